Context: an optimization exercise on an open-source flow, tuned for small area, a short achievable clock period and few clock cycles per item. The choices shown serve that exercise and are no tape-out recipe.
At most, simulation tests tie the RTL to the original design; equivalence was not proved.
Order is by start time. A run may have started before the one above it ended, and the first run may already hold edits.
Some runs may be left out. An edit can pass the tests and still lose a function that they never use.
Only the layout flow was run in runs 7, 12, 16 to 18, 25 to 28, 30, 32, 36 to 40, 42 and 43; the RTL was not checked for function there.
No activity file was given, so power comes from the tool's default toggle rates.

===== run.sh =====
#!/bin/bash
# synth_recipe.tcl (not shown) runs the flow's synth.tcl, then flattens the netlist and writes it again
# the make line also repeats each setting of config.mk as NAME=value (left out here)
make -C /OpenROAD-flow-scripts/flow DESIGN_CONFIG=/design/flow/config.mk WORK_HOME=/design/flow/orfs CLKGATE_MAP_FILE= SYNTH_SCRIPT=/design/flow/synth_recipe.tcl finish

===== config.mk =====
export PLATFORM = sky130hd
export DESIGN_NAME = ISR
export DESIGN_NICKNAME = ISR
export VERILOG_FILES = /design/flow/design.v
export SDC_FILE = /design/flow/constraint.sdc
export NUM_CORES = 4
export LEC_CHECK = 0
export CAP_MARGIN = 20
export CORE_MARGIN = 2
export CORE_UTILIZATION = 40
export PLACE_DENSITY = 0.6
export SLEW_MARGIN = 20

===== constraint.sdc =====
create_clock -name core_clock -period 10.0 [get_ports {clock}]
set_input_delay 2.0000 -clock core_clock [delete_from_list [all_inputs] [get_ports {clock}]]
set_output_delay 2.0000 -clock core_clock [all_outputs]
set_load 0.01 [all_outputs]

===== design.v =====
module ISR(reset,
           value,
           clock,
           result,
           done
);
  input wire reset;
  input wire [63:0] value;
  input wire clock;
  output wire [31:0] result;
  output wire done;
  reg  [55:0] d;       
  reg  [31:0] r;       
  reg  [31:0] q;       
  reg  [4:0]  cnt;     
  reg         fin;
  wire [7:0] v8 = value[63:56];
  reg  [3:0] q0;
  reg  [4:0] r0;
  integer k;
  always @* begin
    q0 = 4'd0;
    for (k = 3; k >= 0; k = k - 1)
      if ({4'd0, q0 | (4'd1 << k)} * {4'd0, q0 | (4'd1 << k)} <= {1'b0, v8})
        q0 = q0 | (4'd1 << k);
    r0 = v8 - q0 * q0;
  end
  wire [33:0] rp = {r, d[55:54]};
  wire [33:0] sb = {q, 2'b01};
  wire [34:0] t  = {1'b0, rp} - {1'b0, sb};
  wire        ge = ~t[34];
  always @(posedge clock) begin
    if (reset) begin
      d   <= value[55:0];
      r   <= {27'd0, r0};
      q   <= {28'd0, q0};
      cnt <= 5'd28;
      fin <= 1'b0;
    end else begin
      d   <= {d[53:0], 2'b00};
      r   <= ge ? t[31:0] : rp[31:0];
      cnt <= cnt - 5'd1;
      if (!fin) begin
        q   <= {q[30:0], ge};
        if (cnt == 5'd1) fin <= 1'b1;
      end
    end
  end
  assign result = q;
  assign done   = fin;
endmodule

==> results of run 1 <==
## power groups by stage
| stage | sequential [mW] | combinational (mW) | clock, mW |
|---|---|---|---|
| floorplan | 0.630 | 0.980 | 0 |
| global placement | 0.643 | 1.19 | 0 |
| detailed placement | 0.643 | 1.21 | 0 |
| CTS | 0.633 | 1.22 | 0.644 |
| global route | 0.642 | 1.36 | 0.670 |
| finish | 0.632 | 1.22 | 0.627 |
## metrics by stage
| step | setup WS [ns] | power, mW | hold slack [ns] |
|---|---|---|---|
| 2_1_floorplan | 1.99 | 1.61 | 0.430 |
| 3_3_place_gp | 1.45 | 1.83 | 0.439 |
| 3_5_place_dp | 1.30 | 1.85 | 0.442 |
| 4_1_cts | 1.73 | 2.50 | 0.457 |
| 5_1_grt | 1.32 | 2.68 | 0.466 |
| 6_report | 1.73 | 2.48 | 0.452 |
## layout by cell type, fill, tap and decap left out, types with 5 or more instances in the layout
| cell | n |
|---|---|
| a31oi_1 | 6 |
| dfxtp_1 | 121 |
| inv_6 | 7 |
| nor2_1 | 72 |
| nand2b_1 | 17 |
| buf_4 | 6 |
| nand4_1 | 11 |
| clkdlybuf4s50_1 | 97 |
| nand2_1 | 28 |
| ha_1 | 60 |
| mux2_2 | 55 |
| xnor2_1 | 19 |
| mux2i_1 | 43 |
| inv_1 | 62 |
| nand3_1 | 12 |
| and2_1 | 5 |
| a21o_1 | 22 |
| and3_1 | 6 |
| a211oi_1 | 7 |
| o22ai_1 | 7 |
| nor3_1 | 10 |
| xor2_1 | 17 |
| o21ai_0 | 28 |
| clkbuf_16 | 17 |
| a21oi_1 | 45 |
## worst paths after layout
kind / to / slack, ns / cells past startpoint
setup reg to reg: q[0] / 6.27 / 11
hold / removal: d[53] / 0.45 / 1
hold reg to reg: d[53] / 0.45 / 1
setup / recovery: r[4] / 1.73 / 30
## logic make-up (layout without fill, tap and decap cells)
group,after synthesis,in the layout,synth area share (%)
buf+inv,98,197,5.77
fa+ha+maj,63,63,11.5
flops,126,126,36.3
xor+xnor,36,36,4.46
mux,98,98,14.9
compound gates,151,151,14.2
simple gates,186,186,13.0
## area by class of cell
type | count | area share (%)
Clock buffer | 18 | 4.99
Clock inverter | 14 | 1.89
Inverter | 62 | 2.65
Multi-Input combinational cell | 534 | 46.6
Sequential cell | 126 | 29.1
Tap cell | 225 | 3.20
Timing Repair Buffer | 103 | 11.5
## state kept, by name, summed over array words and instances (netlist names)
signal and flops:
d 56, r 32, fin 1, q 32, cnt 5
## critical path, delay by kind of cell
| family | cells | cell delay (ns) |
|---|---|---|
| AOI/OAI and AO/OA | 9 | 1.73 |
| and+or+nand+nor | 4 | 0.54 |
| xor gates and xnor gates | 5 | 0.70 |
| buffers and inverters | 3 | 0.72 |
| adders and majority gates | 9 | 2.82 |
## per-layer routing
metal | vias up | routed length [um] | GRT usage (%)
met4 | 0 | 249 | 6.64
met2 | 122 | 7610 | 30.4
li1 | 2849 | - | -
met3 | 18 | 894 | 6.00
met5 | - | 0 | 0
met1 | 2583 | 7030 | 20.3
==> summary.txt, run 1 <==
Status
  – Status: timing/DRC/antenna clean

Placed design
  – Placed cells: 1050
  – Placer congestion estimate: 0.855
  – Placed cell areas: 8190 um2
  – Post-DP HPWL: 11700 um
  – Input/output buffers: 98

Synthesis
  – Top post-synthesis cells by area: dfxtp_1 (35%), ha_1 (11%), mux2_2 (8.8%)
  – Mapped Cells: 758
  – Netlist cell types: 64
  – Main synth FF type: dfxtp_1
  – Synth top cells by count: dfxtp_1 (122), nor2_1 (72), inv_1 (62), ha_1 (60), mux2_2 (55)
  – Syn avg cell area: 9.32 um2
  – Synthesized net count: 887
  – Synthesized cell area: 7070 um2
  – EDFF count, synth: 4
  – Synth Register Bits: 126
  – Sequential share of the synthesized area: 36.3%
  – Post-synth top area cell: dfxtp_1
  – Proportion of netlist area held by the largest area contributor: 34.6%
  – Asr flop ratio synth: 0%
  – Ys Warns: 1
  – Count leader, synth: dfxtp_1

Critical path
  – CP required: 10.26 ns
  – WS Path Type: input port to flip-flop
  – CP endpoint kind: flip-flop
  – Arrival time worst endpoint: 8.53 ns
  – Startpoint Class: input port
  – Worst Setup SP: value[60]
  – CP max FO: 11
  – CP max stage cell: clkdlybuf4s50_1
  – Cell mode on critical path: ha_1
  – Worst r2r src: q[1]
  – Crit path largest cell delay: 0.45 ns

Global route
  – Gr ovfl total: 0
  – Largest net degree at the start of global routing: 92
  – Number of global-route vias before repair: 5715
  – Total track usage: 17.7%
  – Initial antenna violation count: 0
  – First-pass GRT wire length: 26500 um

Layout
  – Layout cells sized above 1: 12.3%
  – Number of fill cells: 1642
  – Ant diodes: 0
  – Cell area after layout: 8800 um2
  – Final Instance Count excl. Fillers: 1082
  – FF/Latch Area: 2560 um2
  – Final nets: 973
  – Area of the multi-input gates: 4100 um2
  – Utilization after layout: 50.9%
  – Area Growth Syn to Fin: 24.5%

Detailed routing
  – Final wirelength: 15800 um
  – DRC viols: 0
  – ANT nets after route: 0
  – DR vias: 5572
  – Initial drt markers: 235
  – Routed WL per cell: 14.6 um
  – Routed vias/inst: 5.15
  – Initial DRT Pass Iterations: 4

Power
  – Comb power frac: 49.1%
  – Sequential Power Share: 25.5%
  – Peak VDD IR: 0.151 mV
  – Leak Pwr: 3.66 nW
  – PD cells: 281 nW/um2
  – Int Pwr: 1.51 mW
  – Clk network pwr share: 25.3%
  – Switch Pwr: 964 uW
  – Sw Share: 38.9%

CTS
  – CTS tree: built
  – Worst-Skew Late Latency: 0.42 ns
  – Postcts setup bufs: 0
  – Clk root buf: clkbuf_16
  – Post-CTS Hold Fix Bufs: 0
  – Num Clock Sinks: 126
  – CTS-repair resized insts: 0
  – Worst-path clk slew: 0.06 ns
  – Cts bufs inserted: 17
  – Maximum clock path buffer count: 2
  – H-tree levels: 4

Die
  – CORE AREA: 17300 um2
  – Die Y: 137 um
  – Starting density of the core: 40.9%
  – Die X: 137 um
  – I/O pins: 99
  – Die ar.: 18700 um2
  – Row count: 48

Timing
  – Max frequency: 121 MHz
  – Slew at the pin with the worst max-slew slack: 0.986 ns
  – Pins over their slew limit: 0
  – Minimum clock period: 8.27 ns
  – RSZ-0062 raised after global routing: false
  – Relative slew slack: 34.3%
  – Hold Vio Cnt, Final: 0
  – Setup tns final: 0 ns
  – Period utilisation layout: 82.7%
  – Fin Clk Skew: 0.00842 ns
  – Final setup viols: 0

Flow run
  – Max cap viols: 0

Worst hold path
  – Hold path start: d[51]
  – HP Class: flip-flop to flip-flop
Testbench counts, summed over its fixed seeds: cycles 13,920, items 480.
==> inputs of run 2 (changes only) <==
==> design.v (replaced) <==
module ISR(reset,
           value,
           clock,
           result,
           done
);
  input wire reset;
  input wire [63:0] value;
  input wire clock;
  output wire [31:0] result;
  output wire done;
  reg  [55:0] d;       
  reg  [30:0] r;       
  reg  [31:0] q;       
  reg  [3:0]  cnt;     
  reg         fin;
  wire [7:0] v8 = value[63:56];
  reg  [3:0] q0;
  reg  [4:0] r0;
  integer k;
  always @* begin
    q0 = 4'd0;
    for (k = 3; k >= 0; k = k - 1)
      if ({4'd0, q0 | (4'd1 << k)} * {4'd0, q0 | (4'd1 << k)} <= {1'b0, v8})
        q0 = q0 | (4'd1 << k);
    r0 = v8 - q0 * q0;
  end
  wire [29:0] qs = q[29:0];
  wire [34:0] x  = {r, d[55:52]};             
  wire [33:0] t1 = {1'b0, x[34:2]} - {2'b00, qs, 2'b01};
  wire        ge1 = ~t1[33];
  wire [35:0] t2a = {1'b0, x} - {3'b000, qs, 3'b001};
  wire        ge2a = ~t2a[35];
  wire [35:0] m1 = {~{2'b00, qs}, 4'b1111};
  wire [35:0] m2 = {~{3'b000, qs}, 3'b000};
  wire [35:0] xe = {1'b0, x};
  wire [35:0] cs = xe ^ m1 ^ m2;
  wire [35:0] cc = (xe & m1) | (xe & m2) | (m1 & m2);
  wire [35:0] t2b = cs + {cc[34:0], 1'b0};
  wire        ge2b = ~t2b[35];
  wire        ge2 = ge1 ? ge2b : ge2a;
  wire [30:0] r1 = ge1 ? (ge2 ? t2b[30:0] : {t1[28:0], x[1:0]})
                       : (ge2 ? t2a[30:0] : x[30:0]);
  always @(posedge clock) begin
    if (reset) begin
      d   <= value[55:0];
      r   <= {26'd0, r0};
      q   <= {28'd0, q0};
      cnt <= 4'd14;
      fin <= 1'b0;
    end else begin
      d   <= {d[51:0], 4'b0000};
      r   <= r1;
      cnt <= cnt - 4'd1;
      if (!fin) begin
        q   <= {q[29:0], ge1, ge2};
        if (cnt == 4'd1) fin <= 1'b1;
      end
    end
  end
  assign result = q;
  assign done   = fin;
endmodule
==> summary.txt, run 2 <==
Status
  – Status: timing/DRC/antenna clean

Layout
  – Layout cells sized above 1: 8.92%
  – Ant diodes: 0
  – Commonest non-fill, non-tap cell in the layout: ha_1
  – Final nets: 1548
  – Final Instance Count excl. Fillers: 1675
  – Number of flip-flops in the largest register: 56
  – Cell area after layout: 12800 um2
  – Biggest register: d
  – Most frequent cells in the layout: ha_1 (127), dfxtp_1 (119), nor2_1 (99), a21oi_1 (98), clkdlybuf4s50_1 (97)
  – Area Growth Syn to Fin: 16.7%
  – Top Registers: d x56, q x32, r x31

Detailed routing
  – ANT nets after route: 0
  – DR vias: 9333
  – Initial DRT Pass Iterations: 5
  – Initial drt markers: 506
  – Routed WL per cell: 17.7 um
  – Final wirelength: 29700 um
  – DRC viols: 0
  – Routed vias/inst: 5.57

CTS
  – Worst-Skew Late Latency: 0.43 ns
  – H-tree levels: 4
  – CTS-repair resized insts: 0
  – Clk root buf: clkbuf_16
  – Postcts setup bufs: 0
  – CTS tree: built
  – Num Clock Sinks: 124
  – Worst-path clk slew: 0.06 ns
  – Maximum clock path buffer count: 2
  – Cts bufs inserted: 17
  – Post-CTS Hold Fix Bufs: 0

Synthesis
  – Ys Warns: 1
  – Synthesized cell area: 10900 um2
  – Netlist cell types: 77
  – Top post-synthesis cells by area: dfxtp_1 (22%), ha_1 (15%), fa_1 (6.2%)
  – Post-synth top area cell: dfxtp_1
  – Count leader, synth: ha_1
  – Mapped Cells: 1246
  – Synth Register Bits: 124
  – Sequential share of the synthesized area: 23.1%
  – Synthesized net count: 1473
  – Syn avg cell area: 8.77 um2
  – Main synth FF type: dfxtp_1
  – EDFF count, synth: 4
  – Synth top cells by count: ha_1 (127), dfxtp_1 (120), nor2_1 (99), a21oi_1 (98), inv_1 (76)
  – Proportion of netlist area held by the largest area contributor: 22.0%
  – Asr flop ratio synth: 0%

Timing
  – Final setup viols: 0
  – Hold Vio Cnt, Final: 0
  – Pins over their slew limit: 0
  – Worst setup margin: 1.76 ns
  – Period utilisation layout: 82.4%
  – Fin Clk Skew: 0.0115 ns
  – Setup tns final: 0 ns
  – RSZ-0062 raised after global routing: false
  – Relative slew slack: 34.0%
  – Minimum clock period: 8.24 ns
  – Max frequency: 121 MHz
  – Slew at the pin with the worst max-slew slack: 0.969 ns

Placed design
  – Placer congestion estimate: 0.927
  – Placed cell areas: 12200 um2
  – Setup WS pre-CTS: 1.27 ns
  – Input/output buffers: 98
  – Placed cells: 1643
  – Post-DP HPWL: 22800 um

Critical path
  – CP required: 10.34 ns
  – CP max FO: 11
  – Cell mode on critical path: ha_1
  – WS Path Type: input port to flip-flop
  – CP max stage cell: clkdlybuf4s50_1
  – Startpoint Class: input port
  – Arrival time worst endpoint: 8.58 ns
  – CP endpoint kind: flip-flop
  – Crit path largest cell delay: 0.48 ns

Flow run
  – Max cap viols: 0

Global route
  – Total track usage: 21.5%
  – Largest net degree at the start of global routing: 78
  – Initial antenna violation count: 0
  – Gr ovfl total: 0
  – First-pass GRT wire length: 49500 um
  – Number of global-route vias before repair: 9376

Die
  – I/O pins: 99
  – CORE AREA: 26900 um2
  – Die X: 169 um
  – Starting density of the core: 40.7%
  – Row count: 60
  – Die ar.: 28700 um2
  – Die Y: 169 um

Worst hold path
  – HP Class: flip-flop to flip-flop
[run 2: changes by cell type in the layout (fill, tap and decap cells not counted), sizes merged, moves of 27 or more]
cell and change:
xnor2 +39, nor2 +27, fa +31, ha +67, a21o +29, o21ai +39, nand2 +35, a21oi +53
[run 2: logic make-up (layout without fill, tap and decap cells)]
family / Yosys count / count (layout) / share of synthesized area (%)
muxes: 86 / 86 / 8.60
adders and majority gates: 161 / 161 / 20.8
xor gates and xnor gates: 90 / 90 / 7.21
DFF: 124 / 124 / 23.1
AOI/OAI and AO/OA: 359 / 359 / 22.3
and+or+nand+nor: 302 / 302 / 13.4
buffers and inverters: 124 / 212 / 4.64
[run 2: metrics by stage]
stage                     hold WS, ns  utilization, %
final                           0.451            47.5
after global routing            0.463            47.5
after CTS                       0.458            47.5
after detailed placement        0.443            45.2
after global placement          0.433            45.2
after floorplan                 0.414               -
[run 2: worst paths after layout]
| check | start | endpoint | slack (ns) | depth (start not counted) |
|---|---|---|---|---|
| max | value[60] | r[4] | 1.76 | 29 |
| min | cnt[0] | cnt[0] | 0.45 | 1 |
| max reg2reg | q[12] | r[4] | 5.09 | 13 |
| min reg2reg | cnt[0] | cnt[0] | 0.45 | 1 |
[run 2: per-layer routing]
metal | share of wire (%) | global-route usage, % | wire, um | up-vias
met5 | 0 | 0 | 0 | -
met2 | 47 | 36.7 | 14000 | 209
met1 | 46 | 27.5 | 13500 | 4410
met3 | 5.6 | 4.48 | 1650 | 38
met4 | 1.8 | 5.98 | 536 | 0
li1 | - | - | - | 4676
[run 2: worst max-delay path, delay by kind of cell]
family	cells	cell delay [ns]
fa+ha+maj	9	2.78
simple gates	3	0.53
xor+xnor	5	0.71
buf+inv	3	0.73
compound gates	9	1.82
[run 2: area by class of cell]
class                           count  area (um2)
Clock buffer                       17         425
Multi-Input combinational cell    998        7900
Timing Repair Buffer              104        1020
Tap cell                          341         427
Clock inverter                     15         170
Fill cell                        2651       14100
Sequential cell                   124        2520
Inverter                           76         285
Testbench counts for the RTL of run 2, summed over its fixed seeds: cycles 7,200, items 480.
Power of run 2 is not shown: the default activity estimate is doubtful for this run.
==> inputs of run 3 (changes only) <==
--- a/design.v
+++ b/design.v
@@ -18,11 +18,263 @@
   reg  [3:0] q0;
   reg  [4:0] r0;
-  integer k;
   always @* begin
-    q0 = 4'd0;
-    for (k = 3; k >= 0; k = k - 1)
-      if ({4'd0, q0 | (4'd1 << k)} * {4'd0, q0 | (4'd1 << k)} <= {1'b0, v8})
-        q0 = q0 | (4'd1 << k);
-    r0 = v8 - q0 * q0;
+    case (v8)
+      8'd0: begin q0 = 4'd0; r0 = 5'd0; end
+      8'd1: begin q0 = 4'd1; r0 = 5'd0; end
+      8'd2: begin q0 = 4'd1; r0 = 5'd1; end
+      8'd3: begin q0 = 4'd1; r0 = 5'd2; end
+      8'd4: begin q0 = 4'd2; r0 = 5'd0; end
+      8'd5: begin q0 = 4'd2; r0 = 5'd1; end
+      8'd6: begin q0 = 4'd2; r0 = 5'd2; end
+      8'd7: begin q0 = 4'd2; r0 = 5'd3; end
+      8'd8: begin q0 = 4'd2; r0 = 5'd4; end
+      8'd9: begin q0 = 4'd3; r0 = 5'd0; end
+      8'd10: begin q0 = 4'd3; r0 = 5'd1; end
+      8'd11: begin q0 = 4'd3; r0 = 5'd2; end
+      8'd12: begin q0 = 4'd3; r0 = 5'd3; end
+      8'd13: begin q0 = 4'd3; r0 = 5'd4; end
+      8'd14: begin q0 = 4'd3; r0 = 5'd5; end
+      8'd15: begin q0 = 4'd3; r0 = 5'd6; end
+      8'd16: begin q0 = 4'd4; r0 = 5'd0; end
+      8'd17: begin q0 = 4'd4; r0 = 5'd1; end
+      8'd18: begin q0 = 4'd4; r0 = 5'd2; end
+      8'd19: begin q0 = 4'd4; r0 = 5'd3; end
+      8'd20: begin q0 = 4'd4; r0 = 5'd4; end
+      8'd21: begin q0 = 4'd4; r0 = 5'd5; end
+      8'd22: begin q0 = 4'd4; r0 = 5'd6; end
+      8'd23: begin q0 = 4'd4; r0 = 5'd7; end
+      8'd24: begin q0 = 4'd4; r0 = 5'd8; end
+      8'd25: begin q0 = 4'd5; r0 = 5'd0; end
+      8'd26: begin q0 = 4'd5; r0 = 5'd1; end
+      8'd27: begin q0 = 4'd5; r0 = 5'd2; end
+      8'd28: begin q0 = 4'd5; r0 = 5'd3; end
+      8'd29: begin q0 = 4'd5; r0 = 5'd4; end
+      8'd30: begin q0 = 4'd5; r0 = 5'd5; end
+      8'd31: begin q0 = 4'd5; r0 = 5'd6; end
+      8'd32: begin q0 = 4'd5; r0 = 5'd7; end
+      8'd33: begin q0 = 4'd5; r0 = 5'd8; end
+      8'd34: begin q0 = 4'd5; r0 = 5'd9; end
+      8'd35: begin q0 = 4'd5; r0 = 5'd10; end
+      8'd36: begin q0 = 4'd6; r0 = 5'd0; end
+      8'd37: begin q0 = 4'd6; r0 = 5'd1; end
+      8'd38: begin q0 = 4'd6; r0 = 5'd2; end
+      8'd39: begin q0 = 4'd6; r0 = 5'd3; end
+      8'd40: begin q0 = 4'd6; r0 = 5'd4; end
+      8'd41: begin q0 = 4'd6; r0 = 5'd5; end
+      8'd42: begin q0 = 4'd6; r0 = 5'd6; end
+      8'd43: begin q0 = 4'd6; r0 = 5'd7; end
+      8'd44: begin q0 = 4'd6; r0 = 5'd8; end
+      8'd45: begin q0 = 4'd6; r0 = 5'd9; end
+      8'd46: begin q0 = 4'd6; r0 = 5'd10; end
+      8'd47: begin q0 = 4'd6; r0 = 5'd11; end
+      8'd48: begin q0 = 4'd6; r0 = 5'd12; end
+      8'd49: begin q0 = 4'd7; r0 = 5'd0; end
+      8'd50: begin q0 = 4'd7; r0 = 5'd1; end
+      8'd51: begin q0 = 4'd7; r0 = 5'd2; end
+      8'd52: begin q0 = 4'd7; r0 = 5'd3; end
+      8'd53: begin q0 = 4'd7; r0 = 5'd4; end
+      8'd54: begin q0 = 4'd7; r0 = 5'd5; end
+      8'd55: begin q0 = 4'd7; r0 = 5'd6; end
+      8'd56: begin q0 = 4'd7; r0 = 5'd7; end
+      8'd57: begin q0 = 4'd7; r0 = 5'd8; end
+      8'd58: begin q0 = 4'd7; r0 = 5'd9; end
+      8'd59: begin q0 = 4'd7; r0 = 5'd10; end
+      8'd60: begin q0 = 4'd7; r0 = 5'd11; end
+      8'd61: begin q0 = 4'd7; r0 = 5'd12; end
+      8'd62: begin q0 = 4'd7; r0 = 5'd13; end
+      8'd63: begin q0 = 4'd7; r0 = 5'd14; end
+      8'd64: begin q0 = 4'd8; r0 = 5'd0; end
+      8'd65: begin q0 = 4'd8; r0 = 5'd1; end
+      8'd66: begin q0 = 4'd8; r0 = 5'd2; end
+      8'd67: begin q0 = 4'd8; r0 = 5'd3; end
+      8'd68: begin q0 = 4'd8; r0 = 5'd4; end
+      8'd69: begin q0 = 4'd8; r0 = 5'd5; end
+      8'd70: begin q0 = 4'd8; r0 = 5'd6; end
+      8'd71: begin q0 = 4'd8; r0 = 5'd7; end
+      8'd72: begin q0 = 4'd8; r0 = 5'd8; end
+      8'd73: begin q0 = 4'd8; r0 = 5'd9; end
+      8'd74: begin q0 = 4'd8; r0 = 5'd10; end
+      8'd75: begin q0 = 4'd8; r0 = 5'd11; end
+      8'd76: begin q0 = 4'd8; r0 = 5'd12; end
+      8'd77: begin q0 = 4'd8; r0 = 5'd13; end
+      8'd78: begin q0 = 4'd8; r0 = 5'd14; end
+      8'd79: begin q0 = 4'd8; r0 = 5'd15; end
+      8'd80: begin q0 = 4'd8; r0 = 5'd16; end
+      8'd81: begin q0 = 4'd9; r0 = 5'd0; end
+      8'd82: begin q0 = 4'd9; r0 = 5'd1; end
+      8'd83: begin q0 = 4'd9; r0 = 5'd2; end
+      8'd84: begin q0 = 4'd9; r0 = 5'd3; end
+      8'd85: begin q0 = 4'd9; r0 = 5'd4; end
+      8'd86: begin q0 = 4'd9; r0 = 5'd5; end
+      8'd87: begin q0 = 4'd9; r0 = 5'd6; end
+      8'd88: begin q0 = 4'd9; r0 = 5'd7; end
+      8'd89: begin q0 = 4'd9; r0 = 5'd8; end
+      8'd90: begin q0 = 4'd9; r0 = 5'd9; end
+      8'd91: begin q0 = 4'd9; r0 = 5'd10; end
+      8'd92: begin q0 = 4'd9; r0 = 5'd11; end
+      8'd93: begin q0 = 4'd9; r0 = 5'd12; end
+      8'd94: begin q0 = 4'd9; r0 = 5'd13; end
+      8'd95: begin q0 = 4'd9; r0 = 5'd14; end
+      8'd96: begin q0 = 4'd9; r0 = 5'd15; end
+      8'd97: begin q0 = 4'd9; r0 = 5'd16; end
+      8'd98: begin q0 = 4'd9; r0 = 5'd17; end
+      8'd99: begin q0 = 4'd9; r0 = 5'd18; end
+      8'd100: begin q0 = 4'd10; r0 = 5'd0; end
+      8'd101: begin q0 = 4'd10; r0 = 5'd1; end
+      8'd102: begin q0 = 4'd10; r0 = 5'd2; end
+      8'd103: begin q0 = 4'd10; r0 = 5'd3; end
+      8'd104: begin q0 = 4'd10; r0 = 5'd4; end
+      8'd105: begin q0 = 4'd10; r0 = 5'd5; end
+      8'd106: begin q0 = 4'd10; r0 = 5'd6; end
+      8'd107: begin q0 = 4'd10; r0 = 5'd7; end
+      8'd108: begin q0 = 4'd10; r0 = 5'd8; end
+      8'd109: begin q0 = 4'd10; r0 = 5'd9; end
+      8'd110: begin q0 = 4'd10; r0 = 5'd10; end
+      8'd111: begin q0 = 4'd10; r0 = 5'd11; end
+      8'd112: begin q0 = 4'd10; r0 = 5'd12; end
+      8'd113: begin q0 = 4'd10; r0 = 5'd13; end
+      8'd114: begin q0 = 4'd10; r0 = 5'd14; end
+      8'd115: begin q0 = 4'd10; r0 = 5'd15; end
+      8'd116: begin q0 = 4'd10; r0 = 5'd16; end
+      8'd117: begin q0 = 4'd10; r0 = 5'd17; end
+      8'd118: begin q0 = 4'd10; r0 = 5'd18; end
+      8'd119: begin q0 = 4'd10; r0 = 5'd19; end
+      8'd120: begin q0 = 4'd10; r0 = 5'd20; end
+      8'd121: begin q0 = 4'd11; r0 = 5'd0; end
+      8'd122: begin q0 = 4'd11; r0 = 5'd1; end
+      8'd123: begin q0 = 4'd11; r0 = 5'd2; end
+      8'd124: begin q0 = 4'd11; r0 = 5'd3; end
+      8'd125: begin q0 = 4'd11; r0 = 5'd4; end
+      8'd126: begin q0 = 4'd11; r0 = 5'd5; end
+      8'd127: begin q0 = 4'd11; r0 = 5'd6; end
+      8'd128: begin q0 = 4'd11; r0 = 5'd7; end
+      8'd129: begin q0 = 4'd11; r0 = 5'd8; end
+      8'd130: begin q0 = 4'd11; r0 = 5'd9; end
+      8'd131: begin q0 = 4'd11; r0 = 5'd10; end
+      8'd132: begin q0 = 4'd11; r0 = 5'd11; end
+      8'd133: begin q0 = 4'd11; r0 = 5'd12; end
+      8'd134: begin q0 = 4'd11; r0 = 5'd13; end
+      8'd135: begin q0 = 4'd11; r0 = 5'd14; end
+      8'd136: begin q0 = 4'd11; r0 = 5'd15; end
+      8'd137: begin q0 = 4'd11; r0 = 5'd16; end
+      8'd138: begin q0 = 4'd11; r0 = 5'd17; end
+      8'd139: begin q0 = 4'd11; r0 = 5'd18; end
+      8'd140: begin q0 = 4'd11; r0 = 5'd19; end
+      8'd141: begin q0 = 4'd11; r0 = 5'd20; end
+      8'd142: begin q0 = 4'd11; r0 = 5'd21; end
+      8'd143: begin q0 = 4'd11; r0 = 5'd22; end
+      8'd144: begin q0 = 4'd12; r0 = 5'd0; end
+      8'd145: begin q0 = 4'd12; r0 = 5'd1; end
+      8'd146: begin q0 = 4'd12; r0 = 5'd2; end
+      8'd147: begin q0 = 4'd12; r0 = 5'd3; end
+      8'd148: begin q0 = 4'd12; r0 = 5'd4; end
+      8'd149: begin q0 = 4'd12; r0 = 5'd5; end
+      8'd150: begin q0 = 4'd12; r0 = 5'd6; end
+      8'd151: begin q0 = 4'd12; r0 = 5'd7; end
+      8'd152: begin q0 = 4'd12; r0 = 5'd8; end
+      8'd153: begin q0 = 4'd12; r0 = 5'd9; end
+      8'd154: begin q0 = 4'd12; r0 = 5'd10; end
+      8'd155: begin q0 = 4'd12; r0 = 5'd11; end
+      8'd156: begin q0 = 4'd12; r0 = 5'd12; end
+      8'd157: begin q0 = 4'd12; r0 = 5'd13; end
+      8'd158: begin q0 = 4'd12; r0 = 5'd14; end
+      8'd159: begin q0 = 4'd12; r0 = 5'd15; end
+      8'd160: begin q0 = 4'd12; r0 = 5'd16; end
+      8'd161: begin q0 = 4'd12; r0 = 5'd17; end
+      8'd162: begin q0 = 4'd12; r0 = 5'd18; end
+      8'd163: begin q0 = 4'd12; r0 = 5'd19; end
+      8'd164: begin q0 = 4'd12; r0 = 5'd20; end
+      8'd165: begin q0 = 4'd12; r0 = 5'd21; end
+      8'd166: begin q0 = 4'd12; r0 = 5'd22; end
+      8'd167: begin q0 = 4'd12; r0 = 5'd23; end
+      8'd168: begin q0 = 4'd12; r0 = 5'd24; end
+      8'd169: begin q0 = 4'd13; r0 = 5'd0; end
+      8'd170: begin q0 = 4'd13; r0 = 5'd1; end
+      8'd171: begin q0 = 4'd13; r0 = 5'd2; end
+      8'd172: begin q0 = 4'd13; r0 = 5'd3; end
+      8'd173: begin q0 = 4'd13; r0 = 5'd4; end
+      8'd174: begin q0 = 4'd13; r0 = 5'd5; end
+      8'd175: begin q0 = 4'd13; r0 = 5'd6; end
+      8'd176: begin q0 = 4'd13; r0 = 5'd7; end
+      8'd177: begin q0 = 4'd13; r0 = 5'd8; end
+      8'd178: begin q0 = 4'd13; r0 = 5'd9; end
+      8'd179: begin q0 = 4'd13; r0 = 5'd10; end
+      8'd180: begin q0 = 4'd13; r0 = 5'd11; end
+      8'd181: begin q0 = 4'd13; r0 = 5'd12; end
+      8'd182: begin q0 = 4'd13; r0 = 5'd13; end
+      8'd183: begin q0 = 4'd13; r0 = 5'd14; end
+      8'd184: begin q0 = 4'd13; r0 = 5'd15; end
+      8'd185: begin q0 = 4'd13; r0 = 5'd16; end
+      8'd186: begin q0 = 4'd13; r0 = 5'd17; end
+      8'd187: begin q0 = 4'd13; r0 = 5'd18; end
+      8'd188: begin q0 = 4'd13; r0 = 5'd19; end
+      8'd189: begin q0 = 4'd13; r0 = 5'd20; end
+      8'd190: begin q0 = 4'd13; r0 = 5'd21; end
+      8'd191: begin q0 = 4'd13; r0 = 5'd22; end
+      8'd192: begin q0 = 4'd13; r0 = 5'd23; end
+      8'd193: begin q0 = 4'd13; r0 = 5'd24; end
+      8'd194: begin q0 = 4'd13; r0 = 5'd25; end
+      8'd195: begin q0 = 4'd13; r0 = 5'd26; end
+      8'd196: begin q0 = 4'd14; r0 = 5'd0; end
+      8'd197: begin q0 = 4'd14; r0 = 5'd1; end
+      8'd198: begin q0 = 4'd14; r0 = 5'd2; end
+      8'd199: begin q0 = 4'd14; r0 = 5'd3; end
+      8'd200: begin q0 = 4'd14; r0 = 5'd4; end
+      8'd201: begin q0 = 4'd14; r0 = 5'd5; end
+      8'd202: begin q0 = 4'd14; r0 = 5'd6; end
+      8'd203: begin q0 = 4'd14; r0 = 5'd7; end
+      8'd204: begin q0 = 4'd14; r0 = 5'd8; end
+      8'd205: begin q0 = 4'd14; r0 = 5'd9; end
+      8'd206: begin q0 = 4'd14; r0 = 5'd10; end
+      8'd207: begin q0 = 4'd14; r0 = 5'd11; end
+      8'd208: begin q0 = 4'd14; r0 = 5'd12; end
+      8'd209: begin q0 = 4'd14; r0 = 5'd13; end
+      8'd210: begin q0 = 4'd14; r0 = 5'd14; end
+      8'd211: begin q0 = 4'd14; r0 = 5'd15; end
+      8'd212: begin q0 = 4'd14; r0 = 5'd16; end
+      8'd213: begin q0 = 4'd14; r0 = 5'd17; end
+      8'd214: begin q0 = 4'd14; r0 = 5'd18; end
+      8'd215: begin q0 = 4'd14; r0 = 5'd19; end
+      8'd216: begin q0 = 4'd14; r0 = 5'd20; end
+      8'd217: begin q0 = 4'd14; r0 = 5'd21; end
+      8'd218: begin q0 = 4'd14; r0 = 5'd22; end
+      8'd219: begin q0 = 4'd14; r0 = 5'd23; end
+      8'd220: begin q0 = 4'd14; r0 = 5'd24; end
+      8'd221: begin q0 = 4'd14; r0 = 5'd25; end
+      8'd222: begin q0 = 4'd14; r0 = 5'd26; end
+      8'd223: begin q0 = 4'd14; r0 = 5'd27; end
+      8'd224: begin q0 = 4'd14; r0 = 5'd28; end
+      8'd225: begin q0 = 4'd15; r0 = 5'd0; end
+      8'd226: begin q0 = 4'd15; r0 = 5'd1; end
+      8'd227: begin q0 = 4'd15; r0 = 5'd2; end
+      8'd228: begin q0 = 4'd15; r0 = 5'd3; end
+      8'd229: begin q0 = 4'd15; r0 = 5'd4; end
+      8'd230: begin q0 = 4'd15; r0 = 5'd5; end
+      8'd231: begin q0 = 4'd15; r0 = 5'd6; end
+      8'd232: begin q0 = 4'd15; r0 = 5'd7; end
+      8'd233: begin q0 = 4'd15; r0 = 5'd8; end
+      8'd234: begin q0 = 4'd15; r0 = 5'd9; end
+      8'd235: begin q0 = 4'd15; r0 = 5'd10; end
+      8'd236: begin q0 = 4'd15; r0 = 5'd11; end
+      8'd237: begin q0 = 4'd15; r0 = 5'd12; end
+      8'd238: begin q0 = 4'd15; r0 = 5'd13; end
+      8'd239: begin q0 = 4'd15; r0 = 5'd14; end
+      8'd240: begin q0 = 4'd15; r0 = 5'd15; end
+      8'd241: begin q0 = 4'd15; r0 = 5'd16; end
+      8'd242: begin q0 = 4'd15; r0 = 5'd17; end
+      8'd243: begin q0 = 4'd15; r0 = 5'd18; end
+      8'd244: begin q0 = 4'd15; r0 = 5'd19; end
+      8'd245: begin q0 = 4'd15; r0 = 5'd20; end
+      8'd246: begin q0 = 4'd15; r0 = 5'd21; end
+      8'd247: begin q0 = 4'd15; r0 = 5'd22; end
+      8'd248: begin q0 = 4'd15; r0 = 5'd23; end
+      8'd249: begin q0 = 4'd15; r0 = 5'd24; end
+      8'd250: begin q0 = 4'd15; r0 = 5'd25; end
+      8'd251: begin q0 = 4'd15; r0 = 5'd26; end
+      8'd252: begin q0 = 4'd15; r0 = 5'd27; end
+      8'd253: begin q0 = 4'd15; r0 = 5'd28; end
+      8'd254: begin q0 = 4'd15; r0 = 5'd29; end
+      8'd255: begin q0 = 4'd15; r0 = 5'd30; end
+    endcase
   end
   wire [29:0] qs = q[29:0];
--- a/config.mk
+++ b/config.mk
@@ -6,4 +6,5 @@
 export NUM_CORES = 4
 export LEC_CHECK = 0
+export ABC_CLOCK_PERIOD_IN_PS = 3000
 export CAP_MARGIN = 20
 export CORE_MARGIN = 2
==> summary.txt, run 3 <==
Timing
  – Slew at the pin with the worst max-slew slack: 1.05 ns
  – Relative slew slack: 30.0%
  – Pins over their slew limit: 0
  – Max frequency: 227 MHz
  – Hold Vio Cnt, Final: 0
  – Fin Clk Skew: 0.0123 ns
  – Setup tns final: 0 ns
  – Final setup viols: 0
  – Minimum clock period: 4.41 ns
  – Period utilisation layout: 44.1%
  – RSZ-0062 raised after global routing: false

Placed design
  – Placed cell areas: 12500 um2
  – Placer congestion estimate: 0.929
  – Input/output buffers: 98
  – Post-DP HPWL: 25000 um
  – Placed cells: 1796

CTS
  – H-tree levels: 4
  – Num Clock Sinks: 124
  – Worst-Skew Late Latency: 0.42 ns
  – Worst-path clk slew: 0.07 ns
  – Clk root buf: clkbuf_16
  – Maximum clock path buffer count: 2
  – Postcts setup bufs: 0
  – CTS-repair resized insts: 0
  – Post-CTS Hold Fix Bufs: 0
  – Cts bufs inserted: 17
  – CTS tree: built

Worst hold path
  – HP Class: flip-flop to flip-flop

Detailed routing
  – Initial drt markers: 628
  – DR vias: 10400
  – DRC viols: 0
  – Routed vias/inst: 5.70
  – ANT nets after route: 0
  – Initial DRT Pass Iterations: 5
  – Routed WL per cell: 18.0 um
  – Final wirelength: 32900 um

Critical path
  – Crit path largest cell delay: 0.88 ns
  – CP endpoint kind: flip-flop
  – Cell mode on critical path: o211ai_1
  – CP max stage cell: a21o_1
  – Worst path bufs/invs: 1
  – WS Path Type: flip-flop to flip-flop
  – Top delay family on crit path: compound AO/OA/AOI/OAI gates
  – CP max FO: 21
  – Arrival time worst endpoint: 4.70 ns
  – CP Cell Sequence: inv_1 -> fa_1 -> ha_1 -> a21oi_1 -> o211ai_1 -> a211o_1 -> o211ai_1 -> a21o_1 -> a211oi_1 -> a311oi_1
  – CP required: 10.29 ns
  – Startpoint Class: flip-flop

Synthesis
  – Synth Register Bits: 124
  – Count leader, synth: nor2_1
  – Synthesized cell area: 11200 um2
  – EDFF count, synth: 4
  – Post-synth top area cell: dfxtp_1
  – Top post-synthesis cells by area: dfxtp_1 (21%), ha_1 (12%), fa_1 (5.5%)
  – Syn avg cell area: 8.18 um2
  – Sequential share of the synthesized area: 22.4%
  – Main synth FF type: dfxtp_1
  – Synth top cells by count: nor2_1 (132), dfxtp_1 (120), a21oi_1 (117), nand2_1 (117), ha_1 (108)
  – Asr flop ratio synth: 0%
  – Ys Warns: 1
  – Proportion of netlist area held by the largest area contributor: 21.4%
  – Mapped Cells: 1375
  – Netlist cell types: 78
  – Synthesized net count: 1580

Layout
  – Layout cells sized above 1: 7.86%
  – Final Instance Count excl. Fillers: 1828
  – Cell area after layout: 13100 um2
  – Area Growth Syn to Fin: 16.8%
  – Commonest non-fill, non-tap cell in the layout: nor2_1
  – Biggest register: d
  – Most frequent cells in the layout: nor2_1 (131), dfxtp_1 (119), nand2_1 (117), a21oi_1 (116), ha_1 (108)
  – Ant diodes: 0
  – Top Registers: d x56, q x32, r x31
  – Final nets: 1642
  – Number of flip-flops in the largest register: 56

Die
  – Row count: 61
  – CORE AREA: 27700 um2
  – Die X: 172 um
  – I/O pins: 99
  – Starting density of the core: 40.6%
  – Die Y: 172 um
  – Die ar.: 29500 um2

Flow run
  – Max cap viols: 0

Global route
  – First-pass GRT wire length: 53400 um
  – Gr ovfl total: 0
  – Initial antenna violation count: 1
  – Number of global-route vias before repair: 9968
  – Total track usage: 22.8%
  – Largest net degree at the start of global routing: 72

Status
  – Status: timing/DRC/antenna clean
## run 3: cell count changes after synthesis, moves of 19 or more
cell,before,now
nand2_1,63,117
nor2_1,99,132
clkbuf_1,27,54
o21ai_0,64,85
xnor2_1,58,38
a21oi_1,98,117
ha_1,127,108
## run 3: worst paths after layout
path              endpoint  slack [ns]  cells after the start  start
setup / recovery     r[24]        5.59                     10  q[12]
hold reg to reg      d[27]        0.45                      1  d[23]
hold / removal       d[27]        0.45                      1  d[23]
setup reg to reg     r[24]        5.59                     10  q[12]
## run 3: layout make-up
cell class / count / area (um2)
Fill cell: 2700 / 14600
Tap cell: 378 / 473
Clock inverter: 15 / 179
Clock buffer: 17 / 425
Inverter: 72 / 270
Multi-Input combinational cell: 1115 / 8220
Sequential cell: 124 / 2520
Timing Repair Buffer: 107 / 1050
## run 3: per-stage QoR
stage | setup slack (ns) | util (%) | hold WS, ns
CTS | 5.68 | 47.4 | 0.453
global placement | 5.44 | 45.2 | 0.433
finish | 5.59 | 47.4 | 0.448
detailed placement | 5.36 | 45.2 | 0.438
global route | 5.39 | 47.4 | 0.461
floorplan | 6.08 | - | 0.414
## run 3: cell families (layout without fill, tap and decap cells)
group	count (synthesis)	count (layout)	share of synthesized area, %
AOI/OAI and AO/OA	426	426	25.3
and+or+nand+nor	392	392	16.2
muxes	89	89	8.63
xor gates and xnor gates	69	69	5.37
DFF	124	124	22.4
adders and majority gates	139	139	17.5
buffers and inverters	136	211	4.57
## run 3: metal layers
| layer | wire, um | part of all wire, % | vias to the layer above | GRT usage, % |
|---|---|---|---|---|
| met5 | 18 | 0.055 | - | 0 |
| met4 | 671 | 2.0 | 2 | 6.45 |
| met3 | 2220 | 6.7 | 45 | 4.74 |
| met2 | 15000 | 46 | 309 | 37.5 |
| met1 | 15000 | 46 | 4908 | 30.3 |
| li1 | - | - | 5149 | - |
Testbench counts for the RTL of run 3, summed over its fixed seeds: cycles 7,200, items 480.
Power of run 3 is not shown: the default activity estimate is doubtful for this run.
==> inputs of run 4 (changes only) <==
--- a/config.mk
+++ b/config.mk
@@ -6,5 +6,4 @@
 export NUM_CORES = 4
 export LEC_CHECK = 0
-export ABC_CLOCK_PERIOD_IN_PS = 3000
 export CAP_MARGIN = 20
 export CORE_MARGIN = 2
==> summary.txt, run 4 <==
Die
  – I/O pins: 99
  – Row count: 61
  – Die Y: 172 um
  – Die ar.: 29500 um2
  – Die X: 172 um
  – CORE AREA: 27700 um2
  – Starting density of the core: 40.6%

Placed design
  – Input/output buffers: 98
  – Placer congestion estimate: 0.929
  – Post-DP HPWL: 25000 um
  – Setup WS pre-CTS: 5.36 ns

Synthesis
  – Post-synth top area cell: dfxtp_1
  – Count leader, synth: nor2_1
  – Synthesized net count: 1580
  – Ys Warns: 1
  – Main synth FF type: dfxtp_1
  – Proportion of netlist area held by the largest area contributor: 21.4%
  – Synth Register Bits: 124
  – Syn avg cell area: 8.18 um2
  – Synthesized cell area: 11200 um2
  – Mapped Cells: 1375
  – Synth top cells by count: nor2_1 (132), dfxtp_1 (120), a21oi_1 (117), nand2_1 (117), ha_1 (108)
  – Sequential share of the synthesized area: 22.4%
  – Top post-synthesis cells by area: dfxtp_1 (21%), ha_1 (12%), fa_1 (5.5%)
  – Netlist cell types: 78
  – Asr flop ratio synth: 0%
  – EDFF count, synth: 4

CTS
  – Worst-path clk slew: 0.07 ns
  – Worst-Skew Late Latency: 0.42 ns
  – H-tree levels: 4
  – CTS tree: built
  – Cts bufs inserted: 17
  – Num Clock Sinks: 124
  – Post-CTS Hold Fix Bufs: 0
  – Postcts setup bufs: 0
  – Clk root buf: clkbuf_16
  – CTS-repair resized insts: 0
  – Maximum clock path buffer count: 2

Timing
  – Minimum clock period: 4.41 ns
  – Worst setup margin: 5.59 ns
  – Max frequency: 227 MHz
  – Hold Vio Cnt, Final: 0
  – RSZ-0062 raised after global routing: false
  – Period utilisation layout: 44.1%
  – Slew at the pin with the worst max-slew slack: 1.05 ns
  – Fin Clk Skew: 0.0123 ns
  – Relative slew slack: 30.0%
  – Final setup viols: 0
  – Setup tns final: 0 ns
  – Pins over their slew limit: 0

Status
  – Status: timing/DRC/antenna clean

Critical path
  – CP endpoint kind: flip-flop
  – CP Cell Sequence: inv_1 -> fa_1 -> ha_1 -> a21oi_1 -> o211ai_1 -> a211o_1 -> o211ai_1 -> a21o_1 -> a211oi_1 -> a311oi_1
  – Worst reg-to-reg setup slack: 5.59 ns
  – R2R depth: 10
  – CP max FO: 21
  – Startpoint Class: flip-flop
  – CP required: 10.29 ns
  – Crit path largest cell delay: 0.88 ns
  – WS Path Type: flip-flop to flip-flop
  – CP max stage cell: a21o_1
  – Worst r2r src: q[12]
  – Reg-to-Reg End: r[24]
  – Arrival time worst endpoint: 4.70 ns
  – Cell mode on critical path: o211ai_1

Worst hold path
  – Hold path start: d[23]
  – HP Class: flip-flop to flip-flop
  – Hold Path End: d[27]
  – Hold depth: 1

Detailed routing
  – DR vias: 10400
  – Final wirelength: 32900 um
  – ANT nets after route: 0
  – Routed WL per cell: 18.0 um
  – DRC viols: 0
  – Initial drt markers: 628
  – Routed vias/inst: 5.70
  – Initial DRT Pass Iterations: 5

Layout
  – Number of flip-flops in the largest register: 56
  – Most frequent cells in the layout: nor2_1 (131), dfxtp_1 (119), nand2_1 (117), a21oi_1 (116), ha_1 (108)
  – Final nets: 1642
  – Ant diodes: 0
  – Layout cells sized above 1: 7.86%
  – Commonest non-fill, non-tap cell in the layout: nor2_1
  – Biggest register: d
  – Top Registers: d x56, q x32, r x31
  – Area Growth Syn to Fin: 16.8%

Global route
  – Number of global-route vias before repair: 9968
  – First-pass GRT wire length: 53400 um
  – Largest net degree at the start of global routing: 72
  – Total track usage: 22.8%
  – Gr ovfl total: 0
  – Initial antenna violation count: 1

Flow run
  – Max cap viols: 0
## run 4: how the worst max path moves through the flow
stage / from / endpoint / depth (start not counted)
after detailed placement: value[56] / r[1] / 11
after global routing: q[12] / r[1] / 11
after CTS: q[12] / r[1] / 11
final: q[12] / r[24] / 10
after global placement: value[59] / r[1] / 9
after floorplan: value[56] / r[3] / 12
## run 4: cells by family (layout without fill, tap and decap cells)
family,after synthesis,count (layout),share of synthesized area [%]
simple gates,392,392,16.2
flops,124,124,22.4
fa+ha+maj,139,139,17.5
compound gates,426,426,25.3
buf+inv,136,211,4.57
mux,89,89,8.63
xor+xnor,69,69,5.37
## run 4: metal layers
| layer | GRT usage [%] | routed length (um) |
|---|---|---|
| met1 | 30.3 | 15000 |
| met4 | 6.45 | 671 |
| met5 | 0 | 18 |
| met2 | 37.5 | 15000 |
| met3 | 4.74 | 2220 |
## run 4: layout make-up
| cell class | instances | area [um2] |
|---|---|---|
| sequential | 124 | 2520 |
| multi-input combinational | 1115 | 8220 |
| fill | 2700 | 14600 |
| tap | 378 | 473 |
| clock inverter | 15 | 179 |
| timing repair buffer | 107 | 1050 |
| clock buffer | 17 | 425 |
| inverter | 72 | 270 |
## run 4: worst max-delay path, delay by kind of cell, from the launching register on
kind | cells | cell delay (ns)
buffers and inverters | 1 | 0.20
flip-flops | 1 | 0.50
adder cells (fa/ha/maj) | 2 | 0.85
AO/OA/AOI/OAI | 7 | 2.72
## run 4: per-stage QoR
step / hold slack, ns / util, % / cell area, um2 / std cells
6_report: 0.448 / 47.4 / 13100 / 1828
4_1_cts: 0.453 / 47.4 / 13100 / 1828
3_3_place_gp: 0.433 / 45.2 / 12500 / 1796
5_1_grt: 0.461 / 47.4 / 13100 / 1828
2_1_floorplan: 0.414 / - / 11200 / 1375
3_5_place_dp: 0.438 / 45.2 / 12500 / 1796
Power of run 4 is not shown: the default activity estimate is doubtful for this run.
==> inputs of run 5 (changes only) <==
==> flow/run.sh (new file) <==
#!/bin/bash
bash standard.sh BUFFER_PORTS_ARGS="-buffer_cell sky130_fd_sc_hd__buf_2" finish > standard.log 2>&1
==> standard.sh (new file) <==
#!/bin/bash
# synth_recipe.tcl (not shown) runs the flow's synth.tcl, then flattens the netlist and writes it again
# the make line also repeats each setting of config.mk as NAME=value (left out here)
make -C /OpenROAD-flow-scripts/flow DESIGN_CONFIG=/design/flow/config.mk WORK_HOME=/design/flow/orfs CLKGATE_MAP_FILE= SYNTH_SCRIPT=/design/flow/synth_recipe.tcl "${@:-finish}"
removed: run.sh
==> summary.txt, run 5 <==
Status
  – Status: timing/DRC/antenna clean

CTS
  – CTS-repair resized insts: 0
  – H-tree levels: 4
  – Post-CTS Hold Fix Bufs: 0
  – Maximum clock path buffer count: 2
  – Worst-Skew Late Latency: 0.43 ns
  – Clk root buf: clkbuf_16
  – Num Clock Sinks: 124
  – CTS tree: built
  – Postcts setup bufs: 0
  – Worst-path clk slew: 0.06 ns
  – Cts bufs inserted: 17

Layout
  – Ant diodes: 0
  – Number of fill cells: 2752
  – Area of the multi-input gates: 8220 um2
  – Number of flip-flops in the largest register: 56
  – Area Growth Syn to Fin: 12.3%
  – Most frequent cells in the layout: nor2_1 (131), dfxtp_1 (119), nand2_1 (117), a21oi_1 (116), ha_1 (108)
  – Final nets: 1639
  – Top Registers: d x56, q x32, r x31
  – Layout cells sized above 1: 14.3%
  – FF/Latch Area: 2520 um2
  – Biggest register: d
  – Commonest non-fill, non-tap cell in the layout: nor2_1

Detailed routing
  – Initial drt markers: 634
  – DRC viols: 0
  – ANT nets after route: 0
  – DR vias: 10500
  – Initial DRT Pass Iterations: 5
  – Final wirelength: 32700 um
  – Routed vias/inst: 5.77
  – Routed WL per cell: 17.9 um

Synthesis
  – Ys Warns: 1
  – Synthesized net count: 1580
  – Synth Register Bits: 124
  – Proportion of netlist area held by the largest area contributor: 21.4%
  – Netlist cell types: 78
  – Asr flop ratio synth: 0%
  – Mapped Cells: 1375
  – Count leader, synth: nor2_1
  – Post-synth top area cell: dfxtp_1
  – Main synth FF type: dfxtp_1
  – Synth top cells by count: nor2_1 (132), dfxtp_1 (120), a21oi_1 (117), nand2_1 (117), ha_1 (108)
  – Synthesized cell area: 11200 um2
  – Sequential share of the synthesized area: 22.4%
  – Top post-synthesis cells by area: dfxtp_1 (21%), ha_1 (12%), fa_1 (5.5%)
  – Syn avg cell area: 8.18 um2
  – EDFF count, synth: 4

Timing
  – Fin Clk Skew: 0.00685 ns
  – Hold Vio Cnt, Final: 0
  – Slew at the pin with the worst max-slew slack: 1.09 ns
  – Max frequency: 219 MHz
  – RSZ-0062 raised after global routing: false
  – Relative slew slack: 27.5%
  – Minimum clock period: 4.56 ns
  – Period utilisation layout: 45.6%
  – Hold slack final: 0.451 ns
  – Pins over their slew limit: 0
  – Final setup viols: 0
  – Setup tns final: 0 ns

Worst hold path
  – HP Class: flip-flop to flip-flop
  – Hold path start: d[43]

Critical path
  – CP endpoint kind: flip-flop
  – Worst Setup SP: q[0]
  – Arrival time worst endpoint: 4.88 ns
  – CP max FO: 10
  – Startpoint Class: flip-flop
  – Worst r2r src: q[0]
  – CP required: 10.32 ns
  – WS Path Type: flip-flop to flip-flop

Global route
  – Initial antenna violation count: 1
  – Largest net degree at the start of global routing: 65
  – Number of global-route vias before repair: 10000
  – Gr ovfl total: 0
  – First-pass GRT wire length: 53200 um
  – Total track usage: 22.7%

Flow run
  – Max cap viols: 0

Placed design
  – Post-DP HPWL: 24800 um
  – Input/output buffers: 98
  – Placer congestion estimate: 0.909

Die
  – Die ar.: 29500 um2
  – CORE AREA: 27700 um2
  – Starting density of the core: 40.6%
  – Die Y: 172 um
  – Die X: 172 um
  – I/O pins: 99
  – Row count: 61
run 5: changes by cell type in the layout (fill, tap and decap cells not counted), sizes merged:
cell,before,now
buf,10,104
clkbuf,17,19
clkinvlp,1,2
inv,80,78
clkinv,4,3
clkdlybuf4s50,97,0
run 5: final timing paths:
path | endpoint | slack (ns) | cells after the start
max | r[1] | 5.44 | 11
min | d[47] | 0.45 | 1
max reg2reg | r[1] | 5.44 | 11
min reg2reg | d[47] | 0.45 | 1
run 5: critical path, stage by stage (launching register included):
cell       delay [ns]
edfxtp_1         0.37
inv_1            0.13
ha_1             0.37
o21ai_0          0.15
a211oi_1         0.64
o211ai_1         0.40
a211oi_1         0.64
o2111ai_1        0.25
a21oi_1          0.76
nand2_1          0.26
and3_1           0.25
o31ai_1          0.22
run 5: metal layers:
layer / global-route usage (%) / vias to the layer above / wire (um)
li1: - / 5152 / -
met4: 8.07 / 0 / 909
met3: 4.21 / 55 / 2020
met5: 0 / - / 0
met2: 37.0 / 347 / 15000
met1: 30.0 / 4974 / 14800
run 5: kinds of logic (layout without fill, tap and decap cells):
family	Yosys count	after routing	share of synthesized area, %
compound gates	426	426	25.3
xor+xnor	69	69	5.37
fa+ha+maj	139	139	17.5
buf+inv	136	208	4.57
flops	124	124	22.4
mux	89	89	8.63
simple gates	392	392	16.2
run 5: area by class of cell:
cell class              count  area share (%)
multi-input cells        1115            65.1
clock inverters            13            1.24
clock buffers              19            3.51
well taps                 378            3.75
flip-flops and latches    124            20.0
repair buffers            104            4.26
inverters                  72            2.14
run 5: per-stage QoR:
step | worst slack (ns) | instances | cell area [um2] | utilization, %
after floorplan | 6.08 | 1375 | 11200 | -
after global placement | 5.73 | 1793 | 12000 | 43.4
after detailed placement | 5.67 | 1793 | 12000 | 43.4
after CTS | 5.64 | 1825 | 12600 | 45.6
after global routing | 5.14 | 1825 | 12600 | 45.6
final | 5.44 | 1825 | 12600 | 45.6
Power of run 5 is not shown: the default activity estimate is doubtful for this run.
==> inputs of run 6 (changes only) <==
==> flow/run.sh (replaced) <==
#!/bin/bash
bash standard.sh BUFFER_PORTS_ARGS="-buffer_cell sky130_fd_sc_hd__buf_2" SETUP_SLACK_MARGIN=6.5 finish > standard.log 2>&1
==> summary.txt, run 6 <==
CTS
  – Worst-path clk slew: 0.07 ns
  – H-tree levels: 4
  – Cts bufs inserted: 17
  – Worst-Skew Late Latency: 0.43 ns
  – CTS tree: built
  – Maximum clock path buffer count: 2
  – Clk root buf: clkbuf_16
  – Num Clock Sinks: 124

Critical path
  – CP endpoint kind: flip-flop
  – Startpoint Class: flip-flop
  – Worst r2r src: r[24]
  – Worst path bufs/invs: 4
  – CP Cell Sequence: fa_1 -> ha_1 -> a21oi_2 -> buf_4 -> nand2_1 -> a21o_1 -> a21o_1 -> a21boi_2 -> a21oi_2 -> buf_12 -> buf_12 -> buf_6 -> a21oi_4 -> a211oi_2 -> a311oi_2
  – CP max FO: 6
  – Crit path largest cell delay: 0.50 ns
  – Worst reg-to-reg setup slack: 6.49 ns
  – CP required: 10.31 ns
  – WS Path Type: flip-flop to flip-flop
  – Top delay family on crit path: compound AO/OA/AOI/OAI gates
  – Reg-to-Reg End: r[25]
  – R2R depth: 15
  – Arrival time worst endpoint: 3.82 ns
  – CP max stage cell: dfxtp_1
  – Critical path depth: 15

Synthesis
  – Top post-synthesis cells by area: dfxtp_1 (21%), ha_1 (12%), fa_1 (5.5%)
  – Sequential share of the synthesized area: 22.4%
  – Main synth FF type: dfxtp_1
  – Post-synth top area cell: dfxtp_1
  – Mapped Cells: 1375
  – Netlist cell types: 78
  – Synth top cells by count: nor2_1 (132), dfxtp_1 (120), a21oi_1 (117), nand2_1 (117), ha_1 (108)
  – Ys Warns: 1
  – Count leader, synth: nor2_1
  – Syn avg cell area: 8.18 um2
  – Synthesized cell area: 11200 um2
  – Synth Register Bits: 124
  – Proportion of netlist area held by the largest area contributor: 21.4%
  – Synthesized net count: 1580
  – EDFF count, synth: 4
  – Asr flop ratio synth: 0%

Global route
  – Largest net degree at the start of global routing: 73
  – First-pass GRT wire length: 54000 um
  – Initial antenna violation count: 3
  – Gr ovfl total: 0
  – Total track usage: 22.9%
  – Number of global-route vias before repair: 10200

Detailed routing
  – Metal3 WL: 2710 um
  – Routed vias/inst: 5.86
  – ANT nets after route: 0
  – Initial drt markers: 927
  – DRC viols: 0
  – WL met2: 16600 um
  – Initial DRT Pass Iterations: 5
  – DR vias: 11000
  – Top layer in use: met5
  – Final wirelength: 36000 um
  – Metal-1 WL: 15600 um
  – Routed WL per cell: 19.2 um

Timing
  – Fin Clk Skew: 0.0142 ns
  – Final setup viols: 0
  – RSZ-0062 raised after global routing: true
  – Relative slew slack: 57.5%
  – Period utilisation layout: 35.1%
  – Pins over their slew limit: 0
  – Max frequency: 285 MHz
  – Setup tns final: 0 ns
  – Hold Vio Cnt, Final: 0
  – Minimum clock period: 3.51 ns
  – Slew at the pin with the worst max-slew slack: 0.627 ns

Die
  – Die Y: 172 um
  – Starting density of the core: 40.6%
  – Die ar.: 29500 um2
  – Row count: 61
  – CORE AREA: 27700 um2
  – I/O pins: 99
  – Die X: 172 um

Worst hold path
  – Hold Path End: d[20]
  – Hold path start: d[16]
  – HP Class: flip-flop to flip-flop
  – Hold depth: 1

Status
  – Status: timing/DRC/antenna clean

Layout
  – Utilization after layout: 49.5%
  – Top Registers: d x56, q x32, r x31
  – Final nets: 1692
  – Final Instance Count excl. Fillers: 1879
  – Commonest non-fill, non-tap cell in the layout: nor2_1
  – Number of flip-flops in the largest register: 56
  – Most frequent cells in the layout: nor2_1 (126), nand2_1 (115), dfxtp_1 (103), a21oi_1 (101), ha_1 (95)
  – Cell area after layout: 13700 um2
  – Area Growth Syn to Fin: 22.0%
  – Layout cells sized above 1: 25.4%
  – Biggest register: d

Placed design
  – Placer congestion estimate: 0.904
  – Post-DP HPWL: 24900 um
  – Input/output buffers: 98
  – Placed cell areas: 12100 um2
  – Placed cells: 1793

Flow run
  – Max cap viols: 0
==> run 6: timing repair <==
| action | in CTS | in global routing |
|---|---|---|
| endpoints found under the setup margin | 37 | 36 |
| cloned | 1 | 7 |
| hold buffers | 0 | 0 |
| pin swaps | 11 | 38 |
| setup buffers | 13 | 32 |
| hold endpoints to repair | 0 | 0 |
| gates resized for setup | 60 | 111 |
==> run 6: cell families after synthesis <==
family	count (synthesis)	share of synthesized area, %
AO/OA/AOI/OAI	426	25.3
AND/OR/NAND/NOR	392	16.2
adder cells (fa/ha/maj)	139	17.5
buffers and inverters	136	4.57
flip-flops	124	22.4
multiplexers	89	8.63
XOR/XNOR	69	5.37
==> run 6: cell type report <==
cell class                      instances  area, um2
Tap cell                              378        473
Clock inverter                         14        134
Fill cell                            2647      14000
Antenna cell                            1       2.50
Multi-Input combinational cell       1119       8800
Sequential cell                       124       2540
Timing Repair Buffer                  153       1060
Inverter                               72        282
Clock buffer                           18        429
==> run 6: stage by stage <==
step / hold slack, ns / setup slack [ns]
4_1_cts: 0.454 / 6.46
3_5_place_dp: 0.442 / 5.76
2_1_floorplan: 0.414 / 6.39
3_3_place_gp: 0.432 / 5.78
6_report: 0.452 / 6.49
5_1_grt: 0.468 / 6.40
==> run 6: how the worst max path moves through the flow <==
stage | to | from
final | r[25] | r[24]
after global routing | r[30] | q[16]
after CTS | r[30] | q[14]
after detailed placement | q[3] | reset
after global placement | q[2] | reset
after floorplan | r[3] | value[56]
==> run 6: metal layers <==
layer | vias to the layer above | GRT usage [%]
li1 | 5267 | -
met3 | 75 | 4.90
met5 | - | 0
met1 | 5246 | 30.2
met4 | 4 | 7.63
met2 | 427 | 37.2
Power of run 6 is not shown: the default activity estimate is doubtful for this run.
==> inputs of run 7 (changes only) <==
==> design.v (replaced) <==
module ISR(reset,
           value,
           clock,
           result,
           done
);
  input wire reset;
  input wire [63:0] value;
  input wire clock;
  output wire [31:0] result;
  output wire done;
  reg  [57:0] d;       
  reg  [31:0] r;       
  reg  [31:0] q;       
  reg  [4:0]  cnt;     
  reg         fin;
  wire [5:0] vt = value[63:58];
  reg  [2:0] q0;
  reg  [3:0] r0;
  always @* begin
    case (vt)
      6'd0: begin q0 = 3'd0; r0 = 4'd0; end
      6'd1: begin q0 = 3'd1; r0 = 4'd0; end
      6'd2: begin q0 = 3'd1; r0 = 4'd1; end
      6'd3: begin q0 = 3'd1; r0 = 4'd2; end
      6'd4: begin q0 = 3'd2; r0 = 4'd0; end
      6'd5: begin q0 = 3'd2; r0 = 4'd1; end
      6'd6: begin q0 = 3'd2; r0 = 4'd2; end
      6'd7: begin q0 = 3'd2; r0 = 4'd3; end
      6'd8: begin q0 = 3'd2; r0 = 4'd4; end
      6'd9: begin q0 = 3'd3; r0 = 4'd0; end
      6'd10: begin q0 = 3'd3; r0 = 4'd1; end
      6'd11: begin q0 = 3'd3; r0 = 4'd2; end
      6'd12: begin q0 = 3'd3; r0 = 4'd3; end
      6'd13: begin q0 = 3'd3; r0 = 4'd4; end
      6'd14: begin q0 = 3'd3; r0 = 4'd5; end
      6'd15: begin q0 = 3'd3; r0 = 4'd6; end
      6'd16: begin q0 = 3'd4; r0 = 4'd0; end
      6'd17: begin q0 = 3'd4; r0 = 4'd1; end
      6'd18: begin q0 = 3'd4; r0 = 4'd2; end
      6'd19: begin q0 = 3'd4; r0 = 4'd3; end
      6'd20: begin q0 = 3'd4; r0 = 4'd4; end
      6'd21: begin q0 = 3'd4; r0 = 4'd5; end
      6'd22: begin q0 = 3'd4; r0 = 4'd6; end
      6'd23: begin q0 = 3'd4; r0 = 4'd7; end
      6'd24: begin q0 = 3'd4; r0 = 4'd8; end
      6'd25: begin q0 = 3'd5; r0 = 4'd0; end
      6'd26: begin q0 = 3'd5; r0 = 4'd1; end
      6'd27: begin q0 = 3'd5; r0 = 4'd2; end
      6'd28: begin q0 = 3'd5; r0 = 4'd3; end
      6'd29: begin q0 = 3'd5; r0 = 4'd4; end
      6'd30: begin q0 = 3'd5; r0 = 4'd5; end
      6'd31: begin q0 = 3'd5; r0 = 4'd6; end
      6'd32: begin q0 = 3'd5; r0 = 4'd7; end
      6'd33: begin q0 = 3'd5; r0 = 4'd8; end
      6'd34: begin q0 = 3'd5; r0 = 4'd9; end
      6'd35: begin q0 = 3'd5; r0 = 4'd10; end
      6'd36: begin q0 = 3'd6; r0 = 4'd0; end
      6'd37: begin q0 = 3'd6; r0 = 4'd1; end
      6'd38: begin q0 = 3'd6; r0 = 4'd2; end
      6'd39: begin q0 = 3'd6; r0 = 4'd3; end
      6'd40: begin q0 = 3'd6; r0 = 4'd4; end
      6'd41: begin q0 = 3'd6; r0 = 4'd5; end
      6'd42: begin q0 = 3'd6; r0 = 4'd6; end
      6'd43: begin q0 = 3'd6; r0 = 4'd7; end
      6'd44: begin q0 = 3'd6; r0 = 4'd8; end
      6'd45: begin q0 = 3'd6; r0 = 4'd9; end
      6'd46: begin q0 = 3'd6; r0 = 4'd10; end
      6'd47: begin q0 = 3'd6; r0 = 4'd11; end
      6'd48: begin q0 = 3'd6; r0 = 4'd12; end
      6'd49: begin q0 = 3'd7; r0 = 4'd0; end
      6'd50: begin q0 = 3'd7; r0 = 4'd1; end
      6'd51: begin q0 = 3'd7; r0 = 4'd2; end
      6'd52: begin q0 = 3'd7; r0 = 4'd3; end
      6'd53: begin q0 = 3'd7; r0 = 4'd4; end
      6'd54: begin q0 = 3'd7; r0 = 4'd5; end
      6'd55: begin q0 = 3'd7; r0 = 4'd6; end
      6'd56: begin q0 = 3'd7; r0 = 4'd7; end
      6'd57: begin q0 = 3'd7; r0 = 4'd8; end
      6'd58: begin q0 = 3'd7; r0 = 4'd9; end
      6'd59: begin q0 = 3'd7; r0 = 4'd10; end
      6'd60: begin q0 = 3'd7; r0 = 4'd11; end
      6'd61: begin q0 = 3'd7; r0 = 4'd12; end
      6'd62: begin q0 = 3'd7; r0 = 4'd13; end
      6'd63: begin q0 = 3'd7; r0 = 4'd14; end
    endcase
  end
  wire [33:0] rp = {r, d[57:56]};
  wire [33:0] sb = {q[30:0], 2'b01};
  wire [34:0] t  = {1'b0, rp} - {1'b0, sb};
  wire        ge = ~t[34];
  always @(posedge clock) begin
    if (reset) begin
      d   <= value[57:0];
      r   <= {28'd0, r0};
      q   <= {29'd0, q0};
      cnt <= 5'd29;
      fin <= 1'b0;
    end else begin
      d   <= {d[55:0], 2'b00};
      r   <= ge ? t[31:0] : rp[31:0];
      cnt <= cnt - 5'd1;
      if (!fin) begin
        q   <= {q[30:0], ge};
        if (cnt == 5'd1) fin <= 1'b1;
      end
    end
  end
  assign result = q;
  assign done   = fin;
endmodule
==> flow/run.sh (replaced) <==
#!/bin/bash
bash standard.sh BUFFER_PORTS_ARGS="-buffer_cell sky130_fd_sc_hd__buf_2" SETUP_SLACK_MARGIN=7.0 finish > standard.log 2>&1
==> summary.txt, run 7 <==
Detailed routing
  – Routed vias/inst: 5.04
  – Initial drt markers: 202
  – ANT nets after route: 0
  – Initial DRT Pass Iterations: 4
  – Final wirelength: 14100 um
  – DRC viols: 0
  – DR vias: 5055
  – Routed WL per cell: 14.0 um

Global route
  – Gr ovfl total: 0
  – First-pass GRT wire length: 23000 um
  – Total track usage: 17.1%
  – Initial antenna violation count: 0
  – Largest net degree at the start of global routing: 94
  – Number of global-route vias before repair: 5015

Critical path
  – CP required: 10.33 ns
  – Arrival time worst endpoint: 3.51 ns
  – WS Path Type: flip-flop to flip-flop
  – Crit path largest cell delay: 0.51 ns
  – CP max FO: 10
  – Worst r2r src: q[1]
  – R2R depth: 13
  – Worst Setup SP: q[1]
  – Top delay family on crit path: compound AO/OA/AOI/OAI gates
  – Startpoint Class: flip-flop
  – Reg-to-Reg End: r[26]
  – Worst reg-to-reg setup slack: 6.83 ns
  – CP endpoint kind: flip-flop
  – Worst path bufs/invs: 3
  – CP max stage cell: or4b_1
  – CP Cell Sequence: inv_1 -> ha_4 -> o21a_1 -> o31a_1 -> o311a_1 -> o21ai_2 -> a2111oi_4 -> o311a_4 -> o41ai_4 -> buf_6 -> buf_16 -> or4b_1 -> a21oi_1

Power
  – PD cells: 317 nW/um2
  – Comb power frac: 49.3%
  – Leak Pwr: 3.45 nW
  – Peak VDD IR: 0.154 mV
  – Sequential Power Share: 24.7%
  – Int Pwr: 1.67 mW
  – Clk network pwr share: 26.0%
  – Sw Share: 34.9%
  – Switch Pwr: 898 uW
  – Tot Pwr: 2.57 mW

Synthesis
  – Ys Warns: 1
  – Mapped Cells: 670
  – Synth Area in Adders: 7.41%
  – Syn avg cell area: 9.58 um2
  – Largest family of logic cells by synthesized area: multiplexers
  – Post-synth top area cell: dfxtp_1
  – Synthesized net count: 774
  – Top post-synthesis cells by area: dfxtp_1 (39%), mux2_2 (9.8%), mux2i_1 (8.3%)
  – Post-synthesis compound-gate area fraction: 12.9%
  – Main synth FF type: dfxtp_1
  – Post-synthesis simple-gate area fraction: 12.3%
  – Sequential share of the synthesized area: 40.4%
  – Synth top cells by count: dfxtp_1 (125), nor2_1 (76), mux2_2 (56), mux2i_1 (53), inv_1 (47)
  – Synthesized cell area: 6420 um2
  – Proportion of netlist area held by the largest area contributor: 39.0%
  – XOR/XNOR share of the synthesized area: 3.69%
  – Asr flop ratio synth: 0%
  – Netlist cell types: 62
  – Proportion of synthesized area in mux cells: 18.1%
  – Count leader, synth: dfxtp_1
  – Synth Register Bits: 128
  – EDFF count, synth: 3

CTS
  – CTS tree: built
  – Worst-Skew Late Latency: 0.41 ns
  – Maximum clock path buffer count: 2
  – Worst-path clk slew: 0.06 ns
  – H-tree levels: 4
  – Clk root buf: clkbuf_16
  – Num Clock Sinks: 128
  – Post-CTS Hold Fix Bufs: 0
  – Cts bufs inserted: 17

Timing
  – Slew at the pin with the worst max-slew slack: 0.770 ns
  – Relative slew slack: 48.2%
  – Minimum clock period: 3.17 ns
  – Pins over their slew limit: 0
  – RSZ-0062 raised after global routing: true
  – Hold Vio Cnt, Final: 0
  – Final setup viols: 0
  – Fin Clk Skew: 0.00886 ns
  – Max frequency: 315 MHz
  – Setup tns final: 0 ns
  – Period utilisation layout: 31.7%
  – Worst setup margin: 6.83 ns

Die
  – I/O pins: 99
  – Row count: 46
  – Die ar.: 17100 um2
  – Die Y: 131 um
  – Starting density of the core: 40.7%
  – Die X: 131 um
  – CORE AREA: 15800 um2

Layout
  – Number of flip-flops in the largest register: 58
  – Top Registers: d x58, q x32, r x32
  – Area of the multi-input gates: 3670 um2
  – Area Growth Syn to Fin: 26.3%
  – Most frequent cells in the layout: dfxtp_1 (117), buf_2 (96), nor2_1 (75), mux2_2 (56), mux2i_1 (53)
  – Final nets: 878
  – Commonest non-fill, non-tap cell in the layout: dfxtp_1
  – Ant diodes: 0
  – Biggest register: d
  – Number of fill cells: 1505
  – FF/Latch Area: 2610 um2
  – Layout cells sized above 1: 30.9%

Flow run
  – Max cap viols: 0

Placed design
  – Post-DP HPWL: 9180 um
  – Setup WS pre-CTS: 6.10 ns
  – Input/output buffers: 98
  – Placer congestion estimate: 0.858

Worst hold path
  – Hold depth: 1
  – Hold path start: cnt[0]
  – HP Class: flip-flop to flip-flop
  – Hold Path End: cnt[0]

Status
  – Status: timing/DRC/antenna clean
run 7: power by group through the flow:
stage	registers [mW]	clock network, mW	logic (mW)
3_3_place_gp	0.639	0	1.01
2_1_floorplan	0.632	0	0.890
6_report	0.634	0.669	1.27
5_1_grt	0.642	0.712	1.39
3_5_place_dp	0.640	0	1.02
4_1_cts	0.634	0.685	1.22
run 7: how the worst max path moves through the flow:
stage / endpoint / slack, ns / depth (start not counted)
after floorplan: r[1] / 6.92 / 7
after global placement: d[40] / 6.14 / 3
after detailed placement: d[35] / 6.10 / 3
after CTS: r[11] / 6.82 / 13
after global routing: r[26] / 6.68 / 13
final: r[26] / 6.83 / 13
run 7: final cells by class:
class,instances,share of cell area (%)
clock inverters,11,2.18
flip-flops and latches,128,32.1
well taps,216,3.33
inverters,47,2.22
repair buffers,115,8.99
multi-input cells,465,45.3
clock buffers,21,5.82
run 7: metrics by stage:
step	hold WS, ns	utilization [%]	std cells	cell area (um2)
after global placement	0.416	45.1	957	7110
after global routing	0.465	51.4	1003	8100
final	0.428	51.4	1003	8100
after detailed placement	0.418	45.1	957	7110
after CTS	0.431	51.0	1001	8040
after floorplan	0.400	-	670	6500
run 7: cells by family after synthesis:
group,Yosys count
compound gates,121
xor+xnor,27
fa+ha+maj,38
buf+inv,77
flops,128
mux,109
simple gates,170
run 7: metal layers:
| metal | vias up | global-route usage (%) | part of all wire (%) |
|---|---|---|---|
| li1 | 2554 | - | - |
| met1 | 2349 | 19.7 | 44 |
| met2 | 125 | 28.4 | 47 |
| met3 | 27 | 6.31 | 6.7 |
| met4 | 0 | 7.38 | 2.5 |
| met5 | - | 0 | 0 |
run 7: repair_timing:
| action | CTS | global route |
|---|---|---|
| gates cloned | 3 | 1 |
| gates resized for setup | 33 | 11 |
| pin swaps | 3 | 7 |
| buffers inserted | 9 | 1 |
| setup endpoints to repair | 108 | 84 |
==> inputs of run 8 (changes only) <==
==> design.v: back to that of run 3 <==
==> summary.txt, run 8 <==
Status
  – Status: timing/DRC/antenna clean

Synthesis
  – Synth top cells by count: nor2_1 (132), dfxtp_1 (120), a21oi_1 (117), nand2_1 (117), ha_1 (108)
  – Main synth FF type: dfxtp_1
  – Asr flop ratio synth: 0%
  – Mapped Cells: 1375
  – Post-synth top area cell: dfxtp_1
  – EDFF count, synth: 4
  – Top post-synthesis cells by area: dfxtp_1 (21%), ha_1 (12%), fa_1 (5.5%)
  – Sequential share of the synthesized area: 22.4%
  – Netlist cell types: 78
  – Count leader, synth: nor2_1
  – Synth Register Bits: 124
  – Ys Warns: 1
  – Synthesized net count: 1580
  – Syn avg cell area: 8.18 um2
  – Proportion of netlist area held by the largest area contributor: 21.4%
  – Synthesized cell area: 11200 um2

Timing
  – Final setup viols: 0
  – Hold Vio Cnt, Final: 0
  – Pins over their slew limit: 0
  – Minimum clock period: 3.51 ns
  – Fin Clk Skew: 0.00909 ns
  – Max frequency: 285 MHz
  – Setup tns final: 0 ns
  – Slew at the pin with the worst max-slew slack: 0.721 ns
  – Period utilisation layout: 35.1%
  – Relative slew slack: 51.3%
  – RSZ-0062 raised after global routing: true

Die
  – Starting density of the core: 40.6%
  – CORE AREA: 27700 um2
  – Row count: 61
  – Die X: 172 um
  – Die ar.: 29500 um2
  – Die Y: 172 um
  – I/O pins: 99

Detailed routing
  – Metal3 WL: 2710 um
  – Metal-1 WL: 16200 um
  – Routed vias/inst: 5.89
  – Routed WL per cell: 19.4 um
  – DRC viols: 0
  – DR vias: 11200
  – WL met2: 16900 um
  – Initial DRT Pass Iterations: 5
  – Top layer in use: met4
  – ANT nets after route: 0
  – Final wirelength: 36800 um
  – Initial drt markers: 672

Placed design
  – Placer congestion estimate: 0.933
  – Post-DP HPWL: 25100 um
  – Input/output buffers: 98

Critical path
  – Worst r2r src: q[8]
  – R2R depth: 14
  – Worst setup endpoint: r[5]
  – CP required: 10.30 ns
  – WS Path Type: flip-flop to flip-flop
  – Startpoint Class: flip-flop
  – CP max FO: 6
  – Arrival time worst endpoint: 3.81 ns
  – Worst Setup SP: q[8]
  – Reg-to-Reg End: r[5]
  – Worst reg-to-reg setup slack: 6.49 ns
  – CP endpoint kind: flip-flop

Layout
  – Commonest non-fill, non-tap cell in the layout: nor2_1
  – Most frequent cells in the layout: nor2_1 (119), nand2_1 (111), a21oi_1 (94), dfxtp_1 (89), buf_2 (85)
  – Number of flip-flops in the largest register: 56
  – Layout cells sized above 1: 31.0%
  – Area Growth Syn to Fin: 27.6%
  – FF/Latch Area: 2590 um2
  – Top Registers: d x56, q x32, r x31
  – Number of fill cells: 2543
  – Area of the multi-input gates: 9180 um2
  – Biggest register: d
  – Final nets: 1713

CTS
  – H-tree levels: 4
  – Post-CTS Hold Fix Bufs: 0
  – Cts bufs inserted: 17
  – Worst-Skew Late Latency: 0.43 ns
  – Maximum clock path buffer count: 2
  – Num Clock Sinks: 124
  – Clk root buf: clkbuf_16
  – CTS tree: built
  – Worst-path clk slew: 0.06 ns

Global route
  – First-pass GRT wire length: 57300 um
  – Total track usage: 24.8%
  – Largest net degree at the start of global routing: 68
  – Gr ovfl total: 0
  – Initial antenna violation count: 0
  – Number of global-route vias before repair: 10700

Worst hold path
  – HP Class: flip-flop to flip-flop

Flow run
  – Max cap viols: 0
run 8: cell count changes after synthesis, moves of 20 or more:
cell,delta
a211oi_1,+30
a21o_1,+31
a21oi_1,+78
a311oi_1,+25
clkbuf_1,+38
fa_1,+31
ha_1,+70
inv_1,+25
nand2_1,+83
nor2_1,+56
o21ai_0,+62
xnor2_1,+22
xor2_1,+20
run 8: critical path: stages, from the launching register on:
cell	delay [ns]
dfxtp_4	0.38
inv_6	0.05
fa_1	0.58
ha_4	0.23
a21oi_2	0.16
o211ai_1	0.15
a211o_1	0.35
o211ai_1	0.43
buf_6	0.23
a21oi_4	0.08
buf_12	0.15
buf_4	0.15
nor2_1	0.08
a211oi_1	0.05
a311oi_1	0.31
run 8: routing by layer:
metal,vias to the layer above,GRT usage (%)
met5,-,0
met4,0,8.03
met3,67,6.30
met2,389,39.6
met1,5417,32.5
li1,5323,-
run 8: worst min-delay path by stage:
| stage | from | endpoint | slack [ns] | cells past startpoint |
|---|---|---|---|---|
| 2_1_floorplan | cnt[0] | cnt[0] | 0.41 | 1 |
| 3_3_place_gp | cnt[0] | cnt[0] | 0.43 | 1 |
| 3_5_place_dp | cnt[0] | cnt[0] | 0.44 | 1 |
| 4_1_cts | cnt[0] | cnt[0] | 0.46 | 1 |
| 5_1_grt | d[50] | d[54] | 0.46 | 1 |
| 6_report | d[48] | d[52] | 0.45 | 1 |
run 8: what timing repair did:
| item | in CTS | in global routing |
|---|---|---|
| gates resized for setup | 126 | 89 |
| endpoints found under the setup margin | 104 | 88 |
| buffers inserted | 48 | 19 |
| gates cloned | 7 | 2 |
| pin swaps | 44 | 36 |
run 8: logic make-up after synthesis:
kind of cell / synth area share (%)
XOR/XNOR: 5.37
AO/OA/AOI/OAI: 25.3
AND/OR/NAND/NOR: 16.2
flip-flops: 22.4
adder cells (fa/ha/maj): 17.5
multiplexers: 8.63
buffers and inverters: 4.57
run 8: final cells by class:
cell class	count	share of cell area, %
diodes	1	0.0174
clock buffers	17	2.97
clock inverters	15	1.00
inverters	72	2.02
multi-input cells	1123	64.0
flip-flops and latches	124	18.0
well taps	378	3.30
repair buffers	170	8.67
run 8: metrics by stage:
stage | instance area (um2) | utilization (%) | instances | setup slack, ns | hold WS (ns)
final | 14300 | 51.8 | 1900 | 6.49 | 0.453
after global routing | 14300 | 51.8 | 1899 | 6.43 | 0.464
after CTS | 13800 | 49.8 | 1878 | 6.62 | 0.456
after detailed placement | 12300 | 44.2 | 1791 | 5.73 | 0.442
after global placement | 12300 | 44.2 | 1791 | 5.78 | 0.430
after floorplan | 11700 | - | 1375 | 6.39 | 0.414
Testbench counts for the RTL of run 8, summed over its fixed seeds: cycles 7,200, items 480.
Power of run 8 is not shown: the default activity estimate is doubtful for this run.
==> inputs of run 9 (changes only) <==
==> flow/run.sh (replaced) <==
#!/bin/bash
bash standard.sh BUFFER_PORTS_ARGS="-buffer_cell sky130_fd_sc_hd__buf_2" SETUP_SLACK_MARGIN=6.5 ABC_AREA=1 finish > standard.log 2>&1
==> summary.txt, run 9 <==
Status
  – Status: timing/DRC/antenna clean

CTS
  – Num Clock Sinks: 124
  – Maximum clock path buffer count: 2
  – Post-CTS Hold Fix Bufs: 0
  – Worst-path clk slew: 0.06 ns
  – Cts bufs inserted: 17
  – H-tree levels: 4
  – CTS tree: built
  – Clk root buf: clkbuf_16
  – Worst-Skew Late Latency: 0.42 ns

Timing
  – RSZ-0062 raised after global routing: false
  – Minimum clock period: 3.34 ns
  – Final setup viols: 0
  – Period utilisation layout: 33.4%
  – Slew at the pin with the worst max-slew slack: 0.759 ns
  – Relative slew slack: 49.0%
  – Setup tns final: 0 ns
  – Pins over their slew limit: 0
  – Fin Clk Skew: 0.0209 ns
  – Hold Vio Cnt, Final: 0
  – Max frequency: 299 MHz

Synthesis
  – Proportion of netlist area held by the largest area contributor: 19.8%
  – Post-synth top area cell: dfxtp_1
  – Ys Warns: 1
  – Top post-synthesis cells by area: dfxtp_1 (20%), nand2_1 (18%), ha_1 (11%)
  – Count leader, synth: nand2_1
  – Synth Register Bits: 124
  – Synth top cells by count: nand2_1 (567), inv_1 (194), a21oi_1 (183), nor2_1 (150), o21ai_0 (129)
  – Syn avg cell area: 6.39 um2
  – Mapped Cells: 1898
  – Asr flop ratio synth: 0%
  – EDFF count, synth: 4
  – Sequential share of the synthesized area: 20.8%
  – Main synth FF type: dfxtp_1
  – Netlist cell types: 50
  – Synthesized net count: 2103
  – Synthesized cell area: 12100 um2

Detailed routing
  – Initial drt markers: 1205
  – Routed WL per cell: 17.3 um
  – ANT nets after route: 0
  – DR vias: 13000
  – Routed vias/inst: 5.43
  – Final wirelength: 41300 um
  – DRC viols: 0
  – Initial DRT Pass Iterations: 7

Critical path
  – CP Cell Sequence: buf_2 -> clkinvlp_4 -> o211ai_1 -> o2111ai_1 -> a31oi_1 -> nand2_1 -> a22oi_1 -> nand2_1
  – CP endpoint kind: flip-flop
  – CP max stage cell: buf_2
  – CP required: 10.30 ns
  – WS Path Type: input port to flip-flop
  – Cell mode on critical path: nand2_1
  – Worst path bufs/invs: 2
  – Crit path largest cell delay: 0.36 ns
  – Startpoint Class: input port
  – Top delay family on crit path: compound AO/OA/AOI/OAI gates
  – CP max FO: 20
  – Arrival time worst endpoint: 3.64 ns

Die
  – Row count: 63
  – Die ar.: 31700 um2
  – CORE AREA: 29700 um2
  – I/O pins: 99
  – Starting density of the core: 40.8%
  – Die Y: 178 um
  – Die X: 178 um

Global route
  – First-pass GRT wire length: 64000 um
  – Gr ovfl total: 0
  – Number of global-route vias before repair: 12000
  – Initial antenna violation count: 0
  – Largest net degree at the start of global routing: 97
  – Total track usage: 25.9%

Worst hold path
  – HP Class: flip-flop to flip-flop

Placed design
  – Placer congestion estimate: 0.969
  – Input/output buffers: 98
  – Post-DP HPWL: 32700 um
  – Placed cells: 2338

Layout
  – Ant diodes: 0
  – Number of flip-flops in the largest register: 56
  – Final Instance Count excl. Fillers: 2384
  – Commonest non-fill, non-tap cell in the layout: nand2_1
  – Area Growth Syn to Fin: 13.0%
  – Biggest register: d
  – Final nets: 2186
  – Most frequent cells in the layout: nand2_1 (567), a21oi_1 (183), inv_1 (182), nor2_1 (149), o21ai_0 (127)
  – Top Registers: d x56, q x32, r x31
  – Layout cells sized above 1: 10.7%

Flow run
  – Max cap viols: 0
==> run 9: area by class of cell <==
| cell class | instances | area, um2 |
|---|---|---|
| fill | 3187 | 16000 |
| clock buffer | 19 | 443 |
| timing repair inverter | 1 | 7.51 |
| inverter | 204 | 782 |
| sequential | 124 | 2530 |
| tap | 390 | 488 |
| clock inverter | 13 | 141 |
| multi-input combinational | 1522 | 8720 |
| timing repair buffer | 111 | 596 |
==> run 9: worst reg2reg max path, cell delays in order, from the launching register on <==
cell,delay [ns]
dfxtp_1,0.33
inv_1,0.29
fa_1,0.49
ha_1,0.37
nand2_1,0.14
o21ai_1,0.21
nand2_1,0.07
nand2_1,0.09
nand2_1,0.06
nand2_1,0.16
inv_1,0.11
nand2_4,0.15
nand2_8,0.13
nand2_4,0.25
nand3_1,0.18
nand2_1,0.10
a21oi_1,0.06
==> run 9: logic make-up after synthesis <==
kind of cell / after synthesis / synth area share, %
xor gates and xnor gates: 52 / 3.76
DFF: 124 / 20.8
and+or+nand+nor: 907 / 31.5
buffers and inverters: 255 / 8.27
AOI/OAI and AO/OA: 421 / 19.4
adders and majority gates: 139 / 16.3
==> run 9: routing by layer <==
layer / GRT usage [%] / vias to the layer above / share of wire (%)
li1: - / 6439 / -
met1: 37.4 / 5938 / 47
met2: 39.6 / 512 / 42
met3: 3.58 / 67 / 7.6
met4: 8.20 / 0 / 2.7
met5: 0 / - / 0
==> run 9: worst paths after layout <==
path | from | to | slack [ns] | cells past startpoint
min | d[20] | d[24] | 0.41 | 2
max | value[60] | r[2] | 6.66 | 8
max reg2reg | q[18] | r[26] | 6.66 | 16
min reg2reg | d[20] | d[24] | 0.41 | 2
==> run 9: timing repair <==
| item | CTS | global route |
|---|---|---|
| endpoints found under the setup margin | 27 | 23 |
| pin swaps | 1 | 4 |
| cloned | 1 | 3 |
| gates resized for setup | 6 | 26 |
| setup buffers | 0 | 10 |
==> run 9: metrics by stage <==
stage	hold WS (ns)	instance area (um2)	util [%]	worst slack, ns
2_1_floorplan	0.396	12100	-	6.60
3_3_place_gp	0.400	12900	43.4	6.03
3_5_place_dp	0.403	12900	43.4	6.00
4_1_cts	0.417	13500	45.5	6.55
5_1_grt	0.431	13700	46.1	6.51
6_report	0.412	13700	46.1	6.66
Power of run 9 is not shown: the default activity estimate is doubtful for this run.
==> inputs of run 10 (changes only) <==
==> flow/run.sh (replaced) <==
#!/bin/bash
bash standard.sh BUFFER_PORTS_ARGS="-buffer_cell sky130_fd_sc_hd__buf_2" SETUP_SLACK_MARGIN=6.5 CTS_BUF_LIST="sky130_fd_sc_hd__clkbuf_4 sky130_fd_sc_hd__clkbuf_8" finish > standard.log 2>&1
==> summary.txt, run 10 <==
Layout
  – Layout cells sized above 1: 24.7%
  – Most frequent cells in the layout: nor2_1 (129), nand2_1 (114), dfxtp_1 (107), a21oi_1 (102), buf_2 (93)
  – Top Registers: d x56, q x32, r x31
  – Cell area after layout: 13500 um2
  – Area Growth Syn to Fin: 20.1%
  – Biggest register: d
  – Number of flip-flops in the largest register: 56
  – Final nets: 1687
  – Commonest non-fill, non-tap cell in the layout: nor2_1

Detailed routing
  – Routed WL per cell: 18.8 um
  – Initial DRT Pass Iterations: 5
  – ANT nets after route: 0
  – DRC viols: 0
  – Final wirelength: 35200 um
  – DR vias: 11000
  – Initial drt markers: 677
  – Routed vias/inst: 5.87

Synthesis
  – Synthesized cell area: 11200 um2
  – Ys Warns: 1
  – Main synth FF type: dfxtp_1
  – Synth Area in Adders: 17.5%
  – Synth top cells by count: nor2_1 (132), dfxtp_1 (120), a21oi_1 (117), nand2_1 (117), ha_1 (108)
  – Proportion of netlist area held by the largest area contributor: 21.4%
  – Asr flop ratio synth: 0%
  – Proportion of synthesized area in mux cells: 8.63%
  – Syn avg cell area: 8.18 um2
  – Top post-synthesis cells by area: dfxtp_1 (21%), ha_1 (12%), fa_1 (5.5%)
  – Sequential share of the synthesized area: 22.4%
  – Largest family of logic cells by synthesized area: compound AO/OA/AOI/OAI gates
  – Post-synthesis compound-gate area fraction: 25.3%
  – Synthesized net count: 1580
  – Post-synth top area cell: dfxtp_1
  – Netlist cell types: 78
  – XOR/XNOR share of the synthesized area: 5.37%
  – Mapped Cells: 1375
  – Synth Register Bits: 124
  – Count leader, synth: nor2_1
  – Post-synthesis simple-gate area fraction: 16.2%
  – EDFF count, synth: 4

CTS
  – Cts bufs inserted: 17
  – H-tree levels: 4
  – CTS tree: built
  – Worst-path clk slew: 0.09 ns
  – Maximum clock path buffer count: 2
  – Num Clock Sinks: 124
  – Clk root buf: clkbuf_8
  – Worst-Skew Late Latency: 0.46 ns

Worst hold path
  – HP Class: flip-flop to flip-flop

Die
  – Row count: 61
  – Die ar.: 29500 um2
  – Die Y: 172 um
  – Die X: 172 um
  – I/O pins: 99
  – Starting density of the core: 40.6%
  – CORE AREA: 27700 um2

Placed design
  – Placed cell areas: 12100 um2
  – Post-DP HPWL: 24900 um
  – Input/output buffers: 98
  – Placer congestion estimate: 0.904
  – Setup WS pre-CTS: 5.76 ns

Global route
  – Gr ovfl total: 0
  – Largest net degree at the start of global routing: 73
  – First-pass GRT wire length: 53600 um
  – Number of global-route vias before repair: 10200
  – Total track usage: 22.8%
  – Initial antenna violation count: 2

Timing
  – Slew at the pin with the worst max-slew slack: 0.891 ns
  – Fin Clk Skew: 0.0204 ns
  – Pins over their slew limit: 0
  – Final setup viols: 0
  – Worst setup margin: 6.48 ns
  – Hold Vio Cnt, Final: 0
  – Setup tns final: 0 ns
  – Minimum clock period: 3.52 ns
  – RSZ-0062 raised after global routing: true
  – Relative slew slack: 39.8%
  – Max frequency: 284 MHz
  – Period utilisation layout: 35.2%

Critical path
  – WS Path Type: flip-flop to flip-flop
  – Startpoint Class: flip-flop
  – CP required: 10.30 ns
  – Worst path bufs/invs: 4
  – Top delay family on crit path: compound AO/OA/AOI/OAI gates
  – CP max FO: 8
  – Arrival time worst endpoint: 3.83 ns
  – Crit path largest cell delay: 0.45 ns
  – CP endpoint kind: flip-flop
  – CP Cell Sequence: inv_2 -> buf_12 -> fa_1 -> ha_4 -> o211a_1 -> o31ai_2 -> a21o_1 -> a21oi_4 -> o211ai_1 -> buf_4 -> a21oi_4 -> buf_12 -> a21oi_2 -> a211oi_1 -> a311oi_2
  – CP max stage cell: fa_1

Status
  – Status: timing/DRC/antenna clean

Flow run
  – Max cap viols: 0
[run 10: changes by cell type in the layout (fill, tap and decap cells not counted), sizes merged, moves of 20 or more]
cell	delta
mux2i	+34
buf	+31
nand2	-471
a211oi	+30
nand3	-87
nor2	-20
a311oi	+25
a21o	+33
inv	-125
o21ai	-65
a21oi	-75
mux2	+54
[run 10: area by class of cell]
type / instances / area [um2]
Inverter: 72 / 293
Tap cell: 378 / 473
Timing Repair Buffer: 148 / 1010
Fill cell: 2673 / 14200
Sequential cell: 124 / 2540
Clock buffer: 18 / 241
Antenna cell: 1 / 2.50
Clock inverter: 14 / 134
Multi-Input combinational cell: 1119 / 8810
[run 10: cells by family after synthesis]
kind of cell / after synthesis
adders and majority gates: 139
buffers and inverters: 136
AOI/OAI and AO/OA: 426
xor gates and xnor gates: 69
muxes: 89
DFF: 124
and+or+nand+nor: 392
[run 10: timing repair]
action,CTS,global route
setup buffers,15,26
resized for setup,61,101
hold buffers,0,0
gates cloned,0,7
hold endpoints to repair,0,0
pin swaps,13,42
endpoints found under the setup margin,37,33
[run 10: worst paths after layout]
| kind | startpoint | to | depth (start not counted) | slack (ns) |
|---|---|---|---|---|
| worst max-delay path | q[0] | r[25] | 15 | 6.48 |
| worst min-delay path | d[16] | d[20] | 1 | 0.45 |
| worst max register to register | q[0] | r[25] | 15 | 6.48 |
| worst min register to register | d[16] | d[20] | 1 | 0.45 |
[run 10: through the flow]
stage	util (%)	instances	hold WS [ns]
finish	48.7	1874	0.452
global route	48.7	1874	0.469
CTS	46.2	1840	0.455
detailed placement	43.6	1793	0.442
global placement	43.5	1793	0.432
floorplan	-	1375	0.414
[run 10: metal layers]
metal,global-route usage (%),vias up,part of all wire (%)
li1,-,5260,-
met1,30.1,5262,44
met2,37.1,416,47
met3,4.46,63,7.2
met4,7.81,2,2.4
met5,0,-,0.020
Power of run 10 is not shown: the default activity estimate is doubtful for this run.
==> inputs of run 11 (changes only) <==
==> flow/run.sh (replaced) <==
#!/bin/bash
bash standard.sh BUFFER_PORTS_ARGS="-buffer_cell sky130_fd_sc_hd__buf_2" SETUP_SLACK_MARGIN=7.0 ABC_AREA=1 CTS_BUF_LIST="sky130_fd_sc_hd__clkbuf_4 sky130_fd_sc_hd__clkbuf_8" finish > standard.log 2>&1
==> summary.txt, run 11 <==
Timing
  – Hold slack final: 0.413 ns
  – Fin Clk Skew: 0.0182 ns
  – Final setup viols: 0
  – Slew at the pin with the worst max-slew slack: 0.623 ns
  – Period utilisation layout: 32.1%
  – Relative slew slack: 58.1%
  – Max frequency: 312 MHz
  – Minimum clock period: 3.21 ns
  – Hold Vio Cnt, Final: 0
  – Setup tns final: 0 ns
  – RSZ-0062 raised after global routing: true
  – Pins over their slew limit: 0

Detailed routing
  – ANT nets after route: 0
  – Routed vias/inst: 5.48
  – Final wirelength: 44800 um
  – DRC viols: 0
  – DR vias: 13400
  – Initial DRT Pass Iterations: 5
  – Initial drt markers: 1210
  – Routed WL per cell: 18.3 um

Layout
  – Area of the multi-input gates: 9620 um2
  – Biggest register: d
  – Layout cells sized above 1: 21.2%
  – Number of flip-flops in the largest register: 56
  – Final nets: 2241
  – Most frequent cells in the layout: nand2_1 (532), a21oi_1 (174), inv_1 (155), nor2_1 (135), o21ai_0 (114)
  – FF/Latch Area: 2570 um2
  – Number of fill cells: 3000
  – Area Growth Syn to Fin: 24.4%
  – Top Registers: d x56, q x32, r x31
  – Commonest non-fill, non-tap cell in the layout: nand2_1
  – Ant diodes: 0

Synthesis
  – Netlist cell types: 50
  – Synthesized cell area: 12100 um2
  – Top post-synthesis cells by area: dfxtp_1 (20%), nand2_1 (18%), ha_1 (11%)
  – Proportion of netlist area held by the largest area contributor: 19.8%
  – Main synth FF type: dfxtp_1
  – Synthesized net count: 2103
  – Syn avg cell area: 6.39 um2
  – Synth top cells by count: nand2_1 (567), inv_1 (194), a21oi_1 (183), nor2_1 (150), o21ai_0 (129)
  – Asr flop ratio synth: 0%
  – Post-synth top area cell: dfxtp_1
  – Ys Warns: 1
  – Synth Register Bits: 124
  – EDFF count, synth: 4
  – Mapped Cells: 1898
  – Count leader, synth: nand2_1
  – Sequential share of the synthesized area: 20.8%

Global route
  – First-pass GRT wire length: 67800 um
  – Number of global-route vias before repair: 12700
  – Gr ovfl total: 0
  – Largest net degree at the start of global routing: 97
  – Initial antenna violation count: 0
  – Total track usage: 27.6%

CTS
  – Cts bufs inserted: 17
  – Worst-Skew Late Latency: 0.44 ns
  – Num Clock Sinks: 124
  – CTS tree: built
  – Maximum clock path buffer count: 2
  – Clk root buf: clkbuf_8
  – H-tree levels: 4
  – Worst-path clk slew: 0.08 ns

Critical path
  – CP endpoint kind: flip-flop
  – CP required: 10.37 ns
  – CP max FO: 4
  – WS Path Type: input port to flip-flop
  – Arrival time worst endpoint: 3.57 ns
  – Startpoint Class: input port

Placed design
  – Post-DP HPWL: 32900 um
  – Input/output buffers: 98
  – Placer congestion estimate: 0.965

Die
  – Die X: 178 um
  – I/O pins: 99
  – Starting density of the core: 40.8%
  – Row count: 63
  – Die ar.: 31700 um2
  – CORE AREA: 29700 um2
  – Die Y: 178 um

Status
  – Status: timing/DRC/antenna clean

Worst hold path
  – HP Class: flip-flop to flip-flop

Flow run
  – Max cap viols: 0
## run 11: worst max-delay path: stages
cell	delay (ns)
buf_8	0.08
clkinvlp_4	0.10
buf_6	0.14
buf_6	0.11
ha_4	0.17
inv_4	0.08
nor2_4	0.05
nor2_2	0.13
inv_1	0.07
o21ai_1	0.07
a22oi_1	0.09
o311a_1	0.38
a21oi_2	0.09
## run 11: routing by layer
metal	GRT usage, %	part of all wire (%)
met5	0	0
met4	10.0	3.2
met3	3.56	8.4
met2	42.9	44
met1	39.0	44
## run 11: kinds of logic after synthesis
kind of cell             count (synthesis)  share of synthesized area [%]
adder cells (fa/ha/maj)                139                           16.3
XOR/XNOR                                52                           3.76
flip-flops                             124                           20.8
AO/OA/AOI/OAI                          421                           19.4
buffers and inverters                  255                           8.27
AND/OR/NAND/NOR                        907                           31.5
## run 11: metrics by stage
stage	cells	util [%]	setup WS [ns]	instance area [um2]
4_1_cts	2407	47.9	6.89	14200
5_1_grt	2439	50.8	6.74	15100
3_5_place_dp	2339	43.5	6.01	12900
6_report	2439	50.8	6.79	15100
2_1_floorplan	1898	-	6.73	12200
3_3_place_gp	2339	43.5	6.05	12900
## run 11: final timing paths
kind	cells after the start	slack, ns	startpoint	endpoint
max reg2reg	16	6.92	q[2]	r[28]
max	13	6.79	value[56]	r[4]
min reg2reg	2	0.41	d[22]	d[26]
min	2	0.41	d[22]	d[26]
## run 11: layout make-up
| class | instances | share of cell area (%) |
|---|---|---|
| Multi-Input combinational cell | 1529 | 63.8 |
| Sequential cell | 124 | 17.1 |
| Timing Repair Buffer | 159 | 7.87 |
| Inverter | 204 | 5.49 |
| Tap cell | 390 | 3.23 |
| Clock buffer | 19 | 1.73 |
| Clock inverter | 13 | 0.788 |
| Timing Repair inverter | 1 | 0.0498 |
## run 11: timing repair
item,4_1_cts,5_1_grt
gates cloned,9,6
endpoints found under the setup margin,130,56
hold buffers,0,0
gates resized for setup,148,150
buffers inserted,27,26
pin swaps,32,52
Power of run 11 is not shown: the default activity estimate is doubtful for this run.
==> inputs of run 12 (changes only) <==
--- a/design.v
+++ b/design.v
@@ -13,4 +13,5 @@
   reg  [30:0] r;       
   reg  [31:0] q;       
+  reg  [31:0] p;       
   reg  [3:0]  cnt;     
   reg         fin;
@@ -284,12 +285,9 @@
   wire [35:0] t2a = {1'b0, x} - {3'b000, qs, 3'b001};
   wire        ge2a = ~t2a[35];
-  wire [35:0] m1 = {~{2'b00, qs}, 4'b1111};
-  wire [35:0] m2 = {~{3'b000, qs}, 3'b000};
-  wire [35:0] xe = {1'b0, x};
-  wire [35:0] cs = xe ^ m1 ^ m2;
-  wire [35:0] cc = (xe & m1) | (xe & m2) | (m1 & m2);
-  wire [35:0] t2b = cs + {cc[34:0], 1'b0};
+  wire [35:0] t2b = {1'b0, x} - {1'b0, p, 3'b001};
   wire        ge2b = ~t2b[35];
   wire        ge2 = ge1 ? ge2b : ge2a;
+  wire [29:0] pp = p[29:0] + 30'd1;
+  wire [29:0] pm = p[29:0] - 30'd1;
   wire [30:0] r1 = ge1 ? (ge2 ? t2b[30:0] : {t1[28:0], x[1:0]})
                        : (ge2 ? t2a[30:0] : x[30:0]);
@@ -299,4 +297,5 @@
       r   <= {26'd0, r0};
       q   <= {28'd0, q0};
+      p   <= {26'd0, q0 + q0 + q0 + 6'd1};
       cnt <= 4'd14;
       fin <= 1'b0;
@@ -304,4 +303,6 @@
       d   <= {d[51:0], 4'b0000};
       r   <= r1;
+      p   <= ge1 ? (ge2 ? {pp[29:0], 2'b10} : {p[29:0], 2'b11})
+                 : (ge2 ? {p[29:0], 2'b00} : {pm[29:0], 2'b01});
       cnt <= cnt - 4'd1;
       if (!fin) begin
==> flow/run.sh (replaced) <==
#!/bin/bash
bash standard.sh BUFFER_PORTS_ARGS="-buffer_cell sky130_fd_sc_hd__buf_2" SETUP_SLACK_MARGIN=6.5 ABC_AREA=1 CTS_BUF_LIST="sky130_fd_sc_hd__clkbuf_4 sky130_fd_sc_hd__clkbuf_8" finish > standard.log 2>&1
==> summary.txt, run 12 <==
Status
  – Status: timing/DRC/antenna clean

Critical path
  – Startpoint Class: input port
  – Arrival time worst endpoint: 3.88 ns
  – WS Path Type: input port to flip-flop
  – Reg-to-Reg End: p[4]
  – CP endpoint kind: flip-flop
  – CP max FO: 5
  – CP required: 10.38 ns
  – Worst reg-to-reg setup slack: 6.66 ns
  – R2R depth: 15
  – Worst r2r src: p[6]

Timing
  – RSZ-0062 raised after global routing: true
  – Hold Vio Cnt, Final: 0
  – Relative slew slack: 42.5%
  – Period utilisation layout: 35.0%
  – Fin Clk Skew: 0.0152 ns
  – Worst setup margin: 6.50 ns
  – Minimum clock period: 3.50 ns
  – Final setup viols: 0
  – Pins over their slew limit: 0
  – Setup tns final: 0 ns
  – Slew at the pin with the worst max-slew slack: 0.862 ns
  – Hold slack final: 0.418 ns
  – Max frequency: 286 MHz

Worst hold path
  – Hold depth: 2
  – Hold path start: d[31]
  – Hold Path End: d[35]
  – HP Class: flip-flop to flip-flop

Global route
  – Gr ovfl total: 0
  – Largest net degree at the start of global routing: 78
  – Total track usage: 26.1%
  – First-pass GRT wire length: 74400 um
  – Initial antenna violation count: 1
  – Number of global-route vias before repair: 13800

Layout
  – Top Registers: d x56, p x32, q x32
  – FF/Latch Area: 3170 um2
  – Area of the multi-input gates: 9700 um2
  – Area Growth Syn to Fin: 12.1%
  – Biggest register: d
  – Number of flip-flops in the largest register: 56
  – Final Instance Count excl. Fillers: 2828
  – Commonest non-fill, non-tap cell in the layout: nand2_1
  – Most frequent cells in the layout: nand2_1 (717), nor2_1 (212), inv_1 (211), a21oi_1 (208), nand3_1 (165)
  – Number of fill cells: 3770
  – Layout cells sized above 1: 9.69%
  – Final nets: 2536
  – Ant diodes: 0

Die
  – Die X: 190 um
  – I/O pins: 99
  – Row count: 68
  – Die Y: 190 um
  – Die ar.: 36100 um2
  – Starting density of the core: 40.3%
  – CORE AREA: 34300 um2

Synthesis
  – Asr flop ratio synth: 0%
  – Top post-synthesis cells by area: dfxtp_1 (22%), nand2_1 (20%), ha_1 (9.9%)
  – Sequential share of the synthesized area: 22.9%
  – Synth top cells by count: nand2_1 (725), inv_1 (221), nor2_1 (219), a21oi_1 (214), nand3_1 (166)
  – EDFF count, synth: 4
  – Post-synth top area cell: dfxtp_1
  – Synthesized net count: 2466
  – Proportion of netlist area held by the largest area contributor: 22.0%
  – Main synth FF type: dfxtp_1
  – Netlist cell types: 52
  – Synth Register Bits: 156
  – Syn avg cell area: 6.04 um2
  – Count leader, synth: nand2_1
  – Ys Warns: 1
  – Mapped Cells: 2290
  – Synthesized cell area: 13800 um2

Detailed routing
  – Initial DRT Pass Iterations: 7
  – Routed WL per cell: 16.9 um
  – Routed vias/inst: 5.35
  – DR vias: 15100
  – DRC viols: 0
  – ANT nets after route: 0
  – Initial drt markers: 1482
  – Final wirelength: 47700 um

CTS
  – CTS tree: built
  – Maximum clock path buffer count: 2
  – Cts bufs inserted: 17
  – Clk root buf: clkbuf_8
  – Worst-path clk slew: 0.10 ns
  – Num Clock Sinks: 156
  – H-tree levels: 4
  – Worst-Skew Late Latency: 0.50 ns

Placed design
  – Input/output buffers: 98
  – Placed cells: 2779
  – Setup WS pre-CTS: 5.71 ns
  – Placer congestion estimate: 0.950
  – Post-DP HPWL: 36900 um

Flow run
  – Max cap viols: 0
==> run 12: cell count changes after synthesis, moves of 21 or more <==
cell and delta:
a21oi_1 +31, dfxtp_1 +32, fa_1 -30, inv_1 +27, nand2_1 +158, nand3_1 +58
nor2_1 +69, xor2_1 +21
==> run 12: metrics by stage <==
stage	instance area, um2	utilization, %
floorplan	14000	-
global placement	14700	42.9
detailed placement	14700	42.9
CTS	15200	44.3
global route	15500	45.2
finish	15500	45.2
==> run 12: worst max-delay path by stage <==
stage	from	end	slack, ns	cells after the start
3_3_place_gp	value[59]	p[4]	5.80	16
3_5_place_dp	reset	r[23]	5.71	6
5_1_grt	value[58]	p[4]	6.41	16
4_1_cts	value[62]	p[4]	6.49	13
6_report	value[56]	r[0]	6.50	14
2_1_floorplan	value[58]	p[4]	6.32	17
==> run 12: cell families after synthesis <==
kind of cell | Yosys count | synth area share [%]
fa+ha+maj | 110 | 10.0
simple gates | 1226 | 37.1
xor+xnor | 71 | 4.50
flops | 156 | 22.9
compound gates | 430 | 16.8
buf+inv | 297 | 8.70
==> run 12: cell type report <==
type / count / share of cell area, %
clock inverters: 14 / 1.15
flip-flops and latches: 156 / 20.4
repair buffers: 117 / 4.58
well taps: 455 / 3.67
clock buffers: 18 / 1.56
multi-input cells: 1838 / 62.6
inverters: 230 / 5.98
==> run 12: metal layers <==
metal,track usage (%),routed length [um],vias up
li1,-,-,7679
met3,3.54,2250,88
met4,9.00,1490,2
met1,34.6,22000,6898
met5,0,13,-
met2,43.5,22000,463
==> run 12: worst max-delay path, stage by stage <==
cell and delay (ns):
buf_12 0.10, clkinv_8 0.05, buf_4 0.13, ha_1 0.18
nand2_1 0.11, o21ai_0 0.15, a21boi_0 0.46, nand3_1 0.13
o211ai_1 0.11, nand2_1 0.08, o211ai_1 0.09, nand3_1 0.13
nand2_1 0.09, o21ai_0 0.07
==> run 12: timing repair <==
action	4_1_cts	5_1_grt
buffers inserted	0	16
setup endpoints to repair	44	46
hold buffers	0	0
pin swaps	0	18
gates resized for setup	16	43
gates cloned	0	1
Power of run 12 is not shown: the default activity estimate is doubtful for this run.
==> inputs of run 13 (changes only) <==
--- a/design.v
+++ b/design.v
@@ -13,5 +13,4 @@
   reg  [30:0] r;       
   reg  [31:0] q;       
-  reg  [31:0] p;       
   reg  [3:0]  cnt;     
   reg         fin;
@@ -285,9 +284,12 @@
   wire [35:0] t2a = {1'b0, x} - {3'b000, qs, 3'b001};
   wire        ge2a = ~t2a[35];
-  wire [35:0] t2b = {1'b0, x} - {1'b0, p, 3'b001};
+  wire [35:0] m1 = {~{2'b00, qs}, 4'b1111};
+  wire [35:0] m2 = {~{3'b000, qs}, 3'b000};
+  wire [35:0] xe = {1'b0, x};
+  wire [35:0] cs = xe ^ m1 ^ m2;
+  wire [35:0] cc = (xe & m1) | (xe & m2) | (m1 & m2);
+  wire [35:0] t2b = cs + {cc[34:0], 1'b0};
   wire        ge2b = ~t2b[35];
   wire        ge2 = ge1 ? ge2b : ge2a;
-  wire [29:0] pp = p[29:0] + 30'd1;
-  wire [29:0] pm = p[29:0] - 30'd1;
   wire [30:0] r1 = ge1 ? (ge2 ? t2b[30:0] : {t1[28:0], x[1:0]})
                        : (ge2 ? t2a[30:0] : x[30:0]);
@@ -297,5 +299,4 @@
       r   <= {26'd0, r0};
       q   <= {28'd0, q0};
-      p   <= {26'd0, q0 + q0 + q0 + 6'd1};
       cnt <= 4'd14;
       fin <= 1'b0;
@@ -303,6 +304,4 @@
       d   <= {d[51:0], 4'b0000};
       r   <= r1;
-      p   <= ge1 ? (ge2 ? {pp[29:0], 2'b10} : {p[29:0], 2'b11})
-                 : (ge2 ? {p[29:0], 2'b00} : {pm[29:0], 2'b01});
       cnt <= cnt - 4'd1;
       if (!fin) begin
==> summary.txt, run 13 <==
Timing
  – Period utilisation layout: 34.1%
  – Setup tns final: 0 ns
  – Max frequency: 293 MHz
  – Final setup viols: 0
  – Slew at the pin with the worst max-slew slack: 0.698 ns
  – Minimum clock period: 3.41 ns
  – RSZ-0062 raised after global routing: true
  – Fin Clk Skew: 0.0204 ns
  – Relative slew slack: 53.1%
  – Pins over their slew limit: 0
  – Hold Vio Cnt, Final: 0

Status
  – Status: timing/DRC/antenna clean

Critical path
  – Crit path largest cell delay: 0.50 ns
  – Worst reg-to-reg setup slack: 6.59 ns
  – Startpoint Class: flip-flop
  – Arrival time worst endpoint: 3.70 ns
  – WS Path Type: flip-flop to flip-flop
  – CP max FO: 11
  – CP required: 10.29 ns
  – CP endpoint kind: flip-flop
  – CP Cell Sequence: clkinvlp_4 -> fa_1 -> ha_1 -> a21oi_1 -> o21ai_1 -> a21oi_1 -> nand2_4 -> nand2_1 -> nand2_4 -> nand2_4 -> nand2_4 -> or2_2 -> nand2_1 -> a21oi_1
  – Worst r2r src: q[11]
  – R2R depth: 14
  – Top delay family on crit path: simple AND/OR/NAND/NOR gates
  – Cell mode on critical path: nand2_4
  – CP max stage cell: fa_1
  – Reg-to-Reg End: r[17]
  – Worst path bufs/invs: 1

Worst hold path
  – Hold path start: d[20]
  – Hold depth: 2
  – HP Class: flip-flop to flip-flop
  – Hold Path End: d[24]

Detailed routing
  – DRC viols: 0
  – Routed WL per cell: 17.2 um
  – Initial DRT Pass Iterations: 5
  – Routed vias/inst: 5.47
  – Final wirelength: 41100 um
  – ANT nets after route: 0
  – DR vias: 13000
  – Initial drt markers: 1235

Synthesis
  – Post-synth top area cell: dfxtp_1
  – Main synth FF type: dfxtp_1
  – Top post-synthesis cells by area: dfxtp_1 (20%), nand2_1 (18%), ha_1 (11%)
  – Synthesized cell area: 12100 um2
  – Sequential share of the synthesized area: 20.8%
  – Netlist cell types: 50
  – Synth Register Bits: 124
  – Syn avg cell area: 6.39 um2
  – EDFF count, synth: 4
  – Proportion of netlist area held by the largest area contributor: 19.8%
  – Synth top cells by count: nand2_1 (567), inv_1 (194), a21oi_1 (183), nor2_1 (150), o21ai_0 (129)
  – Asr flop ratio synth: 0%
  – Synthesized net count: 2103
  – Mapped Cells: 1898
  – Count leader, synth: nand2_1
  – Ys Warns: 1

CTS
  – Num Clock Sinks: 124
  – CTS tree: built
  – Worst-Skew Late Latency: 0.44 ns
  – Cts bufs inserted: 17
  – Clk root buf: clkbuf_8
  – Worst-path clk slew: 0.09 ns
  – H-tree levels: 4
  – Maximum clock path buffer count: 2
  – Post-CTS Hold Fix Bufs: 0

Die
  – Die Y: 178 um
  – CORE AREA: 29700 um2
  – I/O pins: 99
  – Row count: 63
  – Die ar.: 31700 um2
  – Die X: 178 um
  – Starting density of the core: 40.8%

Global route
  – Number of global-route vias before repair: 12000
  – First-pass GRT wire length: 63900 um
  – Largest net degree at the start of global routing: 97
  – Gr ovfl total: 0
  – Initial antenna violation count: 0
  – Total track usage: 25.8%

Layout
  – Final Instance Count excl. Fillers: 2382
  – Most frequent cells in the layout: nand2_1 (567), inv_1 (184), a21oi_1 (183), nor2_1 (150), o21ai_0 (127)
  – Commonest non-fill, non-tap cell in the layout: nand2_1
  – Number of flip-flops in the largest register: 56
  – Number of fill cells: 3213
  – Ant diodes: 0
  – Biggest register: d
  – Top Registers: d x56, q x32, r x31
  – Area Growth Syn to Fin: 10.9%
  – Layout cells sized above 1: 10.5%
  – Final nets: 2184

Placed design
  – Placed cells: 2338
  – Placer congestion estimate: 0.969
  – Input/output buffers: 98
  – Post-DP HPWL: 32700 um

Flow run
  – Max cap viols: 0
==> run 13: worst max path at each step <==
| stage | slack (ns) | start | cells after the start | to |
|---|---|---|---|---|
| detailed placement | 6.00 | reset | 5 | q[3] |
| finish | 6.59 | q[11] | 14 | r[17] |
| floorplan | 6.60 | value[58] | 12 | r[2] |
| global route | 6.46 | value[58] | 12 | r[1] |
| CTS | 6.51 | value[61] | 8 | q[0] |
| global placement | 6.03 | reset | 5 | q[0] |
==> run 13: kinds of logic (layout without fill, tap and decap cells) <==
kind of cell | count (synthesis) | count (layout) | synth area share, %
buffers and inverters | 255 | 347 | 8.27
flip-flops | 124 | 124 | 20.8
AND/OR/NAND/NOR | 907 | 909 | 31.5
AO/OA/AOI/OAI | 421 | 421 | 19.4
adder cells (fa/ha/maj) | 139 | 139 | 16.3
XOR/XNOR | 52 | 52 | 3.76
==> run 13: cell type report <==
class	count	area (um2)	share of cell area, %
Timing Repair inverter	1	5.00	0.0372
Multi-Input combinational cell	1521	8660	64.4
Inverter	204	781	5.81
Tap cell	390	488	3.63
Clock buffer	19	255	1.90
Sequential cell	124	2530	18.8
Timing Repair Buffer	110	588	4.37
Clock inverter	13	141	1.05
==> run 13: routing by layer <==
metal  part of all wire (%)  vias to the layer above  GRT usage, %
li1                       -                     6433             -
met1                     48                     6017          37.6
met2                     42                      520          39.7
met3                    7.0                       62          3.11
met4                    2.5                        0          7.21
met5                      0                        -             0
==> run 13: stage by stage <==
stage	instance area [um2]	utilization, %	hold slack (ns)	worst slack, ns
after floorplan	12100	-	0.396	6.60
after global placement	12900	43.4	0.400	6.03
after detailed placement	12900	43.4	0.403	6.00
after CTS	13300	44.8	0.417	6.51
after global routing	13400	45.3	0.434	6.46
final	13400	45.3	0.414	6.59
==> run 13: timing repair <==
| action | in CTS | in global routing |
|---|---|---|
| buffers inserted | 0 | 9 |
| gates resized for setup | 5 | 20 |
| gates cloned | 1 | 2 |
| endpoints found under the setup margin | 24 | 21 |
| pin swaps | 1 | 2 |
==> run 13: worst reg2reg max path, cell delays in order (launching register included) <==
cell and delay [ns]:
dfxtp_2 0.41, clkinvlp_4 0.22, fa_1 0.50, ha_1 0.36
a21oi_1 0.23, o21ai_1 0.12, a21oi_1 0.25, nand2_4 0.13
nand2_1 0.12, nand2_4 0.13, nand2_4 0.18, nand2_4 0.18
or2_2 0.31, nand2_1 0.06, a21oi_1 0.06
Testbench counts for the RTL of run 13, summed over its fixed seeds: cycles 7,200, items 480.
Power of run 13 is not shown: the default activity estimate is doubtful for this run.
==> inputs of run 14 (changes only) <==
==> flow/run.sh (replaced) <==
#!/bin/bash
bash standard.sh BUFFER_PORTS_ARGS="-buffer_cell sky130_fd_sc_hd__buf_2" SETUP_SLACK_MARGIN=6.0 ABC_AREA=1 CTS_BUF_LIST="sky130_fd_sc_hd__clkbuf_4 sky130_fd_sc_hd__clkbuf_8" finish > standard.log 2>&1
==> summary.txt, run 14 <==
Status
  – Status: timing/DRC/antenna clean

Synthesis
  – Syn avg cell area: 6.39 um2
  – Synth Area in Adders: 16.3%
  – Sequential share of the synthesized area: 20.8%
  – Ys Warns: 1
  – Netlist cell types: 50
  – Post-synth top area cell: dfxtp_1
  – Main synth FF type: dfxtp_1
  – Largest family of logic cells by synthesized area: simple AND/OR/NAND/NOR gates
  – Proportion of netlist area held by the largest area contributor: 19.8%
  – Synth top cells by count: nand2_1 (567), inv_1 (194), a21oi_1 (183), nor2_1 (150), o21ai_0 (129)
  – Asr flop ratio synth: 0%
  – Synthesized cell area: 12100 um2
  – XOR/XNOR share of the synthesized area: 3.76%
  – EDFF count, synth: 4
  – Proportion of synthesized area in mux cells: 0%
  – Synthesized net count: 2103
  – Post-synthesis compound-gate area fraction: 19.4%
  – Post-synthesis simple-gate area fraction: 31.5%
  – Top post-synthesis cells by area: dfxtp_1 (20%), nand2_1 (18%), ha_1 (11%)
  – Synth Register Bits: 124
  – Count leader, synth: nand2_1
  – Mapped Cells: 1898

Layout
  – Utilization after layout: 44.7%
  – Ant diodes: 0
  – Commonest non-fill, non-tap cell in the layout: nand2_1
  – Number of flip-flops in the largest register: 56
  – Area Growth Syn to Fin: 9.65%
  – Layout cells sized above 1: 9.14%
  – Top Registers: d x56, q x32, r x31
  – Biggest register: d
  – Most frequent cells in the layout: nand2_1 (567), inv_1 (194), a21oi_1 (183), nor2_1 (150), o21ai_0 (129)
  – Final nets: 2172
  – Number of fill cells: 3228

Die
  – Die X: 178 um
  – Die ar.: 31700 um2
  – Starting density of the core: 40.8%
  – I/O pins: 99
  – Row count: 63
  – CORE AREA: 29700 um2
  – Die Y: 178 um

Timing
  – Fin Clk Skew: 0.0253 ns
  – Max frequency: 273 MHz
  – Final setup viols: 0
  – Slew at the pin with the worst max-slew slack: 0.976 ns
  – Minimum clock period: 3.66 ns
  – RSZ-0062 raised after global routing: false
  – Setup tns final: 0 ns
  – Relative slew slack: 35.0%
  – Hold slack final: 0.414 ns
  – Hold Vio Cnt, Final: 0
  – Period utilisation layout: 36.6%
  – Pins over their slew limit: 0

Detailed routing
  – Routed WL per cell: 17.1 um
  – DRC viols: 0
  – Initial drt markers: 1093
  – Final wirelength: 40500 um
  – ANT nets after route: 0
  – Routed vias/inst: 5.43
  – Initial DRT Pass Iterations: 6
  – DR vias: 12900

Placed design
  – Placer congestion estimate: 0.969
  – Input/output buffers: 98
  – Post-DP HPWL: 32700 um

Critical path
  – Startpoint Class: flip-flop
  – CP max stage cell: dfxtp_2
  – CP max FO: 55
  – CP required: 8.00 ns
  – Worst path bufs/invs: 1
  – CP endpoint kind: output pin
  – Top delay family on crit path: flip-flops
  – CP Cell Sequence: buf_2
  – Arrival time worst endpoint: 1.66 ns
  – WS Path Type: flip-flop to output pin
  – Crit path largest cell delay: 0.95 ns

Global route
  – First-pass GRT wire length: 63700 um
  – Gr ovfl total: 0
  – Initial antenna violation count: 0
  – Number of global-route vias before repair: 12000
  – Total track usage: 25.7%
  – Largest net degree at the start of global routing: 97

CTS
  – Num Clock Sinks: 124
  – CTS tree: built
  – Postcts setup bufs: 0
  – Clk root buf: clkbuf_8
  – Worst-path clk slew: 0.09 ns
  – Cts bufs inserted: 17
  – Worst-Skew Late Latency: 0.44 ns
  – H-tree levels: 4
  – Post-CTS Hold Fix Bufs: 0
  – Maximum clock path buffer count: 2

Flow run
  – Max cap viols: 0

Worst hold path
  – HP Class: flip-flop to flip-flop
-- run 14: cell types whose count changed in the layout (fill, tap and decap cells not counted), moves of 3 or more --
cell and delta:
inv_1 +10, clkinvlp_4 -4, ha_1 +3, inv_2 -8
buf_4 -7
-- run 14: metal layers --
metal	vias up	wire, um	GRT usage, %
met5	-	0	0
met4	0	820	6.90
met3	53	2850	3.37
met2	463	17400	39.6
met1	5952	19500	37.4
li1	6405	-	-
-- run 14: cell type report --
class	count	area, um2	area share, %
inverters	204	766	5.76
clock buffers	19	255	1.92
well taps	390	488	3.67
clock inverters	13	141	1.06
multi-input cells	1519	8610	64.8
flip-flops and latches	124	2520	19.0
repair buffers	101	513	3.86
-- run 14: cell families after synthesis --
| kind of cell | Yosys count |
|---|---|
| flip-flops | 124 |
| XOR/XNOR | 52 |
| buffers and inverters | 255 |
| AND/OR/NAND/NOR | 907 |
| AO/OA/AOI/OAI | 421 |
| adder cells (fa/ha/maj) | 139 |
-- run 14: repair_timing --
item,CTS,global route
endpoints found under the hold margin,0,0
endpoints found under the setup margin,0,1
resized for setup,0,1
-- run 14: path summary, 6_finish.rpt --
check,startpoint,to,slack (ns),depth (start not counted)
setup reg to reg,q[11],r[28],6.39,14
hold / removal,d[20],d[24],0.41,2
hold reg to reg,d[20],d[24],0.41,2
setup / recovery,fin,done,6.34,1
-- run 14: through the flow --
stage          cells  worst slack, ns  area, um2
6_report        2370             6.34      13300
3_5_place_dp    2338             6.00      12900
3_3_place_gp    2338             6.03      12900
5_1_grt         2370             6.18      13300
2_1_floorplan   1898             6.60      12100
4_1_cts         2370             6.23      13300
Power of run 14 is not shown: the default activity estimate is doubtful for this run.
==> inputs of run 15 (changes only) <==
--- a/design.v
+++ b/design.v
@@ -15,9 +15,9 @@
   reg  [3:0]  cnt;     
   reg         fin;
-  wire [7:0] v8 = value[63:56];
+  wire [7:0] vt = value[63:56];
   reg  [3:0] q0;
   reg  [4:0] r0;
   always @* begin
-    case (v8)
+    case (vt)
       8'd0: begin q0 = 4'd0; r0 = 5'd0; end
       8'd1: begin q0 = 4'd1; r0 = 5'd0; end
@@ -280,7 +280,9 @@
   wire [29:0] qs = q[29:0];
   wire [34:0] x  = {r, d[55:52]};             
-  wire [33:0] t1 = {1'b0, x[34:2]} - {2'b00, qs, 2'b01};
+  wire [33:0] t1;
+  prefix_add #(.W(34), .KIND(0)) u_t1(.a({1'b0, x[34:2]}), .b(~{2'b00, qs, 2'b01}), .ci(1'b1), .y(t1));
   wire        ge1 = ~t1[33];
-  wire [35:0] t2a = {1'b0, x} - {3'b000, qs, 3'b001};
+  wire [35:0] t2a;
+  prefix_add #(.W(36), .KIND(0)) u_t2a(.a({1'b0, x}), .b(~{3'b000, qs, 3'b001}), .ci(1'b1), .y(t2a));
   wire        ge2a = ~t2a[35];
   wire [35:0] m1 = {~{2'b00, qs}, 4'b1111};
@@ -289,5 +291,6 @@
   wire [35:0] cs = xe ^ m1 ^ m2;
   wire [35:0] cc = (xe & m1) | (xe & m2) | (m1 & m2);
-  wire [35:0] t2b = cs + {cc[34:0], 1'b0};
+  wire [35:0] t2b;
+  prefix_add #(.W(36), .KIND(0)) u_t2b(.a(cs), .b({cc[34:0], 1'b0}), .ci(1'b0), .y(t2b));
   wire        ge2b = ~t2b[35];
   wire        ge2 = ge1 ? ge2b : ge2a;
@@ -314,2 +317,77 @@
   assign done   = fin;
 endmodule
+module prefix_add #(parameter W = 8, parameter KIND = 0)
+  (input wire [W-1:0] a, input wire [W-1:0] b, input wire ci,
+   output wire [W-1:0] y);
+  reg [W-1:0] g, p, pp;
+  reg [W-1:0] gn, pn;
+  reg [W:0]   c;
+  integer i, j, l, s;
+  localparam integer TOP = (W > 32) ? 32 : (W > 16) ? 16 : (W > 8) ? 8 :
+                           (W > 4) ? 4 : (W > 2) ? 2 : 1;
+  always @* begin
+    for (i = 0; i < W; i = i + 1) begin
+      g[i]  = a[i] & b[i];
+      pp[i] = a[i] ^ b[i];
+      p[i]  = pp[i];
+    end
+    g[0] = g[0] | (p[0] & ci);
+    if (KIND == 0) begin
+      for (l = 1; l < W; l = l * 2)
+        for (j = 2 * l - 1; j < W; j = j + 2 * l) begin
+          g[j] = g[j] | (p[j] & g[j - l]);
+          p[j] = p[j] & p[j - l];
+        end
+      for (l = TOP / 2; l >= 1; l = l / 2)
+        for (j = 3 * l - 1; j < W; j = j + 2 * l) begin
+          g[j] = g[j] | (p[j] & g[j - l]);
+          p[j] = p[j] & p[j - l];
+        end
+    end else if (KIND == 1) begin
+      for (l = 1; l < W; l = l * 2) begin
+        gn = g; pn = p;
+        for (j = 0; j < W; j = j + 1)
+          if ((j / l) % 2 == 1) begin
+            s = (j / l) * l - 1;
+            gn[j] = g[j] | (p[j] & g[s]);
+            pn[j] = p[j] & p[s];
+          end
+        g = gn; p = pn;
+      end
+    end else if (KIND == 2) begin
+      for (l = 1; l < W; l = l * 2) begin
+        gn = g; pn = p;
+        for (j = l; j < W; j = j + 1) begin
+          gn[j] = g[j] | (p[j] & g[j - l]);
+          pn[j] = p[j] & p[j - l];
+        end
+        g = gn; p = pn;
+      end
+    end else begin
+      for (l = 1; l < W; l = l * 2) begin
+        gn = g; pn = p;
+        for (j = 1; j < W; j = j + 2)
+          if (j - l >= 0) begin
+            if (l == 1) begin
+              gn[j] = g[j] | (p[j] & g[j - 1]);
+              pn[j] = p[j] & p[j - 1];
+            end else if (j - l >= 1) begin
+              gn[j] = g[j] | (p[j] & g[j - l]);
+              pn[j] = p[j] & p[j - l];
+            end
+          end
+        g = gn; p = pn;
+      end
+      gn = g; pn = p;
+      for (j = 2; j < W; j = j + 2) begin
+        gn[j] = g[j] | (p[j] & g[j - 1]);
+        pn[j] = p[j] & p[j - 1];
+      end
+      g = gn; p = pn;
+    end
+    c[0] = ci;
+    for (i = 0; i < W; i = i + 1)
+      c[i + 1] = g[i];
+  end
+  assign y = pp ^ c[W-1:0];
+endmodule
==> flow/run.sh (replaced) <==
#!/bin/bash
bash standard.sh BUFFER_PORTS_ARGS="-buffer_cell sky130_fd_sc_hd__buf_2" SETUP_SLACK_MARGIN=6.5 ABC_AREA=1 CTS_BUF_LIST="sky130_fd_sc_hd__clkbuf_4 sky130_fd_sc_hd__clkbuf_8" finish > standard.log 2>&1
==> summary.txt, run 15 <==
Placed design
  – Post-DP HPWL: 20300 um
  – Placer congestion estimate: 0.857
  – Input/output buffers: 98
  – Setup WS pre-CTS: 5.64 ns

Global route
  – First-pass GRT wire length: 46800 um
  – Number of global-route vias before repair: 9462
  – Largest net degree at the start of global routing: 77
  – Total track usage: 20.7%
  – Initial antenna violation count: 0
  – Gr ovfl total: 0

CTS
  – CTS tree: built
  – Num Clock Sinks: 124
  – Clk root buf: clkbuf_8
  – Worst-path clk slew: 0.09 ns
  – Cts bufs inserted: 17
  – H-tree levels: 4
  – Maximum clock path buffer count: 2
  – Worst-Skew Late Latency: 0.45 ns

Die
  – Die ar.: 27400 um2
  – I/O pins: 99
  – Starting density of the core: 40.4%
  – Die Y: 166 um
  – Row count: 59
  – Die X: 166 um
  – CORE AREA: 25800 um2

Layout
  – Biggest register: d
  – Ant diodes: 0
  – Final nets: 1726
  – Number of flip-flops in the largest register: 56
  – Top Registers: d x56, q x32, r x31
  – Layout cells sized above 1: 14.9%
  – Area Growth Syn to Fin: 12.6%
  – Commonest non-fill, non-tap cell in the layout: nand2_1
  – Most frequent cells in the layout: nand2_1 (398), inv_1 (155), dfxtp_1 (116), ha_1 (107), a21oi_1 (102)

Critical path
  – CP Cell Sequence: clkbuf_4 -> inv_2 -> ha_1 -> inv_1 -> nor2_1 -> or2_4 -> inv_2 -> o21ai_1 -> a21oi_2 -> o21ai_0 -> o211ai_1 -> nand3_1
  – CP endpoint kind: flip-flop
  – CP required: 10.32 ns
  – WS Path Type: input port to flip-flop
  – Crit path largest cell delay: 0.36 ns
  – Worst path bufs/invs: 4
  – Startpoint Class: input port
  – CP max stage cell: o211ai_1
  – Cell mode on critical path: inv_2
  – Arrival time worst endpoint: 3.68 ns
  – CP max FO: 6
  – Top delay family on crit path: compound AO/OA/AOI/OAI gates
  – Worst reg-to-reg setup slack: 6.76 ns

Detailed routing
  – DRC viols: 0
  – Routed vias/inst: 5.02
  – Routed WL per cell: 15.1 um
  – DR vias: 9195
  – Initial drt markers: 458
  – ANT nets after route: 0
  – Initial DRT Pass Iterations: 7
  – Final wirelength: 27700 um

Synthesis
  – Netlist cell types: 52
  – EDFF count, synth: 4
  – Synthesized cell area: 10400 um2
  – Ys Warns: 3
  – Mapped Cells: 1398
  – Proportion of netlist area held by the largest area contributor: 23.0%
  – Synthesized net count: 1641
  – Sequential share of the synthesized area: 24.1%
  – Top post-synthesis cells by area: dfxtp_1 (23%), nand2_1 (14%), fa_1 (13%)
  – Syn avg cell area: 7.47 um2
  – Asr flop ratio synth: 0%
  – Synth top cells by count: nand2_1 (399), inv_1 (174), dfxtp_1 (120), ha_1 (107), a21oi_1 (104)
  – Count leader, synth: nand2_1
  – Post-synth top area cell: dfxtp_1
  – Synth Register Bits: 124
  – Main synth FF type: dfxtp_1

Timing
  – Period utilisation layout: 33.6%
  – Minimum clock period: 3.36 ns
  – Pins over their slew limit: 0
  – RSZ-0062 raised after global routing: true
  – Final setup viols: 0
  – Slew at the pin with the worst max-slew slack: 0.655 ns
  – Worst setup margin: 6.64 ns
  – Max frequency: 298 MHz
  – Relative slew slack: 56.3%
  – Setup tns final: 0 ns
  – Hold Vio Cnt, Final: 0
  – Fin Clk Skew: 0.0146 ns

Status
  – Status: timing/DRC/antenna clean

Worst hold path
  – HP Class: flip-flop to flip-flop

Flow run
  – Max cap viols: 0
-- run 15: worst reg2reg max path, stage by stage (launching register included) --
cell	delay, ns
edfxtp_1	0.41
inv_2	0.11
ha_1	0.35
nand2_1	0.08
o21ai_2	0.21
nand2_1	0.10
nand2_2	0.16
nand2_1	0.09
nand2_2	0.15
nand2_1	0.13
nand3b_1	0.11
nand2_1	0.06
nand2_2	0.48
nand2_4	0.24
or2_2	0.32
o211ai_1	0.08
nand2_1	0.07
-- run 15: path summary, 6_finish.rpt --
kind           end  startpoint  cells after the start
max           r[2]   value[56]                     12
min          d[19]       d[15]                      2
max reg2reg  r[23]        q[0]                     16
min reg2reg  d[19]       d[15]                      2
-- run 15: area by class of cell --
cell class / instances / area [um2]
Tap cell: 335 / 419
Clock buffer: 17 / 234
Timing Repair Buffer: 112 / 614
Fill cell: 2634 / 14100
Timing Repair inverter: 1 / 5.00
Inverter: 180 / 699
Multi-Input combinational cell: 1047 / 7100
Sequential cell: 124 / 2530
Clock inverter: 15 / 169
-- run 15: kinds of logic (layout without fill, tap and decap cells) --
kind of cell	Yosys count	count (layout)	share of synthesized area, %
DFF	124	124	24.1
and+or+nand+nor	562	567	22.1
xor gates and xnor gates	44	44	3.69
buffers and inverters	232	325	9.02
muxes	1	1	0.0958
AOI/OAI and AO/OA	258	258	14.8
adders and majority gates	177	177	26.2
-- run 15: per-stage QoR --
step / cell area, um2 / instances / hold WS, ns / util, %
after floorplan: 10400 / 1398 / 0.396 / -
after global placement: 11100 / 1782 / 0.399 / 43.0
after detailed placement: 11100 / 1782 / 0.405 / 43.0
after CTS: 11600 / 1816 / 0.416 / 44.8
after global routing: 11800 / 1831 / 0.431 / 45.5
final: 11800 / 1831 / 0.411 / 45.5
-- run 15: metal layers --
layer  track usage [%]  wire length (um)  vias up
li1                  -                 -     4702
met1              26.2             12600     4241
met2              36.3             13300      220
met3              3.97              1340       32
met4              5.03               446        0
met5                 0                 0        -
-- run 15: what timing repair did --
| item | in CTS | in global routing |
|---|---|---|
| gates resized for setup | 10 | 37 |
| endpoints found under the setup margin | 34 | 38 |
| buffers inserted | 0 | 11 |
| hold buffers | 0 | 0 |
| pin swaps | 2 | 4 |
| cloned | 2 | 4 |
Testbench counts for the RTL of run 15, summed over its fixed seeds: cycles 7,200, items 480.
Power of run 15 is not shown: the default activity estimate is doubtful for this run.
==> inputs of run 16 (changes only) <==
--- a/design.v
+++ b/design.v
@@ -281,8 +281,8 @@
   wire [34:0] x  = {r, d[55:52]};             
   wire [33:0] t1;
-  prefix_add #(.W(34), .KIND(0)) u_t1(.a({1'b0, x[34:2]}), .b(~{2'b00, qs, 2'b01}), .ci(1'b1), .y(t1));
+  prefix_add #(.W(34), .KIND(3)) u_t1(.a({1'b0, x[34:2]}), .b(~{2'b00, qs, 2'b01}), .ci(1'b1), .y(t1));
   wire        ge1 = ~t1[33];
   wire [35:0] t2a;
-  prefix_add #(.W(36), .KIND(0)) u_t2a(.a({1'b0, x}), .b(~{3'b000, qs, 3'b001}), .ci(1'b1), .y(t2a));
+  prefix_add #(.W(36), .KIND(3)) u_t2a(.a({1'b0, x}), .b(~{3'b000, qs, 3'b001}), .ci(1'b1), .y(t2a));
   wire        ge2a = ~t2a[35];
   wire [35:0] m1 = {~{2'b00, qs}, 4'b1111};
@@ -292,5 +292,5 @@
   wire [35:0] cc = (xe & m1) | (xe & m2) | (m1 & m2);
   wire [35:0] t2b;
-  prefix_add #(.W(36), .KIND(0)) u_t2b(.a(cs), .b({cc[34:0], 1'b0}), .ci(1'b0), .y(t2b));
+  prefix_add #(.W(36), .KIND(3)) u_t2b(.a(cs), .b({cc[34:0], 1'b0}), .ci(1'b0), .y(t2b));
   wire        ge2b = ~t2b[35];
   wire        ge2 = ge1 ? ge2b : ge2a;
@@ -324,6 +324,4 @@
   reg [W:0]   c;
   integer i, j, l, s;
-  localparam integer TOP = (W > 32) ? 32 : (W > 16) ? 16 : (W > 8) ? 8 :
-                           (W > 4) ? 4 : (W > 2) ? 2 : 1;
   always @* begin
     for (i = 0; i < W; i = i + 1) begin
@@ -339,5 +337,5 @@
           p[j] = p[j] & p[j - l];
         end
-      for (l = TOP / 2; l >= 1; l = l / 2)
+      for (l = l / 2; l >= 1; l = l / 2)
         for (j = 3 * l - 1; j < W; j = j + 2 * l) begin
           g[j] = g[j] | (p[j] & g[j - l]);
==> summary.txt, run 16 <==
Layout
  – Number of flip-flops in the largest register: 56
  – Final nets: 1769
  – Cell area after layout: 12200 um2
  – Commonest non-fill, non-tap cell in the layout: nand2_1
  – Top Registers: d x56, q x32, r x31
  – Number of fill cells: 2638
  – Area Growth Syn to Fin: 17.1%
  – Utilization after layout: 47.4%
  – Ant diodes: 0
  – Most frequent cells in the layout: nand2_1 (367), inv_1 (145), a21oi_1 (135), ha_1 (101)
  – Biggest register: d
  – Layout cells sized above 1: 18.3%

Detailed routing
  – Routed WL per cell: 16.1 um
  – DRC viols: 0
  – Final wirelength: 30200 um
  – DR vias: 9732
  – ANT nets after route: 0
  – Initial DRT Pass Iterations: 5
  – Routed vias/inst: 5.19
  – Initial drt markers: 582

CTS
  – Worst-path clk slew: 0.08 ns
  – Clk root buf: clkbuf_8
  – H-tree levels: 4
  – Worst-Skew Late Latency: 0.46 ns
  – Cts bufs inserted: 17
  – CTS tree: built
  – Post-CTS Hold Fix Bufs: 0
  – Maximum clock path buffer count: 2
  – Num Clock Sinks: 124

Synthesis
  – Netlist cell types: 50
  – Main synth FF type: dfxtp_1
  – Post-synth top area cell: dfxtp_1
  – Synth top cells by count: nand2_1 (375), inv_1 (162), a21oi_1 (142), dfxtp_1 (120), ha_1 (107)
  – Synthesized cell area: 10500 um2
  – Ys Warns: 3
  – EDFF count, synth: 4
  – Count leader, synth: nand2_1
  – Synth Register Bits: 124
  – Syn avg cell area: 7.40 um2
  – Synthesized net count: 1655
  – Top post-synthesis cells by area: dfxtp_1 (23%), nand2_1 (13%), fa_1 (13%)
  – Mapped Cells: 1412
  – Proportion of netlist area held by the largest area contributor: 23.0%
  – Sequential share of the synthesized area: 24.1%
  – Asr flop ratio synth: 0%

Timing
  – Fin Clk Skew: 0.0170 ns
  – Setup tns final: 0 ns
  – Pins over their slew limit: 0
  – Period utilisation layout: 33.7%
  – Slew at the pin with the worst max-slew slack: 0.725 ns
  – Max frequency: 297 MHz
  – Final setup viols: 0
  – Minimum clock period: 3.37 ns
  – Relative slew slack: 51.7%
  – RSZ-0062 raised after global routing: true
  – Hold Vio Cnt, Final: 0

Die
  – Die Y: 166 um
  – Die ar.: 27400 um2
  – Row count: 59
  – CORE AREA: 25800 um2
  – Starting density of the core: 40.5%
  – Die X: 166 um
  – I/O pins: 99

Critical path
  – Cell mode on critical path: o21ai_0
  – Startpoint Class: input port
  – CP endpoint kind: flip-flop
  – Top delay family on crit path: compound AO/OA/AOI/OAI gates
  – CP max stage cell: inv_1
  – WS Path Type: input port to flip-flop
  – Worst path bufs/invs: 2
  – CP Cell Sequence: buf_2 -> inv_1 -> o21ai_0 -> a21boi_1 -> nor2_1 -> o21ai_0 -> o221ai_1 -> nand2_1 -> o21ai_0 -> a21oi_1 -> o21ai_1
  – Arrival time worst endpoint: 3.69 ns
  – CP max FO: 14
  – Crit path largest cell delay: 0.34 ns
  – CP required: 10.32 ns

Worst hold path
  – HP Class: flip-flop to flip-flop

Global route
  – Largest net degree at the start of global routing: 98
  – Number of global-route vias before repair: 9249
  – First-pass GRT wire length: 48300 um
  – Initial antenna violation count: 1
  – Total track usage: 21.7%
  – Gr ovfl total: 0

Flow run
  – Max cap viols: 0

Placed design
  – Placed cell areas: 11100 um2
  – Placer congestion estimate: 0.925
  – Post-DP HPWL: 21200 um
  – Input/output buffers: 98

Status
  – Status: timing/DRC/antenna clean
run 16: cell count changes after synthesis, moves of 5 or more:
cell	before	now
o21ai_1	10	21
nand3_1	63	35
inv_1	174	162
a21oi_1	104	142
nor3_1	3	9
o21ai_0	61	103
nor2_1	64	78
a21oi_2	11	4
a21boi_0	1	6
o211ai_1	17	9
xnor2_1	19	14
a31oi_1	14	8
nand2_1	399	375
run 16: stage by stage:
stage	worst slack, ns	cells	hold slack, ns
2_1_floorplan	6.61	1412	0.396
3_3_place_gp	5.95	1798	0.399
3_5_place_dp	5.94	1798	0.406
4_1_cts	6.45	1844	0.425
5_1_grt	6.46	1874	0.438
6_report	6.63	1874	0.421
run 16: per-layer routing:
layer	wire, um	up-vias	global-route usage [%]
li1	-	4845	-
met1	13900	4530	29.5
met2	13700	318	35.5
met3	2110	39	4.28
met4	526	0	5.63
met5	0	-	0
run 16: cells by family after synthesis:
| family | Yosys count | share of synthesized area (%) |
|---|---|---|
| AND/OR/NAND/NOR | 522 | 20.3 |
| AO/OA/AOI/OAI | 329 | 17.5 |
| buffers and inverters | 218 | 8.37 |
| adder cells (fa/ha/maj) | 177 | 26.2 |
| flip-flops | 124 | 24.1 |
| XOR/XNOR | 42 | 3.52 |
run 16: area by class of cell:
class,count,area (um2),share of cell area (%)
repair buffers,140,810,6.61
multi-input cells,1075,7380,60.3
clock inverters,13,154,1.26
well taps,335,419,3.42
inverters,168,646,5.27
clock buffers,19,262,2.14
flip-flops and latches,124,2570,21.0
run 16: timing repair:
action | CTS | global route
hold endpoints to repair | 0 | 0
cloned | 2 | 3
pin swaps | 7 | 20
buffers inserted | 12 | 27
setup endpoints to repair | 36 | 32
resized for setup | 44 | 67
run 16: path summary, 6_finish.rpt:
| check | startpoint | end | slack, ns | cells past startpoint |
|---|---|---|---|---|
| worst min register to register | d[2] | d[6] | 0.42 | 2 |
| worst min-delay path | d[2] | d[6] | 0.42 | 2 |
| worst max-delay path | value[58] | r[0] | 6.63 | 11 |
| worst max register to register | r[6] | r[29] | 6.65 | 18 |
run 16: worst min-delay path, stage by stage (launching register included):
cell and delay (ns):
dfxtp_1 0.31, nand2_1 0.04, nand2_1 0.04
Power of run 16 is not shown: the default activity estimate is doubtful for this run.
==> inputs of run 17 (changes only) <==
--- a/design.v
+++ b/design.v
@@ -11,5 +11,5 @@
   output wire done;
   reg  [55:0] d;       
-  reg  [30:0] r;       
+  reg  [31:0] r;       
   reg  [31:0] q;       
   reg  [3:0]  cnt;     
@@ -278,27 +278,25 @@
     endcase
   end
-  wire [29:0] qs = q[29:0];
-  wire [34:0] x  = {r, d[55:52]};             
+  wire        s  = ~r[31];
+  wire [31:0] qx = {2'b00, q[29:0]} ^ {32{s}};
+  wire [33:0] x  = {r[29:0], d[55:52]};
   wire [33:0] t1;
-  prefix_add #(.W(34), .KIND(3)) u_t1(.a({1'b0, x[34:2]}), .b(~{2'b00, qs, 2'b01}), .ci(1'b1), .y(t1));
-  wire        ge1 = ~t1[33];
-  wire [35:0] t2a;
-  prefix_add #(.W(36), .KIND(3)) u_t2a(.a({1'b0, x}), .b(~{3'b000, qs, 3'b001}), .ci(1'b1), .y(t2a));
-  wire        ge2a = ~t2a[35];
-  wire [35:0] m1 = {~{2'b00, qs}, 4'b1111};
-  wire [35:0] m2 = {~{3'b000, qs}, 3'b000};
-  wire [35:0] xe = {1'b0, x};
-  wire [35:0] cs = xe ^ m1 ^ m2;
-  wire [35:0] cc = (xe & m1) | (xe & m2) | (m1 & m2);
-  wire [35:0] t2b;
-  prefix_add #(.W(36), .KIND(3)) u_t2b(.a(cs), .b({cc[34:0], 1'b0}), .ci(1'b0), .y(t2b));
-  wire        ge2b = ~t2b[35];
-  wire        ge2 = ge1 ? ge2b : ge2a;
-  wire [30:0] r1 = ge1 ? (ge2 ? t2b[30:0] : {t1[28:0], x[1:0]})
-                       : (ge2 ? t2a[30:0] : x[30:0]);
+  prefix_add #(.W(34), .KIND(0)) u_t1(.a({r[31:0], d[55:54]}), .b({qx, 2'b11}), .ci(1'b0), .y(t1));
+  wire        b1 = ~t1[33];
+  wire [33:0] tn;
+  prefix_add #(.W(34), .KIND(0)) u_tn(.a(x), .b({qx[30:0], 3'b111}), .ci(1'b0), .y(tn));
+  wire [33:0] m1 = {qx[29:0], 4'b1111};
+  wire [33:0] m2 = {qx[30:0], 3'b000};
+  wire [33:0] cs = x ^ m1 ^ m2;
+  wire [33:0] cc = (x & m1) | (x & m2) | (m1 & m2);
+  wire [33:0] tf;
+  prefix_add #(.W(34), .KIND(0)) u_tf(.a(cs), .b({cc[32:0], 1'b0}), .ci(1'b0), .y(tf));
+  wire        far = ~(b1 ^ s);
+  wire [33:0] rn = far ? tf : tn;
+  wire        b2 = ~rn[33];
   always @(posedge clock) begin
     if (reset) begin
       d   <= value[55:0];
-      r   <= {26'd0, r0};
+      r   <= {27'd0, r0};
       q   <= {28'd0, q0};
       cnt <= 4'd14;
@@ -306,8 +304,8 @@
     end else begin
       d   <= {d[51:0], 4'b0000};
-      r   <= r1;
+      r   <= rn[31:0];
       cnt <= cnt - 4'd1;
       if (!fin) begin
-        q   <= {q[29:0], ge1, ge2};
+        q   <= {q[29:0], b1, b2};
         if (cnt == 4'd1) fin <= 1'b1;
       end
@@ -324,4 +322,6 @@
   reg [W:0]   c;
   integer i, j, l, s;
+  localparam integer TOP = (W > 32) ? 32 : (W > 16) ? 16 : (W > 8) ? 8 :
+                           (W > 4) ? 4 : (W > 2) ? 2 : 1;
   always @* begin
     for (i = 0; i < W; i = i + 1) begin
@@ -337,5 +337,5 @@
           p[j] = p[j] & p[j - l];
         end
-      for (l = l / 2; l >= 1; l = l / 2)
+      for (l = TOP / 2; l >= 1; l = l / 2)
         for (j = 3 * l - 1; j < W; j = j + 2 * l) begin
           g[j] = g[j] | (p[j] & g[j - l]);
==> summary.txt, run 17 <==
Status
  – Status: timing/DRC/antenna clean

Die
  – Row count: 56
  – Die Y: 159 um
  – Starting density of the core: 40.9%
  – I/O pins: 99
  – Die X: 159 um
  – Die ar.: 25300 um2
  – CORE AREA: 23500 um2

Layout
  – Top Registers: d x56, q x32, r x32
  – Area Growth Syn to Fin: 25.6%
  – Biggest register: d
  – Number of flip-flops in the largest register: 56
  – Layout cells sized above 1: 22.0%
  – Commonest non-fill, non-tap cell in the layout: nand2_1
  – Final nets: 1635
  – Ant diodes: 0
  – Most frequent cells in the layout: nand2_1 (345), nor2_1 (151), dfxtp_1 (120), inv_1 (99), buf_2 (98)

Detailed routing
  – ANT nets after route: 0
  – DR vias: 8682
  – Routed WL per cell: 14.5 um
  – Initial DRT Pass Iterations: 5
  – Initial drt markers: 409
  – Final wirelength: 25300 um
  – Routed vias/inst: 4.98
  – DRC viols: 0

CTS
  – Worst-Skew Late Latency: 0.46 ns
  – Maximum clock path buffer count: 2
  – H-tree levels: 4
  – Clk root buf: clkbuf_8
  – Worst-path clk slew: 0.09 ns
  – CTS tree: built
  – Num Clock Sinks: 125
  – Cts bufs inserted: 17

Synthesis
  – Netlist cell types: 48
  – Synth Register Bits: 125
  – Syn avg cell area: 7.46 um2
  – Sequential share of the synthesized area: 26.4%
  – Mapped Cells: 1290
  – Synth top cells by count: nand2_1 (361), nor2_1 (162), dfxtp_1 (121), inv_1 (115), ha_1 (103)
  – Synthesized net count: 1513
  – Main synth FF type: dfxtp_1
  – EDFF count, synth: 4
  – Asr flop ratio synth: 0%
  – Count leader, synth: nand2_1
  – Proportion of netlist area held by the largest area contributor: 25.2%
  – Top post-synthesis cells by area: dfxtp_1 (25%), nand2_1 (14%), ha_1 (13%)
  – Synthesized cell area: 9620 um2
  – Post-synth top area cell: dfxtp_1
  – Ys Warns: 2

Placed design
  – Input/output buffers: 98
  – Post-DP HPWL: 17800 um
  – Placer congestion estimate: 0.861

Global route
  – Initial antenna violation count: 1
  – First-pass GRT wire length: 40300 um
  – Total track usage: 19.3%
  – Largest net degree at the start of global routing: 85
  – Gr ovfl total: 0
  – Number of global-route vias before repair: 8328

Timing
  – Hold Vio Cnt, Final: 0
  – Period utilisation layout: 35.6%
  – Minimum clock period: 3.56 ns
  – Final setup viols: 0
  – Fin Clk Skew: 0.0166 ns
  – Max frequency: 281 MHz
  – RSZ-0062 raised after global routing: true
  – Relative slew slack: 29.2%
  – Slew at the pin with the worst max-slew slack: 1.06 ns
  – Setup tns final: 0 ns
  – Pins over their slew limit: 0

Critical path
  – CP required: 10.36 ns
  – CP max FO: 8
  – CP endpoint kind: flip-flop
  – WS Path Type: flip-flop to flip-flop
  – Arrival time worst endpoint: 3.92 ns
  – Startpoint Class: flip-flop

Flow run
  – Max cap viols: 0

Worst hold path
  – HP Class: flip-flop to flip-flop
-- run 17: worst max-delay path, cell delays in order, from the launching register on --
cell      delay (ns)
dfxtp_4         0.47
buf_12          0.13
buf_16          0.14
xor2_4          0.20
inv_4           0.07
fa_1            0.57
ha_4            0.23
a21oi_2         0.22
nand2_1         0.09
nand2_1         0.09
nand3_2         0.10
a31oi_4         0.23
o21bai_4        0.10
nand3_2         0.07
nand2_2         0.05
fa_2            0.33
xor2_1          0.16
nor2_1          0.12
nor2_1          0.07
-- run 17: kinds of logic (layout without fill, tap and decap cells) --
| family | after synthesis | in the layout | share of synthesized area, % |
|---|---|---|---|
| AOI/OAI and AO/OA | 175 | 175 | 10.9 |
| xor gates and xnor gates | 68 | 68 | 6.19 |
| buffers and inverters | 167 | 302 | 6.98 |
| DFF | 125 | 125 | 26.4 |
| adders and majority gates | 157 | 157 | 24.6 |
| and+or+nand+nor | 598 | 598 | 24.9 |
-- run 17: timing repair --
item,CTS,global route
pin swaps,19,49
hold buffers,0,0
gates resized for setup,51,102
endpoints found under the setup margin,104,38
setup buffers,25,20
cloned,2,0
-- run 17: worst paths after layout --
kind	slack [ns]	cells after the start	to	startpoint
hold / removal	0.42	2	d[53]	d[49]
setup / recovery	6.44	18	r[31]	r[31]
hold reg to reg	0.42	2	d[53]	d[49]
setup reg to reg	6.44	18	r[31]	r[31]
-- run 17: metal layers --
layer	GRT usage, %	vias to the layer above	wire length [um]	share of wire, %
li1	-	4398	-	-
met1	24.4	4015	11100	44
met2	33.3	229	12300	49
met3	4.45	38	1400	5.5
met4	5.00	2	448	1.8
met5	0	-	13	0.051
-- run 17: through the flow --
step	cell area [um2]	setup WS, ns	std cells	hold slack [ns]	utilization (%)
floorplan	9790	6.48	1290	0.396	-
global placement	10500	5.52	1665	0.401	44.4
detailed placement	10500	5.52	1665	0.404	44.4
CTS	11400	6.50	1724	0.428	48.6
global route	12100	6.24	1744	0.443	51.3
finish	12100	6.44	1744	0.424	51.3
-- run 17: area by class of cell --
type	instances	area [um2]
fillers	2316	11500
multi-input cells	998	7240
flip-flops and latches	125	2550
repair buffers	149	990
inverters	121	472
well taps	319	399
clock buffers	17	234
clock inverters	15	196
Power of run 17 is left out: the tool's default activity adds up to more than one toggle a clock period on the data nets, which glitch-free logic cannot reach.
==> inputs of run 18 (changes only) <==
==> design.v (replaced) <==
module ISR(reset,
           value,
           clock,
           result,
           done
);
  input wire reset;
  input wire [63:0] value;
  input wire clock;
  output wire [31:0] result;
  output wire done;
  reg  [59:0] d;       
  reg  [30:0] r;       
  reg  [31:0] q;       
  reg  [3:0]  cnt;     
  reg         fin;
  wire [3:0] vt = value[63:60];
  reg  [1:0] q0;
  reg  [2:0] r0;
  always @* begin
    case (vt)
      4'd0: begin q0 = 2'd0; r0 = 3'd0; end
      4'd1: begin q0 = 2'd1; r0 = 3'd0; end
      4'd2: begin q0 = 2'd1; r0 = 3'd1; end
      4'd3: begin q0 = 2'd1; r0 = 3'd2; end
      4'd4: begin q0 = 2'd2; r0 = 3'd0; end
      4'd5: begin q0 = 2'd2; r0 = 3'd1; end
      4'd6: begin q0 = 2'd2; r0 = 3'd2; end
      4'd7: begin q0 = 2'd2; r0 = 3'd3; end
      4'd8: begin q0 = 2'd2; r0 = 3'd4; end
      4'd9: begin q0 = 2'd3; r0 = 3'd0; end
      4'd10: begin q0 = 2'd3; r0 = 3'd1; end
      4'd11: begin q0 = 2'd3; r0 = 3'd2; end
      4'd12: begin q0 = 2'd3; r0 = 3'd3; end
      4'd13: begin q0 = 2'd3; r0 = 3'd4; end
      4'd14: begin q0 = 2'd3; r0 = 3'd5; end
      4'd15: begin q0 = 2'd3; r0 = 3'd6; end
    endcase
  end
  wire [29:0] qs = q[29:0];
  wire [34:0] x  = {r, d[59:56]};             
  wire [33:0] t1;
  prefix_add #(.W(34), .KIND(0)) u_t1(.a({1'b0, x[34:2]}), .b(~{2'b00, qs, 2'b01}), .ci(1'b1), .y(t1));
  wire        ge1 = ~t1[33];
  wire [35:0] t2a;
  prefix_add #(.W(36), .KIND(0)) u_t2a(.a({1'b0, x}), .b(~{3'b000, qs, 3'b001}), .ci(1'b1), .y(t2a));
  wire        ge2a = ~t2a[35];
  wire [35:0] m1 = {~{2'b00, qs}, 4'b1111};
  wire [35:0] m2 = {~{3'b000, qs}, 3'b000};
  wire [35:0] xe = {1'b0, x};
  wire [35:0] cs = xe ^ m1 ^ m2;
  wire [35:0] cc = (xe & m1) | (xe & m2) | (m1 & m2);
  wire [35:0] t2b;
  prefix_add #(.W(36), .KIND(0)) u_t2b(.a(cs), .b({cc[34:0], 1'b0}), .ci(1'b0), .y(t2b));
  wire        ge2b = ~t2b[35];
  wire        ge2 = ge1 ? ge2b : ge2a;
  wire [30:0] r1 = ge1 ? (ge2 ? t2b[30:0] : {t1[28:0], x[1:0]})
                       : (ge2 ? t2a[30:0] : x[30:0]);
  always @(posedge clock) begin
    if (reset) begin
      d   <= value[59:0];
      r   <= {28'd0, r0};
      q   <= {30'd0, q0};
      cnt <= 4'd15;
      fin <= 1'b0;
    end else begin
      d   <= {d[55:0], 4'b0000};
      r   <= r1;
      cnt <= cnt - 4'd1;
      if (!fin) begin
        q   <= {q[29:0], ge1, ge2};
        if (cnt == 4'd1) fin <= 1'b1;
      end
    end
  end
  assign result = q;
  assign done   = fin;
endmodule
module prefix_add #(parameter W = 8, parameter KIND = 0)
  (input wire [W-1:0] a, input wire [W-1:0] b, input wire ci,
   output wire [W-1:0] y);
  reg [W-1:0] g, p, pp;
  reg [W-1:0] gn, pn;
  reg [W:0]   c;
  integer i, j, l, s;
  localparam integer TOP = (W > 32) ? 32 : (W > 16) ? 16 : (W > 8) ? 8 :
                           (W > 4) ? 4 : (W > 2) ? 2 : 1;
  always @* begin
    for (i = 0; i < W; i = i + 1) begin
      g[i]  = a[i] & b[i];
      pp[i] = a[i] ^ b[i];
      p[i]  = pp[i];
    end
    g[0] = g[0] | (p[0] & ci);
    if (KIND == 0) begin
      for (l = 1; l < W; l = l * 2)
        for (j = 2 * l - 1; j < W; j = j + 2 * l) begin
          g[j] = g[j] | (p[j] & g[j - l]);
          p[j] = p[j] & p[j - l];
        end
      for (l = TOP / 2; l >= 1; l = l / 2)
        for (j = 3 * l - 1; j < W; j = j + 2 * l) begin
          g[j] = g[j] | (p[j] & g[j - l]);
          p[j] = p[j] & p[j - l];
        end
    end else if (KIND == 1) begin
      for (l = 1; l < W; l = l * 2) begin
        gn = g; pn = p;
        for (j = 0; j < W; j = j + 1)
          if ((j / l) % 2 == 1) begin
            s = (j / l) * l - 1;
            gn[j] = g[j] | (p[j] & g[s]);
            pn[j] = p[j] & p[s];
          end
        g = gn; p = pn;
      end
    end else if (KIND == 2) begin
      for (l = 1; l < W; l = l * 2) begin
        gn = g; pn = p;
        for (j = l; j < W; j = j + 1) begin
          gn[j] = g[j] | (p[j] & g[j - l]);
          pn[j] = p[j] & p[j - l];
        end
        g = gn; p = pn;
      end
    end else begin
      for (l = 1; l < W; l = l * 2) begin
        gn = g; pn = p;
        for (j = 1; j < W; j = j + 2)
          if (j - l >= 0) begin
            if (l == 1) begin
              gn[j] = g[j] | (p[j] & g[j - 1]);
              pn[j] = p[j] & p[j - 1];
            end else if (j - l >= 1) begin
              gn[j] = g[j] | (p[j] & g[j - l]);
              pn[j] = p[j] & p[j - l];
            end
          end
        g = gn; p = pn;
      end
      gn = g; pn = p;
      for (j = 2; j < W; j = j + 2) begin
        gn[j] = g[j] | (p[j] & g[j - 1]);
        pn[j] = p[j] & p[j - 1];
      end
      g = gn; p = pn;
    end
    c[0] = ci;
    for (i = 0; i < W; i = i + 1)
      c[i + 1] = g[i];
  end
  assign y = pp ^ c[W-1:0];
endmodule
==> summary.txt, run 18 <==
Status
  – Status: timing/DRC/antenna clean

Synthesis
  – Sequential share of the synthesized area: 26.3%
  – Synth Register Bits: 128
  – Count leader, synth: nand2_1
  – Mapped Cells: 1301
  – Asr flop ratio synth: 0%
  – Syn avg cell area: 7.56 um2
  – Main synth FF type: dfxtp_1
  – EDFF count, synth: 2
  – Netlist cell types: 40
  – Synthesized cell area: 9840 um2
  – Post-synth top area cell: dfxtp_1
  – Top post-synthesis cells by area: dfxtp_1 (26%), nand2_1 (16%), fa_1 (14%)
  – Proportion of netlist area held by the largest area contributor: 25.6%
  – Synth top cells by count: nand2_1 (411), inv_1 (177), dfxtp_1 (126), ha_1 (105), a21oi_1 (101)
  – Synthesized net count: 1542
  – Ys Warns: 3

CTS
  – Post-CTS Hold Fix Bufs: 0
  – CTS tree: built
  – Cts bufs inserted: 17
  – Worst-path clk slew: 0.10 ns
  – Num Clock Sinks: 128
  – Maximum clock path buffer count: 2
  – Worst-Skew Late Latency: 0.45 ns
  – H-tree levels: 4
  – Clk root buf: clkbuf_8

Timing
  – Final setup viols: 0
  – Period utilisation layout: 33.1%
  – Relative slew slack: 33.2%
  – Max frequency: 302 MHz
  – Minimum clock period: 3.31 ns
  – Setup tns final: 0 ns
  – Worst setup margin: 6.69 ns
  – Hold Vio Cnt, Final: 0
  – Slew at the pin with the worst max-slew slack: 1.00 ns
  – RSZ-0062 raised after global routing: false
  – Fin Clk Skew: 0.0164 ns
  – Pins over their slew limit: 0

Layout
  – Number of flip-flops in the largest register: 60
  – Utilization after layout: 46.6%
  – Final nets: 1637
  – Top Registers: d x60, q x32, r x31
  – Biggest register: d
  – Commonest non-fill, non-tap cell in the layout: nand2_1
  – Most frequent cells in the layout: nand2_1 (409), inv_1 (158), dfxtp_1 (110), a21oi_1 (99), ha_1 (99)
  – Layout cells sized above 1: 15.8%
  – Cell area after layout: 11300 um2
  – Ant diodes: 0
  – Area Growth Syn to Fin: 15.0%

Global route
  – Largest net degree at the start of global routing: 96
  – Total track usage: 20.2%
  – Number of global-route vias before repair: 8339
  – Initial antenna violation count: 1
  – Gr ovfl total: 0
  – First-pass GRT wire length: 41900 um

Critical path
  – CP max FO: 5
  – CP required: 10.37 ns
  – Crit path largest cell delay: 0.56 ns
  – WS Path Type: flip-flop to flip-flop
  – CP endpoint kind: flip-flop
  – Startpoint Class: flip-flop
  – CP Cell Sequence: clkinvlp_4 -> fa_1 -> ha_2 -> nand2_1 -> nand2_1 -> inv_1 -> nor2_1 -> nor2_2 -> nand2_1 -> a21oi_1 -> nand2_1 -> nand2_1 -> nand2_1 -> nand2_4 -> nand3_4 -> buf_4 -> buf_4 -> nand3_1 -> nand3_1 -> a21oi_2
  – Arrival time worst endpoint: 3.69 ns
  – Top delay family on crit path: simple AND/OR/NAND/NOR gates
  – Cell mode on critical path: nand2_1
  – Worst path bufs/invs: 4
  – CP max stage cell: fa_1

Flow run
  – Max cap viols: 0

Die
  – Row count: 57
  – Die ar.: 25900 um2
  – Die Y: 161 um
  – I/O pins: 99
  – Die X: 161 um
  – Starting density of the core: 40.6%
  – CORE AREA: 24200 um2

Detailed routing
  – Initial DRT Pass Iterations: 7
  – Final wirelength: 26100 um
  – DR vias: 8562
  – Routed WL per cell: 15.1 um
  – Initial drt markers: 435
  – ANT nets after route: 0
  – Routed vias/inst: 4.94
  – DRC viols: 0

Placed design
  – Placer congestion estimate: 0.845
  – Post-DP HPWL: 18300 um
  – Input/output buffers: 98
  – Setup WS pre-CTS: 5.97 ns
  – Placed cell areas: 10500 um2

Worst hold path
  – HP Class: flip-flop to flip-flop
run 18: changes by cell type in the layout (fill, tap and decap cells not counted), moves of 11 or more:
cell and delta:
inv_1 +59, nor2_1 -113, dfxtp_2 +11, a21oi_1 +54
fa_1 +22, nand2_1 +64, buf_4 -24
run 18: layer usage:
layer  GRT usage, %  up-vias  part of all wire (%)
li1               -     4320                     -
met1           27.0     3949                    46
met2           33.5      246                    46
met3           3.51       45                   5.9
met4           6.17        2                   1.9
met5              0        -                 0.031
run 18: metrics by stage:
step / instances / hold slack, ns
global route: 1733 / 0.421
floorplan: 1301 / 0.396
CTS: 1722 / 0.415
finish: 1733 / 0.413
global placement: 1683 / 0.400
detailed placement: 1683 / 0.403
run 18: layout make-up:
type                       count  area [um2]
sequential                   128        2620
clock inverter                15         161
multi-input combinational    957        6590
timing repair buffer         113         616
fill                        2410       12900
clock buffer                  17         234
tap                          324         405
inverter                     179         682
run 18: path summary, 6_finish.rpt:
kind / cells after the start / to / start / slack (ns)
setup / recovery: 20 / r[6] / q[25] / 6.69
hold reg to reg: 2 / d[51] / d[47] / 0.41
setup reg to reg: 20 / r[6] / q[25] / 6.69
hold / removal: 2 / d[51] / d[47] / 0.41
run 18: kinds of logic after synthesis:
logic type               share of synthesized area, %
AND/OR/NAND/NOR                                  21.8
buffers and inverters                            9.03
AO/OA/AOI/OAI                                    11.3
adder cells (fa/ha/maj)                          27.6
flip-flops                                       26.3
XOR/XNOR                                         3.92
run 18: repair_timing:
item,CTS,global route
setup buffers,4,8
pin swaps,1,7
setup endpoints to repair,32,32
resized for setup,11,58
gates cloned,3,3
run 18: tightest hold or removal path, stage by stage (launching register included):
cell and delay (ns):
dfxtp_1 0.31, nand2_1 0.04, nand2_1 0.04
Power of run 18 is not shown: the default activity estimate is doubtful for this run.
==> inputs of run 19 (changes only) <==
==> design.v: back to that of run 15 <==
==> flow/run.sh (replaced) <==
#!/bin/bash
# The standard layout (standard.sh, ORFS) with these changes:
# - port buffers are buf_2 cells instead of ORFS's automatic choice;
# - timing repair aims for 6.5 ns of setup slack at the 10 ns clock;
# - ABC maps for area (timing repair then fixes the critical paths);
# - clock tree built from clkbuf_4 and clkbuf_8 cells.
# make's output goes to standard.log; each ORFS step logs to orfs/logs/.
bash standard.sh BUFFER_PORTS_ARGS="-buffer_cell sky130_fd_sc_hd__buf_2" SETUP_SLACK_MARGIN=6.5 ABC_AREA=1 CTS_BUF_LIST="sky130_fd_sc_hd__clkbuf_4 sky130_fd_sc_hd__clkbuf_8" finish > standard.log 2>&1
==> summary.txt, run 19 <==
Status
  – Status: timing/DRC/antenna clean

Timing
  – Hold Vio Cnt, Final: 0
  – Pins over their slew limit: 0
  – Worst setup margin: 6.64 ns
  – Fin Clk Skew: 0.0146 ns
  – Max frequency: 298 MHz
  – Setup tns final: 0 ns
  – Period utilisation layout: 33.6%
  – Slew at the pin with the worst max-slew slack: 0.655 ns
  – Relative slew slack: 56.3%
  – Final setup viols: 0
  – Minimum clock period: 3.36 ns
  – RSZ-0062 raised after global routing: true

CTS
  – CTS tree: built
  – Worst-path clk slew: 0.09 ns
  – Cts bufs inserted: 17
  – Clk root buf: clkbuf_8
  – Worst-Skew Late Latency: 0.45 ns
  – Num Clock Sinks: 124
  – Maximum clock path buffer count: 2
  – H-tree levels: 4

Layout
  – Ant diodes: 0
  – Final nets: 1726
  – Area Growth Syn to Fin: 12.6%
  – Number of fill cells: 2634
  – Biggest register: d
  – Utilization after layout: 45.5%
  – Number of flip-flops in the largest register: 56
  – Layout cells sized above 1: 14.9%
  – Final Instance Count excl. Fillers: 1831
  – Commonest non-fill, non-tap cell in the layout: nand2_1
  – Most frequent cells in the layout: nand2_1 (398), inv_1 (155), dfxtp_1 (116), ha_1 (107), a21oi_1 (102)
  – Top Registers: d x56, q x32, r x31

Worst hold path
  – Hold depth: 2
  – Hold path start: d[15]
  – Hold Path End: d[19]
  – HP Class: flip-flop to flip-flop

Critical path
  – Startpoint Class: input port
  – Worst r2r src: q[0]
  – WS Path Type: input port to flip-flop
  – CP endpoint kind: flip-flop
  – CP max stage cell: o211ai_1
  – CP Cell Sequence: clkbuf_4 -> inv_2 -> ha_1 -> inv_1 -> nor2_1 -> or2_4 -> inv_2 -> o21ai_1 -> a21oi_2 -> o21ai_0 -> o211ai_1 -> nand3_1
  – Top delay family on crit path: compound AO/OA/AOI/OAI gates
  – CP required: 10.32 ns
  – Worst reg-to-reg setup slack: 6.76 ns
  – Cell mode on critical path: inv_2
  – Arrival time worst endpoint: 3.68 ns
  – Crit path largest cell delay: 0.36 ns
  – CP max FO: 6
  – R2R depth: 16
  – Reg-to-Reg End: r[23]
  – Worst path bufs/invs: 4

Synthesis
  – Proportion of synthesized area in mux cells: 0.0958%
  – Sequential share of the synthesized area: 24.1%
  – Mapped Cells: 1398
  – Synth Register Bits: 124
  – Netlist cell types: 52
  – Largest family of logic cells by synthesized area: adder cells
  – Synthesized cell area: 10400 um2
  – Count leader, synth: nand2_1
  – Synthesized net count: 1641
  – Top post-synthesis cells by area: dfxtp_1 (23%), nand2_1 (14%), fa_1 (13%)
  – Main synth FF type: dfxtp_1
  – Ys Warns: 3
  – Synth top cells by count: nand2_1 (399), inv_1 (174), dfxtp_1 (120), ha_1 (107), a21oi_1 (104)
  – Post-synth top area cell: dfxtp_1
  – Post-synthesis compound-gate area fraction: 14.8%
  – Syn avg cell area: 7.47 um2
  – Asr flop ratio synth: 0%
  – Proportion of netlist area held by the largest area contributor: 23.0%
  – Synth Area in Adders: 26.2%
  – Post-synthesis simple-gate area fraction: 22.1%
  – EDFF count, synth: 4
  – XOR/XNOR share of the synthesized area: 3.69%

Global route
  – First-pass GRT wire length: 46800 um
  – Total track usage: 20.7%
  – Gr ovfl total: 0
  – Initial antenna violation count: 0
  – Number of global-route vias before repair: 9462
  – Largest net degree at the start of global routing: 77

Placed design
  – Post-DP HPWL: 20300 um
  – Setup WS pre-CTS: 5.64 ns
  – Placer congestion estimate: 0.857
  – Input/output buffers: 98
  – Placed cells: 1782

Detailed routing
  – DR vias: 9195
  – Initial drt markers: 458
  – Final wirelength: 27700 um
  – ANT nets after route: 0
  – DRC viols: 0
  – Routed vias/inst: 5.02
  – Routed WL per cell: 15.1 um
  – Initial DRT Pass Iterations: 7

Die
  – Die X: 166 um
  – Die Y: 166 um
  – I/O pins: 99
  – Die ar.: 27400 um2
  – Starting density of the core: 40.4%
  – Row count: 59
  – CORE AREA: 25800 um2

Flow run
  – Max cap viols: 0
-- run 19: cell types whose count changed after synthesis, sizes merged, moves of 8 or more --
cell / previous run / this run
nor2: 41 / 67
o21ai: 64 / 72
buf: 13 / 21
o211ai: 4 / 21
nand3: 51 / 64
xor2: 35 / 25
xnor2: 9 / 19
a21oi: 102 / 117
nand2: 422 / 411
-- run 19: final cells by class --
| class | instances | area (um2) | share of cell area (%) |
|---|---|---|---|
| sequential | 124 | 2530 | 21.5 |
| clock buffer | 17 | 234 | 1.99 |
| multi-input combinational | 1047 | 7100 | 60.3 |
| clock inverter | 15 | 169 | 1.44 |
| inverter | 180 | 699 | 5.94 |
| timing repair buffer | 112 | 614 | 5.22 |
| timing repair inverter | 1 | 5.00 | 0.0425 |
| tap | 335 | 419 | 3.56 |
-- run 19: routing by layer --
layer / part of all wire [%] / routed length, um / track usage (%)
met2: 48 / 13300 / 36.3
met3: 4.9 / 1340 / 3.97
met5: 0 / 0 / 0
met1: 45 / 12600 / 26.2
met4: 1.6 / 446 / 5.03
-- run 19: how the worst max path moves through the flow --
stage               from  endpoint  slack (ns)  depth (start not counted)
6_report       value[56]      r[2]        6.64                         12
5_1_grt            q[11]     r[23]        6.48                         18
4_1_cts             q[2]      q[0]        6.50                         19
3_5_place_dp        q[0]      r[1]        5.64                         20
3_3_place_gp        q[0]      r[1]        5.81                         20
2_1_floorplan  value[58]      r[4]        6.56                         11
-- run 19: worst register-to-register path, stage by stage (launching register included) --
cell	delay (ns)
edfxtp_1	0.41
inv_2	0.11
ha_1	0.35
nand2_1	0.08
o21ai_2	0.21
nand2_1	0.10
nand2_2	0.16
nand2_1	0.09
nand2_2	0.15
nand2_1	0.13
nand3b_1	0.11
nand2_1	0.06
nand2_2	0.48
nand2_4	0.24
or2_2	0.32
o211ai_1	0.08
nand2_1	0.07
-- run 19: through the flow --
step | hold slack [ns] | cell area, um2
after floorplan | 0.396 | 10400
after global placement | 0.399 | 11100
after detailed placement | 0.405 | 11100
after CTS | 0.416 | 11600
after global routing | 0.431 | 11800
final | 0.411 | 11800
-- run 19: timing repair --
item / CTS / global route
resized for setup: 10 / 37
buffers inserted: 0 / 11
setup endpoints to repair: 34 / 38
cloned: 2 / 4
hold buffers: 0 / 0
pin swaps: 2 / 4
-- run 19: cells by family (layout without fill, tap and decap cells) --
| family | count (synthesis) | in the layout |
|---|---|---|
| flops | 124 | 124 |
| mux | 1 | 1 |
| simple gates | 562 | 567 |
| compound gates | 258 | 258 |
| xor+xnor | 44 | 44 |
| fa+ha+maj | 177 | 177 |
| buf+inv | 232 | 325 |
Testbench counts for the RTL of run 19, summed over its fixed seeds: cycles 7,200, items 480.
Power of run 19 is not shown: the default activity estimate is doubtful for this run.
==> inputs of run 20 (changes only) <==
==> flow/run.sh (replaced) <==
#!/bin/bash
bash standard.sh BUFFER_PORTS_ARGS="-buffer_cell sky130_fd_sc_hd__buf_2" SETUP_SLACK_MARGIN=7.0 ABC_AREA=1 CTS_BUF_LIST="sky130_fd_sc_hd__clkbuf_4 sky130_fd_sc_hd__clkbuf_8" finish > standard.log 2>&1
==> summary.txt, run 20 <==
Status
  – Status: timing/DRC/antenna clean

Die
  – CORE AREA: 25800 um2
  – Die Y: 166 um
  – Die ar.: 27400 um2
  – Starting density of the core: 40.4%
  – Row count: 59
  – I/O pins: 99
  – Die X: 166 um

Synthesis
  – Synth Register Bits: 124
  – Post-synthesis compound-gate area fraction: 14.8%
  – XOR/XNOR share of the synthesized area: 3.69%
  – Largest family of logic cells by synthesized area: adder cells
  – Ys Warns: 3
  – Synth Area in Adders: 26.2%
  – Synth top cells by count: nand2_1 (399), inv_1 (174), dfxtp_1 (120), ha_1 (107), a21oi_1 (104)
  – Post-synth top area cell: dfxtp_1
  – Post-synthesis simple-gate area fraction: 22.1%
  – Syn avg cell area: 7.47 um2
  – Sequential share of the synthesized area: 24.1%
  – Netlist cell types: 52
  – Proportion of netlist area held by the largest area contributor: 23.0%
  – EDFF count, synth: 4
  – Synthesized cell area: 10400 um2
  – Main synth FF type: dfxtp_1
  – Top post-synthesis cells by area: dfxtp_1 (23%), nand2_1 (14%), fa_1 (13%)
  – Count leader, synth: nand2_1
  – Synthesized net count: 1641
  – Proportion of synthesized area in mux cells: 0.0958%
  – Asr flop ratio synth: 0%
  – Mapped Cells: 1398

Detailed routing
  – Initial DRT Pass Iterations: 5
  – DR vias: 10200
  – Final wirelength: 33100 um
  – DRC viols: 0
  – Initial drt markers: 673
  – Routed vias/inst: 5.24
  – Routed WL per cell: 17.1 um
  – ANT nets after route: 0

CTS
  – CTS tree: built
  – Cts bufs inserted: 17
  – Num Clock Sinks: 124
  – Post-CTS Hold Fix Bufs: 0
  – Maximum clock path buffer count: 2
  – Worst-Skew Late Latency: 0.47 ns
  – Clk root buf: clkbuf_8
  – Worst-path clk slew: 0.09 ns
  – H-tree levels: 4

Placed design
  – Placer congestion estimate: 0.844
  – Post-DP HPWL: 20300 um
  – Input/output buffers: 98

Flow run
  – Max cap viols: 0

Global route
  – First-pass GRT wire length: 49600 um
  – Largest net degree at the start of global routing: 68
  – Gr ovfl total: 0
  – Initial antenna violation count: 1
  – Number of global-route vias before repair: 9682
  – Total track usage: 22.2%

Layout
  – Layout cells sized above 1: 30.1%
  – Top Registers: d x56, q x32, r x31
  – Final nets: 1835
  – Biggest register: d
  – Number of flip-flops in the largest register: 56
  – Area Growth Syn to Fin: 32.3%
  – Ant diodes: 0
  – Commonest non-fill, non-tap cell in the layout: nand2_1
  – Most frequent cells in the layout: nand2_1 (364), inv_1 (132), ha_1 (92), dfxtp_1 (92), a21oi_1 (85)

Critical path
  – Crit path largest cell delay: 0.45 ns
  – CP max FO: 7
  – CP required: 10.34 ns
  – Top delay family on crit path: simple AND/OR/NAND/NOR gates
  – CP max stage cell: fa_1
  – Worst reg-to-reg setup slack: 6.73 ns
  – Worst path bufs/invs: 5
  – CP Cell Sequence: buf_4 -> buf_6 -> inv_6 -> fa_1 -> ha_4 -> nand2_1 -> nor2_1 -> nand2_2 -> nand2_4 -> nand2_4 -> nand2_4 -> nand2_1 -> nand2_1 -> nand2_1 -> nand2_2 -> nand2_4 -> nand2_8 -> buf_12 -> nand2_8 -> clkbuf_4 -> o21ai_0 -> a21oi_1
  – CP endpoint kind: flip-flop
  – WS Path Type: flip-flop to flip-flop
  – Startpoint Class: flip-flop
  – Arrival time worst endpoint: 3.61 ns

Timing
  – Final setup viols: 0
  – Relative slew slack: 54.5%
  – Pins over their slew limit: 0
  – Max frequency: 306 MHz
  – Slew at the pin with the worst max-slew slack: 0.681 ns
  – Minimum clock period: 3.27 ns
  – Fin Clk Skew: 0.0136 ns
  – Period utilisation layout: 32.7%
  – Hold Vio Cnt, Final: 0
  – Setup tns final: 0 ns
  – RSZ-0062 raised after global routing: true

Worst hold path
  – HP Class: flip-flop to flip-flop
==> run 20: tightest hold or removal path, stage by stage, from the launching register on <==
cell and delay [ns]:
dfxtp_1 0.31, nand2_1 0.04, nand2_1 0.04
==> run 20: routing by layer <==
metal	up-vias	global-route usage, %	part of all wire [%]
met1	4791	28.8	42
met3	76	4.44	6.7
met4	2	6.92	3.2
met5	-	0	0.033
li1	4940	-	-
met2	356	37.2	48
==> run 20: worst paths after layout <==
check / startpoint / end / depth (start not counted)
setup reg to reg: q[0] / r[28] / 22
setup / recovery: q[0] / r[28] / 22
hold / removal: d[47] / d[51] / 2
hold reg to reg: d[47] / d[51] / 2
==> run 20: timing repair <==
action                     CTS  global route
setup endpoints to repair  107            50
gates cloned                 8            12
setup buffers               51            56
gates resized for setup    164           152
pin swaps                   39            67
==> run 20: kinds of logic after synthesis <==
| family | Yosys count |
|---|---|
| flip-flops | 124 |
| XOR/XNOR | 44 |
| AO/OA/AOI/OAI | 258 |
| AND/OR/NAND/NOR | 562 |
| buffers and inverters | 232 |
| adder cells (fa/ha/maj) | 177 |
| multiplexers | 1 |
==> run 20: layout make-up <==
cell class	count	area, um2
Clock buffer	17	234
Inverter	180	763
Multi-Input combinational cell	1055	7890
Sequential cell	124	2610
Clock inverter	15	171
Tap cell	335	419
Timing Repair Buffer	207	1640
Timing Repair inverter	7	85.1
Fill cell	2474	12000
==> run 20: metrics by stage <==
step / area (um2) / hold slack (ns) / setup slack [ns] / util (%) / cells
2_1_floorplan: 10500 / 0.396 / 6.74 / - / 1398
3_3_place_gp: 11200 / 0.400 / 5.79 / 43.2 / 1781
3_5_place_dp: 11200 / 0.404 / 5.64 / 43.2 / 1781
4_1_cts: 12600 / 0.420 / 6.80 / 48.6 / 1872
5_1_grt: 13800 / 0.432 / 6.66 / 53.5 / 1940
6_report: 13800 / 0.420 / 6.73 / 53.5 / 1940
Power of run 20 is not shown: the default activity estimate is doubtful for this run.
==> inputs of run 21 (changes only) <==
==> flow/run.sh (replaced) <==
#!/bin/bash
bash standard.sh BUFFER_PORTS_ARGS="-buffer_cell sky130_fd_sc_hd__buf_1" SETUP_SLACK_MARGIN=6.5 ABC_AREA=1 CTS_BUF_LIST="sky130_fd_sc_hd__clkbuf_4 sky130_fd_sc_hd__clkbuf_8" finish > standard.log 2>&1
==> summary.txt, run 21 <==
Timing
  – Relative slew slack: 24.4%
  – RSZ-0062 raised after global routing: false
  – Pins over their slew limit: 0
  – Slew at the pin with the worst max-slew slack: 1.13 ns
  – Max frequency: 295 MHz
  – Minimum clock period: 3.39 ns
  – Setup tns final: 0 ns
  – Final setup viols: 0
  – Fin Clk Skew: 0.0237 ns
  – Period utilisation layout: 33.9%
  – Hold Vio Cnt, Final: 0

Global route
  – Met3 usage: 3.75%
  – Grt met2 use: 34.8%
  – Met1 GRT Util: 26.3%
  – Largest net degree at the start of global routing: 76
  – GRT busiest layer: met2
  – Initial antenna violation count: 0
  – Number of global-route vias before repair: 9022
  – Gr ovfl total: 0
  – First-pass GRT wire length: 45400 um
  – Total track usage: 20.1%

Layout
  – Commonest non-fill, non-tap cell in the layout: nand2_1
  – Most frequent cells in the layout: nand2_1 (398), inv_1 (157), dfxtp_1 (117), ha_1 (106), a21oi_1 (104)
  – Area of the multi-input gates: 7110 um2
  – Layout cells sized above 1: 8.13%
  – Final nets: 1719
  – Ant diodes: 0
  – FF/Latch Area: 2530 um2
  – Number of flip-flops in the largest register: 56
  – Top Registers: d x56, q x32, r x31
  – Area Growth Syn to Fin: 10.9%
  – Number of fill cells: 2647
  – Biggest register: d

Synthesis
  – Mapped Cells: 1398
  – Syn avg cell area: 7.47 um2
  – Netlist cell types: 52
  – Ys Warns: 3
  – Top post-synthesis cells by area: dfxtp_1 (23%), nand2_1 (14%), fa_1 (13%)
  – Asr flop ratio synth: 0%
  – Synth top cells by count: nand2_1 (399), inv_1 (174), dfxtp_1 (120), ha_1 (107), a21oi_1 (104)
  – Count leader, synth: nand2_1
  – Sequential share of the synthesized area: 24.1%
  – Synthesized cell area: 10400 um2
  – Proportion of netlist area held by the largest area contributor: 23.0%
  – Post-synth top area cell: dfxtp_1
  – EDFF count, synth: 4
  – Main synth FF type: dfxtp_1
  – Synth Register Bits: 124
  – Synthesized net count: 1641

Critical path
  – CP max stage cell: dfxtp_4
  – WS Path Type: flip-flop to output pin
  – Startpoint Class: flip-flop
  – Arrival time worst endpoint: 1.39 ns
  – CP required: 8.00 ns
  – Worst path bufs/invs: 1
  – Top delay family on crit path: flip-flops
  – Crit path largest cell delay: 0.72 ns
  – CP endpoint kind: output pin
  – CP Cell Sequence: buf_1
  – CP max FO: 55

CTS
  – CTS tree: built
  – Post-CTS Hold Fix Bufs: 0
  – H-tree levels: 4
  – Maximum clock path buffer count: 2
  – Worst-Skew Late Latency: 0.47 ns
  – Worst-path clk slew: 0.11 ns
  – Cts bufs inserted: 17
  – Clk root buf: clkbuf_8
  – Num Clock Sinks: 124

Detailed routing
  – Routed WL per cell: 15.3 um
  – Initial DRT Pass Iterations: 6
  – Final wirelength: 27800 um
  – DR vias: 9285
  – Initial drt markers: 453
  – DRC viols: 0
  – ANT nets after route: 0
  – Routed vias/inst: 5.09

Die
  – Die Y: 166 um
  – Die ar.: 27400 um2
  – Starting density of the core: 40.4%
  – Row count: 59
  – I/O pins: 99
  – CORE AREA: 25800 um2
  – Die X: 166 um

Placed design
  – Placer congestion estimate: 0.895
  – Post-DP HPWL: 20000 um
  – Input/output buffers: 98

Flow run
  – Max cap viols: 0

Status
  – Status: timing/DRC/antenna clean

Worst hold path
  – HP Class: flip-flop to flip-flop
-- run 21: cell counts after synthesis --
Identical to the previous run, type by type.
-- run 21: tightest hold or removal path, cell delays in order, from the launching register on --
cell     delay (ns)
dfxtp_1        0.31
nand2_1        0.05
nand2_1        0.04
-- run 21: cells by family after synthesis --
kind of cell | synth area share (%)
flops | 24.1
mux | 0.0958
buf+inv | 9.02
fa+ha+maj | 26.2
compound gates | 14.8
xor+xnor | 3.69
simple gates | 22.1
-- run 21: final timing paths --
path / start / endpoint / slack, ns / depth (start not counted)
worst max-delay path: fin / done / 6.61 / 1
worst min register to register: d[5] / d[9] / 0.40 / 2
worst max register to register: q[0] / r[29] / 6.77 / 18
worst min-delay path: d[5] / d[9] / 0.40 / 2
-- run 21: area by class of cell --
type | count | area share, %
repair buffers | 105 | 3.72
well taps | 335 | 3.62
inverters | 180 | 6.01
clock buffers | 17 | 2.02
clock inverters | 15 | 1.44
multi-input cells | 1047 | 61.3
repair inverters | 1 | 0.0432
flip-flops and latches | 124 | 21.8
-- run 21: layer usage --
| metal | wire, um | part of all wire, % |
|---|---|---|
| met2 | 13200 | 48 |
| met3 | 1510 | 5.4 |
| met4 | 334 | 1.2 |
| met5 | 0 | 0 |
| met1 | 12800 | 46 |
-- run 21: per-stage QoR --
stage	cell area (um2)	hold WS (ns)	worst slack, ns	utilization (%)	instances
6_report	11600	0.401	6.61	44.9	1824
5_1_grt	11600	0.440	6.51	44.9	1824
4_1_cts	11500	0.405	6.50	44.3	1816
3_5_place_dp	11000	0.404	5.56	42.6	1782
3_3_place_gp	11000	0.400	5.67	42.6	1782
2_1_floorplan	10400	0.396	6.56	-	1398
-- run 21: repair_timing --
action,in CTS,in global routing
setup buffers,0,4
endpoints found under the setup margin,33,33
gates cloned,2,4
resized for setup,11,31
hold endpoints to repair,0,0
pin swaps,1,4
Power of run 21 is not shown: the default activity estimate is doubtful for this run.
==> inputs of run 22 (changes only) <==
==> flow/run.sh (replaced) <==
#!/bin/bash
bash standard.sh BUFFER_PORTS_ARGS="-buffer_cell sky130_fd_sc_hd__buf_2" SETUP_SLACK_MARGIN=6.5 ABC_AREA=1 CTS_BUF_LIST="sky130_fd_sc_hd__clkbuf_4 sky130_fd_sc_hd__clkbuf_8" CORE_UTILIZATION=60 PLACE_DENSITY=0.75 finish > standard.log 2>&1
==> summary.txt, run 22 <==
Synthesis
  – Synthesized cell area: 10400 um2
  – Count leader, synth: nand2_1
  – Largest family of logic cells by synthesized area: adder cells
  – Proportion of synthesized area in mux cells: 0.0958%
  – Netlist cell types: 52
  – Synthesized net count: 1641
  – Post-synthesis simple-gate area fraction: 22.1%
  – Main synth FF type: dfxtp_1
  – Synth Register Bits: 124
  – Post-synthesis compound-gate area fraction: 14.8%
  – Synth Area in Adders: 26.2%
  – Ys Warns: 3
  – Mapped Cells: 1398
  – Sequential share of the synthesized area: 24.1%
  – Post-synth top area cell: dfxtp_1
  – Synth top cells by count: nand2_1 (399), inv_1 (174), dfxtp_1 (120), ha_1 (107), a21oi_1 (104)
  – EDFF count, synth: 4
  – Proportion of netlist area held by the largest area contributor: 23.0%
  – Asr flop ratio synth: 0%
  – XOR/XNOR share of the synthesized area: 3.69%
  – Top post-synthesis cells by area: dfxtp_1 (23%), nand2_1 (14%), fa_1 (13%)
  – Syn avg cell area: 7.47 um2

Worst hold path
  – HP Class: flip-flop to flip-flop

Timing
  – Hold Vio Cnt, Final: 0
  – Pins over their slew limit: 0
  – Final setup viols: 0
  – Max frequency: 294 MHz
  – Hold slack final: 0.416 ns
  – Minimum clock period: 3.41 ns
  – Relative slew slack: 57.1%
  – Slew at the pin with the worst max-slew slack: 0.641 ns
  – Period utilisation layout: 34.1%
  – Setup tns final: 0 ns
  – Fin Clk Skew: 0.0168 ns
  – RSZ-0062 raised after global routing: true

Detailed routing
  – DR vias: 9363
  – ANT nets after route: 0
  – DRC viols: 0
  – Initial drt markers: 557
  – Routed WL per cell: 15.2 um
  – Final wirelength: 26100 um
  – Routed vias/inst: 5.45
  – Initial DRT Pass Iterations: 5

Status
  – Status: timing/DRC/antenna clean

CTS
  – Post-CTS Hold Fix Bufs: 0
  – CTS tree: built
  – Worst-path clk slew: 0.09 ns
  – Worst-Skew Late Latency: 0.47 ns
  – Cts bufs inserted: 17
  – Clk root buf: clkbuf_8
  – Num Clock Sinks: 124
  – H-tree levels: 4
  – Maximum clock path buffer count: 2

Placed design
  – Placed cells: 1671
  – Placer congestion estimate: 0.894
  – Input/output buffers: 98
  – Post-DP HPWL: 18600 um

Global route
  – Gr ovfl total: 0
  – Total track usage: 29.3%
  – Initial antenna violation count: 1
  – Number of global-route vias before repair: 9034
  – Largest net degree at the start of global routing: 69
  – First-pass GRT wire length: 43000 um

Die
  – I/O pins: 99
  – Die X: 136 um
  – Row count: 48
  – Die ar.: 18500 um2
  – Starting density of the core: 60.8%
  – Die Y: 136 um
  – CORE AREA: 17200 um2

Critical path
  – CP required: 8.00 ns
  – CP max stage cell: dfxtp_4
  – Arrival time worst endpoint: 1.41 ns
  – WS Path Type: flip-flop to output pin
  – CP Cell Sequence: buf_2
  – Crit path largest cell delay: 0.70 ns
  – Worst path bufs/invs: 1
  – Top delay family on crit path: flip-flops
  – CP endpoint kind: output pin
  – Startpoint Class: flip-flop
  – CP max FO: 55

Layout
  – Most frequent cells in the layout: nand2_1 (398), inv_1 (161), dfxtp_1 (116), ha_1 (106), a21oi_1 (102)
  – Layout cells sized above 1: 14.2%
  – Ant diodes: 0
  – Final nets: 1722
  – Top Registers: d x56, q x32, r x31
  – Final Instance Count excl. Fillers: 1717
  – Commonest non-fill, non-tap cell in the layout: nand2_1
  – Area Growth Syn to Fin: 11.0%
  – Number of flip-flops in the largest register: 56
  – Biggest register: d

Flow run
  – Max cap viols: 0
[run 22: cell types whose count changed in the layout (fill, tap and decap cells not counted), moves of 3 or more]
cell      previous run  this run
buf_1               92         0
buf_2                2        97
clkbuf_2             4         0
inv_1              157       161
inv_2               20        14
inv_6                8         5
[run 22: per-stage QoR]
step | utilization, % | worst slack [ns] | area, um2
finish | 67.5 | 6.59 | 11600
global route | 67.5 | 6.49 | 11600
CTS | 66.7 | 6.51 | 11500
detailed placement | 63.9 | 5.44 | 11000
global placement | 63.9 | 5.55 | 11000
floorplan | - | 6.56 | 10400
[run 22: logic make-up after synthesis]
kind of cell | after synthesis
DFF | 124
muxes | 1
buffers and inverters | 232
AOI/OAI and AO/OA | 258
adders and majority gates | 177
and+or+nand+nor | 562
xor gates and xnor gates | 44
[run 22: layout make-up]
class                           instances  area, um2
Fill cell                            1495       5580
Inverter                              180        701
Tap cell                              225        282
Clock buffer                           17        234
Timing Repair Buffer                  108        586
Timing Repair inverter                  1       5.00
Multi-Input combinational cell       1047       7090
Clock inverter                         15        170
Sequential cell                       124       2530
[run 22: timing repair]
| action | CTS | global route |
|---|---|---|
| pin swaps | 2 | 4 |
| cloned | 3 | 3 |
| gates resized for setup | 11 | 30 |
| setup buffers | 1 | 6 |
| endpoints found under the hold margin | 0 | 0 |
| endpoints found under the setup margin | 101 | 46 |
[run 22: routing by layer]
layer	global-route usage, %	vias to the layer above	wire length [um]
met5	0	-	13
met4	8.10	2	497
met3	6.00	51	1750
met2	50.7	308	12500
met1	37.3	4318	11300
li1	-	4684	-
[run 22: path summary, 6_finish.rpt]
check | depth (start not counted) | from | to | slack, ns
worst max-delay path | 1 | fin | done | 6.59
worst min-delay path | 2 | d[9] | d[13] | 0.42
worst max register to register | 21 | q[21] | r[4] | 6.74
worst min register to register | 2 | d[9] | d[13] | 0.42
[run 22: worst min-delay path, stage by stage (launching register included)]
cell	delay, ns
dfxtp_1	0.32
nand2_1	0.05
nand2_1	0.04
Power of run 22 is not shown: the default activity estimate is doubtful for this run.
==> inputs of run 23 (changes only) <==
==> flow/run.sh (replaced) <==
#!/bin/bash
bash standard.sh BUFFER_PORTS_ARGS="-buffer_cell sky130_fd_sc_hd__buf_1" SETUP_SLACK_MARGIN=6.5 ABC_AREA=1 CTS_BUF_LIST="sky130_fd_sc_hd__clkbuf_4 sky130_fd_sc_hd__clkbuf_8" TNS_END_PERCENT=10 finish > standard.log 2>&1
==> summary.txt, run 23 <==
Status
  – Status: timing/DRC/antenna clean

Detailed routing
  – Routed vias/inst: 5.12
  – Initial DRT Pass Iterations: 5
  – DRC viols: 0
  – Routed WL per cell: 15.3 um
  – DR vias: 9336
  – Final wirelength: 27900 um
  – Initial drt markers: 449
  – ANT nets after route: 0

Layout
  – Area Growth Syn to Fin: 10.9%
  – Final Instance Count excl. Fillers: 1824
  – Top Registers: d x56, q x32, r x31
  – Biggest register: d
  – Commonest non-fill, non-tap cell in the layout: nand2_1
  – Number of fill cells: 2648
  – Area of the multi-input gates: 7100 um2
  – Layout cells sized above 1: 7.86%
  – FF/Latch Area: 2530 um2
  – Utilization after layout: 44.8%
  – Number of flip-flops in the largest register: 56
  – Most frequent cells in the layout: nand2_1 (398), inv_1 (159), dfxtp_1 (118), ha_1 (106), a21oi_1 (104)
  – Ant diodes: 0
  – Final nets: 1719
  – Cell area after layout: 11600 um2

Critical path
  – Arrival time worst endpoint: 3.75 ns
  – Worst path bufs/invs: 4
  – CP max stage cell: or2_2
  – Cell mode on critical path: inv_1
  – CP Cell Sequence: clkbuf_2 -> inv_1 -> ha_1 -> inv_1 -> nor2_1 -> or2_2 -> inv_1 -> o21ai_0 -> a21oi_1 -> o21ai_0 -> o211ai_1 -> nand3_1
  – Crit path largest cell delay: 0.35 ns
  – CP required: 10.35 ns
  – Top delay family on crit path: compound AO/OA/AOI/OAI gates
  – Startpoint Class: input port
  – WS Path Type: input port to flip-flop
  – CP max FO: 6
  – CP endpoint kind: flip-flop

Timing
  – Fin Clk Skew: 0.0194 ns
  – Period utilisation layout: 34.0%
  – Setup tns final: 0 ns
  – Final setup viols: 0
  – Hold Vio Cnt, Final: 0
  – Minimum clock period: 3.40 ns
  – Pins over their slew limit: 0
  – Max frequency: 294 MHz
  – RSZ-0062 raised after global routing: true
  – Slew at the pin with the worst max-slew slack: 1.13 ns
  – Relative slew slack: 24.9%

CTS
  – Maximum clock path buffer count: 2
  – Num Clock Sinks: 124
  – Clk root buf: clkbuf_8
  – CTS tree: built
  – H-tree levels: 4
  – Post-CTS Hold Fix Bufs: 0
  – Worst-Skew Late Latency: 0.47 ns
  – Worst-path clk slew: 0.10 ns
  – Cts bufs inserted: 17

Placed design
  – Placer congestion estimate: 0.895
  – Input/output buffers: 98
  – Post-DP HPWL: 20000 um
  – Placed cell areas: 11000 um2
  – Placed cells: 1782

Synthesis
  – Proportion of netlist area held by the largest area contributor: 23.0%
  – Main synth FF type: dfxtp_1
  – EDFF count, synth: 4
  – Syn avg cell area: 7.47 um2
  – Synthesized cell area: 10400 um2
  – Asr flop ratio synth: 0%
  – Ys Warns: 3
  – Sequential share of the synthesized area: 24.1%
  – Netlist cell types: 52
  – Count leader, synth: nand2_1
  – Synth top cells by count: nand2_1 (399), inv_1 (174), dfxtp_1 (120), ha_1 (107), a21oi_1 (104)
  – Top post-synthesis cells by area: dfxtp_1 (23%), nand2_1 (14%), fa_1 (13%)
  – Synth Register Bits: 124
  – Post-synth top area cell: dfxtp_1
  – Mapped Cells: 1398
  – Synthesized net count: 1641

Global route
  – Total track usage: 20.1%
  – Grt met2 use: 34.8%
  – Number of global-route vias before repair: 9021
  – Largest net degree at the start of global routing: 76
  – First-pass GRT wire length: 45400 um
  – GRT busiest layer: met2
  – Gr ovfl total: 0
  – Initial antenna violation count: 0
  – Met1 GRT Util: 26.3%
  – Met3 usage: 3.75%

Die
  – I/O pins: 99
  – Die ar.: 27400 um2
  – Row count: 59
  – Starting density of the core: 40.4%
  – Die X: 166 um
  – Die Y: 166 um
  – CORE AREA: 25800 um2

Flow run
  – Max cap viols: 0

Worst hold path
  – HP Class: flip-flop to flip-flop
run 23: cell counts after synthesis:
Identical to the previous run, type by type.
run 23: stage by stage:
stage / setup WS (ns) / hold slack [ns]
global placement: 5.67 / 0.400
global route: 6.46 / 0.440
CTS: 6.49 / 0.405
floorplan: 6.56 / 0.396
finish: 6.60 / 0.407
detailed placement: 5.56 / 0.404
run 23: cells by family after synthesis:
logic type	synth area share [%]
fa+ha+maj	26.2
xor+xnor	3.69
compound gates	14.8
simple gates	22.1
buf+inv	9.02
mux	0.0958
flops	24.1
run 23: tightest hold or removal path: stages, from the launching register on:
cell	delay, ns
dfxtp_1	0.31
nand2_1	0.05
nand2_1	0.04
run 23: layout make-up:
type / instances / area share, %
repair buffers: 105 / 3.72
clock buffers: 17 / 2.02
well taps: 335 / 3.62
clock inverters: 15 / 1.44
flip-flops and latches: 124 / 21.8
inverters: 180 / 6.04
repair inverters: 1 / 0.0432
multi-input cells: 1047 / 61.3
run 23: what timing repair did:
item / CTS / global route
gates cloned: 2 / 4
endpoints found under the setup margin: 33 / 33
buffers inserted: 0 / 4
gates resized for setup: 10 / 27
pin swaps: 1 / 3
run 23: final timing paths:
path,from,to,slack [ns],cells past startpoint
max,value[56],r[2],6.60,12
max reg2reg,q[0],r[23],6.67,16
min reg2reg,d[5],d[9],0.41,2
min,d[5],d[9],0.41,2
run 23: per-layer routing:
layer	routed length, um	vias to the layer above	part of all wire [%]
met5	0	-	0
met4	326	0	1.2
li1	-	4690	-
met2	13300	277	48
met3	1420	36	5.1
met1	12900	4333	46
Power of run 23 is not shown: the default activity estimate is doubtful for this run.
==> inputs of run 24 (changes only) <==
==> flow/run.sh (replaced) <==
#!/bin/bash
bash standard.sh BUFFER_PORTS_ARGS="-buffer_cell sky130_fd_sc_hd__buf_1" SETUP_SLACK_MARGIN=6.5 ABC_AREA=0 CTS_BUF_LIST="sky130_fd_sc_hd__clkbuf_4 sky130_fd_sc_hd__clkbuf_8" finish > standard.log 2>&1
==> summary.txt, run 24 <==
Synthesis
  – Synthesized cell area: 10500 um2
  – Synth top cells by count: dfxtp_1 (120), ha_1 (107), nor2_1 (100), inv_1 (99), a21oi_1 (94)
  – Count leader, synth: dfxtp_1
  – Main synth FF type: dfxtp_1
  – Mapped Cells: 1146
  – Synth Register Bits: 124
  – Netlist cell types: 72
  – Post-synth top area cell: dfxtp_1
  – Proportion of netlist area held by the largest area contributor: 22.9%
  – Top post-synthesis cells by area: dfxtp_1 (23%), fa_1 (13%), ha_1 (13%)
  – Syn avg cell area: 9.17 um2
  – Ys Warns: 3
  – EDFF count, synth: 4
  – Sequential share of the synthesized area: 24.0%
  – Synthesized net count: 1389
  – Asr flop ratio synth: 0%

Die
  – Die X: 166 um
  – Die Y: 166 um
  – CORE AREA: 25900 um2
  – I/O pins: 99
  – Die ar.: 27600 um2
  – Starting density of the core: 40.5%
  – Row count: 59

Placed design
  – Placed cells: 1531
  – Placer congestion estimate: 0.876
  – Input/output buffers: 98
  – Setup WS pre-CTS: 5.54 ns
  – Post-DP HPWL: 20500 um
  – Placed cell areas: 11100 um2

Timing
  – Hold slack final: 0.454 ns
  – Pins over their slew limit: 0
  – Slew at the pin with the worst max-slew slack: 0.849 ns
  – Hold Vio Cnt, Final: 0
  – RSZ-0062 raised after global routing: true
  – Worst setup margin: 6.25 ns
  – Fin Clk Skew: 0.0187 ns
  – Relative slew slack: 43.4%
  – Period utilisation layout: 37.5%
  – Final setup viols: 0
  – Setup tns final: 0 ns
  – Max frequency: 267 MHz
  – Minimum clock period: 3.75 ns

Layout
  – Commonest non-fill, non-tap cell in the layout: dfxtp_1
  – Ant diodes: 0
  – Final Instance Count excl. Fillers: 1611
  – Number of flip-flops in the largest register: 56
  – Area Growth Syn to Fin: 19.5%
  – Cell area after layout: 12500 um2
  – Layout cells sized above 1: 21.4%
  – Utilization after layout: 48.4%
  – Final nets: 1506
  – Top Registers: d x56, q x32, r x31
  – Biggest register: d
  – Most frequent cells in the layout: dfxtp_1 (101), nor2_1 (99), ha_1 (93), buf_1 (93), a21oi_1 (82)

Critical path
  – CP Cell Sequence: inv_2 -> fa_1 -> ha_4 -> nand2_4 -> o311ai_4 -> o211ai_1 -> or3_4 -> and2_4 -> o21a_1 -> o21bai_1 -> a21oi_1 -> fa_2 -> mux2_4 -> o22ai_1
  – CP required: 10.38 ns
  – WS Path Type: flip-flop to flip-flop
  – CP endpoint kind: flip-flop
  – CP max FO: 4
  – Startpoint Class: flip-flop
  – Arrival time worst endpoint: 4.13 ns
  – Crit path largest cell delay: 0.47 ns
  – CP max stage cell: fa_1

CTS
  – H-tree levels: 4
  – Clk root buf: clkbuf_8
  – Post-CTS Hold Fix Bufs: 0
  – Maximum clock path buffer count: 2
  – Cts bufs inserted: 17
  – Worst-Skew Late Latency: 0.46 ns
  – CTS tree: built
  – Worst-path clk slew: 0.08 ns
  – Num Clock Sinks: 124

Detailed routing
  – Routed vias/inst: 5.47
  – DRC viols: 0
  – ANT nets after route: 0
  – Final wirelength: 28400 um
  – DR vias: 8811
  – Routed WL per cell: 17.6 um
  – Initial drt markers: 629
  – Initial DRT Pass Iterations: 5

Status
  – Status: timing/DRC/antenna clean

Power
  – PD cells: 353 nW/um2
  – Peak VDD IR: 0.170 mV
  – Sw Share: 45.9%
  – Int Pwr: 2.40 mW
  – Leak Pwr: 5.05 nW
  – Comb power frac: 74.0%
  – Switch Pwr: 2.03 mW
  – Sequential Power Share: 15.8%
  – Tot Pwr: 4.43 mW
  – Clk network pwr share: 10.2%

Global route
  – First-pass GRT wire length: 45900 um
  – Number of global-route vias before repair: 8727
  – Initial antenna violation count: 0
  – Total track usage: 20.5%
  – Gr ovfl total: 0
  – Largest net degree at the start of global routing: 73

Worst hold path
  – HP Class: flip-flop to flip-flop

Flow run
  – Max cap viols: 0
[run 24: cell types whose count changed in the layout (fill, tap and decap cells not counted), moves of 17 or more]
cell | before | now
dfxtp_1 | 118 | 101
a21oi_1 | 104 | 82
buf_4 | 6 | 42
mux2_2 | 0 | 52
nand3_1 | 63 | 14
o22ai_1 | 4 | 26
nor2_1 | 62 | 99
mux2i_1 | 1 | 45
nand2_1 | 398 | 42
o21ai_0 | 61 | 41
inv_1 | 159 | 80
[run 24: power groups by stage]
stage,Combinational (mW),Sequential (mW),Clock (mW)
2_1_floorplan,2.09,0.672,0
3_3_place_gp,2.58,0.712,0
3_5_place_dp,2.61,0.712,0
4_1_cts,2.91,0.698,0.464
5_1_grt,3.62,0.709,0.482
6_report,3.28,0.700,0.451
[run 24: logic make-up after synthesis]
family / after synthesis / synth area share, %
AND/OR/NAND/NOR: 239 / 10.6
multiplexers: 113 / 11.7
flip-flops: 124 / 24.0
AO/OA/AOI/OAI: 284 / 17.3
buffers and inverters: 158 / 6.04
XOR/XNOR: 49 / 4.09
adder cells (fa/ha/maj): 179 / 26.3
[run 24: final timing paths]
| path | from | to | slack [ns] | cells after the start |
|---|---|---|---|---|
| setup / recovery | q[1] | r[26] | 6.25 | 14 |
| setup reg to reg | q[1] | r[26] | 6.25 | 14 |
| hold reg to reg | cnt[0] | cnt[0] | 0.45 | 1 |
| hold / removal | cnt[0] | cnt[0] | 0.45 | 1 |
[run 24: metal layers]
layer | wire length [um] | up-vias | GRT usage, %
met4 | 255 | 0 | 4.42
li1 | - | 4295 | -
met3 | 1690 | 24 | 4.69
met5 | 0 | - | 0
met2 | 13300 | 220 | 33.4
met1 | 13200 | 4272 | 27.9
[run 24: worst max-delay path, delay by kind of cell (launching register included)]
| kind | cells | cell delay, ns |
|---|---|---|
| compound gates | 6 | 1.02 |
| flops | 1 | 0.41 |
| simple gates | 3 | 0.65 |
| buf+inv | 1 | 0.13 |
| fa+ha+maj | 3 | 1.22 |
| mux | 1 | 0.26 |
[run 24: repair_timing]
item,in CTS,in global routing
resized for setup,60,104
buffers inserted,24,23
gates cloned,1,0
setup endpoints to repair,33,33
endpoints found under the hold margin,0,0
pin swaps,17,36
[run 24: cell type report]
type	count	area, um2
inverter	102	413
sequential	124	2570
fill	2489	13400
clock buffer	19	255
tap	335	419
clock inverter	13	128
multi-input combinational	865	7880
timing repair buffer	153	880
==> inputs of run 25 (changes only) <==
==> design.v (replaced) <==
module ISR(reset,
           value,
           clock,
           result,
           done
);
  input wire reset;
  input wire [63:0] value;
  input wire clock;
  output wire [31:0] result;
  output wire done;
  reg  [55:0] d;       
  reg  [30:0] r;       
  reg  [31:0] q;       
  reg  [3:0]  cnt;     
  reg         fin;
  wire [7:0] vt = value[63:56];
  reg  [3:0] q0;
  reg  [4:0] r0;
  wire [16:0] ge;
  assign ge[0] = 1'b1;
  assign ge[16] = 1'b0;
  assign ge[1] = vt >= 8'd1;
  assign ge[2] = vt >= 8'd4;
  assign ge[3] = vt >= 8'd9;
  assign ge[4] = vt >= 8'd16;
  assign ge[5] = vt >= 8'd25;
  assign ge[6] = vt >= 8'd36;
  assign ge[7] = vt >= 8'd49;
  assign ge[8] = vt >= 8'd64;
  assign ge[9] = vt >= 8'd81;
  assign ge[10] = vt >= 8'd100;
  assign ge[11] = vt >= 8'd121;
  assign ge[12] = vt >= 8'd144;
  assign ge[13] = vt >= 8'd169;
  assign ge[14] = vt >= 8'd196;
  assign ge[15] = vt >= 8'd225;
  integer kk;
  always @* begin
    q0 = 4'd0;
    r0 = 5'd0;
    for (kk = 1; kk < 16; kk = kk + 1)
      if (ge[kk]) q0 = kk;
    for (kk = 0; kk < 16; kk = kk + 1)
      if (ge[kk] & ~ge[kk + 1]) r0 = r0 | (vt[4:0] - kk * kk);
  end
  wire [29:0] qs = q[29:0];
  wire [34:0] x  = {r, d[55:52]};             
  wire [33:0] t1;
  prefix_add #(.W(34), .KIND(0)) u_t1(.a({1'b0, x[34:2]}), .b(~{2'b00, qs, 2'b01}), .ci(1'b1), .y(t1));
  wire        ge1 = ~t1[33];
  wire [35:0] t2a;
  prefix_add #(.W(36), .KIND(0)) u_t2a(.a({1'b0, x}), .b(~{3'b000, qs, 3'b001}), .ci(1'b1), .y(t2a));
  wire        ge2a = ~t2a[35];
  wire [35:0] m1 = {~{2'b00, qs}, 4'b1111};
  wire [35:0] m2 = {~{3'b000, qs}, 3'b000};
  wire [35:0] xe = {1'b0, x};
  wire [35:0] cs = xe ^ m1 ^ m2;
  wire [35:0] cc = (xe & m1) | (xe & m2) | (m1 & m2);
  wire [35:0] t2b;
  prefix_add #(.W(36), .KIND(0)) u_t2b(.a(cs), .b({cc[34:0], 1'b0}), .ci(1'b0), .y(t2b));
  wire        ge2b = ~t2b[35];
  wire        ge2 = ge1 ? ge2b : ge2a;
  wire [30:0] r1 = ge1 ? (ge2 ? t2b[30:0] : {t1[28:0], x[1:0]})
                       : (ge2 ? t2a[30:0] : x[30:0]);
  always @(posedge clock) begin
    if (reset) begin
      d   <= value[55:0];
      r   <= {26'd0, r0};
      q   <= {28'd0, q0};
      cnt <= 4'd14;
      fin <= 1'b0;
    end else begin
      d   <= {d[51:0], 4'b0000};
      r   <= r1;
      cnt <= cnt - 4'd1;
      if (!fin) begin
        q   <= {q[29:0], ge1, ge2};
        if (cnt == 4'd1) fin <= 1'b1;
      end
    end
  end
  assign result = q;
  assign done   = fin;
endmodule
module prefix_add #(parameter W = 8, parameter KIND = 0)
  (input wire [W-1:0] a, input wire [W-1:0] b, input wire ci,
   output wire [W-1:0] y);
  reg [W-1:0] g, p, pp;
  reg [W-1:0] gn, pn;
  reg [W:0]   c;
  integer i, j, l, s;
  localparam integer TOP = (W > 32) ? 32 : (W > 16) ? 16 : (W > 8) ? 8 :
                           (W > 4) ? 4 : (W > 2) ? 2 : 1;
  always @* begin
    for (i = 0; i < W; i = i + 1) begin
      g[i]  = a[i] & b[i];
      pp[i] = a[i] ^ b[i];
      p[i]  = pp[i];
    end
    g[0] = g[0] | (p[0] & ci);
    if (KIND == 0) begin
      for (l = 1; l < W; l = l * 2)
        for (j = 2 * l - 1; j < W; j = j + 2 * l) begin
          g[j] = g[j] | (p[j] & g[j - l]);
          p[j] = p[j] & p[j - l];
        end
      for (l = TOP / 2; l >= 1; l = l / 2)
        for (j = 3 * l - 1; j < W; j = j + 2 * l) begin
          g[j] = g[j] | (p[j] & g[j - l]);
          p[j] = p[j] & p[j - l];
        end
    end else if (KIND == 1) begin
      for (l = 1; l < W; l = l * 2) begin
        gn = g; pn = p;
        for (j = 0; j < W; j = j + 1)
          if ((j / l) % 2 == 1) begin
            s = (j / l) * l - 1;
            gn[j] = g[j] | (p[j] & g[s]);
            pn[j] = p[j] & p[s];
          end
        g = gn; p = pn;
      end
    end else if (KIND == 2) begin
      for (l = 1; l < W; l = l * 2) begin
        gn = g; pn = p;
        for (j = l; j < W; j = j + 1) begin
          gn[j] = g[j] | (p[j] & g[j - l]);
          pn[j] = p[j] & p[j - l];
        end
        g = gn; p = pn;
      end
    end else begin
      for (l = 1; l < W; l = l * 2) begin
        gn = g; pn = p;
        for (j = 1; j < W; j = j + 2)
          if (j - l >= 0) begin
            if (l == 1) begin
              gn[j] = g[j] | (p[j] & g[j - 1]);
              pn[j] = p[j] & p[j - 1];
            end else if (j - l >= 1) begin
              gn[j] = g[j] | (p[j] & g[j - l]);
              pn[j] = p[j] & p[j - l];
            end
          end
        g = gn; p = pn;
      end
      gn = g; pn = p;
      for (j = 2; j < W; j = j + 2) begin
        gn[j] = g[j] | (p[j] & g[j - 1]);
        pn[j] = p[j] & p[j - 1];
      end
      g = gn; p = pn;
    end
    c[0] = ci;
    for (i = 0; i < W; i = i + 1)
      c[i + 1] = g[i];
  end
  assign y = pp ^ c[W-1:0];
endmodule
==> flow/run.sh (replaced) <==
#!/bin/bash
bash standard.sh BUFFER_PORTS_ARGS="-buffer_cell sky130_fd_sc_hd__buf_1" SETUP_SLACK_MARGIN=6.0 ABC_AREA=1 CTS_BUF_LIST="sky130_fd_sc_hd__clkbuf_4 sky130_fd_sc_hd__clkbuf_8" finish > standard.log 2>&1
==> summary.txt, run 25 <==
Die
  – Die ar.: 26600 um2
  – Row count: 58
  – Die X: 163 um
  – Starting density of the core: 40.5%
  – Die Y: 163 um
  – CORE AREA: 25000 um2
  – I/O pins: 99

Layout
  – FF/Latch Area: 2520 um2
  – Biggest register: d
  – Layout cells sized above 1: 5.47%
  – Final nets: 1677
  – Number of fill cells: 2532
  – Number of flip-flops in the largest register: 56
  – Commonest non-fill, non-tap cell in the layout: nand2_1
  – Ant diodes: 0
  – Area of the multi-input gates: 6800 um2
  – Top Registers: d x56, q x32, r x31
  – Area Growth Syn to Fin: 10.4%
  – Most frequent cells in the layout: nand2_1 (414), inv_1 (169), dfxtp_1 (119), ha_1 (109), buf_1 (97)

Synthesis
  – Sequential share of the synthesized area: 24.9%
  – Mapped Cells: 1350
  – Count leader, synth: nand2_1
  – Synthesized net count: 1595
  – Proportion of netlist area held by the largest area contributor: 23.7%
  – Main synth FF type: dfxtp_1
  – Netlist cell types: 41
  – Syn avg cell area: 7.50 um2
  – Top post-synthesis cells by area: dfxtp_1 (24%), nand2_1 (15%), fa_1 (14%)
  – Post-synth top area cell: dfxtp_1
  – Synthesized cell area: 10100 um2
  – Asr flop ratio synth: 0%
  – EDFF count, synth: 4
  – Synth top cells by count: nand2_1 (414), inv_1 (169), dfxtp_1 (120), ha_1 (109), a21oi_1 (95)
  – Synth Register Bits: 124
  – Ys Warns: 3

Placed design
  – Placer congestion estimate: 0.890
  – Post-DP HPWL: 19400 um
  – Input/output buffers: 98

Global route
  – First-pass GRT wire length: 43200 um
  – Initial antenna violation count: 0
  – Total track usage: 20.3%
  – Largest net degree at the start of global routing: 92
  – Gr ovfl total: 0
  – Number of global-route vias before repair: 8704

Critical path
  – CP max stage cell: a21oi_2
  – Arrival time worst endpoint: 4.00 ns
  – Worst reg-to-reg setup slack: 6.32 ns
  – R2R depth: 18
  – Worst Setup SP: q[2]
  – CP endpoint kind: flip-flop
  – CP max FO: 12
  – CP required: 10.32 ns
  – Worst r2r src: q[2]
  – Cell mode on critical path: nand2_1
  – Reg-to-Reg End: r[9]
  – Startpoint Class: flip-flop
  – Crit path largest cell delay: 0.52 ns
  – WS Path Type: flip-flop to flip-flop
  – CP Cell Sequence: inv_1 -> fa_1 -> ha_1 -> nand2_1 -> nor2_1 -> nand2_1 -> nand2_2 -> nand2_1 -> nand2_2 -> nand2_1 -> nand2_1 -> nand2_1 -> nand2_1 -> nand2_2 -> a21oi_2 -> nand2_1 -> nand3_1 -> a21oi_1
  – Worst setup endpoint: r[9]

Detailed routing
  – DR vias: 8707
  – Final wirelength: 26200 um
  – Routed vias/inst: 4.91
  – Routed WL per cell: 14.7 um
  – Initial drt markers: 489
  – ANT nets after route: 0
  – DRC viols: 0
  – Initial DRT Pass Iterations: 5

CTS
  – Num Clock Sinks: 124
  – H-tree levels: 4
  – Clk root buf: clkbuf_8
  – Post-CTS Hold Fix Bufs: 0
  – Worst-Skew Late Latency: 0.47 ns
  – Maximum clock path buffer count: 2
  – Cts bufs inserted: 17
  – Worst-path clk slew: 0.09 ns
  – CTS tree: built

Worst hold path
  – HP Class: flip-flop to flip-flop

Timing
  – Max frequency: 272 MHz
  – Setup tns final: 0 ns
  – Slew at the pin with the worst max-slew slack: 0.936 ns
  – Pins over their slew limit: 0
  – RSZ-0062 raised after global routing: false
  – Relative slew slack: 37.6%
  – Fin Clk Skew: 0.0200 ns
  – Hold Vio Cnt, Final: 0
  – Final setup viols: 0
  – Minimum clock period: 3.68 ns
  – Period utilisation layout: 36.8%

Flow run
  – Max cap viols: 0

Status
  – Status: timing/DRC/antenna clean
run 25: how the worst min path moves through the flow:
stage                     startpoint  cells past startpoint  slack [ns]     to
after floorplan                 d[6]                      2        0.40  d[10]
after global placement         d[47]                      2        0.40  d[51]
after detailed placement       d[20]                      2        0.41  d[24]
after CTS                      d[16]                      2        0.42  d[20]
after global routing           d[16]                      2        0.44  d[20]
final                          d[42]                      2        0.42  d[46]
run 25: area by class of cell:
cell class	instances	share of cell area (%)
Inverter	173	5.83
Tap cell	330	3.69
Clock buffer	17	2.09
Multi-Input combinational cell	1012	60.8
Sequential cell	124	22.6
Clock inverter	15	1.30
Timing Repair Buffer	104	3.73
run 25: timing repair:
item | 4_1_cts | 5_1_grt
cloned | 1 | 3
pin swaps | 1 | 3
endpoints found under the hold margin | 0 | 0
resized for setup | 3 | 1
buffers inserted | 0 | 2
setup endpoints to repair | 31 | 32
run 25: kinds of logic after synthesis:
kind of cell / synth area share, %
AOI/OAI and AO/OA: 13.3
xor gates and xnor gates: 3.80
adders and majority gates: 27.3
buffers and inverters: 8.59
DFF: 24.9
and+or+nand+nor: 22.1
run 25: per-layer routing:
metal	routed length, um	GRT usage (%)	share of wire, %
met2	12400	34.6	47
met5	0	0	0
met4	250	4.30	0.96
met3	1340	4.37	5.1
met1	12200	26.3	47
run 25: stage by stage:
stage | hold WS (ns) | util (%) | cells | setup slack (ns) | instance area, um2
3_5_place_dp | 0.405 | 42.8 | 1737 | 5.28 | 10700
5_1_grt | 0.436 | 44.7 | 1775 | 6.02 | 11200
2_1_floorplan | 0.396 | - | 1350 | 6.45 | 10100
6_report | 0.419 | 44.7 | 1775 | 6.32 | 11200
4_1_cts | 0.424 | 44.5 | 1770 | 6.01 | 11100
3_3_place_gp | 0.400 | 42.8 | 1737 | 5.35 | 10700
run 25: worst max-delay path, delay by kind of cell, from the launching register on:
family	cells	cell delay [ns]
compound gates	2	0.60
flops	1	0.49
buf+inv	1	0.23
fa+ha+maj	2	0.83
simple gates	13	1.38
Power of run 25 is not shown: the default activity estimate is doubtful for this run.
==> inputs of run 26 (changes only) <==
==> flow/run.sh (replaced) <==
#!/bin/bash
bash standard.sh BUFFER_PORTS_ARGS="-buffer_cell sky130_fd_sc_hd__buf_1" SETUP_SLACK_MARGIN=6.5 ABC_AREA=1 CTS_BUF_LIST="sky130_fd_sc_hd__clkbuf_4 sky130_fd_sc_hd__clkbuf_8" finish > standard.log 2>&1
==> summary.txt, run 26 <==
Synthesis
  – Top post-synthesis cells by area: dfxtp_1 (24%), nand2_1 (15%), fa_1 (14%)
  – EDFF count, synth: 4
  – Sequential share of the synthesized area: 24.9%
  – Synthesized net count: 1595
  – Synth Register Bits: 124
  – Count leader, synth: nand2_1
  – Ys Warns: 3
  – Asr flop ratio synth: 0%
  – Post-synth top area cell: dfxtp_1
  – Synthesized cell area: 10100 um2
  – Synth top cells by count: nand2_1 (414), inv_1 (169), dfxtp_1 (120), ha_1 (109), a21oi_1 (95)
  – Proportion of netlist area held by the largest area contributor: 23.7%
  – Netlist cell types: 41
  – Syn avg cell area: 7.50 um2
  – Main synth FF type: dfxtp_1
  – Mapped Cells: 1350

Placed design
  – Placed cells: 1737
  – Placed cell areas: 10700 um2
  – Input/output buffers: 98
  – Post-DP HPWL: 19000 um
  – Placer congestion estimate: 0.850

Global route
  – GRT busiest layer: met2
  – Initial antenna violation count: 1
  – First-pass GRT wire length: 43200 um
  – Total track usage: 20.4%
  – Grt met2 use: 34.0%
  – Met1 GRT Util: 26.8%
  – Largest net degree at the start of global routing: 92
  – Number of global-route vias before repair: 8516
  – Gr ovfl total: 0
  – Met3 usage: 4.93%

Worst hold path
  – HP Class: flip-flop to flip-flop

Critical path
  – CP required: 10.34 ns
  – Arrival time worst endpoint: 3.69 ns
  – CP endpoint kind: flip-flop
  – Startpoint Class: input port
  – CP Cell Sequence: clkbuf_2 -> inv_2 -> ha_1 -> inv_1 -> nand2_2 -> nand3_1 -> inv_2 -> nand2_1 -> nand3_1 -> inv_1 -> a21oi_2 -> nor2_1 -> a211oi_2 -> o2111ai_2 -> nand2_1 -> nand2_1
  – WS Path Type: input port to flip-flop
  – CP max stage cell: a211oi_2
  – Cell mode on critical path: nand2_1
  – Crit path largest cell delay: 0.23 ns
  – CP max FO: 4

Layout
  – Commonest non-fill, non-tap cell in the layout: nand2_1
  – Ant diodes: 0
  – Area Growth Syn to Fin: 13.7%
  – Final nets: 1688
  – Number of fill cells: 2585
  – Final Instance Count excl. Fillers: 1786
  – Layout cells sized above 1: 11.0%
  – Top Registers: d x56, q x32, r x31
  – Most frequent cells in the layout: nand2_1 (406), inv_1 (147), dfxtp_1 (106), ha_1 (102), buf_1 (93)
  – Biggest register: d
  – Utilization after layout: 46.0%
  – Cell area after layout: 11500 um2
  – Number of flip-flops in the largest register: 56

Timing
  – Minimum clock period: 3.35 ns
  – Slew at the pin with the worst max-slew slack: 0.943 ns
  – Setup tns final: 0 ns
  – RSZ-0062 raised after global routing: true
  – Relative slew slack: 37.1%
  – Max frequency: 299 MHz
  – Final setup viols: 0
  – Pins over their slew limit: 0
  – Period utilisation layout: 33.5%
  – Hold Vio Cnt, Final: 0
  – Fin Clk Skew: 0.0127 ns

Die
  – Starting density of the core: 40.5%
  – Die ar.: 26600 um2
  – Row count: 58
  – CORE AREA: 25000 um2
  – Die X: 163 um
  – I/O pins: 99
  – Die Y: 163 um

CTS
  – Cts bufs inserted: 17
  – H-tree levels: 4
  – CTS tree: built
  – Worst-Skew Late Latency: 0.45 ns
  – Maximum clock path buffer count: 2
  – Post-CTS Hold Fix Bufs: 0
  – Clk root buf: clkbuf_8
  – Num Clock Sinks: 124
  – Worst-path clk slew: 0.08 ns

Detailed routing
  – ANT nets after route: 0
  – Initial DRT Pass Iterations: 4
  – DRC viols: 0
  – DR vias: 8805
  – Routed WL per cell: 14.8 um
  – Final wirelength: 26400 um
  – Initial drt markers: 489
  – Routed vias/inst: 4.93

Status
  – Status: timing/DRC/antenna clean

Flow run
  – Max cap viols: 0
## run 26: cell families (layout without fill, tap and decap cells)
| logic type | Yosys count | in the layout | synth area share (%) |
|---|---|---|---|
| AND/OR/NAND/NOR | 554 | 559 | 22.1 |
| AO/OA/AOI/OAI | 231 | 232 | 13.3 |
| buffers and inverters | 218 | 318 | 8.59 |
| adder cells (fa/ha/maj) | 179 | 179 | 27.3 |
| flip-flops | 124 | 124 | 24.9 |
| XOR/XNOR | 44 | 44 | 3.80 |
## run 26: layout make-up
cell class | instances | area (um2) | area share (%)
sequential | 124 | 2540 | 22.1
inverter | 173 | 658 | 5.71
timing repair buffer | 113 | 508 | 4.41
clock inverter | 12 | 114 | 0.989
multi-input combinational | 1014 | 7010 | 60.9
clock buffer | 20 | 269 | 2.34
tap | 330 | 413 | 3.59
## run 26: per-layer routing
metal,vias to the layer above,wire length (um)
met2,186,12300
met4,2,276
met5,-,13
li1,4532,-
met1,4061,12300
met3,24,1550
## run 26: worst paths after layout
check / startpoint / slack [ns] / cells after the start / to
setup / recovery: value[56] / 6.65 / 16 / r[4]
hold / removal: d[21] / 0.42 / 2 / d[25]
setup reg to reg: q[24] / 6.72 / 16 / r[23]
hold reg to reg: d[21] / 0.42 / 2 / d[25]
## run 26: what timing repair did
item	CTS	global route
pin swaps	3	11
setup buffers	5	6
gates resized for setup	22	73
cloned	4	2
endpoints found under the setup margin	32	33
## run 26: metrics by stage
step | hold slack (ns) | setup slack, ns
after floorplan | 0.396 | 6.53
after global placement | 0.399 | 5.28
after detailed placement | 0.403 | 5.20
after CTS | 0.424 | 6.49
after global routing | 0.440 | 6.49
final | 0.419 | 6.65
## run 26: critical path, delay by kind of cell
| family | cells | cell delay [ns] |
|---|---|---|
| and+or+nand+nor | 7 | 0.56 |
| AOI/OAI and AO/OA | 3 | 0.56 |
| buffers and inverters | 5 | 0.41 |
| adders and majority gates | 1 | 0.16 |
Power of run 26 is not shown: the default activity estimate is doubtful for this run.
==> inputs of run 27 (changes only) <==
==> flow/run.sh (replaced) <==
#!/bin/bash
bash standard.sh BUFFER_PORTS_ARGS="-buffer_cell sky130_fd_sc_hd__buf_1" SETUP_SLACK_MARGIN=6.5 ABC_AREA=1 CTS_BUF_LIST="sky130_fd_sc_hd__clkbuf_4 sky130_fd_sc_hd__clkbuf_8" CTS_CLUSTER_SIZE=30 CTS_CLUSTER_DIAMETER=100 finish > standard.log 2>&1
==> summary.txt, run 27 <==
Status
  – Status: timing/DRC/antenna clean

Timing
  – Hold Vio Cnt, Final: 0
  – Pins over their slew limit: 0
  – Setup tns final: 0 ns
  – Period utilisation layout: 33.5%
  – Fin Clk Skew: 0.0127 ns
  – Relative slew slack: 37.1%
  – RSZ-0062 raised after global routing: true
  – Max frequency: 299 MHz
  – Slew at the pin with the worst max-slew slack: 0.943 ns
  – Minimum clock period: 3.35 ns
  – Final setup viols: 0

Synthesis
  – Mapped Cells: 1350
  – EDFF count, synth: 4
  – Ys Warns: 3
  – Sequential share of the synthesized area: 24.9%
  – Synthesized cell area: 10100 um2
  – Count leader, synth: nand2_1
  – Netlist cell types: 41
  – Main synth FF type: dfxtp_1
  – Syn avg cell area: 7.50 um2
  – Synth top cells by count: nand2_1 (414), inv_1 (169), dfxtp_1 (120), ha_1 (109), a21oi_1 (95)
  – Synth Register Bits: 124
  – Top post-synthesis cells by area: dfxtp_1 (24%), nand2_1 (15%), fa_1 (14%)
  – Post-synth top area cell: dfxtp_1
  – Proportion of netlist area held by the largest area contributor: 23.7%
  – Synthesized net count: 1595
  – Asr flop ratio synth: 0%

Detailed routing
  – DRC viols: 0
  – Routed WL per cell: 14.8 um
  – Initial DRT Pass Iterations: 4
  – DR vias: 8805
  – Final wirelength: 26400 um
  – ANT nets after route: 0
  – Routed vias/inst: 4.93
  – Initial drt markers: 489

Die
  – I/O pins: 99
  – Die Y: 163 um
  – Starting density of the core: 40.5%
  – Die ar.: 26600 um2
  – Die X: 163 um
  – CORE AREA: 25000 um2
  – Row count: 58

Layout
  – Utilization after layout: 46.0%
  – Cell area after layout: 11500 um2
  – Top Registers: d x56, q x32, r x31
  – Number of flip-flops in the largest register: 56
  – Layout cells sized above 1: 11.0%
  – Area Growth Syn to Fin: 13.7%
  – Biggest register: d
  – Number of fill cells: 2585
  – Commonest non-fill, non-tap cell in the layout: nand2_1
  – Most frequent cells in the layout: nand2_1 (406), inv_1 (147), dfxtp_1 (106), ha_1 (102), buf_1 (93)
  – Final nets: 1688
  – Ant diodes: 0

Global route
  – Total track usage: 20.4%
  – Initial antenna violation count: 1
  – Number of global-route vias before repair: 8516
  – Largest net degree at the start of global routing: 92
  – Gr ovfl total: 0
  – First-pass GRT wire length: 43200 um

Flow run
  – Max cap viols: 0

CTS
  – Cts bufs inserted: 17
  – Maximum clock path buffer count: 2
  – CTS tree: built
  – Worst-path clk slew: 0.08 ns
  – Worst-Skew Late Latency: 0.45 ns
  – Clk root buf: clkbuf_8
  – H-tree levels: 4
  – Num Clock Sinks: 124

Critical path
  – CP required: 10.34 ns
  – CP endpoint kind: flip-flop
  – CP max FO: 4
  – Arrival time worst endpoint: 3.69 ns
  – Worst path bufs/invs: 5
  – CP max stage cell: a211oi_2
  – Cell mode on critical path: nand2_1
  – WS Path Type: input port to flip-flop
  – CP Cell Sequence: clkbuf_2 -> inv_2 -> ha_1 -> inv_1 -> nand2_2 -> nand3_1 -> inv_2 -> nand2_1 -> nand3_1 -> inv_1 -> a21oi_2 -> nor2_1 -> a211oi_2 -> o2111ai_2 -> nand2_1 -> nand2_1
  – Top delay family on crit path: simple AND/OR/NAND/NOR gates
  – Crit path largest cell delay: 0.23 ns
  – Startpoint Class: input port

Placed design
  – Placer congestion estimate: 0.850
  – Post-DP HPWL: 19000 um
  – Placed cell areas: 10700 um2
  – Input/output buffers: 98

Worst hold path
  – HP Class: flip-flop to flip-flop
[run 27: repair_timing]
| item | 4_1_cts | 5_1_grt |
|---|---|---|
| setup endpoints to repair | 32 | 33 |
| buffers inserted | 5 | 6 |
| hold buffers | 0 | 0 |
| pin swaps | 3 | 11 |
| gates cloned | 4 | 2 |
| resized for setup | 22 | 73 |
| endpoints found under the hold margin | 0 | 0 |
[run 27: final cells by class]
class	count	area (um2)	share of cell area (%)
Tap cell	330	413	3.59
Sequential cell	124	2540	22.1
Clock inverter	12	114	0.989
Timing Repair Buffer	113	508	4.41
Clock buffer	20	269	2.34
Inverter	173	658	5.71
Multi-Input combinational cell	1014	7010	60.9
[run 27: final timing paths]
kind / from / end / slack, ns / cells past startpoint
worst max-delay path: value[56] / r[4] / 6.65 / 16
worst min register to register: d[21] / d[25] / 0.42 / 2
worst min-delay path: d[21] / d[25] / 0.42 / 2
worst max register to register: q[24] / r[23] / 6.72 / 16
[run 27: per-layer routing]
metal  wire, um  global-route usage [%]
met1      12300                    26.8
met2      12300                    34.0
met3       1550                    4.93
met4        276                    4.63
met5         13                       0
[run 27: tightest hold or removal path: stages, from the launching register on]
cell and delay, ns:
dfxtp_1 0.31, nand2_1 0.04, nand2_1 0.04
[run 27: cell families (layout without fill, tap and decap cells)]
logic type,Yosys count,in the layout,share of synthesized area (%)
flip-flops,124,124,24.9
buffers and inverters,218,318,8.59
XOR/XNOR,44,44,3.80
adder cells (fa/ha/maj),179,179,27.3
AO/OA/AOI/OAI,231,232,13.3
AND/OR/NAND/NOR,554,559,22.1
[run 27: stage by stage]
stage	cells	hold slack, ns	setup slack (ns)
floorplan	1350	0.396	6.53
global placement	1737	0.399	5.28
detailed placement	1737	0.403	5.20
CTS	1778	0.424	6.49
global route	1786	0.440	6.49
finish	1786	0.419	6.65
Power of run 27 is not shown: the default activity estimate is doubtful for this run.
==> inputs of run 28 (changes only) <==
==> flow/run.sh (replaced) <==
#!/bin/bash
bash standard.sh BUFFER_PORTS_ARGS="-buffer_cell sky130_fd_sc_hd__buf_1" SETUP_SLACK_MARGIN=6.8 ABC_AREA=1 CTS_BUF_LIST="sky130_fd_sc_hd__clkbuf_4 sky130_fd_sc_hd__clkbuf_8" finish > standard.log 2>&1
==> summary.txt, run 28 <==
Synthesis
  – Top post-synthesis cells by area: dfxtp_1 (24%), nand2_1 (15%), fa_1 (14%)
  – Ys Warns: 3
  – Synth Register Bits: 124
  – Mapped Cells: 1350
  – Synthesized net count: 1595
  – Main synth FF type: dfxtp_1
  – Synthesized cell area: 10100 um2
  – Asr flop ratio synth: 0%
  – Synth top cells by count: nand2_1 (414), inv_1 (169), dfxtp_1 (120), ha_1 (109), a21oi_1 (95)
  – Count leader, synth: nand2_1
  – Post-synth top area cell: dfxtp_1
  – EDFF count, synth: 4
  – Netlist cell types: 41
  – Sequential share of the synthesized area: 24.9%
  – Syn avg cell area: 7.50 um2
  – Proportion of netlist area held by the largest area contributor: 23.7%

CTS
  – H-tree levels: 4
  – Clk root buf: clkbuf_8
  – Maximum clock path buffer count: 2
  – CTS tree: built
  – Post-CTS Hold Fix Bufs: 0
  – Worst-path clk slew: 0.08 ns
  – Cts bufs inserted: 17
  – Num Clock Sinks: 124
  – Worst-Skew Late Latency: 0.47 ns

Critical path
  – CP Cell Sequence: buf_6 -> inv_4 -> ha_1 -> nand2_1 -> nand2_2 -> o21ai_2 -> inv_1 -> o21ai_4 -> nor2_4 -> buf_4 -> o2111ai_2 -> nand2_1 -> nand3_1
  – Top delay family on crit path: compound AO/OA/AOI/OAI gates
  – CP endpoint kind: flip-flop
  – CP required: 10.40 ns
  – Worst path bufs/invs: 4
  – WS Path Type: input port to flip-flop
  – Startpoint Class: input port
  – Crit path largest cell delay: 0.20 ns
  – CP max stage cell: o21ai_2
  – Cell mode on critical path: nand2_1
  – Arrival time worst endpoint: 3.66 ns
  – CP max FO: 4

Die
  – Die Y: 163 um
  – CORE AREA: 25000 um2
  – Die X: 163 um
  – I/O pins: 99
  – Row count: 58
  – Die ar.: 26600 um2
  – Starting density of the core: 40.5%

Detailed routing
  – DR vias: 9173
  – Initial drt markers: 564
  – ANT nets after route: 0
  – Final wirelength: 28500 um
  – Routed WL per cell: 15.5 um
  – DRC viols: 0
  – Initial DRT Pass Iterations: 7
  – Routed vias/inst: 4.99

Global route
  – Number of global-route vias before repair: 8651
  – Largest net degree at the start of global routing: 92
  – Gr ovfl total: 0
  – Total track usage: 20.8%
  – First-pass GRT wire length: 44100 um
  – Initial antenna violation count: 0

Placed design
  – Input/output buffers: 98
  – Post-DP HPWL: 19200 um
  – Placer congestion estimate: 0.873

Timing
  – Max frequency: 307 MHz
  – Period utilisation layout: 32.6%
  – Hold slack final: 0.421 ns
  – Final setup viols: 0
  – Relative slew slack: 44.9%
  – RSZ-0062 raised after global routing: true
  – Setup tns final: 0 ns
  – Pins over their slew limit: 0
  – Slew at the pin with the worst max-slew slack: 0.826 ns
  – Fin Clk Skew: 0.0177 ns
  – Hold Vio Cnt, Final: 0
  – Minimum clock period: 3.26 ns

Worst hold path
  – HP Class: flip-flop to flip-flop

Layout
  – Commonest non-fill, non-tap cell in the layout: nand2_1
  – Final nets: 1739
  – Number of fill cells: 2424
  – Biggest register: d
  – Layout cells sized above 1: 21.5%
  – Number of flip-flops in the largest register: 56
  – Ant diodes: 0
  – Top Registers: d x56, q x32, r x31
  – Area Growth Syn to Fin: 25.4%
  – Most frequent cells in the layout: nand2_1 (384), inv_1 (131), dfxtp_1 (97), ha_1 (92), buf_1 (85)

Status
  – Status: timing/DRC/antenna clean

Flow run
  – Max cap viols: 0
==> run 28: cell counts after synthesis <==
No cell type changed its count.
==> run 28: tightest hold or removal path, stage by stage (launching register included) <==
cell     delay, ns
dfxtp_1       0.31
nand2_1       0.05
nand2_1       0.05
==> run 28: final timing paths <==
check	start	to	slack, ns	depth (start not counted)
max reg2reg	q[24]	r[25]	6.78	17
min	d[43]	d[47]	0.42	2
min reg2reg	d[43]	d[47]	0.42	2
max	value[59]	r[3]	6.74	13
==> run 28: layer usage <==
metal	vias up	wire length (um)	GRT usage (%)
met5	-	0	0
met4	0	360	4.99
met3	32	1580	4.52
met2	231	13800	35.2
met1	4269	12700	27.2
li1	4641	-	-
==> run 28: per-stage QoR <==
| stage | util (%) | setup WS, ns | std cells | instance area [um2] |
|---|---|---|---|---|
| after global routing | 50.7 | 6.63 | 1837 | 12700 |
| final | 50.7 | 6.74 | 1837 | 12700 |
| after detailed placement | 43.0 | 5.22 | 1737 | 10800 |
| after global placement | 43.0 | 5.35 | 1737 | 10800 |
| after floorplan | - | 6.58 | 1350 | 10200 |
| after CTS | 46.1 | 6.76 | 1787 | 11500 |
==> run 28: logic make-up (layout without fill, tap and decap cells) <==
kind of cell,after synthesis,after routing,share of synthesized area [%]
AOI/OAI and AO/OA,231,231,13.3
adders and majority gates,179,179,27.3
buffers and inverters,218,369,8.59
and+or+nand+nor,554,560,22.1
xor gates and xnor gates,44,44,3.80
DFF,124,124,24.9
==> run 28: final cells by class <==
cell class / instances / area, um2 / area share (%)
repair buffers: 164 / 1130 / 8.89
inverters: 173 / 701 / 5.52
clock inverters: 13 / 110 / 0.867
well taps: 330 / 413 / 3.25
flip-flops and latches: 124 / 2580 / 20.3
multi-input cells: 1014 / 7520 / 59.2
clock buffers: 19 / 255 / 2.01
==> run 28: what timing repair did <==
item,CTS,global route
pin swaps,20,54
gates resized for setup,93,176
endpoints found under the setup margin,37,37
gates cloned,4,7
buffers inserted,14,43
Power of run 28 is not shown: the default activity estimate is doubtful for this run.
==> inputs of run 29 (changes only) <==
--- a/design.v
+++ b/design.v
@@ -15,4 +15,5 @@
   reg  [3:0]  cnt;     
   reg         fin;
+  reg         lead;    
   wire [7:0] vt = value[63:56];
   reg  [3:0] q0;
@@ -64,4 +65,5 @@
   wire [30:0] r1 = ge1 ? (ge2 ? t2b[30:0] : {t1[28:0], x[1:0]})
                        : (ge2 ? t2a[30:0] : x[30:0]);
+  wire        skip = lead && (d[55:40] == 16'd0) && (cnt > 4'd4);
   always @(posedge clock) begin
     if (reset) begin
@@ -71,8 +73,10 @@
       cnt <= 4'd14;
       fin <= 1'b0;
+      lead <= (vt == 8'd0);
     end else begin
-      d   <= {d[51:0], 4'b0000};
+      d   <= skip ? {d[39:0], 16'd0} : {d[51:0], 4'b0000};
+      lead <= lead && (d[55:52] == 4'd0);
       r   <= r1;
-      cnt <= cnt - 4'd1;
+      cnt <= cnt - (skip ? 4'd4 : 4'd1);
       if (!fin) begin
         q   <= {q[29:0], ge1, ge2};
==> flow/run.sh (replaced) <==
#!/bin/bash
bash standard.sh BUFFER_PORTS_ARGS="-buffer_cell sky130_fd_sc_hd__buf_1" SETUP_SLACK_MARGIN=6.5 ABC_AREA=1 CTS_BUF_LIST="sky130_fd_sc_hd__clkbuf_4 sky130_fd_sc_hd__clkbuf_8" finish > standard.log 2>&1
==> summary.txt, run 29 <==
Synthesis
  – Mapped Cells: 1386
  – Count leader, synth: nand2_1
  – Ys Warns: 3
  – Top post-synthesis cells by area: dfxtp_1 (23%), fa_1 (13%), ha_1 (13%)
  – Post-synth top area cell: dfxtp_1
  – Proportion of netlist area held by the largest area contributor: 23.2%
  – Syn avg cell area: 7.53 um2
  – Synth Register Bits: 125
  – Netlist cell types: 43
  – Synthesized cell area: 10400 um2
  – Asr flop ratio synth: 0%
  – Sequential share of the synthesized area: 24.4%
  – Synthesized net count: 1634
  – Synth top cells by count: nand2_1 (326), a21oi_1 (158), inv_1 (155), dfxtp_1 (121), ha_1 (112)
  – EDFF count, synth: 4
  – Main synth FF type: dfxtp_1

Critical path
  – CP max FO: 4
  – CP endpoint kind: flip-flop
  – CP required: 10.34 ns
  – Reg-to-Reg End: r[23]
  – Arrival time worst endpoint: 3.73 ns
  – Cell mode on critical path: nand2_1
  – Worst r2r src: q[2]
  – R2R depth: 17
  – CP Cell Sequence: buf_2 -> inv_4 -> ha_4 -> inv_2 -> a21oi_4 -> nand2_4 -> a31oi_4 -> nor2_1 -> nor2_2 -> nand3_2 -> nor3_4 -> buf_4 -> o22ai_1 -> nand2_1 -> nand2_1
  – Startpoint Class: input port
  – Worst reg-to-reg setup slack: 6.68 ns
  – CP max stage cell: nor3_4
  – WS Path Type: input port to flip-flop
  – Crit path largest cell delay: 0.23 ns

CTS
  – Clk root buf: clkbuf_8
  – Maximum clock path buffer count: 2
  – Cts bufs inserted: 17
  – CTS tree: built
  – H-tree levels: 4
  – Worst-Skew Late Latency: 0.46 ns
  – Post-CTS Hold Fix Bufs: 0
  – Worst-path clk slew: 0.11 ns
  – Num Clock Sinks: 125

Layout
  – Area Growth Syn to Fin: 14.2%
  – Biggest register: d
  – Utilization after layout: 46.1%
  – Layout cells sized above 1: 10.8%
  – Cell area after layout: 11900 um2
  – Number of flip-flops in the largest register: 56
  – Ant diodes: 0
  – Final nets: 1723
  – Commonest non-fill, non-tap cell in the layout: nand2_1
  – Top Registers: d x56, q x32, r x31
  – Most frequent cells in the layout: nand2_1 (319), a21oi_1 (153), inv_1 (132), ha_1 (109), dfxtp_1 (107)

Detailed routing
  – Final wirelength: 28900 um
  – Routed vias/inst: 5.11
  – Routed WL per cell: 15.8 um
  – DR vias: 9318
  – ANT nets after route: 0
  – Initial DRT Pass Iterations: 5
  – DRC viols: 0
  – Initial drt markers: 478

Power
  – Leak Pwr: 5.39 nW
  – PD cells: 334 nW/um2
  – Int Pwr: 1.88 mW
  – Clk network pwr share: 11.7%
  – Comb power frac: 70.4%
  – Switch Pwr: 2.10 mW
  – Peak VDD IR: 0.305 mV
  – Tot Pwr: 3.98 mW
  – Sw Share: 52.8%
  – Sequential Power Share: 17.9%

Die
  – Row count: 59
  – Die Y: 166 um
  – CORE AREA: 25800 um2
  – I/O pins: 99
  – Die ar.: 27400 um2
  – Starting density of the core: 40.4%
  – Die X: 166 um

Flow run
  – Max cap viols: 0

Timing
  – Setup tns final: 0 ns
  – RSZ-0062 raised after global routing: true
  – Max frequency: 294 MHz
  – Minimum clock period: 3.40 ns
  – Worst setup margin: 6.60 ns
  – Pins over their slew limit: 0
  – Relative slew slack: 31.7%
  – Hold Vio Cnt, Final: 0
  – Period utilisation layout: 34.0%
  – Fin Clk Skew: 0.0152 ns
  – Final setup viols: 0
  – Slew at the pin with the worst max-slew slack: 1.02 ns

Worst hold path
  – Hold Path End: d[24]
  – Hold path start: d[20]
  – HP Class: flip-flop to flip-flop
  – Hold depth: 2

Global route
  – First-pass GRT wire length: 45500 um
  – Total track usage: 21.0%
  – Gr ovfl total: 0
  – Initial antenna violation count: 0
  – Largest net degree at the start of global routing: 90
  – Number of global-route vias before repair: 8968

Status
  – Status: timing/DRC/antenna clean

Placed design
  – Placer congestion estimate: 0.881
  – Placed cell areas: 11100 um2
  – Post-DP HPWL: 20500 um
  – Input/output buffers: 98
  – Setup WS pre-CTS: 5.52 ns
run 29: worst max-delay path, delay by kind of cell:
family | cells | cell delay (ns)
AO/OA/AOI/OAI | 3 | 0.36
adder cells (fa/ha/maj) | 1 | 0.13
buffers and inverters | 4 | 0.43
AND/OR/NAND/NOR | 7 | 0.79
run 29: area by class of cell:
class                      instances  area (um2)
clock buffer                      17         234
clock inverter                    15         178
fill                            2624       13900
inverter                         166         659
multi-input combinational       1048        7320
sequential                       125        2560
tap                              335         419
timing repair buffer             117         546
run 29: worst max-delay path by stage:
stage          startpoint   end  slack [ns]  cells after the start
2_1_floorplan   value[57]  q[0]        6.41                     13
3_3_place_gp         q[0]  r[3]        5.66                     16
3_5_place_dp         q[3]  r[2]        5.52                     16
4_1_cts         value[58]  r[0]        6.50                     14
5_1_grt             q[11]  r[3]        6.50                     18
6_report        value[59]  r[1]        6.60                     15
run 29: logic make-up after synthesis:
group / Yosys count / synth area share [%]
AND/OR/NAND/NOR: 483 / 18.9
AO/OA/AOI/OAI: 335 / 17.9
buffers and inverters: 217 / 8.22
adder cells (fa/ha/maj): 182 / 26.9
flip-flops: 125 / 24.4
XOR/XNOR: 44 / 3.69
run 29: power groups by stage:
| stage | Clock [mW] | Combinational [mW] | Sequential, mW |
|---|---|---|---|
| global route | 0.493 | 3.17 | 0.721 |
| CTS | 0.477 | 2.72 | 0.708 |
| floorplan | 0 | 2.03 | 0.684 |
| finish | 0.467 | 2.80 | 0.711 |
| global placement | 0 | 2.55 | 0.725 |
| detailed placement | 0 | 2.57 | 0.725 |
run 29: routing by layer:
layer  wire, um  GRT usage, %  share of wire (%)  vias up
met4        352          4.78                1.2        0
met3       1150          2.97                4.0       23
li1           -             -                  -     4767
met1      13700          28.2                 47     4327
met5          0             0                  0        -
met2      13700          35.9                 47      201
run 29: per-stage QoR:
| step | std cells | hold slack [ns] |
|---|---|---|
| 2_1_floorplan | 1386 | 0.444 |
| 3_3_place_gp | 1774 | 0.453 |
| 3_5_place_dp | 1774 | 0.457 |
| 4_1_cts | 1816 | 0.470 |
| 5_1_grt | 1823 | 0.489 |
| 6_report | 1823 | 0.468 |
run 29: what timing repair did:
item,CTS,global route
resized for setup,20,62
setup buffers,7,6
cloned,3,1
setup endpoints to repair,34,33
pin swaps,8,13
Testbench counts for the RTL of run 29, summed over its fixed seeds: cycles 6,012, items 480.
==> inputs of run 30 (changes only) <==
--- a/design.v
+++ b/design.v
@@ -65,5 +65,5 @@
   wire [30:0] r1 = ge1 ? (ge2 ? t2b[30:0] : {t1[28:0], x[1:0]})
                        : (ge2 ? t2a[30:0] : x[30:0]);
-  wire        skip = lead && (d[55:40] == 16'd0) && (cnt > 4'd4);
+  wire        skip = lead && (d[55:36] == 20'd0) && (cnt > 4'd5);
   always @(posedge clock) begin
     if (reset) begin
@@ -75,8 +75,8 @@
       lead <= (vt == 8'd0);
     end else begin
-      d   <= skip ? {d[39:0], 16'd0} : {d[51:0], 4'b0000};
+      d   <= skip ? {d[35:0], 20'd0} : {d[51:0], 4'b0000};
       lead <= lead && (d[55:52] == 4'd0);
       r   <= r1;
-      cnt <= cnt - (skip ? 4'd4 : 4'd1);
+      cnt <= cnt - (skip ? 4'd5 : 4'd1);
       if (!fin) begin
         q   <= {q[29:0], ge1, ge2};
==> summary.txt, run 30 <==
Detailed routing
  – DRC viols: 0
  – Final wirelength: 29200 um
  – ANT nets after route: 0
  – Routed WL per cell: 15.3 um
  – Initial DRT Pass Iterations: 4
  – Initial drt markers: 572
  – DR vias: 9670
  – Routed vias/inst: 5.08

CTS
  – Maximum clock path buffer count: 2
  – CTS tree: built
  – Clk root buf: clkbuf_8
  – Worst-path clk slew: 0.10 ns
  – Post-CTS Hold Fix Bufs: 0
  – Cts bufs inserted: 17
  – H-tree levels: 4
  – Worst-Skew Late Latency: 0.47 ns
  – Num Clock Sinks: 125

Die
  – Row count: 60
  – Die X: 168 um
  – Starting density of the core: 40.5%
  – Die Y: 168 um
  – I/O pins: 99
  – Die ar.: 28400 um2
  – CORE AREA: 26700 um2

Synthesis
  – EDFF count, synth: 4
  – Top post-synthesis cells by area: dfxtp_1 (22%), fa_1 (13%), ha_1 (13%)
  – Ys Warns: 3
  – Post-synth top area cell: dfxtp_1
  – Netlist cell types: 47
  – Sequential share of the synthesized area: 23.5%
  – Syn avg cell area: 7.43 um2
  – Proportion of netlist area held by the largest area contributor: 22.4%
  – Synth Register Bits: 125
  – Main synth FF type: dfxtp_1
  – Synthesized cell area: 10800 um2
  – Count leader, synth: nand2_1
  – Mapped Cells: 1455
  – Synth top cells by count: nand2_1 (344), inv_1 (221), dfxtp_1 (121), ha_1 (112), a21oi_1 (106)
  – Asr flop ratio synth: 0%
  – Synthesized net count: 1703

Critical path
  – Startpoint Class: input port
  – CP required: 10.34 ns
  – WS Path Type: input port to flip-flop
  – Arrival time worst endpoint: 3.75 ns
  – CP endpoint kind: flip-flop
  – CP max FO: 6

Timing
  – Pins over their slew limit: 0
  – Relative slew slack: 52.9%
  – Fin Clk Skew: 0.0205 ns
  – Period utilisation layout: 34.1%
  – Hold Vio Cnt, Final: 0
  – Final setup viols: 0
  – Slew at the pin with the worst max-slew slack: 0.706 ns
  – Setup tns final: 0 ns
  – RSZ-0062 raised after global routing: true
  – Max frequency: 293 MHz
  – Minimum clock period: 3.41 ns

Layout
  – Area of the multi-input gates: 7320 um2
  – Biggest register: d
  – FF/Latch Area: 2550 um2
  – Ant diodes: 0
  – Number of flip-flops in the largest register: 56
  – Final nets: 1798
  – Layout cells sized above 1: 9.53%
  – Number of fill cells: 2717
  – Commonest non-fill, non-tap cell in the layout: nand2_1
  – Most frequent cells in the layout: nand2_1 (342), inv_1 (204), dfxtp_1 (113), ha_1 (109), a21oi_1 (102)
  – Top Registers: d x56, q x32, r x31
  – Area Growth Syn to Fin: 12.2%

Global route
  – Initial antenna violation count: 0
  – Total track usage: 20.5%
  – First-pass GRT wire length: 46800 um
  – Gr ovfl total: 0
  – Number of global-route vias before repair: 9394
  – Largest net degree at the start of global routing: 72

Placed design
  – Post-DP HPWL: 20400 um
  – Input/output buffers: 98
  – Placer congestion estimate: 0.860

Worst hold path
  – HP Class: flip-flop to flip-flop

Flow run
  – Max cap viols: 0

Status
  – Status: timing/DRC/antenna clean
run 30: cell count changes in the layout (fill, tap and decap cells not counted), moves of 13 or more:
| cell | before | now |
|---|---|---|
| a21oi_1 | 153 | 102 |
| inv_1 | 132 | 204 |
| nand2_1 | 319 | 342 |
| nand3_1 | 55 | 85 |
| nor2_1 | 69 | 54 |
| o21a_1 | 16 | 1 |
| o21ai_0 | 76 | 95 |
| o21ai_1 | 22 | 5 |
| o22a_1 | 0 | 14 |
| o31ai_1 | 4 | 17 |
| xnor2_1 | 28 | 15 |
| xor2_1 | 15 | 30 |
run 30: cell type report:
cell class	instances	share of cell area (%)
Clock buffer	17	1.93
Clock inverter	15	1.41
Inverter	230	7.17
Multi-Input combinational cell	1054	60.4
Sequential cell	125	21.0
Tap cell	341	3.52
Timing Repair Buffer	122	4.57
run 30: kinds of logic (layout without fill, tap and decap cells):
group / count (synthesis) / count (layout) / share of synthesized area, %
AND/OR/NAND/NOR: 541 / 546 / 21.7
buffers and inverters: 282 / 384 / 10.4
AO/OA/AOI/OAI: 280 / 281 / 14.8
adder cells (fa/ha/maj): 182 / 182 / 25.9
flip-flops: 125 / 125 / 23.5
XOR/XNOR: 45 / 45 / 3.65
run 30: path summary, 6_finish.rpt:
kind             start    end  slack (ns)  cells after the start
max          value[59]   r[1]        6.59                     14
max reg2reg      q[15]  r[27]        6.69                     17
min reg2reg       d[6]  d[10]        0.46                      2
min               d[6]  d[10]        0.46                      2
run 30: metal layers:
metal | track usage (%) | up-vias | part of all wire [%]
met4 | 4.76 | 0 | 1.5
met3 | 3.06 | 32 | 4.2
met2 | 36.0 | 196 | 48
li1 | - | 4920 | -
met5 | 0 | - | 0
met1 | 26.7 | 4522 | 46
run 30: worst max-delay path, cell delays in order:
cell	delay [ns]
clkbuf_2	0.13
inv_1	0.11
ha_2	0.25
nand2_1	0.10
a21oi_1	0.26
nand2_1	0.09
nand3_1	0.08
nand3_1	0.13
a21oi_2	0.17
inv_1	0.07
o21ai_0	0.15
o21ai_0	0.10
nand2_1	0.06
o21ai_1	0.06
run 30: per-stage QoR:
step	utilization [%]	worst slack, ns	hold slack (ns)	instance area (um2)	instances
2_1_floorplan	-	6.50	0.430	10800	1455
3_3_place_gp	42.7	5.97	0.443	11400	1847
3_5_place_dp	42.7	5.92	0.453	11400	1847
4_1_cts	44.4	6.50	0.459	11900	1882
5_1_grt	45.4	6.41	0.484	12100	1904
6_report	45.4	6.59	0.458	12100	1904
run 30: repair_timing:
action                                  CTS  global route
buffers inserted                          1            18
gates resized for setup                   9            39
endpoints found under the setup margin   32            32
pin swaps                                 3             9
cloned                                    2             4
Power of run 30 is not shown: the default activity estimate is doubtful for this run.
==> inputs of run 31 (changes only) <==
--- a/design.v
+++ b/design.v
@@ -65,5 +65,5 @@
   wire [30:0] r1 = ge1 ? (ge2 ? t2b[30:0] : {t1[28:0], x[1:0]})
                        : (ge2 ? t2a[30:0] : x[30:0]);
-  wire        skip = lead && (d[55:36] == 20'd0) && (cnt > 4'd5);
+  wire        skip = lead && (d[55:40] == 16'd0) && (cnt > 4'd4);
   always @(posedge clock) begin
     if (reset) begin
@@ -75,8 +75,8 @@
       lead <= (vt == 8'd0);
     end else begin
-      d   <= skip ? {d[35:0], 20'd0} : {d[51:0], 4'b0000};
+      d   <= skip ? {d[39:0], 16'd0} : {d[51:0], 4'b0000};
       lead <= lead && (d[55:52] == 4'd0);
       r   <= r1;
-      cnt <= cnt - (skip ? 4'd5 : 4'd1);
+      cnt <= cnt - (skip ? 4'd4 : 4'd1);
       if (!fin) begin
         q   <= {q[29:0], ge1, ge2};
==> flow/run.sh (replaced) <==
#!/bin/bash
# The standard layout (standard.sh, ORFS) with these changes:
# - port buffers are buf_1 cells instead of ORFS's automatic choice;
# - timing repair aims for 6.5 ns of setup slack at the 10 ns clock;
# - ABC maps for area (timing repair then fixes the critical paths);
# - clock tree built from clkbuf_4 and clkbuf_8 cells.
# make's output goes to standard.log; each ORFS step logs to orfs/logs/.
bash standard.sh BUFFER_PORTS_ARGS="-buffer_cell sky130_fd_sc_hd__buf_1" SETUP_SLACK_MARGIN=6.5 ABC_AREA=1 CTS_BUF_LIST="sky130_fd_sc_hd__clkbuf_4 sky130_fd_sc_hd__clkbuf_8" finish > standard.log 2>&1
==> summary.txt, run 31 <==
Detailed routing
  – Final wirelength: 28900 um
  – ANT nets after route: 0
  – WL met2: 13700 um
  – Initial DRT Pass Iterations: 5
  – Metal-1 WL: 13700 um
  – Initial drt markers: 478
  – Metal3 WL: 1150 um
  – Top layer in use: met4
  – DRC viols: 0
  – DR vias: 9318
  – Routed WL per cell: 15.8 um
  – Routed vias/inst: 5.11

Global route
  – Gr ovfl total: 0
  – Number of global-route vias before repair: 8968
  – Largest net degree at the start of global routing: 90
  – Initial antenna violation count: 0
  – First-pass GRT wire length: 45500 um
  – Total track usage: 21.0%

Timing
  – Relative slew slack: 31.7%
  – Fin Clk Skew: 0.0152 ns
  – Max frequency: 294 MHz
  – Worst setup margin: 6.60 ns
  – Pins over their slew limit: 0
  – Slew at the pin with the worst max-slew slack: 1.02 ns
  – Final setup viols: 0
  – Period utilisation layout: 34.0%
  – RSZ-0062 raised after global routing: true
  – Minimum clock period: 3.40 ns
  – Hold Vio Cnt, Final: 0
  – Setup tns final: 0 ns

Synthesis
  – Asr flop ratio synth: 0%
  – Synth top cells by count: nand2_1 (326), a21oi_1 (158), inv_1 (155), dfxtp_1 (121), ha_1 (112)
  – Mapped Cells: 1386
  – Count leader, synth: nand2_1
  – Synthesized net count: 1634
  – Main synth FF type: dfxtp_1
  – Synthesized cell area: 10400 um2
  – Post-synth top area cell: dfxtp_1
  – Ys Warns: 3
  – EDFF count, synth: 4
  – Proportion of netlist area held by the largest area contributor: 23.2%
  – Syn avg cell area: 7.53 um2
  – Netlist cell types: 43
  – Top post-synthesis cells by area: dfxtp_1 (23%), fa_1 (13%), ha_1 (13%)
  – Synth Register Bits: 125
  – Sequential share of the synthesized area: 24.4%

Layout
  – Layout cells sized above 1: 10.8%
  – Area Growth Syn to Fin: 14.2%
  – Cell area after layout: 11900 um2
  – Number of flip-flops in the largest register: 56
  – Top Registers: d x56, q x32, r x31
  – Biggest register: d
  – Commonest non-fill, non-tap cell in the layout: nand2_1
  – Final nets: 1723
  – Ant diodes: 0
  – Number of fill cells: 2624
  – Area of the multi-input gates: 7320 um2
  – Most frequent cells in the layout: nand2_1 (319), a21oi_1 (153), inv_1 (132), ha_1 (109), dfxtp_1 (107)
  – FF/Latch Area: 2560 um2

Die
  – Die Y: 166 um
  – I/O pins: 99
  – Die ar.: 27400 um2
  – Starting density of the core: 40.4%
  – Row count: 59
  – Die X: 166 um
  – CORE AREA: 25800 um2

Critical path
  – Cell mode on critical path: nand2_1
  – WS Path Type: input port to flip-flop
  – Arrival time worst endpoint: 3.73 ns
  – CP required: 10.34 ns
  – Worst reg-to-reg setup slack: 6.68 ns
  – CP endpoint kind: flip-flop
  – R2R depth: 17
  – CP max stage cell: nor3_4
  – Crit path largest cell delay: 0.23 ns
  – CP max FO: 4
  – Worst r2r src: q[2]
  – Reg-to-Reg End: r[23]
  – CP Cell Sequence: buf_2 -> inv_4 -> ha_4 -> inv_2 -> a21oi_4 -> nand2_4 -> a31oi_4 -> nor2_1 -> nor2_2 -> nand3_2 -> nor3_4 -> buf_4 -> o22ai_1 -> nand2_1 -> nand2_1
  – Startpoint Class: input port

CTS
  – Worst-Skew Late Latency: 0.46 ns
  – Cts bufs inserted: 17
  – Maximum clock path buffer count: 2
  – H-tree levels: 4
  – Clk root buf: clkbuf_8
  – Post-CTS Hold Fix Bufs: 0
  – Worst-path clk slew: 0.11 ns
  – Num Clock Sinks: 125
  – CTS tree: built

Placed design
  – Placer congestion estimate: 0.881
  – Placed cell areas: 11100 um2
  – Input/output buffers: 98
  – Setup WS pre-CTS: 5.52 ns
  – Post-DP HPWL: 20500 um

Worst hold path
  – Hold depth: 2
  – Hold path start: d[20]
  – HP Class: flip-flop to flip-flop
  – Hold Path End: d[24]

Power
  – Leak Pwr: 5.39 nW
  – Tot Pwr: 3.98 mW
  – Peak VDD IR: 0.305 mV
  – PD cells: 334 nW/um2

Flow run
  – Max cap viols: 0

Status
  – Status: timing/DRC/antenna clean
## run 31: changes by cell type after synthesis, moves of 13 or more
cell,change
xnor2_1,+14
inv_1,-66
o31ai_1,-13
nand2_1,-18
o21ai_0,-19
o21a_1,+15
o21ai_1,+17
nor2_1,+15
a21oi_1,+52
nand3_1,-31
xor2_1,-15
o22a_1,-14
## run 31: cell type report
| type | instances | area share, % |
|---|---|---|
| inverters | 166 | 5.53 |
| flip-flops and latches | 125 | 21.5 |
| well taps | 335 | 3.52 |
| multi-input cells | 1048 | 61.4 |
| clock buffers | 17 | 1.96 |
| clock inverters | 15 | 1.49 |
| repair buffers | 117 | 4.58 |
## run 31: power by group
part / leakage, nW / internal, mW / switching (mW)
registers: 1.05 / 0.597 / 0.114
logic: 4.13 / 1.09 / 1.71
clock network: 0.203 / 0.191 / 0.276
## run 31: worst max path at each step
stage / end / startpoint / slack, ns
after global placement: r[3] / q[0] / 5.66
after CTS: r[0] / value[58] / 6.50
final: r[1] / value[59] / 6.60
after floorplan: q[0] / value[57] / 6.41
after detailed placement: r[2] / q[3] / 5.52
after global routing: r[3] / q[11] / 6.50
## run 31: repair_timing
action                     CTS  global route
buffers inserted             7             6
resized for setup           20            62
cloned                       3             1
pin swaps                    8            13
setup endpoints to repair   34            33
## run 31: metrics by stage
stage / util (%) / hold slack [ns] / cells
3_3_place_gp: 43.1 / 0.453 / 1774
6_report: 46.1 / 0.468 / 1823
5_1_grt: 46.1 / 0.489 / 1823
3_5_place_dp: 43.1 / 0.457 / 1774
2_1_floorplan: - / 0.444 / 1386
4_1_cts: 45.2 / 0.470 / 1816
## run 31: critical path: cells and delay by family
family / cells / cell delay, ns
and+or+nand+nor: 7 / 0.79
buffers and inverters: 4 / 0.43
AOI/OAI and AO/OA: 3 / 0.36
adders and majority gates: 1 / 0.13
## run 31: metal layers
metal | GRT usage [%] | vias to the layer above
li1 | - | 4767
met1 | 28.2 | 4327
met2 | 35.9 | 201
met3 | 2.97 | 23
met4 | 4.78 | 0
met5 | 0 | -
## run 31: logic make-up after synthesis
group / Yosys count / synth area share (%)
AND/OR/NAND/NOR: 483 / 18.9
AO/OA/AOI/OAI: 335 / 17.9
adder cells (fa/ha/maj): 182 / 26.9
XOR/XNOR: 44 / 3.69
flip-flops: 125 / 24.4
buffers and inverters: 217 / 8.22
Testbench counts for the RTL of run 31, summed over its fixed seeds: cycles 6,012, items 480.
==> inputs of run 32 (changes only) <==
--- a/design.v
+++ b/design.v
@@ -10,5 +10,5 @@
   output wire [31:0] result;
   output wire done;
-  reg  [55:0] d;       
+  reg  [59:0] d;       
   reg  [30:0] r;       
   reg  [31:0] q;       
@@ -16,36 +16,24 @@
   reg         fin;
   reg         lead;    
-  wire [7:0] vt = value[63:56];
-  reg  [3:0] q0;
-  reg  [4:0] r0;
-  wire [16:0] ge;
+  wire [3:0] vt = value[63:60];
+  reg  [1:0] q0;
+  reg  [2:0] r0;
+  wire [4:0] ge;
   assign ge[0] = 1'b1;
-  assign ge[16] = 1'b0;
-  assign ge[1] = vt >= 8'd1;
-  assign ge[2] = vt >= 8'd4;
-  assign ge[3] = vt >= 8'd9;
-  assign ge[4] = vt >= 8'd16;
-  assign ge[5] = vt >= 8'd25;
-  assign ge[6] = vt >= 8'd36;
-  assign ge[7] = vt >= 8'd49;
-  assign ge[8] = vt >= 8'd64;
-  assign ge[9] = vt >= 8'd81;
-  assign ge[10] = vt >= 8'd100;
-  assign ge[11] = vt >= 8'd121;
-  assign ge[12] = vt >= 8'd144;
-  assign ge[13] = vt >= 8'd169;
-  assign ge[14] = vt >= 8'd196;
-  assign ge[15] = vt >= 8'd225;
+  assign ge[4] = 1'b0;
+  assign ge[1] = vt >= 4'd1;
+  assign ge[2] = vt >= 4'd4;
+  assign ge[3] = vt >= 4'd9;
   integer kk;
   always @* begin
-    q0 = 4'd0;
-    r0 = 5'd0;
-    for (kk = 1; kk < 16; kk = kk + 1)
+    q0 = 2'd0;
+    r0 = 3'd0;
+    for (kk = 1; kk < 4; kk = kk + 1)
       if (ge[kk]) q0 = kk;
-    for (kk = 0; kk < 16; kk = kk + 1)
-      if (ge[kk] & ~ge[kk + 1]) r0 = r0 | (vt[4:0] - kk * kk);
+    for (kk = 0; kk < 4; kk = kk + 1)
+      if (ge[kk] & ~ge[kk + 1]) r0 = r0 | (vt[2:0] - kk * kk);
   end
   wire [29:0] qs = q[29:0];
-  wire [34:0] x  = {r, d[55:52]};             
+  wire [34:0] x  = {r, d[59:56]};             
   wire [33:0] t1;
   prefix_add #(.W(34), .KIND(0)) u_t1(.a({1'b0, x[34:2]}), .b(~{2'b00, qs, 2'b01}), .ci(1'b1), .y(t1));
@@ -65,16 +53,16 @@
   wire [30:0] r1 = ge1 ? (ge2 ? t2b[30:0] : {t1[28:0], x[1:0]})
                        : (ge2 ? t2a[30:0] : x[30:0]);
-  wire        skip = lead && (d[55:40] == 16'd0) && (cnt > 4'd4);
+  wire        skip = lead && (d[59:44] == 16'd0) && (cnt > 4'd4);
   always @(posedge clock) begin
     if (reset) begin
-      d   <= value[55:0];
-      r   <= {26'd0, r0};
-      q   <= {28'd0, q0};
-      cnt <= 4'd14;
+      d   <= value[59:0];
+      r   <= {28'd0, r0};
+      q   <= {30'd0, q0};
+      cnt <= 4'd15;
       fin <= 1'b0;
-      lead <= (vt == 8'd0);
+      lead <= (vt == 4'd0);
     end else begin
-      d   <= skip ? {d[39:0], 16'd0} : {d[51:0], 4'b0000};
-      lead <= lead && (d[55:52] == 4'd0);
+      d   <= skip ? {d[43:0], 16'd0} : {d[55:0], 4'b0000};
+      lead <= lead && (d[59:56] == 4'd0);
       r   <= r1;
       cnt <= cnt - (skip ? 4'd4 : 4'd1);
==> flow/run.sh (replaced) <==
#!/bin/bash
bash standard.sh BUFFER_PORTS_ARGS="-buffer_cell sky130_fd_sc_hd__buf_1" SETUP_SLACK_MARGIN=6.5 ABC_AREA=1 CTS_BUF_LIST="sky130_fd_sc_hd__clkbuf_4 sky130_fd_sc_hd__clkbuf_8" finish > standard.log 2>&1
==> summary.txt, run 32 <==
CTS
  – Clk root buf: clkbuf_8
  – H-tree levels: 4
  – Cts bufs inserted: 17
  – CTS tree: built
  – Worst-path clk slew: 0.10 ns
  – Worst-Skew Late Latency: 0.47 ns
  – Post-CTS Hold Fix Bufs: 0
  – Maximum clock path buffer count: 2
  – Num Clock Sinks: 129

Synthesis
  – Top post-synthesis cells by area: dfxtp_1 (25%), fa_1 (14%), ha_1 (13%)
  – Post-synth top area cell: dfxtp_1
  – Proportion of netlist area held by the largest area contributor: 24.9%
  – Syn avg cell area: 7.56 um2
  – Sequential share of the synthesized area: 25.5%
  – Post-synthesis simple-gate area fraction: 21.5%
  – Ys Warns: 3
  – Synthesized cell area: 10200 um2
  – Synth Area in Adders: 26.7%
  – XOR/XNOR share of the synthesized area: 3.60%
  – Synthesized net count: 1595
  – Main synth FF type: dfxtp_1
  – Largest family of logic cells by synthesized area: adder cells
  – Synth Register Bits: 129
  – Mapped Cells: 1353
  – Count leader, synth: nand2_1
  – Proportion of synthesized area in mux cells: 0%
  – Netlist cell types: 39
  – EDFF count, synth: 2
  – Post-synthesis compound-gate area fraction: 13.9%
  – Asr flop ratio synth: 0%
  – Synth top cells by count: nand2_1 (290), inv_1 (168), a21oi_1 (163), dfxtp_1 (127), nand3_1 (113)

Timing
  – Max frequency: 297 MHz
  – Relative slew slack: 55.4%
  – Setup tns final: 0 ns
  – Final setup viols: 0
  – Pins over their slew limit: 0
  – Minimum clock period: 3.37 ns
  – Fin Clk Skew: 0.0232 ns
  – RSZ-0062 raised after global routing: false
  – Slew at the pin with the worst max-slew slack: 0.669 ns
  – Worst setup margin: 6.63 ns
  – Hold Vio Cnt, Final: 0
  – Period utilisation layout: 33.7%

Global route
  – Gr ovfl total: 0
  – Total track usage: 21.4%
  – Largest net degree at the start of global routing: 74
  – Initial antenna violation count: 0
  – First-pass GRT wire length: 45200 um
  – Number of global-route vias before repair: 8898

Critical path
  – CP max FO: 59
  – Startpoint Class: flip-flop
  – CP endpoint kind: output pin
  – Arrival time worst endpoint: 1.37 ns
  – WS Path Type: flip-flop to output pin
  – CP required: 8.00 ns

Die
  – Die ar.: 26900 um2
  – Row count: 58
  – Starting density of the core: 40.7%
  – Die Y: 164 um
  – CORE AREA: 25100 um2
  – I/O pins: 99
  – Die X: 164 um

Layout
  – Area Growth Syn to Fin: 11.7%
  – Number of flip-flops in the largest register: 60
  – Commonest non-fill, non-tap cell in the layout: nand2_1
  – Biggest register: d
  – Most frequent cells in the layout: nand2_1 (288), a21oi_1 (161), inv_1 (154), dfxtp_1 (115), nand3_1 (113)
  – Ant diodes: 0
  – Final nets: 1677
  – Top Registers: d x60, q x32, r x31
  – Layout cells sized above 1: 7.60%
  – Number of fill cells: 2641

Placed design
  – Setup WS pre-CTS: 5.49 ns
  – Post-DP HPWL: 20000 um
  – Input/output buffers: 98
  – Placer congestion estimate: 0.843

Worst hold path
  – HP Class: flip-flop to flip-flop

Detailed routing
  – Routed vias/inst: 5.12
  – Routed WL per cell: 15.9 um
  – Final wirelength: 28200 um
  – Initial drt markers: 574
  – Initial DRT Pass Iterations: 5
  – ANT nets after route: 0
  – DRC viols: 0
  – DR vias: 9095

Flow run
  – Max cap viols: 0

Status
  – Status: timing/DRC/antenna clean
-- run 32: path summary, 6_finish.rpt --
check             start    end  slack (ns)  cells after the start
setup / recovery    fin   done        6.63                      2
hold / removal     d[7]  d[11]        0.46                      2
hold reg to reg    d[7]  d[11]        0.46                      2
setup reg to reg  q[16]  r[18]        6.68                     17
-- run 32: final cells by class --
cell class	instances	area (um2)	area share (%)
multi-input cells	1004	6870	60.1
flip-flops and latches	129	2620	22.9
inverters	176	673	5.89
repair buffers	107	454	3.98
well taps	330	413	3.62
clock buffers	17	234	2.05
clock inverters	15	158	1.38
-- run 32: per-stage QoR --
stage | instances | instance area [um2] | hold WS, ns | util, %
after CTS | 1770 | 11300 | 0.459 | 44.9
after detailed placement | 1735 | 10800 | 0.455 | 43.1
final | 1778 | 11400 | 0.464 | 45.5
after global routing | 1778 | 11400 | 0.483 | 45.5
after floorplan | 1353 | 10200 | 0.444 | -
after global placement | 1735 | 10800 | 0.451 | 43.1
-- run 32: per-layer routing --
metal,vias up,GRT usage (%),routed length [um]
met4,0,5.54,438
li1,4567,-,-
met5,-,0,0
met1,4237,28.2,12800
met3,28,4.14,1790
met2,263,35.9,13300
-- run 32: cell families after synthesis --
family                     Yosys count
and+or+nand+nor                    516
AOI/OAI and AO/OA                  262
adders and majority gates          176
xor gates and xnor gates            42
DFF                                129
buffers and inverters              228
-- run 32: repair_timing --
action	in CTS	in global routing
gates resized for setup	11	36
setup endpoints to repair	86	76
setup buffers	0	3
gates cloned	3	5
pin swaps	2	2
-- run 32: worst max-delay path: stages (launching register included) --
cell,delay (ns)
dfxtp_2,0.33
buf_6,0.36
buf_1,0.20
Power of run 32 is not shown: the default activity estimate is doubtful for this run.
==> inputs of run 33 (changes only) <==
==> design.v: back to that of run 29 <==
==> flow/run.sh (replaced) <==
#!/bin/bash
bash standard.sh BUFFER_PORTS_ARGS="-buffer_cell sky130_fd_sc_hd__buf_1" SETUP_SLACK_MARGIN=6.5 ABC_AREA=1 CTS_ARGS='-sink_clustering_enable -repair_clock_nets -dont_use_dummy_load -sink_clustering_size 30 -sink_clustering_max_diameter 150 -buf_list sky130_fd_sc_hd__clkbuf_8' finish > standard.log 2>&1
==> summary.txt, run 33 <==
Timing
  – Setup tns final: 0 ns
  – Hold Vio Cnt, Final: 0
  – Slew at the pin with the worst max-slew slack: 1.02 ns
  – Minimum clock period: 3.48 ns
  – Worst setup margin: 6.52 ns
  – Period utilisation layout: 34.8%
  – Pins over their slew limit: 0
  – Final setup viols: 0
  – RSZ-0062 raised after global routing: true
  – Relative slew slack: 31.6%
  – Hold slack final: 0.447 ns
  – Fin Clk Skew: 0.0357 ns
  – Max frequency: 287 MHz

Die
  – Starting density of the core: 40.4%
  – I/O pins: 99
  – Die Y: 166 um
  – CORE AREA: 25800 um2
  – Die ar.: 27400 um2
  – Die X: 166 um
  – Row count: 59

Detailed routing
  – DRC viols: 0
  – DR vias: 9358
  – Routed vias/inst: 5.15
  – Initial DRT Pass Iterations: 5
  – ANT nets after route: 0
  – Routed WL per cell: 16.0 um
  – Final wirelength: 29100 um
  – Initial drt markers: 518

Layout
  – Most frequent cells in the layout: nand2_1 (320), a21oi_1 (153), inv_1 (124), dfxtp_1 (110), ha_1 (109)
  – Layout cells sized above 1: 10.9%
  – Biggest register: d
  – Final Instance Count excl. Fillers: 1817
  – Utilization after layout: 45.8%
  – Ant diodes: 0
  – Commonest non-fill, non-tap cell in the layout: nand2_1
  – Final nets: 1732
  – Number of fill cells: 2633
  – Area Growth Syn to Fin: 13.5%
  – Number of flip-flops in the largest register: 56
  – Cell area after layout: 11800 um2
  – Top Registers: d x56, q x32, r x31

Global route
  – Total track usage: 21.0%
  – Met3 usage: 3.47%
  – GRT busiest layer: met2
  – Grt met2 use: 35.7%
  – Largest net degree at the start of global routing: 90
  – Gr ovfl total: 0
  – First-pass GRT wire length: 45400 um
  – Number of global-route vias before repair: 8924
  – Initial antenna violation count: 0
  – Met1 GRT Util: 28.1%

Synthesis
  – Main synth FF type: dfxtp_1
  – Netlist cell types: 43
  – Syn avg cell area: 7.53 um2
  – Synthesized net count: 1634
  – Top post-synthesis cells by area: dfxtp_1 (23%), fa_1 (13%), ha_1 (13%)
  – Count leader, synth: nand2_1
  – Synth Register Bits: 125
  – Synth top cells by count: nand2_1 (326), a21oi_1 (158), inv_1 (155), dfxtp_1 (121), ha_1 (112)
  – Sequential share of the synthesized area: 24.4%
  – Synthesized cell area: 10400 um2
  – Post-synth top area cell: dfxtp_1
  – Mapped Cells: 1386
  – Ys Warns: 3
  – Proportion of netlist area held by the largest area contributor: 23.2%
  – Asr flop ratio synth: 0%
  – EDFF count, synth: 4

CTS
  – Worst-Skew Late Latency: 0.46 ns
  – H-tree levels: 4
  – Post-CTS Hold Fix Bufs: 0
  – Num Clock Sinks: 125
  – Maximum clock path buffer count: 2
  – Clk root buf: clkbuf_8
  – Cts bufs inserted: 17
  – Worst-path clk slew: 0.11 ns
  – CTS tree: built

Placed design
  – Placed cells: 1774
  – Placed cell areas: 11100 um2
  – Post-DP HPWL: 20500 um
  – Placer congestion estimate: 0.881
  – Setup WS pre-CTS: 5.52 ns
  – Input/output buffers: 98

Power
  – Peak VDD IR: 0.253 mV
  – Tot Pwr: 3.87 mW
  – Leak Pwr: 5.37 nW
  – PD cells: 326 nW/um2

Flow run
  – Max cap viols: 0

Critical path
  – Crit path largest cell delay: 0.23 ns
  – WS Path Type: input port to flip-flop
  – Worst path bufs/invs: 4
  – Top delay family on crit path: simple AND/OR/NAND/NOR gates
  – Worst setup endpoint: r[1]
  – Worst Setup SP: value[59]
  – Worst reg-to-reg setup slack: 6.66 ns
  – Reg-to-Reg End: r[23]
  – CP Cell Sequence: buf_12 -> inv_8 -> ha_4 -> clkinvlp_4 -> a21oi_4 -> nand2_4 -> a31oi_4 -> nor2_2 -> nor2_2 -> nand3_2 -> nor3_4 -> buf_4 -> o22ai_2 -> nand2_1 -> nand2_1
  – R2R depth: 16
  – Arrival time worst endpoint: 3.78 ns
  – CP max stage cell: nor3_4
  – CP endpoint kind: flip-flop
  – Startpoint Class: input port
  – Critical path depth: 15
  – CP max FO: 4
  – CP required: 10.30 ns
  – Worst r2r src: q[9]

Status
  – Status: timing/DRC/antenna clean

Worst hold path
  – HP Class: flip-flop to flip-flop
run 33: cell count changes after synthesis, moves of 20 or more:
cell	delta
xor2_1	-20
nand2_1	+36
o21ai_1	+21
nand3_1	-57
o21ai_0	+25
xnor2_1	+22
run 33: area by class of cell:
cell class	count	area, um2	area share [%]
Multi-Input combinational cell	1049	7330	61.9
Sequential cell	125	2560	21.6
Inverter	166	668	5.64
Timing Repair Buffer	125	633	5.35
Tap cell	335	419	3.54
Clock buffer	17	234	1.98
run 33: metal layers:
metal	vias up	part of all wire, %
met3	23	3.5
met5	-	0
met1	4381	47
met2	185	48
met4	0	1.2
li1	4769	-
run 33: repair_timing:
item	in CTS	in global routing
gates cloned	3	2
setup endpoints to repair	34	33
setup buffers	8	13
pin swaps	10	19
resized for setup	24	74
run 33: how the worst min path moves through the flow:
stage	from	to	slack (ns)	cells past startpoint
3_3_place_gp	d[17]	d[21]	0.45	2
6_report	d[25]	d[29]	0.45	2
5_1_grt	d[20]	d[24]	0.47	2
2_1_floorplan	d[12]	d[16]	0.44	2
3_5_place_dp	d[11]	d[15]	0.46	2
4_1_cts	d[25]	d[29]	0.45	2
run 33: kinds of logic (layout without fill, tap and decap cells):
group | after synthesis | count (layout) | share of synthesized area (%)
DFF | 125 | 125 | 24.4
AOI/OAI and AO/OA | 335 | 336 | 17.9
buffers and inverters | 217 | 308 | 8.22
adders and majority gates | 182 | 182 | 26.9
and+or+nand+nor | 483 | 487 | 18.9
xor gates and xnor gates | 44 | 44 | 3.69
run 33: power by group:
group          internal, mW  switching, mW
clock network         0.150          0.189
registers             0.598          0.114
logic                  1.09           1.73
total                  1.84           2.03
run 33: worst reg2reg max path: stages, from the launching register on:
cell,delay [ns]
dfxtp_2,0.38
inv_2,0.10
fa_1,0.50
ha_1,0.36
a21o_1,0.19
nand2_1,0.06
nand2_1,0.07
nor2_1,0.20
nand2_4,0.13
nand2_1,0.09
nand3_1,0.11
a31o_2,0.24
fa_1,0.40
xnor2_2,0.19
nand2_1,0.07
nand3_1,0.07
a21oi_1,0.08
Testbench counts for the RTL of run 33, summed over its fixed seeds: cycles 6,012, items 480.
==> inputs of run 34 (changes only) <==
==> run.sh (new file) <==
#!/bin/bash
# synth_recipe.tcl (not shown) runs the flow's synth.tcl, then flattens the netlist and writes it again
# the make line also repeats each setting of config.mk as NAME=value (left out here)
make -C /OpenROAD-flow-scripts/flow DESIGN_CONFIG=/design/flow/config.mk WORK_HOME=/design/flow/orfs CLKGATE_MAP_FILE= SYNTH_SCRIPT=/design/flow/synth_recipe.tcl finish
--- a/config.mk
+++ b/config.mk
@@ -6,7 +6,10 @@
 export NUM_CORES = 4
 export LEC_CHECK = 0
+export ABC_AREA = 1
 export CAP_MARGIN = 20
 export CORE_MARGIN = 2
 export CORE_UTILIZATION = 40
+export CTS_BUF_LIST = sky130_fd_sc_hd__clkbuf_4 sky130_fd_sc_hd__clkbuf_8
 export PLACE_DENSITY = 0.6
+export SETUP_SLACK_MARGIN = 5
 export SLEW_MARGIN = 20
removed: flow/run.sh
removed: standard.sh
==> summary.txt, run 34 <==
Status
  – Status: timing/DRC/antenna clean

Detailed routing
  – Routed WL per cell: 15.5 um
  – WL met2: 13400 um
  – ANT nets after route: 0
  – Initial drt markers: 508
  – Final wirelength: 27900 um
  – Top layer in use: met4
  – DRC viols: 0
  – Initial DRT Pass Iterations: 5
  – Routed vias/inst: 5.13
  – DR vias: 9275
  – Metal3 WL: 1020 um
  – Metal-1 WL: 13100 um

Layout
  – Final Instance Count excl. Fillers: 1807
  – Biggest register: d
  – Most frequent cells in the layout: nand2_1 (326), a21oi_1 (158), inv_1 (155), dfxtp_1 (120), ha_1 (112)
  – Commonest non-fill, non-tap cell in the layout: nand2_1
  – Top Registers: d x56, q x32, r x31
  – Area of the multi-input gates: 7060 um2
  – Number of fill cells: 2691
  – Final nets: 1707
  – Layout cells sized above 1: 5.23%
  – Ant diodes: 0
  – Utilization after layout: 46.8%
  – Number of flip-flops in the largest register: 56
  – FF/Latch Area: 2540 um2
  – Area Growth Syn to Fin: 15.9%

CTS
  – H-tree levels: 4
  – Num Clock Sinks: 125
  – Maximum clock path buffer count: 2
  – CTS tree: built
  – Clk root buf: clkbuf_8
  – CTS-repair resized insts: 0
  – Post-CTS Hold Fix Bufs: 0
  – Postcts setup bufs: 0
  – Worst-path clk slew: 0.10 ns
  – Worst-Skew Late Latency: 0.47 ns
  – Cts bufs inserted: 17

Critical path
  – R2R depth: 19
  – Arrival time worst endpoint: 4.68 ns
  – WS Path Type: flip-flop to flip-flop
  – Cell mode on critical path: nand2_1
  – Startpoint Class: flip-flop
  – CP max stage cell: buf_4
  – Crit path largest cell delay: 0.49 ns
  – CP endpoint kind: flip-flop
  – CP Cell Sequence: inv_1 -> ha_1 -> nand2_1 -> nand2_1 -> a21oi_1 -> nand2_1 -> nand2_1 -> nand2_2 -> nand2_4 -> nand3_4 -> inv_4 -> nand3_2 -> nand2_2 -> buf_4 -> nand2_1 -> nand3_1 -> nand2_1 -> nand2_1 -> nand2_1
  – Reg-to-Reg End: r[4]
  – CP required: 10.35 ns
  – Worst r2r src: q[3]
  – Worst reg-to-reg setup slack: 5.66 ns
  – CP max FO: 45

Synthesis
  – Ys Warns: 3
  – Synth top cells by count: nand2_1 (326), a21oi_1 (158), inv_1 (155), dfxtp_1 (121), ha_1 (112)
  – Mapped Cells: 1386
  – Synthesized net count: 1634
  – Post-synth top area cell: dfxtp_1
  – Count leader, synth: nand2_1
  – Top post-synthesis cells by area: dfxtp_1 (23%), fa_1 (13%), ha_1 (13%)
  – Proportion of netlist area held by the largest area contributor: 23.2%
  – Main synth FF type: dfxtp_1
  – Synth Register Bits: 125
  – Asr flop ratio synth: 0%
  – Sequential share of the synthesized area: 24.4%
  – Synthesized cell area: 10400 um2
  – Syn avg cell area: 7.53 um2
  – EDFF count, synth: 4
  – Netlist cell types: 43

Timing
  – RSZ-0062 raised after global routing: false
  – Final setup viols: 0
  – Relative slew slack: 29.1%
  – Fin Clk Skew: 0.0195 ns
  – Worst setup margin: 5.66 ns
  – Slew at the pin with the worst max-slew slack: 1.06 ns
  – Setup tns final: 0 ns
  – Period utilisation layout: 43.4%
  – Hold Vio Cnt, Final: 0
  – Pins over their slew limit: 0
  – Max frequency: 231 MHz
  – Minimum clock period: 4.34 ns

Power
  – Switch Pwr: 1.96 mW
  – Sequential Power Share: 18.7%
  – Peak VDD IR: 0.153 mV
  – Clk network pwr share: 12.7%
  – Int Pwr: 1.86 mW
  – Sw Share: 51.3%
  – Leak Pwr: 5.51 nW
  – Comb power frac: 68.5%
  – PD cells: 316 nW/um2

Worst hold path
  – Hold path start: d[27]
  – Hold Path End: d[31]
  – Hold depth: 2
  – HP Class: flip-flop to flip-flop

Global route
  – Number of global-route vias before repair: 9182
  – Total track usage: 21.2%
  – First-pass GRT wire length: 45900 um
  – Gr ovfl total: 0
  – Initial antenna violation count: 0
  – Largest net degree at the start of global routing: 108

Die
  – Die ar.: 27400 um2
  – Row count: 59
  – I/O pins: 99
  – Die Y: 166 um
  – Starting density of the core: 40.4%
  – CORE AREA: 25800 um2
  – Die X: 166 um

Flow run
  – Max cap viols: 0

Placed design
  – Placed cells: 1775
  – Setup WS pre-CTS: 5.31 ns
  – Placer congestion estimate: 0.887
  – Post-DP HPWL: 21000 um
  – Input/output buffers: 98
==> run 34: cell counts after synthesis <==
Identical to the previous run, type by type.
==> run 34: metal layers <==
metal  global-route usage, %  up-vias
li1                        -     4706
met2                    36.1      207
met1                    28.2     4328
met5                       0        -
met3                    3.02       34
met4                    5.64        0
==> run 34: critical path, delay by kind of cell (launching register included) <==
kind	cells	cell delay, ns
adder cells (fa/ha/maj)	1	0.31
flip-flops	1	0.47
buffers and inverters	3	1.02
AO/OA/AOI/OAI	1	0.14
AND/OR/NAND/NOR	14	2.25
==> run 34: logic make-up (layout without fill, tap and decap cells) <==
kind of cell | Yosys count | after routing | share of synthesized area (%)
compound gates | 335 | 335 | 17.9
buf+inv | 217 | 303 | 8.22
xor+xnor | 44 | 44 | 3.69
fa+ha+maj | 182 | 182 | 26.9
flops | 125 | 125 | 24.4
simple gates | 483 | 483 | 18.9
==> run 34: layout make-up <==
cell class	instances	share of cell area (%)
tap	335	3.47
timing repair buffer	105	8.52
multi-input combinational	1044	58.3
clock inverter	15	1.54
sequential	125	21.0
clock buffer	17	1.93
inverter	166	5.17
==> run 34: stage by stage <==
stage | total power [mW] | cell area [um2] | hold slack, ns
floorplan | 2.71 | 10400 | 0.444
global placement | 3.32 | 11700 | 0.455
detailed placement | 3.34 | 11700 | 0.454
CTS | 3.84 | 12100 | 0.460
global route | 4.26 | 12100 | 0.481
finish | 3.82 | 12100 | 0.464
==> run 34: worst max path at each step <==
stage | startpoint | end | slack [ns] | cells past startpoint
CTS | q[1] | r[4] | 5.67 | 19
detailed placement | value[58] | q[0] | 5.31 | 13
global placement | value[58] | q[0] | 5.40 | 13
finish | q[3] | r[4] | 5.66 | 19
global route | q[1] | r[4] | 5.30 | 19
floorplan | value[57] | q[0] | 6.27 | 12
==> run 34: power by group through the flow <==
stage	clock network (mW)	registers [mW]	logic [mW]
floorplan	0	0.684	2.03
global placement	0	0.730	2.59
detailed placement	0	0.727	2.61
CTS	0.495	0.717	2.63
global route	0.517	0.729	3.02
finish	0.488	0.717	2.62
==> inputs of run 35 (changes only) <==
==> flow/run.sh (new file) <==
#!/bin/bash
bash standard.sh BUFFER_PORTS_ARGS="-buffer_cell sky130_fd_sc_hd__buf_1" SETUP_SLACK_MARGIN=6.3 ABC_AREA=1 CTS_BUF_LIST="sky130_fd_sc_hd__clkbuf_4 sky130_fd_sc_hd__clkbuf_8" finish > standard.log 2>&1
==> standard.sh (new file) <==
#!/bin/bash
# synth_recipe.tcl (not shown) runs the flow's synth.tcl, then flattens the netlist and writes it again
# the make line also repeats each setting of config.mk as NAME=value (left out here)
make -C /OpenROAD-flow-scripts/flow DESIGN_CONFIG=/design/flow/config.mk WORK_HOME=/design/flow/orfs CLKGATE_MAP_FILE= SYNTH_SCRIPT=/design/flow/synth_recipe.tcl "${@:-finish}"
==> config.mk (replaced) <==
export PLATFORM = sky130hd
export DESIGN_NAME = ISR
export DESIGN_NICKNAME = ISR
export VERILOG_FILES = /design/flow/design.v
export SDC_FILE = /design/flow/constraint.sdc
export NUM_CORES = 4
export LEC_CHECK = 0
export CAP_MARGIN = 20
export CORE_MARGIN = 2
export CORE_UTILIZATION = 40
export PLACE_DENSITY = 0.6
export SLEW_MARGIN = 20
removed: run.sh
==> summary.txt, run 35 <==
Power
  – Leak Pwr: 5.33 nW
  – Switch Pwr: 2.07 mW
  – Peak VDD IR: 0.165 mV
  – Comb power frac: 69.7%
  – Clk network pwr share: 12.3%
  – Sw Share: 52.2%
  – Int Pwr: 1.90 mW
  – PD cells: 339 nW/um2
  – Sequential Power Share: 18.1%

Critical path
  – Crit path largest cell delay: 0.21 ns
  – CP required: 10.18 ns
  – CP endpoint kind: flip-flop
  – CP max FO: 4
  – Arrival time worst endpoint: 3.76 ns
  – CP Cell Sequence: buf_1 -> inv_2 -> ha_2 -> inv_1 -> a21oi_2 -> nand2_2 -> a31oi_2 -> nor2_1 -> nor2_2 -> nand3_2 -> nor3_4 -> inv_1 -> nand2_1 -> o21ai_0
  – Cell mode on critical path: inv_1
  – Startpoint Class: input port
  – WS Path Type: input port to flip-flop
  – CP max stage cell: a21oi_2

CTS
  – Cts bufs inserted: 17
  – Worst-path clk slew: 0.11 ns
  – Maximum clock path buffer count: 2
  – Post-CTS Hold Fix Bufs: 0
  – Num Clock Sinks: 125
  – H-tree levels: 4
  – CTS tree: built
  – Clk root buf: clkbuf_8
  – Worst-Skew Late Latency: 0.46 ns

Worst hold path
  – HP Class: flip-flop to flip-flop

Status
  – Status: timing/DRC/antenna clean

Die
  – Starting density of the core: 40.4%
  – Row count: 59
  – I/O pins: 99
  – Die Y: 166 um
  – CORE AREA: 25800 um2
  – Die ar.: 27400 um2
  – Die X: 166 um

Placed design
  – Input/output buffers: 98
  – Setup WS pre-CTS: 5.60 ns
  – Post-DP HPWL: 20700 um
  – Placer congestion estimate: 0.883
  – Placed cells: 1774

Timing
  – Relative slew slack: 30.8%
  – Hold Vio Cnt, Final: 0
  – Period utilisation layout: 35.9%
  – RSZ-0062 raised after global routing: true
  – Pins over their slew limit: 0
  – Final setup viols: 0
  – Fin Clk Skew: 0.0202 ns
  – Minimum clock period: 3.59 ns
  – Setup tns final: 0 ns
  – Max frequency: 279 MHz
  – Worst setup margin: 6.41 ns
  – Slew at the pin with the worst max-slew slack: 1.03 ns

Synthesis
  – Synthesized cell area: 10400 um2
  – Main synth FF type: dfxtp_1
  – Synth Register Bits: 125
  – Netlist cell types: 43
  – Sequential share of the synthesized area: 24.4%
  – Syn avg cell area: 7.53 um2
  – Proportion of netlist area held by the largest area contributor: 23.2%
  – Top post-synthesis cells by area: dfxtp_1 (23%), fa_1 (13%), ha_1 (13%)
  – Asr flop ratio synth: 0%
  – Ys Warns: 3
  – Synth top cells by count: nand2_1 (326), a21oi_1 (158), inv_1 (155), dfxtp_1 (121), ha_1 (112)
  – Mapped Cells: 1386
  – Synthesized net count: 1634
  – Count leader, synth: nand2_1
  – Post-synth top area cell: dfxtp_1
  – EDFF count, synth: 4

Detailed routing
  – Initial drt markers: 509
  – Final wirelength: 28400 um
  – Initial DRT Pass Iterations: 4
  – Routed vias/inst: 5.13
  – Routed WL per cell: 15.6 um
  – DRC viols: 0
  – ANT nets after route: 0
  – DR vias: 9335

Layout
  – Top Registers: d x56, q x32, r x31
  – Number of flip-flops in the largest register: 56
  – Biggest register: d
  – Number of fill cells: 2613
  – Ant diodes: 0
  – Most frequent cells in the layout: nand2_1 (323), a21oi_1 (155), inv_1 (145), dfxtp_1 (117), ha_1 (111)
  – Area of the multi-input gates: 7190 um2
  – Final nets: 1718
  – Commonest non-fill, non-tap cell in the layout: nand2_1
  – Layout cells sized above 1: 7.62%
  – Final Instance Count excl. Fillers: 1818
  – Area Growth Syn to Fin: 12.1%
  – FF/Latch Area: 2550 um2

Global route
  – Initial antenna violation count: 0
  – Largest net degree at the start of global routing: 83
  – Total track usage: 21.3%
  – First-pass GRT wire length: 45900 um
  – Gr ovfl total: 0
  – Number of global-route vias before repair: 9074

Flow run
  – Max cap viols: 0
run 35: per-stage QoR:
step | hold WS [ns] | cell area (um2) | utilization, % | total power, mW
2_1_floorplan | 0.444 | 10400 | - | 2.72
3_3_place_gp | 0.455 | 11100 | 42.8 | 3.27
6_report | 0.467 | 11700 | 45.3 | 3.97
3_5_place_dp | 0.459 | 11100 | 42.8 | 3.29
4_1_cts | 0.465 | 11600 | 44.8 | 3.90
5_1_grt | 0.494 | 11700 | 45.3 | 4.40
run 35: power by group through the flow:
stage          combinational (mW)  sequential [mW]  clock, mW
6_report                     2.76            0.716      0.487
5_1_grt                      3.15            0.728      0.518
4_1_cts                      2.69            0.715      0.498
3_5_place_dp                 2.56            0.727          0
3_3_place_gp                 2.54            0.726          0
2_1_floorplan                2.03            0.684          0
run 35: layer usage:
metal / vias up / wire length (um) / track usage [%]
met1: 4337 / 13400 / 28.7
li1: 4751 / - / -
met2: 216 / 13300 / 35.4
met5: - / 0 / 0
met4: 0 / 457 / 5.76
met3: 31 / 1230 / 3.30
run 35: critical path, delay by kind of cell:
kind            cells  cell delay [ns]
compound gates      3             0.50
fa+ha+maj           1             0.18
buf+inv             4             0.38
simple gates        6             0.70
run 35: path summary, 6_finish.rpt:
kind	from	end	slack, ns	depth (start not counted)
max	value[56]	q[0]	6.41	14
min reg2reg	d[24]	d[28]	0.47	2
min	d[24]	d[28]	0.47	2
max reg2reg	q[0]	r[3]	6.56	18
run 35: cell type report:
cell class,instances,area share (%)
multi-input combinational,1048,61.4
sequential,125,21.8
inverter,166,5.35
timing repair buffer,112,4.23
tap,335,3.58
clock buffer,17,2.00
clock inverter,15,1.62
run 35: kinds of logic (layout without fill, tap and decap cells):
group / count (synthesis) / in the layout / share of synthesized area [%]
and+or+nand+nor: 483 / 486 / 18.9
AOI/OAI and AO/OA: 335 / 336 / 17.9
buffers and inverters: 217 / 310 / 8.22
xor gates and xnor gates: 44 / 44 / 3.69
DFF: 125 / 125 / 24.4
adders and majority gates: 182 / 182 / 26.9
run 35: what timing repair did:
item	4_1_cts	5_1_grt
buffers inserted	1	7
pin swaps	2	6
gates cloned	3	1
resized for setup	7	26
endpoints found under the setup margin	32	32
==> inputs of run 36 (changes only) <==
--- a/design.v
+++ b/design.v
@@ -10,42 +10,31 @@
   output wire [31:0] result;
   output wire done;
-  reg  [55:0] d;       
+  reg  [59:0] d;       
   reg  [30:0] r;       
   reg  [31:0] q;       
   reg  [3:0]  cnt;     
   reg         fin;
+  reg         run;     
   reg         lead;    
-  wire [7:0] vt = value[63:56];
-  reg  [3:0] q0;
-  reg  [4:0] r0;
-  wire [16:0] ge;
+  wire [3:0] vt = value[63:60];
+  reg  [1:0] q0;
+  reg  [2:0] r0;
+  wire [4:0] ge;
   assign ge[0] = 1'b1;
-  assign ge[16] = 1'b0;
-  assign ge[1] = vt >= 8'd1;
-  assign ge[2] = vt >= 8'd4;
-  assign ge[3] = vt >= 8'd9;
-  assign ge[4] = vt >= 8'd16;
-  assign ge[5] = vt >= 8'd25;
-  assign ge[6] = vt >= 8'd36;
-  assign ge[7] = vt >= 8'd49;
-  assign ge[8] = vt >= 8'd64;
-  assign ge[9] = vt >= 8'd81;
-  assign ge[10] = vt >= 8'd100;
-  assign ge[11] = vt >= 8'd121;
-  assign ge[12] = vt >= 8'd144;
-  assign ge[13] = vt >= 8'd169;
-  assign ge[14] = vt >= 8'd196;
-  assign ge[15] = vt >= 8'd225;
+  assign ge[4] = 1'b0;
+  assign ge[1] = vt >= 4'd1;
+  assign ge[2] = vt >= 4'd4;
+  assign ge[3] = vt >= 4'd9;
   integer kk;
   always @* begin
-    q0 = 4'd0;
-    r0 = 5'd0;
-    for (kk = 1; kk < 16; kk = kk + 1)
+    q0 = 2'd0;
+    r0 = 3'd0;
+    for (kk = 1; kk < 4; kk = kk + 1)
       if (ge[kk]) q0 = kk;
-    for (kk = 0; kk < 16; kk = kk + 1)
-      if (ge[kk] & ~ge[kk + 1]) r0 = r0 | (vt[4:0] - kk * kk);
+    for (kk = 0; kk < 4; kk = kk + 1)
+      if (ge[kk] & ~ge[kk + 1]) r0 = r0 | (vt[2:0] - kk * kk);
   end
   wire [29:0] qs = q[29:0];
-  wire [34:0] x  = {r, d[55:52]};             
+  wire [34:0] x  = {r, d[59:56]};             
   wire [33:0] t1;
   prefix_add #(.W(34), .KIND(0)) u_t1(.a({1'b0, x[34:2]}), .b(~{2'b00, qs, 2'b01}), .ci(1'b1), .y(t1));
@@ -65,21 +54,25 @@
   wire [30:0] r1 = ge1 ? (ge2 ? t2b[30:0] : {t1[28:0], x[1:0]})
                        : (ge2 ? t2a[30:0] : x[30:0]);
-  wire        skip = lead && (d[55:40] == 16'd0) && (cnt > 4'd4);
+  wire        skip = lead && (d[59:44] == 16'd0) && (cnt > 4'd4);
   always @(posedge clock) begin
     if (reset) begin
-      d   <= value[55:0];
-      r   <= {26'd0, r0};
-      q   <= {28'd0, q0};
-      cnt <= 4'd14;
+      d   <= value[59:0];
+      r   <= {28'd0, r0};
+      q   <= {30'd0, q0};
+      cnt <= 4'd15;
       fin <= 1'b0;
-      lead <= (vt == 8'd0);
+      run <= 1'b1;
+      lead <= (vt == 4'd0);
     end else begin
-      d   <= skip ? {d[39:0], 16'd0} : {d[51:0], 4'b0000};
-      lead <= lead && (d[55:52] == 4'd0);
+      d   <= skip ? {d[43:0], 16'd0} : {d[55:0], 4'b0000};
+      lead <= lead && (d[59:56] == 4'd0);
       r   <= r1;
       cnt <= cnt - (skip ? 4'd4 : 4'd1);
-      if (!fin) begin
+      if (run) begin
         q   <= {q[29:0], ge1, ge2};
-        if (cnt == 4'd1) fin <= 1'b1;
+        if (cnt == 4'd1) begin
+          fin <= 1'b1;
+          run <= 1'b0;
+        end
       end
     end
==> flow/run.sh (replaced) <==
#!/bin/bash
bash standard.sh BUFFER_PORTS_ARGS="-buffer_cell sky130_fd_sc_hd__buf_1" SETUP_SLACK_MARGIN=6.5 ABC_AREA=1 CTS_BUF_LIST="sky130_fd_sc_hd__clkbuf_4 sky130_fd_sc_hd__clkbuf_8" finish > standard.log 2>&1
==> summary.txt, run 36 <==
Status
  – Status: timing/DRC/antenna clean

CTS
  – Clk root buf: clkbuf_8
  – Post-CTS Hold Fix Bufs: 0
  – Worst-Skew Late Latency: 0.48 ns
  – CTS tree: built
  – Num Clock Sinks: 130
  – Cts bufs inserted: 17
  – Worst-path clk slew: 0.11 ns
  – H-tree levels: 4
  – Maximum clock path buffer count: 2

Detailed routing
  – Final wirelength: 28100 um
  – DRC viols: 0
  – Initial drt markers: 583
  – Routed WL per cell: 15.8 um
  – ANT nets after route: 0
  – Initial DRT Pass Iterations: 7
  – Routed vias/inst: 5.08
  – DR vias: 9054

Synthesis
  – Netlist cell types: 37
  – EDFF count, synth: 2
  – Synthesized net count: 1607
  – Asr flop ratio synth: 0%
  – Post-synth top area cell: dfxtp_1
  – Sequential share of the synthesized area: 25.3%
  – Ys Warns: 3
  – Main synth FF type: dfxtp_1
  – Synth top cells by count: nand2_1 (290), inv_1 (175), a21oi_1 (155), dfxtp_1 (128), ha_1 (106)
  – Synthesized cell area: 10300 um2
  – Mapped Cells: 1365
  – Syn avg cell area: 7.58 um2
  – Synth Register Bits: 130
  – Proportion of netlist area held by the largest area contributor: 24.8%
  – Count leader, synth: nand2_1
  – Top post-synthesis cells by area: dfxtp_1 (25%), fa_1 (14%), ha_1 (13%)

Critical path
  – Worst reg-to-reg setup slack: 6.68 ns
  – Worst r2r src: q[0]
  – Worst path bufs/invs: 1
  – R2R depth: 17
  – WS Path Type: flip-flop to flip-flop
  – Reg-to-Reg End: r[27]
  – CP required: 10.35 ns
  – CP max FO: 5
  – Startpoint Class: flip-flop
  – CP Cell Sequence: inv_2 -> fa_1 -> ha_1 -> nand2_1 -> nor2_1 -> nand3_1 -> nand2_1 -> nand2_1 -> nand2_4 -> nand2_1 -> nand2_2 -> a31oi_1 -> fa_1 -> xor2_2 -> nand3_1 -> nand3_1 -> a21oi_1
  – CP max stage cell: edfxtp_1
  – Top delay family on crit path: adder cells
  – Crit path largest cell delay: 0.47 ns
  – CP endpoint kind: flip-flop
  – Cell mode on critical path: nand2_1
  – Arrival time worst endpoint: 3.67 ns

Layout
  – Final nets: 1683
  – Ant diodes: 0
  – Area of the multi-input gates: 6910 um2
  – Number of flip-flops in the largest register: 60
  – Utilization after layout: 45.6%
  – Top Registers: d x60, q x32, r x31
  – Number of fill cells: 2634
  – FF/Latch Area: 2640 um2
  – Area Growth Syn to Fin: 11.3%
  – Most frequent cells in the layout: nand2_1 (288), inv_1 (161), a21oi_1 (153), dfxtp_1 (115), ha_1 (106)
  – Biggest register: d
  – Layout cells sized above 1: 9.22%
  – Commonest non-fill, non-tap cell in the layout: nand2_1

Timing
  – Max frequency: 301 MHz
  – Period utilisation layout: 33.2%
  – RSZ-0062 raised after global routing: true
  – Hold Vio Cnt, Final: 0
  – Relative slew slack: 44.0%
  – Fin Clk Skew: 0.0242 ns
  – Minimum clock period: 3.32 ns
  – Final setup viols: 0
  – Setup tns final: 0 ns
  – Hold slack final: 0.462 ns
  – Pins over their slew limit: 0
  – Slew at the pin with the worst max-slew slack: 0.840 ns

Die
  – I/O pins: 99
  – Starting density of the core: 41.0%
  – Die X: 165 um
  – Die ar.: 27200 um2
  – CORE AREA: 25300 um2
  – Die Y: 165 um
  – Row count: 58

Global route
  – Largest net degree at the start of global routing: 83
  – First-pass GRT wire length: 44700 um
  – Gr ovfl total: 0
  – Total track usage: 21.1%
  – Number of global-route vias before repair: 8850
  – Initial antenna violation count: 0

Worst hold path
  – HP Class: flip-flop to flip-flop
  – Hold Path End: d[10]
  – Hold depth: 2
  – Hold path start: d[6]

Placed design
  – Placer congestion estimate: 0.860
  – Input/output buffers: 98
  – Post-DP HPWL: 20600 um

Flow run
  – Max cap viols: 0
run 36: cell count changes after synthesis, sizes merged, moves of 8 or more:
cell,change
inv,+18
nand2,-21
nand3,+54
nor2,+10
o211ai,-8
o21a,-16
o21ai,-42
xnor2,-22
xor2,+20
run 36: cell families after synthesis:
logic type                 after synthesis  synth area share, %
AOI/OAI and AO/OA                      260                 13.8
xor gates and xnor gates                42                 3.55
adders and majority gates              176                 26.4
buffers and inverters                  236                 9.04
DFF                                    130                 25.3
and+or+nand+nor                        521                 21.9
run 36: worst reg2reg max path, delay by kind of cell (launching register included):
| kind | cells | cell delay (ns) |
|---|---|---|
| flip-flops | 1 | 0.47 |
| XOR/XNOR | 1 | 0.24 |
| AO/OA/AOI/OAI | 2 | 0.19 |
| buffers and inverters | 1 | 0.17 |
| AND/OR/NAND/NOR | 10 | 0.95 |
| adder cells (fa/ha/maj) | 3 | 1.19 |
run 36: repair_timing:
item	4_1_cts	5_1_grt
pin swaps	1	2
buffers inserted	0	5
cloned	1	2
resized for setup	7	37
setup endpoints to repair	32	32
run 36: layout make-up:
type / count / area share, %
Inverter: 182 / 6.02
Sequential cell: 130 / 22.9
Clock buffer: 17 / 2.03
Clock inverter: 15 / 1.35
Timing Repair Buffer: 108 / 4.10
Tap cell: 330 / 3.59
Multi-Input combinational cell: 1002 / 60.0
run 36: stage by stage:
step           worst slack [ns]  instances  cell area [um2]
5_1_grt                    6.46       1784            11500
6_report                   6.68       1784            11500
4_1_cts                    6.49       1777            11400
2_1_floorplan              6.82       1365            10300
3_3_place_gp               5.96       1744            10900
3_5_place_dp               5.85       1744            10900
run 36: worst max-delay path by stage:
| stage | startpoint | endpoint | slack, ns | cells after the start |
|---|---|---|---|---|
| floorplan | reset | r[23] | 6.82 | 4 |
| global placement | q[0] | r[30] | 5.96 | 20 |
| detailed placement | q[0] | r[28] | 5.85 | 20 |
| CTS | q[22] | r[4] | 6.49 | 19 |
| global route | q[9] | r[27] | 6.46 | 17 |
| finish | q[0] | r[27] | 6.68 | 17 |
run 36: metal layers:
metal / share of wire [%] / routed length, um / GRT usage (%) / up-vias
met5: 0 / 0 / 0 / -
met4: 2.2 / 616 / 6.52 / 0
met3: 3.7 / 1050 / 3.94 / 44
met2: 46 / 13000 / 34.1 / 181
met1: 48 / 13500 / 28.7 / 4255
li1: - / - / - / 4574
Power of run 36 is not shown: the default activity estimate is doubtful for this run.
==> inputs of run 37 (changes only) <==
--- a/design.v
+++ b/design.v
@@ -10,5 +10,5 @@
   output wire [31:0] result;
   output wire done;
-  reg  [59:0] d;       
+  reg  [55:0] d;       
   reg  [30:0] r;       
   reg  [31:0] q;       
@@ -17,24 +17,36 @@
   reg         run;     
   reg         lead;    
-  wire [3:0] vt = value[63:60];
-  reg  [1:0] q0;
-  reg  [2:0] r0;
-  wire [4:0] ge;
+  wire [7:0] vt = value[63:56];
+  reg  [3:0] q0;
+  reg  [4:0] r0;
+  wire [16:0] ge;
   assign ge[0] = 1'b1;
-  assign ge[4] = 1'b0;
-  assign ge[1] = vt >= 4'd1;
-  assign ge[2] = vt >= 4'd4;
-  assign ge[3] = vt >= 4'd9;
+  assign ge[16] = 1'b0;
+  assign ge[1] = vt >= 8'd1;
+  assign ge[2] = vt >= 8'd4;
+  assign ge[3] = vt >= 8'd9;
+  assign ge[4] = vt >= 8'd16;
+  assign ge[5] = vt >= 8'd25;
+  assign ge[6] = vt >= 8'd36;
+  assign ge[7] = vt >= 8'd49;
+  assign ge[8] = vt >= 8'd64;
+  assign ge[9] = vt >= 8'd81;
+  assign ge[10] = vt >= 8'd100;
+  assign ge[11] = vt >= 8'd121;
+  assign ge[12] = vt >= 8'd144;
+  assign ge[13] = vt >= 8'd169;
+  assign ge[14] = vt >= 8'd196;
+  assign ge[15] = vt >= 8'd225;
   integer kk;
   always @* begin
-    q0 = 2'd0;
-    r0 = 3'd0;
-    for (kk = 1; kk < 4; kk = kk + 1)
+    q0 = 4'd0;
+    r0 = 5'd0;
+    for (kk = 1; kk < 16; kk = kk + 1)
       if (ge[kk]) q0 = kk;
-    for (kk = 0; kk < 4; kk = kk + 1)
-      if (ge[kk] & ~ge[kk + 1]) r0 = r0 | (vt[2:0] - kk * kk);
+    for (kk = 0; kk < 16; kk = kk + 1)
+      if (ge[kk] & ~ge[kk + 1]) r0 = r0 | (vt[4:0] - kk * kk);
   end
   wire [29:0] qs = q[29:0];
-  wire [34:0] x  = {r, d[59:56]};             
+  wire [34:0] x  = {r, d[55:52]};             
   wire [33:0] t1;
   prefix_add #(.W(34), .KIND(0)) u_t1(.a({1'b0, x[34:2]}), .b(~{2'b00, qs, 2'b01}), .ci(1'b1), .y(t1));
@@ -54,17 +66,17 @@
   wire [30:0] r1 = ge1 ? (ge2 ? t2b[30:0] : {t1[28:0], x[1:0]})
                        : (ge2 ? t2a[30:0] : x[30:0]);
-  wire        skip = lead && (d[59:44] == 16'd0) && (cnt > 4'd4);
+  wire        skip = lead && (d[55:40] == 16'd0) && (cnt > 4'd4);
   always @(posedge clock) begin
     if (reset) begin
-      d   <= value[59:0];
-      r   <= {28'd0, r0};
-      q   <= {30'd0, q0};
-      cnt <= 4'd15;
+      d   <= value[55:0];
+      r   <= {26'd0, r0};
+      q   <= {28'd0, q0};
+      cnt <= 4'd14;
       fin <= 1'b0;
       run <= 1'b1;
-      lead <= (vt == 4'd0);
+      lead <= (vt == 8'd0);
     end else begin
-      d   <= skip ? {d[43:0], 16'd0} : {d[55:0], 4'b0000};
-      lead <= lead && (d[59:56] == 4'd0);
+      d   <= skip ? {d[39:0], 16'd0} : {d[51:0], 4'b0000};
+      lead <= lead && (d[55:52] == 4'd0);
       r   <= r1;
       cnt <= cnt - (skip ? 4'd4 : 4'd1);
==> summary.txt, run 37 <==
Status
  – Status: timing/DRC/antenna clean

Timing
  – Slew at the pin with the worst max-slew slack: 1.01 ns
  – Setup tns final: 0 ns
  – Max frequency: 288 MHz
  – Period utilisation layout: 34.7%
  – Pins over their slew limit: 0
  – Fin Clk Skew: 0.0202 ns
  – Relative slew slack: 32.6%
  – Minimum clock period: 3.47 ns
  – Hold Vio Cnt, Final: 0
  – RSZ-0062 raised after global routing: true
  – Final setup viols: 0

Detailed routing
  – Routed WL per cell: 15.5 um
  – Initial DRT Pass Iterations: 5
  – DR vias: 9564
  – ANT nets after route: 0
  – Initial drt markers: 543
  – DRC viols: 0
  – Routed vias/inst: 5.16
  – Final wirelength: 28800 um

Global route
  – Total track usage: 20.7%
  – Largest net degree at the start of global routing: 63
  – Number of global-route vias before repair: 9308
  – Initial antenna violation count: 0
  – First-pass GRT wire length: 47200 um
  – Gr ovfl total: 0

Critical path
  – CP required: 10.19 ns
  – CP max stage cell: o211ai_1
  – CP Cell Sequence: buf_4 -> inv_4 -> ha_4 -> inv_4 -> a21oi_4 -> nand2_2 -> o211ai_1 -> o21ai_1 -> inv_1 -> nand4_1 -> buf_4 -> nand2_1 -> o21ai_0
  – Worst reg-to-reg setup slack: 6.68 ns
  – Worst r2r src: q[3]
  – WS Path Type: input port to flip-flop
  – Startpoint Class: input port
  – Arrival time worst endpoint: 3.66 ns
  – Reg-to-Reg End: r[27]
  – R2R depth: 17
  – CP endpoint kind: flip-flop
  – Crit path largest cell delay: 0.30 ns
  – CP max FO: 4

Placed design
  – Placed cells: 1791
  – Post-DP HPWL: 20500 um
  – Input/output buffers: 98
  – Placer congestion estimate: 0.857

CTS
  – Clk root buf: clkbuf_8
  – Num Clock Sinks: 126
  – CTS tree: built
  – Post-CTS Hold Fix Bufs: 0
  – Worst-Skew Late Latency: 0.47 ns
  – Cts bufs inserted: 17
  – H-tree levels: 4
  – Worst-path clk slew: 0.11 ns
  – Maximum clock path buffer count: 2

Layout
  – Number of flip-flops in the largest register: 56
  – Final nets: 1754
  – Area Growth Syn to Fin: 14.5%
  – Most frequent cells in the layout: nand2_1 (302), a21oi_1 (170), inv_1 (153), dfxtp_1 (111), ha_1 (107)
  – Top Registers: d x56, q x32, r x31
  – Commonest non-fill, non-tap cell in the layout: nand2_1
  – Biggest register: d
  – Ant diodes: 0
  – Final Instance Count excl. Fillers: 1854
  – Layout cells sized above 1: 11.6%

Die
  – Die Y: 167 um
  – Die ar.: 27800 um2
  – Starting density of the core: 40.7%
  – Die X: 167 um
  – CORE AREA: 26000 um2
  – Row count: 59
  – I/O pins: 99

Flow run
  – Max cap viols: 0

Synthesis
  – Asr flop ratio synth: 0%
  – Post-synth top area cell: dfxtp_1
  – Synth top cells by count: nand2_1 (310), a21oi_1 (174), inv_1 (174), dfxtp_1 (122), ha_1 (112)
  – Ys Warns: 3
  – Mapped Cells: 1405
  – Synthesized cell area: 10600 um2
  – EDFF count, synth: 4
  – Sequential share of the synthesized area: 24.2%
  – Count leader, synth: nand2_1
  – Proportion of netlist area held by the largest area contributor: 23.1%
  – Synthesized net count: 1653
  – Synth Register Bits: 126
  – Main synth FF type: dfxtp_1
  – Top post-synthesis cells by area: dfxtp_1 (23%), fa_1 (13%), ha_1 (13%)
  – Syn avg cell area: 7.53 um2
  – Netlist cell types: 47

Worst hold path
  – Hold Path End: d[4]
  – Hold depth: 2
  – Hold path start: d[0]
  – HP Class: flip-flop to flip-flop
[run 37: layout make-up]
type / instances / area, um2
fillers: 2604 / 13900
multi-input cells: 1052 / 7340
flip-flops and latches: 126 / 2580
inverters: 180 / 707
repair buffers: 129 / 661
well taps: 335 / 419
clock buffers: 17 / 234
clock inverters: 15 / 166
[run 37: cell families (layout without fill, tap and decap cells)]
kind of cell	Yosys count	after routing	synth area share, %
and+or+nand+nor	505	509	20.0
buffers and inverters	231	341	8.99
AOI/OAI and AO/OA	317	317	16.7
DFF	126	126	24.2
adders and majority gates	182	182	26.5
xor gates and xnor gates	44	44	3.64
[run 37: how the worst max path moves through the flow]
stage	start	end	slack, ns
floorplan	value[58]	r[1]	6.49
global placement	reset	r[2]	5.70
detailed placement	reset	r[2]	5.65
CTS	reset	q[1]	6.50
global route	value[59]	r[3]	6.40
finish	value[56]	q[0]	6.53
[run 37: worst max-delay path, delay by kind of cell]
kind                     cells  cell delay (ns)
AO/OA/AOI/OAI                4             0.68
AND/OR/NAND/NOR              3             0.33
adder cells (fa/ha/maj)      1             0.14
buffers and inverters        5             0.52
[run 37: through the flow]
| step | hold WS (ns) | instance area (um2) | util, % | setup slack (ns) |
|---|---|---|---|---|
| global placement | 0.442 | 11200 | 43.0 | 5.70 |
| detailed placement | 0.450 | 11200 | 43.0 | 5.65 |
| floorplan | 0.429 | 10600 | - | 6.49 |
| finish | 0.460 | 12100 | 46.6 | 6.53 |
| global route | 0.486 | 12100 | 46.6 | 6.40 |
| CTS | 0.462 | 11700 | 45.1 | 6.50 |
[run 37: repair_timing]
action / in CTS / in global routing
gates cloned: 3 / 1
setup buffers: 4 / 23
endpoints found under the hold margin: 0 / 0
setup endpoints to repair: 39 / 33
resized for setup: 23 / 72
pin swaps: 6 / 17
[run 37: routing by layer]
layer	routed length (um)	up-vias	track usage [%]
met5	0	-	0
met4	503	0	5.66
met3	1430	39	3.14
met2	13500	264	33.9
met1	13300	4442	28.5
li1	-	4819	-
Power of run 37 is not shown: the default activity estimate is doubtful for this run.
==> inputs of run 38 (changes only) <==
--- a/design.v
+++ b/design.v
@@ -15,5 +15,4 @@
   reg  [3:0]  cnt;     
   reg         fin;
-  reg         run;     
   reg         lead;    
   wire [7:0] vt = value[63:56];
@@ -67,4 +66,5 @@
                        : (ge2 ? t2a[30:0] : x[30:0]);
   wire        skip = lead && (d[55:40] == 16'd0) && (cnt > 4'd4);
+  wire        skip2 = !skip && lead && (d[55:48] == 8'd0) && (cnt > 4'd2);
   always @(posedge clock) begin
     if (reset) begin
@@ -74,17 +74,13 @@
       cnt <= 4'd14;
       fin <= 1'b0;
-      run <= 1'b1;
       lead <= (vt == 8'd0);
     end else begin
-      d   <= skip ? {d[39:0], 16'd0} : {d[51:0], 4'b0000};
+      d   <= skip ? {d[39:0], 16'd0} : skip2 ? {d[47:0], 8'd0} : {d[51:0], 4'b0000};
       lead <= lead && (d[55:52] == 4'd0);
       r   <= r1;
-      cnt <= cnt - (skip ? 4'd4 : 4'd1);
-      if (run) begin
+      cnt <= cnt - (skip ? 4'd4 : skip2 ? 4'd2 : 4'd1);
+      if (!fin) begin
         q   <= {q[29:0], ge1, ge2};
-        if (cnt == 4'd1) begin
-          fin <= 1'b1;
-          run <= 1'b0;
-        end
+        if (cnt == 4'd1) fin <= 1'b1;
       end
     end
==> summary.txt, run 38 <==
Synthesis
  – Mapped Cells: 1532
  – Synth Register Bits: 125
  – Proportion of netlist area held by the largest area contributor: 21.9%
  – Post-synth top area cell: dfxtp_1
  – Synth top cells by count: nand2_1 (373), inv_1 (220), a21oi_1 (131), dfxtp_1 (121), ha_1 (112)
  – Top post-synthesis cells by area: dfxtp_1 (22%), fa_1 (13%), ha_1 (13%)
  – Asr flop ratio synth: 0%
  – Synthesized cell area: 11000 um2
  – Synthesized net count: 1781
  – Sequential share of the synthesized area: 23.0%
  – Syn avg cell area: 7.21 um2
  – EDFF count, synth: 4
  – Netlist cell types: 49
  – Ys Warns: 3
  – Main synth FF type: dfxtp_1
  – Count leader, synth: nand2_1

Critical path
  – WS Path Type: input port to flip-flop
  – Top delay family on crit path: simple AND/OR/NAND/NOR gates
  – CP required: 10.20 ns
  – Arrival time worst endpoint: 3.62 ns
  – Startpoint Class: input port
  – Worst path bufs/invs: 5
  – CP Cell Sequence: buf_2 -> inv_12 -> ha_1 -> nand2_1 -> inv_1 -> nor2_2 -> inv_1 -> o21ai_2 -> nor3_1 -> nor2_1 -> nand3_1 -> nor2_2 -> inv_1 -> nand2_1 -> o21ai_1
  – Crit path largest cell delay: 0.19 ns
  – CP endpoint kind: flip-flop
  – CP max stage cell: ha_1
  – CP max FO: 5
  – Cell mode on critical path: inv_1

Die
  – Die ar.: 28900 um2
  – I/O pins: 99
  – Die Y: 170 um
  – CORE AREA: 27000 um2
  – Die X: 170 um
  – Row count: 60
  – Starting density of the core: 40.8%

Detailed routing
  – Initial DRT Pass Iterations: 5
  – ANT nets after route: 0
  – Initial drt markers: 605
  – Final wirelength: 31300 um
  – Routed WL per cell: 15.8 um
  – Routed vias/inst: 5.14
  – DR vias: 10200
  – DRC viols: 0

CTS
  – Maximum clock path buffer count: 2
  – Worst-Skew Late Latency: 0.47 ns
  – CTS tree: built
  – H-tree levels: 4
  – Worst-path clk slew: 0.09 ns
  – Num Clock Sinks: 125
  – Clk root buf: clkbuf_8
  – Cts bufs inserted: 17

Timing
  – Final setup viols: 0
  – Minimum clock period: 3.42 ns
  – RSZ-0062 raised after global routing: true
  – Hold Vio Cnt, Final: 0
  – Slew at the pin with the worst max-slew slack: 0.637 ns
  – Period utilisation layout: 34.2%
  – Pins over their slew limit: 0
  – Relative slew slack: 57.3%
  – Fin Clk Skew: 0.0177 ns
  – Max frequency: 292 MHz
  – Setup tns final: 0 ns

Placed design
  – Placer congestion estimate: 0.883
  – Post-DP HPWL: 22300 um
  – Input/output buffers: 98

Global route
  – Gr ovfl total: 0
  – Number of global-route vias before repair: 9992
  – Total track usage: 22.0%
  – First-pass GRT wire length: 50700 um
  – Initial antenna violation count: 1
  – Largest net degree at the start of global routing: 102

Layout
  – Final nets: 1880
  – Area Growth Syn to Fin: 14.6%
  – Number of flip-flops in the largest register: 56
  – Ant diodes: 0
  – Commonest non-fill, non-tap cell in the layout: nand2_1
  – Most frequent cells in the layout: nand2_1 (369), inv_1 (197), a21oi_1 (126), ha_1 (106), dfxtp_1 (106)
  – Biggest register: d
  – Top Registers: d x56, q x32, r x31
  – Number of fill cells: 2775
  – Layout cells sized above 1: 10.7%

Worst hold path
  – HP Class: flip-flop to flip-flop

Status
  – Status: timing/DRC/antenna clean

Flow run
  – Max cap viols: 0
==> run 38: cell types whose count changed after synthesis, sizes merged, moves of 11 or more <==
cell / before / now
nand2: 321 / 383
inv: 179 / 228
a21oi: 178 / 134
nand3: 73 / 96
o21ai: 75 / 97
o21a: 16 / 1
xnor2: 28 / 15
xor2: 16 / 28
o22ai: 2 / 13
==> run 38: worst paths after layout <==
| kind | from | slack [ns] | to | cells after the start |
|---|---|---|---|---|
| worst min-delay path | d[36] | 0.48 | d[40] | 2 |
| worst max-delay path | value[57] | 6.58 | q[0] | 15 |
| worst min register to register | d[36] | 0.48 | d[40] | 2 |
| worst max register to register | q[2] | 6.65 | r[14] | 16 |
==> run 38: logic make-up after synthesis <==
family / count (synthesis) / share of synthesized area, %
simple gates: 592 / 22.3
compound gates: 303 / 15.5
buf+inv: 286 / 10.2
fa+ha+maj: 183 / 25.6
flops: 125 / 23.0
xor+xnor: 43 / 3.41
==> run 38: worst min-delay path, delay by kind of cell, from the launching register on <==
kind	cells	cell delay, ns
compound gates	1	0.06
flops	1	0.32
simple gates	1	0.06
==> run 38: what timing repair did <==
item,4_1_cts,5_1_grt
cloned,3,0
gates resized for setup,23,76
hold buffers,0,0
pin swaps,4,10
endpoints found under the setup margin,108,54
setup buffers,10,21
==> run 38: metal layers <==
metal	up-vias	GRT usage [%]	wire length, um	share of wire (%)
met1	4740	28.5	14200	45
li1	5181	-	-	-
met2	239	37.7	15000	48
met5	-	0	13	0.042
met4	2	5.91	609	1.9
met3	39	3.91	1500	4.8
==> run 38: layout make-up <==
type                       instances  area, um2  area share, %
clock buffer                      17        234           1.85
clock inverter                    15        168           1.32
inverter                         230        916           7.24
multi-input combinational       1124       7650           60.4
sequential                       125       2580           20.4
tap                              341        427           3.37
timing repair buffer             133        687           5.43
==> run 38: stage by stage <==
step / cells / worst slack, ns / hold slack, ns / instance area, um2 / util [%]
CTS: 1964 / 6.50 / 0.479 / 12300 / 45.4
floorplan: 1532 / 6.50 / 0.439 / 11100 / -
detailed placement: 1919 / 5.69 / 0.462 / 11700 / 43.2
global placement: 1919 / 5.73 / 0.453 / 11700 / 43.2
finish: 1985 / 6.58 / 0.476 / 12700 / 46.8
global route: 1985 / 6.43 / 0.487 / 12700 / 46.8
Power of run 38 is not shown: the default activity estimate is doubtful for this run.
==> inputs of run 39 (changes only) <==
--- a/design.v
+++ b/design.v
@@ -10,5 +10,5 @@
   output wire [31:0] result;
   output wire done;
-  reg  [55:0] d;       
+  reg  [59:0] d;       
   reg  [30:0] r;       
   reg  [31:0] q;       
@@ -16,36 +16,24 @@
   reg         fin;
   reg         lead;    
-  wire [7:0] vt = value[63:56];
-  reg  [3:0] q0;
-  reg  [4:0] r0;
-  wire [16:0] ge;
+  wire [3:0] vt = value[63:60];
+  reg  [1:0] q0;
+  reg  [2:0] r0;
+  wire [4:0] ge;
   assign ge[0] = 1'b1;
-  assign ge[16] = 1'b0;
-  assign ge[1] = vt >= 8'd1;
-  assign ge[2] = vt >= 8'd4;
-  assign ge[3] = vt >= 8'd9;
-  assign ge[4] = vt >= 8'd16;
-  assign ge[5] = vt >= 8'd25;
-  assign ge[6] = vt >= 8'd36;
-  assign ge[7] = vt >= 8'd49;
-  assign ge[8] = vt >= 8'd64;
-  assign ge[9] = vt >= 8'd81;
-  assign ge[10] = vt >= 8'd100;
-  assign ge[11] = vt >= 8'd121;
-  assign ge[12] = vt >= 8'd144;
-  assign ge[13] = vt >= 8'd169;
-  assign ge[14] = vt >= 8'd196;
-  assign ge[15] = vt >= 8'd225;
+  assign ge[4] = 1'b0;
+  assign ge[1] = vt >= 4'd1;
+  assign ge[2] = vt >= 4'd4;
+  assign ge[3] = vt >= 4'd9;
   integer kk;
   always @* begin
-    q0 = 4'd0;
-    r0 = 5'd0;
-    for (kk = 1; kk < 16; kk = kk + 1)
+    q0 = 2'd0;
+    r0 = 3'd0;
+    for (kk = 1; kk < 4; kk = kk + 1)
       if (ge[kk]) q0 = kk;
-    for (kk = 0; kk < 16; kk = kk + 1)
-      if (ge[kk] & ~ge[kk + 1]) r0 = r0 | (vt[4:0] - kk * kk);
+    for (kk = 0; kk < 4; kk = kk + 1)
+      if (ge[kk] & ~ge[kk + 1]) r0 = r0 | (vt[2:0] - kk * kk);
   end
   wire [29:0] qs = q[29:0];
-  wire [34:0] x  = {r, d[55:52]};             
+  wire [34:0] x  = {r, d[59:56]};             
   wire [33:0] t1;
   prefix_add #(.W(34), .KIND(0)) u_t1(.a({1'b0, x[34:2]}), .b(~{2'b00, qs, 2'b01}), .ci(1'b1), .y(t1));
@@ -65,17 +53,17 @@
   wire [30:0] r1 = ge1 ? (ge2 ? t2b[30:0] : {t1[28:0], x[1:0]})
                        : (ge2 ? t2a[30:0] : x[30:0]);
-  wire        skip = lead && (d[55:40] == 16'd0) && (cnt > 4'd4);
-  wire        skip2 = !skip && lead && (d[55:48] == 8'd0) && (cnt > 4'd2);
+  wire        skip = lead && (d[59:44] == 16'd0) && (cnt > 4'd4);
+  wire        skip2 = !skip && lead && (d[59:52] == 8'd0) && (cnt > 4'd2);
   always @(posedge clock) begin
     if (reset) begin
-      d   <= value[55:0];
-      r   <= {26'd0, r0};
-      q   <= {28'd0, q0};
-      cnt <= 4'd14;
+      d   <= value[59:0];
+      r   <= {28'd0, r0};
+      q   <= {30'd0, q0};
+      cnt <= 4'd15;
       fin <= 1'b0;
-      lead <= (vt == 8'd0);
+      lead <= (vt == 4'd0);
     end else begin
-      d   <= skip ? {d[39:0], 16'd0} : skip2 ? {d[47:0], 8'd0} : {d[51:0], 4'b0000};
-      lead <= lead && (d[55:52] == 4'd0);
+      d   <= skip ? {d[43:0], 16'd0} : skip2 ? {d[51:0], 8'd0} : {d[55:0], 4'b0000};
+      lead <= lead && (d[59:56] == 4'd0);
       r   <= r1;
       cnt <= cnt - (skip ? 4'd4 : skip2 ? 4'd2 : 4'd1);
==> summary.txt, run 39 <==
Timing
  – Max frequency: 299 MHz
  – Hold slack final: 0.470 ns
  – Relative slew slack: 31.1%
  – Final setup viols: 0
  – Slew at the pin with the worst max-slew slack: 1.03 ns
  – Minimum clock period: 3.34 ns
  – Period utilisation layout: 33.4%
  – Hold Vio Cnt, Final: 0
  – Pins over their slew limit: 0
  – Setup tns final: 0 ns
  – Fin Clk Skew: 0.0167 ns
  – RSZ-0062 raised after global routing: false

Layout
  – Layout cells sized above 1: 8.13%
  – Number of flip-flops in the largest register: 60
  – Top Registers: d x60, q x32, r x31
  – Final nets: 1768
  – Ant diodes: 0
  – Most frequent cells in the layout: nand2_1 (282), inv_1 (219), a21oi_1 (136), dfxtp_1 (119), ha_1 (106)
  – Commonest non-fill, non-tap cell in the layout: nand2_1
  – Number of fill cells: 2737
  – Area Growth Syn to Fin: 11.3%
  – Biggest register: d

Synthesis
  – Syn avg cell area: 7.48 um2
  – Synth top cells by count: nand2_1 (283), inv_1 (231), a21oi_1 (140), dfxtp_1 (127), ha_1 (107)
  – Synthesized net count: 1691
  – Synth Register Bits: 129
  – Main synth FF type: dfxtp_1
  – Count leader, synth: nand2_1
  – Top post-synthesis cells by area: dfxtp_1 (23%), fa_1 (13%), ha_1 (12%)
  – Asr flop ratio synth: 0%
  – EDFF count, synth: 2
  – Netlist cell types: 51
  – Post-synth top area cell: dfxtp_1
  – Synthesized cell area: 10800 um2
  – Mapped Cells: 1447
  – Proportion of netlist area held by the largest area contributor: 23.5%
  – Ys Warns: 3
  – Sequential share of the synthesized area: 24.0%

Die
  – Starting density of the core: 40.4%
  – Die Y: 169 um
  – Die ar.: 28400 um2
  – CORE AREA: 26800 um2
  – Row count: 60
  – I/O pins: 99
  – Die X: 169 um

Placed design
  – Input/output buffers: 98
  – Placer congestion estimate: 0.875
  – Post-DP HPWL: 20800 um

CTS
  – Post-CTS Hold Fix Bufs: 0
  – H-tree levels: 4
  – Clk root buf: clkbuf_8
  – CTS tree: built
  – Maximum clock path buffer count: 2
  – Num Clock Sinks: 129
  – Worst-path clk slew: 0.09 ns
  – Worst-Skew Late Latency: 0.48 ns
  – Cts bufs inserted: 17

Global route
  – Largest net degree at the start of global routing: 117
  – Number of global-route vias before repair: 9480
  – First-pass GRT wire length: 48400 um
  – Total track usage: 21.2%
  – Initial antenna violation count: 0
  – Gr ovfl total: 0

Detailed routing
  – Top layer in use: met4
  – DRC viols: 0
  – Routed WL per cell: 15.6 um
  – Metal-1 WL: 13300 um
  – Initial drt markers: 555
  – ANT nets after route: 0
  – DR vias: 9629
  – Final wirelength: 29400 um
  – Initial DRT Pass Iterations: 5
  – Routed vias/inst: 5.13
  – WL met2: 14000 um
  – Metal3 WL: 1550 um

Critical path
  – WS Path Type: flip-flop to flip-flop
  – CP max FO: 5
  – Worst r2r src: q[3]
  – Arrival time worst endpoint: 3.74 ns
  – CP required: 10.39 ns
  – Worst Setup SP: q[3]
  – R2R depth: 18
  – CP endpoint kind: flip-flop
  – Startpoint Class: flip-flop
  – Worst reg-to-reg setup slack: 6.66 ns

Status
  – Status: timing/DRC/antenna clean

Flow run
  – Max cap viols: 0

Worst hold path
  – HP Class: flip-flop to flip-flop
  – Hold path start: d[1]
  – Hold depth: 2
-- run 39: changes by cell type after synthesis, moves of 6 or more --
cell	delta
o22ai_1	-13
nand2_2	+17
nand3_1	-12
a21oi_1	+9
nand4_1	+27
a221oi_1	-7
o221ai_1	+6
nand2_1	-90
dfxtp_1	+6
nor2_1	-47
o21ai_1	+25
inv_1	+11
a41oi_1	-7
-- run 39: cell type report --
| type | instances | area (um2) | share of cell area (%) |
|---|---|---|---|
| multi-input combinational | 1025 | 7180 | 59.6 |
| sequential | 129 | 2620 | 21.7 |
| inverter | 236 | 898 | 7.46 |
| timing repair buffer | 115 | 515 | 4.28 |
| tap | 341 | 427 | 3.54 |
| clock buffer | 17 | 234 | 1.94 |
| clock inverter | 15 | 184 | 1.53 |
-- run 39: path summary, 6_finish.rpt --
kind / endpoint
hold / removal: d[5]
setup / recovery: r[29]
setup reg to reg: r[29]
hold reg to reg: d[5]
-- run 39: timing repair --
item,in CTS,in global routing
resized for setup,15,28
endpoints found under the setup margin,55,43
buffers inserted,2,8
endpoints found under the hold margin,0,0
pin swaps,1,3
cloned,2,2
-- run 39: worst max-delay path, cell delays in order (launching register included) --
cell and delay [ns]:
dfxtp_2 0.39, inv_2 0.09, fa_1 0.52, ha_1 0.36
nand2_1 0.10, inv_1 0.04, a21oi_1 0.16, nand2_2 0.11
nand2_1 0.10, nand2_2 0.12, nand2_1 0.10, nand2_2 0.09
nand2_1 0.08, nand2_1 0.08, fa_1 0.39, xnor2_1 0.15
nand2_1 0.07, nand3_1 0.09, a21oi_2 0.22
-- run 39: cell families (layout without fill, tap and decap cells) --
| group | count (synthesis) | in the layout | share of synthesized area [%] |
|---|---|---|---|
| and+or+nand+nor | 488 | 490 | 20.2 |
| DFF | 129 | 129 | 24.0 |
| buffers and inverters | 297 | 383 | 11.0 |
| xor gates and xnor gates | 43 | 43 | 3.48 |
| adders and majority gates | 178 | 178 | 25.5 |
| AOI/OAI and AO/OA | 312 | 314 | 15.8 |
-- run 39: routing by layer --
layer,GRT usage [%],vias up
met4,5.58,0
met3,3.27,30
met2,35.8,240
met1,28.3,4484
met5,0,-
li1,-,4875
-- run 39: through the flow --
stage | std cells | worst slack [ns] | util (%) | area, um2
after floorplan | 1447 | 6.81 | - | 10800
after global placement | 1832 | 5.74 | 42.5 | 11400
after detailed placement | 1832 | 5.72 | 42.5 | 11400
after CTS | 1868 | 6.50 | 44.2 | 11900
after global routing | 1878 | 6.50 | 45.0 | 12000
final | 1878 | 6.66 | 45.0 | 12000
Power of run 39 is not shown: the default activity estimate is doubtful for this run.
==> inputs of run 40 (changes only) <==
--- a/design.v
+++ b/design.v
@@ -15,4 +15,5 @@
   reg  [3:0]  cnt;     
   reg         fin;
+  reg         run;     
   reg         lead;    
   wire [3:0] vt = value[63:60];
@@ -54,5 +55,4 @@
                        : (ge2 ? t2a[30:0] : x[30:0]);
   wire        skip = lead && (d[59:44] == 16'd0) && (cnt > 4'd4);
-  wire        skip2 = !skip && lead && (d[59:52] == 8'd0) && (cnt > 4'd2);
   always @(posedge clock) begin
     if (reset) begin
@@ -62,13 +62,17 @@
       cnt <= 4'd15;
       fin <= 1'b0;
+      run <= 1'b1;
       lead <= (vt == 4'd0);
     end else begin
-      d   <= skip ? {d[43:0], 16'd0} : skip2 ? {d[51:0], 8'd0} : {d[55:0], 4'b0000};
+      d   <= skip ? {d[43:0], 16'd0} : {d[55:0], 4'b0000};
       lead <= lead && (d[59:56] == 4'd0);
       r   <= r1;
-      cnt <= cnt - (skip ? 4'd4 : skip2 ? 4'd2 : 4'd1);
-      if (!fin) begin
+      cnt <= cnt - (skip ? 4'd4 : 4'd1);
+      if (run) begin
         q   <= {q[29:0], ge1, ge2};
-        if (cnt == 4'd1) fin <= 1'b1;
+        if (cnt == 4'd1) begin
+          fin <= 1'b1;
+          run <= 1'b0;
+        end
       end
     end
--- a/config.mk
+++ b/config.mk
@@ -6,7 +6,7 @@
 export NUM_CORES = 4
 export LEC_CHECK = 0
-export CAP_MARGIN = 20
+export CAP_MARGIN = 0
 export CORE_MARGIN = 2
 export CORE_UTILIZATION = 40
 export PLACE_DENSITY = 0.6
-export SLEW_MARGIN = 20
+export SLEW_MARGIN = 0
==> summary.txt, run 40 <==
Status
  – Status: timing/DRC/antenna clean

Worst hold path
  – Hold depth: 2
  – HP Class: flip-flop to flip-flop

Critical path
  – R2R depth: 17
  – CP Cell Sequence: clkbuf_4 -> inv_2 -> buf_4 -> nand2_1
  – CP max FO: 56
  – Startpoint Class: input port
  – CP max stage cell: buf_4
  – Crit path largest cell delay: 0.58 ns
  – CP endpoint kind: flip-flop
  – Critical path depth: 4
  – WS Path Type: input port to flip-flop
  – Worst path bufs/invs: 3
  – CP required: 10.20 ns
  – Top delay family on crit path: buffers and inverters
  – Arrival time worst endpoint: 3.52 ns

Timing
  – Period utilisation layout: 33.2%
  – Slew at the pin with the worst max-slew slack: 1.08 ns
  – Pins over their slew limit: 0
  – Setup tns final: 0 ns
  – Minimum clock period: 3.32 ns
  – Max frequency: 301 MHz
  – Final setup viols: 0
  – Relative slew slack: 28.2%
  – Fin Clk Skew: 0.0250 ns
  – RSZ-0062 raised after global routing: true
  – Hold Vio Cnt, Final: 0

Global route
  – Gr ovfl total: 0
  – First-pass GRT wire length: 44700 um
  – Initial antenna violation count: 0
  – Largest net degree at the start of global routing: 83
  – Number of global-route vias before repair: 8850
  – Total track usage: 21.1%

Die
  – Starting density of the core: 41.0%
  – Row count: 58
  – CORE AREA: 25300 um2
  – Die ar.: 27200 um2
  – Die X: 165 um
  – Die Y: 165 um
  – I/O pins: 99

Detailed routing
  – Final wirelength: 28100 um
  – DRC viols: 0
  – Routed WL per cell: 15.8 um
  – Initial DRT Pass Iterations: 7
  – DR vias: 9055
  – Initial drt markers: 583
  – ANT nets after route: 0
  – Routed vias/inst: 5.08

Synthesis
  – Synthesized cell area: 10300 um2
  – Synth top cells by count: nand2_1 (290), inv_1 (175), a21oi_1 (155), dfxtp_1 (128), ha_1 (106)
  – Count leader, synth: nand2_1
  – Mapped Cells: 1365
  – EDFF count, synth: 2
  – Ys Warns: 3
  – Main synth FF type: dfxtp_1
  – Sequential share of the synthesized area: 25.3%
  – Asr flop ratio synth: 0%
  – Post-synth top area cell: dfxtp_1
  – Synthesized net count: 1607
  – Syn avg cell area: 7.58 um2
  – Top post-synthesis cells by area: dfxtp_1 (25%), fa_1 (14%), ha_1 (13%)
  – Synth Register Bits: 130
  – Netlist cell types: 37
  – Proportion of netlist area held by the largest area contributor: 24.8%

Layout
  – Area Growth Syn to Fin: 11.3%
  – Number of flip-flops in the largest register: 60
  – Top Registers: d x60, q x32, r x31
  – Area of the multi-input gates: 6910 um2
  – Layout cells sized above 1: 9.22%
  – Commonest non-fill, non-tap cell in the layout: nand2_1
  – Biggest register: d
  – Most frequent cells in the layout: nand2_1 (288), inv_1 (161), a21oi_1 (153), dfxtp_1 (115), ha_1 (106)
  – FF/Latch Area: 2640 um2
  – Number of fill cells: 2635
  – Final nets: 1683
  – Ant diodes: 0

CTS
  – Cts bufs inserted: 17
  – Post-CTS Hold Fix Bufs: 0
  – Worst-Skew Late Latency: 0.48 ns
  – Maximum clock path buffer count: 2
  – H-tree levels: 4
  – Clk root buf: clkbuf_8
  – Worst-path clk slew: 0.11 ns
  – CTS tree: built
  – Num Clock Sinks: 130

Placed design
  – Placer congestion estimate: 0.860
  – Input/output buffers: 98
  – Post-DP HPWL: 20600 um

Flow run
  – Max cap viols: 0
run 40: changes by cell type after synthesis, moves of 7 or more:
| cell | before | now |
|---|---|---|
| nand2_2 | 24 | 15 |
| nand4_1 | 35 | 4 |
| o21ai_0 | 97 | 40 |
| nand3_2 | 1 | 10 |
| o221ai_1 | 7 | 0 |
| nand3_1 | 83 | 102 |
| a21oi_1 | 140 | 155 |
| nor2_1 | 42 | 81 |
| a21oi_2 | 2 | 12 |
| nand2_1 | 283 | 290 |
| o21ai_1 | 25 | 16 |
| inv_1 | 231 | 175 |
run 40: per-stage QoR:
stage / cells / instance area (um2) / util (%) / setup WS [ns] / hold slack [ns]
CTS: 1777 / 11400 / 45.0 / 6.49 / 0.464
detailed placement: 1744 / 10900 / 43.3 / 5.85 / 0.455
floorplan: 1365 / 10300 / - / 6.82 / 0.444
global placement: 1744 / 10900 / 43.3 / 5.96 / 0.450
global route: 1784 / 11500 / 45.6 / 6.46 / 0.477
finish: 1784 / 11500 / 45.6 / 6.68 / 0.462
run 40: area by class of cell:
class / count / share of cell area, %
multi-input cells: 1002 / 60.0
flip-flops and latches: 130 / 22.9
inverters: 182 / 6.02
repair buffers: 108 / 4.10
well taps: 330 / 3.59
clock buffers: 17 / 2.03
clock inverters: 15 / 1.35
run 40: worst paths after layout:
kind / startpoint / end / slack [ns]
worst max-delay path: reset / q[1] / 6.68
worst min-delay path: d[6] / d[10] / 0.46
worst max register to register: q[0] / r[27] / 6.68
worst min register to register: d[6] / d[10] / 0.46
run 40: cells by family after synthesis:
kind of cell    count (synthesis)  synth area share (%)
compound gates                260                  13.8
xor+xnor                       42                  3.55
fa+ha+maj                     176                  26.4
simple gates                  521                  21.9
buf+inv                       236                  9.04
flops                         130                  25.3
run 40: timing repair:
item | 4_1_cts | 5_1_grt
setup endpoints to repair | 32 | 32
pin swaps | 1 | 2
gates resized for setup | 7 | 37
gates cloned | 1 | 2
buffers inserted | 0 | 5
run 40: layer usage:
metal / global-route usage (%) / vias up / wire length (um)
li1: - / 4573 / -
met5: 0 / - / 0
met2: 34.1 / 180 / 13000
met3: 3.94 / 44 / 1040
met1: 28.7 / 4258 / 13400
met4: 6.52 / 0 / 616
run 40: worst register-to-register path: cells and delay by family (launching register included):
family | cells | cell delay [ns]
compound gates | 2 | 0.19
xor+xnor | 1 | 0.24
fa+ha+maj | 3 | 1.27
buf+inv | 1 | 0.12
flops | 1 | 0.44
simple gates | 10 | 0.95
Power of run 40 is not shown: the default activity estimate is doubtful for this run.
==> inputs of run 41 (changes only) <==
==> design.v: back to that of run 29 <==
==> summary.txt, run 41 <==
Timing
  – Pins over their slew limit: 0
  – Period utilisation layout: 34.0%
  – RSZ-0062 raised after global routing: true
  – Setup tns final: 0 ns
  – Max frequency: 294 MHz
  – Final setup viols: 0
  – Hold slack final: 0.468 ns
  – Fin Clk Skew: 0.0152 ns
  – Slew at the pin with the worst max-slew slack: 1.02 ns
  – Relative slew slack: 31.7%
  – Minimum clock period: 3.40 ns
  – Hold Vio Cnt, Final: 0
  – Worst setup margin: 6.60 ns

Die
  – Die X: 166 um
  – CORE AREA: 25800 um2
  – Row count: 59
  – Die Y: 166 um
  – I/O pins: 99
  – Starting density of the core: 40.4%
  – Die ar.: 27400 um2

Placed design
  – Placed cells: 1774
  – Setup WS pre-CTS: 5.52 ns
  – Post-DP HPWL: 20500 um
  – Placed cell areas: 11100 um2
  – Input/output buffers: 98
  – Placer congestion estimate: 0.881

CTS
  – Clk root buf: clkbuf_8
  – Worst-path clk slew: 0.11 ns
  – Num Clock Sinks: 125
  – Worst-Skew Late Latency: 0.46 ns
  – Cts bufs inserted: 17
  – CTS tree: built
  – H-tree levels: 4
  – Maximum clock path buffer count: 2

Flow run
  – Max cap viols: 0

Synthesis
  – Post-synth top area cell: dfxtp_1
  – Count leader, synth: nand2_1
  – Sequential share of the synthesized area: 24.4%
  – Synth Register Bits: 125
  – Proportion of netlist area held by the largest area contributor: 23.2%
  – EDFF count, synth: 4
  – Ys Warns: 3
  – Syn avg cell area: 7.53 um2
  – Netlist cell types: 43
  – Top post-synthesis cells by area: dfxtp_1 (23%), fa_1 (13%), ha_1 (13%)
  – Synthesized net count: 1634
  – Asr flop ratio synth: 0%
  – Mapped Cells: 1386
  – Main synth FF type: dfxtp_1
  – Synth top cells by count: nand2_1 (326), a21oi_1 (158), inv_1 (155), dfxtp_1 (121), ha_1 (112)
  – Synthesized cell area: 10400 um2

Power
  – Tot Pwr: 3.98 mW
  – Leak Pwr: 5.39 nW
  – PD cells: 334 nW/um2
  – Peak VDD IR: 0.305 mV

Detailed routing
  – Initial drt markers: 478
  – Final wirelength: 28900 um
  – Initial DRT Pass Iterations: 5
  – ANT nets after route: 0
  – Routed WL per cell: 15.8 um
  – Routed vias/inst: 5.11
  – DRC viols: 0
  – DR vias: 9318

Layout
  – Final nets: 1723
  – Layout cells sized above 1: 10.8%
  – Number of fill cells: 2624
  – Biggest register: d
  – Number of flip-flops in the largest register: 56
  – Area Growth Syn to Fin: 14.2%
  – Most frequent cells in the layout: nand2_1 (319), a21oi_1 (153), inv_1 (132), ha_1 (109), dfxtp_1 (107)
  – Final Instance Count excl. Fillers: 1823
  – Utilization after layout: 46.1%
  – Commonest non-fill, non-tap cell in the layout: nand2_1
  – Top Registers: d x56, q x32, r x31
  – Ant diodes: 0
  – Cell area after layout: 11900 um2

Critical path
  – Arrival time worst endpoint: 3.73 ns
  – Startpoint Class: input port
  – Reg-to-Reg End: r[23]
  – CP max FO: 4
  – R2R depth: 17
  – Worst Setup SP: value[59]
  – Worst reg-to-reg setup slack: 6.68 ns
  – WS Path Type: input port to flip-flop
  – CP endpoint kind: flip-flop
  – CP required: 10.34 ns
  – Worst r2r src: q[2]

Global route
  – Largest net degree at the start of global routing: 90
  – Gr ovfl total: 0
  – Initial antenna violation count: 0
  – First-pass GRT wire length: 45500 um
  – Number of global-route vias before repair: 8968
  – Total track usage: 21.0%

Worst hold path
  – Hold depth: 2
  – Hold path start: d[20]
  – Hold Path End: d[24]
  – HP Class: flip-flop to flip-flop

Status
  – Status: timing/DRC/antenna clean
## run 41: layer usage
metal,track usage [%],routed length (um)
met1,28.2,13700
met2,35.9,13700
met3,2.97,1150
met4,4.78,352
met5,0,0
## run 41: timing repair
item / in CTS / in global routing
hold buffers: 0 / 0
gates cloned: 3 / 1
endpoints found under the setup margin: 34 / 33
setup buffers: 7 / 6
resized for setup: 20 / 62
pin swaps: 8 / 13
## run 41: layout make-up
cell class / instances / area, um2 / area share, %
Clock buffer: 17 / 234 / 1.96
Tap cell: 335 / 419 / 3.52
Clock inverter: 15 / 178 / 1.49
Timing Repair Buffer: 117 / 546 / 4.58
Sequential cell: 125 / 2560 / 21.5
Multi-Input combinational cell: 1048 / 7320 / 61.4
Inverter: 166 / 659 / 5.53
## run 41: how the worst max path moves through the flow
stage	end	slack (ns)
final	r[1]	6.60
after global routing	r[3]	6.50
after CTS	r[0]	6.50
after detailed placement	r[2]	5.52
after global placement	r[3]	5.66
after floorplan	q[0]	6.41
## run 41: logic make-up after synthesis
family	synth area share [%]
flops	24.4
fa+ha+maj	26.9
buf+inv	8.22
simple gates	18.9
xor+xnor	3.69
compound gates	17.9
## run 41: critical path, cell delays in order
cell and delay (ns):
buf_2 0.14, inv_4 0.09, ha_4 0.13, inv_2 0.06, a21oi_4 0.15, nand2_4 0.09
a31oi_4 0.15, nor2_1 0.07, nor2_2 0.14, nand3_2 0.12, nor3_4 0.23, buf_4 0.14
o22ai_1 0.06, nand2_1 0.07, nand2_1 0.07
## run 41: report_power, final
part	leakage (nW)	total, mW	internal, mW	switching (mW)
logic	4.13	2.80	1.09	1.71
clock network	0.203	0.467	0.191	0.276
registers	1.05	0.711	0.597	0.114
Testbench counts for the RTL of run 41, summed over its fixed seeds: cycles 6,012, items 480.
==> inputs of run 42 (changes only) <==
--- a/design.v
+++ b/design.v
@@ -10,5 +10,5 @@
   output wire [31:0] result;
   output wire done;
-  reg  [55:0] d;       
+  reg  [59:0] d;       
   reg  [30:0] r;       
   reg  [31:0] q;       
@@ -16,41 +16,29 @@
   reg         fin;
   reg         lead;    
-  wire [7:0] vt = value[63:56];
-  reg  [3:0] q0;
-  reg  [4:0] r0;
-  wire [16:0] ge;
+  wire [3:0] vt = value[63:60];
+  reg  [1:0] q0;
+  reg  [2:0] r0;
+  wire [4:0] ge;
   assign ge[0] = 1'b1;
-  assign ge[16] = 1'b0;
-  assign ge[1] = vt >= 8'd1;
-  assign ge[2] = vt >= 8'd4;
-  assign ge[3] = vt >= 8'd9;
-  assign ge[4] = vt >= 8'd16;
-  assign ge[5] = vt >= 8'd25;
-  assign ge[6] = vt >= 8'd36;
-  assign ge[7] = vt >= 8'd49;
-  assign ge[8] = vt >= 8'd64;
-  assign ge[9] = vt >= 8'd81;
-  assign ge[10] = vt >= 8'd100;
-  assign ge[11] = vt >= 8'd121;
-  assign ge[12] = vt >= 8'd144;
-  assign ge[13] = vt >= 8'd169;
-  assign ge[14] = vt >= 8'd196;
-  assign ge[15] = vt >= 8'd225;
+  assign ge[4] = 1'b0;
+  assign ge[1] = vt >= 4'd1;
+  assign ge[2] = vt >= 4'd4;
+  assign ge[3] = vt >= 4'd9;
   integer kk;
   always @* begin
-    q0 = 4'd0;
-    r0 = 5'd0;
-    for (kk = 1; kk < 16; kk = kk + 1)
+    q0 = 2'd0;
+    r0 = 3'd0;
+    for (kk = 1; kk < 4; kk = kk + 1)
       if (ge[kk]) q0 = kk;
-    for (kk = 0; kk < 16; kk = kk + 1)
-      if (ge[kk] & ~ge[kk + 1]) r0 = r0 | (vt[4:0] - kk * kk);
+    for (kk = 0; kk < 4; kk = kk + 1)
+      if (ge[kk] & ~ge[kk + 1]) r0 = r0 | (vt[2:0] - kk * kk);
   end
   wire [29:0] qs = q[29:0];
-  wire [34:0] x  = {r, d[55:52]};             
+  wire [34:0] x  = {r, d[59:56]};             
   wire [33:0] t1;
-  prefix_add #(.W(34), .KIND(0)) u_t1(.a({1'b0, x[34:2]}), .b(~{2'b00, qs, 2'b01}), .ci(1'b1), .y(t1));
+  prefix_add #(.W(34), .KIND(1)) u_t1(.a({1'b0, x[34:2]}), .b(~{2'b00, qs, 2'b01}), .ci(1'b1), .y(t1));
   wire        ge1 = ~t1[33];
   wire [35:0] t2a;
-  prefix_add #(.W(36), .KIND(0)) u_t2a(.a({1'b0, x}), .b(~{3'b000, qs, 3'b001}), .ci(1'b1), .y(t2a));
+  prefix_add #(.W(36), .KIND(1)) u_t2a(.a({1'b0, x}), .b(~{3'b000, qs, 3'b001}), .ci(1'b1), .y(t2a));
   wire        ge2a = ~t2a[35];
   wire [35:0] m1 = {~{2'b00, qs}, 4'b1111};
@@ -60,21 +48,21 @@
   wire [35:0] cc = (xe & m1) | (xe & m2) | (m1 & m2);
   wire [35:0] t2b;
-  prefix_add #(.W(36), .KIND(0)) u_t2b(.a(cs), .b({cc[34:0], 1'b0}), .ci(1'b0), .y(t2b));
+  prefix_add #(.W(36), .KIND(1)) u_t2b(.a(cs), .b({cc[34:0], 1'b0}), .ci(1'b0), .y(t2b));
   wire        ge2b = ~t2b[35];
   wire        ge2 = ge1 ? ge2b : ge2a;
   wire [30:0] r1 = ge1 ? (ge2 ? t2b[30:0] : {t1[28:0], x[1:0]})
                        : (ge2 ? t2a[30:0] : x[30:0]);
-  wire        skip = lead && (d[55:40] == 16'd0) && (cnt > 4'd4);
+  wire        skip = lead && (d[59:44] == 16'd0) && (cnt > 4'd4);
   always @(posedge clock) begin
     if (reset) begin
-      d   <= value[55:0];
-      r   <= {26'd0, r0};
-      q   <= {28'd0, q0};
-      cnt <= 4'd14;
+      d   <= value[59:0];
+      r   <= {28'd0, r0};
+      q   <= {30'd0, q0};
+      cnt <= 4'd15;
       fin <= 1'b0;
-      lead <= (vt == 8'd0);
+      lead <= (vt == 4'd0);
     end else begin
-      d   <= skip ? {d[39:0], 16'd0} : {d[51:0], 4'b0000};
-      lead <= lead && (d[55:52] == 4'd0);
+      d   <= skip ? {d[43:0], 16'd0} : {d[55:0], 4'b0000};
+      lead <= lead && (d[59:56] == 4'd0);
       r   <= r1;
       cnt <= cnt - (skip ? 4'd4 : 4'd1);
--- a/config.mk
+++ b/config.mk
@@ -6,7 +6,7 @@
 export NUM_CORES = 4
 export LEC_CHECK = 0
-export CAP_MARGIN = 0
+export CAP_MARGIN = 20
 export CORE_MARGIN = 2
 export CORE_UTILIZATION = 40
 export PLACE_DENSITY = 0.6
-export SLEW_MARGIN = 0
+export SLEW_MARGIN = 20
==> summary.txt, run 42 <==
Timing
  – Setup tns final: 0 ns
  – Slew at the pin with the worst max-slew slack: 0.801 ns
  – Max frequency: 302 MHz
  – Fin Clk Skew: 0.0245 ns
  – Hold Vio Cnt, Final: 0
  – Relative slew slack: 46.6%
  – Pins over their slew limit: 0
  – Period utilisation layout: 33.1%
  – RSZ-0062 raised after global routing: true
  – Final setup viols: 0
  – Minimum clock period: 3.31 ns

Critical path
  – WS Path Type: flip-flop to flip-flop
  – CP max stage cell: fa_1
  – Arrival time worst endpoint: 3.67 ns
  – R2R depth: 20
  – Worst reg-to-reg setup slack: 6.69 ns
  – Cell mode on critical path: nand2_1
  – Crit path largest cell delay: 0.55 ns
  – Reg-to-Reg End: r[0]
  – Worst r2r src: q[1]
  – CP endpoint kind: flip-flop
  – CP max FO: 12
  – CP required: 10.36 ns
  – Startpoint Class: flip-flop
  – CP Cell Sequence: buf_4 -> fa_1 -> inv_1 -> ha_1 -> nand2_1 -> nor2_1 -> nand3_1 -> nand2_2 -> nand2_1 -> nand2_4 -> nand2_1 -> nand2_1 -> nand2_4 -> nand2_8 -> nand2_8 -> clkinvlp_4 -> buf_4 -> nand2_1 -> o21ai_0 -> inv_1

Synthesis
  – XOR/XNOR share of the synthesized area: 2.97%
  – Synthesized net count: 1834
  – Proportion of synthesized area in mux cells: 0%
  – Syn avg cell area: 6.72 um2
  – Top post-synthesis cells by area: dfxtp_1 (23%), nand2_1 (15%), ha_1 (12%)
  – Post-synth top area cell: dfxtp_1
  – Post-synthesis simple-gate area fraction: 27.9%
  – Largest family of logic cells by synthesized area: simple AND/OR/NAND/NOR gates
  – Mapped Cells: 1621
  – Sequential share of the synthesized area: 23.9%
  – Post-synthesis compound-gate area fraction: 15.1%
  – Netlist cell types: 43
  – Asr flop ratio synth: 0%
  – Proportion of netlist area held by the largest area contributor: 23.3%
  – Main synth FF type: dfxtp_1
  – EDFF count, synth: 2
  – Synthesized cell area: 10900 um2
  – Ys Warns: 3
  – Synth Area in Adders: 19.7%
  – Count leader, synth: nand2_1
  – Synth top cells by count: nand2_1 (429), inv_1 (216), a21oi_1 (197), dfxtp_1 (127), nand3_1 (124)
  – Synth Register Bits: 129

Detailed routing
  – Initial drt markers: 712
  – ANT nets after route: 0
  – DRC viols: 0
  – DR vias: 10600
  – Final wirelength: 30000 um
  – Routed vias/inst: 5.15
  – Routed WL per cell: 14.6 um
  – Initial DRT Pass Iterations: 5

Placed design
  – Placed cell areas: 11500 um2
  – Input/output buffers: 98
  – Post-DP HPWL: 21700 um
  – Placer congestion estimate: 0.850

Die
  – Starting density of the core: 40.6%
  – Die ar.: 28600 um2
  – Die Y: 169 um
  – Row count: 60
  – I/O pins: 99
  – Die X: 169 um
  – CORE AREA: 26900 um2

CTS
  – Maximum clock path buffer count: 2
  – Worst-path clk slew: 0.11 ns
  – Num Clock Sinks: 129
  – CTS tree: built
  – Cts bufs inserted: 17
  – Clk root buf: clkbuf_8
  – Worst-Skew Late Latency: 0.47 ns
  – H-tree levels: 4

Layout
  – Biggest register: d
  – Area Growth Syn to Fin: 11.6%
  – Number of flip-flops in the largest register: 60
  – Top Registers: d x60, q x32, r x31
  – Layout cells sized above 1: 6.93%
  – Ant diodes: 0
  – Cell area after layout: 12200 um2
  – Most frequent cells in the layout: nand2_1 (426), inv_1 (212), a21oi_1 (196), nand3_1 (124), dfxtp_1 (121)
  – Final nets: 1917
  – Commonest non-fill, non-tap cell in the layout: nand2_1

Flow run
  – Max cap viols: 0

Global route
  – Number of global-route vias before repair: 9805
  – First-pass GRT wire length: 48600 um
  – Gr ovfl total: 0
  – Largest net degree at the start of global routing: 72
  – Total track usage: 21.0%
  – Initial antenna violation count: 0

Worst hold path
  – HP Class: flip-flop to flip-flop
  – Hold Path End: d[25]
  – Hold path start: d[21]
  – Hold depth: 2

Status
  – Status: timing/DRC/antenna clean
## run 42: cell types whose count changed in the layout (fill, tap and decap cells not counted), moves of 13 or more
cell,change
nand2_1,+107
inv_1,+80
nand3_1,+69
a21oi_1,+43
nor2_1,+35
fa_1,-29
o21ai_1,-22
inv_2,-17
o21ai_0,-17
xnor2_1,-17
dfxtp_1,+14
o211ai_1,-13
## run 42: cells by family after synthesis
kind of cell	count (synthesis)
simple gates	719
xor+xnor	37
compound gates	306
fa+ha+maj	147
buf+inv	283
flops	129
## run 42: through the flow
step / hold slack, ns / setup slack (ns) / cells / util, %
floorplan: 0.437 / 6.82 / 1621 / -
CTS: 0.446 / 6.51 / 2049 / 44.7
finish: 0.445 / 6.69 / 2058 / 45.2
detailed placement: 0.456 / 5.31 / 2010 / 42.7
global placement: 0.451 / 5.38 / 2009 / 42.6
global route: 0.465 / 6.49 / 2058 / 45.2
## run 42: final cells by class
type                       instances  area (um2)
fill                            2854       14700
multi-input combinational       1213        7280
sequential                       129        2610
inverter                         226         858
timing repair buffer             117         569
tap                              341         427
clock buffer                      17         234
clock inverter                    15         183
## run 42: how the worst max path moves through the flow
stage                   start    to  slack, ns  cells past startpoint
floorplan           value[61]  r[0]       6.82                     11
global placement         q[1]  r[0]       5.38                     17
detailed placement       q[1]  r[0]       5.31                     17
CTS                      q[2]  q[0]       6.51                     18
global route             q[1]  r[0]       6.49                     20
finish                   q[1]  r[0]       6.69                     20
## run 42: layer usage
layer  share of wire, %  vias up  wire, um  GRT usage [%]
li1                   -     5412         -              -
met1                 49     4872     14600           30.4
met2                 44      303     13300           32.8
met3                6.4       17      1910           3.48
met4               0.82        0       245           4.53
met5                  0        -         0              0
## run 42: critical path: cells and delay by family (launching register included)
family	cells	cell delay (ns)
simple gates	12	1.26
fa+ha+maj	2	0.82
buf+inv	5	0.52
flops	1	0.43
compound gates	1	0.17
## run 42: timing repair
action                                  CTS  global route
buffers inserted                          5             7
pin swaps                                 1             3
gates resized for setup                   9            21
cloned                                    2             2
endpoints found under the setup margin   32            32
hold buffers                              0             0
Power of run 42 is not shown: the default activity estimate is doubtful for this run.
==> inputs of run 43 (changes only) <==
--- a/design.v
+++ b/design.v
@@ -37,8 +37,8 @@
   wire [34:0] x  = {r, d[59:56]};             
   wire [33:0] t1;
-  prefix_add #(.W(34), .KIND(1)) u_t1(.a({1'b0, x[34:2]}), .b(~{2'b00, qs, 2'b01}), .ci(1'b1), .y(t1));
+  prefix_add #(.W(34), .KIND(3)) u_t1(.a({1'b0, x[34:2]}), .b(~{2'b00, qs, 2'b01}), .ci(1'b1), .y(t1));
   wire        ge1 = ~t1[33];
   wire [35:0] t2a;
-  prefix_add #(.W(36), .KIND(1)) u_t2a(.a({1'b0, x}), .b(~{3'b000, qs, 3'b001}), .ci(1'b1), .y(t2a));
+  prefix_add #(.W(36), .KIND(3)) u_t2a(.a({1'b0, x}), .b(~{3'b000, qs, 3'b001}), .ci(1'b1), .y(t2a));
   wire        ge2a = ~t2a[35];
   wire [35:0] m1 = {~{2'b00, qs}, 4'b1111};
@@ -48,5 +48,5 @@
   wire [35:0] cc = (xe & m1) | (xe & m2) | (m1 & m2);
   wire [35:0] t2b;
-  prefix_add #(.W(36), .KIND(1)) u_t2b(.a(cs), .b({cc[34:0], 1'b0}), .ci(1'b0), .y(t2b));
+  prefix_add #(.W(36), .KIND(3)) u_t2b(.a(cs), .b({cc[34:0], 1'b0}), .ci(1'b0), .y(t2b));
   wire        ge2b = ~t2b[35];
   wire        ge2 = ge1 ? ge2b : ge2a;
==> summary.txt, run 43 <==
CTS
  – CTS tree: built
  – Cts bufs inserted: 17
  – Worst-Skew Late Latency: 0.47 ns
  – Clk root buf: clkbuf_8
  – Worst-path clk slew: 0.11 ns
  – Maximum clock path buffer count: 2
  – Post-CTS Hold Fix Bufs: 0
  – Num Clock Sinks: 129
  – H-tree levels: 4

Synthesis
  – Synth Register Bits: 129
  – Proportion of netlist area held by the largest area contributor: 24.6%
  – EDFF count, synth: 2
  – Sequential share of the synthesized area: 25.2%
  – Synthesized cell area: 10300 um2
  – Proportion of synthesized area in mux cells: 0%
  – Top post-synthesis cells by area: dfxtp_1 (25%), fa_1 (14%), ha_1 (13%)
  – Main synth FF type: dfxtp_1
  – Netlist cell types: 45
  – Asr flop ratio synth: 0%
  – Post-synthesis simple-gate area fraction: 18.1%
  – Post-synth top area cell: dfxtp_1
  – Synth Area in Adders: 26.4%
  – Syn avg cell area: 7.67 um2
  – Synthesized net count: 1589
  – Ys Warns: 3
  – Count leader, synth: nand2_1
  – Synth top cells by count: nand2_1 (271), a21oi_1 (188), inv_1 (156), dfxtp_1 (127), ha_1 (106)
  – Largest family of logic cells by synthesized area: adder cells
  – XOR/XNOR share of the synthesized area: 3.56%
  – Post-synthesis compound-gate area fraction: 18.5%
  – Mapped Cells: 1347

Status
  – Status: timing/DRC/antenna clean

Layout
  – Commonest non-fill, non-tap cell in the layout: nand2_1
  – Area Growth Syn to Fin: 15.1%
  – Most frequent cells in the layout: nand2_1 (266), a21oi_1 (180), inv_1 (128), dfxtp_1 (102), ha_1 (100)
  – Number of flip-flops in the largest register: 60
  – Top Registers: d x60, q x32, r x31
  – Number of fill cells: 2538
  – Cell area after layout: 11900 um2
  – Final nets: 1693
  – Layout cells sized above 1: 13.2%
  – Biggest register: d
  – Ant diodes: 0

Global route
  – Initial antenna violation count: 0
  – Total track usage: 23.2%
  – Gr ovfl total: 0
  – Number of global-route vias before repair: 9150
  – Largest net degree at the start of global routing: 85
  – First-pass GRT wire length: 48600 um

Timing
  – Fin Clk Skew: 0.0221 ns
  – Pins over their slew limit: 0
  – Minimum clock period: 3.35 ns
  – Period utilisation layout: 33.5%
  – Max frequency: 298 MHz
  – Worst setup margin: 6.65 ns
  – RSZ-0062 raised after global routing: true
  – Relative slew slack: 41.7%
  – Hold slack final: 0.465 ns
  – Final setup viols: 0
  – Slew at the pin with the worst max-slew slack: 0.875 ns
  – Setup tns final: 0 ns
  – Hold Vio Cnt, Final: 0

Detailed routing
  – Initial DRT Pass Iterations: 7
  – Initial drt markers: 704
  – Routed vias/inst: 5.30
  – ANT nets after route: 0
  – DRC viols: 0
  – Final wirelength: 30900 um
  – Routed WL per cell: 17.2 um
  – DR vias: 9505

Critical path
  – CP endpoint kind: flip-flop
  – Startpoint Class: input port
  – CP required: 10.15 ns
  – WS Path Type: input port to flip-flop
  – CP max FO: 84
  – Arrival time worst endpoint: 3.50 ns

Placed design
  – Input/output buffers: 98
  – Setup WS pre-CTS: 5.93 ns
  – Placed cell areas: 10900 um2
  – Post-DP HPWL: 21900 um
  – Placer congestion estimate: 0.863

Worst hold path
  – HP Class: flip-flop to flip-flop

Die
  – Die Y: 165 um
  – Die ar.: 27100 um2
  – CORE AREA: 25300 um2
  – I/O pins: 99
  – Row count: 58
  – Starting density of the core: 40.9%
  – Die X: 165 um

Flow run
  – Max cap viols: 0
[run 43: changes by cell type after synthesis, sizes merged, moves of 17 or more]
| cell | before | now |
|---|---|---|
| fa | 41 | 70 |
| nand3 | 127 | 53 |
| o21ai | 59 | 111 |
| nor2 | 109 | 92 |
| inv | 225 | 159 |
| nand2 | 449 | 274 |
[run 43: logic make-up (layout without fill, tap and decap cells)]
kind of cell / Yosys count / in the layout
adder cells (fa/ha/maj): 176 / 176
AO/OA/AOI/OAI: 350 / 350
buffers and inverters: 209 / 322
flip-flops: 129 / 129
AND/OR/NAND/NOR: 441 / 445
XOR/XNOR: 42 / 42
[run 43: timing repair]
item                                    in CTS  in global routing
cloned                                       3                  2
pin swaps                                    4                  9
resized for setup                           61                 57
setup buffers                               11                 17
endpoints found under the setup margin      32                 34
[run 43: metal layers]
layer | up-vias | GRT usage (%) | part of all wire (%) | wire length (um)
li1 | 4661 | - | - | -
met1 | 4492 | 30.8 | 44 | 13500
met2 | 286 | 38.7 | 48 | 14900
met3 | 66 | 3.37 | 5.3 | 1630
met4 | 0 | 7.67 | 2.6 | 799
met5 | - | 0 | 0 | 0
[run 43: worst max-delay path: stages]
cell and delay (ns):
clkbuf_4 0.35, inv_2 0.13, buf_4 0.69, nand2_1 0.29
[run 43: cell type report]
class	instances	area [um2]	share of cell area, %
clock buffer	17	234	1.97
clock inverter	15	178	1.50
inverter	159	622	5.23
multi-input combinational	1013	7150	60.2
sequential	129	2650	22.3
tap	330	413	3.48
timing repair buffer	130	624	5.26
timing repair inverter	1	5.00	0.0421
[run 43: metrics by stage]
step / util (%) / cells
after global routing: 47.0 / 1794
after CTS: 45.8 / 1775
after floorplan: - / 1347
final: 47.0 / 1794
after global placement: 43.2 / 1729
after detailed placement: 43.2 / 1729
[run 43: path summary, 6_finish.rpt]
kind         cells after the start  startpoint  slack [ns]    end
max                              4       reset        6.65   q[1]
min                              2       d[18]        0.47  d[22]
max reg2reg                     15        r[6]        6.66  r[29]
min reg2reg                      2       d[18]        0.47  d[22]
Power of run 43 is not shown: the default activity estimate is doubtful for this run.

==> re-timing with driven ports <==
Ports are ideal in the flow. The routed layouts listed here were re-timed in OpenROAD. Step 1, drivers: a clkbuf_16 drives clock and a buf_2 each remaining input, both assumed. Step 2 adds t to the input delays and takes it off the output delays; t is the mean of the earliest and latest rising clock arrival at the registers after step 1. Input paths then give back, and output paths get back, about the clock's delay inside the block. Three values: ideal ports, drivers, drivers and shift; two values: the first two.
| run | shift t [ns] | slack for setup (ns) | worst hold slack (ns) | worst data-port slew with drivers (ns) |
|---|---|---|---|---|
| run 1 | 0.456 | 1.730 / 1.745 / 1.289 | 0.452 / 0.452 / 0.452 | 0.05 |
| run 2 | 0.470 | 1.759 / 1.786 / 1.316 | 0.451 / 0.451 / 0.451 | 0.06 |
| run 3 | 0.463 | 5.588 / 5.588 / 5.297 | 0.448 / 0.448 / 0.448 | 0.07 |
| run 4 | 0.463 | 5.588 / 5.588 / 5.297 | 0.448 / 0.448 / 0.448 | 0.07 |
| run 5 | 0.474 | 5.441 / 5.441 / 5.441 | 0.451 / 0.451 / 0.451 | 0.05 |
| run 6 | 0.464 | 6.486 / 6.486 / 6.159 | 0.452 / 0.452 / 0.452 | 0.05 |
| run 7 | 0.449 | 6.826 / 6.787 / 6.538 | 0.428 / 0.428 / 0.428 | 0.04 |
| run 8 | 0.475 | 6.490 / 6.490 / 6.176 | 0.453 / 0.453 / 0.453 | 0.06 |
| run 9 | 0.457 | 6.657 / 6.623 / 6.224 | 0.412 / 0.412 / 0.412 | 0.05 |
| run 10 | 0.489 | 6.476 / 6.476 / 6.116 | 0.452 / 0.452 / 0.452 | 0.05 |
| run 11 | 0.469 | 6.793 / 6.782 / 6.313 | 0.413 / 0.413 / 0.413 | 0.06 |
| run 12 | 0.540 | 6.503 / 6.490 / 5.950 | 0.418 / 0.418 / 0.418 | 0.06 |
| run 13 | 0.472 | 6.588 / 6.586 / 6.180 | 0.414 / 0.414 / 0.414 | 0.05 |
| run 14 | 0.475 | 6.337 / 6.293 / 6.019 | 0.414 / 0.414 / 0.414 | 0.05 |
| run 15 | 0.489 | 6.641 / 6.658 / 6.175 | 0.411 / 0.411 / 0.411 | 0.05 |
| run 16 | 0.495 | 6.630 / 6.619 / 6.156 | 0.421 / 0.421 / 0.421 | 0.05 |
| run 17 | 0.494 | 6.436 / 6.436 / 6.044 | 0.424 / 0.424 / 0.424 | 0.05 |
| run 18 | 0.480 | 6.685 / 6.685 / 6.276 | 0.413 / 0.413 / 0.413 | 0.05 |
| run 19 | 0.489 | 6.641 / 6.658 / 6.175 | 0.411 / 0.411 / 0.411 | 0.05 |
| run 20 | 0.499 | 6.729 / 6.714 / 6.267 | 0.420 / 0.420 / 0.420 | 0.08 |
| run 21 | 0.504 | 6.610 / 6.568 / 6.130 | 0.401 / 0.401 / 0.401 | 0.05 |
| run 22 | 0.500 | 6.594 / 6.555 / 6.171 | 0.416 / 0.416 / 0.416 | 0.05 |
| run 23 | 0.499 | 6.596 / 6.568 / 6.114 | 0.407 / 0.407 / 0.407 | 0.05 |
| run 24 | 0.490 | 6.250 / 6.250 / 6.025 | 0.454 / 0.454 / 0.454 | 0.05 |
| run 25 | 0.499 | 6.323 / 6.323 / 5.850 | 0.419 / 0.419 / 0.419 | 0.06 |
| run 26 | 0.485 | 6.654 / 6.664 / 6.179 | 0.419 / 0.419 / 0.419 | 0.05 |
| run 27 | 0.485 | 6.654 / 6.664 / 6.179 | 0.419 / 0.419 / 0.419 | 0.05 |
| run 28 | 0.500 | 6.743 / 6.706 / 6.227 | 0.421 / 0.421 / 0.421 | 0.07 |
| run 29 | 0.498 | 6.603 / 6.634 / 6.135 | 0.468 / 0.468 / 0.468 | 0.03 |
| run 30 | 0.508 | 6.591 / 6.618 / 6.110 | 0.458 / 0.458 / 0.458 | 0.05 |
| run 31 | 0.498 | 6.603 / 6.634 / 6.135 | 0.468 / 0.468 / 0.468 | 0.03 |
| run 32 | 0.499 | 6.633 / 6.592 / 6.249 | 0.464 / 0.464 / 0.464 | 0.06 |
| run 33 | 0.486 | 6.520 / 6.519 / 6.033 | 0.447 / 0.447 / 0.447 | 0.06 |
| run 34 | 0.508 | 5.664 / 5.664 / 5.277 | 0.464 / 0.464 / 0.464 | 0.04 |
| run 35 | 0.501 | 6.414 / 6.440 / 5.939 | 0.467 / 0.467 / 0.467 | 0.04 |
| run 36 | 0.512 | 6.681 / 6.681 / 6.191 | 0.462 / 0.462 / 0.462 | 0.05 |
| run 37 | 0.502 | 6.532 / 6.551 / 6.050 | 0.460 / 0.460 / 0.460 | 0.05 |
| run 38 | 0.508 | 6.580 / 6.598 / 6.091 | 0.476 / 0.476 / 0.476 | 0.06 |
| run 39 | 0.518 | 6.655 / 6.655 / 6.303 | 0.470 / 0.470 / 0.470 | 0.04 |
| run 40 | 0.510 | 6.680 / 6.683 / 6.191 | 0.462 / 0.462 / 0.462 | 0.05 |
| run 41 | 0.498 | 6.603 / 6.634 / 6.135 | 0.468 / 0.468 / 0.468 | 0.03 |
| run 42 | 0.502 | 6.685 / 6.685 / 6.494 | 0.445 / 0.445 / 0.445 | 0.03 |
| run 43 | 0.505 | 6.648 / 6.664 / 6.169 | 0.465 / 0.465 / 0.465 | 0.05 |
After both steps setup and hold are still met in every run listed. For run 12, which loses most, drivers alone change the setup slack by -0.013 ns; drivers and shift together by -0.553 ns.
